Source: an optimization exercise on an open RTL-to-GDS flow (aim: small area and a short achievable clock period). Production flows keep margins and buffers that such runs may drop.
At most, simulation tests tie the RTL to the original design; equivalence was not proved.
The runs stand in the order in which they began. Some may have run side by side, so a run need not build on the results above it, and the first need not be the original design.
The series may have gaps, and a smaller design here may also do less where the tests do not look.
The RTL of runs 2 to 4, 11 and 14 to 18 was laid out without a check of its function.
Power is estimated from default activity; no workload was simulated.

[flow/design.v]
module reflex_core (
    input wire clk,                   
    input wire rst_n,                 
    input wire signed [15:0] z_pos,   
    input wire signed [15:0] z_vel,   
    input wire signed [15:0] kp_gain,
    input wire signed [15:0] kd_gain,
    input wire signed [15:0] vel_threshold,  
    output reg signed [15:0] u_out,   
    output reg guardian_active        
);
    reg signed [31:0] p_term;
    reg signed [31:0] d_term;
    reg signed [31:0] raw_sum;
    localparam signed [15:0] MAX_OUT = 16'd2000;   
    localparam signed [15:0] MIN_OUT = -16'd2000;  
    always @(posedge clk or negedge rst_n) begin
        if (!rst_n) begin
            u_out <= 16'd0;
            guardian_active <= 1'b0;
            p_term <= 32'd0;
            d_term <= 32'd0;
        end else begin
            if (($signed(z_vel) > $signed(vel_threshold)) || 
                ($signed(z_vel) < -$signed(vel_threshold))) begin
                guardian_active <= 1'b1;
                d_term <= z_vel * (kd_gain <<< 1); 
            end else begin
                guardian_active <= 1'b0;
                d_term <= z_vel * kd_gain;
            end
            p_term <= z_pos * kp_gain;  
            raw_sum = -(p_term + d_term); 
            if (raw_sum > MAX_OUT) 
                u_out <= MAX_OUT;
            else if (raw_sum < MIN_OUT) 
                u_out <= MIN_OUT;
            else
                u_out <= raw_sum[15:0];  
        end
    end
endmodule
[flow/run.sh]
#!/bin/bash
# synth_recipe.tcl (not shown) runs the flow's synth.tcl, then flattens the netlist and writes it again
# the make line also repeats each setting of config.mk as NAME=value (left out here)
make -C /OpenROAD-flow-scripts/flow DESIGN_CONFIG=/design/flow/config.mk WORK_HOME=/design/flow/orfs CLKGATE_MAP_FILE= SYNTH_SCRIPT=/design/flow/synth_recipe.tcl finish
[flow/config.mk]
export PLATFORM = sky130hd
export DESIGN_NAME = reflex_core
export DESIGN_NICKNAME = reflex_core
export VERILOG_FILES = /design/flow/design.v
export SDC_FILE = /design/flow/constraint.sdc
export NUM_CORES = 4
export LEC_CHECK = 0
export CAP_MARGIN = 20
export CORE_MARGIN = 2
export CORE_UTILIZATION = 40
export SLEW_MARGIN = 20
[flow/constraint.sdc]
create_clock -name core_clock -period 8.0 [get_ports {clk}]
set_input_delay 1.6000 -clock core_clock [delete_from_list [all_inputs] [get_ports {clk}]]
set_output_delay 1.6000 -clock core_clock [all_outputs]
set_load 0.01 [all_outputs]
==> results of run 1 <==
[per-layer routing]
metal / routed length [um] / vias to the layer above / global-route usage
met5: 13 / - / 0
met4: 1270 / 2 / 0.0400
met3: 2080 / 75 / 0.0194
met2: 29400 / 360 / 0.324
met1: 27200 / 9976 / 0.264
li1: - / 9265 / -
[how the worst max path moves through the flow]
stage                from          to  slack (ps)
6_report       kd_gain[3]  d_term[25]         300
5_1_grt        kd_gain[5]  d_term[31]         -20
4_1_cts          z_vel[4]  d_term[25]          90
3_5_place_dp     z_vel[4]  d_term[25]        -240
3_3_place_gp     z_vel[4]  d_term[25]        -180
2_1_floorplan   z_vel[15]  d_term[30]         410
[final cells by class]
class	count	area [um^2]
clock buffer	11	253
multi-input combinational	2008	21000
sequential	81	2030
clock inverter	5	77.6
tap	855	1070
fill	6170	34300
inverter	699	2620
timing repair buffer	332	2940
[per-stage QoR]
stage / hold WS [ps] / utilization / TNS, ps
after detailed placement: 763 / 0.460 / -1140
after global placement: 743 / 0.460 / -738
after CTS: 776 / 0.465 / 0
final: 765 / 0.467 / 0
after global routing: 821 / 0.467 / -27.9
after floorplan: 676 / - / 0
[kinds of logic after synthesis]
group	Yosys count
adder cells (fa/ha/maj)	782
AND/OR/NAND/NOR	785
XOR/XNOR	104
flip-flops	81
AO/OA/AOI/OAI	319
buffers and inverters	780
multiplexers	18
[registers in the layout, indices dropped and copies added (netlist names)]
signal           cells
guardian_active      1
d_term              32
p_term              32
u_out               16
[worst max-delay path: cells and delay by family]
kind | cells | cell delay, ps
AOI/OAI and AO/OA | 5 | 890
xor gates and xnor gates | 1 | 210
adders and majority gates | 7 | 3000
buffers and inverters | 7 | 960
and+or+nand+nor | 4 | 1230
[layout by cell type, fill, tap and decap left out, types with 15 or more instances in the layout]
cell type	synthesis	routed
ha_1	257	257
a21oi_1	74	69
buf_4	0	220
clkdlybuf4s50_1	0	85
nand3_1	23	23
nand2b_1	25	25
nor3_1	25	25
o21a_1	23	22
nand2_1	321	320
nor2_1	87	86
a21o_1	37	37
nand4_1	15	15
and2_1	236	236
o21ai_0	56	56
xor2_1	25	25
inv_1	698	697
xnor2_1	76	76
dfrtp_1	81	81
fa_1	525	524
[timing repair]
item / in CTS / in global routing
endpoints found under the setup margin: 0 / 9
gates resized for setup: 0 / 26
buffers inserted: 0 / 2
==> results.txt, run 1 <==
* Run status: complete, no violations
* Synth Cell Area at 0.0259 mm^2
* GRT Resource Usage Total at 0.190
* Most common cell in the synthesized netlist: inv_1
* Slew @ Worst Pin at 750 ps
* Post-Synthesis Cells at 2869
* Critical-path top delay cell: fa_1
* Final wirelength at 60000 um
* Hold endpoint: u_out[0]
* Hold Startpoint: d_term[0]
* # DRC at 0
* Root buf cell: clkbuf_16
* Max FO, Critical Path at 12
* Pre-antenna DRT Iters at 5
* Dpl hpwl at 53400 um
* Synthesized area per cell at 9.02 um^2
* Die Y at 258 um
* Critical R2R Launch: d_term[1]
* Number of synthesized flops with an enable pin at 0
* Global-route congestion overflow total at 0
* CP Launch Type: input pin
* Worst Path Required at 8210 ps
* Crit share post-route at 0.963
* Fmax at 130 MHz
* Multiplexer share of the synthesized area at 0.00754
* Reg2reg end: u_out[5]
* Core Area at 0.0642 mm^2
* # diodes at 0
* Hold bufs inserted after CTS at 0
* Hold depth at 3
* Crit Path Class: input pin to flop
* CP Capture Type: flop
* Worst slack, placed at -242 ps
* First-pass GRT wire length at 104000 um
* Via count at 19700
* Max_slew headroom at 0.495
* Final min period at 7700 ps
* Critical Path AT at 7920 ps
* Xor/xnor share of the synthesized area at 0.0361
* Worst Setup Slack, final at 298 ps
* Pins over their slew limit at 0
* Post-Place Cell Area at 0.0295 mm^2
* Syn. warnings at 1
* Die area at 0.0667 mm^2
* Prevailing post-synth register cell: dfrtp_1
* CTS H-tree lvls at 3
* Nets@finish at 3995
* Synth Area in Adders at 0.530
* MaxCap Viol Count at 0
* Ranking of synthesized cells by area: fa_1 41%, ha_1 12%, inv_1 10%
* Final Hold Fails at 0
* Delay of the slowest critical-path stage at 550 ps
* Gpl congestion at 0.866
* Post-route ant nets at 0
* Synth-to-layout area growth at 15.8%
* Clock buffer depth at 2
* Asr flop ratio synth at 1.00
* Setup Skew at 7.22 ps
* Routed WL per cell at 15.0 um
* Clock Sinks at 81
* Share of layout cells above drive strength 1 at 0.0963
* Largest net degree at the start of global routing at 82
* Site row count at 93
* Post-synth top cells: 698 x inv_1, 525 x fa_1, 321 x nand2_1
* Yosys top cell by area: fa_1
* Post-synthesis simple-gate area fraction at 0.150
* Starting Density at 0.403
* Reg-to-reg setup timing slack at 3110 ps
* CTS tree: yes
* Number of synthesized register bits at 81
* Compound-Gate Fraction of Synth Area at 0.0841
* R2R cell count at 14
* Vias in the first global route at 21400
* Final non-filler cell total at 3991
* Initial DRC count at 1166
* I/O pins at 99
* Initial antenna violation count at 1
* Largest family of logic cells by synthesized area: adder cells
* Cts bufs inserted at 9
* Cells along the critical path: clkdlybuf4s50_1 -> buf_12 -> buf_4 -> and2_1 -> fa_1 -> inv_1 -> fa_1 -> inv_1 -> ha_1 -> fa_1 -> inv_1 -> fa_1 -> fa_1 -> inv_1 -> ha_1 -> or4_1 -> o22ai_2 -> o221ai_2 -> and3_1 -> o31a_1 -> or4_1 -> a31oi_2 -> xor2_1 -> o21ai_0
* Via density at 4.93
* Skew-Pair Late Insertion Delay at 340 ps
* Final Cell Area at 0.0300 mm^2
* Netlist cell types at 79
* Final setup vio count at 0
* Clk slew on worst S/H paths at 60 ps
* Most common cell on crit path: fa_1
* DIE WIDTH at 258 um
* Port-buffer cells at 98
* Share of the synthesized area in the top cell type at 0.406
* DP Cell Count at 3973
* Seq/Total Area, Yosys at 0.0783
* Class of the worst hold path: flop to flop
Power of run 1 is not shown: default switching activity piles up to over one toggle a cycle in this logic, so the estimate is an artifact.
==> run 2, diff against run 1 <==
==> flow/design.v (replaced) <==
module reflex_core (
    input wire clk,
    input wire rst_n,
    input wire signed [15:0] z_pos,
    input wire signed [15:0] z_vel,
    input wire signed [15:0] kp_gain,
    input wire signed [15:0] kd_gain,
    input wire signed [15:0] vel_threshold,
    output wire signed [15:0] u_out,
    output reg guardian_active
);
    wire [15:0] nthr = -vel_threshold;
    wire g = ($signed(z_vel) > $signed(vel_threshold)) | ($signed(z_vel) < $signed(nthr));
    wire [7:0] bp_one_d, bp_two_d, bp_ngn_d;
    wire [7:0] bd_one_d, bd_two_d, bd_ngn_d;
    assign bp_one_d[0] = ~(kp_gain[0] ^ 1'b0);
    assign bp_two_d[0] = ~((kp_gain[1] & ~kp_gain[0] & ~1'b0) | (~kp_gain[1] & kp_gain[0] & 1'b0));
    assign bp_ngn_d[0] = ~kp_gain[1] & (kp_gain[0] | 1'b0);
    assign bp_one_d[1] = ~(kp_gain[2] ^ kp_gain[1]);
    assign bp_two_d[1] = ~((kp_gain[3] & ~kp_gain[2] & ~kp_gain[1]) | (~kp_gain[3] & kp_gain[2] & kp_gain[1]));
    assign bp_ngn_d[1] = ~kp_gain[3] & (kp_gain[2] | kp_gain[1]);
    assign bp_one_d[2] = ~(kp_gain[4] ^ kp_gain[3]);
    assign bp_two_d[2] = ~((kp_gain[5] & ~kp_gain[4] & ~kp_gain[3]) | (~kp_gain[5] & kp_gain[4] & kp_gain[3]));
    assign bp_ngn_d[2] = ~kp_gain[5] & (kp_gain[4] | kp_gain[3]);
    assign bp_one_d[3] = ~(kp_gain[6] ^ kp_gain[5]);
    assign bp_two_d[3] = ~((kp_gain[7] & ~kp_gain[6] & ~kp_gain[5]) | (~kp_gain[7] & kp_gain[6] & kp_gain[5]));
    assign bp_ngn_d[3] = ~kp_gain[7] & (kp_gain[6] | kp_gain[5]);
    assign bp_one_d[4] = ~(kp_gain[8] ^ kp_gain[7]);
    assign bp_two_d[4] = ~((kp_gain[9] & ~kp_gain[8] & ~kp_gain[7]) | (~kp_gain[9] & kp_gain[8] & kp_gain[7]));
    assign bp_ngn_d[4] = ~kp_gain[9] & (kp_gain[8] | kp_gain[7]);
    assign bp_one_d[5] = ~(kp_gain[10] ^ kp_gain[9]);
    assign bp_two_d[5] = ~((kp_gain[11] & ~kp_gain[10] & ~kp_gain[9]) | (~kp_gain[11] & kp_gain[10] & kp_gain[9]));
    assign bp_ngn_d[5] = ~kp_gain[11] & (kp_gain[10] | kp_gain[9]);
    assign bp_one_d[6] = ~(kp_gain[12] ^ kp_gain[11]);
    assign bp_two_d[6] = ~((kp_gain[13] & ~kp_gain[12] & ~kp_gain[11]) | (~kp_gain[13] & kp_gain[12] & kp_gain[11]));
    assign bp_ngn_d[6] = ~kp_gain[13] & (kp_gain[12] | kp_gain[11]);
    assign bp_one_d[7] = ~(kp_gain[14] ^ kp_gain[13]);
    assign bp_two_d[7] = ~((kp_gain[15] & ~kp_gain[14] & ~kp_gain[13]) | (~kp_gain[15] & kp_gain[14] & kp_gain[13]));
    assign bp_ngn_d[7] = ~kp_gain[15] & (kp_gain[14] | kp_gain[13]);
    assign bd_one_d[0] = ~(kd_gain[0] ^ 1'b0);
    assign bd_two_d[0] = ~((kd_gain[1] & ~kd_gain[0] & ~1'b0) | (~kd_gain[1] & kd_gain[0] & 1'b0));
    assign bd_ngn_d[0] = ~kd_gain[1] & (kd_gain[0] | 1'b0);
    assign bd_one_d[1] = ~(kd_gain[2] ^ kd_gain[1]);
    assign bd_two_d[1] = ~((kd_gain[3] & ~kd_gain[2] & ~kd_gain[1]) | (~kd_gain[3] & kd_gain[2] & kd_gain[1]));
    assign bd_ngn_d[1] = ~kd_gain[3] & (kd_gain[2] | kd_gain[1]);
    assign bd_one_d[2] = ~(kd_gain[4] ^ kd_gain[3]);
    assign bd_two_d[2] = ~((kd_gain[5] & ~kd_gain[4] & ~kd_gain[3]) | (~kd_gain[5] & kd_gain[4] & kd_gain[3]));
    assign bd_ngn_d[2] = ~kd_gain[5] & (kd_gain[4] | kd_gain[3]);
    assign bd_one_d[3] = ~(kd_gain[6] ^ kd_gain[5]);
    assign bd_two_d[3] = ~((kd_gain[7] & ~kd_gain[6] & ~kd_gain[5]) | (~kd_gain[7] & kd_gain[6] & kd_gain[5]));
    assign bd_ngn_d[3] = ~kd_gain[7] & (kd_gain[6] | kd_gain[5]);
    assign bd_one_d[4] = ~(kd_gain[8] ^ kd_gain[7]);
    assign bd_two_d[4] = ~((kd_gain[9] & ~kd_gain[8] & ~kd_gain[7]) | (~kd_gain[9] & kd_gain[8] & kd_gain[7]));
    assign bd_ngn_d[4] = ~kd_gain[9] & (kd_gain[8] | kd_gain[7]);
    assign bd_one_d[5] = ~(kd_gain[10] ^ kd_gain[9]);
    assign bd_two_d[5] = ~((kd_gain[11] & ~kd_gain[10] & ~kd_gain[9]) | (~kd_gain[11] & kd_gain[10] & kd_gain[9]));
    assign bd_ngn_d[5] = ~kd_gain[11] & (kd_gain[10] | kd_gain[9]);
    assign bd_one_d[6] = ~(kd_gain[12] ^ kd_gain[11]);
    assign bd_two_d[6] = ~((kd_gain[13] & ~kd_gain[12] & ~kd_gain[11]) | (~kd_gain[13] & kd_gain[12] & kd_gain[11]));
    assign bd_ngn_d[6] = ~kd_gain[13] & (kd_gain[12] | kd_gain[11]);
    assign bd_one_d[7] = ~(kd_gain[14] ^ kd_gain[13]);
    assign bd_two_d[7] = ~((kd_gain[15] & ~kd_gain[14] & ~kd_gain[13]) | (~kd_gain[15] & kd_gain[14] & kd_gain[13]));
    assign bd_ngn_d[7] = ~kd_gain[15] & (kd_gain[14] | kd_gain[13]);
    reg vld_a;
    always @(posedge clk or negedge rst_n)
        if (!rst_n) begin vld_a <= 1'b0; guardian_active <= 1'b0; end
        else begin vld_a <= 1'b1; guardian_active <= g; end
    reg [15:0] zp;
    reg [16:0] zv;
    reg [7:0] bp_one, bp_two, bp_ngn;
    reg [7:0] bd_one, bd_two, bd_ngn;
    always @(posedge clk) begin
        zp <= z_pos;
        zv <= g ? {z_vel, 1'b0} : {z_vel[15], z_vel};
        bp_one <= bp_one_d;
        bp_two <= bp_two_d;
        bp_ngn <= bp_ngn_d;
        bd_one <= bd_one_d;
        bd_two <= bd_two_d;
        bd_ngn <= bd_ngn_d;
    end
    wire px1 = ~(zp[0] ^ bp_ngn[0]);
    wire px2 = ~(zp[1] ^ bp_ngn[0]);
    wire px3 = ~(zp[2] ^ bp_ngn[0]);
    wire px4 = ~(zp[3] ^ bp_ngn[0]);
    wire px5 = ~(zp[4] ^ bp_ngn[0]);
    wire px6 = ~(zp[5] ^ bp_ngn[0]);
    wire px7 = ~(zp[6] ^ bp_ngn[0]);
    wire px8 = ~(zp[7] ^ bp_ngn[0]);
    wire px9 = ~(zp[8] ^ bp_ngn[0]);
    wire px10 = ~(zp[9] ^ bp_ngn[0]);
    wire px11 = ~(zp[10] ^ bp_ngn[0]);
    wire px12 = ~(zp[11] ^ bp_ngn[0]);
    wire px13 = ~(zp[12] ^ bp_ngn[0]);
    wire px14 = ~(zp[13] ^ bp_ngn[0]);
    wire px15 = ~(zp[14] ^ bp_ngn[0]);
    wire px16 = ~(zp[15] ^ bp_ngn[0]);
    wire pq17;
    rc_pp u_pq17 (.onen(bp_one[0]), .twon(bp_two[0]), .x0n(px1), .x1n(~bp_ngn[0]), .pp(pq17));
    wire pq18;
    rc_pp u_pq18 (.onen(bp_one[0]), .twon(bp_two[0]), .x0n(px2), .x1n(px1), .pp(pq18));
    wire pq19;
    rc_pp u_pq19 (.onen(bp_one[0]), .twon(bp_two[0]), .x0n(px3), .x1n(px2), .pp(pq19));
    wire pq20;
    rc_pp u_pq20 (.onen(bp_one[0]), .twon(bp_two[0]), .x0n(px4), .x1n(px3), .pp(pq20));
    wire pq21;
    rc_pp u_pq21 (.onen(bp_one[0]), .twon(bp_two[0]), .x0n(px5), .x1n(px4), .pp(pq21));
    wire pq22;
    rc_pp u_pq22 (.onen(bp_one[0]), .twon(bp_two[0]), .x0n(px6), .x1n(px5), .pp(pq22));
    wire pq23;
    rc_pp u_pq23 (.onen(bp_one[0]), .twon(bp_two[0]), .x0n(px7), .x1n(px6), .pp(pq23));
    wire pq24;
    rc_pp u_pq24 (.onen(bp_one[0]), .twon(bp_two[0]), .x0n(px8), .x1n(px7), .pp(pq24));
    wire pq25;
    rc_pp u_pq25 (.onen(bp_one[0]), .twon(bp_two[0]), .x0n(px9), .x1n(px8), .pp(pq25));
    wire pq26;
    rc_pp u_pq26 (.onen(bp_one[0]), .twon(bp_two[0]), .x0n(px10), .x1n(px9), .pp(pq26));
    wire pq27;
    rc_pp u_pq27 (.onen(bp_one[0]), .twon(bp_two[0]), .x0n(px11), .x1n(px10), .pp(pq27));
    wire pq28;
    rc_pp u_pq28 (.onen(bp_one[0]), .twon(bp_two[0]), .x0n(px12), .x1n(px11), .pp(pq28));
    wire pq29;
    rc_pp u_pq29 (.onen(bp_one[0]), .twon(bp_two[0]), .x0n(px13), .x1n(px12), .pp(pq29));
    wire pq30;
    rc_pp u_pq30 (.onen(bp_one[0]), .twon(bp_two[0]), .x0n(px14), .x1n(px13), .pp(pq30));
    wire pq31;
    rc_pp u_pq31 (.onen(bp_one[0]), .twon(bp_two[0]), .x0n(px15), .x1n(px14), .pp(pq31));
    wire pq32;
    rc_pp u_pq32 (.onen(bp_one[0]), .twon(bp_two[0]), .x0n(px16), .x1n(px15), .pp(pq32));
    wire pt33 = (bp_one[0] & bp_two[0]) | px16;
    wire px34 = ~(zp[0] ^ bp_ngn[1]);
    wire px35 = ~(zp[1] ^ bp_ngn[1]);
    wire px36 = ~(zp[2] ^ bp_ngn[1]);
    wire px37 = ~(zp[3] ^ bp_ngn[1]);
    wire px38 = ~(zp[4] ^ bp_ngn[1]);
    wire px39 = ~(zp[5] ^ bp_ngn[1]);
    wire px40 = ~(zp[6] ^ bp_ngn[1]);
    wire px41 = ~(zp[7] ^ bp_ngn[1]);
    wire px42 = ~(zp[8] ^ bp_ngn[1]);
    wire px43 = ~(zp[9] ^ bp_ngn[1]);
    wire px44 = ~(zp[10] ^ bp_ngn[1]);
    wire px45 = ~(zp[11] ^ bp_ngn[1]);
    wire px46 = ~(zp[12] ^ bp_ngn[1]);
    wire px47 = ~(zp[13] ^ bp_ngn[1]);
    wire px48 = ~(zp[14] ^ bp_ngn[1]);
    wire px49 = ~(zp[15] ^ bp_ngn[1]);
    wire pq50;
    rc_pp u_pq50 (.onen(bp_one[1]), .twon(bp_two[1]), .x0n(px34), .x1n(~bp_ngn[1]), .pp(pq50));
    wire pq51;
    rc_pp u_pq51 (.onen(bp_one[1]), .twon(bp_two[1]), .x0n(px35), .x1n(px34), .pp(pq51));
    wire pq52;
    rc_pp u_pq52 (.onen(bp_one[1]), .twon(bp_two[1]), .x0n(px36), .x1n(px35), .pp(pq52));
    wire pq53;
    rc_pp u_pq53 (.onen(bp_one[1]), .twon(bp_two[1]), .x0n(px37), .x1n(px36), .pp(pq53));
    wire pq54;
    rc_pp u_pq54 (.onen(bp_one[1]), .twon(bp_two[1]), .x0n(px38), .x1n(px37), .pp(pq54));
    wire pq55;
    rc_pp u_pq55 (.onen(bp_one[1]), .twon(bp_two[1]), .x0n(px39), .x1n(px38), .pp(pq55));
    wire pq56;
    rc_pp u_pq56 (.onen(bp_one[1]), .twon(bp_two[1]), .x0n(px40), .x1n(px39), .pp(pq56));
    wire pq57;
    rc_pp u_pq57 (.onen(bp_one[1]), .twon(bp_two[1]), .x0n(px41), .x1n(px40), .pp(pq57));
    wire pq58;
    rc_pp u_pq58 (.onen(bp_one[1]), .twon(bp_two[1]), .x0n(px42), .x1n(px41), .pp(pq58));
    wire pq59;
    rc_pp u_pq59 (.onen(bp_one[1]), .twon(bp_two[1]), .x0n(px43), .x1n(px42), .pp(pq59));
    wire pq60;
    rc_pp u_pq60 (.onen(bp_one[1]), .twon(bp_two[1]), .x0n(px44), .x1n(px43), .pp(pq60));
    wire pq61;
    rc_pp u_pq61 (.onen(bp_one[1]), .twon(bp_two[1]), .x0n(px45), .x1n(px44), .pp(pq61));
    wire pq62;
    rc_pp u_pq62 (.onen(bp_one[1]), .twon(bp_two[1]), .x0n(px46), .x1n(px45), .pp(pq62));
    wire pq63;
    rc_pp u_pq63 (.onen(bp_one[1]), .twon(bp_two[1]), .x0n(px47), .x1n(px46), .pp(pq63));
    wire pq64;
    rc_pp u_pq64 (.onen(bp_one[1]), .twon(bp_two[1]), .x0n(px48), .x1n(px47), .pp(pq64));
    wire pq65;
    rc_pp u_pq65 (.onen(bp_one[1]), .twon(bp_two[1]), .x0n(px49), .x1n(px48), .pp(pq65));
    wire pt66 = (bp_one[1] & bp_two[1]) | px49;
    wire px67 = ~(zp[0] ^ bp_ngn[2]);
    wire px68 = ~(zp[1] ^ bp_ngn[2]);
    wire px69 = ~(zp[2] ^ bp_ngn[2]);
    wire px70 = ~(zp[3] ^ bp_ngn[2]);
    wire px71 = ~(zp[4] ^ bp_ngn[2]);
    wire px72 = ~(zp[5] ^ bp_ngn[2]);
    wire px73 = ~(zp[6] ^ bp_ngn[2]);
    wire px74 = ~(zp[7] ^ bp_ngn[2]);
    wire px75 = ~(zp[8] ^ bp_ngn[2]);
    wire px76 = ~(zp[9] ^ bp_ngn[2]);
    wire px77 = ~(zp[10] ^ bp_ngn[2]);
    wire px78 = ~(zp[11] ^ bp_ngn[2]);
    wire px79 = ~(zp[12] ^ bp_ngn[2]);
    wire px80 = ~(zp[13] ^ bp_ngn[2]);
    wire px81 = ~(zp[14] ^ bp_ngn[2]);
    wire px82 = ~(zp[15] ^ bp_ngn[2]);
    wire pq83;
    rc_pp u_pq83 (.onen(bp_one[2]), .twon(bp_two[2]), .x0n(px67), .x1n(~bp_ngn[2]), .pp(pq83));
    wire pq84;
    rc_pp u_pq84 (.onen(bp_one[2]), .twon(bp_two[2]), .x0n(px68), .x1n(px67), .pp(pq84));
    wire pq85;
    rc_pp u_pq85 (.onen(bp_one[2]), .twon(bp_two[2]), .x0n(px69), .x1n(px68), .pp(pq85));
    wire pq86;
    rc_pp u_pq86 (.onen(bp_one[2]), .twon(bp_two[2]), .x0n(px70), .x1n(px69), .pp(pq86));
    wire pq87;
    rc_pp u_pq87 (.onen(bp_one[2]), .twon(bp_two[2]), .x0n(px71), .x1n(px70), .pp(pq87));
    wire pq88;
    rc_pp u_pq88 (.onen(bp_one[2]), .twon(bp_two[2]), .x0n(px72), .x1n(px71), .pp(pq88));
    wire pq89;
    rc_pp u_pq89 (.onen(bp_one[2]), .twon(bp_two[2]), .x0n(px73), .x1n(px72), .pp(pq89));
    wire pq90;
    rc_pp u_pq90 (.onen(bp_one[2]), .twon(bp_two[2]), .x0n(px74), .x1n(px73), .pp(pq90));
    wire pq91;
    rc_pp u_pq91 (.onen(bp_one[2]), .twon(bp_two[2]), .x0n(px75), .x1n(px74), .pp(pq91));
    wire pq92;
    rc_pp u_pq92 (.onen(bp_one[2]), .twon(bp_two[2]), .x0n(px76), .x1n(px75), .pp(pq92));
    wire pq93;
    rc_pp u_pq93 (.onen(bp_one[2]), .twon(bp_two[2]), .x0n(px77), .x1n(px76), .pp(pq93));
    wire pq94;
    rc_pp u_pq94 (.onen(bp_one[2]), .twon(bp_two[2]), .x0n(px78), .x1n(px77), .pp(pq94));
    wire pq95;
    rc_pp u_pq95 (.onen(bp_one[2]), .twon(bp_two[2]), .x0n(px79), .x1n(px78), .pp(pq95));
    wire pq96;
    rc_pp u_pq96 (.onen(bp_one[2]), .twon(bp_two[2]), .x0n(px80), .x1n(px79), .pp(pq96));
    wire pq97;
    rc_pp u_pq97 (.onen(bp_one[2]), .twon(bp_two[2]), .x0n(px81), .x1n(px80), .pp(pq97));
    wire pq98;
    rc_pp u_pq98 (.onen(bp_one[2]), .twon(bp_two[2]), .x0n(px82), .x1n(px81), .pp(pq98));
    wire pt99 = (bp_one[2] & bp_two[2]) | px82;
    wire px100 = ~(zp[0] ^ bp_ngn[3]);
    wire px101 = ~(zp[1] ^ bp_ngn[3]);
    wire px102 = ~(zp[2] ^ bp_ngn[3]);
    wire px103 = ~(zp[3] ^ bp_ngn[3]);
    wire px104 = ~(zp[4] ^ bp_ngn[3]);
    wire px105 = ~(zp[5] ^ bp_ngn[3]);
    wire px106 = ~(zp[6] ^ bp_ngn[3]);
    wire px107 = ~(zp[7] ^ bp_ngn[3]);
    wire px108 = ~(zp[8] ^ bp_ngn[3]);
    wire px109 = ~(zp[9] ^ bp_ngn[3]);
    wire px110 = ~(zp[10] ^ bp_ngn[3]);
    wire px111 = ~(zp[11] ^ bp_ngn[3]);
    wire px112 = ~(zp[12] ^ bp_ngn[3]);
    wire px113 = ~(zp[13] ^ bp_ngn[3]);
    wire px114 = ~(zp[14] ^ bp_ngn[3]);
    wire px115 = ~(zp[15] ^ bp_ngn[3]);
    wire pq116;
    rc_pp u_pq116 (.onen(bp_one[3]), .twon(bp_two[3]), .x0n(px100), .x1n(~bp_ngn[3]), .pp(pq116));
    wire pq117;
    rc_pp u_pq117 (.onen(bp_one[3]), .twon(bp_two[3]), .x0n(px101), .x1n(px100), .pp(pq117));
    wire pq118;
    rc_pp u_pq118 (.onen(bp_one[3]), .twon(bp_two[3]), .x0n(px102), .x1n(px101), .pp(pq118));
    wire pq119;
    rc_pp u_pq119 (.onen(bp_one[3]), .twon(bp_two[3]), .x0n(px103), .x1n(px102), .pp(pq119));
    wire pq120;
    rc_pp u_pq120 (.onen(bp_one[3]), .twon(bp_two[3]), .x0n(px104), .x1n(px103), .pp(pq120));
    wire pq121;
    rc_pp u_pq121 (.onen(bp_one[3]), .twon(bp_two[3]), .x0n(px105), .x1n(px104), .pp(pq121));
    wire pq122;
    rc_pp u_pq122 (.onen(bp_one[3]), .twon(bp_two[3]), .x0n(px106), .x1n(px105), .pp(pq122));
    wire pq123;
    rc_pp u_pq123 (.onen(bp_one[3]), .twon(bp_two[3]), .x0n(px107), .x1n(px106), .pp(pq123));
    wire pq124;
    rc_pp u_pq124 (.onen(bp_one[3]), .twon(bp_two[3]), .x0n(px108), .x1n(px107), .pp(pq124));
    wire pq125;
    rc_pp u_pq125 (.onen(bp_one[3]), .twon(bp_two[3]), .x0n(px109), .x1n(px108), .pp(pq125));
    wire pq126;
    rc_pp u_pq126 (.onen(bp_one[3]), .twon(bp_two[3]), .x0n(px110), .x1n(px109), .pp(pq126));
    wire pq127;
    rc_pp u_pq127 (.onen(bp_one[3]), .twon(bp_two[3]), .x0n(px111), .x1n(px110), .pp(pq127));
    wire pq128;
    rc_pp u_pq128 (.onen(bp_one[3]), .twon(bp_two[3]), .x0n(px112), .x1n(px111), .pp(pq128));
    wire pq129;
    rc_pp u_pq129 (.onen(bp_one[3]), .twon(bp_two[3]), .x0n(px113), .x1n(px112), .pp(pq129));
    wire pq130;
    rc_pp u_pq130 (.onen(bp_one[3]), .twon(bp_two[3]), .x0n(px114), .x1n(px113), .pp(pq130));
    wire pq131;
    rc_pp u_pq131 (.onen(bp_one[3]), .twon(bp_two[3]), .x0n(px115), .x1n(px114), .pp(pq131));
    wire pt132 = (bp_one[3] & bp_two[3]) | px115;
    wire px133 = ~(zp[0] ^ bp_ngn[4]);
    wire px134 = ~(zp[1] ^ bp_ngn[4]);
    wire px135 = ~(zp[2] ^ bp_ngn[4]);
    wire px136 = ~(zp[3] ^ bp_ngn[4]);
    wire px137 = ~(zp[4] ^ bp_ngn[4]);
    wire px138 = ~(zp[5] ^ bp_ngn[4]);
    wire px139 = ~(zp[6] ^ bp_ngn[4]);
    wire px140 = ~(zp[7] ^ bp_ngn[4]);
    wire px141 = ~(zp[8] ^ bp_ngn[4]);
    wire px142 = ~(zp[9] ^ bp_ngn[4]);
    wire px143 = ~(zp[10] ^ bp_ngn[4]);
    wire px144 = ~(zp[11] ^ bp_ngn[4]);
    wire px145 = ~(zp[12] ^ bp_ngn[4]);
    wire px146 = ~(zp[13] ^ bp_ngn[4]);
    wire px147 = ~(zp[14] ^ bp_ngn[4]);
    wire px148 = ~(zp[15] ^ bp_ngn[4]);
    wire pq149;
    rc_pp u_pq149 (.onen(bp_one[4]), .twon(bp_two[4]), .x0n(px133), .x1n(~bp_ngn[4]), .pp(pq149));
    wire pq150;
    rc_pp u_pq150 (.onen(bp_one[4]), .twon(bp_two[4]), .x0n(px134), .x1n(px133), .pp(pq150));
    wire pq151;
    rc_pp u_pq151 (.onen(bp_one[4]), .twon(bp_two[4]), .x0n(px135), .x1n(px134), .pp(pq151));
    wire pq152;
    rc_pp u_pq152 (.onen(bp_one[4]), .twon(bp_two[4]), .x0n(px136), .x1n(px135), .pp(pq152));
    wire pq153;
    rc_pp u_pq153 (.onen(bp_one[4]), .twon(bp_two[4]), .x0n(px137), .x1n(px136), .pp(pq153));
    wire pq154;
    rc_pp u_pq154 (.onen(bp_one[4]), .twon(bp_two[4]), .x0n(px138), .x1n(px137), .pp(pq154));
    wire pq155;
    rc_pp u_pq155 (.onen(bp_one[4]), .twon(bp_two[4]), .x0n(px139), .x1n(px138), .pp(pq155));
    wire pq156;
    rc_pp u_pq156 (.onen(bp_one[4]), .twon(bp_two[4]), .x0n(px140), .x1n(px139), .pp(pq156));
    wire pq157;
    rc_pp u_pq157 (.onen(bp_one[4]), .twon(bp_two[4]), .x0n(px141), .x1n(px140), .pp(pq157));
    wire pq158;
    rc_pp u_pq158 (.onen(bp_one[4]), .twon(bp_two[4]), .x0n(px142), .x1n(px141), .pp(pq158));
    wire pq159;
    rc_pp u_pq159 (.onen(bp_one[4]), .twon(bp_two[4]), .x0n(px143), .x1n(px142), .pp(pq159));
    wire pq160;
    rc_pp u_pq160 (.onen(bp_one[4]), .twon(bp_two[4]), .x0n(px144), .x1n(px143), .pp(pq160));
    wire pq161;
    rc_pp u_pq161 (.onen(bp_one[4]), .twon(bp_two[4]), .x0n(px145), .x1n(px144), .pp(pq161));
    wire pq162;
    rc_pp u_pq162 (.onen(bp_one[4]), .twon(bp_two[4]), .x0n(px146), .x1n(px145), .pp(pq162));
    wire pq163;
    rc_pp u_pq163 (.onen(bp_one[4]), .twon(bp_two[4]), .x0n(px147), .x1n(px146), .pp(pq163));
    wire pq164;
    rc_pp u_pq164 (.onen(bp_one[4]), .twon(bp_two[4]), .x0n(px148), .x1n(px147), .pp(pq164));
    wire pt165 = (bp_one[4] & bp_two[4]) | px148;
    wire px166 = ~(zp[0] ^ bp_ngn[5]);
    wire px167 = ~(zp[1] ^ bp_ngn[5]);
    wire px168 = ~(zp[2] ^ bp_ngn[5]);
    wire px169 = ~(zp[3] ^ bp_ngn[5]);
    wire px170 = ~(zp[4] ^ bp_ngn[5]);
    wire px171 = ~(zp[5] ^ bp_ngn[5]);
    wire px172 = ~(zp[6] ^ bp_ngn[5]);
    wire px173 = ~(zp[7] ^ bp_ngn[5]);
    wire px174 = ~(zp[8] ^ bp_ngn[5]);
    wire px175 = ~(zp[9] ^ bp_ngn[5]);
    wire px176 = ~(zp[10] ^ bp_ngn[5]);
    wire px177 = ~(zp[11] ^ bp_ngn[5]);
    wire px178 = ~(zp[12] ^ bp_ngn[5]);
    wire px179 = ~(zp[13] ^ bp_ngn[5]);
    wire px180 = ~(zp[14] ^ bp_ngn[5]);
    wire px181 = ~(zp[15] ^ bp_ngn[5]);
    wire pq182;
    rc_pp u_pq182 (.onen(bp_one[5]), .twon(bp_two[5]), .x0n(px166), .x1n(~bp_ngn[5]), .pp(pq182));
    wire pq183;
    rc_pp u_pq183 (.onen(bp_one[5]), .twon(bp_two[5]), .x0n(px167), .x1n(px166), .pp(pq183));
    wire pq184;
    rc_pp u_pq184 (.onen(bp_one[5]), .twon(bp_two[5]), .x0n(px168), .x1n(px167), .pp(pq184));
    wire pq185;
    rc_pp u_pq185 (.onen(bp_one[5]), .twon(bp_two[5]), .x0n(px169), .x1n(px168), .pp(pq185));
    wire pq186;
    rc_pp u_pq186 (.onen(bp_one[5]), .twon(bp_two[5]), .x0n(px170), .x1n(px169), .pp(pq186));
    wire pq187;
    rc_pp u_pq187 (.onen(bp_one[5]), .twon(bp_two[5]), .x0n(px171), .x1n(px170), .pp(pq187));
    wire pq188;
    rc_pp u_pq188 (.onen(bp_one[5]), .twon(bp_two[5]), .x0n(px172), .x1n(px171), .pp(pq188));
    wire pq189;
    rc_pp u_pq189 (.onen(bp_one[5]), .twon(bp_two[5]), .x0n(px173), .x1n(px172), .pp(pq189));
    wire pq190;
    rc_pp u_pq190 (.onen(bp_one[5]), .twon(bp_two[5]), .x0n(px174), .x1n(px173), .pp(pq190));
    wire pq191;
    rc_pp u_pq191 (.onen(bp_one[5]), .twon(bp_two[5]), .x0n(px175), .x1n(px174), .pp(pq191));
    wire pq192;
    rc_pp u_pq192 (.onen(bp_one[5]), .twon(bp_two[5]), .x0n(px176), .x1n(px175), .pp(pq192));
    wire pq193;
    rc_pp u_pq193 (.onen(bp_one[5]), .twon(bp_two[5]), .x0n(px177), .x1n(px176), .pp(pq193));
    wire pq194;
    rc_pp u_pq194 (.onen(bp_one[5]), .twon(bp_two[5]), .x0n(px178), .x1n(px177), .pp(pq194));
    wire pq195;
    rc_pp u_pq195 (.onen(bp_one[5]), .twon(bp_two[5]), .x0n(px179), .x1n(px178), .pp(pq195));
    wire pq196;
    rc_pp u_pq196 (.onen(bp_one[5]), .twon(bp_two[5]), .x0n(px180), .x1n(px179), .pp(pq196));
    wire pq197;
    rc_pp u_pq197 (.onen(bp_one[5]), .twon(bp_two[5]), .x0n(px181), .x1n(px180), .pp(pq197));
    wire pt198 = (bp_one[5] & bp_two[5]) | px181;
    wire px199 = ~(zp[0] ^ bp_ngn[6]);
    wire px200 = ~(zp[1] ^ bp_ngn[6]);
    wire px201 = ~(zp[2] ^ bp_ngn[6]);
    wire px202 = ~(zp[3] ^ bp_ngn[6]);
    wire px203 = ~(zp[4] ^ bp_ngn[6]);
    wire px204 = ~(zp[5] ^ bp_ngn[6]);
    wire px205 = ~(zp[6] ^ bp_ngn[6]);
    wire px206 = ~(zp[7] ^ bp_ngn[6]);
    wire px207 = ~(zp[8] ^ bp_ngn[6]);
    wire px208 = ~(zp[9] ^ bp_ngn[6]);
    wire px209 = ~(zp[10] ^ bp_ngn[6]);
    wire px210 = ~(zp[11] ^ bp_ngn[6]);
    wire px211 = ~(zp[12] ^ bp_ngn[6]);
    wire px212 = ~(zp[13] ^ bp_ngn[6]);
    wire px213 = ~(zp[14] ^ bp_ngn[6]);
    wire px214 = ~(zp[15] ^ bp_ngn[6]);
    wire pq215;
    rc_pp u_pq215 (.onen(bp_one[6]), .twon(bp_two[6]), .x0n(px199), .x1n(~bp_ngn[6]), .pp(pq215));
    wire pq216;
    rc_pp u_pq216 (.onen(bp_one[6]), .twon(bp_two[6]), .x0n(px200), .x1n(px199), .pp(pq216));
    wire pq217;
    rc_pp u_pq217 (.onen(bp_one[6]), .twon(bp_two[6]), .x0n(px201), .x1n(px200), .pp(pq217));
    wire pq218;
    rc_pp u_pq218 (.onen(bp_one[6]), .twon(bp_two[6]), .x0n(px202), .x1n(px201), .pp(pq218));
    wire pq219;
    rc_pp u_pq219 (.onen(bp_one[6]), .twon(bp_two[6]), .x0n(px203), .x1n(px202), .pp(pq219));
    wire pq220;
    rc_pp u_pq220 (.onen(bp_one[6]), .twon(bp_two[6]), .x0n(px204), .x1n(px203), .pp(pq220));
    wire pq221;
    rc_pp u_pq221 (.onen(bp_one[6]), .twon(bp_two[6]), .x0n(px205), .x1n(px204), .pp(pq221));
    wire pq222;
    rc_pp u_pq222 (.onen(bp_one[6]), .twon(bp_two[6]), .x0n(px206), .x1n(px205), .pp(pq222));
    wire pq223;
    rc_pp u_pq223 (.onen(bp_one[6]), .twon(bp_two[6]), .x0n(px207), .x1n(px206), .pp(pq223));
    wire pq224;
    rc_pp u_pq224 (.onen(bp_one[6]), .twon(bp_two[6]), .x0n(px208), .x1n(px207), .pp(pq224));
    wire pq225;
    rc_pp u_pq225 (.onen(bp_one[6]), .twon(bp_two[6]), .x0n(px209), .x1n(px208), .pp(pq225));
    wire pq226;
    rc_pp u_pq226 (.onen(bp_one[6]), .twon(bp_two[6]), .x0n(px210), .x1n(px209), .pp(pq226));
    wire pq227;
    rc_pp u_pq227 (.onen(bp_one[6]), .twon(bp_two[6]), .x0n(px211), .x1n(px210), .pp(pq227));
    wire pq228;
    rc_pp u_pq228 (.onen(bp_one[6]), .twon(bp_two[6]), .x0n(px212), .x1n(px211), .pp(pq228));
    wire pq229;
    rc_pp u_pq229 (.onen(bp_one[6]), .twon(bp_two[6]), .x0n(px213), .x1n(px212), .pp(pq229));
    wire pq230;
    rc_pp u_pq230 (.onen(bp_one[6]), .twon(bp_two[6]), .x0n(px214), .x1n(px213), .pp(pq230));
    wire pt231 = (bp_one[6] & bp_two[6]) | px214;
    wire px232 = ~(zp[0] ^ bp_ngn[7]);
    wire px233 = ~(zp[1] ^ bp_ngn[7]);
    wire px234 = ~(zp[2] ^ bp_ngn[7]);
    wire px235 = ~(zp[3] ^ bp_ngn[7]);
    wire px236 = ~(zp[4] ^ bp_ngn[7]);
    wire px237 = ~(zp[5] ^ bp_ngn[7]);
    wire px238 = ~(zp[6] ^ bp_ngn[7]);
    wire px239 = ~(zp[7] ^ bp_ngn[7]);
    wire px240 = ~(zp[8] ^ bp_ngn[7]);
    wire px241 = ~(zp[9] ^ bp_ngn[7]);
    wire px242 = ~(zp[10] ^ bp_ngn[7]);
    wire px243 = ~(zp[11] ^ bp_ngn[7]);
    wire px244 = ~(zp[12] ^ bp_ngn[7]);
    wire px245 = ~(zp[13] ^ bp_ngn[7]);
    wire px246 = ~(zp[14] ^ bp_ngn[7]);
    wire px247 = ~(zp[15] ^ bp_ngn[7]);
    wire pq248;
    rc_pp u_pq248 (.onen(bp_one[7]), .twon(bp_two[7]), .x0n(px232), .x1n(~bp_ngn[7]), .pp(pq248));
    wire pq249;
    rc_pp u_pq249 (.onen(bp_one[7]), .twon(bp_two[7]), .x0n(px233), .x1n(px232), .pp(pq249));
    wire pq250;
    rc_pp u_pq250 (.onen(bp_one[7]), .twon(bp_two[7]), .x0n(px234), .x1n(px233), .pp(pq250));
    wire pq251;
    rc_pp u_pq251 (.onen(bp_one[7]), .twon(bp_two[7]), .x0n(px235), .x1n(px234), .pp(pq251));
    wire pq252;
    rc_pp u_pq252 (.onen(bp_one[7]), .twon(bp_two[7]), .x0n(px236), .x1n(px235), .pp(pq252));
    wire pq253;
    rc_pp u_pq253 (.onen(bp_one[7]), .twon(bp_two[7]), .x0n(px237), .x1n(px236), .pp(pq253));
    wire pq254;
    rc_pp u_pq254 (.onen(bp_one[7]), .twon(bp_two[7]), .x0n(px238), .x1n(px237), .pp(pq254));
    wire pq255;
    rc_pp u_pq255 (.onen(bp_one[7]), .twon(bp_two[7]), .x0n(px239), .x1n(px238), .pp(pq255));
    wire pq256;
    rc_pp u_pq256 (.onen(bp_one[7]), .twon(bp_two[7]), .x0n(px240), .x1n(px239), .pp(pq256));
    wire pq257;
    rc_pp u_pq257 (.onen(bp_one[7]), .twon(bp_two[7]), .x0n(px241), .x1n(px240), .pp(pq257));
    wire pq258;
    rc_pp u_pq258 (.onen(bp_one[7]), .twon(bp_two[7]), .x0n(px242), .x1n(px241), .pp(pq258));
    wire pq259;
    rc_pp u_pq259 (.onen(bp_one[7]), .twon(bp_two[7]), .x0n(px243), .x1n(px242), .pp(pq259));
    wire pq260;
    rc_pp u_pq260 (.onen(bp_one[7]), .twon(bp_two[7]), .x0n(px244), .x1n(px243), .pp(pq260));
    wire pq261;
    rc_pp u_pq261 (.onen(bp_one[7]), .twon(bp_two[7]), .x0n(px245), .x1n(px244), .pp(pq261));
    wire pq262;
    rc_pp u_pq262 (.onen(bp_one[7]), .twon(bp_two[7]), .x0n(px246), .x1n(px245), .pp(pq262));
    wire pq263;
    rc_pp u_pq263 (.onen(bp_one[7]), .twon(bp_two[7]), .x0n(px247), .x1n(px246), .pp(pq263));
    wire pt264 = (bp_one[7] & bp_two[7]) | px247;
    wire dx265 = ~(zv[0] ^ bd_ngn[0]);
    wire dx266 = ~(zv[1] ^ bd_ngn[0]);
    wire dx267 = ~(zv[2] ^ bd_ngn[0]);
    wire dx268 = ~(zv[3] ^ bd_ngn[0]);
    wire dx269 = ~(zv[4] ^ bd_ngn[0]);
    wire dx270 = ~(zv[5] ^ bd_ngn[0]);
    wire dx271 = ~(zv[6] ^ bd_ngn[0]);
    wire dx272 = ~(zv[7] ^ bd_ngn[0]);
    wire dx273 = ~(zv[8] ^ bd_ngn[0]);
    wire dx274 = ~(zv[9] ^ bd_ngn[0]);
    wire dx275 = ~(zv[10] ^ bd_ngn[0]);
    wire dx276 = ~(zv[11] ^ bd_ngn[0]);
    wire dx277 = ~(zv[12] ^ bd_ngn[0]);
    wire dx278 = ~(zv[13] ^ bd_ngn[0]);
    wire dx279 = ~(zv[14] ^ bd_ngn[0]);
    wire dx280 = ~(zv[15] ^ bd_ngn[0]);
    wire dx281 = ~(zv[16] ^ bd_ngn[0]);
    wire dq282;
    rc_pp u_dq282 (.onen(bd_one[0]), .twon(bd_two[0]), .x0n(dx265), .x1n(~bd_ngn[0]), .pp(dq282));
    wire dq283;
    rc_pp u_dq283 (.onen(bd_one[0]), .twon(bd_two[0]), .x0n(dx266), .x1n(dx265), .pp(dq283));
    wire dq284;
    rc_pp u_dq284 (.onen(bd_one[0]), .twon(bd_two[0]), .x0n(dx267), .x1n(dx266), .pp(dq284));
    wire dq285;
    rc_pp u_dq285 (.onen(bd_one[0]), .twon(bd_two[0]), .x0n(dx268), .x1n(dx267), .pp(dq285));
    wire dq286;
    rc_pp u_dq286 (.onen(bd_one[0]), .twon(bd_two[0]), .x0n(dx269), .x1n(dx268), .pp(dq286));
    wire dq287;
    rc_pp u_dq287 (.onen(bd_one[0]), .twon(bd_two[0]), .x0n(dx270), .x1n(dx269), .pp(dq287));
    wire dq288;
    rc_pp u_dq288 (.onen(bd_one[0]), .twon(bd_two[0]), .x0n(dx271), .x1n(dx270), .pp(dq288));
    wire dq289;
    rc_pp u_dq289 (.onen(bd_one[0]), .twon(bd_two[0]), .x0n(dx272), .x1n(dx271), .pp(dq289));
    wire dq290;
    rc_pp u_dq290 (.onen(bd_one[0]), .twon(bd_two[0]), .x0n(dx273), .x1n(dx272), .pp(dq290));
    wire dq291;
    rc_pp u_dq291 (.onen(bd_one[0]), .twon(bd_two[0]), .x0n(dx274), .x1n(dx273), .pp(dq291));
    wire dq292;
    rc_pp u_dq292 (.onen(bd_one[0]), .twon(bd_two[0]), .x0n(dx275), .x1n(dx274), .pp(dq292));
    wire dq293;
    rc_pp u_dq293 (.onen(bd_one[0]), .twon(bd_two[0]), .x0n(dx276), .x1n(dx275), .pp(dq293));
    wire dq294;
    rc_pp u_dq294 (.onen(bd_one[0]), .twon(bd_two[0]), .x0n(dx277), .x1n(dx276), .pp(dq294));
    wire dq295;
    rc_pp u_dq295 (.onen(bd_one[0]), .twon(bd_two[0]), .x0n(dx278), .x1n(dx277), .pp(dq295));
    wire dq296;
    rc_pp u_dq296 (.onen(bd_one[0]), .twon(bd_two[0]), .x0n(dx279), .x1n(dx278), .pp(dq296));
    wire dq297;
    rc_pp u_dq297 (.onen(bd_one[0]), .twon(bd_two[0]), .x0n(dx280), .x1n(dx279), .pp(dq297));
    wire dq298;
    rc_pp u_dq298 (.onen(bd_one[0]), .twon(bd_two[0]), .x0n(dx281), .x1n(dx280), .pp(dq298));
    wire dt299 = (bd_one[0] & bd_two[0]) | dx281;
    wire dx300 = ~(zv[0] ^ bd_ngn[1]);
    wire dx301 = ~(zv[1] ^ bd_ngn[1]);
    wire dx302 = ~(zv[2] ^ bd_ngn[1]);
    wire dx303 = ~(zv[3] ^ bd_ngn[1]);
    wire dx304 = ~(zv[4] ^ bd_ngn[1]);
    wire dx305 = ~(zv[5] ^ bd_ngn[1]);
    wire dx306 = ~(zv[6] ^ bd_ngn[1]);
    wire dx307 = ~(zv[7] ^ bd_ngn[1]);
    wire dx308 = ~(zv[8] ^ bd_ngn[1]);
    wire dx309 = ~(zv[9] ^ bd_ngn[1]);
    wire dx310 = ~(zv[10] ^ bd_ngn[1]);
    wire dx311 = ~(zv[11] ^ bd_ngn[1]);
    wire dx312 = ~(zv[12] ^ bd_ngn[1]);
    wire dx313 = ~(zv[13] ^ bd_ngn[1]);
    wire dx314 = ~(zv[14] ^ bd_ngn[1]);
    wire dx315 = ~(zv[15] ^ bd_ngn[1]);
    wire dx316 = ~(zv[16] ^ bd_ngn[1]);
    wire dq317;
    rc_pp u_dq317 (.onen(bd_one[1]), .twon(bd_two[1]), .x0n(dx300), .x1n(~bd_ngn[1]), .pp(dq317));
    wire dq318;
    rc_pp u_dq318 (.onen(bd_one[1]), .twon(bd_two[1]), .x0n(dx301), .x1n(dx300), .pp(dq318));
    wire dq319;
    rc_pp u_dq319 (.onen(bd_one[1]), .twon(bd_two[1]), .x0n(dx302), .x1n(dx301), .pp(dq319));
    wire dq320;
    rc_pp u_dq320 (.onen(bd_one[1]), .twon(bd_two[1]), .x0n(dx303), .x1n(dx302), .pp(dq320));
    wire dq321;
    rc_pp u_dq321 (.onen(bd_one[1]), .twon(bd_two[1]), .x0n(dx304), .x1n(dx303), .pp(dq321));
    wire dq322;
    rc_pp u_dq322 (.onen(bd_one[1]), .twon(bd_two[1]), .x0n(dx305), .x1n(dx304), .pp(dq322));
    wire dq323;
    rc_pp u_dq323 (.onen(bd_one[1]), .twon(bd_two[1]), .x0n(dx306), .x1n(dx305), .pp(dq323));
    wire dq324;
    rc_pp u_dq324 (.onen(bd_one[1]), .twon(bd_two[1]), .x0n(dx307), .x1n(dx306), .pp(dq324));
    wire dq325;
    rc_pp u_dq325 (.onen(bd_one[1]), .twon(bd_two[1]), .x0n(dx308), .x1n(dx307), .pp(dq325));
    wire dq326;
    rc_pp u_dq326 (.onen(bd_one[1]), .twon(bd_two[1]), .x0n(dx309), .x1n(dx308), .pp(dq326));
    wire dq327;
    rc_pp u_dq327 (.onen(bd_one[1]), .twon(bd_two[1]), .x0n(dx310), .x1n(dx309), .pp(dq327));
    wire dq328;
    rc_pp u_dq328 (.onen(bd_one[1]), .twon(bd_two[1]), .x0n(dx311), .x1n(dx310), .pp(dq328));
    wire dq329;
    rc_pp u_dq329 (.onen(bd_one[1]), .twon(bd_two[1]), .x0n(dx312), .x1n(dx311), .pp(dq329));
    wire dq330;
    rc_pp u_dq330 (.onen(bd_one[1]), .twon(bd_two[1]), .x0n(dx313), .x1n(dx312), .pp(dq330));
    wire dq331;
    rc_pp u_dq331 (.onen(bd_one[1]), .twon(bd_two[1]), .x0n(dx314), .x1n(dx313), .pp(dq331));
    wire dq332;
    rc_pp u_dq332 (.onen(bd_one[1]), .twon(bd_two[1]), .x0n(dx315), .x1n(dx314), .pp(dq332));
    wire dq333;
    rc_pp u_dq333 (.onen(bd_one[1]), .twon(bd_two[1]), .x0n(dx316), .x1n(dx315), .pp(dq333));
    wire dt334 = (bd_one[1] & bd_two[1]) | dx316;
    wire dx335 = ~(zv[0] ^ bd_ngn[2]);
    wire dx336 = ~(zv[1] ^ bd_ngn[2]);
    wire dx337 = ~(zv[2] ^ bd_ngn[2]);
    wire dx338 = ~(zv[3] ^ bd_ngn[2]);
    wire dx339 = ~(zv[4] ^ bd_ngn[2]);
    wire dx340 = ~(zv[5] ^ bd_ngn[2]);
    wire dx341 = ~(zv[6] ^ bd_ngn[2]);
    wire dx342 = ~(zv[7] ^ bd_ngn[2]);
    wire dx343 = ~(zv[8] ^ bd_ngn[2]);
    wire dx344 = ~(zv[9] ^ bd_ngn[2]);
    wire dx345 = ~(zv[10] ^ bd_ngn[2]);
    wire dx346 = ~(zv[11] ^ bd_ngn[2]);
    wire dx347 = ~(zv[12] ^ bd_ngn[2]);
    wire dx348 = ~(zv[13] ^ bd_ngn[2]);
    wire dx349 = ~(zv[14] ^ bd_ngn[2]);
    wire dx350 = ~(zv[15] ^ bd_ngn[2]);
    wire dx351 = ~(zv[16] ^ bd_ngn[2]);
    wire dq352;
    rc_pp u_dq352 (.onen(bd_one[2]), .twon(bd_two[2]), .x0n(dx335), .x1n(~bd_ngn[2]), .pp(dq352));
    wire dq353;
    rc_pp u_dq353 (.onen(bd_one[2]), .twon(bd_two[2]), .x0n(dx336), .x1n(dx335), .pp(dq353));
    wire dq354;
    rc_pp u_dq354 (.onen(bd_one[2]), .twon(bd_two[2]), .x0n(dx337), .x1n(dx336), .pp(dq354));
    wire dq355;
    rc_pp u_dq355 (.onen(bd_one[2]), .twon(bd_two[2]), .x0n(dx338), .x1n(dx337), .pp(dq355));
    wire dq356;
    rc_pp u_dq356 (.onen(bd_one[2]), .twon(bd_two[2]), .x0n(dx339), .x1n(dx338), .pp(dq356));
    wire dq357;
    rc_pp u_dq357 (.onen(bd_one[2]), .twon(bd_two[2]), .x0n(dx340), .x1n(dx339), .pp(dq357));
    wire dq358;
    rc_pp u_dq358 (.onen(bd_one[2]), .twon(bd_two[2]), .x0n(dx341), .x1n(dx340), .pp(dq358));
    wire dq359;
    rc_pp u_dq359 (.onen(bd_one[2]), .twon(bd_two[2]), .x0n(dx342), .x1n(dx341), .pp(dq359));
    wire dq360;
    rc_pp u_dq360 (.onen(bd_one[2]), .twon(bd_two[2]), .x0n(dx343), .x1n(dx342), .pp(dq360));
    wire dq361;
    rc_pp u_dq361 (.onen(bd_one[2]), .twon(bd_two[2]), .x0n(dx344), .x1n(dx343), .pp(dq361));
    wire dq362;
    rc_pp u_dq362 (.onen(bd_one[2]), .twon(bd_two[2]), .x0n(dx345), .x1n(dx344), .pp(dq362));
    wire dq363;
    rc_pp u_dq363 (.onen(bd_one[2]), .twon(bd_two[2]), .x0n(dx346), .x1n(dx345), .pp(dq363));
    wire dq364;
    rc_pp u_dq364 (.onen(bd_one[2]), .twon(bd_two[2]), .x0n(dx347), .x1n(dx346), .pp(dq364));
    wire dq365;
    rc_pp u_dq365 (.onen(bd_one[2]), .twon(bd_two[2]), .x0n(dx348), .x1n(dx347), .pp(dq365));
    wire dq366;
    rc_pp u_dq366 (.onen(bd_one[2]), .twon(bd_two[2]), .x0n(dx349), .x1n(dx348), .pp(dq366));
    wire dq367;
    rc_pp u_dq367 (.onen(bd_one[2]), .twon(bd_two[2]), .x0n(dx350), .x1n(dx349), .pp(dq367));
    wire dq368;
    rc_pp u_dq368 (.onen(bd_one[2]), .twon(bd_two[2]), .x0n(dx351), .x1n(dx350), .pp(dq368));
    wire dt369 = (bd_one[2] & bd_two[2]) | dx351;
    wire dx370 = ~(zv[0] ^ bd_ngn[3]);
    wire dx371 = ~(zv[1] ^ bd_ngn[3]);
    wire dx372 = ~(zv[2] ^ bd_ngn[3]);
    wire dx373 = ~(zv[3] ^ bd_ngn[3]);
    wire dx374 = ~(zv[4] ^ bd_ngn[3]);
    wire dx375 = ~(zv[5] ^ bd_ngn[3]);
    wire dx376 = ~(zv[6] ^ bd_ngn[3]);
    wire dx377 = ~(zv[7] ^ bd_ngn[3]);
    wire dx378 = ~(zv[8] ^ bd_ngn[3]);
    wire dx379 = ~(zv[9] ^ bd_ngn[3]);
    wire dx380 = ~(zv[10] ^ bd_ngn[3]);
    wire dx381 = ~(zv[11] ^ bd_ngn[3]);
    wire dx382 = ~(zv[12] ^ bd_ngn[3]);
    wire dx383 = ~(zv[13] ^ bd_ngn[3]);
    wire dx384 = ~(zv[14] ^ bd_ngn[3]);
    wire dx385 = ~(zv[15] ^ bd_ngn[3]);
    wire dx386 = ~(zv[16] ^ bd_ngn[3]);
    wire dq387;
    rc_pp u_dq387 (.onen(bd_one[3]), .twon(bd_two[3]), .x0n(dx370), .x1n(~bd_ngn[3]), .pp(dq387));
    wire dq388;
    rc_pp u_dq388 (.onen(bd_one[3]), .twon(bd_two[3]), .x0n(dx371), .x1n(dx370), .pp(dq388));
    wire dq389;
    rc_pp u_dq389 (.onen(bd_one[3]), .twon(bd_two[3]), .x0n(dx372), .x1n(dx371), .pp(dq389));
    wire dq390;
    rc_pp u_dq390 (.onen(bd_one[3]), .twon(bd_two[3]), .x0n(dx373), .x1n(dx372), .pp(dq390));
    wire dq391;
    rc_pp u_dq391 (.onen(bd_one[3]), .twon(bd_two[3]), .x0n(dx374), .x1n(dx373), .pp(dq391));
    wire dq392;
    rc_pp u_dq392 (.onen(bd_one[3]), .twon(bd_two[3]), .x0n(dx375), .x1n(dx374), .pp(dq392));
    wire dq393;
    rc_pp u_dq393 (.onen(bd_one[3]), .twon(bd_two[3]), .x0n(dx376), .x1n(dx375), .pp(dq393));
    wire dq394;
    rc_pp u_dq394 (.onen(bd_one[3]), .twon(bd_two[3]), .x0n(dx377), .x1n(dx376), .pp(dq394));
    wire dq395;
    rc_pp u_dq395 (.onen(bd_one[3]), .twon(bd_two[3]), .x0n(dx378), .x1n(dx377), .pp(dq395));
    wire dq396;
    rc_pp u_dq396 (.onen(bd_one[3]), .twon(bd_two[3]), .x0n(dx379), .x1n(dx378), .pp(dq396));
    wire dq397;
    rc_pp u_dq397 (.onen(bd_one[3]), .twon(bd_two[3]), .x0n(dx380), .x1n(dx379), .pp(dq397));
    wire dq398;
    rc_pp u_dq398 (.onen(bd_one[3]), .twon(bd_two[3]), .x0n(dx381), .x1n(dx380), .pp(dq398));
    wire dq399;
    rc_pp u_dq399 (.onen(bd_one[3]), .twon(bd_two[3]), .x0n(dx382), .x1n(dx381), .pp(dq399));
    wire dq400;
    rc_pp u_dq400 (.onen(bd_one[3]), .twon(bd_two[3]), .x0n(dx383), .x1n(dx382), .pp(dq400));
    wire dq401;
    rc_pp u_dq401 (.onen(bd_one[3]), .twon(bd_two[3]), .x0n(dx384), .x1n(dx383), .pp(dq401));
    wire dq402;
    rc_pp u_dq402 (.onen(bd_one[3]), .twon(bd_two[3]), .x0n(dx385), .x1n(dx384), .pp(dq402));
    wire dq403;
    rc_pp u_dq403 (.onen(bd_one[3]), .twon(bd_two[3]), .x0n(dx386), .x1n(dx385), .pp(dq403));
    wire dt404 = (bd_one[3] & bd_two[3]) | dx386;
    wire dx405 = ~(zv[0] ^ bd_ngn[4]);
    wire dx406 = ~(zv[1] ^ bd_ngn[4]);
    wire dx407 = ~(zv[2] ^ bd_ngn[4]);
    wire dx408 = ~(zv[3] ^ bd_ngn[4]);
    wire dx409 = ~(zv[4] ^ bd_ngn[4]);
    wire dx410 = ~(zv[5] ^ bd_ngn[4]);
    wire dx411 = ~(zv[6] ^ bd_ngn[4]);
    wire dx412 = ~(zv[7] ^ bd_ngn[4]);
    wire dx413 = ~(zv[8] ^ bd_ngn[4]);
    wire dx414 = ~(zv[9] ^ bd_ngn[4]);
    wire dx415 = ~(zv[10] ^ bd_ngn[4]);
    wire dx416 = ~(zv[11] ^ bd_ngn[4]);
    wire dx417 = ~(zv[12] ^ bd_ngn[4]);
    wire dx418 = ~(zv[13] ^ bd_ngn[4]);
    wire dx419 = ~(zv[14] ^ bd_ngn[4]);
    wire dx420 = ~(zv[15] ^ bd_ngn[4]);
    wire dx421 = ~(zv[16] ^ bd_ngn[4]);
    wire dq422;
    rc_pp u_dq422 (.onen(bd_one[4]), .twon(bd_two[4]), .x0n(dx405), .x1n(~bd_ngn[4]), .pp(dq422));
    wire dq423;
    rc_pp u_dq423 (.onen(bd_one[4]), .twon(bd_two[4]), .x0n(dx406), .x1n(dx405), .pp(dq423));
    wire dq424;
    rc_pp u_dq424 (.onen(bd_one[4]), .twon(bd_two[4]), .x0n(dx407), .x1n(dx406), .pp(dq424));
    wire dq425;
    rc_pp u_dq425 (.onen(bd_one[4]), .twon(bd_two[4]), .x0n(dx408), .x1n(dx407), .pp(dq425));
    wire dq426;
    rc_pp u_dq426 (.onen(bd_one[4]), .twon(bd_two[4]), .x0n(dx409), .x1n(dx408), .pp(dq426));
    wire dq427;
    rc_pp u_dq427 (.onen(bd_one[4]), .twon(bd_two[4]), .x0n(dx410), .x1n(dx409), .pp(dq427));
    wire dq428;
    rc_pp u_dq428 (.onen(bd_one[4]), .twon(bd_two[4]), .x0n(dx411), .x1n(dx410), .pp(dq428));
    wire dq429;
    rc_pp u_dq429 (.onen(bd_one[4]), .twon(bd_two[4]), .x0n(dx412), .x1n(dx411), .pp(dq429));
    wire dq430;
    rc_pp u_dq430 (.onen(bd_one[4]), .twon(bd_two[4]), .x0n(dx413), .x1n(dx412), .pp(dq430));
    wire dq431;
    rc_pp u_dq431 (.onen(bd_one[4]), .twon(bd_two[4]), .x0n(dx414), .x1n(dx413), .pp(dq431));
    wire dq432;
    rc_pp u_dq432 (.onen(bd_one[4]), .twon(bd_two[4]), .x0n(dx415), .x1n(dx414), .pp(dq432));
    wire dq433;
    rc_pp u_dq433 (.onen(bd_one[4]), .twon(bd_two[4]), .x0n(dx416), .x1n(dx415), .pp(dq433));
    wire dq434;
    rc_pp u_dq434 (.onen(bd_one[4]), .twon(bd_two[4]), .x0n(dx417), .x1n(dx416), .pp(dq434));
    wire dq435;
    rc_pp u_dq435 (.onen(bd_one[4]), .twon(bd_two[4]), .x0n(dx418), .x1n(dx417), .pp(dq435));
    wire dq436;
    rc_pp u_dq436 (.onen(bd_one[4]), .twon(bd_two[4]), .x0n(dx419), .x1n(dx418), .pp(dq436));
    wire dq437;
    rc_pp u_dq437 (.onen(bd_one[4]), .twon(bd_two[4]), .x0n(dx420), .x1n(dx419), .pp(dq437));
    wire dq438;
    rc_pp u_dq438 (.onen(bd_one[4]), .twon(bd_two[4]), .x0n(dx421), .x1n(dx420), .pp(dq438));
    wire dt439 = (bd_one[4] & bd_two[4]) | dx421;
    wire dx440 = ~(zv[0] ^ bd_ngn[5]);
    wire dx441 = ~(zv[1] ^ bd_ngn[5]);
    wire dx442 = ~(zv[2] ^ bd_ngn[5]);
    wire dx443 = ~(zv[3] ^ bd_ngn[5]);
    wire dx444 = ~(zv[4] ^ bd_ngn[5]);
    wire dx445 = ~(zv[5] ^ bd_ngn[5]);
    wire dx446 = ~(zv[6] ^ bd_ngn[5]);
    wire dx447 = ~(zv[7] ^ bd_ngn[5]);
    wire dx448 = ~(zv[8] ^ bd_ngn[5]);
    wire dx449 = ~(zv[9] ^ bd_ngn[5]);
    wire dx450 = ~(zv[10] ^ bd_ngn[5]);
    wire dx451 = ~(zv[11] ^ bd_ngn[5]);
    wire dx452 = ~(zv[12] ^ bd_ngn[5]);
    wire dx453 = ~(zv[13] ^ bd_ngn[5]);
    wire dx454 = ~(zv[14] ^ bd_ngn[5]);
    wire dx455 = ~(zv[15] ^ bd_ngn[5]);
    wire dx456 = ~(zv[16] ^ bd_ngn[5]);
    wire dq457;
    rc_pp u_dq457 (.onen(bd_one[5]), .twon(bd_two[5]), .x0n(dx440), .x1n(~bd_ngn[5]), .pp(dq457));
    wire dq458;
    rc_pp u_dq458 (.onen(bd_one[5]), .twon(bd_two[5]), .x0n(dx441), .x1n(dx440), .pp(dq458));
    wire dq459;
    rc_pp u_dq459 (.onen(bd_one[5]), .twon(bd_two[5]), .x0n(dx442), .x1n(dx441), .pp(dq459));
    wire dq460;
    rc_pp u_dq460 (.onen(bd_one[5]), .twon(bd_two[5]), .x0n(dx443), .x1n(dx442), .pp(dq460));
    wire dq461;
    rc_pp u_dq461 (.onen(bd_one[5]), .twon(bd_two[5]), .x0n(dx444), .x1n(dx443), .pp(dq461));
    wire dq462;
    rc_pp u_dq462 (.onen(bd_one[5]), .twon(bd_two[5]), .x0n(dx445), .x1n(dx444), .pp(dq462));
    wire dq463;
    rc_pp u_dq463 (.onen(bd_one[5]), .twon(bd_two[5]), .x0n(dx446), .x1n(dx445), .pp(dq463));
    wire dq464;
    rc_pp u_dq464 (.onen(bd_one[5]), .twon(bd_two[5]), .x0n(dx447), .x1n(dx446), .pp(dq464));
    wire dq465;
    rc_pp u_dq465 (.onen(bd_one[5]), .twon(bd_two[5]), .x0n(dx448), .x1n(dx447), .pp(dq465));
    wire dq466;
    rc_pp u_dq466 (.onen(bd_one[5]), .twon(bd_two[5]), .x0n(dx449), .x1n(dx448), .pp(dq466));
    wire dq467;
    rc_pp u_dq467 (.onen(bd_one[5]), .twon(bd_two[5]), .x0n(dx450), .x1n(dx449), .pp(dq467));
    wire dq468;
    rc_pp u_dq468 (.onen(bd_one[5]), .twon(bd_two[5]), .x0n(dx451), .x1n(dx450), .pp(dq468));
    wire dq469;
    rc_pp u_dq469 (.onen(bd_one[5]), .twon(bd_two[5]), .x0n(dx452), .x1n(dx451), .pp(dq469));
    wire dq470;
    rc_pp u_dq470 (.onen(bd_one[5]), .twon(bd_two[5]), .x0n(dx453), .x1n(dx452), .pp(dq470));
    wire dq471;
    rc_pp u_dq471 (.onen(bd_one[5]), .twon(bd_two[5]), .x0n(dx454), .x1n(dx453), .pp(dq471));
    wire dq472;
    rc_pp u_dq472 (.onen(bd_one[5]), .twon(bd_two[5]), .x0n(dx455), .x1n(dx454), .pp(dq472));
    wire dq473;
    rc_pp u_dq473 (.onen(bd_one[5]), .twon(bd_two[5]), .x0n(dx456), .x1n(dx455), .pp(dq473));
    wire dt474 = (bd_one[5] & bd_two[5]) | dx456;
    wire dx475 = ~(zv[0] ^ bd_ngn[6]);
    wire dx476 = ~(zv[1] ^ bd_ngn[6]);
    wire dx477 = ~(zv[2] ^ bd_ngn[6]);
    wire dx478 = ~(zv[3] ^ bd_ngn[6]);
    wire dx479 = ~(zv[4] ^ bd_ngn[6]);
    wire dx480 = ~(zv[5] ^ bd_ngn[6]);
    wire dx481 = ~(zv[6] ^ bd_ngn[6]);
    wire dx482 = ~(zv[7] ^ bd_ngn[6]);
    wire dx483 = ~(zv[8] ^ bd_ngn[6]);
    wire dx484 = ~(zv[9] ^ bd_ngn[6]);
    wire dx485 = ~(zv[10] ^ bd_ngn[6]);
    wire dx486 = ~(zv[11] ^ bd_ngn[6]);
    wire dx487 = ~(zv[12] ^ bd_ngn[6]);
    wire dx488 = ~(zv[13] ^ bd_ngn[6]);
    wire dx489 = ~(zv[14] ^ bd_ngn[6]);
    wire dx490 = ~(zv[15] ^ bd_ngn[6]);
    wire dx491 = ~(zv[16] ^ bd_ngn[6]);
    wire dq492;
    rc_pp u_dq492 (.onen(bd_one[6]), .twon(bd_two[6]), .x0n(dx475), .x1n(~bd_ngn[6]), .pp(dq492));
    wire dq493;
    rc_pp u_dq493 (.onen(bd_one[6]), .twon(bd_two[6]), .x0n(dx476), .x1n(dx475), .pp(dq493));
    wire dq494;
    rc_pp u_dq494 (.onen(bd_one[6]), .twon(bd_two[6]), .x0n(dx477), .x1n(dx476), .pp(dq494));
    wire dq495;
    rc_pp u_dq495 (.onen(bd_one[6]), .twon(bd_two[6]), .x0n(dx478), .x1n(dx477), .pp(dq495));
    wire dq496;
    rc_pp u_dq496 (.onen(bd_one[6]), .twon(bd_two[6]), .x0n(dx479), .x1n(dx478), .pp(dq496));
    wire dq497;
    rc_pp u_dq497 (.onen(bd_one[6]), .twon(bd_two[6]), .x0n(dx480), .x1n(dx479), .pp(dq497));
    wire dq498;
    rc_pp u_dq498 (.onen(bd_one[6]), .twon(bd_two[6]), .x0n(dx481), .x1n(dx480), .pp(dq498));
    wire dq499;
    rc_pp u_dq499 (.onen(bd_one[6]), .twon(bd_two[6]), .x0n(dx482), .x1n(dx481), .pp(dq499));
    wire dq500;
    rc_pp u_dq500 (.onen(bd_one[6]), .twon(bd_two[6]), .x0n(dx483), .x1n(dx482), .pp(dq500));
    wire dq501;
    rc_pp u_dq501 (.onen(bd_one[6]), .twon(bd_two[6]), .x0n(dx484), .x1n(dx483), .pp(dq501));
    wire dq502;
    rc_pp u_dq502 (.onen(bd_one[6]), .twon(bd_two[6]), .x0n(dx485), .x1n(dx484), .pp(dq502));
    wire dq503;
    rc_pp u_dq503 (.onen(bd_one[6]), .twon(bd_two[6]), .x0n(dx486), .x1n(dx485), .pp(dq503));
    wire dq504;
    rc_pp u_dq504 (.onen(bd_one[6]), .twon(bd_two[6]), .x0n(dx487), .x1n(dx486), .pp(dq504));
    wire dq505;
    rc_pp u_dq505 (.onen(bd_one[6]), .twon(bd_two[6]), .x0n(dx488), .x1n(dx487), .pp(dq505));
    wire dq506;
    rc_pp u_dq506 (.onen(bd_one[6]), .twon(bd_two[6]), .x0n(dx489), .x1n(dx488), .pp(dq506));
    wire dq507;
    rc_pp u_dq507 (.onen(bd_one[6]), .twon(bd_two[6]), .x0n(dx490), .x1n(dx489), .pp(dq507));
    wire dq508;
    rc_pp u_dq508 (.onen(bd_one[6]), .twon(bd_two[6]), .x0n(dx491), .x1n(dx490), .pp(dq508));
    wire dt509 = (bd_one[6] & bd_two[6]) | dx491;
    wire dx510 = ~(zv[0] ^ bd_ngn[7]);
    wire dx511 = ~(zv[1] ^ bd_ngn[7]);
    wire dx512 = ~(zv[2] ^ bd_ngn[7]);
    wire dx513 = ~(zv[3] ^ bd_ngn[7]);
    wire dx514 = ~(zv[4] ^ bd_ngn[7]);
    wire dx515 = ~(zv[5] ^ bd_ngn[7]);
    wire dx516 = ~(zv[6] ^ bd_ngn[7]);
    wire dx517 = ~(zv[7] ^ bd_ngn[7]);
    wire dx518 = ~(zv[8] ^ bd_ngn[7]);
    wire dx519 = ~(zv[9] ^ bd_ngn[7]);
    wire dx520 = ~(zv[10] ^ bd_ngn[7]);
    wire dx521 = ~(zv[11] ^ bd_ngn[7]);
    wire dx522 = ~(zv[12] ^ bd_ngn[7]);
    wire dx523 = ~(zv[13] ^ bd_ngn[7]);
    wire dx524 = ~(zv[14] ^ bd_ngn[7]);
    wire dx525 = ~(zv[15] ^ bd_ngn[7]);
    wire dx526 = ~(zv[16] ^ bd_ngn[7]);
    wire dq527;
    rc_pp u_dq527 (.onen(bd_one[7]), .twon(bd_two[7]), .x0n(dx510), .x1n(~bd_ngn[7]), .pp(dq527));
    wire dq528;
    rc_pp u_dq528 (.onen(bd_one[7]), .twon(bd_two[7]), .x0n(dx511), .x1n(dx510), .pp(dq528));
    wire dq529;
    rc_pp u_dq529 (.onen(bd_one[7]), .twon(bd_two[7]), .x0n(dx512), .x1n(dx511), .pp(dq529));
    wire dq530;
    rc_pp u_dq530 (.onen(bd_one[7]), .twon(bd_two[7]), .x0n(dx513), .x1n(dx512), .pp(dq530));
    wire dq531;
    rc_pp u_dq531 (.onen(bd_one[7]), .twon(bd_two[7]), .x0n(dx514), .x1n(dx513), .pp(dq531));
    wire dq532;
    rc_pp u_dq532 (.onen(bd_one[7]), .twon(bd_two[7]), .x0n(dx515), .x1n(dx514), .pp(dq532));
    wire dq533;
    rc_pp u_dq533 (.onen(bd_one[7]), .twon(bd_two[7]), .x0n(dx516), .x1n(dx515), .pp(dq533));
    wire dq534;
    rc_pp u_dq534 (.onen(bd_one[7]), .twon(bd_two[7]), .x0n(dx517), .x1n(dx516), .pp(dq534));
    wire dq535;
    rc_pp u_dq535 (.onen(bd_one[7]), .twon(bd_two[7]), .x0n(dx518), .x1n(dx517), .pp(dq535));
    wire dq536;
    rc_pp u_dq536 (.onen(bd_one[7]), .twon(bd_two[7]), .x0n(dx519), .x1n(dx518), .pp(dq536));
    wire dq537;
    rc_pp u_dq537 (.onen(bd_one[7]), .twon(bd_two[7]), .x0n(dx520), .x1n(dx519), .pp(dq537));
    wire dq538;
    rc_pp u_dq538 (.onen(bd_one[7]), .twon(bd_two[7]), .x0n(dx521), .x1n(dx520), .pp(dq538));
    wire dq539;
    rc_pp u_dq539 (.onen(bd_one[7]), .twon(bd_two[7]), .x0n(dx522), .x1n(dx521), .pp(dq539));
    wire dq540;
    rc_pp u_dq540 (.onen(bd_one[7]), .twon(bd_two[7]), .x0n(dx523), .x1n(dx522), .pp(dq540));
    wire dq541;
    rc_pp u_dq541 (.onen(bd_one[7]), .twon(bd_two[7]), .x0n(dx524), .x1n(dx523), .pp(dq541));
    wire dq542;
    rc_pp u_dq542 (.onen(bd_one[7]), .twon(bd_two[7]), .x0n(dx525), .x1n(dx524), .pp(dq542));
    wire dq543;
    rc_pp u_dq543 (.onen(bd_one[7]), .twon(bd_two[7]), .x0n(dx526), .x1n(dx525), .pp(dq543));
    wire dt544 = (bd_one[7] & bd_two[7]) | dx526;
    wire s545, c546;
    rc_ha u_s545 (.a(pq27), .b(pq58), .s(s545), .co(c546));
    wire s547, c548;
    rc_fa u_s547 (.a(pq29), .b(pq60), .c(pq91), .s(s547), .co(c548));
    wire s549, c550;
    rc_ha u_s549 (.a(pq122), .b(pq153), .s(s549), .co(c550));
    wire s551, c552;
    rc_fa u_s551 (.a(pq30), .b(pq61), .c(pq92), .s(s551), .co(c552));
    wire s553, c554;
    rc_ha u_s553 (.a(pq123), .b(pq154), .s(s553), .co(c554));
    wire s555, c556;
    rc_fa u_s555 (.a(pq31), .b(pq62), .c(pq93), .s(s555), .co(c556));
    wire s557, c558;
    rc_fa u_s557 (.a(pq124), .b(pq155), .c(pq186), .s(s557), .co(c558));
    wire s559, c560;
    rc_fa u_s559 (.a(pq217), .b(pq248), .c(bp_ngn[7]), .s(s559), .co(c560));
    wire s561, c562;
    rc_ha u_s561 (.a(dq296), .b(dq329), .s(s561), .co(c562));
    wire s563, c564;
    rc_fa u_s563 (.a(pq32), .b(pq63), .c(pq94), .s(s563), .co(c564));
    wire s565, c566;
    rc_fa u_s565 (.a(pq125), .b(pq156), .c(pq187), .s(s565), .co(c566));
    wire s567, c568;
    rc_fa u_s567 (.a(pq218), .b(pq249), .c(dq297), .s(s567), .co(c568));
    wire s569, c570;
    rc_ha u_s569 (.a(dq330), .b(dq363), .s(s569), .co(c570));
    wire s571 = 1'b1 ^ pt33 ^ pq64;
    wire c572 = (1'b1 & pt33) | (1'b1 & pq64) | (pt33 & pq64);
    wire s573, c574;
    rc_fa u_s573 (.a(pq95), .b(pq126), .c(pq157), .s(s573), .co(c574));
    wire s575, c576;
    rc_fa u_s575 (.a(pq188), .b(pq219), .c(pq250), .s(s575), .co(c576));
    wire s577, c578;
    rc_fa u_s577 (.a(dq298), .b(dq331), .c(dq364), .s(s577), .co(c578));
    wire s579, c580;
    rc_fa u_s579 (.a(pq65), .b(pq96), .c(pq127), .s(s579), .co(c580));
    wire s581, c582;
    rc_fa u_s581 (.a(pq158), .b(pq189), .c(pq220), .s(s581), .co(c582));
    wire s583, c584;
    rc_fa u_s583 (.a(pq251), .b(dt299), .c(dq332), .s(s583), .co(c584));
    wire s585, c586;
    rc_fa u_s585 (.a(pt66), .b(pq97), .c(pq128), .s(s585), .co(c586));
    wire s587, c588;
    rc_fa u_s587 (.a(pq159), .b(pq190), .c(pq221), .s(s587), .co(c588));
    wire s589, c590;
    rc_fa u_s589 (.a(pq98), .b(pq129), .c(pq160), .s(s589), .co(c590));
    wire s591, c592;
    rc_ha u_s591 (.a(pq23), .b(pq54), .s(s591), .co(c592));
    wire s593, c594;
    rc_fa u_s593 (.a(pq25), .b(pq56), .c(pq87), .s(s593), .co(c594));
    wire s595, c596;
    rc_ha u_s595 (.a(pq118), .b(pq149), .s(s595), .co(c596));
    wire s597, c598;
    rc_fa u_s597 (.a(pq26), .b(pq57), .c(pq88), .s(s597), .co(c598));
    wire s599, c600;
    rc_ha u_s599 (.a(pq119), .b(pq150), .s(s599), .co(c600));
    wire s601, c602;
    rc_fa u_s601 (.a(pq89), .b(pq120), .c(pq151), .s(s601), .co(c602));
    wire s603, c604;
    rc_fa u_s603 (.a(pq182), .b(bp_ngn[5]), .c(dq292), .s(s603), .co(c604));
    wire s605, c606;
    rc_fa u_s605 (.a(dq325), .b(dq358), .c(dq391), .s(s605), .co(c606));
    wire s607, c608;
    rc_fa u_s607 (.a(pq28), .b(pq59), .c(pq90), .s(s607), .co(c608));
    wire s609, c610;
    rc_fa u_s609 (.a(pq121), .b(pq152), .c(pq183), .s(s609), .co(c610));
    wire s611, c612;
    rc_fa u_s611 (.a(dq293), .b(dq326), .c(dq359), .s(s611), .co(c612));
    wire s613, c614;
    rc_ha u_s613 (.a(dq392), .b(dq425), .s(s613), .co(c614));
    wire s615, c616;
    rc_fa u_s615 (.a(pq184), .b(pq215), .c(bp_ngn[6]), .s(s615), .co(c616));
    wire s617, c618;
    rc_fa u_s617 (.a(dq294), .b(dq327), .c(dq360), .s(s617), .co(c618));
    wire s619, c620;
    rc_fa u_s619 (.a(dq393), .b(dq426), .c(dq459), .s(s619), .co(c620));
    wire s621, c622;
    rc_fa u_s621 (.a(dq492), .b(bd_ngn[6]), .c(s547), .s(s621), .co(c622));
    wire s623, c624;
    rc_fa u_s623 (.a(pq185), .b(pq216), .c(dq295), .s(s623), .co(c624));
    wire s625, c626;
    rc_fa u_s625 (.a(dq328), .b(dq361), .c(dq394), .s(s625), .co(c626));
    wire s627, c628;
    rc_fa u_s627 (.a(dq427), .b(dq460), .c(dq493), .s(s627), .co(c628));
    wire s629, c630;
    rc_fa u_s629 (.a(c548), .b(c550), .c(s551), .s(s629), .co(c630));
    wire s631, c632;
    rc_fa u_s631 (.a(dq362), .b(dq395), .c(dq428), .s(s631), .co(c632));
    wire s633, c634;
    rc_fa u_s633 (.a(dq461), .b(dq494), .c(dq527), .s(s633), .co(c634));
    wire s635, c636;
    rc_fa u_s635 (.a(bd_ngn[7]), .b(c552), .c(c554), .s(s635), .co(c636));
    wire s637, c638;
    rc_fa u_s637 (.a(s555), .b(s557), .c(s559), .s(s637), .co(c638));
    wire s639, c640;
    rc_fa u_s639 (.a(dq396), .b(dq429), .c(dq462), .s(s639), .co(c640));
    wire s641, c642;
    rc_fa u_s641 (.a(dq495), .b(dq528), .c(c556), .s(s641), .co(c642));
    wire s643, c644;
    rc_fa u_s643 (.a(c558), .b(c560), .c(c562), .s(s643), .co(c644));
    wire s645, c646;
    rc_fa u_s645 (.a(s563), .b(s565), .c(s567), .s(s645), .co(c646));
    wire s647, c648;
    rc_fa u_s647 (.a(dq397), .b(dq430), .c(dq463), .s(s647), .co(c648));
    wire s649, c650;
    rc_fa u_s649 (.a(dq496), .b(dq529), .c(c564), .s(s649), .co(c650));
    wire s651, c652;
    rc_fa u_s651 (.a(c566), .b(c568), .c(c570), .s(s651), .co(c652));
    wire s653, c654;
    rc_fa u_s653 (.a(s571), .b(s573), .c(s575), .s(s653), .co(c654));
    wire s655, c656;
    rc_fa u_s655 (.a(dq365), .b(dq398), .c(dq431), .s(s655), .co(c656));
    wire s657, c658;
    rc_fa u_s657 (.a(dq464), .b(dq497), .c(dq530), .s(s657), .co(c658));
    wire s659, c660;
    rc_fa u_s659 (.a(c572), .b(c574), .c(c576), .s(s659), .co(c660));
    wire s661, c662;
    rc_fa u_s661 (.a(c578), .b(s579), .c(s581), .s(s661), .co(c662));
    wire s663, c664;
    rc_fa u_s663 (.a(pq252), .b(dq333), .c(dq366), .s(s663), .co(c664));
    wire s665, c666;
    rc_fa u_s665 (.a(dq399), .b(dq432), .c(dq465), .s(s665), .co(c666));
    wire s667, c668;
    rc_fa u_s667 (.a(dq498), .b(dq531), .c(c580), .s(s667), .co(c668));
    wire s669, c670;
    rc_fa u_s669 (.a(c582), .b(c584), .c(s585), .s(s669), .co(c670));
    wire s671, c672;
    rc_fa u_s671 (.a(pq191), .b(pq222), .c(pq253), .s(s671), .co(c672));
    wire s673, c674;
    rc_fa u_s673 (.a(dt334), .b(dq367), .c(dq400), .s(s673), .co(c674));
    wire s675, c676;
    rc_fa u_s675 (.a(dq433), .b(dq466), .c(dq499), .s(s675), .co(c676));
    wire s677, c678;
    rc_fa u_s677 (.a(dq532), .b(c586), .c(c588), .s(s677), .co(c678));
    wire s679, c680;
    rc_fa u_s679 (.a(pt99), .b(pq130), .c(pq161), .s(s679), .co(c680));
    wire s681, c682;
    rc_fa u_s681 (.a(pq192), .b(pq223), .c(pq254), .s(s681), .co(c682));
    wire s683, c684;
    rc_fa u_s683 (.a(dq368), .b(dq401), .c(dq434), .s(s683), .co(c684));
    wire s685, c686;
    rc_fa u_s685 (.a(dq467), .b(dq500), .c(dq533), .s(s685), .co(c686));
    wire s687, c688;
    rc_fa u_s687 (.a(pq131), .b(pq162), .c(pq193), .s(s687), .co(c688));
    wire s689, c690;
    rc_fa u_s689 (.a(pq224), .b(pq255), .c(dt369), .s(s689), .co(c690));
    wire s691, c692;
    rc_fa u_s691 (.a(dq402), .b(dq435), .c(dq468), .s(s691), .co(c692));
    wire s693, c694;
    rc_fa u_s693 (.a(pt132), .b(pq163), .c(pq194), .s(s693), .co(c694));
    wire s695, c696;
    rc_fa u_s695 (.a(pq225), .b(pq256), .c(dq403), .s(s695), .co(c696));
    wire s697, c698;
    rc_fa u_s697 (.a(pq164), .b(pq195), .c(pq226), .s(s697), .co(c698));
    wire s699, c700;
    rc_fa u_s699 (.a(pq21), .b(pq52), .c(pq83), .s(s699), .co(c700));
    wire s701, c702;
    rc_ha u_s701 (.a(pq22), .b(pq53), .s(s701), .co(c702));
    wire s703, c704;
    rc_fa u_s703 (.a(pq85), .b(pq116), .c(bp_ngn[3]), .s(s703), .co(c704));
    wire s705, c706;
    rc_fa u_s705 (.a(dq288), .b(dq321), .c(dq354), .s(s705), .co(c706));
    wire s707, c708;
    rc_fa u_s707 (.a(pq24), .b(pq55), .c(pq86), .s(s707), .co(c708));
    wire s709, c710;
    rc_fa u_s709 (.a(pq117), .b(dq289), .c(dq322), .s(s709), .co(c710));
    wire s711, c712;
    rc_ha u_s711 (.a(dq355), .b(dq388), .s(s711), .co(c712));
    wire s713, c714;
    rc_fa u_s713 (.a(bp_ngn[4]), .b(dq290), .c(dq323), .s(s713), .co(c714));
    wire s715, c716;
    rc_fa u_s715 (.a(dq356), .b(dq389), .c(dq422), .s(s715), .co(c716));
    wire s717, c718;
    rc_fa u_s717 (.a(bd_ngn[4]), .b(s593), .c(s595), .s(s717), .co(c718));
    wire s719, c720;
    rc_fa u_s719 (.a(dq291), .b(dq324), .c(dq357), .s(s719), .co(c720));
    wire s721, c722;
    rc_fa u_s721 (.a(dq390), .b(dq423), .c(c594), .s(s721), .co(c722));
    wire s723, c724;
    rc_fa u_s723 (.a(c596), .b(s597), .c(s599), .s(s723), .co(c724));
    wire s725, c726;
    rc_fa u_s725 (.a(dq424), .b(dq457), .c(bd_ngn[5]), .s(s725), .co(c726));
    wire s727, c728;
    rc_fa u_s727 (.a(s545), .b(c598), .c(c600), .s(s727), .co(c728));
    wire s729, c730;
    rc_fa u_s729 (.a(s601), .b(s603), .c(s605), .s(s729), .co(c730));
    wire s731, c732;
    rc_fa u_s731 (.a(dq458), .b(c546), .c(c602), .s(s731), .co(c732));
    wire s733, c734;
    rc_fa u_s733 (.a(c604), .b(c606), .c(s607), .s(s733), .co(c734));
    wire s735, c736;
    rc_fa u_s735 (.a(s609), .b(s611), .c(s613), .s(s735), .co(c736));
    wire s737, c738;
    rc_fa u_s737 (.a(s549), .b(c608), .c(c610), .s(s737), .co(c738));
    wire s739, c740;
    rc_fa u_s739 (.a(c612), .b(c614), .c(s615), .s(s739), .co(c740));
    wire s741, c742;
    rc_fa u_s741 (.a(s617), .b(s619), .c(s621), .s(s741), .co(c742));
    wire s743, c744;
    rc_fa u_s743 (.a(s553), .b(c616), .c(c618), .s(s743), .co(c744));
    wire s745, c746;
    rc_fa u_s745 (.a(c620), .b(c622), .c(s623), .s(s745), .co(c746));
    wire s747, c748;
    rc_fa u_s747 (.a(s625), .b(s627), .c(s629), .s(s747), .co(c748));
    wire s749, c750;
    rc_fa u_s749 (.a(s561), .b(c624), .c(c626), .s(s749), .co(c750));
    wire s751, c752;
    rc_fa u_s751 (.a(c628), .b(c630), .c(s631), .s(s751), .co(c752));
    wire s753, c754;
    rc_fa u_s753 (.a(s633), .b(s635), .c(s637), .s(s753), .co(c754));
    wire s755, c756;
    rc_fa u_s755 (.a(s569), .b(c632), .c(c634), .s(s755), .co(c756));
    wire s757, c758;
    rc_fa u_s757 (.a(c636), .b(c638), .c(s639), .s(s757), .co(c758));
    wire s759, c760;
    rc_fa u_s759 (.a(s641), .b(s643), .c(s645), .s(s759), .co(c760));
    wire s761, c762;
    rc_fa u_s761 (.a(s577), .b(c640), .c(c642), .s(s761), .co(c762));
    wire s763, c764;
    rc_fa u_s763 (.a(c644), .b(c646), .c(s647), .s(s763), .co(c764));
    wire s765, c766;
    rc_fa u_s765 (.a(s649), .b(s651), .c(s653), .s(s765), .co(c766));
    wire s767, c768;
    rc_fa u_s767 (.a(s583), .b(c648), .c(c650), .s(s767), .co(c768));
    wire s769, c770;
    rc_fa u_s769 (.a(c652), .b(c654), .c(s655), .s(s769), .co(c770));
    wire s771, c772;
    rc_fa u_s771 (.a(s657), .b(s659), .c(s661), .s(s771), .co(c772));
    wire s773, c774;
    rc_fa u_s773 (.a(s587), .b(c656), .c(c658), .s(s773), .co(c774));
    wire s775, c776;
    rc_fa u_s775 (.a(c660), .b(c662), .c(s663), .s(s775), .co(c776));
    wire s777, c778;
    rc_fa u_s777 (.a(s665), .b(s667), .c(s669), .s(s777), .co(c778));
    wire s779, c780;
    rc_fa u_s779 (.a(s589), .b(c664), .c(c666), .s(s779), .co(c780));
    wire s781, c782;
    rc_fa u_s781 (.a(c668), .b(c670), .c(s671), .s(s781), .co(c782));
    wire s783, c784;
    rc_fa u_s783 (.a(s673), .b(s675), .c(s677), .s(s783), .co(c784));
    wire s785, c786;
    rc_fa u_s785 (.a(c590), .b(c672), .c(c674), .s(s785), .co(c786));
    wire s787, c788;
    rc_fa u_s787 (.a(c676), .b(c678), .c(s679), .s(s787), .co(c788));
    wire s789, c790;
    rc_fa u_s789 (.a(s681), .b(s683), .c(s685), .s(s789), .co(c790));
    wire s791, c792;
    rc_fa u_s791 (.a(dq501), .b(dq534), .c(c680), .s(s791), .co(c792));
    wire s793, c794;
    rc_fa u_s793 (.a(c682), .b(c684), .c(c686), .s(s793), .co(c794));
    wire s795, c796;
    rc_fa u_s795 (.a(s687), .b(s689), .c(s691), .s(s795), .co(c796));
    wire s797, c798;
    rc_fa u_s797 (.a(dq436), .b(dq469), .c(dq502), .s(s797), .co(c798));
    wire s799, c800;
    rc_fa u_s799 (.a(dq535), .b(c688), .c(c690), .s(s799), .co(c800));
    wire s801, c802;
    rc_fa u_s801 (.a(c692), .b(s693), .c(s695), .s(s801), .co(c802));
    wire s803, c804;
    rc_fa u_s803 (.a(pq257), .b(dt404), .c(dq437), .s(s803), .co(c804));
    wire s805, c806;
    rc_fa u_s805 (.a(dq470), .b(dq503), .c(dq536), .s(s805), .co(c806));
    wire s807, c808;
    rc_fa u_s807 (.a(c694), .b(c696), .c(s697), .s(s807), .co(c808));
    wire s809, c810;
    rc_fa u_s809 (.a(pt165), .b(pq196), .c(pq227), .s(s809), .co(c810));
    wire s811, c812;
    rc_fa u_s811 (.a(pq258), .b(dq438), .c(dq471), .s(s811), .co(c812));
    wire s813, c814;
    rc_fa u_s813 (.a(dq504), .b(dq537), .c(c698), .s(s813), .co(c814));
    wire s815, c816;
    rc_fa u_s815 (.a(pq197), .b(pq228), .c(pq259), .s(s815), .co(c816));
    wire s817, c818;
    rc_fa u_s817 (.a(dt439), .b(dq472), .c(dq505), .s(s817), .co(c818));
    wire s819, c820;
    rc_fa u_s819 (.a(pt198), .b(pq229), .c(pq260), .s(s819), .co(c820));
    wire s821, c822;
    rc_fa u_s821 (.a(pq19), .b(pq50), .c(bp_ngn[1]), .s(s821), .co(c822));
    wire s823, c824;
    rc_ha u_s823 (.a(pq20), .b(pq51), .s(s823), .co(c824));
    wire s825, c826;
    rc_fa u_s825 (.a(bp_ngn[2]), .b(dq286), .c(dq319), .s(s825), .co(c826));
    wire s827, c828;
    rc_ha u_s827 (.a(dq352), .b(bd_ngn[2]), .s(s827), .co(c828));
    wire s829, c830;
    rc_fa u_s829 (.a(pq84), .b(dq287), .c(dq320), .s(s829), .co(c830));
    wire s831, c832;
    rc_fa u_s831 (.a(dq353), .b(c700), .c(s701), .s(s831), .co(c832));
    wire s833, c834;
    rc_fa u_s833 (.a(dq387), .b(bd_ngn[3]), .c(s591), .s(s833), .co(c834));
    wire s835, c836;
    rc_fa u_s835 (.a(c702), .b(s703), .c(s705), .s(s835), .co(c836));
    wire s837, c838;
    rc_fa u_s837 (.a(c592), .b(c704), .c(c706), .s(s837), .co(c838));
    wire s839, c840;
    rc_fa u_s839 (.a(s707), .b(s709), .c(s711), .s(s839), .co(c840));
    wire s841, c842;
    rc_fa u_s841 (.a(c708), .b(c710), .c(c712), .s(s841), .co(c842));
    wire s843, c844;
    rc_fa u_s843 (.a(s713), .b(s715), .c(s717), .s(s843), .co(c844));
    wire s845, c846;
    rc_fa u_s845 (.a(c714), .b(c716), .c(c718), .s(s845), .co(c846));
    wire s847, c848;
    rc_fa u_s847 (.a(s719), .b(s721), .c(s723), .s(s847), .co(c848));
    wire s849, c850;
    rc_fa u_s849 (.a(c720), .b(c722), .c(c724), .s(s849), .co(c850));
    wire s851, c852;
    rc_fa u_s851 (.a(s725), .b(s727), .c(s729), .s(s851), .co(c852));
    wire s853, c854;
    rc_fa u_s853 (.a(c726), .b(c728), .c(c730), .s(s853), .co(c854));
    wire s855, c856;
    rc_fa u_s855 (.a(s731), .b(s733), .c(s735), .s(s855), .co(c856));
    wire s857, c858;
    rc_fa u_s857 (.a(c732), .b(c734), .c(c736), .s(s857), .co(c858));
    wire s859, c860;
    rc_fa u_s859 (.a(s737), .b(s739), .c(s741), .s(s859), .co(c860));
    wire s861, c862;
    rc_fa u_s861 (.a(c738), .b(c740), .c(c742), .s(s861), .co(c862));
    wire s863, c864;
    rc_fa u_s863 (.a(s743), .b(s745), .c(s747), .s(s863), .co(c864));
    wire s865, c866;
    rc_fa u_s865 (.a(c744), .b(c746), .c(c748), .s(s865), .co(c866));
    wire s867, c868;
    rc_fa u_s867 (.a(s749), .b(s751), .c(s753), .s(s867), .co(c868));
    wire s869, c870;
    rc_fa u_s869 (.a(c750), .b(c752), .c(c754), .s(s869), .co(c870));
    wire s871, c872;
    rc_fa u_s871 (.a(s755), .b(s757), .c(s759), .s(s871), .co(c872));
    wire s873, c874;
    rc_fa u_s873 (.a(c756), .b(c758), .c(c760), .s(s873), .co(c874));
    wire s875, c876;
    rc_fa u_s875 (.a(s761), .b(s763), .c(s765), .s(s875), .co(c876));
    wire s877, c878;
    rc_fa u_s877 (.a(c762), .b(c764), .c(c766), .s(s877), .co(c878));
    wire s879, c880;
    rc_fa u_s879 (.a(s767), .b(s769), .c(s771), .s(s879), .co(c880));
    wire s881, c882;
    rc_fa u_s881 (.a(c768), .b(c770), .c(c772), .s(s881), .co(c882));
    wire s883, c884;
    rc_fa u_s883 (.a(s773), .b(s775), .c(s777), .s(s883), .co(c884));
    wire s885, c886;
    rc_fa u_s885 (.a(c774), .b(c776), .c(c778), .s(s885), .co(c886));
    wire s887, c888;
    rc_fa u_s887 (.a(s779), .b(s781), .c(s783), .s(s887), .co(c888));
    wire s889, c890;
    rc_fa u_s889 (.a(c780), .b(c782), .c(c784), .s(s889), .co(c890));
    wire s891, c892;
    rc_fa u_s891 (.a(s785), .b(s787), .c(s789), .s(s891), .co(c892));
    wire s893, c894;
    rc_fa u_s893 (.a(c786), .b(c788), .c(c790), .s(s893), .co(c894));
    wire s895, c896;
    rc_fa u_s895 (.a(s791), .b(s793), .c(s795), .s(s895), .co(c896));
    wire s897, c898;
    rc_fa u_s897 (.a(c792), .b(c794), .c(c796), .s(s897), .co(c898));
    wire s899, c900;
    rc_fa u_s899 (.a(s797), .b(s799), .c(s801), .s(s899), .co(c900));
    wire s901, c902;
    rc_fa u_s901 (.a(c798), .b(c800), .c(c802), .s(s901), .co(c902));
    wire s903, c904;
    rc_fa u_s903 (.a(s803), .b(s805), .c(s807), .s(s903), .co(c904));
    wire s905, c906;
    rc_fa u_s905 (.a(c804), .b(c806), .c(c808), .s(s905), .co(c906));
    wire s907, c908;
    rc_fa u_s907 (.a(s809), .b(s811), .c(s813), .s(s907), .co(c908));
    wire s909, c910;
    rc_fa u_s909 (.a(dq538), .b(c810), .c(c812), .s(s909), .co(c910));
    wire s911, c912;
    rc_fa u_s911 (.a(c814), .b(s815), .c(s817), .s(s911), .co(c912));
    wire s913, c914;
    rc_fa u_s913 (.a(dq473), .b(dq506), .c(dq539), .s(s913), .co(c914));
    wire s915, c916;
    rc_fa u_s915 (.a(c816), .b(c818), .c(s819), .s(s915), .co(c916));
    wire s917, c918;
    rc_fa u_s917 (.a(pq230), .b(pq261), .c(dt474), .s(s917), .co(c918));
    wire s919, c920;
    rc_fa u_s919 (.a(dq507), .b(dq540), .c(c820), .s(s919), .co(c920));
    wire s921, c922;
    rc_fa u_s921 (.a(pt231), .b(pq262), .c(dq508), .s(s921), .co(c922));
    wire s923, c924;
    rc_ha u_s923 (.a(pq17), .b(bp_ngn[0]), .s(s923), .co(c924));
    wire s925, c926;
    rc_ha u_s925 (.a(dq284), .b(dq317), .s(s925), .co(c926));
    wire s927, c928;
    rc_fa u_s927 (.a(dq285), .b(dq318), .c(c822), .s(s927), .co(c928));
    wire s929, c930;
    rc_fa u_s929 (.a(s699), .b(c824), .c(s825), .s(s929), .co(c930));
    wire s931, c932;
    rc_fa u_s931 (.a(c826), .b(c828), .c(s829), .s(s931), .co(c932));
    wire s933, c934;
    rc_fa u_s933 (.a(c830), .b(c832), .c(s833), .s(s933), .co(c934));
    wire s935, c936;
    rc_fa u_s935 (.a(c834), .b(c836), .c(s837), .s(s935), .co(c936));
    wire s937, c938;
    rc_fa u_s937 (.a(c838), .b(c840), .c(s841), .s(s937), .co(c938));
    wire s939, c940;
    rc_fa u_s939 (.a(c842), .b(c844), .c(s845), .s(s939), .co(c940));
    wire s941, c942;
    rc_fa u_s941 (.a(c846), .b(c848), .c(s849), .s(s941), .co(c942));
    wire s943, c944;
    rc_fa u_s943 (.a(c850), .b(c852), .c(s853), .s(s943), .co(c944));
    wire s945, c946;
    rc_fa u_s945 (.a(c854), .b(c856), .c(s857), .s(s945), .co(c946));
    wire s947, c948;
    rc_fa u_s947 (.a(c858), .b(c860), .c(s861), .s(s947), .co(c948));
    wire s949, c950;
    rc_fa u_s949 (.a(c862), .b(c864), .c(s865), .s(s949), .co(c950));
    wire s951, c952;
    rc_fa u_s951 (.a(c866), .b(c868), .c(s869), .s(s951), .co(c952));
    wire s953, c954;
    rc_fa u_s953 (.a(c870), .b(c872), .c(s873), .s(s953), .co(c954));
    wire s955, c956;
    rc_fa u_s955 (.a(c874), .b(c876), .c(s877), .s(s955), .co(c956));
    wire s957, c958;
    rc_fa u_s957 (.a(c878), .b(c880), .c(s881), .s(s957), .co(c958));
    wire s959, c960;
    rc_fa u_s959 (.a(c882), .b(c884), .c(s885), .s(s959), .co(c960));
    wire s961, c962;
    rc_fa u_s961 (.a(c886), .b(c888), .c(s889), .s(s961), .co(c962));
    wire s963, c964;
    rc_fa u_s963 (.a(c890), .b(c892), .c(s893), .s(s963), .co(c964));
    wire s965, c966;
    rc_fa u_s965 (.a(c894), .b(c896), .c(s897), .s(s965), .co(c966));
    wire s967, c968;
    rc_fa u_s967 (.a(c898), .b(c900), .c(s901), .s(s967), .co(c968));
    wire s969, c970;
    rc_fa u_s969 (.a(c902), .b(c904), .c(s905), .s(s969), .co(c970));
    wire s971, c972;
    rc_fa u_s971 (.a(c906), .b(c908), .c(s909), .s(s971), .co(c972));
    wire s973, c974;
    rc_fa u_s973 (.a(c910), .b(c912), .c(s913), .s(s973), .co(c974));
    wire s975, c976;
    rc_fa u_s975 (.a(c914), .b(c916), .c(s917), .s(s975), .co(c976));
    wire s977, c978;
    rc_fa u_s977 (.a(dq541), .b(c918), .c(c920), .s(s977), .co(c978));
    wire s979, c980;
    rc_fa u_s979 (.a(pq263), .b(dt509), .c(dq542), .s(s979), .co(c980));
    wire s981, c982;
    rc_ha u_s981 (.a(dq282), .b(bd_ngn[0]), .s(s981), .co(c982));
    wire s983, c984;
    rc_fa u_s983 (.a(pq18), .b(dq283), .c(c924), .s(s983), .co(c984));
    wire s985, c986;
    rc_fa u_s985 (.a(bd_ngn[1]), .b(s821), .c(s925), .s(s985), .co(c986));
    wire s987, c988;
    rc_fa u_s987 (.a(s823), .b(c926), .c(s927), .s(s987), .co(c988));
    wire s989, c990;
    rc_fa u_s989 (.a(s827), .b(c928), .c(s929), .s(s989), .co(c990));
    wire s991, c992;
    rc_fa u_s991 (.a(s831), .b(c930), .c(s931), .s(s991), .co(c992));
    wire s993, c994;
    rc_fa u_s993 (.a(s835), .b(c932), .c(s933), .s(s993), .co(c994));
    wire s995, c996;
    rc_fa u_s995 (.a(s839), .b(c934), .c(s935), .s(s995), .co(c996));
    wire s997, c998;
    rc_fa u_s997 (.a(s843), .b(c936), .c(s937), .s(s997), .co(c998));
    wire s999, c1000;
    rc_fa u_s999 (.a(s847), .b(c938), .c(s939), .s(s999), .co(c1000));
    wire s1001, c1002;
    rc_fa u_s1001 (.a(s851), .b(c940), .c(s941), .s(s1001), .co(c1002));
    wire s1003, c1004;
    rc_fa u_s1003 (.a(s855), .b(c942), .c(s943), .s(s1003), .co(c1004));
    wire s1005, c1006;
    rc_fa u_s1005 (.a(s859), .b(c944), .c(s945), .s(s1005), .co(c1006));
    wire s1007, c1008;
    rc_fa u_s1007 (.a(s863), .b(c946), .c(s947), .s(s1007), .co(c1008));
    wire s1009, c1010;
    rc_fa u_s1009 (.a(s867), .b(c948), .c(s949), .s(s1009), .co(c1010));
    wire s1011, c1012;
    rc_fa u_s1011 (.a(s871), .b(c950), .c(s951), .s(s1011), .co(c1012));
    wire s1013, c1014;
    rc_fa u_s1013 (.a(s875), .b(c952), .c(s953), .s(s1013), .co(c1014));
    wire s1015, c1016;
    rc_fa u_s1015 (.a(s879), .b(c954), .c(s955), .s(s1015), .co(c1016));
    wire s1017, c1018;
    rc_fa u_s1017 (.a(s883), .b(c956), .c(s957), .s(s1017), .co(c1018));
    wire s1019, c1020;
    rc_fa u_s1019 (.a(s887), .b(c958), .c(s959), .s(s1019), .co(c1020));
    wire s1021, c1022;
    rc_fa u_s1021 (.a(s891), .b(c960), .c(s961), .s(s1021), .co(c1022));
    wire s1023, c1024;
    rc_fa u_s1023 (.a(s895), .b(c962), .c(s963), .s(s1023), .co(c1024));
    wire s1025, c1026;
    rc_fa u_s1025 (.a(s899), .b(c964), .c(s965), .s(s1025), .co(c1026));
    wire s1027, c1028;
    rc_fa u_s1027 (.a(s903), .b(c966), .c(s967), .s(s1027), .co(c1028));
    wire s1029, c1030;
    rc_fa u_s1029 (.a(s907), .b(c968), .c(s969), .s(s1029), .co(c1030));
    wire s1031, c1032;
    rc_fa u_s1031 (.a(s911), .b(c970), .c(s971), .s(s1031), .co(c1032));
    wire s1033, c1034;
    rc_fa u_s1033 (.a(s915), .b(c972), .c(s973), .s(s1033), .co(c1034));
    wire s1035, c1036;
    rc_fa u_s1035 (.a(s919), .b(c974), .c(s975), .s(s1035), .co(c1036));
    wire s1037, c1038;
    rc_fa u_s1037 (.a(s921), .b(c976), .c(s977), .s(s1037), .co(c1038));
    wire s1039, c1040;
    rc_fa u_s1039 (.a(c922), .b(c978), .c(s979), .s(s1039), .co(c1040));
    wire s1041, c1042;
    rc_fa u_s1041 (.a(pt264), .b(dq543), .c(c980), .s(s1041), .co(c1042));
    reg vld_b;
    always @(posedge clk or negedge rst_n)
        if (!rst_n) vld_b <= 1'b0;
        else vld_b <= vld_a;
    reg [63:0] cs;
    always @(posedge clk) cs <= {c1042, dt544, s1041, c1040, s1039, c1038, s1037, c1036, s1035, c1034, s1033, c1032, s1031, c1030, s1029, c1028, s1027, c1026, s1025, c1024, s1023, c1022, s1021, c1020, s1019, c1018, s1017, c1016, s1015, c1014, s1013, c1012, s1011, c1010, s1009, c1008, s1007, c1006, s1005, c1004, s1003, c1002, s1001, c1000, s999, c998, s997, c996, s995, c994, s993, c992, s991, c990, s989, c988, s987, c986, s985, c984, s983, c982, s981, s923};
    wire [31:0] ra = {cs[62], cs[60], cs[58], cs[56], cs[54], cs[52], cs[50], cs[48], cs[46], cs[44], cs[42], cs[40], cs[38], cs[36], cs[34], cs[32], cs[30], cs[28], cs[26], cs[24], cs[22], cs[20], cs[18], cs[16], cs[14], cs[12], cs[10], cs[8], cs[6], cs[4], cs[2], cs[0]};
    wire [31:0] rb = {cs[63], cs[61], cs[59], cs[57], cs[55], cs[53], cs[51], cs[49], cs[47], cs[45], cs[43], cs[41], cs[39], cs[37], cs[35], cs[33], cs[31], cs[29], cs[27], cs[25], cs[23], cs[21], cs[19], cs[17], cs[15], cs[13], cs[11], cs[9], cs[7], cs[5], cs[3], cs[1]};
    wire [31:0] r = ra + rb;
    wire sat_hi = ~r[31] & ((|r[30:11]) | (r[10:0] > 11'd2000));
    wire sat_lo = r[31] & (~(&r[30:11]) | (r[10:0] < 11'd48));
    assign u_out = ~vld_b ? 16'd0 : sat_hi ? 16'd2000 : sat_lo ? 16'hf830 : r[15:0];
endmodule
module rc_fa (input wire a, input wire b, input wire c, output wire s, output wire co);
    assign s = a ^ b ^ c;
    assign co = (a & b) | (a & c) | (b & c);
endmodule
module rc_ha (input wire a, input wire b, output wire s, output wire co);
    assign s = a ^ b;
    assign co = a & b;
endmodule
module rc_pp (input wire onen, input wire twon, input wire x0n, input wire x1n, output wire pp);
    assign pp = ~((onen | x0n) & (twon | x1n));
endmodule
--- a/flow/config.mk
+++ b/flow/config.mk
@@ -9,3 +9,4 @@
 export CORE_MARGIN = 2
 export CORE_UTILIZATION = 40
 export SLEW_MARGIN = 20
+export SYNTH_HIERARCHICAL = 1
==> results.txt, run 2 <==
* Run status: complete, no violations
* Largest net degree at the start of global routing at 20 (-76%)
* Via density at 5.86 (+19%)
* Worst slack, placed at 2440 ps (+2680 ps)
* Cts bufs inserted at 17 (+8)
* GRT Resource Usage Total at 0.224 (+0.0341)
* Slew @ Worst Pin at 1080 ps (+329 ps)
* Clock buffer depth at 2 (unchanged)
* Skew-Pair Late Insertion Delay at 450 ps (+110 ps)
* Final Hold Fails at 0 (unchanged)
* Vias in the first global route at 13600 (-37%)
* Starting Density at 0.406 (+0.00347)
* Clock Sinks at 148 (+83%)
* Setup TNS at 0 ps (unchanged)
* Max_slew headroom at 0.279 (-0.216)
* Reg-to-reg setup timing slack at 3380 ps (+270 ps)
* Global-route congestion overflow total at 0 (unchanged)
* Critical-path top delay cell: clkdlybuf4s50_1
* Synth-to-layout area growth at 12.1%
* Cells along the critical path: ha_1 -> a21oi_2 -> o22ai_2 -> nor3_1 -> a211oi_1 -> a211oi_1 -> o41a_1 -> nor4bb_1 -> and4_1 -> nand2_2 -> a211oi_2 -> clkdlybuf4s50_1
* Most frequent cells in the layout: 293 x xnor2_1, 267 x o22ai_1, 233 x fa_1
* Max reg flops at 64
* Unrepaired setup endpoints after global routing: false
* Pre-antenna DRT Iters at 5 (unchanged)
* Hold bufs inserted after CTS at 0 (unchanged)
* CP Launch Type: flop
* Hold depth at 0 (-3)
* Via count at 13400 (-32%)
* Asr flop ratio synth at 0.0203 (-0.980)
* Dpl hpwl at 40600 um (-24%)
* DP Cell Count at 2248 (-43%)
* Class of the worst hold path: flop to flop
* Share of the synthesized area in the top cell type at 0.280 (-0.126)
* CP delay by family, top: compound AO/OA/AOI/OAI gates
* # DRC at 0 (unchanged)
* Syn. warnings at 7 (+6)
* Gpl congestion at 0.928 (+7.2%)
* Synthesized area per cell at 9.85 um^2 (+9.2%)
* Largest reg by FF count: cs
* MaxCap Viol Count at 0 (unchanged)
* Final wirelength at 47600 um (-21%)
* Most common cell on crit path: a211oi_1
* Site row count at 74 (-20%)
* Root buf cell: clkbuf_16
* Core Area at 0.0409 mm^2 (-36%)
* CTS H-tree lvls at 4 (+1)
* Critical Path AT at 4440 ps (-3480 ps)
* I/O pins at 99 (unchanged)
* Worst Path Required at 6400 ps (-1810 ps)
* R2R cell count at 8 (-6)
* Initial DRC count at 966 (-17%)
* Synth Cell Area at 0.0166 mm^2 (-36%)
* Post-synth top cells: 293 x xnor2_1, 267 x o22ai_1, 233 x fa_1
* Prevailing post-synth register cell: dfxtp_1
* Seq/Total Area, Yosys at 0.179 (+0.101)
* Worst Setup Slack, final at 1960 ps (+1660 ps)
* Netlist cell types at 78 (-1.3%)
* Crit path buf inv count at 1 (-6)
* Die area at 0.0432 mm^2 (-35%)
* Fmax at 165 MHz (+27%)
* Max FO, Critical Path at 11 (-1)
* Routed WL per cell at 20.9 um (+39%)
* Most common cell in the synthesized netlist: xnor2_1
* First-pass GRT wire length at 76100 um (-27%)
* Crit share post-route at 0.756 (-0.207)
* Setup bufs post-CTS at 0 (unchanged)
* Crit Path Class: flop to output pin
* Clk slew on worst S/H paths at 60 ps (about the same)
* CP Capture Type: output pin
* Delay of the slowest critical-path stage at 560 ps (about the same)
* Commonest non-fill, non-tap cell in the layout: xnor2_1
* Top flop regs: cs x64, zv x17, zp x16
* Yosys top cell by area: fa_1
* Ranking of synthesized cells by area: fa_1 28%, dfxtp_1 17%, xnor2_1 15%
* Final min period at 6040 ps (-1660 ps)
* Number of synthesized flops with an enable pin at 0 (unchanged)
* Number of synthesized register bits at 148 (+83%)
* Resize count post-CTS at 0 (unchanged)
* Port-buffer cells at 98 (unchanged)
* DIE WIDTH at 208 um (-20%)
* Die Y at 208 um (-20%)
* Fillers at 3930 (-36%)
* Share of layout cells above drive strength 1 at 0.0440 (-0.0523)
* Initial antenna violation count at 0 (-1)
* Post-route ant nets at 0 (unchanged)
* Final setup vio count at 0 (unchanged)
* Worst path depth at 12 (-50%)
* # diodes at 0 (unchanged)
* Pins over their slew limit at 0 (unchanged)
* Nets@finish at 2145 (-46%)
* Post-Synthesis Cells at 1688 (-41%)
* Setup Skew at 15.0 ps (+7.79 ps)
* CTS tree: yes
* Final non-filler cell total at 2281 (-43%)
-- run 2: cell types whose count changed in the layout (fill, tap and decap cells not counted), sizes merged, moves of 19 or more --
cell / previous run / this run
o22ai: 3 / 268
xor2: 26 / 6
and2: 236 / 4
xnor2: 78 / 293
nand2b: 25 / 6
fa: 525 / 233
dfrtp: 81 / 3
dfxtp: 0 / 145
o21ai: 66 / 34
ha: 257 / 94
buf: 235 / 15
nand2: 321 / 47
inv: 698 / 109
-- run 2: kinds of logic (layout without fill, tap and decap cells) --
family,after synthesis,count (layout),share of synthesized area
compound gates,480,480,0.187
fa+ha+maj,327,327,0.351
xor+xnor,299,299,0.159
simple gates,229,229,0.0696
buf+inv,187,248,0.0432
flops,148,148,0.179
mux,17,17,0.0114
other cells,1,1,0.000225
-- run 2: area by class of cell --
class	count	area (um^2)	share of cell area
sequential	148	2980	0.160
clock buffer	21	460	0.0247
tap	532	666	0.0357
clock inverter	11	115	0.00617
multi-input combinational	1353	12900	0.694
timing repair buffer	113	1100	0.0591
inverter	103	387	0.0207
-- run 2: through the flow --
step                utilization  area, um^2  hold slack, ps
global route              0.456       18600             369
global placement          0.441       18100             341
floorplan                     -       16600             331
CTS                       0.455       18600             357
detailed placement        0.441       18100             339
finish                    0.456       18600             355
-- run 2: final timing paths --
kind,from,end
worst min-delay path,vld_a,vld_b
min in group asynchronous,rst_n,vld_a
worst min register to register,vld_a,vld_b
max in group asynchronous,rst_n,guardian_active
worst max-delay path,cs[12],u_out[2]
worst max register to register,bp_ngn[5],cs[35]
-- run 2: layer usage --
metal  wire length (um)  global-route usage  vias up
li1                   -                   -     6118
met1              20800               0.301     6631
met2              22100               0.366      520
met3               3270              0.0414      102
met4               1400              0.0746        0
met5                  0                   0        -
-- run 2: per-module statistics from Yosys, one instance, submodules excluded --
| module | flip-flops and latches | area (um^2) | times used | cells |
|---|---|---|---|---|
| rc_fa | 0 | 20.0 | 232 | 1 |
| rc_pp | 0 | 6.26 | 264 | 1 |
| reflex_core | 148 | 10100 | 1 | 1176 |
| rc_ha | 0 | 12.5 | 16 | 1 |
Power of run 2 is not shown: the default activity estimate is doubtful for this run.
==> run 3, diff against run 2 <==
--- a/flow/design.v
+++ b/flow/design.v
@@ -9,8 +9,9 @@
     output wire signed [15:0] u_out,
     output reg guardian_active
 );
-    wire [15:0] nthr = -vel_threshold;
-    wire g = ($signed(z_vel) > $signed(vel_threshold)) | ($signed(z_vel) < $signed(nthr));
+    wire [16:0] g_dif = {vel_threshold[15], vel_threshold} - {z_vel[15], z_vel};
+    wire [16:0] g_sum = {z_vel[15], z_vel} + {vel_threshold[15], vel_threshold};
+    wire g = g_dif[16] | (g_sum[16] & ~(vel_threshold == 16'h8000));
     wire [7:0] bp_one_d, bp_two_d, bp_ngn_d;
     wire [7:0] bd_one_d, bd_two_d, bd_ngn_d;
     assign bp_one_d[0] = ~(kp_gain[0] ^ 1'b0);
@@ -1394,8 +1395,17 @@
     wire [31:0] ra = {cs[62], cs[60], cs[58], cs[56], cs[54], cs[52], cs[50], cs[48], cs[46], cs[44], cs[42], cs[40], cs[38], cs[36], cs[34], cs[32], cs[30], cs[28], cs[26], cs[24], cs[22], cs[20], cs[18], cs[16], cs[14], cs[12], cs[10], cs[8], cs[6], cs[4], cs[2], cs[0]};
     wire [31:0] rb = {cs[63], cs[61], cs[59], cs[57], cs[55], cs[53], cs[51], cs[49], cs[47], cs[45], cs[43], cs[41], cs[39], cs[37], cs[35], cs[33], cs[31], cs[29], cs[27], cs[25], cs[23], cs[21], cs[19], cs[17], cs[15], cs[13], cs[11], cs[9], cs[7], cs[5], cs[3], cs[1]};
     wire [31:0] r = ra + rb;
-    wire sat_hi = ~r[31] & ((|r[30:11]) | (r[10:0] > 11'd2000));
-    wire sat_lo = r[31] & (~(&r[30:11]) | (r[10:0] < 11'd48));
+    wire [31:0] rp = ra ^ rb;
+    wire [31:0] rk = ~(ra | rb);
+    wire [31:0] rg = ra & rb;
+    wire [11:0] rlo = {1'b0, ra[10:0]} + {1'b0, rb[10:0]};
+    wire c11 = rlo[11];
+    wire z_hi = &(rp[30:12] ^ rk[29:11]) & (rp[11] == c11);
+    wire o_hi = &(rp[30:12] ^ rg[29:11]) & (rp[11] != c11);
+    wire gt2000 = (&rlo[10:5]) | ((rlo[10:4] == 7'b1111101) & (|rlo[3:0]));
+    wire lt48 = ~(|rlo[10:6]) & ~(rlo[5] & rlo[4]);
+    wire sat_hi = ~r[31] & (~z_hi | gt2000);
+    wire sat_lo = r[31] & (~o_hi | lt48);
     assign u_out = ~vld_b ? 16'd0 : sat_hi ? 16'd2000 : sat_lo ? 16'hf830 : r[15:0];
 endmodule
 module rc_fa (input wire a, input wire b, input wire c, output wire s, output wire co);
--- a/flow/config.mk
+++ b/flow/config.mk
@@ -8,5 +8,6 @@
 export CAP_MARGIN = 20
 export CORE_MARGIN = 2
 export CORE_UTILIZATION = 40
+export SETUP_SLACK_MARGIN = 3.8
 export SLEW_MARGIN = 20
 export SYNTH_HIERARCHICAL = 1
==> results.txt, run 3 <==
* Number of synthesized flops with an enable pin at 0 (unchanged)
* Skew-Pair Late Insertion Delay at 450 ps (about the same)
* Routed WL per cell at 20.4 um (-2.1%)
* Core Area at 0.0400 mm^2 (-2.2%)
* Compound-Gate Fraction of Synth Area at 0.163 (-0.0237)
* Pre-antenna DRT Iters at 5 (unchanged)
* Largest family of logic cells by synthesized area: adder cells
* Synthesized area per cell at 10.4 um^2 (+5.3%)
* Reg-to-reg setup timing slack at 3860 ps (+480 ps)
* Synth-to-layout area growth at 15.8%
* Port-buffer cells at 98 (unchanged)
* Final setup vio count at 0 (unchanged)
* Netlist cell types at 72 (-7.7%)
* Reg2reg end: cs[35]
* Final Hold Fails at 0 (unchanged)
* Asr flop ratio synth at 0.0203 (unchanged)
* Final wirelength at 44800 um (-5.8%)
* Fmax at 203 MHz (+22%)
* Run status: complete, no violations
* Prevailing post-synth register cell: dfxtp_1
* Synth Area in Adders at 0.385 (+0.0339)
* Unrepaired setup endpoints after global routing: true
* CP Launch Type: flop
* Root buf cell: clkbuf_16
* Critical Path AT at 3340 ps (-1100 ps)
* Finished Core Util at 0.471 (+0.0160)
* Clock Sinks at 148 (unchanged)
* # DRC at 0 (unchanged)
* Commonest non-fill, non-tap cell in the layout: xnor2_1
* Yosys top cell by area: fa_1
* Crit path buf inv count at 3 (+2)
* Gpl congestion at 0.924 (-0.43%)
* GRT Resource Usage Total at 0.220 (-0.00412)
* Site row count at 73 (-1.4%)
* Crit share post-route at 0.617 (-0.138)
* Seq/Total Area, Yosys at 0.183 (+0.00371)
* Clock buffer depth at 2 (unchanged)
* Pins over their slew limit at 0 (unchanged)
* Setup crit start: cs[1]
* Delay of the slowest critical-path stage at 360 ps (-200 ps)
* Cells along the critical path: ha_4 -> fa_2 -> a211oi_4 -> o21ai_2 -> or3_4 -> a32oi_1 -> nand4_1 -> a211oi_4 -> buf_12 -> buf_4 -> a311oi_2 -> buf_2
* Max reg flops at 64 (unchanged)
* FF/Latch Area at 0.00304 mm^2 (+2.0%)
* Most common cell in the synthesized netlist: xnor2_1
* Number of synthesized register bits at 148 (unchanged)
* Area of the multi-input gates at 0.0128 mm^2 (-1.1%)
* Clk slew on worst S/H paths at 70 ps (about the same)
* Multiplexer share of the synthesized area at 0.0107 (-0.000761)
* Most common cell on crit path: a211oi_4
* Cts bufs inserted at 17 (unchanged)
* Share of layout cells above drive strength 1 at 0.113 (+0.0685)
* Top flop regs: cs x64, zv x17, zp x16
* Post-synth top cells: 293 x xnor2_1, 265 x o22ai_1, 244 x fa_1
* Via count at 12300 (-8.1%)
* Setup TNS at 0 ps (unchanged)
* Worst path depth at 12 (unchanged)
* Largest net degree at the start of global routing at 20 (unchanged)
* Nets@finish at 2094 (-2.4%)
* Crit Path Class: flop to output pin
* CP delay by family, top: compound AO/OA/AOI/OAI gates
* Most frequent cells in the layout: 293 x xnor2_1, 264 x o22ai_1, 241 x fa_1
* Post-Synthesis Cells at 1570 (-7.0%)
* Starting Density at 0.407 (+0.000885)
* Initial antenna violation count at 2 (+2)
* Final min period at 4940 ps (-1110 ps)
* First-pass GRT wire length at 71300 um (-6.3%)
* CTS tree: yes
* Post-synthesis simple-gate area fraction at 0.0452 (-0.0244)
* Worst setup path end: u_out[12]
* Critical-path top delay cell: fa_2
* Worst Path Required at 6400 ps (about the same)
* Global-route congestion overflow total at 0 (unchanged)
* # diodes at 0 (unchanged)
* Critical R2R Launch: bp_ngn[7]
* MaxCap Viol Count at 0 (unchanged)
* Slew @ Worst Pin at 700 ps (-379 ps)
* Fillers at 3703 (-5.8%)
* Setup Skew at 14.3 ps (-0.655 ps)
* Synth Cell Area at 0.0163 mm^2 (-2.0%)
* Die area at 0.0424 mm^2 (-2.0%)
* Dpl hpwl at 38000 um (-6.5%)
* CP Capture Type: output pin
* Initial DRC count at 779 (-19%)
* Via density at 5.60 (-4.5%)
* Max_slew headroom at 0.533 (+0.253)
* Xor/xnor share of the synthesized area at 0.164 (+0.00536)
* Syn. warnings at 7 (unchanged)
* Class of the worst hold path: flop to flop
* Largest reg by FF count: cs
* Ranking of synthesized cells by area: fa_1 30%, dfxtp_1 18%, xnor2_1 16%
* R2R cell count at 9 (+1)
* Die Y at 206 um (-1.0%)
* Vias in the first global route at 12800 (-5.9%)
* I/O pins at 99 (unchanged)
* Post-route ant nets at 0 (unchanged)
* Max FO, Critical Path at 7 (-4)
* CTS H-tree lvls at 4 (unchanged)
* Share of the synthesized area in the top cell type at 0.300 (+0.0193)
* DIE WIDTH at 206 um (-1.0%)
-- run 3: cell types whose count changed after synthesis, sizes merged, moves of 14 or more --
cell	change
mux2	-15
inv	+30
mux2i	+14
a21oi	-39
o21ai	-19
nor2	-36
ha	+17
nand2	-25
-- run 3: cell type report --
type	instances	area share
multi-input combinational	1217	0.678
sequential	148	0.161
timing repair buffer	140	0.0684
tap	525	0.0348
inverter	133	0.0265
clock buffer	17	0.0226
clock inverter	15	0.00856
-- run 3: worst register-to-register path: stages, from the launching register on --
cell and delay [ps]:
dfxtp_1 310, buf_4 290, xnor2_1 170, o22ai_1 240
fa_1 500, fa_1 590, fa_1 450, fa_1 400
fa_1 630, fa_1 440
-- run 3: metal layers --
layer	part of all wire	up-vias	routed length (um)	GRT usage
li1	-	5667	-	-
met5	0.00025	-	11	0
met2	0.46	402	20600	0.351
met3	0.071	73	3200	0.0420
met1	0.45	6150	20000	0.302
met4	0.023	2	1020	0.0719
-- run 3: worst min path at each step --
stage / slack, ps / end / cells after the start / startpoint
finish: 350 / vld_b / 0 / vld_a
global route: 370 / vld_b / 0 / vld_a
CTS: 360 / vld_b / 0 / vld_a
detailed placement: 340 / vld_b / 0 / vld_a
global placement: 340 / vld_b / 0 / vld_a
floorplan: 330 / vld_b / 0 / vld_a
-- run 3: timing repair --
action,CTS,global route
endpoints found under the setup margin,53,35
gates resized for setup,125,45
hold buffers,0,0
pin swaps,26,8
setup buffers,22,7
endpoints found under the hold margin,0,0
-- run 3: kinds of logic after synthesis --
family	Yosys count
mux	16
xor+xnor	305
flops	148
buf+inv	205
simple gates	142
other cells	1
compound gates	398
fa+ha+maj	355
-- run 3: modules after synthesis, one instance, submodules excluded --
module | area, um^2 | cells inside | times used | flip-flops and latches
rc_fa | 20.0 | 1 | 232 | 0
rc_ha | 12.5 | 1 | 16 | 0
reflex_core | 9800 | 1058 | 1 | 148
rc_pp | 6.26 | 1 | 264 | 0
-- run 3: per-stage QoR --
step,setup slack [ps],instances,area (um^2),hold slack [ps]
3_3_place_gp,2870,2134,17800,335
4_1_cts,3130,2188,18700,358
6_report,3060,2195,18900,354
3_5_place_dp,2820,2134,17800,342
5_1_grt,2890,2195,18900,367
2_1_floorplan,3760,1570,16300,331
Power of run 3 is not shown: the default activity estimate is doubtful for this run.
==> run 4, diff against run 3 <==
--- a/flow/config.mk
+++ b/flow/config.mk
@@ -8,6 +8,6 @@
 export CAP_MARGIN = 20
 export CORE_MARGIN = 2
 export CORE_UTILIZATION = 40
-export SETUP_SLACK_MARGIN = 3.8
+export SETUP_SLACK_MARGIN = 3.0
 export SLEW_MARGIN = 20
 export SYNTH_HIERARCHICAL = 1
==> results.txt, run 4 <==
* Run status: complete, no violations
* # diodes at 0 (unchanged)
* Reg-to-reg setup timing slack at 3360 ps (-500 ps)
* Max reg flops at 64 (unchanged)
* Critical R2R Launch: bp_ngn[2]
* Port-buffer cells at 98 (unchanged)
* Critical Path AT at 3450 ps (+110 ps)
* Final min period at 5050 ps (+113 ps)
* Largest net degree at the start of global routing at 20 (unchanged)
* Global-route congestion overflow total at 0 (unchanged)
* Number of synthesized register bits at 148 (unchanged)
* Initial DRC count at 744 (-4.5%)
* Fillers at 3729 (+0.70%)
* Max FO, Critical Path at 7 (unchanged)
* Clock buffer depth at 2 (unchanged)
* Die area at 0.0424 mm^2 (unchanged)
* Largest reg by FF count: cs
* Netlist cell types at 72 (unchanged)
* Seq/Total Area, Yosys at 0.183 (unchanged)
* Routed wl met2 at 20600 um (about the same)
* CP Launch Type: flop
* Crit share post-route at 0.631 (+0.0141)
* CTS tree: yes
* Prevailing post-synth register cell: dfxtp_1
* Post-Synthesis Cells at 1570 (unchanged)
* Syn. warnings at 7 (unchanged)
* Vias in the first global route at 12700 (-0.41%)
* Post-route ant nets at 0 (unchanged)
* R2R cell count at 8 (-1)
* Slew @ Worst Pin at 1130 ps (+432 ps)
* Initial antenna violation count at 0 (-2)
* Nets@finish at 2080 (-0.67%)
* Final Hold Fails at 0 (unchanged)
* Setup TNS at 0 ps (unchanged)
* GRT Resource Usage Total at 0.218 (-0.00196)
* Gpl congestion at 0.938 (+1.5%)
* Commonest non-fill, non-tap cell in the layout: xnor2_1
* Pre-antenna DRT Iters at 5 (unchanged)
* Synth-to-layout area growth at 14.3%
* Class of the worst hold path: flop to flop
* MaxCap Viol Count at 0 (unchanged)
* CTS H-tree lvls at 4 (unchanged)
* Clk slew on worst S/H paths at 70 ps (about the same)
* Final wirelength at 44800 um (-0.17%)
* Unrepaired setup endpoints after global routing: true
* CP Capture Type: output pin
* Post-synth top cells: 293 x xnor2_1, 265 x o22ai_1, 244 x fa_1
* Site row count at 73 (unchanged)
* Via density at 5.60 (about the same)
* Crit Path Class: flop to output pin
* Hold endpoint: vld_b
* Core Area at 0.0400 mm^2 (unchanged)
* Via count at 12200 (-0.72%)
* Clock Sinks at 148 (unchanged)
* Number of synthesized flops with an enable pin at 0 (unchanged)
* WL met1 at 20100 um (+0.55%)
* Final setup vio count at 0 (unchanged)
* Skew-Pair Late Insertion Delay at 450 ps (about the same)
* Pins over their slew limit at 0 (unchanged)
* Starting Density at 0.407 (unchanged)
* Dpl hpwl at 37900 um (-0.39%)
* Synth Cell Area at 0.0163 mm^2 (unchanged)
* Worst Path Required at 6400 ps (about the same)
* I/O pins at 99 (unchanged)
* Cts bufs inserted at 17 (unchanged)
* Met3 wire length at 3180 um (-0.66%)
* Share of layout cells above drive strength 1 at 0.0731 (-0.0395)
* Asr flop ratio synth at 0.0203 (unchanged)
* Yosys top cell by area: fa_1
* Synthesized area per cell at 10.4 um^2 (unchanged)
* # DRC at 0 (unchanged)
* Ranking of synthesized cells by area: fa_1 30%, dfxtp_1 18%, xnor2_1 16%
* Fmax at 198 MHz (-2.2%)
* Hold Startpoint: vld_a
* Most frequent cells in the layout: 291 x xnor2_1, 265 x o22ai_1, 243 x fa_1
* DIE WIDTH at 206 um (unchanged)
* Routed WL per cell at 20.5 um (+0.47%)
* Die Y at 206 um (unchanged)
* Reg2reg end: cs[31]
* Hold depth at 0 (unchanged)
* Max_slew headroom at 0.244 (-0.288)
* Share of the synthesized area in the top cell type at 0.300 (unchanged)
* Max layer used: met4
* Most common cell in the synthesized netlist: xnor2_1
* First-pass GRT wire length at 70700 um (-0.81%)
* Root buf cell: clkbuf_16
* Top flop regs: cs x64, zv x17, zp x16
* Setup Skew at 13.8 ps (-0.588 ps)
[run 4: cell counts after synthesis]
Identical to the previous run, type by type.
[run 4: layout make-up]
| type | count | area (um^2) | area share |
|---|---|---|---|
| clock buffer | 17 | 425 | 0.0229 |
| clock inverter | 15 | 140 | 0.00753 |
| inverter | 133 | 499 | 0.0268 |
| multi-input combinational | 1217 | 12700 | 0.683 |
| sequential | 148 | 2980 | 0.160 |
| tap | 525 | 657 | 0.0353 |
| timing repair buffer | 126 | 1190 | 0.0641 |
[run 4: through the flow]
stage               hold slack, ps  cell area [um^2]  cells  worst slack (ps)  utilization
floorplan                      331             16300   1570              3650            -
global placement               333             17700   2131              2840        0.443
detailed placement             335             17700   2131              2810        0.443
CTS                            352             18500   2176              2970        0.461
global route                   387             18600   2181              2800        0.465
finish                         351             18600   2181              2950        0.465
[run 4: routing by layer]
metal,global-route usage,vias to the layer above
met5,0,-
met4,0.0587,0
met3,0.0464,57
met2,0.352,408
met1,0.298,6101
li1,-,5640
[run 4: worst max path at each step]
stage,start,endpoint,slack (ps)
2_1_floorplan,bp_ngn[4],cs[31],3650
3_3_place_gp,cs[0],u_out[7],2840
3_5_place_dp,cs[0],u_out[8],2810
4_1_cts,cs[0],u_out[12],2970
5_1_grt,cs[0],u_out[4],2800
6_report,cs[0],u_out[4],2950
[run 4: repair_timing]
item / in CTS / in global routing
pin swaps: 13 / 12
setup endpoints to repair: 15 / 15
setup buffers: 12 / 5
cloned: 1 / 0
hold buffers: 0 / 0
resized for setup: 60 / 33
[run 4: critical path: stages (launching register included)]
cell and delay (ps):
dfxtp_2 340, ha_4 160, fa_2 370, a211oi_4 270, o21ai_2 130, a311oi_2 350
o211ai_1 200, nor4_4 330, buf_4 190, a2bb2oi_4 240, o31a_2 190, clkdlybuf4s15_2 220
[run 4: cells by family (layout without fill, tap and decap cells)]
family | after synthesis | after routing | share of synthesized area
other | 1 | 1 | 0.000230
flip-flops | 148 | 148 | 0.183
buffers and inverters | 205 | 291 | 0.0491
XOR/XNOR | 305 | 305 | 0.164
AND/OR/NAND/NOR | 142 | 142 | 0.0452
AO/OA/AOI/OAI | 398 | 398 | 0.163
multiplexers | 16 | 16 | 0.0107
adder cells (fa/ha/maj) | 355 | 355 | 0.385
[run 4: Yosys stat by module, one instance, submodules excluded]
module,area [um^2],flip-flops and latches,times used
rc_fa,20.0,0,232
rc_ha,12.5,0,16
rc_pp,6.26,0,264
reflex_core,9800,148,1
Power of run 4 is not shown: the default activity estimate is doubtful for this run.
==> run 5, diff against run 4 <==
--- a/flow/design.v
+++ b/flow/design.v
@@ -1390,20 +1390,204 @@
     always @(posedge clk or negedge rst_n)
         if (!rst_n) vld_b <= 1'b0;
         else vld_b <= vld_a;
-    reg [63:0] cs;
-    always @(posedge clk) cs <= {c1042, dt544, s1041, c1040, s1039, c1038, s1037, c1036, s1035, c1034, s1033, c1032, s1031, c1030, s1029, c1028, s1027, c1026, s1025, c1024, s1023, c1022, s1021, c1020, s1019, c1018, s1017, c1016, s1015, c1014, s1013, c1012, s1011, c1010, s1009, c1008, s1007, c1006, s1005, c1004, s1003, c1002, s1001, c1000, s999, c998, s997, c996, s995, c994, s993, c992, s991, c990, s989, c988, s987, c986, s985, c984, s983, c982, s981, s923};
-    wire [31:0] ra = {cs[62], cs[60], cs[58], cs[56], cs[54], cs[52], cs[50], cs[48], cs[46], cs[44], cs[42], cs[40], cs[38], cs[36], cs[34], cs[32], cs[30], cs[28], cs[26], cs[24], cs[22], cs[20], cs[18], cs[16], cs[14], cs[12], cs[10], cs[8], cs[6], cs[4], cs[2], cs[0]};
-    wire [31:0] rb = {cs[63], cs[61], cs[59], cs[57], cs[55], cs[53], cs[51], cs[49], cs[47], cs[45], cs[43], cs[41], cs[39], cs[37], cs[35], cs[33], cs[31], cs[29], cs[27], cs[25], cs[23], cs[21], cs[19], cs[17], cs[15], cs[13], cs[11], cs[9], cs[7], cs[5], cs[3], cs[1]};
-    wire [31:0] r = ra + rb;
-    wire [31:0] rp = ra ^ rb;
-    wire [31:0] rk = ~(ra | rb);
-    wire [31:0] rg = ra & rb;
-    wire [11:0] rlo = {1'b0, ra[10:0]} + {1'b0, rb[10:0]};
-    wire c11 = rlo[11];
-    wire z_hi = &(rp[30:12] ^ rk[29:11]) & (rp[11] == c11);
-    wire o_hi = &(rp[30:12] ^ rg[29:11]) & (rp[11] != c11);
-    wire gt2000 = (&rlo[10:5]) | ((rlo[10:4] == 7'b1111101) & (|rlo[3:0]));
-    wire lt48 = ~(|rlo[10:6]) & ~(rlo[5] & rlo[4]);
+    reg [62:0] cs;
+    always @(posedge clk) cs <= {(dt544 ^ c1042), (c1040 & s1041), (c1040 ^ s1041), (c1038 & s1039), (c1038 ^ s1039), (c1036 & s1037), (c1036 ^ s1037), (c1034 & s1035), (c1034 ^ s1035), (c1032 & s1033), (c1032 ^ s1033), (c1030 & s1031), (c1030 ^ s1031), (c1028 & s1029), (c1028 ^ s1029), (c1026 & s1027), (c1026 ^ s1027), (c1024 & s1025), (c1024 ^ s1025), (c1022 & s1023), (c1022 ^ s1023), (c1020 & s1021), (c1020 ^ s1021), (c1018 & s1019), (c1018 ^ s1019), (c1016 & s1017), (c1016 ^ s1017), (c1014 & s1015), (c1014 ^ s1015), (c1012 & s1013), (c1012 ^ s1013), (c1010 & s1011), (c1010 ^ s1011), (c1008 & s1009), (c1008 ^ s1009), (c1006 & s1007), (c1006 ^ s1007), (c1004 & s1005), (c1004 ^ s1005), (c1002 & s1003), (c1002 ^ s1003), (c1000 & s1001), (c1000 ^ s1001), (c998 & s999), (c998 ^ s999), (c996 & s997), (c996 ^ s997), (c994 & s995), (c994 ^ s995), (c992 & s993), (c992 ^ s993), (c990 & s991), (c990 ^ s991), (c988 & s989), (c988 ^ s989), (c986 & s987), (c986 ^ s987), (c984 & s985), (c984 ^ s985), (c982 & s983), (c982 ^ s983), (s923 & s981), (s923 ^ s981)};
+    wire [31:0] rp = {cs[62], cs[60], cs[58], cs[56], cs[54], cs[52], cs[50], cs[48], cs[46], cs[44], cs[42], cs[40], cs[38], cs[36], cs[34], cs[32], cs[30], cs[28], cs[26], cs[24], cs[22], cs[20], cs[18], cs[16], cs[14], cs[12], cs[10], cs[8], cs[6], cs[4], cs[2], cs[0]};
+    wire [31:0] rg = {1'b0, cs[61], cs[59], cs[57], cs[55], cs[53], cs[51], cs[49], cs[47], cs[45], cs[43], cs[41], cs[39], cs[37], cs[35], cs[33], cs[31], cs[29], cs[27], cs[25], cs[23], cs[21], cs[19], cs[17], cs[15], cs[13], cs[11], cs[9], cs[7], cs[5], cs[3], cs[1]};
+    wire [31:0] rk = ~(rp | rg);
+    wire pg0_1 = rg[1] | (rp[1] & rg[0]);
+    wire pp0_1 = rp[1] & rp[0];
+    wire pg0_3 = rg[3] | (rp[3] & rg[2]);
+    wire pp0_3 = rp[3] & rp[2];
+    wire pg0_5 = rg[5] | (rp[5] & rg[4]);
+    wire pp0_5 = rp[5] & rp[4];
+    wire pg0_7 = rg[7] | (rp[7] & rg[6]);
+    wire pp0_7 = rp[7] & rp[6];
+    wire pg0_9 = rg[9] | (rp[9] & rg[8]);
+    wire pp0_9 = rp[9] & rp[8];
+    wire pg0_11 = rg[11] | (rp[11] & rg[10]);
+    wire pp0_11 = rp[11] & rp[10];
+    wire pg0_13 = rg[13] | (rp[13] & rg[12]);
+    wire pp0_13 = rp[13] & rp[12];
+    wire pg0_15 = rg[15] | (rp[15] & rg[14]);
+    wire pp0_15 = rp[15] & rp[14];
+    wire pg0_17 = rg[17] | (rp[17] & rg[16]);
+    wire pp0_17 = rp[17] & rp[16];
+    wire pg0_19 = rg[19] | (rp[19] & rg[18]);
+    wire pp0_19 = rp[19] & rp[18];
+    wire pg0_21 = rg[21] | (rp[21] & rg[20]);
+    wire pp0_21 = rp[21] & rp[20];
+    wire pg0_23 = rg[23] | (rp[23] & rg[22]);
+    wire pp0_23 = rp[23] & rp[22];
+    wire pg0_25 = rg[25] | (rp[25] & rg[24]);
+    wire pp0_25 = rp[25] & rp[24];
+    wire pg0_27 = rg[27] | (rp[27] & rg[26]);
+    wire pp0_27 = rp[27] & rp[26];
+    wire pg0_29 = rg[29] | (rp[29] & rg[28]);
+    wire pp0_29 = rp[29] & rp[28];
+    wire pg1_2 = rg[2] | (rp[2] & pg0_1);
+    wire pp1_2 = rp[2] & pp0_1;
+    wire pg1_3 = pg0_3 | (pp0_3 & pg0_1);
+    wire pp1_3 = pp0_3 & pp0_1;
+    wire pg1_6 = rg[6] | (rp[6] & pg0_5);
+    wire pp1_6 = rp[6] & pp0_5;
+    wire pg1_7 = pg0_7 | (pp0_7 & pg0_5);
+    wire pp1_7 = pp0_7 & pp0_5;
+    wire pg1_10 = rg[10] | (rp[10] & pg0_9);
+    wire pp1_10 = rp[10] & pp0_9;
+    wire pg1_11 = pg0_11 | (pp0_11 & pg0_9);
+    wire pp1_11 = pp0_11 & pp0_9;
+    wire pg1_14 = rg[14] | (rp[14] & pg0_13);
+    wire pp1_14 = rp[14] & pp0_13;
+    wire pg1_15 = pg0_15 | (pp0_15 & pg0_13);
+    wire pp1_15 = pp0_15 & pp0_13;
+    wire pg1_18 = rg[18] | (rp[18] & pg0_17);
+    wire pp1_18 = rp[18] & pp0_17;
+    wire pg1_19 = pg0_19 | (pp0_19 & pg0_17);
+    wire pp1_19 = pp0_19 & pp0_17;
+    wire pg1_22 = rg[22] | (rp[22] & pg0_21);
+    wire pp1_22 = rp[22] & pp0_21;
+    wire pg1_23 = pg0_23 | (pp0_23 & pg0_21);
+    wire pp1_23 = pp0_23 & pp0_21;
+    wire pg1_26 = rg[26] | (rp[26] & pg0_25);
+    wire pp1_26 = rp[26] & pp0_25;
+    wire pg1_27 = pg0_27 | (pp0_27 & pg0_25);
+    wire pp1_27 = pp0_27 & pp0_25;
+    wire pg1_30 = rg[30] | (rp[30] & pg0_29);
+    wire pp1_30 = rp[30] & pp0_29;
+    wire pg2_4 = rg[4] | (rp[4] & pg1_3);
+    wire pp2_4 = rp[4] & pp1_3;
+    wire pg2_5 = pg0_5 | (pp0_5 & pg1_3);
+    wire pp2_5 = pp0_5 & pp1_3;
+    wire pg2_6 = pg1_6 | (pp1_6 & pg1_3);
+    wire pp2_6 = pp1_6 & pp1_3;
+    wire pg2_7 = pg1_7 | (pp1_7 & pg1_3);
+    wire pp2_7 = pp1_7 & pp1_3;
+    wire pg2_12 = rg[12] | (rp[12] & pg1_11);
+    wire pp2_12 = rp[12] & pp1_11;
+    wire pg2_13 = pg0_13 | (pp0_13 & pg1_11);
+    wire pp2_13 = pp0_13 & pp1_11;
+    wire pg2_14 = pg1_14 | (pp1_14 & pg1_11);
+    wire pp2_14 = pp1_14 & pp1_11;
+    wire pg2_15 = pg1_15 | (pp1_15 & pg1_11);
+    wire pp2_15 = pp1_15 & pp1_11;
+    wire pg2_20 = rg[20] | (rp[20] & pg1_19);
+    wire pp2_20 = rp[20] & pp1_19;
+    wire pg2_21 = pg0_21 | (pp0_21 & pg1_19);
+    wire pp2_21 = pp0_21 & pp1_19;
+    wire pg2_22 = pg1_22 | (pp1_22 & pg1_19);
+    wire pp2_22 = pp1_22 & pp1_19;
+    wire pg2_23 = pg1_23 | (pp1_23 & pg1_19);
+    wire pp2_23 = pp1_23 & pp1_19;
+    wire pg2_28 = rg[28] | (rp[28] & pg1_27);
+    wire pp2_28 = rp[28] & pp1_27;
+    wire pg2_29 = pg0_29 | (pp0_29 & pg1_27);
+    wire pp2_29 = pp0_29 & pp1_27;
+    wire pg2_30 = pg1_30 | (pp1_30 & pg1_27);
+    wire pp2_30 = pp1_30 & pp1_27;
+    wire pg3_8 = rg[8] | (rp[8] & pg2_7);
+    wire pp3_8 = rp[8] & pp2_7;
+    wire pg3_9 = pg0_9 | (pp0_9 & pg2_7);
+    wire pp3_9 = pp0_9 & pp2_7;
+    wire pg3_10 = pg1_10 | (pp1_10 & pg2_7);
+    wire pp3_10 = pp1_10 & pp2_7;
+    wire pg3_11 = pg1_11 | (pp1_11 & pg2_7);
+    wire pp3_11 = pp1_11 & pp2_7;
+    wire pg3_12 = pg2_12 | (pp2_12 & pg2_7);
+    wire pp3_12 = pp2_12 & pp2_7;
+    wire pg3_13 = pg2_13 | (pp2_13 & pg2_7);
+    wire pp3_13 = pp2_13 & pp2_7;
+    wire pg3_14 = pg2_14 | (pp2_14 & pg2_7);
+    wire pp3_14 = pp2_14 & pp2_7;
+    wire pg3_15 = pg2_15 | (pp2_15 & pg2_7);
+    wire pp3_15 = pp2_15 & pp2_7;
+    wire pg3_24 = rg[24] | (rp[24] & pg2_23);
+    wire pp3_24 = rp[24] & pp2_23;
+    wire pg3_25 = pg0_25 | (pp0_25 & pg2_23);
+    wire pp3_25 = pp0_25 & pp2_23;
+    wire pg3_26 = pg1_26 | (pp1_26 & pg2_23);
+    wire pp3_26 = pp1_26 & pp2_23;
+    wire pg3_27 = pg1_27 | (pp1_27 & pg2_23);
+    wire pp3_27 = pp1_27 & pp2_23;
+    wire pg3_28 = pg2_28 | (pp2_28 & pg2_23);
+    wire pp3_28 = pp2_28 & pp2_23;
+    wire pg3_29 = pg2_29 | (pp2_29 & pg2_23);
+    wire pp3_29 = pp2_29 & pp2_23;
+    wire pg3_30 = pg2_30 | (pp2_30 & pg2_23);
+    wire pp3_30 = pp2_30 & pp2_23;
+    wire pg4_16 = rg[16] | (rp[16] & pg3_15);
+    wire pp4_16 = rp[16] & pp3_15;
+    wire pg4_17 = pg0_17 | (pp0_17 & pg3_15);
+    wire pp4_17 = pp0_17 & pp3_15;
+    wire pg4_18 = pg1_18 | (pp1_18 & pg3_15);
+    wire pp4_18 = pp1_18 & pp3_15;
+    wire pg4_19 = pg1_19 | (pp1_19 & pg3_15);
+    wire pp4_19 = pp1_19 & pp3_15;
+    wire pg4_20 = pg2_20 | (pp2_20 & pg3_15);
+    wire pp4_20 = pp2_20 & pp3_15;
+    wire pg4_21 = pg2_21 | (pp2_21 & pg3_15);
+    wire pp4_21 = pp2_21 & pp3_15;
+    wire pg4_22 = pg2_22 | (pp2_22 & pg3_15);
+    wire pp4_22 = pp2_22 & pp3_15;
+    wire pg4_23 = pg2_23 | (pp2_23 & pg3_15);
+    wire pp4_23 = pp2_23 & pp3_15;
+    wire pg4_24 = pg3_24 | (pp3_24 & pg3_15);
+    wire pp4_24 = pp3_24 & pp3_15;
+    wire pg4_25 = pg3_25 | (pp3_25 & pg3_15);
+    wire pp4_25 = pp3_25 & pp3_15;
+    wire pg4_26 = pg3_26 | (pp3_26 & pg3_15);
+    wire pp4_26 = pp3_26 & pp3_15;
+    wire pg4_27 = pg3_27 | (pp3_27 & pg3_15);
+    wire pp4_27 = pp3_27 & pp3_15;
+    wire pg4_28 = pg3_28 | (pp3_28 & pg3_15);
+    wire pp4_28 = pp3_28 & pp3_15;
+    wire pg4_29 = pg3_29 | (pp3_29 & pg3_15);
+    wire pp4_29 = pp3_29 & pp3_15;
+    wire pg4_30 = pg3_30 | (pp3_30 & pg3_15);
+    wire pp4_30 = pp3_30 & pp3_15;
+    wire [31:0] c;
+    assign c[0] = 1'b0;
+    assign c[1] = rg[0];
+    assign c[2] = pg0_1;
+    assign c[3] = pg1_2;
+    assign c[4] = pg1_3;
+    assign c[5] = pg2_4;
+    assign c[6] = pg2_5;
+    assign c[7] = pg2_6;
+    assign c[8] = pg2_7;
+    assign c[9] = pg3_8;
+    assign c[10] = pg3_9;
+    assign c[11] = pg3_10;
+    assign c[12] = pg3_11;
+    assign c[13] = pg3_12;
+    assign c[14] = pg3_13;
+    assign c[15] = pg3_14;
+    assign c[16] = pg3_15;
+    assign c[17] = pg4_16;
+    assign c[18] = pg4_17;
+    assign c[19] = pg4_18;
+    assign c[20] = pg4_19;
+    assign c[21] = pg4_20;
+    assign c[22] = pg4_21;
+    assign c[23] = pg4_22;
+    assign c[24] = pg4_23;
+    assign c[25] = pg4_24;
+    assign c[26] = pg4_25;
+    assign c[27] = pg4_26;
+    assign c[28] = pg4_27;
+    assign c[29] = pg4_28;
+    assign c[30] = pg4_29;
+    assign c[31] = pg4_30;
+    wire [31:0] r = rp ^ {c[31:1], 1'b0};
+    wire z_hi = ~(rp[11] ^ c[11]) & ~(~rk[11] ^ rp[12]) & ~(~rk[12] ^ rp[13]) & ~(~rk[13] ^ rp[14]) & ~(~rk[14] ^ rp[15]) & ~(~rk[15] ^ rp[16]) & ~(~rk[16] ^ rp[17]) & ~(~rk[17] ^ rp[18]) & ~(~rk[18] ^ rp[19]) & ~(~rk[19] ^ rp[20]) & ~(~rk[20] ^ rp[21]) & ~(~rk[21] ^ rp[22]) & ~(~rk[22] ^ rp[23]) & ~(~rk[23] ^ rp[24]) & ~(~rk[24] ^ rp[25]) & ~(~rk[25] ^ rp[26]) & ~(~rk[26] ^ rp[27]) & ~(~rk[27] ^ rp[28]) & ~(~rk[28] ^ rp[29]) & ~(~rk[29] ^ rp[30]);
+    wire o_hi = (rp[11] ^ c[11]) & ~(rg[11] ^ ~rp[12]) & ~(rg[12] ^ ~rp[13]) & ~(rg[13] ^ ~rp[14]) & ~(rg[14] ^ ~rp[15]) & ~(rg[15] ^ ~rp[16]) & ~(rg[16] ^ ~rp[17]) & ~(rg[17] ^ ~rp[18]) & ~(rg[18] ^ ~rp[19]) & ~(rg[19] ^ ~rp[20]) & ~(rg[20] ^ ~rp[21]) & ~(rg[21] ^ ~rp[22]) & ~(rg[22] ^ ~rp[23]) & ~(rg[23] ^ ~rp[24]) & ~(rg[24] ^ ~rp[25]) & ~(rg[25] ^ ~rp[26]) & ~(rg[26] ^ ~rp[27]) & ~(rg[27] ^ ~rp[28]) & ~(rg[28] ^ ~rp[29]) & ~(rg[29] ^ ~rp[30]);
+    wire f_a = (rp[5] ^ c[5]) & ~(rg[5] ^ ~rp[6]) & ~(rg[6] ^ ~rp[7]) & ~(rg[7] ^ ~rp[8]) & ~(rg[8] ^ ~rp[9]) & ~(rg[9] ^ ~rp[10]);
+    wire f_b = (rp[4] ^ c[4]) & ~(rg[4] ^ rp[5]) & ~(~rk[5] ^ ~rp[6]) & ~(rg[6] ^ ~rp[7]) & ~(rg[7] ^ ~rp[8]) & ~(rg[8] ^ ~rp[9]) & ~(rg[9] ^ ~rp[10]);
+    wire f_c = ~rp[0] & ~(~rk[0] ^ rp[1]) & ~(~rk[1] ^ rp[2]) & ~(~rk[2] ^ rp[3]);
+    wire f_d = ~(rp[6] ^ c[6]) & ~(~rk[6] ^ rp[7]) & ~(~rk[7] ^ rp[8]) & ~(~rk[8] ^ rp[9]) & ~(~rk[9] ^ rp[10]);
+    wire f_e = (rp[4] ^ c[4]) & ~(rg[4] ^ ~rp[5]);
+    wire gt2000 = f_a | (f_b & ~f_c);
+    wire lt48 = f_d & ~f_e;
     wire sat_hi = ~r[31] & (~z_hi | gt2000);
     wire sat_lo = r[31] & (~o_hi | lt48);
     assign u_out = ~vld_b ? 16'd0 : sat_hi ? 16'd2000 : sat_lo ? 16'hf830 : r[15:0];
--- a/flow/config.mk
+++ b/flow/config.mk
@@ -8,6 +8,6 @@
 export CAP_MARGIN = 20
 export CORE_MARGIN = 2
 export CORE_UTILIZATION = 40
-export SETUP_SLACK_MARGIN = 3.0
+export SETUP_SLACK_MARGIN = 4.5
 export SLEW_MARGIN = 20
 export SYNTH_HIERARCHICAL = 1
==> results.txt, run 5 <==
* Run status: complete, no violations
* Asr flop ratio synth at 0.0204 (+0.000138)
* Final non-filler cell total at 2357 (+8.1%)
* Ranking of synthesized cells by area: fa_1 29%, dfxtp_1 18%, xnor2_1 15%
* Max_slew headroom at 0.529 (+0.285)
* Die Y at 205 um (-0.38%)
* # DRC at 0 (unchanged)
* Synth Cell Area at 0.0162 mm^2 (-0.78%)
* Most frequent cells in the layout: 218 x o22ai_1, 208 x xnor2_1, 118 x fa_2
* Final min period at 4820 ps (-233 ps)
* Max reg flops at 63 (-1.6%)
* Final wirelength at 52100 um (+16%)
* Setup TNS at 0 ps (unchanged)
* Post-Synthesis Cells at 1618 (+3.1%)
* Starting Density at 0.406 (-0.00131)
* Pre-antenna DRT Iters at 5 (unchanged)
* Initial antenna violation count at 0 (unchanged)
* Core Area at 0.0398 mm^2 (-0.46%)
* Final Hold Fails at 0 (unchanged)
* Gpl congestion at 0.969 (+3.3%)
* Slew @ Worst Pin at 697 ps (-435 ps)
* GRT Resource Usage Total at 0.245 (+0.0266)
* CP Launch Type: flop
* Yosys top cell by area: fa_1
* DP Cell Count at 2168 (+1.7%)
* Number of synthesized flops with an enable pin at 0 (unchanged)
* Syn. warnings at 7 (unchanged)
* Class of the worst hold path: flop to flop
* Port-buffer cells at 98 (unchanged)
* Via count at 13700 (+12%)
* Prevailing post-synth register cell: dfxtp_1
* Vias in the first global route at 13800 (+8.6%)
* Initial DRC count at 849 (+14%)
* Worst Path Required at 6400 ps (about the same)
* Critical Path AT at 3220 ps (-230 ps)
* Commonest non-fill, non-tap cell in the layout: o22ai_1
* First-pass GRT wire length at 78600 um (+11%)
* Largest net degree at the start of global routing at 28 (+40%)
* Crit share post-route at 0.602 (-0.0291)
* Synthesized area per cell at 9.99 um^2 (-3.7%)
* Post-synth top cells: 284 x xnor2_1, 264 x o22ai_1, 232 x fa_1
* Share of the synthesized area in the top cell type at 0.287 (-0.0125)
* DIE WIDTH at 205 um (-0.38%)
* Crit Path Class: flop to output pin
* Skew-Pair Late Insertion Delay at 450 ps (about the same)
* Clock Sinks at 147 (-0.68%)
* Setup Skew at 17.4 ps (+3.62 ps)
* Root buf cell: clkbuf_16
* Pins over their slew limit at 0 (unchanged)
* Most common cell in the synthesized netlist: xnor2_1
* CTS H-tree lvls at 4 (unchanged)
* Via density at 5.82 (+4.0%)
* CTS tree: yes
* Nets@finish at 2241 (+7.7%)
* Hold bufs inserted after CTS at 0 (unchanged)
* Clk slew on worst S/H paths at 70 ps (about the same)
* Cts bufs inserted at 17 (unchanged)
* Seq/Total Area, Yosys at 0.183 (+0.000190)
* Global-route congestion overflow total at 0 (unchanged)
* Post-route ant nets at 0 (unchanged)
* Dpl hpwl at 38700 um (+2.2%)
* Die area at 0.0420 mm^2 (-0.76%)
* Top flop regs: cs x63, zv x17, zp x16
* Clock buffer depth at 2 (unchanged)
* Final setup vio count at 0 (unchanged)
* Fillers at 3344 (-10%)
* Site row count at 73 (unchanged)
* Largest reg by FF count: cs
* Netlist cell types at 63 (-13%)
* Fmax at 208 MHz (+4.8%)
* MaxCap Viol Count at 0 (unchanged)
* I/O pins at 99 (unchanged)
* WHS at 349 ps (-2.20 ps)
* Number of synthesized register bits at 147 (-0.68%)
* Max FO, Critical Path at 3 (-4)
* Share of layout cells above drive strength 1 at 0.354 (+0.281)
* Unrepaired setup endpoints after global routing: true
* CP Capture Type: output pin
* # diodes at 0 (unchanged)
* Routed WL per cell at 22.1 um (+7.7%)
* Synth-to-layout area growth at 37.4%
==> run 5: per-module statistics from Yosys, one instance, submodules excluded <==
module,flip-flops and latches,cells inside,copies in the design,area [um^2]
reflex_core,147,1106,1,9670
rc_fa,0,1,232,20.0
rc_ha,0,1,16,12.5
rc_pp,0,1,264,6.26
==> run 5: final cells by class <==
type | count | area, um^2 | share of cell area
inverters | 89 | 354 | 0.0159
clock inverters | 13 | 140 | 0.00631
repair buffers | 260 | 2590 | 0.117
clock buffers | 19 | 454 | 0.0205
multi-input cells | 1304 | 14900 | 0.670
well taps | 525 | 657 | 0.0296
flip-flops and latches | 147 | 3140 | 0.141
==> run 5: timing repair <==
action	in CTS	in global routing
pin swaps	100	84
setup buffers	95	53
setup endpoints to repair	81	75
gates resized for setup	483	141
gates cloned	7	2
==> run 5: per-layer routing <==
layer | global-route usage | part of all wire | vias to the layer above
li1 | - | - | 6207
met1 | 0.309 | 0.40 | 6848
met2 | 0.423 | 0.49 | 558
met3 | 0.0452 | 0.074 | 103
met4 | 0.0773 | 0.032 | 0
met5 | 0 | 0 | -
==> run 5: critical path, cell delays in order (launching register included) <==
cell      delay, ps
dfxtp_4         350
nand4_1         110
or4_4           590
or3_1           320
a211o_1         270
a221oi_4        330
buf_6           170
mux2i_4         270
buf_6           140
o21a_1          110
buf_2           120
==> run 5: through the flow <==
stage | util | worst slack, ps | instance area (um^2)
floorplan | - | 3930 | 17100
global placement | 0.454 | 2950 | 18100
detailed placement | 0.454 | 2860 | 18100
CTS | 0.527 | 3200 | 21000
global route | 0.558 | 3080 | 22200
finish | 0.558 | 3180 | 22200
==> run 5: final timing paths <==
check | startpoint | endpoint | slack (ps) | depth (start not counted)
min in group asynchronous | rst_n | vld_a | 1330 | 1
min | vld_a | vld_b | 350 | 0
max reg2reg | zp[9] | cs[26] | 3760 | 9
max | cs[46] | u_out[4] | 3180 | 10
max in group asynchronous | rst_n | guardian_active | 6530 | 1
min reg2reg | vld_a | vld_b | 350 | 0
==> run 5: logic make-up (layout without fill, tap and decap cells) <==
| logic type | Yosys count | in the layout | synth area share |
|---|---|---|---|
| AOI/OAI and AO/OA | 423 | 426 | 0.171 |
| adders and majority gates | 340 | 340 | 0.371 |
| xor gates and xnor gates | 292 | 292 | 0.158 |
| and+or+nand+nor | 240 | 244 | 0.0753 |
| buffers and inverters | 174 | 381 | 0.0404 |
| DFF | 147 | 147 | 0.183 |
| other | 1 | 1 | 0.000232 |
| muxes | 1 | 1 | 0.000619 |
Power of run 5 is not shown: the default activity estimate is doubtful for this run.
==> run 6, diff against run 5 <==
--- a/flow/config.mk
+++ b/flow/config.mk
@@ -8,6 +8,6 @@
 export CAP_MARGIN = 20
 export CORE_MARGIN = 2
 export CORE_UTILIZATION = 40
-export SETUP_SLACK_MARGIN = 4.5
+export SETUP_SLACK_MARGIN = 3.3
 export SLEW_MARGIN = 20
 export SYNTH_HIERARCHICAL = 1
==> results.txt, run 6 <==
* Synth Cell Area at 0.0162 mm^2 (unchanged)
* Top flop regs: cs x63, zv x17, zp x16
* Synth-to-layout area growth at 14.6%
* Synthesized area per cell at 9.99 um^2 (unchanged)
* Cells along the critical path: nand4_1 -> or4_4 -> or3_4 -> a211o_1 -> a221oi_4 -> buf_6 -> mux2i_4 -> buf_6 -> nor3_2 -> buf_2
* Run status: complete, no violations
* Yosys top cell by area: fa_1
* Number of synthesized register bits at 147 (unchanged)
* Setup TNS at 0 ps (unchanged)
* Hold Startpoint: vld_a
* Area of the multi-input gates at 0.0127 mm^2 (-15%)
* Most common cell on crit path: buf_6
* Hold endpoint: vld_b
* Core Area at 0.0398 mm^2 (unchanged)
* Netlist cell types at 63 (unchanged)
* Global-route congestion overflow total at 0 (unchanged)
* Post-route ant nets at 0 (unchanged)
* Syn. warnings at 7 (unchanged)
* Finished Core Util at 0.465 (-0.0924)
* Seq/Total Area, Yosys at 0.183 (unchanged)
* Vias in the first global route at 13300 (-3.8%)
* Max FO, Critical Path at 4 (+1)
* CTS H-tree lvls at 4 (unchanged)
* Die Y at 205 um (unchanged)
* Prevailing post-synth register cell: dfxtp_1
* Max_slew headroom at 0.276 (-0.254)
* Via density at 5.73 (-1.5%)
* Nets@finish at 2109 (-5.9%)
* Asr flop ratio synth at 0.0204 (unchanged)
* Final min period at 4770 ps (-42.2 ps)
* Hold depth at 0 (unchanged)
* Initial DRC count at 718 (-15%)
* Crit Path Class: flop to output pin
* Final wirelength at 46200 um (-11%)
* Crit share post-route at 0.597 (-0.00527)
* DP Cell Count at 2166 (-0.092%)
* Pre-antenna DRT Iters at 7 (+2)
* Clock buffer depth at 2 (unchanged)
* I/O pins at 99 (unchanged)
* Critical R2R Launch: zp[7]
* Share of the synthesized area in the top cell type at 0.287 (unchanged)
* Delay of the slowest critical-path stage at 590 ps (about the same)
* Starting Density at 0.406 (unchanged)
* Final Hold Fails at 0 (unchanged)
* Largest reg by FF count: cs
* FF/Latch Area at 0.00300 mm^2 (-4.5%)
* CTS tree: yes
* Reg2reg end: cs[32]
* Setup Skew at 9.32 ps (-8.06 ps)
* Die area at 0.0420 mm^2 (unchanged)
* CP delay by family, top: simple AND/OR/NAND/NOR gates
* # DRC at 0 (unchanged)
* Largest net degree at the start of global routing at 54 (+93%)
* R2R cell count at 9 (unchanged)
* Number of synthesized flops with an enable pin at 0 (unchanged)
* Unrepaired setup endpoints after global routing: true
* First-pass GRT wire length at 73800 um (-6.2%)
* Worst slack, placed at 2950 ps (+92.5 ps)
* CP Launch Type: flop
* Gpl congestion at 0.971 (+0.17%)
* Most frequent cells in the layout: 284 x xnor2_1, 264 x o22ai_1, 232 x fa_1
* Fillers at 3801 (+14%)
* Setup crit start: cs[50]
* Critical-path top delay cell: or4_4
* Commonest non-fill, non-tap cell in the layout: xnor2_1
* Share of layout cells above drive strength 1 at 0.0853 (-0.268)
* Slew @ Worst Pin at 1080 ps (+388 ps)
* Site row count at 73 (unchanged)
* Post-synth top cells: 284 x xnor2_1, 264 x o22ai_1, 232 x fa_1
* Worst Path Required at 6400 ps (about the same)
* Dpl hpwl at 38800 um (+0.16%)
* Clk slew on worst S/H paths at 70 ps (about the same)
* Post-Synthesis Cells at 1618 (unchanged)
* Max reg flops at 63 (unchanged)
* Clock Sinks at 147 (unchanged)
* Crit path buf inv count at 3 (unchanged)
* Initial antenna violation count at 0 (unchanged)
* Routed WL per cell at 20.8 um (-6.1%)
* Fmax at 209 MHz (+0.88%)
* Critical Path AT at 3170 ps (-50 ps)
* MaxCap Viol Count at 0 (unchanged)
* Final non-filler cell total at 2225 (-5.6%)
* Final setup vio count at 0 (unchanged)
* GRT Resource Usage Total at 0.227 (-0.0175)
* Root buf cell: clkbuf_16
* Class of the worst hold path: flop to flop
* Ranking of synthesized cells by area: fa_1 29%, dfxtp_1 18%, xnor2_1 15%
* Via count at 12800 (-7.0%)
* Pins over their slew limit at 0 (unchanged)
* Most common cell in the synthesized netlist: xnor2_1
* CP Capture Type: output pin
* Port-buffer cells at 98 (unchanged)
* Skew-Pair Late Insertion Delay at 440 ps (about the same)
* # diodes at 0 (unchanged)
* DIE WIDTH at 205 um (unchanged)
* Reg-to-reg setup timing slack at 3470 ps (-290 ps)
* Worst Setup Slack, final at 3230 ps (+42.2 ps)
* Cts bufs inserted at 17 (unchanged)
## run 6: modules after synthesis, one instance, submodules excluded
module / copies in the design / cells / flops+latches
rc_ha: 16 / 1 / 0
reflex_core: 1 / 1106 / 147
rc_pp: 264 / 1 / 0
rc_fa: 232 / 1 / 0
## run 6: worst max-delay path by stage
stage / end / depth (start not counted)
finish: u_out[3] / 10
global route: u_out[2] / 10
CTS: u_out[4] / 9
detailed placement: zv[7] / 10
global placement: zv[13] / 11
floorplan: cs[30] / 11
## run 6: kinds of logic (layout without fill, tap and decap cells)
group                    Yosys count  after routing  synth area share
other                              1              1          0.000232
AND/OR/NAND/NOR                  240            240            0.0753
XOR/XNOR                         292            292             0.158
adder cells (fa/ha/maj)          340            340             0.371
multiplexers                       1              1          0.000619
buffers and inverters            174            256            0.0404
AO/OA/AOI/OAI                    423            423             0.171
flip-flops                       147            147             0.183
## run 6: final cells by class
class / count / area share
sequential: 147 / 0.162
clock buffer: 20 / 0.0241
clock inverter: 12 / 0.00905
multi-input combinational: 1297 / 0.686
inverter: 89 / 0.0180
tap: 525 / 0.0355
timing repair buffer: 135 / 0.0659
## run 6: per-stage QoR
stage / hold WS [ps] / area, um^2
floorplan: 331 / 16200
global placement: 334 / 17600
detailed placement: 337 / 17600
CTS: 353 / 18400
global route: 359 / 18500
finish: 350 / 18500
## run 6: layer usage
| layer | part of all wire | track usage | vias to the layer above |
|---|---|---|---|
| li1 | - | - | 5899 |
| met1 | 0.42 | 0.301 | 6320 |
| met2 | 0.47 | 0.377 | 456 |
| met3 | 0.079 | 0.0434 | 85 |
| met4 | 0.025 | 0.0686 | 0 |
| met5 | 0 | 0 | - |
## run 6: timing repair
action / in CTS / in global routing
setup buffers: 24 / 3
hold buffers: 0 / 0
pin swaps: 11 / 11
endpoints found under the setup margin: 22 / 33
gates resized for setup: 103 / 26
Power of run 6 is not shown: the default activity estimate is doubtful for this run.
==> run 7, diff against run 6 <==
--- a/flow/config.mk
+++ b/flow/config.mk
@@ -8,6 +8,6 @@
 export CAP_MARGIN = 20
 export CORE_MARGIN = 2
 export CORE_UTILIZATION = 40
-export SETUP_SLACK_MARGIN = 3.3
+export SETUP_SLACK_MARGIN = 3.5
 export SLEW_MARGIN = 20
 export SYNTH_HIERARCHICAL = 1
==> results.txt, run 7 <==
* Hold endpoint: vld_b
* Die Y at 205 um (unchanged)
* # diodes at 0 (unchanged)
* Initial DRC count at 877 (+22%)
* MaxCap Viol Count at 0 (unchanged)
* Critical Path AT at 3140 ps (-30 ps)
* FF/Latch Area at 0.00303 mm^2 (+1.2%)
* Max_slew headroom at 0.511 (+0.235)
* Root buf cell: clkbuf_16
* CTS H-tree lvls at 4 (unchanged)
* Crit path buf inv count at 3 (unchanged)
* Hold bufs inserted after CTS at 0 (unchanged)
* Final min period at 4740 ps (-31.6 ps)
* Run status: complete, no violations
* Setup TNS at 0 ps (unchanged)
* Area of the multi-input gates at 0.0127 mm^2 (-0.24%)
* Vias in the first global route at 13000 (-2.0%)
* Top flop regs: cs x63, zv x17, zp x16
* Crit share post-route at 0.593 (-0.00395)
* First-pass GRT wire length at 73600 um (-0.24%)
* Dpl hpwl at 38700 um (about the same)
* Slew @ Worst Pin at 724 ps (-360 ps)
* Number of synthesized flops with an enable pin at 0 (unchanged)
* Setup Skew at 10.3 ps (+1.00 ps)
* Yosys top cell by area: fa_1
* Final wirelength at 46300 um (+0.27%)
* Starting Density at 0.406 (unchanged)
* Largest net degree at the start of global routing at 54 (unchanged)
* GRT Resource Usage Total at 0.227 (about the same)
* Fmax at 211 MHz (+0.67%)
* Nets@finish at 2110 (+0.047%)
* Critical R2R Launch: zv[11]
* Port-buffer cells at 98 (unchanged)
* Most common cell in the synthesized netlist: xnor2_1
* Seq/Total Area, Yosys at 0.183 (unchanged)
* Worst slack, placed at 2920 ps (-36.0 ps)
* Unrepaired setup endpoints after global routing: true
* Number of synthesized register bits at 147 (unchanged)
* Asr flop ratio synth at 0.0204 (unchanged)
* Synth-to-layout area growth at 14.9%
* Pre-antenna DRT Iters at 5 (-2)
* Cts bufs inserted at 17 (unchanged)
* Via count at 12800 (-0.016%)
* Share of the synthesized area in the top cell type at 0.287 (unchanged)
* Commonest non-fill, non-tap cell in the layout: xnor2_1
* Initial antenna violation count at 0 (unchanged)
* Max reg flops at 63 (unchanged)
* Hold Startpoint: vld_a
* Crit Path Class: flop to output pin
* Worst Setup Slack, final at 3260 ps (+31.6 ps)
* Post-route ant nets at 0 (unchanged)
* Clk slew on worst S/H paths at 60 ps (about the same)
* Die area at 0.0420 mm^2 (unchanged)
* R2R cell count at 9 (unchanged)
* Cells along the critical path: nand4_1 -> or4_4 -> or3_1 -> a211o_1 -> a221oi_4 -> buf_12 -> mux2i_4 -> buf_6 -> o21a_1 -> buf_2
* Prevailing post-synth register cell: dfxtp_1
* Reg2reg end: cs[40]
* Synthesized area per cell at 9.99 um^2 (unchanged)
* I/O pins at 99 (unchanged)
* Largest reg by FF count: cs
* Routed WL per cell at 20.8 um (+0.23%)
* Delay of the slowest critical-path stage at 580 ps (about the same)
* Clock buffer depth at 2 (unchanged)
* Class of the worst hold path: flop to flop
* CP Launch Type: flop
* Synth Cell Area at 0.0162 mm^2 (unchanged)
* Most frequent cells in the layout: 284 x xnor2_1, 264 x o22ai_1, 232 x fa_1
* Netlist cell types at 63 (unchanged)
* Clock Sinks at 147 (unchanged)
* Critical-path top delay cell: or4_4
* Pins over their slew limit at 0 (unchanged)
* Global-route congestion overflow total at 0 (unchanged)
* Site row count at 73 (unchanged)
* Share of layout cells above drive strength 1 at 0.0976 (+0.0123)
* # DRC at 0 (unchanged)
* Gpl congestion at 0.955 (-1.6%)
* Hold depth at 0 (unchanged)
* DIE WIDTH at 205 um (unchanged)
* Final Hold Fails at 0 (unchanged)
* Syn. warnings at 7 (unchanged)
* Fillers at 3790 (-0.29%)
* CP delay by family, top: simple AND/OR/NAND/NOR gates
* Skew-Pair Late Insertion Delay at 440 ps (about the same)
* CTS tree: yes
* CP Capture Type: output pin
* Reg-to-reg setup timing slack at 3620 ps (+150 ps)
* Max FO, Critical Path at 4 (unchanged)
* Post-Synthesis Cells at 1618 (unchanged)
* Core Area at 0.0398 mm^2 (unchanged)
* Post-synth top cells: 284 x xnor2_1, 264 x o22ai_1, 232 x fa_1
* Ranking of synthesized cells by area: fa_1 29%, dfxtp_1 18%, xnor2_1 15%
* Final setup vio count at 0 (unchanged)
* Worst Path Required at 6400 ps (about the same)
* WHS at 351 ps (+1.04 ps)
* Via density at 5.73 (about the same)
==> run 7: changes by cell type in the layout (fill, tap and decap cells not counted), sizes merged <==
cell | before | now
dlygate4sd2 | 2 | 0
clkinv | 2 | 1
inv | 93 | 94
buf | 51 | 54
==> run 7: layout make-up <==
| cell class | instances | share of cell area |
|---|---|---|
| tap | 525 | 0.0354 |
| clock buffer | 20 | 0.0240 |
| multi-input combinational | 1297 | 0.682 |
| clock inverter | 12 | 0.00903 |
| sequential | 147 | 0.163 |
| timing repair buffer | 136 | 0.0681 |
| inverter | 89 | 0.0180 |
==> run 7: worst max path at each step <==
stage	from	end	slack (ps)	cells after the start
6_report	cs[50]	u_out[4]	3260	10
5_1_grt	cs[50]	u_out[4]	3150	10
4_1_cts	cs[48]	u_out[4]	3210	10
3_5_place_dp	z_vel[15]	zv[3]	2920	10
3_3_place_gp	z_vel[15]	zv[13]	3000	10
2_1_floorplan	bp_ngn[4]	cs[30]	3540	11
==> run 7: metal layers <==
layer / vias up / routed length [um] / global-route usage / share of wire
li1: 5914 / - / - / -
met1: 6352 / 20000 / 0.299 / 0.43
met2: 443 / 22200 / 0.382 / 0.48
met3: 49 / 3370 / 0.0452 / 0.073
met4: 0 / 796 / 0.0583 / 0.017
met5: - / 0 / 0 / 0
==> run 7: what timing repair did <==
action,4_1_cts,5_1_grt
resized for setup,106,51
pin swaps,11,11
endpoints found under the hold margin,0,0
endpoints found under the setup margin,56,49
buffers inserted,19,6
==> run 7: cell families after synthesis <==
group           Yosys count  share of synthesized area
mux                       1                   0.000619
simple gates            240                     0.0753
fa+ha+maj               340                      0.371
xor+xnor                292                      0.158
other cells               1                   0.000232
buf+inv                 174                     0.0404
compound gates          423                      0.171
flops                   147                      0.183
==> run 7: worst register-to-register path, delay by kind of cell (launching register included) <==
family / cells / cell delay (ps)
adders and majority gates: 7 / 3210
DFF: 1 / 700
AOI/OAI and AO/OA: 1 / 140
xor gates and xnor gates: 1 / 210
==> run 7: through the flow <==
stage          std cells  cell area (um^2)  utilization
3_5_place_dp        2169             17600        0.442
2_1_floorplan       1618             16200            -
3_3_place_gp        2169             17600        0.442
4_1_cts             2220             18400        0.462
5_1_grt             2226             18600        0.466
6_report            2226             18600        0.466
==> run 7: modules after synthesis, one instance, submodules excluded <==
module | area, um^2 | flops+latches | times used | cells inside
reflex_core | 9670 | 147 | 1 | 1106
rc_ha | 12.5 | 0 | 16 | 1
rc_fa | 20.0 | 0 | 232 | 1
rc_pp | 6.26 | 0 | 264 | 1
Power of run 7 is not shown: the default activity estimate is doubtful for this run.
==> run 8, diff against run 7 <==
--- a/flow/config.mk
+++ b/flow/config.mk
@@ -8,6 +8,6 @@
 export CAP_MARGIN = 20
 export CORE_MARGIN = 2
 export CORE_UTILIZATION = 40
-export SETUP_SLACK_MARGIN = 3.5
+export SETUP_SLACK_MARGIN = 3.8
 export SLEW_MARGIN = 20
 export SYNTH_HIERARCHICAL = 1
==> results.txt, run 8 <==
* Clk slew on worst S/H paths at 70 ps (about the same)
* Site row count at 73 (unchanged)
* Final wirelength at 47500 um (+2.5%)
* Largest reg by FF count: cs
* Netlist cell types at 63 (unchanged)
* First-pass GRT wire length at 73400 um (-0.19%)
* Largest net degree at the start of global routing at 54 (unchanged)
* Yosys top cell by area: fa_1
* MaxCap Viol Count at 0 (unchanged)
* Ranking of synthesized cells by area: fa_1 29%, dfxtp_1 18%, xnor2_1 15%
* Most frequent cells in the layout: 254 x xnor2_1, 247 x o22ai_1, 202 x fa_1
* Initial antenna violation count at 0 (unchanged)
* GRT Resource Usage Total at 0.229 (+0.00135)
* DP Cell Count at 2168 (-0.046%)
* Clock buffer depth at 2 (unchanged)
* Most common cell in the synthesized netlist: xnor2_1
* Delay of the slowest critical-path stage at 470 ps (-110 ps)
* Clock Sinks at 147 (unchanged)
* Cells along the critical path: buf_4 -> or3_2 -> a22oi_1 -> o221ai_1 -> nor4_1 -> and4b_2 -> mux2i_4 -> buf_6 -> nor3b_1 -> buf_2
* Commonest non-fill, non-tap cell in the layout: xnor2_1
* Skew-Pair Late Insertion Delay at 430 ps (about the same)
* Pre-antenna DRT Iters at 5 (unchanged)
* Core Area at 0.0398 mm^2 (unchanged)
* Starting Density at 0.406 (unchanged)
* Max FO, Critical Path at 5 (+1)
* Final min period at 4710 ps (-29.9 ps)
* Worst Path Required at 6400 ps (about the same)
* Final Hold Fails at 0 (unchanged)
* Syn. warnings at 7 (unchanged)
* Synth Cell Area at 0.0162 mm^2 (unchanged)
* CTS H-tree lvls at 4 (unchanged)
* Gpl congestion at 0.956 (+0.18%)
* Pins over their slew limit at 0 (unchanged)
* Number of synthesized flops with an enable pin at 0 (unchanged)
* Routed WL per cell at 20.9 um (+0.19%)
* Crit share post-route at 0.589 (-0.00374)
* Vias in the first global route at 12900 (-0.72%)
* Root buf cell: clkbuf_16
* # DRC at 0 (unchanged)
* Number of synthesized register bits at 147 (unchanged)
* Nets@finish at 2162 (+2.5%)
* Run status: complete, no violations
* Crit Path Class: flop to output pin
* Worst Setup Slack, final at 3290 ps (+29.9 ps)
* CP Launch Type: flop
* Top flop regs: cs x63, zv x17, zp x16
* Critical-path top delay cell: or3_2
* CTS tree: yes
* Prevailing post-synth register cell: dfxtp_1
* Share of the synthesized area in the top cell type at 0.287 (unchanged)
* Class of the worst hold path: flop to flop
* Final non-filler cell total at 2278 (+2.3%)
* Setup TNS at 0 ps (unchanged)
* Dpl hpwl at 38300 um (-0.98%)
* Max_slew headroom at 0.525 (+0.0139)
* Max reg flops at 63 (unchanged)
* Port-buffer cells at 98 (unchanged)
* DIE WIDTH at 205 um (unchanged)
* Post-route ant nets at 0 (unchanged)
* Final setup vio count at 0 (unchanged)
* Critical Path AT at 3110 ps (-30 ps)
* # diodes at 0 (unchanged)
* Die Y at 205 um (unchanged)
* Share of layout cells above drive strength 1 at 0.186 (+0.0884)
* Synth-to-layout area growth at 21.7%
* CP Capture Type: output pin
* Initial DRC count at 787 (-10%)
* Post-synth top cells: 284 x xnor2_1, 264 x o22ai_1, 232 x fa_1
* Die area at 0.0420 mm^2 (unchanged)
* Via density at 5.73 (about the same)
* Unrepaired setup endpoints after global routing: true
* Worst slack, placed at 2930 ps (+15.0 ps)
* I/O pins at 99 (unchanged)
* Post-Synthesis Cells at 1618 (unchanged)
* Slew @ Worst Pin at 712 ps (-12.4 ps)
* Via count at 13100 (+2.4%)
* Setup Skew at 7.63 ps (-2.70 ps)
* Cts bufs inserted at 17 (unchanged)
* Global-route congestion overflow total at 0 (unchanged)
* Synthesized area per cell at 9.99 um^2 (unchanged)
* Seq/Total Area, Yosys at 0.183 (unchanged)
* Asr flop ratio synth at 0.0204 (unchanged)
* Fmax at 212 MHz (+0.64%)
==> run 8: per-stage QoR <==
stage                      util  hold WS (ps)  area (um^2)
after floorplan               -           331        16200
after global placement    0.441           333        17600
after CTS                 0.472           352        18800
final                     0.494           350        19700
after global routing      0.494           354        19700
after detailed placement  0.441           336        17600
==> run 8: what timing repair did <==
item	4_1_cts	5_1_grt
gates cloned	0	0
hold buffers	0	0
buffers inserted	32	46
resized for setup	226	102
endpoints found under the setup margin	65	54
pin swaps	16	24
==> run 8: kinds of logic after synthesis <==
group                    synth area share
adder cells (fa/ha/maj)             0.371
other                            0.000232
AND/OR/NAND/NOR                    0.0753
buffers and inverters              0.0404
multiplexers                     0.000619
XOR/XNOR                            0.158
flip-flops                          0.183
AO/OA/AOI/OAI                       0.171
==> run 8: area by class of cell <==
type | instances | area [um^2]
clock buffers | 19 | 453
clock inverters | 13 | 113
fillers | 3651 | 20100
inverters | 89 | 334
multi-input cells | 1297 | 13300
flip-flops and latches | 147 | 3110
well taps | 525 | 657
repair buffers | 188 | 1760
==> run 8: final timing paths <==
path	start	to	slack, ps	cells past startpoint
max	cs[44]	u_out[1]	3290	10
min	vld_a	vld_b	350	0
max reg2reg	zp[8]	cs[30]	3800	9
min reg2reg	vld_a	vld_b	350	0
max in group asynchronous	rst_n	vld_b	6530	1
min in group asynchronous	rst_n	vld_a	1340	1
==> run 8: Yosys stat by module (local to each module, per instance) <==
module	copies in the design	area (um^2)	flip-flops and latches	cells inside
rc_fa	232	20.0	0	1
rc_ha	16	12.5	0	1
rc_pp	264	6.26	0	1
reflex_core	1	9670	147	1106
==> run 8: routing by layer <==
metal | vias to the layer above | routed length, um | global-route usage
met5 | - | 0 | 0
met4 | 0 | 1470 | 0.0758
met3 | 96 | 3470 | 0.0423
met2 | 527 | 22300 | 0.377
met1 | 6424 | 20200 | 0.302
li1 | 6012 | - | -
==> run 8: worst max-delay path, delay by kind of cell, from the launching register on <==
| kind | cells | cell delay (ps) |
|---|---|---|
| AND/OR/NAND/NOR | 4 | 1350 |
| buffers and inverters | 3 | 460 |
| AO/OA/AOI/OAI | 2 | 450 |
| flip-flops | 1 | 340 |
| multiplexers | 1 | 100 |
Power of run 8 is not shown: the default activity estimate is doubtful for this run.
==> run 9, diff against run 8 <==
--- a/flow/design.v
+++ b/flow/design.v
@@ -889,23 +889,23 @@
     rc_pp u_dq543 (.onen(bd_one[7]), .twon(bd_two[7]), .x0n(dx526), .x1n(dx525), .pp(dq543));
     wire dt544 = (bd_one[7] & bd_two[7]) | dx526;
     wire s545, c546;
-    rc_ha u_s545 (.a(pq27), .b(pq58), .s(s545), .co(c546));
+    rc_ha u_s545 (.a(bp_ngn[5]), .b(bd_ngn[5]), .s(s545), .co(c546));
     wire s547, c548;
-    rc_fa u_s547 (.a(pq29), .b(pq60), .c(pq91), .s(s547), .co(c548));
+    rc_fa u_s547 (.a(bp_ngn[6]), .b(bd_ngn[6]), .c(pq29), .s(s547), .co(c548));
     wire s549, c550;
-    rc_ha u_s549 (.a(pq122), .b(pq153), .s(s549), .co(c550));
+    rc_ha u_s549 (.a(pq60), .b(pq91), .s(s549), .co(c550));
     wire s551, c552;
     rc_fa u_s551 (.a(pq30), .b(pq61), .c(pq92), .s(s551), .co(c552));
     wire s553, c554;
     rc_ha u_s553 (.a(pq123), .b(pq154), .s(s553), .co(c554));
     wire s555, c556;
-    rc_fa u_s555 (.a(pq31), .b(pq62), .c(pq93), .s(s555), .co(c556));
+    rc_fa u_s555 (.a(bp_ngn[7]), .b(bd_ngn[7]), .c(pq31), .s(s555), .co(c556));
     wire s557, c558;
-    rc_fa u_s557 (.a(pq124), .b(pq155), .c(pq186), .s(s557), .co(c558));
+    rc_fa u_s557 (.a(pq62), .b(pq93), .c(pq124), .s(s557), .co(c558));
     wire s559, c560;
-    rc_fa u_s559 (.a(pq217), .b(pq248), .c(bp_ngn[7]), .s(s559), .co(c560));
+    rc_fa u_s559 (.a(pq155), .b(pq186), .c(pq217), .s(s559), .co(c560));
     wire s561, c562;
-    rc_ha u_s561 (.a(dq296), .b(dq329), .s(s561), .co(c562));
+    rc_ha u_s561 (.a(pq248), .b(dq296), .s(s561), .co(c562));
     wire s563, c564;
     rc_fa u_s563 (.a(pq32), .b(pq63), .c(pq94), .s(s563), .co(c564));
     wire s565, c566;
@@ -923,49 +923,49 @@
     wire s577, c578;
     rc_fa u_s577 (.a(dq298), .b(dq331), .c(dq364), .s(s577), .co(c578));
     wire s579, c580;
-    rc_fa u_s579 (.a(pq65), .b(pq96), .c(pq127), .s(s579), .co(c580));
+    rc_fa u_s579 (.a(dt299), .b(pq65), .c(pq96), .s(s579), .co(c580));
     wire s581, c582;
-    rc_fa u_s581 (.a(pq158), .b(pq189), .c(pq220), .s(s581), .co(c582));
+    rc_fa u_s581 (.a(pq127), .b(pq158), .c(pq189), .s(s581), .co(c582));
     wire s583, c584;
-    rc_fa u_s583 (.a(pq251), .b(dt299), .c(dq332), .s(s583), .co(c584));
+    rc_fa u_s583 (.a(pq220), .b(pq251), .c(dq332), .s(s583), .co(c584));
     wire s585, c586;
     rc_fa u_s585 (.a(pt66), .b(pq97), .c(pq128), .s(s585), .co(c586));
     wire s587, c588;
     rc_fa u_s587 (.a(pq159), .b(pq190), .c(pq221), .s(s587), .co(c588));
     wire s589, c590;
-    rc_fa u_s589 (.a(pq98), .b(pq129), .c(pq160), .s(s589), .co(c590));
+    rc_fa u_s589 (.a(dt334), .b(pq98), .c(pq129), .s(s589), .co(c590));
     wire s591, c592;
-    rc_ha u_s591 (.a(pq23), .b(pq54), .s(s591), .co(c592));
+    rc_ha u_s591 (.a(bp_ngn[3]), .b(bd_ngn[3]), .s(s591), .co(c592));
     wire s593, c594;
-    rc_fa u_s593 (.a(pq25), .b(pq56), .c(pq87), .s(s593), .co(c594));
+    rc_fa u_s593 (.a(bp_ngn[4]), .b(bd_ngn[4]), .c(pq25), .s(s593), .co(c594));
     wire s595, c596;
-    rc_ha u_s595 (.a(pq118), .b(pq149), .s(s595), .co(c596));
+    rc_ha u_s595 (.a(pq56), .b(pq87), .s(s595), .co(c596));
     wire s597, c598;
     rc_fa u_s597 (.a(pq26), .b(pq57), .c(pq88), .s(s597), .co(c598));
     wire s599, c600;
     rc_ha u_s599 (.a(pq119), .b(pq150), .s(s599), .co(c600));
     wire s601, c602;
-    rc_fa u_s601 (.a(pq89), .b(pq120), .c(pq151), .s(s601), .co(c602));
+    rc_fa u_s601 (.a(s545), .b(pq27), .c(pq58), .s(s601), .co(c602));
     wire s603, c604;
-    rc_fa u_s603 (.a(pq182), .b(bp_ngn[5]), .c(dq292), .s(s603), .co(c604));
+    rc_fa u_s603 (.a(pq89), .b(pq120), .c(pq151), .s(s603), .co(c604));
     wire s605, c606;
-    rc_fa u_s605 (.a(dq325), .b(dq358), .c(dq391), .s(s605), .co(c606));
+    rc_fa u_s605 (.a(pq182), .b(dq292), .c(dq325), .s(s605), .co(c606));
     wire s607, c608;
-    rc_fa u_s607 (.a(pq28), .b(pq59), .c(pq90), .s(s607), .co(c608));
+    rc_fa u_s607 (.a(c546), .b(pq28), .c(pq59), .s(s607), .co(c608));
     wire s609, c610;
-    rc_fa u_s609 (.a(pq121), .b(pq152), .c(pq183), .s(s609), .co(c610));
+    rc_fa u_s609 (.a(pq90), .b(pq121), .c(pq152), .s(s609), .co(c610));
     wire s611, c612;
-    rc_fa u_s611 (.a(dq293), .b(dq326), .c(dq359), .s(s611), .co(c612));
+    rc_fa u_s611 (.a(pq183), .b(dq293), .c(dq326), .s(s611), .co(c612));
     wire s613, c614;
-    rc_ha u_s613 (.a(dq392), .b(dq425), .s(s613), .co(c614));
+    rc_ha u_s613 (.a(dq359), .b(dq392), .s(s613), .co(c614));
     wire s615, c616;
-    rc_fa u_s615 (.a(pq184), .b(pq215), .c(bp_ngn[6]), .s(s615), .co(c616));
+    rc_fa u_s615 (.a(pq122), .b(pq153), .c(pq184), .s(s615), .co(c616));
     wire s617, c618;
-    rc_fa u_s617 (.a(dq294), .b(dq327), .c(dq360), .s(s617), .co(c618));
+    rc_fa u_s617 (.a(pq215), .b(dq294), .c(dq327), .s(s617), .co(c618));
     wire s619, c620;
-    rc_fa u_s619 (.a(dq393), .b(dq426), .c(dq459), .s(s619), .co(c620));
+    rc_fa u_s619 (.a(dq360), .b(dq393), .c(dq426), .s(s619), .co(c620));
     wire s621, c622;
-    rc_fa u_s621 (.a(dq492), .b(bd_ngn[6]), .c(s547), .s(s621), .co(c622));
+    rc_fa u_s621 (.a(dq459), .b(dq492), .c(s549), .s(s621), .co(c622));
     wire s623, c624;
     rc_fa u_s623 (.a(pq185), .b(pq216), .c(dq295), .s(s623), .co(c624));
     wire s625, c626;
@@ -973,29 +973,29 @@
     wire s627, c628;
     rc_fa u_s627 (.a(dq427), .b(dq460), .c(dq493), .s(s627), .co(c628));
     wire s629, c630;
-    rc_fa u_s629 (.a(c548), .b(c550), .c(s551), .s(s629), .co(c630));
+    rc_fa u_s629 (.a(c550), .b(s553), .c(c548), .s(s629), .co(c630));
     wire s631, c632;
-    rc_fa u_s631 (.a(dq362), .b(dq395), .c(dq428), .s(s631), .co(c632));
+    rc_fa u_s631 (.a(dq329), .b(dq362), .c(dq395), .s(s631), .co(c632));
     wire s633, c634;
-    rc_fa u_s633 (.a(dq461), .b(dq494), .c(dq527), .s(s633), .co(c634));
+    rc_fa u_s633 (.a(dq428), .b(dq461), .c(dq494), .s(s633), .co(c634));
     wire s635, c636;
-    rc_fa u_s635 (.a(bd_ngn[7]), .b(c552), .c(c554), .s(s635), .co(c636));
+    rc_fa u_s635 (.a(dq527), .b(c554), .c(s561), .s(s635), .co(c636));
     wire s637, c638;
-    rc_fa u_s637 (.a(s555), .b(s557), .c(s559), .s(s637), .co(c638));
+    rc_fa u_s637 (.a(c552), .b(s555), .c(s557), .s(s637), .co(c638));
     wire s639, c640;
     rc_fa u_s639 (.a(dq396), .b(dq429), .c(dq462), .s(s639), .co(c640));
     wire s641, c642;
-    rc_fa u_s641 (.a(dq495), .b(dq528), .c(c556), .s(s641), .co(c642));
+    rc_fa u_s641 (.a(dq495), .b(dq528), .c(c562), .s(s641), .co(c642));
     wire s643, c644;
-    rc_fa u_s643 (.a(c558), .b(c560), .c(c562), .s(s643), .co(c644));
+    rc_fa u_s643 (.a(s569), .b(c556), .c(c558), .s(s643), .co(c644));
     wire s645, c646;
-    rc_fa u_s645 (.a(s563), .b(s565), .c(s567), .s(s645), .co(c646));
+    rc_fa u_s645 (.a(c560), .b(s563), .c(s565), .s(s645), .co(c646));
     wire s647, c648;
     rc_fa u_s647 (.a(dq397), .b(dq430), .c(dq463), .s(s647), .co(c648));
     wire s649, c650;
-    rc_fa u_s649 (.a(dq496), .b(dq529), .c(c564), .s(s649), .co(c650));
+    rc_fa u_s649 (.a(dq496), .b(dq529), .c(c570), .s(s649), .co(c650));
     wire s651, c652;
-    rc_fa u_s651 (.a(c566), .b(c568), .c(c570), .s(s651), .co(c652));
+    rc_fa u_s651 (.a(c564), .b(c566), .c(c568), .s(s651), .co(c652));
     wire s653, c654;
     rc_fa u_s653 (.a(s571), .b(s573), .c(s575), .s(s653), .co(c654));
     wire s655, c656;
@@ -1015,9 +1015,9 @@
     wire s669, c670;
     rc_fa u_s669 (.a(c582), .b(c584), .c(s585), .s(s669), .co(c670));
     wire s671, c672;
-    rc_fa u_s671 (.a(pq191), .b(pq222), .c(pq253), .s(s671), .co(c672));
+    rc_fa u_s671 (.a(pq160), .b(pq191), .c(pq222), .s(s671), .co(c672));
     wire s673, c674;
-    rc_fa u_s673 (.a(dt334), .b(dq367), .c(dq400), .s(s673), .co(c674));
+    rc_fa u_s673 (.a(pq253), .b(dq367), .c(dq400), .s(s673), .co(c674));
     wire s675, c676;
     rc_fa u_s675 (.a(dq433), .b(dq466), .c(dq499), .s(s675), .co(c676));
     wire s677, c678;
@@ -1031,9 +1031,9 @@
     wire s685, c686;
     rc_fa u_s685 (.a(dq467), .b(dq500), .c(dq533), .s(s685), .co(c686));
     wire s687, c688;
-    rc_fa u_s687 (.a(pq131), .b(pq162), .c(pq193), .s(s687), .co(c688));
+    rc_fa u_s687 (.a(dt369), .b(pq131), .c(pq162), .s(s687), .co(c688));
     wire s689, c690;
-    rc_fa u_s689 (.a(pq224), .b(pq255), .c(dt369), .s(s689), .co(c690));
+    rc_fa u_s689 (.a(pq193), .b(pq224), .c(pq255), .s(s689), .co(c690));
     wire s691, c692;
     rc_fa u_s691 (.a(dq402), .b(dq435), .c(dq468), .s(s691), .co(c692));
     wire s693, c694;
@@ -1041,99 +1041,99 @@
     wire s695, c696;
     rc_fa u_s695 (.a(pq225), .b(pq256), .c(dq403), .s(s695), .co(c696));
     wire s697, c698;
-    rc_fa u_s697 (.a(pq164), .b(pq195), .c(pq226), .s(s697), .co(c698));
+    rc_fa u_s697 (.a(dt404), .b(pq164), .c(pq195), .s(s697), .co(c698));
     wire s699, c700;
-    rc_fa u_s699 (.a(pq21), .b(pq52), .c(pq83), .s(s699), .co(c700));
+    rc_fa u_s699 (.a(bp_ngn[2]), .b(bd_ngn[2]), .c(pq21), .s(s699), .co(c700));
     wire s701, c702;
     rc_ha u_s701 (.a(pq22), .b(pq53), .s(s701), .co(c702));
     wire s703, c704;
-    rc_fa u_s703 (.a(pq85), .b(pq116), .c(bp_ngn[3]), .s(s703), .co(c704));
+    rc_fa u_s703 (.a(s591), .b(pq23), .c(pq54), .s(s703), .co(c704));
     wire s705, c706;
-    rc_fa u_s705 (.a(dq288), .b(dq321), .c(dq354), .s(s705), .co(c706));
+    rc_fa u_s705 (.a(pq85), .b(pq116), .c(dq288), .s(s705), .co(c706));
     wire s707, c708;
-    rc_fa u_s707 (.a(pq24), .b(pq55), .c(pq86), .s(s707), .co(c708));
+    rc_fa u_s707 (.a(c592), .b(pq24), .c(pq55), .s(s707), .co(c708));
     wire s709, c710;
-    rc_fa u_s709 (.a(pq117), .b(dq289), .c(dq322), .s(s709), .co(c710));
+    rc_fa u_s709 (.a(pq86), .b(pq117), .c(dq289), .s(s709), .co(c710));
     wire s711, c712;
-    rc_ha u_s711 (.a(dq355), .b(dq388), .s(s711), .co(c712));
+    rc_ha u_s711 (.a(dq322), .b(dq355), .s(s711), .co(c712));
     wire s713, c714;
-    rc_fa u_s713 (.a(bp_ngn[4]), .b(dq290), .c(dq323), .s(s713), .co(c714));
+    rc_fa u_s713 (.a(pq118), .b(pq149), .c(dq290), .s(s713), .co(c714));
     wire s715, c716;
-    rc_fa u_s715 (.a(dq356), .b(dq389), .c(dq422), .s(s715), .co(c716));
+    rc_fa u_s715 (.a(dq323), .b(dq356), .c(dq389), .s(s715), .co(c716));
     wire s717, c718;
-    rc_fa u_s717 (.a(bd_ngn[4]), .b(s593), .c(s595), .s(s717), .co(c718));
+    rc_fa u_s717 (.a(dq422), .b(s595), .c(s593), .s(s717), .co(c718));
     wire s719, c720;
     rc_fa u_s719 (.a(dq291), .b(dq324), .c(dq357), .s(s719), .co(c720));
     wire s721, c722;
-    rc_fa u_s721 (.a(dq390), .b(dq423), .c(c594), .s(s721), .co(c722));
+    rc_fa u_s721 (.a(dq390), .b(dq423), .c(c596), .s(s721), .co(c722));
     wire s723, c724;
-    rc_fa u_s723 (.a(c596), .b(s597), .c(s599), .s(s723), .co(c724));
+    rc_fa u_s723 (.a(s599), .b(c594), .c(s597), .s(s723), .co(c724));
     wire s725, c726;
-    rc_fa u_s725 (.a(dq424), .b(dq457), .c(bd_ngn[5]), .s(s725), .co(c726));
+    rc_fa u_s725 (.a(dq358), .b(dq391), .c(dq424), .s(s725), .co(c726));
     wire s727, c728;
-    rc_fa u_s727 (.a(s545), .b(c598), .c(c600), .s(s727), .co(c728));
+    rc_fa u_s727 (.a(dq457), .b(c600), .c(c598), .s(s727), .co(c728));
     wire s729, c730;
     rc_fa u_s729 (.a(s601), .b(s603), .c(s605), .s(s729), .co(c730));
     wire s731, c732;
-    rc_fa u_s731 (.a(dq458), .b(c546), .c(c602), .s(s731), .co(c732));
+    rc_fa u_s731 (.a(dq425), .b(dq458), .c(s613), .s(s731), .co(c732));
     wire s733, c734;
-    rc_fa u_s733 (.a(c604), .b(c606), .c(s607), .s(s733), .co(c734));
+    rc_fa u_s733 (.a(c602), .b(c604), .c(c606), .s(s733), .co(c734));
     wire s735, c736;
-    rc_fa u_s735 (.a(s609), .b(s611), .c(s613), .s(s735), .co(c736));
+    rc_fa u_s735 (.a(s607), .b(s609), .c(s611), .s(s735), .co(c736));
     wire s737, c738;
-    rc_fa u_s737 (.a(s549), .b(c608), .c(c610), .s(s737), .co(c738));
+    rc_fa u_s737 (.a(c614), .b(c608), .c(c610), .s(s737), .co(c738));
     wire s739, c740;
-    rc_fa u_s739 (.a(c612), .b(c614), .c(s615), .s(s739), .co(c740));
+    rc_fa u_s739 (.a(c612), .b(s547), .c(s615), .s(s739), .co(c740));
     wire s741, c742;
     rc_fa u_s741 (.a(s617), .b(s619), .c(s621), .s(s741), .co(c742));
     wire s743, c744;
-    rc_fa u_s743 (.a(s553), .b(c616), .c(c618), .s(s743), .co(c744));
+    rc_fa u_s743 (.a(c616), .b(c618), .c(c620), .s(s743), .co(c744));
     wire s745, c746;
-    rc_fa u_s745 (.a(c620), .b(c622), .c(s623), .s(s745), .co(c746));
+    rc_fa u_s745 (.a(s551), .b(s623), .c(s625), .s(s745), .co(c746));
     wire s747, c748;
-    rc_fa u_s747 (.a(s625), .b(s627), .c(s629), .s(s747), .co(c748));
+    rc_fa u_s747 (.a(s627), .b(c622), .c(s629), .s(s747), .co(c748));
     wire s749, c750;
-    rc_fa u_s749 (.a(s561), .b(c624), .c(c626), .s(s749), .co(c750));
+    rc_fa u_s749 (.a(c624), .b(c626), .c(c628), .s(s749), .co(c750));
     wire s751, c752;
-    rc_fa u_s751 (.a(c628), .b(c630), .c(s631), .s(s751), .co(c752));
+    rc_fa u_s751 (.a(s559), .b(s631), .c(s633), .s(s751), .co(c752));
     wire s753, c754;
-    rc_fa u_s753 (.a(s633), .b(s635), .c(s637), .s(s753), .co(c754));
+    rc_fa u_s753 (.a(s635), .b(c630), .c(s637), .s(s753), .co(c754));
     wire s755, c756;
-    rc_fa u_s755 (.a(s569), .b(c632), .c(c634), .s(s755), .co(c756));
+    rc_fa u_s755 (.a(c632), .b(c634), .c(s567), .s(s755), .co(c756));
     wire s757, c758;
-    rc_fa u_s757 (.a(c636), .b(c638), .c(s639), .s(s757), .co(c758));
+    rc_fa u_s757 (.a(s639), .b(c636), .c(s641), .s(s757), .co(c758));
     wire s759, c760;
-    rc_fa u_s759 (.a(s641), .b(s643), .c(s645), .s(s759), .co(c760));
+    rc_fa u_s759 (.a(c638), .b(s643), .c(s645), .s(s759), .co(c760));
     wire s761, c762;
-    rc_fa u_s761 (.a(s577), .b(c640), .c(c642), .s(s761), .co(c762));
+    rc_fa u_s761 (.a(c640), .b(s577), .c(s647), .s(s761), .co(c762));
     wire s763, c764;
-    rc_fa u_s763 (.a(c644), .b(c646), .c(s647), .s(s763), .co(c764));
+    rc_fa u_s763 (.a(c642), .b(s649), .c(c644), .s(s763), .co(c764));
     wire s765, c766;
-    rc_fa u_s765 (.a(s649), .b(s651), .c(s653), .s(s765), .co(c766));
+    rc_fa u_s765 (.a(c646), .b(s651), .c(s653), .s(s765), .co(c766));
     wire s767, c768;
-    rc_fa u_s767 (.a(s583), .b(c648), .c(c650), .s(s767), .co(c768));
+    rc_fa u_s767 (.a(c648), .b(s583), .c(s655), .s(s767), .co(c768));
     wire s769, c770;
-    rc_fa u_s769 (.a(c652), .b(c654), .c(s655), .s(s769), .co(c770));
+    rc_fa u_s769 (.a(s657), .b(c650), .c(c652), .s(s769), .co(c770));
     wire s771, c772;
-    rc_fa u_s771 (.a(s657), .b(s659), .c(s661), .s(s771), .co(c772));
+    rc_fa u_s771 (.a(c654), .b(s659), .c(s661), .s(s771), .co(c772));
     wire s773, c774;
-    rc_fa u_s773 (.a(s587), .b(c656), .c(c658), .s(s773), .co(c774));
+    rc_fa u_s773 (.a(c656), .b(c658), .c(s587), .s(s773), .co(c774));
     wire s775, c776;
-    rc_fa u_s775 (.a(c660), .b(c662), .c(s663), .s(s775), .co(c776));
+    rc_fa u_s775 (.a(s663), .b(s665), .c(c660), .s(s775), .co(c776));
     wire s777, c778;
-    rc_fa u_s777 (.a(s665), .b(s667), .c(s669), .s(s777), .co(c778));
+    rc_fa u_s777 (.a(c662), .b(s667), .c(s669), .s(s777), .co(c778));
     wire s779, c780;
-    rc_fa u_s779 (.a(s589), .b(c664), .c(c666), .s(s779), .co(c780));
+    rc_fa u_s779 (.a(c664), .b(c666), .c(s589), .s(s779), .co(c780));
     wire s781, c782;
-    rc_fa u_s781 (.a(c668), .b(c670), .c(s671), .s(s781), .co(c782));
+    rc_fa u_s781 (.a(s671), .b(s673), .c(s675), .s(s781), .co(c782));
     wire s783, c784;
-    rc_fa u_s783 (.a(s673), .b(s675), .c(s677), .s(s783), .co(c784));
+    rc_fa u_s783 (.a(c668), .b(c670), .c(s677), .s(s783), .co(c784));
     wire s785, c786;
     rc_fa u_s785 (.a(c590), .b(c672), .c(c674), .s(s785), .co(c786));
     wire s787, c788;
-    rc_fa u_s787 (.a(c676), .b(c678), .c(s679), .s(s787), .co(c788));
+    rc_fa u_s787 (.a(c676), .b(s679), .c(s681), .s(s787), .co(c788));
     wire s789, c790;
-    rc_fa u_s789 (.a(s681), .b(s683), .c(s685), .s(s789), .co(c790));
+    rc_fa u_s789 (.a(s683), .b(s685), .c(c678), .s(s789), .co(c790));
     wire s791, c792;
     rc_fa u_s791 (.a(dq501), .b(dq534), .c(c680), .s(s791), .co(c792));
     wire s793, c794;
@@ -1147,7 +1147,7 @@
     wire s801, c802;
     rc_fa u_s801 (.a(c692), .b(s693), .c(s695), .s(s801), .co(c802));
     wire s803, c804;
-    rc_fa u_s803 (.a(pq257), .b(dt404), .c(dq437), .s(s803), .co(c804));
+    rc_fa u_s803 (.a(pq226), .b(pq257), .c(dq437), .s(s803), .co(c804));
     wire s805, c806;
     rc_fa u_s805 (.a(dq470), .b(dq503), .c(dq536), .s(s805), .co(c806));
     wire s807, c808;
@@ -1159,191 +1159,191 @@
     wire s813, c814;
     rc_fa u_s813 (.a(dq504), .b(dq537), .c(c698), .s(s813), .co(c814));
     wire s815, c816;
-    rc_fa u_s815 (.a(pq197), .b(pq228), .c(pq259), .s(s815), .co(c816));
+    rc_fa u_s815 (.a(dt439), .b(pq197), .c(pq228), .s(s815), .co(c816));
     wire s817, c818;
-    rc_fa u_s817 (.a(dt439), .b(dq472), .c(dq505), .s(s817), .co(c818));
+    rc_fa u_s817 (.a(pq259), .b(dq472), .c(dq505), .s(s817), .co(c818));
     wire s819, c820;
     rc_fa u_s819 (.a(pt198), .b(pq229), .c(pq260), .s(s819), .co(c820));
     wire s821, c822;
-    rc_fa u_s821 (.a(pq19), .b(pq50), .c(bp_ngn[1]), .s(s821), .co(c822));
+    rc_fa u_s821 (.a(bp_ngn[1]), .b(bd_ngn[1]), .c(pq19), .s(s821), .co(c822));
     wire s823, c824;
     rc_ha u_s823 (.a(pq20), .b(pq51), .s(s823), .co(c824));
     wire s825, c826;
-    rc_fa u_s825 (.a(bp_ngn[2]), .b(dq286), .c(dq319), .s(s825), .co(c826));
+    rc_fa u_s825 (.a(pq52), .b(pq83), .c(dq286), .s(s825), .co(c826));
     wire s827, c828;
-    rc_ha u_s827 (.a(dq352), .b(bd_ngn[2]), .s(s827), .co(c828));
+    rc_ha u_s827 (.a(dq319), .b(dq352), .s(s827), .co(c828));
     wire s829, c830;
     rc_fa u_s829 (.a(pq84), .b(dq287), .c(dq320), .s(s829), .co(c830));
     wire s831, c832;
-    rc_fa u_s831 (.a(dq353), .b(c700), .c(s701), .s(s831), .co(c832));
+    rc_fa u_s831 (.a(dq353), .b(s701), .c(c700), .s(s831), .co(c832));
     wire s833, c834;
-    rc_fa u_s833 (.a(dq387), .b(bd_ngn[3]), .c(s591), .s(s833), .co(c834));
+    rc_fa u_s833 (.a(dq321), .b(dq354), .c(dq387), .s(s833), .co(c834));
     wire s835, c836;
     rc_fa u_s835 (.a(c702), .b(s703), .c(s705), .s(s835), .co(c836));
     wire s837, c838;
-    rc_fa u_s837 (.a(c592), .b(c704), .c(c706), .s(s837), .co(c838));
+    rc_fa u_s837 (.a(dq388), .b(s711), .c(c704), .s(s837), .co(c838));
     wire s839, c840;
-    rc_fa u_s839 (.a(s707), .b(s709), .c(s711), .s(s839), .co(c840));
+    rc_fa u_s839 (.a(c706), .b(s707), .c(s709), .s(s839), .co(c840));
     wire s841, c842;
-    rc_fa u_s841 (.a(c708), .b(c710), .c(c712), .s(s841), .co(c842));
+    rc_fa u_s841 (.a(c712), .b(c708), .c(c710), .s(s841), .co(c842));
     wire s843, c844;
     rc_fa u_s843 (.a(s713), .b(s715), .c(s717), .s(s843), .co(c844));
     wire s845, c846;
-    rc_fa u_s845 (.a(c714), .b(c716), .c(c718), .s(s845), .co(c846));
+    rc_fa u_s845 (.a(c714), .b(c716), .c(s719), .s(s845), .co(c846));
     wire s847, c848;
-    rc_fa u_s847 (.a(s719), .b(s721), .c(s723), .s(s847), .co(c848));
+    rc_fa u_s847 (.a(s721), .b(c718), .c(s723), .s(s847), .co(c848));
     wire s849, c850;
-    rc_fa u_s849 (.a(c720), .b(c722), .c(c724), .s(s849), .co(c850));
+    rc_fa u_s849 (.a(c720), .b(s725), .c(c722), .s(s849), .co(c850));
     wire s851, c852;
-    rc_fa u_s851 (.a(s725), .b(s727), .c(s729), .s(s851), .co(c852));
+    rc_fa u_s851 (.a(c724), .b(s727), .c(s729), .s(s851), .co(c852));
     wire s853, c854;
-    rc_fa u_s853 (.a(c726), .b(c728), .c(c730), .s(s853), .co(c854));
+    rc_fa u_s853 (.a(c726), .b(s731), .c(c728), .s(s853), .co(c854));
     wire s855, c856;
-    rc_fa u_s855 (.a(s731), .b(s733), .c(s735), .s(s855), .co(c856));
+    rc_fa u_s855 (.a(c730), .b(s733), .c(s735), .s(s855), .co(c856));
     wire s857, c858;
     rc_fa u_s857 (.a(c732), .b(c734), .c(c736), .s(s857), .co(c858));
     wire s859, c860;
     rc_fa u_s859 (.a(s737), .b(s739), .c(s741), .s(s859), .co(c860));
     wire s861, c862;
-    rc_fa u_s861 (.a(c738), .b(c740), .c(c742), .s(s861), .co(c862));
+    rc_fa u_s861 (.a(c738), .b(c740), .c(s743), .s(s861), .co(c862));
     wire s863, c864;
-    rc_fa u_s863 (.a(s743), .b(s745), .c(s747), .s(s863), .co(c864));
+    rc_fa u_s863 (.a(s745), .b(c742), .c(s747), .s(s863), .co(c864));
     wire s865, c866;
-    rc_fa u_s865 (.a(c744), .b(c746), .c(c748), .s(s865), .co(c866));
+    rc_fa u_s865 (.a(c744), .b(c746), .c(s749), .s(s865), .co(c866));
     wire s867, c868;
-    rc_fa u_s867 (.a(s749), .b(s751), .c(s753), .s(s867), .co(c868));
+    rc_fa u_s867 (.a(s751), .b(c748), .c(s753), .s(s867), .co(c868));
     wire s869, c870;
-    rc_fa u_s869 (.a(c750), .b(c752), .c(c754), .s(s869), .co(c870));
+    rc_fa u_s869 (.a(c750), .b(c752), .c(s755), .s(s869), .co(c870));
     wire s871, c872;
-    rc_fa u_s871 (.a(s755), .b(s757), .c(s759), .s(s871), .co(c872));
+    rc_fa u_s871 (.a(s757), .b(c754), .c(s759), .s(s871), .co(c872));
     wire s873, c874;
-    rc_fa u_s873 (.a(c756), .b(c758), .c(c760), .s(s873), .co(c874));
+    rc_fa u_s873 (.a(c756), .b(s761), .c(c758), .s(s873), .co(c874));
     wire s875, c876;
-    rc_fa u_s875 (.a(s761), .b(s763), .c(s765), .s(s875), .co(c876));
+    rc_fa u_s875 (.a(s763), .b(c760), .c(s765), .s(s875), .co(c876));
     wire s877, c878;
-    rc_fa u_s877 (.a(c762), .b(c764), .c(c766), .s(s877), .co(c878));
+    rc_fa u_s877 (.a(c762), .b(s767), .c(c764), .s(s877), .co(c878));
     wire s879, c880;
-    rc_fa u_s879 (.a(s767), .b(s769), .c(s771), .s(s879), .co(c880));
+    rc_fa u_s879 (.a(s769), .b(c766), .c(s771), .s(s879), .co(c880));
     wire s881, c882;
-    rc_fa u_s881 (.a(c768), .b(c770), .c(c772), .s(s881), .co(c882));
+    rc_fa u_s881 (.a(c768), .b(s773), .c(c770), .s(s881), .co(c882));
     wire s883, c884;
-    rc_fa u_s883 (.a(s773), .b(s775), .c(s777), .s(s883), .co(c884));
+    rc_fa u_s883 (.a(s775), .b(c772), .c(s777), .s(s883), .co(c884));
     wire s885, c886;
-    rc_fa u_s885 (.a(c774), .b(c776), .c(c778), .s(s885), .co(c886));
+    rc_fa u_s885 (.a(c774), .b(s779), .c(s781), .s(s885), .co(c886));
     wire s887, c888;
-    rc_fa u_s887 (.a(s779), .b(s781), .c(s783), .s(s887), .co(c888));
+    rc_fa u_s887 (.a(c776), .b(c778), .c(s783), .s(s887), .co(c888));
     wire s889, c890;
-    rc_fa u_s889 (.a(c780), .b(c782), .c(c784), .s(s889), .co(c890));
+    rc_fa u_s889 (.a(c780), .b(c782), .c(s785), .s(s889), .co(c890));
     wire s891, c892;
-    rc_fa u_s891 (.a(s785), .b(s787), .c(s789), .s(s891), .co(c892));
+    rc_fa u_s891 (.a(s787), .b(c784), .c(s789), .s(s891), .co(c892));
     wire s893, c894;
-    rc_fa u_s893 (.a(c786), .b(c788), .c(c790), .s(s893), .co(c894));
+    rc_fa u_s893 (.a(c786), .b(c788), .c(s791), .s(s893), .co(c894));
     wire s895, c896;
-    rc_fa u_s895 (.a(s791), .b(s793), .c(s795), .s(s895), .co(c896));
+    rc_fa u_s895 (.a(s793), .b(s795), .c(c790), .s(s895), .co(c896));
     wire s897, c898;
-    rc_fa u_s897 (.a(c792), .b(c794), .c(c796), .s(s897), .co(c898));
+    rc_fa u_s897 (.a(s797), .b(c792), .c(c794), .s(s897), .co(c898));
     wire s899, c900;
-    rc_fa u_s899 (.a(s797), .b(s799), .c(s801), .s(s899), .co(c900));
+    rc_fa u_s899 (.a(c796), .b(s799), .c(s801), .s(s899), .co(c900));
     wire s901, c902;
-    rc_fa u_s901 (.a(c798), .b(c800), .c(c802), .s(s901), .co(c902));
+    rc_fa u_s901 (.a(c798), .b(s803), .c(s805), .s(s901), .co(c902));
     wire s903, c904;
-    rc_fa u_s903 (.a(s803), .b(s805), .c(s807), .s(s903), .co(c904));
+    rc_fa u_s903 (.a(c800), .b(c802), .c(s807), .s(s903), .co(c904));
     wire s905, c906;
-    rc_fa u_s905 (.a(c804), .b(c806), .c(c808), .s(s905), .co(c906));
+    rc_fa u_s905 (.a(c804), .b(c806), .c(s809), .s(s905), .co(c906));
     wire s907, c908;
-    rc_fa u_s907 (.a(s809), .b(s811), .c(s813), .s(s907), .co(c908));
+    rc_fa u_s907 (.a(s811), .b(c808), .c(s813), .s(s907), .co(c908));
     wire s909, c910;
     rc_fa u_s909 (.a(dq538), .b(c810), .c(c812), .s(s909), .co(c910));
     wire s911, c912;
-    rc_fa u_s911 (.a(c814), .b(s815), .c(s817), .s(s911), .co(c912));
+    rc_fa u_s911 (.a(s815), .b(s817), .c(c814), .s(s911), .co(c912));
     wire s913, c914;
     rc_fa u_s913 (.a(dq473), .b(dq506), .c(dq539), .s(s913), .co(c914));
     wire s915, c916;
     rc_fa u_s915 (.a(c816), .b(c818), .c(s819), .s(s915), .co(c916));
     wire s917, c918;
-    rc_fa u_s917 (.a(pq230), .b(pq261), .c(dt474), .s(s917), .co(c918));
+    rc_fa u_s917 (.a(dt474), .b(pq230), .c(pq261), .s(s917), .co(c918));
     wire s919, c920;
     rc_fa u_s919 (.a(dq507), .b(dq540), .c(c820), .s(s919), .co(c920));
     wire s921, c922;
     rc_fa u_s921 (.a(pt231), .b(pq262), .c(dq508), .s(s921), .co(c922));
     wire s923, c924;
-    rc_ha u_s923 (.a(pq17), .b(bp_ngn[0]), .s(s923), .co(c924));
+    rc_ha u_s923 (.a(bp_ngn[0]), .b(bd_ngn[0]), .s(s923), .co(c924));
     wire s925, c926;
-    rc_ha u_s925 (.a(dq284), .b(dq317), .s(s925), .co(c926));
+    rc_ha u_s925 (.a(pq50), .b(dq284), .s(s925), .co(c926));
     wire s927, c928;
-    rc_fa u_s927 (.a(dq285), .b(dq318), .c(c822), .s(s927), .co(c928));
+    rc_fa u_s927 (.a(dq285), .b(dq318), .c(s823), .s(s927), .co(c928));
     wire s929, c930;
-    rc_fa u_s929 (.a(s699), .b(c824), .c(s825), .s(s929), .co(c930));
+    rc_fa u_s929 (.a(c824), .b(s827), .c(s699), .s(s929), .co(c930));
     wire s931, c932;
-    rc_fa u_s931 (.a(c826), .b(c828), .c(s829), .s(s931), .co(c932));
+    rc_fa u_s931 (.a(c828), .b(c826), .c(s829), .s(s931), .co(c932));
     wire s933, c934;
-    rc_fa u_s933 (.a(c830), .b(c832), .c(s833), .s(s933), .co(c934));
+    rc_fa u_s933 (.a(c830), .b(s833), .c(c832), .s(s933), .co(c934));
     wire s935, c936;
     rc_fa u_s935 (.a(c834), .b(c836), .c(s837), .s(s935), .co(c936));
     wire s937, c938;
     rc_fa u_s937 (.a(c838), .b(c840), .c(s841), .s(s937), .co(c938));
     wire s939, c940;
-    rc_fa u_s939 (.a(c842), .b(c844), .c(s845), .s(s939), .co(c940));
+    rc_fa u_s939 (.a(c842), .b(s845), .c(c844), .s(s939), .co(c940));
     wire s941, c942;
-    rc_fa u_s941 (.a(c846), .b(c848), .c(s849), .s(s941), .co(c942));
+    rc_fa u_s941 (.a(c846), .b(s849), .c(c848), .s(s941), .co(c942));
     wire s943, c944;
-    rc_fa u_s943 (.a(c850), .b(c852), .c(s853), .s(s943), .co(c944));
+    rc_fa u_s943 (.a(c850), .b(s853), .c(c852), .s(s943), .co(c944));
     wire s945, c946;
     rc_fa u_s945 (.a(c854), .b(c856), .c(s857), .s(s945), .co(c946));
     wire s947, c948;
-    rc_fa u_s947 (.a(c858), .b(c860), .c(s861), .s(s947), .co(c948));
+    rc_fa u_s947 (.a(c858), .b(s861), .c(c860), .s(s947), .co(c948));
     wire s949, c950;
-    rc_fa u_s949 (.a(c862), .b(c864), .c(s865), .s(s949), .co(c950));
+    rc_fa u_s949 (.a(c862), .b(s865), .c(c864), .s(s949), .co(c950));
     wire s951, c952;
-    rc_fa u_s951 (.a(c866), .b(c868), .c(s869), .s(s951), .co(c952));
+    rc_fa u_s951 (.a(c866), .b(s869), .c(c868), .s(s951), .co(c952));
     wire s953, c954;
-    rc_fa u_s953 (.a(c870), .b(c872), .c(s873), .s(s953), .co(c954));
+    rc_fa u_s953 (.a(c870), .b(s873), .c(c872), .s(s953), .co(c954));
     wire s955, c956;
-    rc_fa u_s955 (.a(c874), .b(c876), .c(s877), .s(s955), .co(c956));
+    rc_fa u_s955 (.a(c874), .b(s877), .c(c876), .s(s955), .co(c956));
     wire s957, c958;
-    rc_fa u_s957 (.a(c878), .b(c880), .c(s881), .s(s957), .co(c958));
+    rc_fa u_s957 (.a(c878), .b(s881), .c(c880), .s(s957), .co(c958));
     wire s959, c960;
-    rc_fa u_s959 (.a(c882), .b(c884), .c(s885), .s(s959), .co(c960));
+    rc_fa u_s959 (.a(s885), .b(c882), .c(c884), .s(s959), .co(c960));
     wire s961, c962;
-    rc_fa u_s961 (.a(c886), .b(c888), .c(s889), .s(s961), .co(c962));
+    rc_fa u_s961 (.a(c886), .b(s889), .c(s891), .s(s961), .co(c962));
     wire s963, c964;
-    rc_fa u_s963 (.a(c890), .b(c892), .c(s893), .s(s963), .co(c964));
+    rc_fa u_s963 (.a(c890), .b(s893), .c(c892), .s(s963), .co(c964));
     wire s965, c966;
-    rc_fa u_s965 (.a(c894), .b(c896), .c(s897), .s(s965), .co(c966));
+    rc_fa u_s965 (.a(c894), .b(s897), .c(s899), .s(s965), .co(c966));
     wire s967, c968;
-    rc_fa u_s967 (.a(c898), .b(c900), .c(s901), .s(s967), .co(c968));
+    rc_fa u_s967 (.a(s901), .b(c898), .c(c900), .s(s967), .co(c968));
     wire s969, c970;
-    rc_fa u_s969 (.a(c902), .b(c904), .c(s905), .s(s969), .co(c970));
+    rc_fa u_s969 (.a(c902), .b(s905), .c(c904), .s(s969), .co(c970));
     wire s971, c972;
-    rc_fa u_s971 (.a(c906), .b(c908), .c(s909), .s(s971), .co(c972));
+    rc_fa u_s971 (.a(c906), .b(s909), .c(c908), .s(s971), .co(c972));
     wire s973, c974;
-    rc_fa u_s973 (.a(c910), .b(c912), .c(s913), .s(s973), .co(c974));
+    rc_fa u_s973 (.a(s913), .b(c910), .c(s915), .s(s973), .co(c974));
     wire s975, c976;
-    rc_fa u_s975 (.a(c914), .b(c916), .c(s917), .s(s975), .co(c976));
+    rc_fa u_s975 (.a(c914), .b(s917), .c(c916), .s(s975), .co(c976));
     wire s977, c978;
-    rc_fa u_s977 (.a(dq541), .b(c918), .c(c920), .s(s977), .co(c978));
+    rc_fa u_s977 (.a(dq541), .b(c918), .c(s921), .s(s977), .co(c978));
     wire s979, c980;
-    rc_fa u_s979 (.a(pq263), .b(dt509), .c(dq542), .s(s979), .co(c980));
+    rc_fa u_s979 (.a(dt509), .b(pq263), .c(dq542), .s(s979), .co(c980));
     wire s981, c982;
-    rc_ha u_s981 (.a(dq282), .b(bd_ngn[0]), .s(s981), .co(c982));
+    rc_ha u_s981 (.a(s923), .b(pq17), .s(s981), .co(c982));
     wire s983, c984;
-    rc_fa u_s983 (.a(pq18), .b(dq283), .c(c924), .s(s983), .co(c984));
+    rc_fa u_s983 (.a(c924), .b(pq18), .c(dq283), .s(s983), .co(c984));
     wire s985, c986;
-    rc_fa u_s985 (.a(bd_ngn[1]), .b(s821), .c(s925), .s(s985), .co(c986));
+    rc_fa u_s985 (.a(dq317), .b(s925), .c(s821), .s(s985), .co(c986));
     wire s987, c988;
-    rc_fa u_s987 (.a(s823), .b(c926), .c(s927), .s(s987), .co(c988));
+    rc_fa u_s987 (.a(c926), .b(c822), .c(s927), .s(s987), .co(c988));
     wire s989, c990;
-    rc_fa u_s989 (.a(s827), .b(c928), .c(s929), .s(s989), .co(c990));
+    rc_fa u_s989 (.a(s825), .b(c928), .c(s929), .s(s989), .co(c990));
     wire s991, c992;
     rc_fa u_s991 (.a(s831), .b(c930), .c(s931), .s(s991), .co(c992));
     wire s993, c994;
-    rc_fa u_s993 (.a(s835), .b(c932), .c(s933), .s(s993), .co(c994));
+    rc_fa u_s993 (.a(c932), .b(s835), .c(s933), .s(s993), .co(c994));
     wire s995, c996;
     rc_fa u_s995 (.a(s839), .b(c934), .c(s935), .s(s995), .co(c996));
     wire s997, c998;
-    rc_fa u_s997 (.a(s843), .b(c936), .c(s937), .s(s997), .co(c998));
+    rc_fa u_s997 (.a(c936), .b(s937), .c(s843), .s(s997), .co(c998));
     wire s999, c1000;
-    rc_fa u_s999 (.a(s847), .b(c938), .c(s939), .s(s999), .co(c1000));
+    rc_fa u_s999 (.a(c938), .b(s847), .c(s939), .s(s999), .co(c1000));
     wire s1001, c1002;
     rc_fa u_s1001 (.a(s851), .b(c940), .c(s941), .s(s1001), .co(c1002));
     wire s1003, c1004;
@@ -1351,7 +1351,7 @@
     wire s1005, c1006;
     rc_fa u_s1005 (.a(s859), .b(c944), .c(s945), .s(s1005), .co(c1006));
     wire s1007, c1008;
-    rc_fa u_s1007 (.a(s863), .b(c946), .c(s947), .s(s1007), .co(c1008));
+    rc_fa u_s1007 (.a(c946), .b(s863), .c(s947), .s(s1007), .co(c1008));
     wire s1009, c1010;
     rc_fa u_s1009 (.a(s867), .b(c948), .c(s949), .s(s1009), .co(c1010));
     wire s1011, c1012;
@@ -1365,25 +1365,25 @@
     wire s1019, c1020;
     rc_fa u_s1019 (.a(s887), .b(c958), .c(s959), .s(s1019), .co(c1020));
     wire s1021, c1022;
-    rc_fa u_s1021 (.a(s891), .b(c960), .c(s961), .s(s1021), .co(c1022));
+    rc_fa u_s1021 (.a(c888), .b(s961), .c(c960), .s(s1021), .co(c1022));
     wire s1023, c1024;
     rc_fa u_s1023 (.a(s895), .b(c962), .c(s963), .s(s1023), .co(c1024));
     wire s1025, c1026;
-    rc_fa u_s1025 (.a(s899), .b(c964), .c(s965), .s(s1025), .co(c1026));
+    rc_fa u_s1025 (.a(c896), .b(s965), .c(c964), .s(s1025), .co(c1026));
     wire s1027, c1028;
     rc_fa u_s1027 (.a(s903), .b(c966), .c(s967), .s(s1027), .co(c1028));
     wire s1029, c1030;
     rc_fa u_s1029 (.a(s907), .b(c968), .c(s969), .s(s1029), .co(c1030));
     wire s1031, c1032;
-    rc_fa u_s1031 (.a(s911), .b(c970), .c(s971), .s(s1031), .co(c1032));
+    rc_fa u_s1031 (.a(s911), .b(s971), .c(c970), .s(s1031), .co(c1032));
     wire s1033, c1034;
-    rc_fa u_s1033 (.a(s915), .b(c972), .c(s973), .s(s1033), .co(c1034));
+    rc_fa u_s1033 (.a(c912), .b(s973), .c(c972), .s(s1033), .co(c1034));
     wire s1035, c1036;
     rc_fa u_s1035 (.a(s919), .b(c974), .c(s975), .s(s1035), .co(c1036));
     wire s1037, c1038;
-    rc_fa u_s1037 (.a(s921), .b(c976), .c(s977), .s(s1037), .co(c1038));
+    rc_fa u_s1037 (.a(c920), .b(s977), .c(c976), .s(s1037), .co(c1038));
     wire s1039, c1040;
-    rc_fa u_s1039 (.a(c922), .b(c978), .c(s979), .s(s1039), .co(c1040));
+    rc_fa u_s1039 (.a(c922), .b(s979), .c(c978), .s(s1039), .co(c1040));
     wire s1041, c1042;
     rc_fa u_s1041 (.a(pt264), .b(dq543), .c(c980), .s(s1041), .co(c1042));
     reg vld_b;
@@ -1391,7 +1391,7 @@
         if (!rst_n) vld_b <= 1'b0;
         else vld_b <= vld_a;
     reg [62:0] cs;
-    always @(posedge clk) cs <= {(dt544 ^ c1042), (c1040 & s1041), (c1040 ^ s1041), (c1038 & s1039), (c1038 ^ s1039), (c1036 & s1037), (c1036 ^ s1037), (c1034 & s1035), (c1034 ^ s1035), (c1032 & s1033), (c1032 ^ s1033), (c1030 & s1031), (c1030 ^ s1031), (c1028 & s1029), (c1028 ^ s1029), (c1026 & s1027), (c1026 ^ s1027), (c1024 & s1025), (c1024 ^ s1025), (c1022 & s1023), (c1022 ^ s1023), (c1020 & s1021), (c1020 ^ s1021), (c1018 & s1019), (c1018 ^ s1019), (c1016 & s1017), (c1016 ^ s1017), (c1014 & s1015), (c1014 ^ s1015), (c1012 & s1013), (c1012 ^ s1013), (c1010 & s1011), (c1010 ^ s1011), (c1008 & s1009), (c1008 ^ s1009), (c1006 & s1007), (c1006 ^ s1007), (c1004 & s1005), (c1004 ^ s1005), (c1002 & s1003), (c1002 ^ s1003), (c1000 & s1001), (c1000 ^ s1001), (c998 & s999), (c998 ^ s999), (c996 & s997), (c996 ^ s997), (c994 & s995), (c994 ^ s995), (c992 & s993), (c992 ^ s993), (c990 & s991), (c990 ^ s991), (c988 & s989), (c988 ^ s989), (c986 & s987), (c986 ^ s987), (c984 & s985), (c984 ^ s985), (c982 & s983), (c982 ^ s983), (s923 & s981), (s923 ^ s981)};
+    always @(posedge clk) cs <= {(dt544 ^ c1042), (c1040 & s1041), (c1040 ^ s1041), (c1038 & s1039), (c1038 ^ s1039), (c1036 & s1037), (c1036 ^ s1037), (c1034 & s1035), (c1034 ^ s1035), (c1032 & s1033), (c1032 ^ s1033), (c1030 & s1031), (c1030 ^ s1031), (c1028 & s1029), (c1028 ^ s1029), (c1026 & s1027), (c1026 ^ s1027), (c1024 & s1025), (c1024 ^ s1025), (c1022 & s1023), (c1022 ^ s1023), (c1020 & s1021), (c1020 ^ s1021), (c1018 & s1019), (c1018 ^ s1019), (c1016 & s1017), (c1016 ^ s1017), (c1014 & s1015), (c1014 ^ s1015), (c1012 & s1013), (c1012 ^ s1013), (c1010 & s1011), (c1010 ^ s1011), (c1008 & s1009), (c1008 ^ s1009), (c1006 & s1007), (c1006 ^ s1007), (c1004 & s1005), (c1004 ^ s1005), (c1002 & s1003), (c1002 ^ s1003), (c1000 & s1001), (c1000 ^ s1001), (c998 & s999), (c998 ^ s999), (c996 & s997), (c996 ^ s997), (c994 & s995), (c994 ^ s995), (c992 & s993), (c992 ^ s993), (c990 & s991), (c990 ^ s991), (c988 & s989), (c988 ^ s989), (c986 & s987), (c986 ^ s987), (c984 & s985), (c984 ^ s985), (c982 & s983), (c982 ^ s983), (dq282 & s981), (dq282 ^ s981)};
     wire [31:0] rp = {cs[62], cs[60], cs[58], cs[56], cs[54], cs[52], cs[50], cs[48], cs[46], cs[44], cs[42], cs[40], cs[38], cs[36], cs[34], cs[32], cs[30], cs[28], cs[26], cs[24], cs[22], cs[20], cs[18], cs[16], cs[14], cs[12], cs[10], cs[8], cs[6], cs[4], cs[2], cs[0]};
     wire [31:0] rg = {1'b0, cs[61], cs[59], cs[57], cs[55], cs[53], cs[51], cs[49], cs[47], cs[45], cs[43], cs[41], cs[39], cs[37], cs[35], cs[33], cs[31], cs[29], cs[27], cs[25], cs[23], cs[21], cs[19], cs[17], cs[15], cs[13], cs[11], cs[9], cs[7], cs[5], cs[3], cs[1]};
     wire [31:0] rk = ~(rp | rg);
@@ -1579,8 +1579,8 @@
     assign c[30] = pg4_29;
     assign c[31] = pg4_30;
     wire [31:0] r = rp ^ {c[31:1], 1'b0};
-    wire z_hi = ~(rp[11] ^ c[11]) & ~(~rk[11] ^ rp[12]) & ~(~rk[12] ^ rp[13]) & ~(~rk[13] ^ rp[14]) & ~(~rk[14] ^ rp[15]) & ~(~rk[15] ^ rp[16]) & ~(~rk[16] ^ rp[17]) & ~(~rk[17] ^ rp[18]) & ~(~rk[18] ^ rp[19]) & ~(~rk[19] ^ rp[20]) & ~(~rk[20] ^ rp[21]) & ~(~rk[21] ^ rp[22]) & ~(~rk[22] ^ rp[23]) & ~(~rk[23] ^ rp[24]) & ~(~rk[24] ^ rp[25]) & ~(~rk[25] ^ rp[26]) & ~(~rk[26] ^ rp[27]) & ~(~rk[27] ^ rp[28]) & ~(~rk[28] ^ rp[29]) & ~(~rk[29] ^ rp[30]);
-    wire o_hi = (rp[11] ^ c[11]) & ~(rg[11] ^ ~rp[12]) & ~(rg[12] ^ ~rp[13]) & ~(rg[13] ^ ~rp[14]) & ~(rg[14] ^ ~rp[15]) & ~(rg[15] ^ ~rp[16]) & ~(rg[16] ^ ~rp[17]) & ~(rg[17] ^ ~rp[18]) & ~(rg[18] ^ ~rp[19]) & ~(rg[19] ^ ~rp[20]) & ~(rg[20] ^ ~rp[21]) & ~(rg[21] ^ ~rp[22]) & ~(rg[22] ^ ~rp[23]) & ~(rg[23] ^ ~rp[24]) & ~(rg[24] ^ ~rp[25]) & ~(rg[25] ^ ~rp[26]) & ~(rg[26] ^ ~rp[27]) & ~(rg[27] ^ ~rp[28]) & ~(rg[28] ^ ~rp[29]) & ~(rg[29] ^ ~rp[30]);
+    wire z_hi = ~(rp[11] ^ c[11]) & ~(~rk[11] ^ rp[12]) & ~(~rk[12] ^ rp[13]) & ~(~rk[13] ^ rp[14]) & ~(~rk[14] ^ rp[15]) & ~(~rk[15] ^ rp[16]) & ~(~rk[16] ^ rp[17]) & ~(~rk[17] ^ rp[18]) & ~(~rk[18] ^ rp[19]) & ~(~rk[19] ^ rp[20]) & ~(~rk[20] ^ rp[21]) & ~(~rk[21] ^ rp[22]) & ~(~rk[22] ^ rp[23]) & ~(~rk[23] ^ rp[24]) & ~(~rk[24] ^ rp[25]) & ~(~rk[25] ^ rp[26]) & ~(~rk[26] ^ rp[27]) & ~(~rk[27] ^ rp[28]) & ~(~rk[28] ^ rp[29]) & ~(~rk[29] ^ rp[30]) & ~(~rk[30] ^ rp[31]);
+    wire o_hi = (rp[11] ^ c[11]) & ~(rg[11] ^ ~rp[12]) & ~(rg[12] ^ ~rp[13]) & ~(rg[13] ^ ~rp[14]) & ~(rg[14] ^ ~rp[15]) & ~(rg[15] ^ ~rp[16]) & ~(rg[16] ^ ~rp[17]) & ~(rg[17] ^ ~rp[18]) & ~(rg[18] ^ ~rp[19]) & ~(rg[19] ^ ~rp[20]) & ~(rg[20] ^ ~rp[21]) & ~(rg[21] ^ ~rp[22]) & ~(rg[22] ^ ~rp[23]) & ~(rg[23] ^ ~rp[24]) & ~(rg[24] ^ ~rp[25]) & ~(rg[25] ^ ~rp[26]) & ~(rg[26] ^ ~rp[27]) & ~(rg[27] ^ ~rp[28]) & ~(rg[28] ^ ~rp[29]) & ~(rg[29] ^ ~rp[30]) & ~(rg[30] ^ ~rp[31]);
     wire f_a = (rp[5] ^ c[5]) & ~(rg[5] ^ ~rp[6]) & ~(rg[6] ^ ~rp[7]) & ~(rg[7] ^ ~rp[8]) & ~(rg[8] ^ ~rp[9]) & ~(rg[9] ^ ~rp[10]);
     wire f_b = (rp[4] ^ c[4]) & ~(rg[4] ^ rp[5]) & ~(~rk[5] ^ ~rp[6]) & ~(rg[6] ^ ~rp[7]) & ~(rg[7] ^ ~rp[8]) & ~(rg[8] ^ ~rp[9]) & ~(rg[9] ^ ~rp[10]);
     wire f_c = ~rp[0] & ~(~rk[0] ^ rp[1]) & ~(~rk[1] ^ rp[2]) & ~(~rk[2] ^ rp[3]);
@@ -1588,8 +1588,9 @@
     wire f_e = (rp[4] ^ c[4]) & ~(rg[4] ^ ~rp[5]);
     wire gt2000 = f_a | (f_b & ~f_c);
     wire lt48 = f_d & ~f_e;
-    wire sat_hi = ~r[31] & (~z_hi | gt2000);
-    wire sat_lo = r[31] & (~o_hi | lt48);
+    wire fits = z_hi | o_hi;
+    wire sat_hi = fits ? (z_hi & gt2000) : ~r[31];
+    wire sat_lo = fits ? (o_hi & lt48) : r[31];
     assign u_out = ~vld_b ? 16'd0 : sat_hi ? 16'd2000 : sat_lo ? 16'hf830 : r[15:0];
 endmodule
 module rc_fa (input wire a, input wire b, input wire c, output wire s, output wire co);
--- a/flow/config.mk
+++ b/flow/config.mk
@@ -8,6 +8,6 @@
 export CAP_MARGIN = 20
 export CORE_MARGIN = 2
 export CORE_UTILIZATION = 40
-export SETUP_SLACK_MARGIN = 3.8
+export SETUP_SLACK_MARGIN = 3.5
 export SLEW_MARGIN = 20
 export SYNTH_HIERARCHICAL = 1
==> results.txt, run 9 <==
* Largest reg by FF count: cs
* Skew-Pair Late Insertion Delay at 440 ps (about the same)
* Initial antenna violation count at 0 (unchanged)
* Worst vdd ir at 272 uV
* Share of layout cells above drive strength 1 at 0.0942 (-0.0918)
* Max_slew headroom at 0.540 (+0.0158)
* # DRC at 0 (unchanged)
* Fillers at 3656 (+0.14%)
* CP Capture Type: output pin
* Slew @ Worst Pin at 688 ps (-23.6 ps)
* Cells along the critical path: xnor2_2 -> nand2b_1 -> a221o_1 -> or4_4 -> a211oi_4 -> buf_4 -> a211oi_2 -> or3_4 -> a21oi_2 -> buf_2
* Via density at 5.66 (-1.3%)
* Synth Area in Adders at 0.384 (+0.0135)
* Class of the worst hold path: flop to flop
* Site row count at 72 (-1.4%)
* Share of the synthesized area in the top cell type at 0.298 (+0.0105)
* Final min period at 4590 ps (-119 ps)
* Switching share of power at 0.468
* Clk slew on worst S/H paths at 70 ps (about the same)
* Largest net degree at the start of global routing at 20 (-63%)
* Top flop regs: cs x63, zv x17, zp x16
* Worst slack, placed at 3080 ps (+147 ps)
* Commonest non-fill, non-tap cell in the layout: xnor2_1
* Critical Path AT at 2990 ps (-120 ps)
* Multiplexer share of the synthesized area at 0.0104 (+0.00981)
* Number of synthesized register bits at 147 (unchanged)
* Gpl congestion at 0.958 (+0.13%)
* Critical-path top delay cell: or4_4
* Worst Path Required at 6400 ps (about the same)
* Comb power frac at 0.718
* Max FO, Critical Path at 6 (+1)
* Die area at 0.0406 mm^2 (-3.4%)
* Global-route congestion overflow total at 0 (unchanged)
* Post-Synthesis Cells at 1518 (-6.2%)
* Initial DRC count at 862 (+9.5%)
* CP Launch Type: flop
* Crit Path Class: flop to output pin
* Pins over their slew limit at 0 (unchanged)
* Vias in the first global route at 12300 (-4.6%)
* Nets@finish at 2012 (-6.9%)
* Xor/xnor share of the synthesized area at 0.163 (+0.00464)
* Post-synth top cells: 282 x xnor2_1, 267 x o22ai_1, 232 x fa_1
* GRT Resource Usage Total at 0.217 (-0.0112)
* Starting Density at 0.405 (-0.00140)
* Most common cell in the synthesized netlist: xnor2_1
* Largest family of logic cells by synthesized area: adder cells
* Final wirelength at 43100 um (-9.2%)
* Crit share post-route at 0.574 (-0.0148)
* Core Area at 0.0386 mm^2 (-3.2%)
* Cts bufs inserted at 17 (unchanged)
* Ranking of synthesized cells by area: fa_1 30%, dfxtp_1 18%, xnor2_1 16%
* Number of synthesized flops with an enable pin at 0 (unchanged)
* Via count at 12000 (-8.1%)
* DP Cell Count at 2071 (-4.5%)
* Hold bufs inserted after CTS at 0 (unchanged)
* Static leakage at 6.94 nW
* Clock Sinks at 147 (unchanged)
* Clock buffer depth at 2 (unchanged)
* Prevailing post-synth register cell: dfxtp_1
* Root buf cell: clkbuf_16
* Post-route ant nets at 0 (unchanged)
* CTS H-tree lvls at 4 (unchanged)
* Asr flop ratio synth at 0.0204 (unchanged)
* Port-buffer cells at 98 (unchanged)
* Synth-to-layout area growth at 14.9%
* Setup Skew at 12.6 ps (+4.93 ps)
* Final Hold Fails at 0 (unchanged)
* Netlist cell types at 61 (-3.2%)
* DIE WIDTH at 201 um (-1.7%)
* Seq/Total Area, Yosys at 0.190 (+0.00666)
* Fmax at 218 MHz (+2.6%)
* I/O pins at 99 (unchanged)
* Synth Cell Area at 0.0156 mm^2 (-3.5%)
* Power per cell area at 445 mW/mm^2
* Syn. warnings at 7 (unchanged)
* Worst Setup Slack, final at 3410 ps (+119 ps)
* Delay of the slowest critical-path stage at 550 ps (+80 ps)
* First-pass GRT wire length at 68800 um (-6.4%)
* # diodes at 0 (unchanged)
* Run status: complete, no violations
* CTS tree: yes
* Most frequent cells in the layout: 280 x xnor2_1, 266 x o22ai_1, 232 x fa_1
* Final non-filler cell total at 2121 (-6.9%)
* Setup TNS at 0 ps (unchanged)
* P_int at 4.24 mW
* Unrepaired setup endpoints after global routing: true
* Routed WL per cell at 20.3 um (-2.5%)
* Sequential power share at 0.185
* Die Y at 201 um (-1.7%)
* Switch Pwr at 3.73 mW
* Yosys top cell by area: fa_1
* Post-synthesis simple-gate area fraction at 0.0532 (-0.0221)
* Dpl hpwl at 36400 um (-5.1%)
* Compound-Gate Fraction of Synth Area at 0.159 (-0.0122)
* Final setup vio count at 0 (unchanged)
* Clock share of power at 0.097
* Max reg flops at 63 (unchanged)
* WHS at 351 ps (+1.25 ps)
* Synthesized area per cell at 10.3 um^2 (+2.8%)
* MaxCap Viol Count at 0 (unchanged)
* Pre-antenna DRT Iters at 5 (unchanged)
* Total Power at 7.98 mW
[run 9: changes by cell type after synthesis, moves of 5 or more]
| cell | delta |
|---|---|
| nand2b_1 | -14 |
| a21oi_1 | +7 |
| nand2_1 | -15 |
| a221oi_1 | -14 |
| mux2i_1 | +13 |
| o211ai_1 | -16 |
| a211oi_1 | +6 |
| buf_1 | +5 |
| nor3_1 | -15 |
| clkbuf_1 | -21 |
| a22o_1 | -6 |
| or3_1 | -8 |
| nor2_1 | -9 |
[run 9: layer usage]
layer | global-route usage | routed length, um | vias up
met3 | 0.0408 | 3440 | 66
met2 | 0.346 | 19300 | 458
met5 | 0 | 0 | -
met4 | 0.0609 | 889 | 0
li1 | - | - | 5524
met1 | 0.303 | 19500 | 5950
[run 9: cell families after synthesis]
family	count (synthesis)
compound gates	393
xor+xnor	290
fa+ha+maj	340
buf+inv	164
flops	147
mux	16
other cells	1
simple gates	167
[run 9: Yosys stat by module, one instance, submodules excluded]
module       flip-flops and latches  cell area [um^2]  cells  times used
rc_pp                             0              6.26      1         264
rc_ha                             0              12.5      1          16
rc_fa                             0              20.0      1         232
reflex_core                     147              9100   1006           1
[run 9: path summary, 6_finish.rpt]
path                       depth (start not counted)         to       from  slack [ps]
setup / recovery                                  10  u_out[14]     cs[56]        3410
hold / removal                                     0      vld_b      vld_a         350
setup reg to reg                                   9     cs[30]  bp_ngn[3]        3630
hold reg to reg                                    0      vld_b      vld_a         350
max in group asynchronous                          1      vld_b      rst_n        6490
min in group asynchronous                          1      vld_a      rst_n        1350
[run 9: area by class of cell]
class	instances	area (um^2)	share of cell area
Sequential cell	147	3010	0.168
Clock buffer	19	443	0.0247
Multi-Input combinational cell	1207	12200	0.683
Inverter	92	345	0.0193
Clock inverter	13	118	0.00656
Tap cell	518	648	0.0362
Timing Repair Buffer	125	1110	0.0621
[run 9: stage by stage]
step / utilization / cell area [um^2]
2_1_floorplan: - / 15600
3_3_place_gp: 0.441 / 17000
3_5_place_dp: 0.441 / 17000
4_1_cts: 0.460 / 17700
5_1_grt: 0.465 / 17900
6_report: 0.465 / 17900
[run 9: timing repair]
| item | 4_1_cts | 5_1_grt |
|---|---|---|
| resized for setup | 114 | 41 |
| pin swaps | 19 | 17 |
| buffers inserted | 11 | 7 |
| hold endpoints to repair | 0 | 0 |
| setup endpoints to repair | 28 | 33 |
| cloned | 0 | 0 |
[run 9: worst max-delay path: cells and delay by family, from the launching register on]
| kind | cells | cell delay, ps |
|---|---|---|
| xor+xnor | 1 | 170 |
| compound gates | 4 | 700 |
| buf+inv | 2 | 280 |
| simple gates | 3 | 1040 |
| flops | 1 | 360 |
[run 9: power groups by stage]
| stage | Combinational [mW] | Sequential (mW) | Clock (mW) |
|---|---|---|---|
| after CTS | 5.71 | 1.46 | 0.793 |
| after global routing | 6.67 | 1.51 | 0.822 |
| after global placement | 5.47 | 1.47 | 0 |
| after floorplan | 3.88 | 1.29 | 0 |
| after detailed placement | 5.58 | 1.47 | 0 |
| final | 5.73 | 1.48 | 0.773 |
==> run 10, diff against run 9 <==
--- a/flow/config.mk
+++ b/flow/config.mk
@@ -8,6 +8,8 @@
 export CAP_MARGIN = 20
 export CORE_MARGIN = 2
 export CORE_UTILIZATION = 40
+export CTS_CLUSTER_DIAMETER = 100
+export CTS_CLUSTER_SIZE = 50
 export SETUP_SLACK_MARGIN = 3.5
 export SLEW_MARGIN = 20
 export SYNTH_HIERARCHICAL = 1
==> results.txt, run 10 <==
* Run status: complete, no violations
* Static leakage at 6.94 nW (unchanged)
* Vias in the first global route at 12300 (unchanged)
* Share of layout cells above drive strength 1 at 0.0942 (unchanged)
* First-pass GRT wire length at 68800 um (unchanged)
* Most common cell in the synthesized netlist: xnor2_1
* Hold Startpoint: vld_a
* Crit share post-route at 0.574 (unchanged)
* Port-buffer cells at 98 (unchanged)
* Max_slew headroom at 0.540 (unchanged)
* CP Launch Type: flop
* Number of synthesized register bits at 147 (unchanged)
* # DRC at 0 (unchanged)
* WHS at 351 ps (unchanged)
* Asr flop ratio synth at 0.0204 (unchanged)
* Setup Skew at 12.6 ps (unchanged)
* Core Area at 0.0386 mm^2 (unchanged)
* Clock buffer depth at 2 (unchanged)
* Netlist cell types at 61 (unchanged)
* Number of synthesized flops with an enable pin at 0 (unchanged)
* Ranking of synthesized cells by area: fa_1 30%, dfxtp_1 18%, xnor2_1 16%
* Clk slew on worst S/H paths at 70 ps (about the same)
* Yosys top cell by area: fa_1
* Largest reg by FF count: cs
* Clock Sinks at 147 (unchanged)
* Via count at 12000 (unchanged)
* Post-synthesis simple-gate area fraction at 0.0532 (unchanged)
* Unrepaired setup endpoints after global routing: true
* Syn. warnings at 7 (unchanged)
* Max FO, Critical Path at 6 (unchanged)
* Fmax at 218 MHz (unchanged)
* Compound-Gate Fraction of Synth Area at 0.159 (unchanged)
* Routed WL per cell at 20.3 um (unchanged)
* Dpl hpwl at 36400 um (unchanged)
* Largest family of logic cells by synthesized area: adder cells
* Cts bufs inserted at 17 (unchanged)
* Final Cell Area at 0.0179 mm^2 (unchanged)
* Post-synth top cells: 282 x xnor2_1, 267 x o22ai_1, 232 x fa_1
* Reg-to-reg setup timing slack at 3630 ps (about the same)
* CP Capture Type: output pin
* Class of the worst hold path: flop to flop
* Pins over their slew limit at 0 (unchanged)
* Finished Core Util at 0.465 (unchanged)
* # diodes at 0 (unchanged)
* I/O pins at 99 (unchanged)
* Prevailing post-synth register cell: dfxtp_1
* Reg2reg end: cs[30]
* Initial antenna violation count at 0 (unchanged)
* Site row count at 72 (unchanged)
* Top flop regs: cs x63, zv x17, zp x16
* Post-Place Cell Area at 0.0170 mm^2 (unchanged)
* MaxCap Viol Count at 0 (unchanged)
* Initial DRC count at 862 (unchanged)
* Synth-to-layout area growth at 14.9% (unchanged)
* Setup TNS at 0 ps (unchanged)
* Crit Path Class: flop to output pin
* Starting Density at 0.405 (unchanged)
* Die Y at 201 um (unchanged)
* Most frequent cells in the layout: 280 x xnor2_1, 266 x o22ai_1, 232 x fa_1
* Hold endpoint: vld_b
* Nets@finish at 2012 (unchanged)
* Hold depth at 0 (unchanged)
* Critical R2R Launch: bp_ngn[3]
* Power per cell area at 445 mW/mm^2 (unchanged)
* Post-Synthesis Cells at 1518 (unchanged)
* GRT Resource Usage Total at 0.217 (unchanged)
* Root buf cell: clkbuf_16
* Pre-antenna DRT Iters at 5 (unchanged)
* CTS H-tree lvls at 4 (unchanged)
* Via density at 5.66 (unchanged)
* Worst vdd ir at 272 uV (unchanged)
* DIE WIDTH at 201 um (unchanged)
* Seq/Total Area, Yosys at 0.190 (unchanged)
* Worst Path Required at 6400 ps (about the same)
* Die area at 0.0406 mm^2 (unchanged)
* Final min period at 4590 ps (unchanged)
* Fillers at 3656 (unchanged)
* Global-route congestion overflow total at 0 (unchanged)
* Hold bufs inserted after CTS at 0 (unchanged)
* Slew @ Worst Pin at 688 ps (unchanged)
* Post-route ant nets at 0 (unchanged)
* Max reg flops at 63 (unchanged)
* Synth Area in Adders at 0.384 (unchanged)
* Final wirelength at 43100 um (unchanged)
* Synth Cell Area at 0.0156 mm^2 (unchanged)
* Synthesized area per cell at 10.3 um^2 (unchanged)
* Xor/xnor share of the synthesized area at 0.163 (unchanged)
* R2R cell count at 9 (unchanged)
* Skew-Pair Late Insertion Delay at 440 ps (about the same)
* Multiplexer share of the synthesized area at 0.0104 (unchanged)
* Critical Path AT at 2990 ps (about the same)
* CTS tree: yes
* Commonest non-fill, non-tap cell in the layout: xnor2_1
* Largest net degree at the start of global routing at 20 (unchanged)
* Gpl congestion at 0.958 (unchanged)
* Share of the synthesized area in the top cell type at 0.298 (unchanged)
* Final setup vio count at 0 (unchanged)
* Final Hold Fails at 0 (unchanged)
run 10: cell counts in the layout (fill, tap and decap cells not counted):
No cell type changed its count.
run 10: worst max path at each step:
| stage | startpoint | endpoint | slack (ps) | depth (start not counted) |
|---|---|---|---|---|
| 4_1_cts | cs[56] | u_out[3] | 3400 | 9 |
| 3_5_place_dp | cs[56] | u_out[3] | 3080 | 9 |
| 2_1_floorplan | bp_ngn[4] | cs[32] | 3580 | 11 |
| 5_1_grt | cs[56] | u_out[3] | 3290 | 10 |
| 6_report | cs[56] | u_out[14] | 3410 | 10 |
| 3_3_place_gp | cs[56] | u_out[3] | 3110 | 9 |
run 10: kinds of logic after synthesis:
family	Yosys count
compound gates	393
xor+xnor	290
flops	147
mux	16
other cells	1
simple gates	167
buf+inv	164
fa+ha+maj	340
run 10: area by class of cell:
type                    count  area (um^2)  share of cell area
repair buffers            125         1110              0.0621
flip-flops and latches    147         3010               0.168
well taps                 518          648              0.0362
inverters                  92          345              0.0193
multi-input cells        1207        12200               0.683
clock inverters            13          118             0.00656
clock buffers              19          443              0.0247
run 10: routing by layer:
| metal | GRT usage | part of all wire | vias to the layer above |
|---|---|---|---|
| li1 | - | - | 5524 |
| met1 | 0.303 | 0.45 | 5950 |
| met2 | 0.346 | 0.45 | 458 |
| met3 | 0.0408 | 0.080 | 66 |
| met4 | 0.0609 | 0.021 | 0 |
| met5 | 0 | 0 | - |
run 10: report_power, final:
group | internal, mW | switching, mW | total, mW
Clock | 0.416 | 0.357 | 0.773
Sequential | 1.11 | 0.367 | 1.48
Combinational | 2.72 | 3.01 | 5.73
Total | 4.24 | 3.73 | 7.98
run 10: timing repair:
item / CTS / global route
endpoints found under the hold margin: 0 / 0
setup buffers: 11 / 7
pin swaps: 19 / 17
resized for setup: 114 / 41
setup endpoints to repair: 28 / 33
run 10: per-stage QoR:
step / worst slack [ps] / std cells / total power, mW
3_3_place_gp: 3110 / 2071 / 6.94
2_1_floorplan: 3580 / 1518 / 5.16
4_1_cts: 3400 / 2114 / 7.96
3_5_place_dp: 3080 / 2071 / 7.05
6_report: 3410 / 2121 / 7.98
5_1_grt: 3290 / 2121 / 9.00
run 10: critical path: stages (launching register included):
cell and delay, ps:
dfxtp_4 360, xnor2_2 170, nand2b_1 90, a221o_1 330, or4_4 550, a211oi_4 220, buf_4 150, a211oi_2 40
or3_4 400, a21oi_2 110, buf_2 130
run 10: modules after synthesis (local to each module, per instance):
module | area (um^2) | times used | cells inside | flip-flops and latches
rc_ha | 12.5 | 16 | 1 | 0
rc_pp | 6.26 | 264 | 1 | 0
rc_fa | 20.0 | 232 | 1 | 0
reflex_core | 9100 | 1 | 1006 | 147
==> run 11, diff against run 10 <==
--- a/flow/design.v
+++ b/flow/design.v
@@ -1579,8 +1579,76 @@
     assign c[30] = pg4_29;
     assign c[31] = pg4_30;
     wire [31:0] r = rp ^ {c[31:1], 1'b0};
-    wire z_hi = ~(rp[11] ^ c[11]) & ~(~rk[11] ^ rp[12]) & ~(~rk[12] ^ rp[13]) & ~(~rk[13] ^ rp[14]) & ~(~rk[14] ^ rp[15]) & ~(~rk[15] ^ rp[16]) & ~(~rk[16] ^ rp[17]) & ~(~rk[17] ^ rp[18]) & ~(~rk[18] ^ rp[19]) & ~(~rk[19] ^ rp[20]) & ~(~rk[20] ^ rp[21]) & ~(~rk[21] ^ rp[22]) & ~(~rk[22] ^ rp[23]) & ~(~rk[23] ^ rp[24]) & ~(~rk[24] ^ rp[25]) & ~(~rk[25] ^ rp[26]) & ~(~rk[26] ^ rp[27]) & ~(~rk[27] ^ rp[28]) & ~(~rk[28] ^ rp[29]) & ~(~rk[29] ^ rp[30]) & ~(~rk[30] ^ rp[31]);
-    wire o_hi = (rp[11] ^ c[11]) & ~(rg[11] ^ ~rp[12]) & ~(rg[12] ^ ~rp[13]) & ~(rg[13] ^ ~rp[14]) & ~(rg[14] ^ ~rp[15]) & ~(rg[15] ^ ~rp[16]) & ~(rg[16] ^ ~rp[17]) & ~(rg[17] ^ ~rp[18]) & ~(rg[18] ^ ~rp[19]) & ~(rg[19] ^ ~rp[20]) & ~(rg[20] ^ ~rp[21]) & ~(rg[21] ^ ~rp[22]) & ~(rg[22] ^ ~rp[23]) & ~(rg[23] ^ ~rp[24]) & ~(rg[24] ^ ~rp[25]) & ~(rg[25] ^ ~rp[26]) & ~(rg[26] ^ ~rp[27]) & ~(rg[27] ^ ~rp[28]) & ~(rg[28] ^ ~rp[29]) & ~(rg[29] ^ ~rp[30]) & ~(rg[30] ^ ~rp[31]);
+    wire z_hi_t0 = ~(~rk[11] ^ rp[12]);
+    wire z_hi_t1 = ~(~rk[12] ^ rp[13]);
+    wire z_hi_t2 = ~(~rk[13] ^ rp[14]);
+    wire z_hi_t3 = ~(~rk[14] ^ rp[15]);
+    wire z_hi_t4 = ~(~rk[15] ^ rp[16]);
+    wire z_hi_t5 = ~(~rk[16] ^ rp[17]);
+    wire z_hi_t6 = ~(~rk[17] ^ rp[18]);
+    wire z_hi_t7 = ~(~rk[18] ^ rp[19]);
+    wire z_hi_t8 = ~(~rk[19] ^ rp[20]);
+    wire z_hi_t9 = ~(~rk[20] ^ rp[21]);
+    wire z_hi_t10 = ~(~rk[21] ^ rp[22]);
+    wire z_hi_t11 = ~(~rk[22] ^ rp[23]);
+    wire z_hi_t12 = ~(~rk[23] ^ rp[24]);
+    wire z_hi_t13 = ~(~rk[24] ^ rp[25]);
+    wire z_hi_t14 = ~(~rk[25] ^ rp[26]);
+    wire z_hi_t15 = ~(~rk[26] ^ rp[27]);
+    wire z_hi_t16 = ~(~rk[27] ^ rp[28]);
+    wire z_hi_t17 = ~(~rk[28] ^ rp[29]);
+    wire z_hi_t18 = ~(~rk[29] ^ rp[30]);
+    wire z_hi_t19 = ~(~rk[30] ^ rp[31]);
+    wire z_hi_n0;
+    rc_nand4 u_z_hi_n0 (.a(z_hi_t0), .b(z_hi_t1), .c(z_hi_t2), .d(z_hi_t3), .y(z_hi_n0));
+    wire z_hi_n1;
+    rc_nand4 u_z_hi_n1 (.a(z_hi_t4), .b(z_hi_t5), .c(z_hi_t6), .d(z_hi_t7), .y(z_hi_n1));
+    wire z_hi_n2;
+    rc_nand4 u_z_hi_n2 (.a(z_hi_t8), .b(z_hi_t9), .c(z_hi_t10), .d(z_hi_t11), .y(z_hi_n2));
+    wire z_hi_n3;
+    rc_nand4 u_z_hi_n3 (.a(z_hi_t12), .b(z_hi_t13), .c(z_hi_t14), .d(z_hi_t15), .y(z_hi_n3));
+    wire z_hi_n4;
+    rc_nand4 u_z_hi_n4 (.a(z_hi_t16), .b(z_hi_t17), .c(z_hi_t18), .d(z_hi_t19), .y(z_hi_n4));
+    wire z_hi_a0;
+    rc_nor4 u_z_hi_a0 (.a(z_hi_n0), .b(z_hi_n1), .c(z_hi_n2), .d(z_hi_n3), .y(z_hi_a0));
+    wire z_hi_a1;
+    rc_nor4 u_z_hi_a1 (.a(z_hi_n4), .b(1'b0), .c(1'b0), .d(1'b0), .y(z_hi_a1));
+    wire z_hi = z_hi_a0 & z_hi_a1 & ~(rp[11] ^ c[11]);
+    wire o_hi_t0 = ~(rg[11] ^ ~rp[12]);
+    wire o_hi_t1 = ~(rg[12] ^ ~rp[13]);
+    wire o_hi_t2 = ~(rg[13] ^ ~rp[14]);
+    wire o_hi_t3 = ~(rg[14] ^ ~rp[15]);
+    wire o_hi_t4 = ~(rg[15] ^ ~rp[16]);
+    wire o_hi_t5 = ~(rg[16] ^ ~rp[17]);
+    wire o_hi_t6 = ~(rg[17] ^ ~rp[18]);
+    wire o_hi_t7 = ~(rg[18] ^ ~rp[19]);
+    wire o_hi_t8 = ~(rg[19] ^ ~rp[20]);
+    wire o_hi_t9 = ~(rg[20] ^ ~rp[21]);
+    wire o_hi_t10 = ~(rg[21] ^ ~rp[22]);
+    wire o_hi_t11 = ~(rg[22] ^ ~rp[23]);
+    wire o_hi_t12 = ~(rg[23] ^ ~rp[24]);
+    wire o_hi_t13 = ~(rg[24] ^ ~rp[25]);
+    wire o_hi_t14 = ~(rg[25] ^ ~rp[26]);
+    wire o_hi_t15 = ~(rg[26] ^ ~rp[27]);
+    wire o_hi_t16 = ~(rg[27] ^ ~rp[28]);
+    wire o_hi_t17 = ~(rg[28] ^ ~rp[29]);
+    wire o_hi_t18 = ~(rg[29] ^ ~rp[30]);
+    wire o_hi_t19 = ~(rg[30] ^ ~rp[31]);
+    wire o_hi_n0;
+    rc_nand4 u_o_hi_n0 (.a(o_hi_t0), .b(o_hi_t1), .c(o_hi_t2), .d(o_hi_t3), .y(o_hi_n0));
+    wire o_hi_n1;
+    rc_nand4 u_o_hi_n1 (.a(o_hi_t4), .b(o_hi_t5), .c(o_hi_t6), .d(o_hi_t7), .y(o_hi_n1));
+    wire o_hi_n2;
+    rc_nand4 u_o_hi_n2 (.a(o_hi_t8), .b(o_hi_t9), .c(o_hi_t10), .d(o_hi_t11), .y(o_hi_n2));
+    wire o_hi_n3;
+    rc_nand4 u_o_hi_n3 (.a(o_hi_t12), .b(o_hi_t13), .c(o_hi_t14), .d(o_hi_t15), .y(o_hi_n3));
+    wire o_hi_n4;
+    rc_nand4 u_o_hi_n4 (.a(o_hi_t16), .b(o_hi_t17), .c(o_hi_t18), .d(o_hi_t19), .y(o_hi_n4));
+    wire o_hi_a0;
+    rc_nor4 u_o_hi_a0 (.a(o_hi_n0), .b(o_hi_n1), .c(o_hi_n2), .d(o_hi_n3), .y(o_hi_a0));
+    wire o_hi_a1;
+    rc_nor4 u_o_hi_a1 (.a(o_hi_n4), .b(1'b0), .c(1'b0), .d(1'b0), .y(o_hi_a1));
+    wire o_hi = o_hi_a0 & o_hi_a1 & (rp[11] ^ c[11]);
     wire f_a = (rp[5] ^ c[5]) & ~(rg[5] ^ ~rp[6]) & ~(rg[6] ^ ~rp[7]) & ~(rg[7] ^ ~rp[8]) & ~(rg[8] ^ ~rp[9]) & ~(rg[9] ^ ~rp[10]);
     wire f_b = (rp[4] ^ c[4]) & ~(rg[4] ^ rp[5]) & ~(~rk[5] ^ ~rp[6]) & ~(rg[6] ^ ~rp[7]) & ~(rg[7] ^ ~rp[8]) & ~(rg[8] ^ ~rp[9]) & ~(rg[9] ^ ~rp[10]);
     wire f_c = ~rp[0] & ~(~rk[0] ^ rp[1]) & ~(~rk[1] ^ rp[2]) & ~(~rk[2] ^ rp[3]);
@@ -1597,6 +1665,12 @@
     assign s = a ^ b ^ c;
     assign co = (a & b) | (a & c) | (b & c);
 endmodule
+module rc_nand4 (input wire a, input wire b, input wire c, input wire d, output wire y);
+    assign y = ~(a & b & c & d);
+endmodule
+module rc_nor4 (input wire a, input wire b, input wire c, input wire d, output wire y);
+    assign y = ~(a | b | c | d);
+endmodule
 module rc_ha (input wire a, input wire b, output wire s, output wire co);
     assign s = a ^ b;
     assign co = a & b;
--- a/flow/config.mk
+++ b/flow/config.mk
@@ -8,8 +8,6 @@
 export CAP_MARGIN = 20
 export CORE_MARGIN = 2
 export CORE_UTILIZATION = 40
-export CTS_CLUSTER_DIAMETER = 100
-export CTS_CLUSTER_SIZE = 50
 export SETUP_SLACK_MARGIN = 3.5
 export SLEW_MARGIN = 20
 export SYNTH_HIERARCHICAL = 1
==> results.txt, run 11 <==
* Unrepaired setup endpoints after global routing: true
* Final Cell Area at 0.0183 mm^2 (+2.4%)
* Post-Synthesis Cells at 1574 (+3.7%)
* Via count at 12600 (+4.8%)
* Final min period at 4610 ps (+13.9 ps)
* Core Area at 0.0396 mm^2 (+2.8%)
* Root buf cell: clkbuf_16
* Synth Cell Area at 0.0160 mm^2 (+2.5%)
* Number of synthesized flops with an enable pin at 0 (unchanged)
* Slew @ Worst Pin at 758 ps (+70.0 ps)
* Class of the worst hold path: flop to flop
* Most frequent cells in the layout: 269 x xnor2_1, 265 x o22ai_1, 232 x fa_1
* CP Launch Type: flop
* Port-buffer cells at 98 (unchanged)
* Seq/Total Area, Yosys at 0.185 (-0.00467)
* Via density at 5.74 (+1.5%)
* Fillers at 3714 (+1.6%)
* Final setup vio count at 0 (unchanged)
* Synthesized area per cell at 10.2 um^2 (-1.1%)
* Critical Path AT at 3010 ps (+20 ps)
* Power per cell area at 443 mW/mm^2 (-0.56%)
* Largest net degree at the start of global routing at 20 (unchanged)
* Setup TNS at 0 ps (unchanged)
* Gpl congestion at 0.972 (+1.5%)
* CP Capture Type: output pin
* Site row count at 73 (+1.4%)
* Post-route ant nets at 0 (unchanged)
* Vias in the first global route at 12900 (+4.4%)
* Die area at 0.0416 mm^2 (+2.5%)
* Syn. warnings at 7 (unchanged)
* Top flop regs: cs x63, zv x17, zp x16
* Commonest non-fill, non-tap cell in the layout: xnor2_1
* Total Power at 8.12 mW (+1.8%)
* Netlist cell types at 62 (+1.6%)
* Initial DRC count at 837 (-2.9%)
* CTS tree: yes
* Global-route congestion overflow total at 0 (unchanged)
* Post-synth top cells: 269 x xnor2_1, 267 x o22ai_1, 232 x fa_1
* Most common cell in the synthesized netlist: xnor2_1
* Max FO, Critical Path at 4 (-2)
* Crit Path Class: flop to output pin
* Ranking of synthesized cells by area: fa_1 29%, dfxtp_1 18%, xnor2_1 15%
* Synth-to-layout area growth at 14.7%
* Crit share post-route at 0.576 (+0.00174)
* Asr flop ratio synth at 0.0204 (unchanged)
* Post-Place Cell Area at 0.0174 mm^2 (+2.3%)
* Clk slew on worst S/H paths at 70 ps (about the same)
* Static leakage at 6.97 nW (+0.39%)
* Pins over their slew limit at 0 (unchanged)
* Cts bufs inserted at 17 (unchanged)
* I/O pins at 99 (unchanged)
* Number of synthesized register bits at 147 (unchanged)
* Largest reg by FF count: cs
* Run status: complete, no violations
* Final Hold Fails at 0 (unchanged)
* Max_slew headroom at 0.494 (-0.0467)
* CTS H-tree lvls at 4 (unchanged)
* Max reg flops at 63 (unchanged)
* MaxCap Viol Count at 0 (unchanged)
* Clock Sinks at 147 (unchanged)
* Starting Density at 0.403 (-0.00112)
* Prevailing post-synth register cell: dfxtp_1
* Share of layout cells above drive strength 1 at 0.0907 (-0.00351)
* Initial antenna violation count at 0 (unchanged)
* DIE WIDTH at 204 um (+1.2%)
* Routed WL per cell at 20.9 um (+2.9%)
* Yosys top cell by area: fa_1
* # DRC at 0 (unchanged)
* GRT Resource Usage Total at 0.226 (+0.00828)
* First-pass GRT wire length at 72500 um (+5.4%)
* # diodes at 0 (unchanged)
* Worst vdd ir at 253 uV (-7.3%)
* Die Y at 204 um (+1.2%)
* Worst Path Required at 6400 ps (about the same)
* Clock buffer depth at 2 (unchanged)
* Fmax at 217 MHz (-0.30%)
* Nets@finish at 2075 (+3.1%)
* Pre-antenna DRT Iters at 4 (-1)
* Hold bufs inserted after CTS at 0 (unchanged)
* Final wirelength at 45800 um (+6.2%)
* Setup Skew at 10.9 ps (-1.65 ps)
* Dpl hpwl at 38600 um (+6.1%)
* Skew-Pair Late Insertion Delay at 440 ps (about the same)
* Share of the synthesized area in the top cell type at 0.290 (-0.00734)
run 11: per-layer routing:
layer  routed length (um)  share of wire  GRT usage  vias to the layer above
li1                     -              -          -                     5768
met1                20500           0.45      0.314                     6260
met2                21000           0.46      0.367                      492
met3                 3380          0.074     0.0362                       49
met4                  872          0.019     0.0580                        0
met5                    0              0          0                        -
run 11: metrics by stage:
stage               worst slack [ps]  hold WS [ps]   util  cells
finish                          3390           355  0.463   2190
global route                    3260           367  0.463   2190
CTS                             3290           359  0.460   2184
detailed placement              2870           343  0.439   2132
global placement                2880           333  0.439   2132
floorplan                       3580           331      -   1579
run 11: cell type report:
type	count	area, um^2	share of cell area
Inverter	85	319	0.0174
Multi-Input combinational cell	1270	12700	0.690
Clock buffer	18	429	0.0234
Clock inverter	13	114	0.00621
Timing Repair Buffer	132	1180	0.0642
Sequential cell	147	3000	0.163
Tap cell	525	657	0.0358
run 11: cells by family after synthesis:
group           after synthesis  synth area share
other cells                   2          0.000470
xor+xnor                    307             0.168
fa+ha+maj                   340             0.375
flops                       147             0.185
buf+inv                     163            0.0390
compound gates              412             0.168
simple gates                203            0.0647
run 11: final timing paths:
| path | slack [ps] | endpoint | from | cells after the start |
|---|---|---|---|---|
| worst max-delay path | 3390 | u_out[13] | cs[18] | 11 |
| worst min-delay path | 350 | vld_b | vld_a | 0 |
| worst max register to register | 3620 | cs[32] | zp[6] | 9 |
| worst min register to register | 350 | vld_b | vld_a | 0 |
| max in group asynchronous | 6490 | guardian_active | rst_n | 1 |
| min in group asynchronous | 1350 | vld_b | rst_n | 1 |
run 11: timing repair:
item / CTS / global route
gates resized for setup: 98 / 35
cloned: 1 / 0
setup endpoints to repair: 30 / 39
pin swaps: 23 / 18
hold endpoints to repair: 0 / 0
buffers inserted: 20 / 6
run 11: per-module statistics from Yosys (local to each module, per instance):
module	copies in the design	cells	flops+latches
rc_nor4	4	1	0
rc_ha	16	1	0
rc_pp	264	1	0
rc_fa	232	1	0
reflex_core	1	1048	147
rc_nand4	10	1	0
run 11: power by group:
group          total [mW]  internal (mW)  switching, mW
clock network       0.756          0.405          0.351
registers            1.48           1.12          0.365
logic                5.88           2.82           3.07
run 11: worst max-delay path: stages, from the launching register on:
cell      delay [ps]
dfxtp_4          360
ha_4             150
o21a_1           190
or2_4            290
a221oi_4         260
o22ai_2          130
o32a_4           410
a211oi_4         320
buf_6            160
buf_4            110
a211oi_1          30
buf_2            150
==> run 12, diff against run 11 <==
==> flow/design.v: back to that of run 9 <==
--- a/flow/config.mk
+++ b/flow/config.mk
@@ -7,7 +7,7 @@
 export LEC_CHECK = 0
 export CAP_MARGIN = 20
 export CORE_MARGIN = 2
-export CORE_UTILIZATION = 40
+export CORE_UTILIZATION = 60
 export SETUP_SLACK_MARGIN = 3.5
 export SLEW_MARGIN = 20
 export SYNTH_HIERARCHICAL = 1
==> results.txt, run 12 <==
* CTS H-tree lvls at 4 (unchanged)
* Critical Path AT at 3070 ps (+60 ps)
* Post-synth top cells: 282 x xnor2_1, 267 x o22ai_1, 232 x fa_1
* Number of synthesized register bits at 147 (unchanged)
* Final Cell Area at 0.0177 mm^2 (-3.6%)
* CTS tree: yes
* Met2 Usage GRT at 0.532 (+0.165)
* Die Y at 165 um (-19%)
* Post-Place Cell Area at 0.0168 mm^2 (-3.6%)
* Commonest non-fill, non-tap cell in the layout: xnor2_1
* Port-buffer cells at 98 (unchanged)
* Hold bufs inserted after CTS at 0 (unchanged)
* Cts bufs inserted at 17 (unchanged)
* Delay of the slowest critical-path stage at 560 ps (+150 ps)
* Final min period at 4670 ps (+60.7 ps)
* Asr flop ratio synth at 0.0204 (unchanged)
* Clock buffer depth at 2 (unchanged)
* Synth-to-layout area growth at 13.4%
* DIE WIDTH at 165 um (-19%)
* Unrepaired setup endpoints after global routing: true
* Final Hold Fails at 0 (unchanged)
* CP Capture Type: output pin
* Starting Density at 0.605 (+0.202)
* Worst Path Required at 6400 ps (about the same)
* Worst vdd ir at 301 uV (+19%)
* Share of the synthesized area in the top cell type at 0.298 (+0.00734)
* Largest net degree at the start of global routing at 20 (unchanged)
* Most frequent cells in the layout: 281 x xnor2_1, 267 x o22ai_1, 232 x fa_1
* Crit path buf inv count at 3 (unchanged)
* GR peak layer: met2
* Worst slack, placed at 3080 ps (+208 ps)
* Max_slew headroom at 0.403 (-0.0910)
* Total Power at 8.16 mW (+0.52%)
* Post-route ant nets at 0 (unchanged)
* Clock Sinks at 147 (unchanged)
* MaxCap Viol Count at 0 (unchanged)
* Max reg flops at 63 (unchanged)
* Critical-path top delay cell: or4_4
* Routed WL per cell at 23.4 um (+12%)
* Synth Cell Area at 0.0156 mm^2 (-2.5%)
* Initial DRC count at 1327 (+59%)
* Die area at 0.0273 mm^2 (-34%)
* Number of synthesized flops with an enable pin at 0 (unchanged)
* Most common cell on crit path: buf_4
* Skew-Pair Late Insertion Delay at 450 ps (about the same)
* CP Launch Type: flop
* Top flop regs: cs x63, zv x17, zp x16
* Netlist cell types at 61 (-1.6%)
* GRT Resource Usage Total at 0.342 (+0.116)
* Dpl hpwl at 35500 um (-8.1%)
* Run status: complete, no violations
* Setup Skew at 19.1 ps (+8.23 ps)
* I/O pins at 99 (unchanged)
* Core Area at 0.0258 mm^2 (-35%)
* Largest reg by FF count: cs
* Static leakage at 6.94 nW (-0.42%)
* Initial antenna violation count at 0 (unchanged)
* Share of layout cells above drive strength 1 at 0.0899 (-0.000747)
* Nets@finish at 2010 (-3.1%)
* Fmax at 214 MHz (-1.3%)
* First-pass GRT wire length at 69300 um (-4.4%)
* # DRC at 0 (unchanged)
* Cells along the critical path: nor3b_2 -> o21ai_1 -> a221o_1 -> or4_4 -> a211oi_4 -> buf_4 -> nor2_4 -> nor4_4 -> buf_4 -> and3_1 -> buf_2
* Gpl congestion at 0.984 (+1.2%)
* Prevailing post-synth register cell: dfxtp_1
* WHS at 348 ps (-6.11 ps)
* M1 GR Usage at 0.448 (+0.135)
* Site row count at 59 (-19%)
* Post-Synthesis Cells at 1518 (-3.6%)
* Vias in the first global route at 12500 (-2.7%)
* Pins over their slew limit at 0 (unchanged)
* Crit Path Class: flop to output pin
* Worst Setup Slack, final at 3330 ps (-60.7 ps)
* Max FO, Critical Path at 5 (+1)
* Root buf cell: clkbuf_16
* Pre-antenna DRT Iters at 7 (+3)
* Final wirelength at 45300 um (-1.0%)
* Power per cell area at 461 mW/mm^2 (+4.3%)
* Syn. warnings at 7 (unchanged)
* Met3 Usage GRT at 0.109 (+0.0727)
* Final setup vio count at 0 (unchanged)
* Via density at 6.42 (+12%)
* Ranking of synthesized cells by area: fa_1 30%, dfxtp_1 18%, xnor2_1 16%
* Class of the worst hold path: flop to flop
* Seq/Total Area, Yosys at 0.190 (+0.00467)
* Via count at 12400 (-1.0%)
* Global-route congestion overflow total at 0 (unchanged)
* Clk slew on worst S/H paths at 60 ps (about the same)
* Most common cell in the synthesized netlist: xnor2_1
* Crit share post-route at 0.584 (+0.00759)
* Setup TNS at 0 ps (unchanged)
* Synthesized area per cell at 10.3 um^2 (+1.1%)
* Yosys top cell by area: fa_1
* Slew @ Worst Pin at 895 ps (+136 ps)
* CP delay by family, top: simple AND/OR/NAND/NOR gates
==> run 12: timing repair <==
action	CTS	global route
gates resized for setup	108	39
hold endpoints to repair	0	0
pin swaps	20	13
endpoints found under the setup margin	36	32
cloned	0	0
setup buffers	14	2
==> run 12: cells by family after synthesis <==
logic type | synth area share
fa+ha+maj | 0.384
mux | 0.0104
xor+xnor | 0.163
compound gates | 0.159
buf+inv | 0.0401
other cells | 0.000240
simple gates | 0.0532
flops | 0.190
==> run 12: per-module statistics from Yosys (local to each module, per instance) <==
module       area, um^2  cells  flops+latches  copies in the design
rc_fa              20.0      1              0                   232
reflex_core        9100   1006            147                     1
rc_ha              12.5      1              0                    16
rc_pp              6.26      1              0                   264
==> run 12: worst paths after layout <==
check	cells past startpoint	slack [ps]	start	to
hold / removal	0	350	vld_a	vld_b
hold reg to reg	0	350	vld_a	vld_b
setup reg to reg	9	3560	zv[15]	cs[36]
setup / recovery	11	3330	cs[36]	u_out[3]
max in group asynchronous	1	6350	rst_n	guardian_active
min in group asynchronous	1	1420	rst_n	vld_b
==> run 12: stage by stage <==
step                      utilization  instances
after floorplan                     -       1518
after global placement          0.652       1888
after detailed placement        0.652       1888
after CTS                       0.683       1934
after global routing            0.687       1936
final                           0.687       1937
==> run 12: worst register-to-register path, delay by kind of cell (launching register included) <==
| family | cells | cell delay (ps) |
|---|---|---|
| adders and majority gates | 7 | 3180 |
| DFF | 1 | 770 |
| xor gates and xnor gates | 1 | 230 |
| AOI/OAI and AO/OA | 1 | 160 |
==> run 12: report_power, final <==
group	internal, mW	switching (mW)
combinational	2.73	3.06
clock	0.506	0.358
sequential	1.11	0.396
==> run 12: cell type report <==
class                           instances  area (um^2)
Timing Repair Buffer                  123         1090
Tap cell                              335          419
Antenna cell                            1         2.50
Clock inverter                         13          173
Clock buffer                           19          443
Inverter                               92          345
Multi-Input combinational cell       1207        12200
Sequential cell                       147         3020
Fill cell                            2047         8070
==> run 12: metal layers <==
| layer | vias up | wire, um |
|---|---|---|
| li1 | 5529 | - |
| met1 | 6035 | 18600 |
| met2 | 722 | 20000 |
| met3 | 150 | 5060 |
| met4 | 2 | 1620 |
| met5 | - | 90 |
==> run 13, diff against run 12 <==
==> flow/flow/run.sh (new file) <==
#!/bin/bash
set -o pipefail
export BUFFER_PORTS_ARGS="-buffer_cell sky130_fd_sc_hd__buf_1"
bash standard.sh > standard.log 2>&1
status=$?
tail -n 40 standard.log
exit $status
==> flow/standard.sh (new file) <==
#!/bin/bash
# synth_recipe.tcl (not shown) runs the flow's synth.tcl, then flattens the netlist and writes it again
# the make line also repeats each setting of config.mk as NAME=value (left out here)
make -C /OpenROAD-flow-scripts/flow DESIGN_CONFIG=/design/flow/config.mk WORK_HOME=/design/flow/orfs CLKGATE_MAP_FILE= SYNTH_SCRIPT=/design/flow/synth_recipe.tcl "${@:-finish}"
--- a/flow/config.mk
+++ b/flow/config.mk
@@ -7,7 +7,7 @@
 export LEC_CHECK = 0
 export CAP_MARGIN = 20
 export CORE_MARGIN = 2
-export CORE_UTILIZATION = 60
+export CORE_UTILIZATION = 40
 export SETUP_SLACK_MARGIN = 3.5
 export SLEW_MARGIN = 20
 export SYNTH_HIERARCHICAL = 1
removed: flow/run.sh
==> results.txt, run 13 <==
* Power per cell area at 456 mW/mm^2 (-1.3%)
* Gpl congestion at 0.972 (-1.2%)
* Worst Path Required at 6400 ps (about the same)
* Number of synthesized flops with an enable pin at 0 (unchanged)
* First-pass GRT wire length at 71700 um (+3.4%)
* Top flop regs: cs x63, zv x17, zp x16
* Pins over their slew limit at 0 (unchanged)
* Skew-Pair Late Insertion Delay at 440 ps (about the same)
* Synthesized area per cell at 10.3 um^2 (unchanged)
* Synth Cell Area at 0.0156 mm^2 (unchanged)
* Post-synth top cells: 282 x xnor2_1, 267 x o22ai_1, 232 x fa_1
* Clock share of power at 0.104 (-0.002)
* Setup crit start: cs[40]
* Final Cell Area at 0.0174 mm^2 (-1.8%)
* Final setup vio count at 0 (unchanged)
* Static leakage at 6.72 nW (-3.2%)
* Netlist cell types at 61 (unchanged)
* Post-route ant nets at 0 (unchanged)
* Core Area at 0.0386 mm^2 (+50%)
* Final wirelength at 46000 um (+1.3%)
* Worst vdd ir at 251 uV (-17%)
* Hold Startpoint: vld_a
* R2R cell count at 9 (unchanged)
* Crit share post-route at 0.577 (-0.00665)
* CP Capture Type: output pin
* Asr flop ratio synth at 0.0204 (unchanged)
* Yosys top cell by area: fa_1
* Setup TNS at 0 ps (unchanged)
* # DRC at 0 (unchanged)
* Syn. warnings at 7 (unchanged)
* Nets@finish at 2009 (-0.050%)
* Global-route congestion overflow total at 0 (unchanged)
* CP Launch Type: flop
* Clock buffer depth at 2 (unchanged)
* Prevailing post-synth register cell: dfxtp_1
* DIE WIDTH at 201 um (+22%)
* Routed WL per cell at 21.7 um (-7.3%)
* Share of layout cells above drive strength 1 at 0.0881 (-0.00182)
* Area of the multi-input gates at 0.0122 mm^2 (about the same)
* Compound-Gate Fraction of Synth Area at 0.159 (unchanged)
* Max reg flops at 63 (unchanged)
* Xor/xnor share of the synthesized area at 0.163 (unchanged)
* Largest reg by FF count: cs
* Reg2reg end: cs[36]
* Critical R2R Launch: zp[14]
* Most frequent cells in the layout: 281 x xnor2_1, 267 x o22ai_1, 232 x fa_1
* Critical Path AT at 3020 ps (-50 ps)
* Root buf cell: clkbuf_16
* Switching share of power at 0.470 (+0.00257)
* Fillers at 3727 (+82%)
* Crit Path Class: flop to output pin
* Final min period at 4620 ps (-53.2 ps)
* Via count at 12100 (-2.5%)
* Largest family of logic cells by synthesized area: adder cells
* Max_slew headroom at 0.393 (-0.00974)
* Via density at 5.72 (-11%)
* Initial DRC count at 1024 (-23%)
* Seq/Total Area, Yosys at 0.190 (unchanged)
* Starting Density at 0.405 (-0.201)
* Die Y at 201 um (+22%)
* Dpl hpwl at 38200 um (+7.6%)
* Port-buffer cells at 98 (unchanged)
* Comb power frac at 0.708 (-0.002)
* Post-Place Cell Area at 0.0164 mm^2 (-2.4%)
* Clock Sinks at 147 (unchanged)
* WHS at 357 ps (+8.52 ps)
* MaxCap Viol Count at 0 (unchanged)
* Reg-to-reg setup timing slack at 3570 ps (about the same)
* Largest net degree at the start of global routing at 20 (unchanged)
* Max FO, Critical Path at 6 (+1)
* Pre-antenna DRT Iters at 7 (unchanged)
* Ranking of synthesized cells by area: fa_1 30%, dfxtp_1 18%, xnor2_1 16%
* Site row count at 72 (+22%)
* Fmax at 217 MHz (+1.2%)
* Post-synthesis simple-gate area fraction at 0.0532 (unchanged)
* Switch Pwr at 3.72 mW (-2.6%)
* Clk slew on worst S/H paths at 70 ps (about the same)
* P_int at 4.19 mW (-3.6%)
* Unrepaired setup endpoints after global routing: true
* Synth Area in Adders at 0.384 (unchanged)
* Cts bufs inserted at 17 (unchanged)
* FF/Latch Area at 0.00302 mm^2 (-0.17%)
* Die area at 0.0406 mm^2 (+49%)
* CTS H-tree lvls at 4 (unchanged)
* Synth-to-layout area growth at 11.3%
* Run status: complete, no violations
* GRT Resource Usage Total at 0.230 (-0.112)
* Most common cell in the synthesized netlist: xnor2_1
* Sequential power share at 0.189 (+0.004)
* Worst setup path end: u_out[12]
* Final Hold Fails at 0 (unchanged)
* Class of the worst hold path: flop to flop
* Setup Skew at 11.6 ps (-7.50 ps)
* Commonest non-fill, non-tap cell in the layout: xnor2_1
* Initial antenna violation count at 0 (unchanged)
* Number of synthesized register bits at 147 (unchanged)
* I/O pins at 99 (unchanged)
* Total Power at 7.91 mW (-3.1%)
* Vias in the first global route at 12300 (-1.8%)
* CTS tree: yes
* # diodes at 0 (-1)
* Slew @ Worst Pin at 911 ps (+15.8 ps)
* Multiplexer share of the synthesized area at 0.0104 (unchanged)
* Share of the synthesized area in the top cell type at 0.298 (unchanged)
* Post-Synthesis Cells at 1518 (unchanged)
==> run 13: cell types whose count changed in the layout (fill, tap and decap cells not counted), sizes merged <==
| cell | change |
|---|---|
| buf | +82 |
| clkdlybuf4s50 | -82 |
| inv | +5 |
| clkbuf | -3 |
| bufinv | -2 |
| clkinvlp | -2 |
| clkinv | +1 |
| diode | -1 |
==> run 13: area by class of cell <==
type	count	area share
clock buffers	17	0.0245
multi-input cells	1207	0.702
repair buffers	122	0.0331
clock inverters	15	0.00951
flip-flops and latches	147	0.174
inverters	92	0.0199
well taps	518	0.0373
==> run 13: how the worst min path moves through the flow <==
| stage | cells past startpoint | end | slack [ps] |
|---|---|---|---|
| after floorplan | 0 | vld_b | 330 |
| after global routing | 0 | vld_b | 370 |
| after CTS | 0 | vld_b | 360 |
| after detailed placement | 0 | vld_b | 340 |
| after global placement | 0 | vld_b | 340 |
| final | 0 | vld_b | 360 |
==> run 13: what timing repair did <==
action,CTS,global route
setup buffers,11,5
hold endpoints to repair,0,0
hold buffers,0,0
endpoints found under the setup margin,33,23
cloned,0,0
resized for setup,72,25
pin swaps,21,13
==> run 13: power by group through the flow <==
stage / logic [mW] / clock network (mW) / registers (mW)
floorplan: 3.88 / 0 / 1.29
global placement: 5.25 / 0 / 1.49
detailed placement: 5.49 / 0 / 1.49
CTS: 5.64 / 0.835 / 1.48
global route: 6.55 / 0.864 / 1.52
finish: 5.60 / 0.819 / 1.49
==> run 13: stage by stage <==
step / utilization / worst slack (ps) / instances
CTS: 0.447 / 3410 / 2112
floorplan: - / 3580 / 1518
global route: 0.450 / 3270 / 2118
detailed placement: 0.425 / 3360 / 2069
global placement: 0.425 / 3390 / 2069
finish: 0.450 / 3380 / 2118
==> run 13: cells by family (layout without fill, tap and decap cells) <==
| group | count (synthesis) | count (layout) |
|---|---|---|
| mux | 16 | 16 |
| buf+inv | 164 | 246 |
| simple gates | 167 | 167 |
| flops | 147 | 147 |
| fa+ha+maj | 340 | 340 |
| xor+xnor | 290 | 290 |
| other cells | 1 | 1 |
| compound gates | 393 | 393 |
==> run 13: per-module statistics from Yosys (local to each module, per instance) <==
module | flops+latches | area (um^2) | copies in the design | cells
rc_ha | 0 | 12.5 | 16 | 1
rc_pp | 0 | 6.26 | 264 | 1
reflex_core | 147 | 9100 | 1 | 1006
rc_fa | 0 | 20.0 | 232 | 1
==> run 13: critical path, cell delays in order, from the launching register on <==
cell and delay (ps):
dfxtp_4 360, nor3_2 180, nand2_1 70, a221o_1 320
or4_4 560, a211oi_4 330, a211oi_2 120, or3_4 390
nor2_1 120, buf_2 130
==> run 13: metal layers <==
| layer | wire [um] | global-route usage | share of wire | up-vias |
|---|---|---|---|---|
| met5 | 0 | 0 | 0 | - |
| met4 | 714 | 0.0538 | 0.016 | 0 |
| met3 | 3930 | 0.0465 | 0.085 | 56 |
| met2 | 20400 | 0.361 | 0.44 | 489 |
| met1 | 20900 | 0.327 | 0.46 | 6045 |
| li1 | - | - | - | 5531 |
==> run 14, diff against run 13 <==
--- a/flow/design.v
+++ b/flow/design.v
@@ -1386,14 +1386,46 @@
     rc_fa u_s1039 (.a(c922), .b(s979), .c(c978), .s(s1039), .co(c1040));
     wire s1041, c1042;
     rc_fa u_s1041 (.a(pt264), .b(dq543), .c(c980), .s(s1041), .co(c1042));
+    wire lp0 = (dq282 ^ s981);
+    wire lg0 = (dq282 & s981);
+    wire lp1 = (c982 ^ s983);
+    wire lg1 = (c982 & s983);
+    wire lp2 = (c984 ^ s985);
+    wire lg2 = (c984 & s985);
+    wire lp3 = (c986 ^ s987);
+    wire lg3 = (c986 & s987);
+    wire lp4 = (c988 ^ s989);
+    wire lg4 = (c988 & s989);
+    wire lp5 = (c990 ^ s991);
+    wire lg5 = (c990 & s991);
+    wire lpg1_1 = lg1 | (lp1 & lg0);
+    wire lpp1_1 = lp1 & lp0;
+    wire lpg1_3 = lg3 | (lp3 & lg2);
+    wire lpp1_3 = lp3 & lp2;
+    wire lpg1_5 = lg5 | (lp5 & lg4);
+    wire lpp1_5 = lp5 & lp4;
+    wire lpg2_2 = lg2 | (lp2 & lpg1_1);
+    wire lpp2_2 = lp2 & lpp1_1;
+    wire lpg2_3 = lpg1_3 | (lpp1_3 & lpg1_1);
+    wire lpp2_3 = lpp1_3 & lpp1_1;
+    wire lpg4_4 = lg4 | (lp4 & lpg2_3);
+    wire lpp4_4 = lp4 & lpp2_3;
+    wire lpg4_5 = lpg1_5 | (lpp1_5 & lpg2_3);
+    wire lpp4_5 = lpp1_5 & lpp2_3;
+    wire ls0 = lp0 ^ 1'b0;
+    wire ls1 = lp1 ^ lg0;
+    wire ls2 = lp2 ^ lpg1_1;
+    wire ls3 = lp3 ^ lpg2_2;
+    wire ls4 = lp4 ^ lpg2_3;
+    wire ls5 = lp5 ^ lpg4_4;
     reg vld_b;
     always @(posedge clk or negedge rst_n)
         if (!rst_n) vld_b <= 1'b0;
         else vld_b <= vld_a;
-    reg [62:0] cs;
-    always @(posedge clk) cs <= {(dt544 ^ c1042), (c1040 & s1041), (c1040 ^ s1041), (c1038 & s1039), (c1038 ^ s1039), (c1036 & s1037), (c1036 ^ s1037), (c1034 & s1035), (c1034 ^ s1035), (c1032 & s1033), (c1032 ^ s1033), (c1030 & s1031), (c1030 ^ s1031), (c1028 & s1029), (c1028 ^ s1029), (c1026 & s1027), (c1026 ^ s1027), (c1024 & s1025), (c1024 ^ s1025), (c1022 & s1023), (c1022 ^ s1023), (c1020 & s1021), (c1020 ^ s1021), (c1018 & s1019), (c1018 ^ s1019), (c1016 & s1017), (c1016 ^ s1017), (c1014 & s1015), (c1014 ^ s1015), (c1012 & s1013), (c1012 ^ s1013), (c1010 & s1011), (c1010 ^ s1011), (c1008 & s1009), (c1008 ^ s1009), (c1006 & s1007), (c1006 ^ s1007), (c1004 & s1005), (c1004 ^ s1005), (c1002 & s1003), (c1002 ^ s1003), (c1000 & s1001), (c1000 ^ s1001), (c998 & s999), (c998 ^ s999), (c996 & s997), (c996 ^ s997), (c994 & s995), (c994 ^ s995), (c992 & s993), (c992 ^ s993), (c990 & s991), (c990 ^ s991), (c988 & s989), (c988 ^ s989), (c986 & s987), (c986 ^ s987), (c984 & s985), (c984 ^ s985), (c982 & s983), (c982 ^ s983), (dq282 & s981), (dq282 ^ s981)};
-    wire [31:0] rp = {cs[62], cs[60], cs[58], cs[56], cs[54], cs[52], cs[50], cs[48], cs[46], cs[44], cs[42], cs[40], cs[38], cs[36], cs[34], cs[32], cs[30], cs[28], cs[26], cs[24], cs[22], cs[20], cs[18], cs[16], cs[14], cs[12], cs[10], cs[8], cs[6], cs[4], cs[2], cs[0]};
-    wire [31:0] rg = {1'b0, cs[61], cs[59], cs[57], cs[55], cs[53], cs[51], cs[49], cs[47], cs[45], cs[43], cs[41], cs[39], cs[37], cs[35], cs[33], cs[31], cs[29], cs[27], cs[25], cs[23], cs[21], cs[19], cs[17], cs[15], cs[13], cs[11], cs[9], cs[7], cs[5], cs[3], cs[1]};
+    reg [57:0] cs;
+    always @(posedge clk) cs <= {lpg4_5, ls5, ls4, ls3, ls2, ls1, ls0, (dt544 ^ c1042), (c1040 & s1041), (c1040 ^ s1041), (c1038 & s1039), (c1038 ^ s1039), (c1036 & s1037), (c1036 ^ s1037), (c1034 & s1035), (c1034 ^ s1035), (c1032 & s1033), (c1032 ^ s1033), (c1030 & s1031), (c1030 ^ s1031), (c1028 & s1029), (c1028 ^ s1029), (c1026 & s1027), (c1026 ^ s1027), (c1024 & s1025), (c1024 ^ s1025), (c1022 & s1023), (c1022 ^ s1023), (c1020 & s1021), (c1020 ^ s1021), (c1018 & s1019), (c1018 ^ s1019), (c1016 & s1017), (c1016 ^ s1017), (c1014 & s1015), (c1014 ^ s1015), (c1012 & s1013), (c1012 ^ s1013), (c1010 & s1011), (c1010 ^ s1011), (c1008 & s1009), (c1008 ^ s1009), (c1006 & s1007), (c1006 ^ s1007), (c1004 & s1005), (c1004 ^ s1005), (c1002 & s1003), (c1002 ^ s1003), (c1000 & s1001), (c1000 ^ s1001), (c998 & s999), (c998 ^ s999), (c996 & s997), (c996 ^ s997), (c994 & s995), (c994 ^ s995), (c992 & s993), (c992 ^ s993)};
+    wire [31:0] rp = {cs[50], cs[48], cs[46], cs[44], cs[42], cs[40], cs[38], cs[36], cs[34], cs[32], cs[30], cs[28], cs[26], cs[24], cs[22], cs[20], cs[18], cs[16], cs[14], cs[12], cs[10], cs[8], cs[6], cs[4], cs[2], cs[0], 1'b0, 1'b0, 1'b0, 1'b0, 1'b0, 1'b0};
+    wire [31:0] rg = {1'b0, cs[49], cs[47], cs[45], cs[43], cs[41], cs[39], cs[37], cs[35], cs[33], cs[31], cs[29], cs[27], cs[25], cs[23], cs[21], cs[19], cs[17], cs[15], cs[13], cs[11], cs[9], cs[7], cs[5], cs[3], cs[1], cs[57], 1'b0, 1'b0, 1'b0, 1'b0, 1'b0};
     wire [31:0] rk = ~(rp | rg);
     wire pg0_1 = rg[1] | (rp[1] & rg[0]);
     wire pp0_1 = rp[1] & rp[0];
@@ -1578,16 +1610,11 @@
     assign c[29] = pg4_28;
     assign c[30] = pg4_29;
     assign c[31] = pg4_30;
-    wire [31:0] r = rp ^ {c[31:1], 1'b0};
+    wire [31:0] r = {rp[31] ^ c[31], rp[30] ^ c[30], rp[29] ^ c[29], rp[28] ^ c[28], rp[27] ^ c[27], rp[26] ^ c[26], rp[25] ^ c[25], rp[24] ^ c[24], rp[23] ^ c[23], rp[22] ^ c[22], rp[21] ^ c[21], rp[20] ^ c[20], rp[19] ^ c[19], rp[18] ^ c[18], rp[17] ^ c[17], rp[16] ^ c[16], rp[15] ^ c[15], rp[14] ^ c[14], rp[13] ^ c[13], rp[12] ^ c[12], rp[11] ^ c[11], rp[10] ^ c[10], rp[9] ^ c[9], rp[8] ^ c[8], rp[7] ^ c[7], rp[6] ^ c[6], cs[56], cs[55], cs[54], cs[53], cs[52], cs[51]};
     wire z_hi = ~(rp[11] ^ c[11]) & ~(~rk[11] ^ rp[12]) & ~(~rk[12] ^ rp[13]) & ~(~rk[13] ^ rp[14]) & ~(~rk[14] ^ rp[15]) & ~(~rk[15] ^ rp[16]) & ~(~rk[16] ^ rp[17]) & ~(~rk[17] ^ rp[18]) & ~(~rk[18] ^ rp[19]) & ~(~rk[19] ^ rp[20]) & ~(~rk[20] ^ rp[21]) & ~(~rk[21] ^ rp[22]) & ~(~rk[22] ^ rp[23]) & ~(~rk[23] ^ rp[24]) & ~(~rk[24] ^ rp[25]) & ~(~rk[25] ^ rp[26]) & ~(~rk[26] ^ rp[27]) & ~(~rk[27] ^ rp[28]) & ~(~rk[28] ^ rp[29]) & ~(~rk[29] ^ rp[30]) & ~(~rk[30] ^ rp[31]);
     wire o_hi = (rp[11] ^ c[11]) & ~(rg[11] ^ ~rp[12]) & ~(rg[12] ^ ~rp[13]) & ~(rg[13] ^ ~rp[14]) & ~(rg[14] ^ ~rp[15]) & ~(rg[15] ^ ~rp[16]) & ~(rg[16] ^ ~rp[17]) & ~(rg[17] ^ ~rp[18]) & ~(rg[18] ^ ~rp[19]) & ~(rg[19] ^ ~rp[20]) & ~(rg[20] ^ ~rp[21]) & ~(rg[21] ^ ~rp[22]) & ~(rg[22] ^ ~rp[23]) & ~(rg[23] ^ ~rp[24]) & ~(rg[24] ^ ~rp[25]) & ~(rg[25] ^ ~rp[26]) & ~(rg[26] ^ ~rp[27]) & ~(rg[27] ^ ~rp[28]) & ~(rg[28] ^ ~rp[29]) & ~(rg[29] ^ ~rp[30]) & ~(rg[30] ^ ~rp[31]);
-    wire f_a = (rp[5] ^ c[5]) & ~(rg[5] ^ ~rp[6]) & ~(rg[6] ^ ~rp[7]) & ~(rg[7] ^ ~rp[8]) & ~(rg[8] ^ ~rp[9]) & ~(rg[9] ^ ~rp[10]);
-    wire f_b = (rp[4] ^ c[4]) & ~(rg[4] ^ rp[5]) & ~(~rk[5] ^ ~rp[6]) & ~(rg[6] ^ ~rp[7]) & ~(rg[7] ^ ~rp[8]) & ~(rg[8] ^ ~rp[9]) & ~(rg[9] ^ ~rp[10]);
-    wire f_c = ~rp[0] & ~(~rk[0] ^ rp[1]) & ~(~rk[1] ^ rp[2]) & ~(~rk[2] ^ rp[3]);
-    wire f_d = ~(rp[6] ^ c[6]) & ~(~rk[6] ^ rp[7]) & ~(~rk[7] ^ rp[8]) & ~(~rk[8] ^ rp[9]) & ~(~rk[9] ^ rp[10]);
-    wire f_e = (rp[4] ^ c[4]) & ~(rg[4] ^ ~rp[5]);
-    wire gt2000 = f_a | (f_b & ~f_c);
-    wire lt48 = f_d & ~f_e;
+    wire gt2000 = (&r[10:5]) | ((r[10:4] == 7'b1111101) & (|r[3:0]));
+    wire lt48 = ~(|r[10:6]) & ~(r[5] & r[4]);
     wire fits = z_hi | o_hi;
     wire sat_hi = fits ? (z_hi & gt2000) : ~r[31];
     wire sat_lo = fits ? (o_hi & lt48) : r[31];
==> results.txt, run 14 <==
* MaxCap Viol Count at 0 (unchanged)
* Prevailing post-synth register cell: dfxtp_1
* Syn. warnings at 7 (unchanged)
* Synth Cell Area at 0.0154 mm^2 (-1.5%)
* Die Y at 200 um (-0.73%)
* Commonest non-fill, non-tap cell in the layout: xnor2_1
* Clock buffer depth at 2 (unchanged)
* Post-Synthesis Cells at 1478 (-2.6%)
* Skew-Pair Late Insertion Delay at 440 ps (about the same)
* DIE WIDTH at 200 um (-0.73%)
* Routed WL per cell at 22.2 um (+2.3%)
* Die area at 0.0400 mm^2 (-1.5%)
* Most common cell in the synthesized netlist: xnor2_1
* Total Power at 7.84 mW (-0.91%)
* Synthesized area per cell at 10.4 um^2 (+1.2%)
* Yosys top cell by area: fa_1
* Max_slew headroom at 0.497 (+0.104)
* Clk slew on worst S/H paths at 70 ps (about the same)
* Final Cell Area at 0.0170 mm^2 (-2.2%)
* Share of layout cells above drive strength 1 at 0.0734 (-0.0147)
* Max reg flops at 58 (-7.9%)
* First-pass GRT wire length at 70600 um (-1.6%)
* Power per cell area at 462 mW/mm^2 (+1.4%)
* CTS tree: yes
* Critical Path AT at 3010 ps (about the same)
* Netlist cell types at 60 (-1.6%)
* Post-Place Cell Area at 0.0162 mm^2 (-1.4%)
* Seq/Total Area, Yosys at 0.186 (-0.00364)
* Root buf cell: clkbuf_16
* Setup Skew at 12.5 ps (+0.826 ps)
* Final min period at 4610 ps (-10.3 ps)
* Largest reg by FF count: cs
* Final wirelength at 45800 um (-0.35%)
* Asr flop ratio synth at 0.0211 (+0.000719)
* Max FO, Critical Path at 4 (-2)
* Initial antenna violation count at 0 (unchanged)
* Hold bufs inserted after CTS at 0 (unchanged)
* Final Hold Fails at 0 (unchanged)
* Site row count at 71 (-1.4%)
* Initial DRC count at 1103 (+7.7%)
* Fillers at 3559 (-4.5%)
* Cts bufs inserted at 17 (unchanged)
* Number of synthesized flops with an enable pin at 0 (unchanged)
* Ranking of synthesized cells by area: fa_1 31%, dfxtp_1 18%, xnor2_1 15%
* Global-route congestion overflow total at 0 (unchanged)
* Largest net degree at the start of global routing at 20 (unchanged)
* I/O pins at 99 (unchanged)
* Clock Sinks at 142 (-3.4%)
* # diodes at 0 (unchanged)
* Number of synthesized register bits at 142 (-3.4%)
* Area of the multi-input gates at 0.0120 mm^2 (-1.9%)
* Run status: complete, no violations
* Gpl congestion at 0.974 (+0.14%)
* Class of the worst hold path: flop to flop
* Nets@finish at 1959 (-2.5%)
* Final setup vio count at 0 (unchanged)
* Share of the synthesized area in the top cell type at 0.306 (+0.00842)
* Worst vdd ir at 334 uV (+33%)
* Top flop regs: cs x58, zv x17, zp x16
* Pre-antenna DRT Iters at 7 (unchanged)
* Core Area at 0.0378 mm^2 (-2.1%)
* Via count at 11800 (-2.8%)
* Crit Path Class: flop to output pin
* GRT Resource Usage Total at 0.239 (+0.00881)
* Unrepaired setup endpoints after global routing: true
* Dpl hpwl at 38500 um (+0.85%)
* Most frequent cells in the layout: 270 x xnor2_1, 266 x o22ai_1, 235 x fa_1
* Post-route ant nets at 0 (unchanged)
* Static leakage at 6.62 nW (-1.5%)
* Pins over their slew limit at 0 (unchanged)
* CP Capture Type: output pin
* Slew @ Worst Pin at 754 ps (-156 ps)
* Final non-filler cell total at 2064 (-2.5%)
* FF/Latch Area at 0.00290 mm^2 (-3.9%)
* Worst Path Required at 6400 ps (about the same)
* CP Launch Type: flop
* # DRC at 0 (unchanged)
* Starting Density at 0.407 (+0.00243)
* Vias in the first global route at 11900 (-3.0%)
* Post-synth top cells: 270 x xnor2_1, 266 x o22ai_1, 235 x fa_1
* Port-buffer cells at 98 (unchanged)
* Crit share post-route at 0.576 (-0.00128)
* Fmax at 217 MHz (+0.22%)
* DP Cell Count at 2025 (-2.1%)
* CTS H-tree lvls at 4 (unchanged)
* Synth-to-layout area growth at 10.5%
* Via density at 5.71 (-0.29%)
* Setup TNS at 0 ps (unchanged)
* WHS at 353 ps (-4.03 ps)
## run 14: cell types whose count changed after synthesis, sizes merged, moves of 7 or more
cell,change
xor2,+9
nor2,-7
xnor2,-12
o21ai,-9
a21oi,-8
## run 14: per-module statistics from Yosys (local to each module, per instance)
module | copies in the design | cells inside | flip-flops and latches
reflex_core | 1 | 966 | 142
rc_pp | 264 | 1 | 0
rc_fa | 232 | 1 | 0
rc_ha | 16 | 1 | 0
## run 14: path summary, 6_finish.rpt
kind                              from         endpoint  slack, ps  cells after the start
worst max-delay path            cs[29]         u_out[0]       3390                      8
worst min-delay path             vld_a            vld_b        350                      0
worst max register to register   zp[1]           cs[22]       3580                      9
worst min register to register   vld_a            vld_b        350                      0
max in group asynchronous        rst_n            vld_a       6660                      1
min in group asynchronous        rst_n  guardian_active       1050                      1
## run 14: area by class of cell
type                    instances  share of cell area
well taps                     511              0.0377
multi-input cells            1170               0.705
inverters                      97              0.0214
clock buffers                  17              0.0251
clock inverters                15              0.0110
flip-flops and latches        142               0.171
repair buffers                112              0.0294
## run 14: timing repair
| item | CTS | global route |
|---|---|---|
| endpoints found under the setup margin | 31 | 34 |
| pin swaps | 14 | 10 |
| setup buffers | 4 | 3 |
| resized for setup | 37 | 25 |
## run 14: critical path: stages, from the launching register on
cell and delay, ps:
dfxtp_2 320, or3_1 370, a222oi_1 280, o211ai_1 170, or4_4 610, nor4_4 280
o21a_1 250, and2_1 150, buf_2 130
## run 14: cell families after synthesis
logic type,count (synthesis),synth area share
other,1,0.000244
flip-flops,142,0.186
multiplexers,16,0.0105
AO/OA/AOI/OAI,380,0.159
XOR/XNOR,287,0.164
buffers and inverters,166,0.0411
AND/OR/NAND/NOR,149,0.0504
adder cells (fa/ha/maj),337,0.389
## run 14: routing by layer
layer  part of all wire  vias to the layer above  track usage
met5                  0                        -            0
met4              0.024                        0       0.0647
met3              0.095                       90       0.0558
met2               0.43                      541        0.364
met1               0.45                     5813        0.340
li1                   -                     5334            -
## run 14: stage by stage
step | worst slack [ps] | util
2_1_floorplan | 3580 | -
3_3_place_gp | 3370 | 0.428
3_5_place_dp | 3350 | 0.428
4_1_cts | 3380 | 0.447
5_1_grt | 3300 | 0.450
6_report | 3390 | 0.450
## run 14: where the power goes
part           switching (mW)  internal [mW]
Sequential              0.335           1.08
Combinational            2.97           2.61
Clock                   0.367          0.475
==> run 15, diff against run 14 <==
--- a/flow/design.v
+++ b/flow/design.v
@@ -1398,34 +1398,55 @@
     wire lg4 = (c988 & s989);
     wire lp5 = (c990 ^ s991);
     wire lg5 = (c990 & s991);
+    wire lp6 = (c992 ^ s993);
+    wire lg6 = (c992 & s993);
+    wire lp7 = (c994 ^ s995);
+    wire lg7 = (c994 & s995);
+    wire lp8 = (c996 ^ s997);
+    wire lg8 = (c996 & s997);
     wire lpg1_1 = lg1 | (lp1 & lg0);
     wire lpp1_1 = lp1 & lp0;
     wire lpg1_3 = lg3 | (lp3 & lg2);
     wire lpp1_3 = lp3 & lp2;
     wire lpg1_5 = lg5 | (lp5 & lg4);
     wire lpp1_5 = lp5 & lp4;
+    wire lpg1_7 = lg7 | (lp7 & lg6);
+    wire lpp1_7 = lp7 & lp6;
     wire lpg2_2 = lg2 | (lp2 & lpg1_1);
     wire lpp2_2 = lp2 & lpp1_1;
     wire lpg2_3 = lpg1_3 | (lpp1_3 & lpg1_1);
     wire lpp2_3 = lpp1_3 & lpp1_1;
+    wire lpg2_6 = lg6 | (lp6 & lpg1_5);
+    wire lpp2_6 = lp6 & lpp1_5;
+    wire lpg2_7 = lpg1_7 | (lpp1_7 & lpg1_5);
+    wire lpp2_7 = lpp1_7 & lpp1_5;
     wire lpg4_4 = lg4 | (lp4 & lpg2_3);
     wire lpp4_4 = lp4 & lpp2_3;
     wire lpg4_5 = lpg1_5 | (lpp1_5 & lpg2_3);
     wire lpp4_5 = lpp1_5 & lpp2_3;
+    wire lpg4_6 = lpg2_6 | (lpp2_6 & lpg2_3);
+    wire lpp4_6 = lpp2_6 & lpp2_3;
+    wire lpg4_7 = lpg2_7 | (lpp2_7 & lpg2_3);
+    wire lpp4_7 = lpp2_7 & lpp2_3;
+    wire lpg8_8 = lg8 | (lp8 & lpg4_7);
+    wire lpp8_8 = lp8 & lpp4_7;
     wire ls0 = lp0 ^ 1'b0;
     wire ls1 = lp1 ^ lg0;
     wire ls2 = lp2 ^ lpg1_1;
     wire ls3 = lp3 ^ lpg2_2;
     wire ls4 = lp4 ^ lpg2_3;
     wire ls5 = lp5 ^ lpg4_4;
+    wire ls6 = lp6 ^ lpg4_5;
+    wire ls7 = lp7 ^ lpg4_6;
+    wire ls8 = lp8 ^ lpg4_7;
     reg vld_b;
     always @(posedge clk or negedge rst_n)
         if (!rst_n) vld_b <= 1'b0;
         else vld_b <= vld_a;
-    reg [57:0] cs;
-    always @(posedge clk) cs <= {lpg4_5, ls5, ls4, ls3, ls2, ls1, ls0, (dt544 ^ c1042), (c1040 & s1041), (c1040 ^ s1041), (c1038 & s1039), (c1038 ^ s1039), (c1036 & s1037), (c1036 ^ s1037), (c1034 & s1035), (c1034 ^ s1035), (c1032 & s1033), (c1032 ^ s1033), (c1030 & s1031), (c1030 ^ s1031), (c1028 & s1029), (c1028 ^ s1029), (c1026 & s1027), (c1026 ^ s1027), (c1024 & s1025), (c1024 ^ s1025), (c1022 & s1023), (c1022 ^ s1023), (c1020 & s1021), (c1020 ^ s1021), (c1018 & s1019), (c1018 ^ s1019), (c1016 & s1017), (c1016 ^ s1017), (c1014 & s1015), (c1014 ^ s1015), (c1012 & s1013), (c1012 ^ s1013), (c1010 & s1011), (c1010 ^ s1011), (c1008 & s1009), (c1008 ^ s1009), (c1006 & s1007), (c1006 ^ s1007), (c1004 & s1005), (c1004 ^ s1005), (c1002 & s1003), (c1002 ^ s1003), (c1000 & s1001), (c1000 ^ s1001), (c998 & s999), (c998 ^ s999), (c996 & s997), (c996 ^ s997), (c994 & s995), (c994 ^ s995), (c992 & s993), (c992 ^ s993)};
-    wire [31:0] rp = {cs[50], cs[48], cs[46], cs[44], cs[42], cs[40], cs[38], cs[36], cs[34], cs[32], cs[30], cs[28], cs[26], cs[24], cs[22], cs[20], cs[18], cs[16], cs[14], cs[12], cs[10], cs[8], cs[6], cs[4], cs[2], cs[0], 1'b0, 1'b0, 1'b0, 1'b0, 1'b0, 1'b0};
-    wire [31:0] rg = {1'b0, cs[49], cs[47], cs[45], cs[43], cs[41], cs[39], cs[37], cs[35], cs[33], cs[31], cs[29], cs[27], cs[25], cs[23], cs[21], cs[19], cs[17], cs[15], cs[13], cs[11], cs[9], cs[7], cs[5], cs[3], cs[1], cs[57], 1'b0, 1'b0, 1'b0, 1'b0, 1'b0};
+    reg [54:0] cs;
+    always @(posedge clk) cs <= {lpg8_8, ls8, ls7, ls6, ls5, ls4, ls3, ls2, ls1, ls0, (dt544 ^ c1042), (c1040 & s1041), (c1040 ^ s1041), (c1038 & s1039), (c1038 ^ s1039), (c1036 & s1037), (c1036 ^ s1037), (c1034 & s1035), (c1034 ^ s1035), (c1032 & s1033), (c1032 ^ s1033), (c1030 & s1031), (c1030 ^ s1031), (c1028 & s1029), (c1028 ^ s1029), (c1026 & s1027), (c1026 ^ s1027), (c1024 & s1025), (c1024 ^ s1025), (c1022 & s1023), (c1022 ^ s1023), (c1020 & s1021), (c1020 ^ s1021), (c1018 & s1019), (c1018 ^ s1019), (c1016 & s1017), (c1016 ^ s1017), (c1014 & s1015), (c1014 ^ s1015), (c1012 & s1013), (c1012 ^ s1013), (c1010 & s1011), (c1010 ^ s1011), (c1008 & s1009), (c1008 ^ s1009), (c1006 & s1007), (c1006 ^ s1007), (c1004 & s1005), (c1004 ^ s1005), (c1002 & s1003), (c1002 ^ s1003), (c1000 & s1001), (c1000 ^ s1001), (c998 & s999), (c998 ^ s999)};
+    wire [31:0] rp = {cs[44], cs[42], cs[40], cs[38], cs[36], cs[34], cs[32], cs[30], cs[28], cs[26], cs[24], cs[22], cs[20], cs[18], cs[16], cs[14], cs[12], cs[10], cs[8], cs[6], cs[4], cs[2], cs[0], 1'b0, 1'b0, 1'b0, 1'b0, 1'b0, 1'b0, 1'b0, 1'b0, 1'b0};
+    wire [31:0] rg = {1'b0, cs[43], cs[41], cs[39], cs[37], cs[35], cs[33], cs[31], cs[29], cs[27], cs[25], cs[23], cs[21], cs[19], cs[17], cs[15], cs[13], cs[11], cs[9], cs[7], cs[5], cs[3], cs[1], cs[54], 1'b0, 1'b0, 1'b0, 1'b0, 1'b0, 1'b0, 1'b0, 1'b0};
     wire [31:0] rk = ~(rp | rg);
     wire pg0_1 = rg[1] | (rp[1] & rg[0]);
     wire pp0_1 = rp[1] & rp[0];
@@ -1610,7 +1631,7 @@
     assign c[29] = pg4_28;
     assign c[30] = pg4_29;
     assign c[31] = pg4_30;
-    wire [31:0] r = {rp[31] ^ c[31], rp[30] ^ c[30], rp[29] ^ c[29], rp[28] ^ c[28], rp[27] ^ c[27], rp[26] ^ c[26], rp[25] ^ c[25], rp[24] ^ c[24], rp[23] ^ c[23], rp[22] ^ c[22], rp[21] ^ c[21], rp[20] ^ c[20], rp[19] ^ c[19], rp[18] ^ c[18], rp[17] ^ c[17], rp[16] ^ c[16], rp[15] ^ c[15], rp[14] ^ c[14], rp[13] ^ c[13], rp[12] ^ c[12], rp[11] ^ c[11], rp[10] ^ c[10], rp[9] ^ c[9], rp[8] ^ c[8], rp[7] ^ c[7], rp[6] ^ c[6], cs[56], cs[55], cs[54], cs[53], cs[52], cs[51]};
+    wire [31:0] r = {rp[31] ^ c[31], rp[30] ^ c[30], rp[29] ^ c[29], rp[28] ^ c[28], rp[27] ^ c[27], rp[26] ^ c[26], rp[25] ^ c[25], rp[24] ^ c[24], rp[23] ^ c[23], rp[22] ^ c[22], rp[21] ^ c[21], rp[20] ^ c[20], rp[19] ^ c[19], rp[18] ^ c[18], rp[17] ^ c[17], rp[16] ^ c[16], rp[15] ^ c[15], rp[14] ^ c[14], rp[13] ^ c[13], rp[12] ^ c[12], rp[11] ^ c[11], rp[10] ^ c[10], rp[9] ^ c[9], cs[53], cs[52], cs[51], cs[50], cs[49], cs[48], cs[47], cs[46], cs[45]};
     wire z_hi = ~(rp[11] ^ c[11]) & ~(~rk[11] ^ rp[12]) & ~(~rk[12] ^ rp[13]) & ~(~rk[13] ^ rp[14]) & ~(~rk[14] ^ rp[15]) & ~(~rk[15] ^ rp[16]) & ~(~rk[16] ^ rp[17]) & ~(~rk[17] ^ rp[18]) & ~(~rk[18] ^ rp[19]) & ~(~rk[19] ^ rp[20]) & ~(~rk[20] ^ rp[21]) & ~(~rk[21] ^ rp[22]) & ~(~rk[22] ^ rp[23]) & ~(~rk[23] ^ rp[24]) & ~(~rk[24] ^ rp[25]) & ~(~rk[25] ^ rp[26]) & ~(~rk[26] ^ rp[27]) & ~(~rk[27] ^ rp[28]) & ~(~rk[28] ^ rp[29]) & ~(~rk[29] ^ rp[30]) & ~(~rk[30] ^ rp[31]);
     wire o_hi = (rp[11] ^ c[11]) & ~(rg[11] ^ ~rp[12]) & ~(rg[12] ^ ~rp[13]) & ~(rg[13] ^ ~rp[14]) & ~(rg[14] ^ ~rp[15]) & ~(rg[15] ^ ~rp[16]) & ~(rg[16] ^ ~rp[17]) & ~(rg[17] ^ ~rp[18]) & ~(rg[18] ^ ~rp[19]) & ~(rg[19] ^ ~rp[20]) & ~(rg[20] ^ ~rp[21]) & ~(rg[21] ^ ~rp[22]) & ~(rg[22] ^ ~rp[23]) & ~(rg[23] ^ ~rp[24]) & ~(rg[24] ^ ~rp[25]) & ~(rg[25] ^ ~rp[26]) & ~(rg[26] ^ ~rp[27]) & ~(rg[27] ^ ~rp[28]) & ~(rg[28] ^ ~rp[29]) & ~(rg[29] ^ ~rp[30]) & ~(rg[30] ^ ~rp[31]);
     wire gt2000 = (&r[10:5]) | ((r[10:4] == 7'b1111101) & (|r[3:0]));
==> results.txt, run 15 <==
* Run status: complete, no violations
* Largest net degree at the start of global routing at 20 (unchanged)
* Dpl hpwl at 38300 um (-0.48%)
* Setup crit start: cs[54]
* Share of the synthesized area in the top cell type at 0.308 (+0.00168)
* DP Cell Count at 2033 (+0.40%)
* # DRC at 0 (unchanged)
* Class of the worst hold path: flop to flop
* Clk slew on worst S/H paths at 60 ps (about the same)
* Prevailing post-synth register cell: dfxtp_1
* Switching share of power at 0.472 (+0.00300)
* Critical Path AT at 3090 ps (+80 ps)
* Initial antenna violation count at 0 (unchanged)
* Yosys top cell by area: fa_1
* Switch Pwr at 3.70 mW (+0.62%)
* DIE WIDTH at 200 um (about the same)
* Reg2reg end: cs[16]
* Max_slew headroom at 0.510 (+0.0135)
* Clock Sinks at 139 (-2.1%)
* Asr flop ratio synth at 0.0216 (+0.000456)
* Vias in the first global route at 11900 (-0.49%)
* Most frequent cells in the layout: 267 x xnor2_1, 264 x o22ai_1, 236 x fa_1
* Finished Core Util at 0.449 (-0.00103)
* Post-route ant nets at 0 (unchanged)
* I/O pins at 99 (unchanged)
* GRT Resource Usage Total at 0.238 (-0.000793)
* Comb power frac at 0.721 (+0.008)
* Most common cell in the synthesized netlist: xnor2_1
* R2R cell count at 9 (unchanged)
* Final non-filler cell total at 2069 (+0.24%)
* CTS H-tree lvls at 4 (unchanged)
* Number of synthesized flops with an enable pin at 0 (unchanged)
* Skew-Pair Late Insertion Delay at 450 ps (about the same)
* Netlist cell types at 58 (-3.3%)
* Unrepaired setup endpoints after global routing: true
* Hold depth at 0 (unchanged)
* Cts bufs inserted at 17 (unchanged)
* Final setup vio count at 0 (unchanged)
* WL met1 at 20600 um (-0.71%)
* Fmax at 213 MHz (-1.8%)
* Worst setup path end: u_out[13]
* # diodes at 0 (unchanged)
* Static leakage at 6.60 nW (-0.25%)
* Pins over their slew limit at 0 (unchanged)
* Post-Place Cell Area at 0.0162 mm^2 (unchanged)
* Largest reg by FF count: cs
* Via density at 5.65 (-1.0%)
* Seq/Total Area, Yosys at 0.182 (-0.00369)
* Clock share of power at 0.102 (-0.006)
* First-pass GRT wire length at 70600 um (+0.13%)
* Synth Cell Area at 0.0153 mm^2 (-0.12%)
* Max layer used: met4
* Post-synth top cells: 267 x xnor2_1, 264 x o22ai_1, 236 x fa_1
* Ranking of synthesized cells by area: fa_1 31%, dfxtp_1 18%, xnor2_1 15%
* Die Y at 200 um (about the same)
* CTS tree: yes
* MaxCap Viol Count at 0 (unchanged)
* Routed WL per cell at 22.0 um (-1.0%)
* Number of synthesized register bits at 139 (-2.1%)
* Worst Path Required at 6400 ps (about the same)
* Final min period at 4690 ps (+86.0 ps)
* Clock buffer depth at 2 (unchanged)
* Syn. warnings at 7 (unchanged)
* Pre-antenna DRT Iters at 5 (-2)
* Slew @ Worst Pin at 735 ps (-19.2 ps)
* Crit Path Class: flop to output pin
* Critical R2R Launch: zp[2]
* Root buf cell: clkbuf_16
* Sequential power share at 0.177 (-0.003)
* Synthesized area per cell at 10.3 um^2 (-0.46%)
* Die area at 0.0400 mm^2 (-0.12%)
* Gpl congestion at 0.989 (+1.5%)
* WHS at 358 ps (+4.81 ps)
* Max reg flops at 55 (-5.2%)
* Nets@finish at 1965 (+0.31%)
* Power per cell area at 463 mW/mm^2 (+0.21%)
* Crit share post-route at 0.586 (+0.0108)
* Core Area at 0.0378 mm^2 (unchanged)
* Starting Density at 0.406 (-0.000497)
* Global-route congestion overflow total at 0 (unchanged)
* Port-buffer cells at 98 (unchanged)
* Met3 wire length at 3840 um (-11%)
* Share of layout cells above drive strength 1 at 0.0674 (-0.00601)
* Reg-to-reg setup timing slack at 3600 ps (+20 ps)
* Commonest non-fill, non-tap cell in the layout: xnor2_1
* Top flop regs: cs x55, zv x17, zp x16
* Final Hold Fails at 0 (unchanged)
* Site row count at 71 (unchanged)
* Via count at 11700 (-0.81%)
* Final wirelength at 45400 um (-0.78%)
* Initial DRC count at 924 (-16%)
* CP Launch Type: flop
* Setup Skew at 13.3 ps (+0.873 ps)
* Post-Synthesis Cells at 1483 (+0.34%)
* Synth-to-layout area growth at 10.4%
* CP Capture Type: output pin
* Final Cell Area at 0.0169 mm^2 (-0.23%)
* Routed wl met2 at 20100 um (+2.7%)
* Setup TNS at 0 ps (unchanged)
* Max FO, Critical Path at 6 (+2)
* Worst vdd ir at 258 uV (-23%)
* P_int at 4.14 mW (-0.58%)
-- run 15: changes by cell type after synthesis, sizes merged, moves of 4 or more --
cell    previous run  this run
a21o              22        18
and2               9         2
and3               2         6
buf               23        27
clkbuf            46        41
inv               97       101
nand2             14        24
o211ai            10         6
o21a               7        11
o21ai             13        18
-- run 15: area by class of cell --
cell class,instances,area (um^2)
sequential,139,2830
clock buffer,21,470
clock inverter,11,111
tap,511,639
fill,3623,20800
inverter,101,379
multi-input combinational,1175,12000
timing repair buffer,111,495
-- run 15: power by group through the flow --
stage	sequential (mW)	combinational [mW]	clock, mW
floorplan	1.22	3.91	0
global placement	1.38	5.46	0
detailed placement	1.39	5.60	0
CTS	1.37	5.70	0.817
global route	1.41	6.63	0.845
finish	1.39	5.65	0.797
-- run 15: per-module statistics from Yosys (local to each module, per instance) --
module,flip-flops and latches,times used
reflex_core,139,1
rc_fa,0,232
rc_ha,0,16
rc_pp,0,264
-- run 15: critical path, stage by stage (launching register included) --
cell	delay [ps]
dfxtp_2	330
ha_4	150
or2_4	230
ha_4	160
or3_4	350
a22oi_2	200
o2111ai_2	160
nor4b_4	230
buf_4	190
a21oi_4	90
a21oi_4	210
buf_6	140
a21oi_1	60
buf_2	150
-- run 15: metrics by stage --
step | power (mW) | worst slack, ps
floorplan | 5.13 | 3580
global placement | 6.84 | 3370
detailed placement | 6.99 | 3320
CTS | 7.89 | 3210
global route | 8.89 | 3180
finish | 7.84 | 3310
-- run 15: what timing repair did --
action,CTS,global route
setup buffers,4,0
gates resized for setup,36,25
endpoints found under the setup margin,31,24
pin swaps,9,7
hold buffers,0,0
-- run 15: cells by family (layout without fill, tap and decap cells) --
group	Yosys count	count (layout)	synth area share
AND/OR/NAND/NOR	153	153	0.0513
AO/OA/AOI/OAI	386	386	0.162
buffers and inverters	169	244	0.0419
multiplexers	15	15	0.00986
flip-flops	139	139	0.182
other	1	1	0.000244
XOR/XNOR	282	282	0.161
adder cells (fa/ha/maj)	338	338	0.391
-- run 15: worst min-delay path by stage --
| stage | start | to | slack (ps) |
|---|---|---|---|
| 6_report | vld_a | vld_b | 360 |
| 3_5_place_dp | vld_a | vld_b | 350 |
| 4_1_cts | vld_a | vld_b | 370 |
| 3_3_place_gp | vld_a | vld_b | 330 |
| 5_1_grt | vld_a | vld_b | 360 |
| 2_1_floorplan | vld_a | vld_b | 330 |
-- run 15: metal layers --
layer  vias to the layer above  GRT usage
li1                       5364          -
met1                      5819      0.335
met2                       440      0.368
met3                        60     0.0549
met4                         0     0.0653
met5                         -          0
## Run 16: large edit since run 15, in outline
flow/design.v: 1654 -> 1685 lines; modules unchanged: 3
  reflex_core: edited, 1643 -> 1674 lines, shown in part
==> module reflex_core, changes in run 16, first 45 of 1670 lines <==
@@ -62,416 +62,568 @@
     assign bd_one_d[7] = ~(kd_gain[14] ^ kd_gain[13]);
     assign bd_two_d[7] = ~((kd_gain[15] & ~kd_gain[14] & ~kd_gain[13]) | (~kd_gain[15] & kd_gain[14] & kd_gain[13]));
     assign bd_ngn_d[7] = ~kd_gain[15] & (kd_gain[14] | kd_gain[13]);
-    reg vld_a;
-    always @(posedge clk or negedge rst_n)
-        if (!rst_n) begin vld_a <= 1'b0; guardian_active <= 1'b0; end
-        else begin vld_a <= 1'b1; guardian_active <= g; end
-    reg [15:0] zp;
-    reg [16:0] zv;
-    reg [7:0] bp_one, bp_two, bp_ngn;
-    reg [7:0] bd_one, bd_two, bd_ngn;
-    always @(posedge clk) begin
-        zp <= z_pos;
-        zv <= g ? {z_vel, 1'b0} : {z_vel[15], z_vel};
-        bp_one <= bp_one_d;
-        bp_two <= bp_two_d;
-        bp_ngn <= bp_ngn_d;
-        bd_one <= bd_one_d;
-        bd_two <= bd_two_d;
-        bd_ngn <= bd_ngn_d;
-    end
-    wire px1 = ~(zp[0] ^ bp_ngn[0]);
-    wire px2 = ~(zp[1] ^ bp_ngn[0]);
-    wire px3 = ~(zp[2] ^ bp_ngn[0]);
-    wire px4 = ~(zp[3] ^ bp_ngn[0]);
-    wire px5 = ~(zp[4] ^ bp_ngn[0]);
-    wire px6 = ~(zp[5] ^ bp_ngn[0]);
-    wire px7 = ~(zp[6] ^ bp_ngn[0]);
-    wire px8 = ~(zp[7] ^ bp_ngn[0]);
-    wire px9 = ~(zp[8] ^ bp_ngn[0]);
-    wire px10 = ~(zp[9] ^ bp_ngn[0]);
-    wire px11 = ~(zp[10] ^ bp_ngn[0]);
-    wire px12 = ~(zp[11] ^ bp_ngn[0]);
-    wire px13 = ~(zp[12] ^ bp_ngn[0]);
-    wire px14 = ~(zp[13] ^ bp_ngn[0]);
-    wire px15 = ~(zp[14] ^ bp_ngn[0]);
-    wire px16 = ~(zp[15] ^ bp_ngn[0]);
+    wire px1 = ~(z_pos[0] ^ bp_ngn_d[0]);
+    wire px2 = ~(z_pos[1] ^ bp_ngn_d[0]);
+    wire px3 = ~(z_pos[2] ^ bp_ngn_d[0]);
+    wire px4 = ~(z_pos[3] ^ bp_ngn_d[0]);
+    wire px5 = ~(z_pos[4] ^ bp_ngn_d[0]);
+    wire px6 = ~(z_pos[5] ^ bp_ngn_d[0]);
+    wire px7 = ~(z_pos[6] ^ bp_ngn_d[0]);
--- a/flow/config.mk
+++ b/flow/config.mk
@@ -8,6 +8,6 @@
 export CAP_MARGIN = 20
 export CORE_MARGIN = 2
 export CORE_UTILIZATION = 40
-export SETUP_SLACK_MARGIN = 3.5
+export SETUP_SLACK_MARGIN = 3.8
 export SLEW_MARGIN = 20
 export SYNTH_HIERARCHICAL = 1
==> results.txt, run 16 <==
* Compound-Gate Fraction of Synth Area at 0.153 (-0.00998)
* Largest reg by FF count: pa
* Synthesized area per cell at 10.7 um^2 (+3.6%)
* Unrepaired setup endpoints after global routing: true
* Most common cell in the synthesized netlist: xnor2_1
* Via density at 5.62 (-0.47%)
* Die area at 0.0435 mm^2 (+8.8%)
* Final wirelength at 44700 um (-1.6%)
* Power per cell area at 457 mW/mm^2 (-1.3%)
* Largest family of logic cells by synthesized area: adder cells
* Site row count at 74 (+4.2%)
* Number of synthesized register bits at 186 (+34%)
* Share of layout cells above drive strength 1 at 0.101 (+0.0333)
* Cells along the critical path: or4_4 -> o21ai_4 -> a31oi_4 -> nor4_4 -> buf_4 -> or3b_4 -> a211oi_4 -> a22o_1 -> buf_2
* Number of synthesized flops with an enable pin at 0 (unchanged)
* Syn. warnings at 7 (unchanged)
* CTS tree: yes
* Fmax at 217 MHz (+1.9%)
* Delay of the slowest critical-path stage at 520 ps (+170 ps)
* Most frequent cells in the layout: 272 x xnor2_1, 266 x o22ai_1, 230 x fa_1
* Netlist cell types at 69 (+19%)
* Die Y at 209 um (+4.3%)
* CP Capture Type: output pin
* Final setup vio count at 0 (unchanged)
* Asr flop ratio synth at 0.0161 (-0.00545)
* Gpl congestion at 0.925 (-6.4%)
* Switching share of power at 0.449 (-0.0231)
* CTS H-tree lvls at 4 (unchanged)
* Critical-path top delay cell: or4_4
* Fillers at 3855 (+6.4%)
* Top flop regs: pa x84, cs x58, zv x17
* Comb power frac at 0.688 (-0.033)
* First-pass GRT wire length at 71500 um (+1.3%)
* Commonest non-fill, non-tap cell in the layout: xnor2_1
* MaxCap Viol Count at 0 (unchanged)
* Final min period at 4600 ps (-88.3 ps)
* Share of the synthesized area in the top cell type at 0.280 (-0.0278)
* Post-Synthesis Cells at 1560 (+5.2%)
* Static leakage at 7.54 nW (+14%)
* Worst vdd ir at 278 uV (+7.9%)
* Synth-to-layout area growth at 13.3%
* Core Area at 0.0410 mm^2 (+8.6%)
* Prevailing post-synth register cell: dfxtp_1
* Run status: complete, no violations
* Clock Sinks at 186 (+34%)
* Nets@finish at 2112 (+7.5%)
* Root buf cell: clkbuf_16
* Xor/xnor share of the synthesized area at 0.149 (-0.0122)
* Switch Pwr at 3.88 mW (+5.0%)
* Multiplexer share of the synthesized area at 0.00987 (about the same)
* Initial DRC count at 893 (-3.4%)
* Pre-antenna DRT Iters at 5 (unchanged)
* Max_slew headroom at 0.315 (-0.195)
* CP Launch Type: flop
* Post-synth top cells: 272 x xnor2_1, 266 x o22ai_1, 234 x fa_1
* Slew @ Worst Pin at 1030 ps (+292 ps)
* Synth Area in Adders at 0.378 (-0.0130)
* Post-route ant nets at 0 (unchanged)
* Class of the worst hold path: flop to flop
* Starting Density at 0.408 (+0.00135)
* I/O pins at 99 (unchanged)
* Initial antenna violation count at 0 (unchanged)
* Via count at 12400 (+6.3%)
* Seq/Total Area, Yosys at 0.223 (+0.0412)
* Clock share of power at 0.104 (+0.002)
* Max FO, Critical Path at 5 (-1)
* Pins over their slew limit at 0 (unchanged)
* Max reg flops at 84 (+53%)
* Cts bufs inserted at 17 (unchanged)
* Worst Path Required at 6400 ps (about the same)
* Setup TNS at 0 ps (unchanged)
* Clock buffer depth at 2 (unchanged)
* Hold bufs inserted after CTS at 0 (unchanged)
* Clk slew on worst S/H paths at 70 ps (about the same)
* Port-buffer cells at 98 (unchanged)
* Dpl hpwl at 37100 um (-3.3%)
* Ranking of synthesized cells by area: fa_1 28%, dfxtp_1 22%, xnor2_1 14%
* Yosys top cell by area: fa_1
* Sequential power share at 0.208 (+0.031)
* Global-route congestion overflow total at 0 (unchanged)
* Critical Path AT at 3000 ps (-90 ps)
* Setup Skew at 12.2 ps (-1.12 ps)
* Synth Cell Area at 0.0167 mm^2 (+9.0%)
* DP Cell Count at 2138 (+5.2%)
* GRT Resource Usage Total at 0.209 (-0.0286)
* Largest net degree at the start of global routing at 20 (unchanged)
* P_int at 4.77 mW (+15%)
* Final Hold Fails at 0 (unchanged)
* Vias in the first global route at 13100 (+11%)
* Skew-Pair Late Insertion Delay at 450 ps (about the same)
* Final non-filler cell total at 2210 (+6.8%)
* Post-synthesis simple-gate area fraction at 0.0482 (-0.00311)
* Routed WL per cell at 20.2 um (-7.9%)
* # diodes at 0 (unchanged)
* Crit share post-route at 0.575 (-0.0110)
* DIE WIDTH at 209 um (+4.3%)
* # DRC at 0 (unchanged)
* Crit Path Class: flop to output pin
==> run 16: final timing paths <==
check | startpoint | to | slack (ps) | depth (start not counted)
setup / recovery | cs[36] | u_out[6] | 3400 | 9
min in group asynchronous | rst_n | guardian_active | 980 | 1
hold reg to reg | vld_a | vld_b | 360 | 0
hold / removal | vld_a | vld_b | 360 | 0
max in group asynchronous | rst_n | vld_a | 6830 | 1
setup reg to reg | zv[16] | cs[28] | 4010 | 8
==> run 16: per-module statistics from Yosys (local to each module, per instance) <==
module	area, um^2	cells	flops+latches
rc_fa	20.0	1	0
reflex_core	9890	1020	186
rc_pp	6.26	1	0
rc_ha	12.5	1	0
==> run 16: critical path: cells and delay by family, from the launching register on <==
| kind | cells | cell delay, ps |
|---|---|---|
| compound gates | 4 | 670 |
| simple gates | 3 | 1200 |
| buf+inv | 2 | 310 |
| flops | 1 | 360 |
==> run 16: what timing repair did <==
item / in CTS / in global routing
buffers inserted: 12 / 28
gates cloned: 0 / 0
endpoints found under the setup margin: 32 / 34
gates resized for setup: 57 / 14
pin swaps: 6 / 10
==> run 16: logic make-up (layout without fill, tap and decap cells) <==
group	Yosys count	count (layout)
AO/OA/AOI/OAI	389	389
adder cells (fa/ha/maj)	365	365
XOR/XNOR	284	284
flip-flops	186	186
buffers and inverters	169	287
AND/OR/NAND/NOR	150	150
multiplexers	16	16
other	1	1
==> run 16: metal layers <==
metal,vias to the layer above,share of wire,global-route usage
met1,6211,0.46,0.285
met4,0,0.027,0.0719
met5,-,0,0
met3,85,0.049,0.0225
li1,5731,-,-
met2,393,0.47,0.348
==> run 16: power groups by stage <==
stage / registers, mW / clock network [mW] / logic, mW
2_1_floorplan: 1.64 / 0 / 4.16
3_3_place_gp: 1.79 / 0 / 5.69
3_5_place_dp: 1.80 / 0 / 5.79
4_1_cts: 1.79 / 0.920 / 5.98
5_1_grt: 1.84 / 0.957 / 6.96
6_report: 1.80 / 0.902 / 5.96
==> run 16: stage by stage <==
stage / instance area, um^2 / utilization / hold slack (ps) / power (mW) / setup WS, ps
2_1_floorplan: 16800 / - / 331 / 5.80 / 3770
6_report: 19000 / 0.462 / 355 / 8.66 / 3400
3_3_place_gp: 17700 / 0.430 / 336 / 7.48 / 3210
4_1_cts: 18600 / 0.454 / 355 / 8.69 / 3420
5_1_grt: 19000 / 0.462 / 361 / 9.76 / 3290
3_5_place_dp: 17700 / 0.430 / 339 / 7.59 / 3110
==> run 16: layout make-up <==
class | instances | area (um^2) | area share
tap | 532 | 666 | 0.0351
timing repair buffer | 153 | 863 | 0.0456
inverter | 102 | 383 | 0.0202
clock inverter | 13 | 179 | 0.00944
clock buffer | 19 | 453 | 0.0239
multi-input combinational | 1205 | 12600 | 0.667
sequential | 186 | 3760 | 0.198
==> run 17, diff against run 16 <==
==> flow/design.v: back to that of run 14 <==
--- a/flow/config.mk
+++ b/flow/config.mk
@@ -8,6 +8,6 @@
 export CAP_MARGIN = 20
 export CORE_MARGIN = 2
 export CORE_UTILIZATION = 40
-export SETUP_SLACK_MARGIN = 3.8
+export SETUP_SLACK_MARGIN = 3.7
 export SLEW_MARGIN = 20
 export SYNTH_HIERARCHICAL = 1
==> results.txt, run 17 <==
* Run status: complete, no violations
* Number of synthesized flops with an enable pin at 0 (unchanged)
* Reg2reg end: cs[26]
* Initial DRC count at 1017 (+14%)
* Die Y at 200 um (-4.1%)
* Number of synthesized register bits at 142 (-24%)
* Largest reg by FF count: cs
* Prevailing post-synth register cell: dfxtp_1
* Synth Cell Area at 0.0154 mm^2 (-8.1%)
* CTS tree: yes
* FF/Latch Area at 0.00296 mm^2 (-21%)
* Pre-antenna DRT Iters at 9 (+4)
* Max_slew headroom at 0.462 (+0.148)
* Setup TNS at 0 ps (unchanged)
* Nets@finish at 1956 (-7.4%)
* Top flop regs: cs x58, zv x17, zp x16
* I/O pins at 99 (unchanged)
* CP Capture Type: output pin
* Switching share of power at 0.470 (+0.0216)
* Commonest non-fill, non-tap cell in the layout: xnor2_1
* Final wirelength at 46400 um (+3.8%)
* Clock buffer depth at 2 (unchanged)
* Final setup vio count at 0 (unchanged)
* R2R cell count at 9 (+1)
* WHS at 364 ps (+8.70 ps)
* Slew @ Worst Pin at 805 ps (-221 ps)
* Final Hold Fails at 0 (unchanged)
* Asr flop ratio synth at 0.0211 (+0.00500)
* Post-synth top cells: 270 x xnor2_1, 266 x o22ai_1, 235 x fa_1
* GRT Resource Usage Total at 0.239 (+0.0298)
* Post-Synthesis Cells at 1478 (-5.3%)
* DP Cell Count at 2027 (-5.2%)
* Power per cell area at 456 mW/mm^2 (-0.28%)
* Crit share post-route at 0.576 (+0.000988)
* Synthesized area per cell at 10.4 um^2 (-3.0%)
* Via density at 5.74 (+2.2%)
* Port-buffer cells at 98 (unchanged)
* Fillers at 3607 (-6.4%)
* Die area at 0.0400 mm^2 (-8.0%)
* Total Power at 7.78 mW (-10%)
* Post-route ant nets at 0 (unchanged)
* Pins over their slew limit at 0 (unchanged)
* Fmax at 217 MHz (-0.17%)
* Critical Path AT at 3010 ps (about the same)
* Clock share of power at 0.104 (about the same)
* Max reg flops at 58 (-31%)
* Share of the synthesized area in the top cell type at 0.306 (+0.0261)
* MaxCap Viol Count at 0 (unchanged)
* Initial antenna violation count at 0 (unchanged)
* Worst vdd ir at 278 uV (about the same)
* Netlist cell types at 60 (-13%)
* Most frequent cells in the layout: 267 x xnor2_1, 264 x o22ai_1, 235 x fa_1
* Via count at 11800 (-4.7%)
* Dpl hpwl at 38900 um (+4.9%)
* Comb power frac at 0.713 (+0.025)
* Crit Path Class: flop to output pin
* Setup crit start: cs[30]
* Setup Skew at 15.6 ps (+3.35 ps)
* Switch Pwr at 3.66 mW (-5.8%)
* Seq/Total Area, Yosys at 0.186 (-0.0375)
* Ranking of synthesized cells by area: fa_1 31%, dfxtp_1 18%, xnor2_1 15%
* Max FO, Critical Path at 6 (+1)
* CP Launch Type: flop
* Share of layout cells above drive strength 1 at 0.0942 (-0.00652)
* Most common cell in the synthesized netlist: xnor2_1
* Class of the worst hold path: flop to flop
* P_int at 4.12 mW (-14%)
* Syn. warnings at 7 (unchanged)
* Static leakage at 6.63 nW (-12%)
* Final min period at 4610 ps (+7.90 ps)
* Area of the multi-input gates at 0.0120 mm^2 (-5.2%)
* Cts bufs inserted at 17 (unchanged)
* Global-route congestion overflow total at 0 (unchanged)
* # DRC at 0 (unchanged)
* First-pass GRT wire length at 71100 um (-0.67%)
* Worst setup path end: u_out[0]
* Site row count at 71 (-4.1%)
* Core Area at 0.0378 mm^2 (-8.0%)
* Worst Path Required at 6400 ps (about the same)
* Unrepaired setup endpoints after global routing: true
* Sequential power share at 0.183 (-0.025)
* Routed WL per cell at 22.5 um (+11%)
* CTS H-tree lvls at 4 (unchanged)
* Reg-to-reg setup timing slack at 3810 ps (-200 ps)
* Yosys top cell by area: fa_1
* Starting Density at 0.407 (-0.000853)
* Skew-Pair Late Insertion Delay at 440 ps (about the same)
* Largest net degree at the start of global routing at 20 (unchanged)
* Clock Sinks at 142 (-24%)
* Vias in the first global route at 12000 (-8.9%)
* Critical R2R Launch: zp[4]
* Synth-to-layout area growth at 11.1%
* Final non-filler cell total at 2061 (-6.7%)
* Root buf cell: clkbuf_16
* # diodes at 0 (unchanged)
* Clk slew on worst S/H paths at 80 ps (about the same)
* Gpl congestion at 0.950 (+2.7%)
* DIE WIDTH at 200 um (-4.1%)
-- run 17: worst min-delay path by stage --
| stage | endpoint | slack (ps) | start | cells after the start |
|---|---|---|---|---|
| 2_1_floorplan | vld_b | 330 | vld_a | 0 |
| 3_3_place_gp | vld_b | 330 | vld_a | 0 |
| 3_5_place_dp | vld_b | 360 | vld_a | 0 |
| 4_1_cts | vld_b | 370 | vld_a | 0 |
| 5_1_grt | vld_b | 370 | vld_a | 0 |
| 6_report | vld_b | 360 | vld_a | 0 |
-- run 17: logic make-up after synthesis --
group                      after synthesis  share of synthesized area
DFF                                    142                      0.186
other                                    1                   0.000244
xor gates and xnor gates               287                      0.164
AOI/OAI and AO/OA                      380                      0.159
buffers and inverters                  166                     0.0411
adders and majority gates              337                      0.389
and+or+nand+nor                        149                     0.0504
muxes                                   16                     0.0105
-- run 17: power by group through the flow --
stage | combinational [mW] | sequential (mW) | clock (mW)
3_5_place_dp | 5.45 | 1.42 | 0
2_1_floorplan | 3.86 | 1.24 | 0
5_1_grt | 6.44 | 1.45 | 0.856
6_report | 5.54 | 1.42 | 0.810
3_3_place_gp | 5.25 | 1.42 | 0
4_1_cts | 5.55 | 1.41 | 0.826
-- run 17: through the flow --
| step | area [um^2] | setup WS (ps) | util |
|---|---|---|---|
| finish | 17100 | 3390 | 0.452 |
| floorplan | 15400 | 3730 | - |
| global route | 17100 | 3290 | 0.452 |
| detailed placement | 16200 | 3320 | 0.428 |
| global placement | 16200 | 3330 | 0.428 |
| CTS | 16900 | 3400 | 0.448 |
-- run 17: what timing repair did --
action                     in CTS  in global routing
gates resized for setup        64                 56
setup endpoints to repair      41                 32
hold buffers                    0                  0
pin swaps                      15                  7
buffers inserted                2                  0
-- run 17: routing by layer --
metal  GRT usage  share of wire  vias up  routed length, um
met5           0              0        -                  0
met4      0.0606          0.018        0                833
met3      0.0484          0.082       71               3810
met2       0.372           0.44      504              20600
met1       0.341           0.46     5930              21200
li1            -              -     5335                  -
-- run 17: layout make-up --
class | count | area share
timing repair buffer | 109 | 0.0309
sequential | 142 | 0.173
inverter | 97 | 0.0213
clock buffer | 17 | 0.0249
clock inverter | 15 | 0.00960
multi-input combinational | 1170 | 0.703
tap | 511 | 0.0375
-- run 17: modules after synthesis (local to each module, per instance) --
module	cells	area (um^2)	flip-flops and latches
rc_pp	1	6.26	0
reflex_core	966	8870	142
rc_fa	1	20.0	0
rc_ha	1	12.5	0
-- run 17: critical path, stage by stage (launching register included) --
cell and delay [ps]:
dfxtp_2 370, or3_1 350, a222oi_1 260, o211ai_1 180, or4_4 600, nor4_4 310, o21a_1 230, and2_1 140
buf_2 120
==> run 18, diff against run 17 <==
==> flow/flow/run.sh (replaced) <==
#!/bin/bash
set -o pipefail
export BUFFER_PORTS_ARGS="-buffer_cell sky130_fd_sc_hd__buf_1"
export CTS_ARGS="-sink_clustering_enable -sink_clustering_size 40 -sink_clustering_max_diameter 150 -repair_clock_nets -root_buf sky130_fd_sc_hd__clkbuf_16 -buf_list sky130_fd_sc_hd__clkbuf_16"
bash standard.sh > standard.log 2>&1
status=$?
tail -n 40 standard.log
exit $status
--- a/flow/config.mk
+++ b/flow/config.mk
@@ -8,6 +8,6 @@
 export CAP_MARGIN = 20
 export CORE_MARGIN = 2
 export CORE_UTILIZATION = 40
-export SETUP_SLACK_MARGIN = 3.7
+export SETUP_SLACK_MARGIN = 3.5
 export SLEW_MARGIN = 20
 export SYNTH_HIERARCHICAL = 1
==> results.txt, run 18 <==
* Post-Synthesis Cells at 1478 (unchanged)
* GRT Resource Usage Total at 0.239 (-0.000325)
* Commonest non-fill, non-tap cell in the layout: xnor2_1
* Most common cell in the synthesized netlist: xnor2_1
* Share of the synthesized area in the top cell type at 0.306 (unchanged)
* Number of synthesized register bits at 142 (unchanged)
* GR peak layer: met2
* Nets@finish at 1959 (+0.15%)
* I/O pins at 99 (unchanged)
* Largest net degree at the start of global routing at 20 (unchanged)
* Critical Path AT at 3010 ps (about the same)
* Pre-antenna DRT Iters at 7 (-2)
* Dpl hpwl at 38500 um (-0.93%)
* CP delay by family, top: simple AND/OR/NAND/NOR gates
* Fillers at 3559 (-1.3%)
* Multiplexer share of the synthesized area at 0.0105 (unchanged)
* Slew @ Worst Pin at 754 ps (-51.0 ps)
* Synth Cell Area at 0.0154 mm^2 (unchanged)
* Site row count at 71 (unchanged)
* CTS H-tree lvls at 4 (unchanged)
* Post-synthesis simple-gate area fraction at 0.0504 (unchanged)
* Vias in the first global route at 11900 (-0.18%)
* CP Launch Type: flop
* Initial antenna violation count at 0 (unchanged)
* Largest reg by FF count: cs
* Clock Sinks at 142 (unchanged)
* Final min period at 4610 ps (-5.61 ps)
* Root buf cell: clkbuf_16
* Final wirelength at 45800 um (-1.3%)
* Initial DRC count at 1103 (+8.5%)
* Xor/xnor share of the synthesized area at 0.164 (unchanged)
* Starting Density at 0.407 (unchanged)
* Cells along the critical path: or3_1 -> a222oi_1 -> o211ai_1 -> or4_4 -> nor4_4 -> o21a_1 -> and2_1 -> buf_2
* Final Hold Fails at 0 (unchanged)
* Worst slack, placed at 3350 ps (+28.0 ps)
* Worst Path Required at 6400 ps (about the same)
* Hold bufs inserted after CTS at 0 (unchanged)
* Cts bufs inserted at 17 (unchanged)
* Seq/Total Area, Yosys at 0.186 (unchanged)
* Synthesized area per cell at 10.4 um^2 (unchanged)
* Class of the worst hold path: flop to flop
* Clk slew on worst S/H paths at 70 ps (about the same)
* Via density at 5.71 (-0.67%)
* Routed WL per cell at 22.2 um (-1.5%)
* Post-Place Cell Area at 0.0162 mm^2 (about the same)
* Prevailing post-synth register cell: dfxtp_1
* Static leakage at 6.62 nW (-0.11%)
* Yosys top cell by area: fa_1
* Setup Skew at 12.5 ps (-3.11 ps)
* Crit share post-route at 0.576 (-0.000701)
* Total Power at 7.84 mW (+0.80%)
* Share of layout cells above drive strength 1 at 0.0734 (-0.0208)
* Crit Path Class: flop to output pin
* Via count at 11800 (-0.52%)
* DP Cell Count at 2025 (-0.099%)
* Fmax at 217 MHz (+0.12%)
* Ranking of synthesized cells by area: fa_1 31%, dfxtp_1 18%, xnor2_1 15%
* Worst path depth at 8 (unchanged)
* Global-route congestion overflow total at 0 (unchanged)
* Synth Area in Adders at 0.389 (unchanged)
* Post-route ant nets at 0 (unchanged)
* Top flop regs: cs x58, zv x17, zp x16
* Critical-path top delay cell: or4_4
* Largest family of logic cells by synthesized area: adder cells
* Compound-Gate Fraction of Synth Area at 0.159 (unchanged)
* Gpl congestion at 0.974 (+2.5%)
* Final non-filler cell total at 2064 (+0.15%)
* Setup TNS at 0 ps (unchanged)
* Syn. warnings at 7 (unchanged)
* Post-synth top cells: 270 x xnor2_1, 266 x o22ai_1, 235 x fa_1
* Met2 Usage GRT at 0.364 (-0.00746)
* # diodes at 0 (unchanged)
* Max FO, Critical Path at 4 (-2)
* Power per cell area at 462 mW/mm^2 (+1.4%)
* Hold depth at 0 (unchanged)
* Unrepaired setup endpoints after global routing: true
* Most frequent cells in the layout: 270 x xnor2_1, 266 x o22ai_1, 235 x fa_1
* Die area at 0.0400 mm^2 (unchanged)
* Synth-to-layout area growth at 10.5%
* Skew-Pair Late Insertion Delay at 440 ps (about the same)
* Met3 Usage GRT at 0.0558 (+0.00739)
* Final setup vio count at 0 (unchanged)
* M1 GR Usage at 0.340 (-0.000885)
* # DRC at 0 (unchanged)
* Port-buffer cells at 98 (unchanged)
* First-pass GRT wire length at 70600 um (-0.73%)
* Number of synthesized flops with an enable pin at 0 (unchanged)
* Asr flop ratio synth at 0.0211 (unchanged)
* Clock buffer depth at 2 (unchanged)
* DIE WIDTH at 200 um (unchanged)
* R2R cell count at 9 (unchanged)
* Delay of the slowest critical-path stage at 610 ps (about the same)
* CTS tree: yes
* Max reg flops at 58 (unchanged)
* Pins over their slew limit at 0 (unchanged)
* CP Capture Type: output pin
* MaxCap Viol Count at 0 (unchanged)
* Die Y at 200 um (unchanged)
* Core Area at 0.0378 mm^2 (unchanged)
* Netlist cell types at 60 (unchanged)
* Final Cell Area at 0.0170 mm^2 (-0.56%)
* Run status: complete, no violations
* Max_slew headroom at 0.497 (+0.0341)
* Worst vdd ir at 334 uV (+20%)
* Worst Setup Slack, final at 3390 ps (+5.61 ps)
* Crit path buf inv count at 1 (unchanged)
run 18: cell counts after synthesis:
Identical to the previous run, type by type.
run 18: stage by stage:
step                      hold WS [ps]   util
after floorplan                    331      -
after global placement             335  0.428
after detailed placement           338  0.428
after CTS                          353  0.447
after global routing               359  0.450
final                              353  0.450
run 18: layout make-up:
class | count | area, um^2 | area share
clock buffer | 17 | 425 | 0.0251
clock inverter | 15 | 186 | 0.0110
inverter | 97 | 364 | 0.0214
multi-input combinational | 1170 | 12000 | 0.705
sequential | 142 | 2900 | 0.171
tap | 511 | 639 | 0.0377
timing repair buffer | 112 | 499 | 0.0294
run 18: what timing repair did:
action                                  4_1_cts  5_1_grt
buffers inserted                              4        3
pin swaps                                    14       10
endpoints found under the setup margin       31       34
resized for setup                            37       25
run 18: report_power, final:
part / internal [mW] / leakage [nW] / total (mW) / switching, mW
sequential: 1.08 / 1.20 / 1.41 / 0.335
combinational: 2.61 / 5.12 / 5.59 / 2.97
clock: 0.475 / 0.300 / 0.843 / 0.367
run 18: cells by family after synthesis:
| kind of cell | Yosys count |
|---|---|
| compound gates | 380 |
| xor+xnor | 287 |
| fa+ha+maj | 337 |
| buf+inv | 166 |
| flops | 142 |
| mux | 16 |
| other cells | 1 |
| simple gates | 149 |
run 18: Yosys stat by module, one instance, submodules excluded:
module,cells,times used
rc_fa,1,232
rc_ha,1,16
rc_pp,1,264
reflex_core,966,1
run 18: path summary, 6_finish.rpt:
kind                                   end  slack, ps    from
setup / recovery                  u_out[0]       3390  cs[29]
hold / removal                       vld_b        350   vld_a
setup reg to reg                    cs[22]       3580   zp[1]
hold reg to reg                      vld_b        350   vld_a
max in group asynchronous            vld_a       6660   rst_n
min in group asynchronous  guardian_active       1050   rst_n
run 18: routing by layer:
metal  part of all wire  wire length (um)  vias up
li1                   -                 -     5334
met1               0.45             20800     5813
met2               0.43             19600      541
met3              0.095              4330       90
met4              0.024              1100        0
met5                  0                 0        -
==> run 19, diff against run 18 <==
--- a/flow/design.v
+++ b/flow/design.v
@@ -9,9 +9,9 @@
     output wire signed [15:0] u_out,
     output reg guardian_active
 );
-    wire [16:0] g_dif = {vel_threshold[15], vel_threshold} - {z_vel[15], z_vel};
-    wire [16:0] g_sum = {z_vel[15], z_vel} + {vel_threshold[15], vel_threshold};
-    wire g = g_dif[16] | (g_sum[16] & ~(vel_threshold == 16'h8000));
+    wire [15:0] g_zx = z_vel ^ {16{z_vel[15]}};
+    wire [16:0] g_cmp = {1'b0, g_zx} + {1'b0, ~vel_threshold} + {16'd0, z_vel[15]};
+    wire g = vel_threshold[15] ? ~((vel_threshold == 16'h8000) & (z_vel == 16'h8000)) : g_cmp[16];
     wire [7:0] bp_one_d, bp_two_d, bp_ngn_d;
     wire [7:0] bd_one_d, bd_two_d, bd_ngn_d;
     assign bp_one_d[0] = ~(kp_gain[0] ^ 1'b0);
==> flow/flow/run.sh (replaced) <==
#!/bin/bash
set -o pipefail
export BUFFER_PORTS_ARGS="-buffer_cell sky130_fd_sc_hd__buf_1"
bash standard.sh > standard.log 2>&1
status=$?
tail -n 40 standard.log
exit $status
--- a/flow/config.mk
+++ b/flow/config.mk
@@ -8,6 +8,7 @@
 export CAP_MARGIN = 20
 export CORE_MARGIN = 2
 export CORE_UTILIZATION = 40
+export PLACE_DENSITY = 0.75
 export SETUP_SLACK_MARGIN = 3.5
 export SLEW_MARGIN = 20
 export SYNTH_HIERARCHICAL = 1
==> results.txt, run 19 <==
* Delay of the slowest critical-path stage at 770 ps (+160 ps)
* Clk slew on worst S/H paths at 60 ps (about the same)
* Max_slew headroom at 0.323 (-0.174)
* Max FO, Critical Path at 8 (+4)
* Prevailing post-synth register cell: dfxtp_1
* Core Area at 0.0376 mm^2 (-0.47%)
* Yosys top cell by area: fa_1
* Critical Path AT at 4760 ps (+1750 ps)
* Final wirelength at 45500 um (-0.66%)
* First-pass GRT wire length at 69900 um (-0.98%)
* Die area at 0.0397 mm^2 (-0.79%)
* Via count at 11900 (+0.98%)
* Starting Density at 0.406 (-0.00137)
* Dpl hpwl at 37600 um (-2.2%)
* MaxCap Viol Count at 0 (unchanged)
* CP Capture Type: flop
* # DRC at 0 (unchanged)
* Most common cell in the synthesized netlist: xnor2_1
* Clock buffer depth at 2 (unchanged)
* Share of layout cells above drive strength 1 at 0.0820 (+0.00857)
* Fmax at 226 MHz (+3.9%)
* Largest net degree at the start of global routing at 20 (unchanged)
* Number of synthesized register bits at 142 (unchanged)
* Setup TNS at 0 ps (unchanged)
* Global-route congestion overflow total at 0 (unchanged)
* Unrepaired setup endpoints after global routing: false
* Final min period at 4430 ps (-172 ps)
* Crit path buf inv count at 0 (-1)
* Site row count at 71 (unchanged)
* Vias in the first global route at 11900 (-0.42%)
* Netlist cell types at 55 (-8.3%)
* Largest reg by FF count: cs
* Critical-path top delay cell: dfxtp_1
* Crit share post-route at 0.554 (-0.0216)
* CP Launch Type: flop
* Ranking of synthesized cells by area: fa_1 31%, dfxtp_1 18%, xnor2_1 16%
* Final Hold Fails at 0 (unchanged)
* Skew-Pair Late Insertion Delay at 450 ps (about the same)
* Nets@finish at 1928 (-1.6%)
* Slew @ Worst Pin at 1020 ps (+262 ps)
* Asr flop ratio synth at 0.0211 (unchanged)
* Share of the synthesized area in the top cell type at 0.309 (+0.00249)
* Gpl congestion at 0.992 (+1.8%)
* Max reg flops at 58 (unchanged)
* Initial antenna violation count at 0 (unchanged)
* Crit Path Class: flop to flop
* Most frequent cells in the layout: 281 x xnor2_1, 265 x o22ai_1, 235 x fa_1
* Post-route ant nets at 0 (unchanged)
* Run status: complete, no violations
* Syn. warnings at 7 (unchanged)
* I/O pins at 99 (unchanged)
* Synth-to-layout area growth at 10.8%
* Class of the worst hold path: flop to flop
* CP delay by family, top: adder cells
* Initial DRC count at 1324 (+20%)
* Final Cell Area at 0.0169 mm^2 (-0.54%)
* Via density at 5.81 (+1.8%)
* DIE WIDTH at 199 um (-0.40%)
* Post-synth top cells: 281 x xnor2_1, 265 x o22ai_1, 235 x fa_1
* Setup Skew at 11.9 ps (-0.599 ps)
* Cts bufs inserted at 17 (unchanged)
* Clock Sinks at 142 (unchanged)
* Worst Path Required at 8320 ps (+1920 ps)
* Pins over their slew limit at 0 (unchanged)
* Commonest non-fill, non-tap cell in the layout: xnor2_1
* Seq/Total Area, Yosys at 0.187 (+0.00151)
* Routed WL per cell at 22.2 um (+0.12%)
* Pre-antenna DRT Iters at 9 (+2)
* Root buf cell: clkbuf_16
* Top flop regs: cs x58, zv x17, zp x16
* Number of synthesized flops with an enable pin at 0 (unchanged)
* # diodes at 0 (unchanged)
* Synth Cell Area at 0.0152 mm^2 (-0.81%)
* Synthesized area per cell at 10.4 um^2 (about the same)
* Die Y at 199 um (-0.40%)
* Post-Place Cell Area at 0.0160 mm^2 (-0.70%)
* GRT Resource Usage Total at 0.236 (-0.00250)
* Port-buffer cells at 98 (unchanged)
* CTS tree: yes
* Most common cell on crit path: fa_1
* Cells along the critical path: xnor2_1 -> o22ai_1 -> fa_1 -> fa_1 -> fa_1 -> fa_1 -> fa_1 -> fa_1 -> ha_1
* Final setup vio count at 0 (unchanged)
* CTS H-tree lvls at 4 (unchanged)
* Post-Synthesis Cells at 1466 (-0.81%)
==> run 19: cell types whose count changed in the layout (fill, tap and decap cells not counted), sizes merged, moves of 4 or more <==
| cell | before | now |
|---|---|---|
| o21ai | 13 | 17 |
| a21oi | 36 | 28 |
| mux2i | 15 | 0 |
| xnor2 | 270 | 281 |
| inv | 107 | 98 |
| mux2 | 1 | 15 |
| ha | 102 | 87 |
| a211oi | 3 | 7 |
| and2 | 9 | 5 |
==> run 19: worst reg2reg max path: cells and delay by family, from the launching register on <==
| family | cells | cell delay, ps |
|---|---|---|
| adders and majority gates | 7 | 3070 |
| xor gates and xnor gates | 1 | 220 |
| AOI/OAI and AO/OA | 1 | 260 |
| DFF | 1 | 770 |
==> run 19: repair_timing <==
| action | 4_1_cts | 5_1_grt |
|---|---|---|
| endpoints found under the setup margin | 33 | 31 |
| hold endpoints to repair | 0 | 0 |
| pin swaps | 8 | 9 |
| hold buffers | 0 | 0 |
| setup buffers | 1 | 3 |
| resized for setup | 40 | 29 |
==> run 19: final timing paths <==
path,startpoint,endpoint,slack (ps),depth (start not counted)
worst max-delay path,zp[10],cs[22],3570,9
worst min register to register,vld_a,vld_b,350,0
worst min-delay path,vld_a,vld_b,350,0
max in group asynchronous,rst_n,guardian_active,6670,1
worst max register to register,zp[10],cs[22],3570,9
min in group asynchronous,rst_n,vld_b,1050,1
==> run 19: Yosys stat by module (local to each module, per instance) <==
| module | times used | flip-flops and latches | cell area (um^2) | cells inside |
|---|---|---|---|---|
| reflex_core | 1 | 142 | 8750 | 954 |
| rc_fa | 232 | 0 | 20.0 | 1 |
| rc_ha | 16 | 0 | 12.5 | 1 |
| rc_pp | 264 | 0 | 6.26 | 1 |
==> run 19: logic make-up after synthesis <==
family / count (synthesis) / synth area share
fa+ha+maj: 322 / 0.380
mux: 15 / 0.0111
compound gates: 385 / 0.163
simple gates: 138 / 0.0458
buf+inv: 165 / 0.0410
other cells: 1 / 0.000246
xor+xnor: 298 / 0.171
flops: 142 / 0.187
==> run 19: per-stage QoR <==
stage | hold WS (ps) | std cells | utilization | setup slack, ps
floorplan | 331 | 1466 | - | 3580
global placement | 335 | 2012 | 0.427 | 3330
detailed placement | 335 | 2012 | 0.427 | 3250
CTS | 349 | 2045 | 0.446 | 3510
global route | 353 | 2048 | 0.449 | 3480
finish | 348 | 2048 | 0.449 | 3570
==> run 19: layer usage <==
layer  wire (um)  up-vias  track usage
met2       20200      631        0.368
li1            -     5295            -
met5           0        -            0
met4        1080        0       0.0680
met3        5070       90       0.0719
met1       19100     5877        0.318
==> run 19: cell type report <==
cell class                      instances  area (um^2)
Fill cell                            3513        20700
Multi-Input combinational cell       1159        11900
Sequential cell                       142         2900
Tap cell                              511          639
Timing Repair Buffer                  112          485
Clock buffer                           20          467
Inverter                               92          345
Clock inverter                         12          123
Power of run 19 is not shown: the default activity estimate is doubtful for this run.
==> run 20, diff against run 19 <==
--- a/flow/config.mk
+++ b/flow/config.mk
@@ -8,7 +8,6 @@
 export CAP_MARGIN = 20
 export CORE_MARGIN = 2
 export CORE_UTILIZATION = 40
-export PLACE_DENSITY = 0.75
 export SETUP_SLACK_MARGIN = 3.5
 export SLEW_MARGIN = 20
 export SYNTH_HIERARCHICAL = 1
==> results.txt, run 20 <==
* Run status: complete, no violations
* Worst Setup Slack, final at 3630 ps (+66.0 ps)
* Seq/Total Area, Yosys at 0.187 (unchanged)
* Slew @ Worst Pin at 1020 ps (+7.78 ps)
* Share of layout cells above drive strength 1 at 0.0825 (+0.000543)
* # diodes at 0 (unchanged)
* Site row count at 71 (unchanged)
* Worst slack, placed at 3370 ps (+120 ps)
* Met3 wire length at 4590 um (-9.3%)
* Worst Path Required at 8320 ps (about the same)
* Core Area at 0.0376 mm^2 (unchanged)
* I/O pins at 99 (unchanged)
* Post-route ant nets at 0 (unchanged)
* Pre-antenna DRT Iters at 7 (-2)
* Max_slew headroom at 0.317 (-0.00518)
* Starting Density at 0.406 (unchanged)
* Top flop regs: cs x58, zv x17, zp x16
* Synth Area in Adders at 0.380 (unchanged)
* WHS at 354 ps (+5.85 ps)
* Post-synth top cells: 281 x xnor2_1, 265 x o22ai_1, 235 x fa_1
* Power per cell area at 462 mW/mm^2
* Compound-Gate Fraction of Synth Area at 0.163 (unchanged)
* Class of the worst hold path: flop to flop
* Skew-Pair Late Insertion Delay at 440 ps (about the same)
* Share of the synthesized area in the top cell type at 0.309 (unchanged)
* CP Launch Type: flop
* Max FO, Critical Path at 8 (unchanged)
* Dpl hpwl at 37600 um (-0.13%)
* Cells along the critical path: xnor2_1 -> o22ai_1 -> fa_1 -> fa_1 -> fa_1 -> fa_1 -> fa_1 -> fa_1 -> ha_1
* Initial antenna violation count at 0 (unchanged)
* Via density at 5.70 (-1.9%)
* Most common cell on crit path: fa_1
* Synth-to-layout area growth at 10.4%
* Multiplexer share of the synthesized area at 0.0111 (unchanged)
* Static leakage at 6.42 nW
* Gpl congestion at 0.973 (-1.9%)
* Final Hold Fails at 0 (unchanged)
* Most common cell in the synthesized netlist: xnor2_1
* Largest reg by FF count: cs
* Asr flop ratio synth at 0.0211 (unchanged)
* Clk slew on worst S/H paths at 70 ps (about the same)
* Unrepaired setup endpoints after global routing: false
* Finished Core Util at 0.448 (-0.00137)
* Routed WL per cell at 22.0 um (-1.1%)
* First-pass GRT wire length at 70400 um (+0.79%)
* Largest family of logic cells by synthesized area: adder cells
* Die area at 0.0397 mm^2 (unchanged)
* Pins over their slew limit at 0 (unchanged)
* Clock Sinks at 142 (unchanged)
* Crit Path Class: flop to flop
* Root buf cell: clkbuf_16
* Yosys top cell by area: fa_1
* Ranking of synthesized cells by area: fa_1 31%, dfxtp_1 18%, xnor2_1 16%
* Crit share post-route at 0.546 (-0.00826)
* Reg-to-reg setup timing slack at 3630 ps (+70 ps)
* Vias in the first global route at 12000 (+0.75%)
* Nets@finish at 1930 (+0.10%)
* Setup Skew at 16.9 ps (+5.03 ps)
* CP delay by family, top: adder cells
* MaxCap Viol Count at 0 (unchanged)
* Netlist cell types at 55 (unchanged)
* Final min period at 4370 ps (-66.0 ps)
* Max reg flops at 58 (unchanged)
* CTS H-tree lvls at 4 (unchanged)
* Setup TNS at 0 ps (unchanged)
* Final wirelength at 45000 um (-1.0%)
* Clock buffer depth at 2 (unchanged)
* Port-buffer cells at 98 (unchanged)
* Synthesized area per cell at 10.4 um^2 (unchanged)
* CTS tree: yes
* Final setup vio count at 0 (unchanged)
* Critical-path top delay cell: dfxtp_1
* DIE WIDTH at 199 um (unchanged)
* Xor/xnor share of the synthesized area at 0.171 (unchanged)
* Post-Synthesis Cells at 1466 (unchanged)
* Worst vdd ir at 216 uV
* Post-synthesis simple-gate area fraction at 0.0458 (unchanged)
* Routed wl met2 at 19000 um (-5.9%)
* Delay of the slowest critical-path stage at 750 ps (-20 ps)
* Most frequent cells in the layout: 280 x xnor2_1, 265 x o22ai_1, 235 x fa_1
* Crit path buf inv count at 0 (unchanged)
* Syn. warnings at 7 (unchanged)
* Initial DRC count at 978 (-26%)
* GRT Resource Usage Total at 0.238 (+0.00124)
* Largest net degree at the start of global routing at 20 (unchanged)
* Number of synthesized flops with an enable pin at 0 (unchanged)
* WL met1 at 20500 um (+7.2%)
* CP Capture Type: flop
* Critical Path AT at 4680 ps (-80 ps)
* Fillers at 3531 (+0.51%)
* Cts bufs inserted at 17 (unchanged)
* Global-route congestion overflow total at 0 (unchanged)
* Fmax at 229 MHz (+1.5%)
* Via count at 11700 (-1.8%)
* Prevailing post-synth register cell: dfxtp_1
* Max layer used: met4
* Die Y at 199 um (unchanged)
* Number of synthesized register bits at 142 (unchanged)
* Commonest non-fill, non-tap cell in the layout: xnor2_1
* Synth Cell Area at 0.0152 mm^2 (unchanged)
* # DRC at 0 (unchanged)
-- run 20: where the power goes --
part,internal [mW],switching [mW]
Sequential,1.08,0.356
Clock,0.399,0.341
Combinational,2.64,2.96
Total,4.12,3.65
-- run 20: path summary, 6_finish.rpt --
path	to	cells after the start	startpoint
min reg2reg	vld_b	0	vld_a
min	vld_b	0	vld_a
min in group asynchronous	vld_a	1	rst_n
max reg2reg	cs[18]	9	zp[7]
max	cs[18]	9	zp[7]
max in group asynchronous	guardian_active	1	rst_n
-- run 20: modules after synthesis (local to each module, per instance) --
module / flops+latches / cell area [um^2]
rc_fa: 0 / 20.0
rc_ha: 0 / 12.5
reflex_core: 142 / 8750
rc_pp: 0 / 6.26
-- run 20: what timing repair did --
item                       in CTS  in global routing
pin swaps                       6                 12
setup endpoints to repair      30                 29
hold buffers                    0                  0
gates resized for setup        34                 38
setup buffers                   2                  6
-- run 20: cells by family after synthesis --
| logic type | count (synthesis) |
|---|---|
| xor+xnor | 298 |
| buf+inv | 165 |
| fa+ha+maj | 322 |
| mux | 15 |
| flops | 142 |
| other cells | 1 |
| simple gates | 138 |
| compound gates | 385 |
-- run 20: through the flow --
stage	instance area, um^2	std cells	total power [mW]
detailed placement	16000	2010	6.98
global route	16800	2050	8.75
finish	16800	2050	7.77
CTS	16700	2044	7.83
floorplan	15200	1466	5.20
global placement	16000	2010	6.81
-- run 20: layout make-up --
cell class                      instances  area (um^2)  share of cell area
Clock buffer                           20          437              0.0259
Clock inverter                         12         87.6             0.00520
Inverter                               92          345              0.0205
Multi-Input combinational cell       1159        11900               0.709
Sequential cell                       142         2900               0.172
Tap cell                              511          639              0.0380
Timing Repair Buffer                  114          500              0.0297
-- run 20: routing by layer --
layer  vias up  track usage
met1      5829        0.332
met3        75       0.0770
met4         0       0.0644
li1       5299            -
met2       478        0.353
met5         -            0
-- run 20: worst reg2reg max path, delay by kind of cell, from the launching register on --
family                   cells  cell delay, ps
flip-flops                   1             750
XOR/XNOR                     1             220
AO/OA/AOI/OAI                1             290
adder cells (fa/ha/maj)      7            3000
==> run 21, diff against run 20 <==
--- a/flow/config.mk
+++ b/flow/config.mk
@@ -8,6 +8,6 @@
 export CAP_MARGIN = 20
 export CORE_MARGIN = 2
 export CORE_UTILIZATION = 40
-export SETUP_SLACK_MARGIN = 3.5
+export SETUP_SLACK_MARGIN = 3.7
 export SLEW_MARGIN = 20
 export SYNTH_HIERARCHICAL = 1
==> results.txt, run 21 <==
* Run status: complete, no violations
* Number of synthesized flops with an enable pin at 0 (unchanged)
* Worst Path Required at 6400 ps (-1920 ps)
* Reg2reg end: cs[24]
* Setup Skew at 18.3 ps (+1.45 ps)
* Final wirelength at 44700 um (-0.71%)
* Cts bufs inserted at 17 (unchanged)
* R2R cell count at 10 (+1)
* Setup TNS at 0 ps (unchanged)
* Final Hold Fails at 0 (unchanged)
* Vias in the first global route at 12000 (-0.11%)
* Ranking of synthesized cells by area: fa_1 31%, dfxtp_1 18%, xnor2_1 16%
* Largest net degree at the start of global routing at 20 (unchanged)
* Core Area at 0.0376 mm^2 (unchanged)
* Post-Synthesis Cells at 1466 (unchanged)
* Starting Density at 0.406 (unchanged)
* Hold depth at 0 (unchanged)
* Number of synthesized register bits at 142 (unchanged)
* Synthesized area per cell at 10.4 um^2 (unchanged)
* CP Capture Type: output pin
* Fmax at 230 MHz (+0.63%)
* Critical Path AT at 2740 ps (-1940 ps)
* Clock Sinks at 142 (unchanged)
* Syn. warnings at 7 (unchanged)
* Most frequent cells in the layout: 277 x xnor2_1, 263 x o22ai_1, 235 x fa_1
* Die area at 0.0397 mm^2 (unchanged)
* Nets@finish at 1947 (+0.88%)
* Max reg flops at 58 (unchanged)
* Routed WL per cell at 21.6 um (-1.5%)
* Site row count at 71 (unchanged)
* Max_slew headroom at 0.314 (-0.00368)
* Commonest non-fill, non-tap cell in the layout: xnor2_1
* Synth Cell Area at 0.0152 mm^2 (unchanged)
* Clk slew on worst S/H paths at 70 ps (about the same)
* Worst setup path end: u_out[1]
* Synth-to-layout area growth at 13.4%
* Die Y at 199 um (unchanged)
* Root buf cell: clkbuf_16
* Netlist cell types at 55 (unchanged)
* Largest reg by FF count: cs
* First-pass GRT wire length at 70200 um (-0.32%)
* Yosys top cell by area: fa_1
* Critical R2R Launch: bd_ngn[2]
* Reg-to-reg setup timing slack at 3790 ps (+160 ps)
* Most common cell in the synthesized netlist: xnor2_1
* Share of the synthesized area in the top cell type at 0.309 (unchanged)
* Fillers at 3527 (-0.11%)
* # diodes at 0 (unchanged)
* Crit Path Class: flop to output pin
* Post-route ant nets at 0 (unchanged)
* Slew @ Worst Pin at 1030 ps (+5.52 ps)
* Share of layout cells above drive strength 1 at 0.132 (+0.0500)
* Skew-Pair Late Insertion Delay at 460 ps (+20 ps)
* Clock buffer depth at 2 (unchanged)
* Setup crit start: cs[57]
* Most common cell on crit path: a21o_1
* DIE WIDTH at 199 um (unchanged)
* Seq/Total Area, Yosys at 0.187 (unchanged)
* Power per cell area at 463 mW/mm^2 (+0.30%)
* Hold bufs inserted after CTS at 0 (unchanged)
* MaxCap Viol Count at 0 (unchanged)
* Initial DRC count at 845 (-14%)
* I/O pins at 99 (unchanged)
* Top flop regs: cs x58, zv x17, zp x16
* CP Launch Type: flop
* Critical-path top delay cell: or4_4
* Gpl congestion at 0.957 (-1.6%)
* Via density at 5.70 (about the same)
* Global-route congestion overflow total at 0 (unchanged)
* Final min period at 4340 ps (-27.4 ps)
* Crit share post-route at 0.542 (-0.00342)
* FF/Latch Area at 0.00297 mm^2 (+2.6%)
* Area of the multi-input gates at 0.0121 mm^2 (+1.3%)
* Max FO, Critical Path at 4 (-4)
* CTS tree: yes
* GRT Resource Usage Total at 0.237 (-0.000662)
* Delay of the slowest critical-path stage at 520 ps (-230 ps)
* Dpl hpwl at 37400 um (-0.58%)
* Class of the worst hold path: flop to flop
* Unrepaired setup endpoints after global routing: true
* Final setup vio count at 0 (unchanged)
* Pins over their slew limit at 0 (unchanged)
* Post-synth top cells: 281 x xnor2_1, 265 x o22ai_1, 235 x fa_1
* # DRC at 0 (unchanged)
* WHS at 352 ps (-1.99 ps)
* Cells along the critical path: a21o_1 -> a21o_1 -> ha_4 -> nor2_2 -> xnor2_2 -> or4_4 -> and2_4 -> o21a_1 -> and2_1 -> buf_2
* Port-buffer cells at 98 (unchanged)
* Pre-antenna DRT Iters at 5 (-2)
* Worst vdd ir at 236 uV (+9.1%)
* Asr flop ratio synth at 0.0211 (unchanged)
* Static leakage at 6.59 nW (+2.7%)
* Initial antenna violation count at 1 (+1)
* Via count at 11800 (+0.75%)
* CTS H-tree lvls at 4 (unchanged)
* Prevailing post-synth register cell: dfxtp_1
-- run 21: cell families (layout without fill, tap and decap cells) --
family | count (synthesis) | after routing | synth area share
DFF | 142 | 142 | 0.187
AOI/OAI and AO/OA | 385 | 385 | 0.163
muxes | 15 | 15 | 0.0111
adders and majority gates | 322 | 322 | 0.380
xor gates and xnor gates | 298 | 298 | 0.171
other | 1 | 1 | 0.000246
and+or+nand+nor | 138 | 138 | 0.0458
buffers and inverters | 165 | 254 | 0.0410
-- run 21: how the worst min path moves through the flow --
stage / start / to
6_report: vld_a / vld_b
5_1_grt: vld_a / vld_b
4_1_cts: vld_a / vld_b
3_5_place_dp: vld_a / vld_b
3_3_place_gp: vld_a / vld_b
2_1_floorplan: vld_a / vld_b
-- run 21: layout make-up --
cell class | instances | area share
clock inverters | 12 | 0.00659
well taps | 511 | 0.0370
repair buffers | 131 | 0.0409
flip-flops and latches | 142 | 0.172
clock buffers | 19 | 0.0250
inverters | 92 | 0.0200
multi-input cells | 1159 | 0.699
-- run 21: what timing repair did --
action | 4_1_cts | 5_1_grt
pin swaps | 15 | 20
cloned | 0 | 0
setup buffers | 9 | 16
gates resized for setup | 77 | 89
endpoints found under the setup margin | 39 | 29
-- run 21: power by group --
part	leakage, nW	switching (mW)	internal (mW)	total (mW)
Sequential	1.21	0.360	1.09	1.45
Clock	0.262	0.342	0.429	0.771
Combinational	5.12	3.06	2.73	5.79
Total	6.59	3.76	4.25	8.01
-- run 21: per-module statistics from Yosys (local to each module, per instance) --
module | flip-flops and latches | cell area, um^2 | times used
rc_pp | 0 | 6.26 | 264
reflex_core | 142 | 8750 | 1
rc_fa | 0 | 20.0 | 232
rc_ha | 0 | 12.5 | 16
-- run 21: per-stage QoR --
stage | cells | cell area (um^2) | setup WS, ps | power [mW] | util
6_report | 2066 | 17300 | 3660 | 8.01 | 0.460
5_1_grt | 2066 | 17300 | 3560 | 9.01 | 0.460
2_1_floorplan | 1466 | 15300 | 3730 | 5.20 | -
4_1_cts | 2050 | 16900 | 3590 | 7.93 | 0.449
3_3_place_gp | 2010 | 16000 | 3320 | 6.88 | 0.427
3_5_place_dp | 2010 | 16000 | 3310 | 6.99 | 0.427
-- run 21: metal layers --
metal	track usage	vias up	part of all wire
met4	0.0636	0	0.019
li1	-	5335	-
met5	0	-	0
met1	0.341	5903	0.47
met2	0.358	467	0.43
met3	0.0532	64	0.086
-- run 21: critical path: cells and delay by family, from the launching register on --
kind	cells	cell delay, ps
adder cells (fa/ha/maj)	1	160
buffers and inverters	1	130
XOR/XNOR	1	100
AO/OA/AOI/OAI	3	580
flip-flops	1	330
AND/OR/NAND/NOR	4	1000
==> run 22, diff against run 21 <==
--- a/flow/config.mk
+++ b/flow/config.mk
@@ -8,6 +8,6 @@
 export CAP_MARGIN = 20
 export CORE_MARGIN = 2
 export CORE_UTILIZATION = 40
-export SETUP_SLACK_MARGIN = 3.7
+export SETUP_SLACK_MARGIN = 3.6
 export SLEW_MARGIN = 20
 export SYNTH_HIERARCHICAL = 1
==> results.txt, run 22 <==
* Clk slew on worst S/H paths at 60 ps (about the same)
* Initial antenna violation count at 0 (-1)
* Pins over their slew limit at 0 (unchanged)
* Share of the synthesized area in the top cell type at 0.309 (unchanged)
* Number of synthesized flops with an enable pin at 0 (unchanged)
* Dpl hpwl at 37600 um (+0.57%)
* Fmax at 231 MHz (about the same)
* CP Capture Type: output pin
* Clock Sinks at 142 (unchanged)
* R2R cell count at 10 (unchanged)
* Hold depth at 0 (unchanged)
* Die Y at 199 um (unchanged)
* Via count at 11600 (-1.3%)
* Worst vdd ir at 243 uV (+2.7%)
* Pre-antenna DRT Iters at 5 (unchanged)
* Via density at 5.65 (-0.73%)
* Post-Synthesis Cells at 1466 (unchanged)
* Seq/Total Area, Yosys at 0.187 (unchanged)
* Synthesized area per cell at 10.4 um^2 (unchanged)
* Skew-Pair Late Insertion Delay at 450 ps (about the same)
* GRT Resource Usage Total at 0.236 (-0.000715)
* Initial DRC count at 811 (-4.0%)
* Final Hold Fails at 0 (unchanged)
* Post-synth top cells: 281 x xnor2_1, 265 x o22ai_1, 235 x fa_1
* Synth Cell Area at 0.0152 mm^2 (unchanged)
* Post-route ant nets at 0 (unchanged)
* Crit Path Class: flop to output pin
* Static leakage at 6.50 nW (-1.4%)
* # DRC at 0 (unchanged)
* Unrepaired setup endpoints after global routing: true
* Largest net degree at the start of global routing at 20 (unchanged)
* Vias in the first global route at 12000 (+0.025%)
* Ranking of synthesized cells by area: fa_1 31%, dfxtp_1 18%, xnor2_1 16%
* Setup TNS at 0 ps (unchanged)
* Max_slew headroom at 0.318 (+0.00438)
* Synth-to-layout area growth at 12.1%
* Die area at 0.0397 mm^2 (unchanged)
* Starting Density at 0.406 (unchanged)
* Largest reg by FF count: cs
* Post-Place Cell Area at 0.0160 mm^2 (about the same)
* Max FO, Critical Path at 8 (+4)
* Final Cell Area at 0.0171 mm^2 (-1.2%)
* Delay of the slowest critical-path stage at 370 ps (-150 ps)
* Crit path buf inv count at 2 (+1)
* Setup Skew at 20.2 ps (+1.89 ps)
* I/O pins at 99 (unchanged)
* Final wirelength at 44700 um (about the same)
* Nets@finish at 1934 (-0.67%)
* Critical Path AT at 2740 ps (about the same)
* Slew @ Worst Pin at 1020 ps (-6.57 ps)
* Routed WL per cell at 21.8 um (+0.64%)
* Share of layout cells above drive strength 1 at 0.112 (-0.0204)
* CP delay by family, top: compound AO/OA/AOI/OAI gates
* Yosys top cell by area: fa_1
* Most frequent cells in the layout: 279 x xnor2_1, 265 x o22ai_1, 235 x fa_1
* MaxCap Viol Count at 0 (unchanged)
* Netlist cell types at 55 (unchanged)
* CTS H-tree lvls at 4 (unchanged)
* Gpl congestion at 0.936 (-2.2%)
* Class of the worst hold path: flop to flop
* Top flop regs: cs x58, zv x17, zp x16
* Hold bufs inserted after CTS at 0 (unchanged)
* Crit share post-route at 0.542 (about the same)
* Critical-path top delay cell: o31ai_2
* Asr flop ratio synth at 0.0211 (unchanged)
* Worst path depth at 11 (+1)
* Final setup vio count at 0 (unchanged)
* # diodes at 0 (unchanged)
* Clock buffer depth at 2 (unchanged)
* Number of synthesized register bits at 142 (unchanged)
* DIE WIDTH at 199 um (unchanged)
* Cells along the critical path: ha_4 -> nor4_4 -> a211oi_2 -> o31ai_2 -> o221ai_1 -> a21oi_2 -> buf_6 -> nand3_4 -> o21ai_4 -> o21a_1 -> buf_2
* Root buf cell: clkbuf_16
* Worst Path Required at 6400 ps (about the same)
* CTS tree: yes
* Commonest non-fill, non-tap cell in the layout: xnor2_1
* Syn. warnings at 7 (unchanged)
* Cts bufs inserted at 17 (unchanged)
* Most common cell in the synthesized netlist: xnor2_1
* First-pass GRT wire length at 69700 um (-0.73%)
* Prevailing post-synth register cell: dfxtp_1
* Port-buffer cells at 98 (unchanged)
* Run status: complete, no violations
* Core Area at 0.0376 mm^2 (unchanged)
* Power per cell area at 464 mW/mm^2 (+0.19%)
* Global-route congestion overflow total at 0 (unchanged)
* Site row count at 71 (unchanged)
* Fillers at 3556 (+0.82%)
* Max reg flops at 58 (unchanged)
* Final min period at 4340 ps (-2.72 ps)
* CP Launch Type: flop
## run 22: changes by cell type in the layout (fill, tap and decap cells not counted), moves of 4 or more
cell,change
dfxtp_1,+13
buf_1,+4
buf_6,-4
dfxtp_2,-11
buf_4,-9
## run 22: metal layers
metal,wire [um],global-route usage,vias to the layer above
li1,-,-,5318
met1,20900,0.336,5794
met2,19100,0.351,438
met3,3840,0.0655,65
met4,875,0.0652,0
met5,0,0,-
## run 22: path summary, 6_finish.rpt
check                           startpoint              end  slack, ps
worst max-delay path                cs[30]         u_out[5]       3660
worst min-delay path                 vld_a            vld_b        350
worst max register to register   bd_ngn[2]           cs[24]       3770
worst min register to register       vld_a            vld_b        350
max in group asynchronous            rst_n            vld_a       6660
min in group asynchronous            rst_n  guardian_active       1050
## run 22: through the flow
step	util	setup slack, ps	power, mW	hold WS (ps)	instances
global route	0.455	3550	8.99	369	2054
floorplan	-	3620	5.20	331	1466
CTS	0.449	3570	7.91	355	2050
finish	0.455	3660	7.93	353	2054
detailed placement	0.426	3370	6.97	340	2009
global placement	0.426	3400	6.77	338	2009
## run 22: cell type report
class | count | area (um^2) | share of cell area
clock buffer | 21 | 470 | 0.0275
clock inverter | 11 | 98.8 | 0.00579
inverter | 92 | 345 | 0.0202
multi-input combinational | 1159 | 12000 | 0.704
sequential | 142 | 2950 | 0.173
tap | 511 | 639 | 0.0374
timing repair buffer | 118 | 554 | 0.0324
## run 22: cells by family after synthesis
logic type / count (synthesis) / synth area share
other: 1 / 0.000246
multiplexers: 15 / 0.0111
XOR/XNOR: 298 / 0.171
flip-flops: 142 / 0.187
AO/OA/AOI/OAI: 385 / 0.163
buffers and inverters: 165 / 0.0410
adder cells (fa/ha/maj): 322 / 0.380
AND/OR/NAND/NOR: 138 / 0.0458
## run 22: report_power, final
group | internal (mW) | total (mW) | switching (mW)
Clock | 0.430 | 0.779 | 0.349
Sequential | 1.09 | 1.45 | 0.361
Combinational | 2.70 | 5.70 | 3.00
Total | 4.22 | 7.93 | 3.71
## run 22: timing repair
action                                  in CTS  in global routing
setup buffers                                9                  4
gates resized for setup                     59                 72
pin swaps                                   15                 22
hold endpoints to repair                     0                  0
endpoints found under the setup margin      35                 30
## run 22: per-module statistics from Yosys, one instance, submodules excluded
module / copies in the design / cell area, um^2 / flops+latches
reflex_core: 1 / 8750 / 142
rc_fa: 232 / 20.0 / 0
rc_ha: 16 / 12.5 / 0
rc_pp: 264 / 6.26 / 0
==> run 23, diff against run 22 <==
--- a/flow/design.v
+++ b/flow/design.v
@@ -1398,34 +1398,55 @@
     wire lg4 = (c988 & s989);
     wire lp5 = (c990 ^ s991);
     wire lg5 = (c990 & s991);
+    wire lp6 = (c992 ^ s993);
+    wire lg6 = (c992 & s993);
+    wire lp7 = (c994 ^ s995);
+    wire lg7 = (c994 & s995);
+    wire lp8 = (c996 ^ s997);
+    wire lg8 = (c996 & s997);
     wire lpg1_1 = lg1 | (lp1 & lg0);
     wire lpp1_1 = lp1 & lp0;
     wire lpg1_3 = lg3 | (lp3 & lg2);
     wire lpp1_3 = lp3 & lp2;
     wire lpg1_5 = lg5 | (lp5 & lg4);
     wire lpp1_5 = lp5 & lp4;
+    wire lpg1_7 = lg7 | (lp7 & lg6);
+    wire lpp1_7 = lp7 & lp6;
     wire lpg2_2 = lg2 | (lp2 & lpg1_1);
     wire lpp2_2 = lp2 & lpp1_1;
     wire lpg2_3 = lpg1_3 | (lpp1_3 & lpg1_1);
     wire lpp2_3 = lpp1_3 & lpp1_1;
+    wire lpg2_6 = lg6 | (lp6 & lpg1_5);
+    wire lpp2_6 = lp6 & lpp1_5;
+    wire lpg2_7 = lpg1_7 | (lpp1_7 & lpg1_5);
+    wire lpp2_7 = lpp1_7 & lpp1_5;
     wire lpg4_4 = lg4 | (lp4 & lpg2_3);
     wire lpp4_4 = lp4 & lpp2_3;
     wire lpg4_5 = lpg1_5 | (lpp1_5 & lpg2_3);
     wire lpp4_5 = lpp1_5 & lpp2_3;
+    wire lpg4_6 = lpg2_6 | (lpp2_6 & lpg2_3);
+    wire lpp4_6 = lpp2_6 & lpp2_3;
+    wire lpg4_7 = lpg2_7 | (lpp2_7 & lpg2_3);
+    wire lpp4_7 = lpp2_7 & lpp2_3;
+    wire lpg8_8 = lg8 | (lp8 & lpg4_7);
+    wire lpp8_8 = lp8 & lpp4_7;
     wire ls0 = lp0 ^ 1'b0;
     wire ls1 = lp1 ^ lg0;
     wire ls2 = lp2 ^ lpg1_1;
     wire ls3 = lp3 ^ lpg2_2;
     wire ls4 = lp4 ^ lpg2_3;
     wire ls5 = lp5 ^ lpg4_4;
+    wire ls6 = lp6 ^ lpg4_5;
+    wire ls7 = lp7 ^ lpg4_6;
+    wire ls8 = lp8 ^ lpg4_7;
     reg vld_b;
     always @(posedge clk or negedge rst_n)
         if (!rst_n) vld_b <= 1'b0;
         else vld_b <= vld_a;
-    reg [57:0] cs;
-    always @(posedge clk) cs <= {lpg4_5, ls5, ls4, ls3, ls2, ls1, ls0, (dt544 ^ c1042), (c1040 & s1041), (c1040 ^ s1041), (c1038 & s1039), (c1038 ^ s1039), (c1036 & s1037), (c1036 ^ s1037), (c1034 & s1035), (c1034 ^ s1035), (c1032 & s1033), (c1032 ^ s1033), (c1030 & s1031), (c1030 ^ s1031), (c1028 & s1029), (c1028 ^ s1029), (c1026 & s1027), (c1026 ^ s1027), (c1024 & s1025), (c1024 ^ s1025), (c1022 & s1023), (c1022 ^ s1023), (c1020 & s1021), (c1020 ^ s1021), (c1018 & s1019), (c1018 ^ s1019), (c1016 & s1017), (c1016 ^ s1017), (c1014 & s1015), (c1014 ^ s1015), (c1012 & s1013), (c1012 ^ s1013), (c1010 & s1011), (c1010 ^ s1011), (c1008 & s1009), (c1008 ^ s1009), (c1006 & s1007), (c1006 ^ s1007), (c1004 & s1005), (c1004 ^ s1005), (c1002 & s1003), (c1002 ^ s1003), (c1000 & s1001), (c1000 ^ s1001), (c998 & s999), (c998 ^ s999), (c996 & s997), (c996 ^ s997), (c994 & s995), (c994 ^ s995), (c992 & s993), (c992 ^ s993)};
-    wire [31:0] rp = {cs[50], cs[48], cs[46], cs[44], cs[42], cs[40], cs[38], cs[36], cs[34], cs[32], cs[30], cs[28], cs[26], cs[24], cs[22], cs[20], cs[18], cs[16], cs[14], cs[12], cs[10], cs[8], cs[6], cs[4], cs[2], cs[0], 1'b0, 1'b0, 1'b0, 1'b0, 1'b0, 1'b0};
-    wire [31:0] rg = {1'b0, cs[49], cs[47], cs[45], cs[43], cs[41], cs[39], cs[37], cs[35], cs[33], cs[31], cs[29], cs[27], cs[25], cs[23], cs[21], cs[19], cs[17], cs[15], cs[13], cs[11], cs[9], cs[7], cs[5], cs[3], cs[1], cs[57], 1'b0, 1'b0, 1'b0, 1'b0, 1'b0};
+    reg [54:0] cs;
+    always @(posedge clk) cs <= {lpg8_8, ls8, ls7, ls6, ls5, ls4, ls3, ls2, ls1, ls0, (dt544 ^ c1042), (c1040 & s1041), (c1040 ^ s1041), (c1038 & s1039), (c1038 ^ s1039), (c1036 & s1037), (c1036 ^ s1037), (c1034 & s1035), (c1034 ^ s1035), (c1032 & s1033), (c1032 ^ s1033), (c1030 & s1031), (c1030 ^ s1031), (c1028 & s1029), (c1028 ^ s1029), (c1026 & s1027), (c1026 ^ s1027), (c1024 & s1025), (c1024 ^ s1025), (c1022 & s1023), (c1022 ^ s1023), (c1020 & s1021), (c1020 ^ s1021), (c1018 & s1019), (c1018 ^ s1019), (c1016 & s1017), (c1016 ^ s1017), (c1014 & s1015), (c1014 ^ s1015), (c1012 & s1013), (c1012 ^ s1013), (c1010 & s1011), (c1010 ^ s1011), (c1008 & s1009), (c1008 ^ s1009), (c1006 & s1007), (c1006 ^ s1007), (c1004 & s1005), (c1004 ^ s1005), (c1002 & s1003), (c1002 ^ s1003), (c1000 & s1001), (c1000 ^ s1001), (c998 & s999), (c998 ^ s999)};
+    wire [31:0] rp = {cs[44], cs[42], cs[40], cs[38], cs[36], cs[34], cs[32], cs[30], cs[28], cs[26], cs[24], cs[22], cs[20], cs[18], cs[16], cs[14], cs[12], cs[10], cs[8], cs[6], cs[4], cs[2], cs[0], 1'b0, 1'b0, 1'b0, 1'b0, 1'b0, 1'b0, 1'b0, 1'b0, 1'b0};
+    wire [31:0] rg = {1'b0, cs[43], cs[41], cs[39], cs[37], cs[35], cs[33], cs[31], cs[29], cs[27], cs[25], cs[23], cs[21], cs[19], cs[17], cs[15], cs[13], cs[11], cs[9], cs[7], cs[5], cs[3], cs[1], cs[54], 1'b0, 1'b0, 1'b0, 1'b0, 1'b0, 1'b0, 1'b0, 1'b0};
     wire [31:0] rk = ~(rp | rg);
     wire pg0_1 = rg[1] | (rp[1] & rg[0]);
     wire pp0_1 = rp[1] & rp[0];
@@ -1610,7 +1631,7 @@
     assign c[29] = pg4_28;
     assign c[30] = pg4_29;
     assign c[31] = pg4_30;
-    wire [31:0] r = {rp[31] ^ c[31], rp[30] ^ c[30], rp[29] ^ c[29], rp[28] ^ c[28], rp[27] ^ c[27], rp[26] ^ c[26], rp[25] ^ c[25], rp[24] ^ c[24], rp[23] ^ c[23], rp[22] ^ c[22], rp[21] ^ c[21], rp[20] ^ c[20], rp[19] ^ c[19], rp[18] ^ c[18], rp[17] ^ c[17], rp[16] ^ c[16], rp[15] ^ c[15], rp[14] ^ c[14], rp[13] ^ c[13], rp[12] ^ c[12], rp[11] ^ c[11], rp[10] ^ c[10], rp[9] ^ c[9], rp[8] ^ c[8], rp[7] ^ c[7], rp[6] ^ c[6], cs[56], cs[55], cs[54], cs[53], cs[52], cs[51]};
+    wire [31:0] r = {rp[31] ^ c[31], rp[30] ^ c[30], rp[29] ^ c[29], rp[28] ^ c[28], rp[27] ^ c[27], rp[26] ^ c[26], rp[25] ^ c[25], rp[24] ^ c[24], rp[23] ^ c[23], rp[22] ^ c[22], rp[21] ^ c[21], rp[20] ^ c[20], rp[19] ^ c[19], rp[18] ^ c[18], rp[17] ^ c[17], rp[16] ^ c[16], rp[15] ^ c[15], rp[14] ^ c[14], rp[13] ^ c[13], rp[12] ^ c[12], rp[11] ^ c[11], rp[10] ^ c[10], rp[9] ^ c[9], cs[53], cs[52], cs[51], cs[50], cs[49], cs[48], cs[47], cs[46], cs[45]};
     wire z_hi = ~(rp[11] ^ c[11]) & ~(~rk[11] ^ rp[12]) & ~(~rk[12] ^ rp[13]) & ~(~rk[13] ^ rp[14]) & ~(~rk[14] ^ rp[15]) & ~(~rk[15] ^ rp[16]) & ~(~rk[16] ^ rp[17]) & ~(~rk[17] ^ rp[18]) & ~(~rk[18] ^ rp[19]) & ~(~rk[19] ^ rp[20]) & ~(~rk[20] ^ rp[21]) & ~(~rk[21] ^ rp[22]) & ~(~rk[22] ^ rp[23]) & ~(~rk[23] ^ rp[24]) & ~(~rk[24] ^ rp[25]) & ~(~rk[25] ^ rp[26]) & ~(~rk[26] ^ rp[27]) & ~(~rk[27] ^ rp[28]) & ~(~rk[28] ^ rp[29]) & ~(~rk[29] ^ rp[30]) & ~(~rk[30] ^ rp[31]);
     wire o_hi = (rp[11] ^ c[11]) & ~(rg[11] ^ ~rp[12]) & ~(rg[12] ^ ~rp[13]) & ~(rg[13] ^ ~rp[14]) & ~(rg[14] ^ ~rp[15]) & ~(rg[15] ^ ~rp[16]) & ~(rg[16] ^ ~rp[17]) & ~(rg[17] ^ ~rp[18]) & ~(rg[18] ^ ~rp[19]) & ~(rg[19] ^ ~rp[20]) & ~(rg[20] ^ ~rp[21]) & ~(rg[21] ^ ~rp[22]) & ~(rg[22] ^ ~rp[23]) & ~(rg[23] ^ ~rp[24]) & ~(rg[24] ^ ~rp[25]) & ~(rg[25] ^ ~rp[26]) & ~(rg[26] ^ ~rp[27]) & ~(rg[27] ^ ~rp[28]) & ~(rg[28] ^ ~rp[29]) & ~(rg[29] ^ ~rp[30]) & ~(rg[30] ^ ~rp[31]);
     wire gt2000 = (&r[10:5]) | ((r[10:4] == 7'b1111101) & (|r[3:0]));
--- a/flow/config.mk
+++ b/flow/config.mk
@@ -8,6 +8,7 @@
 export CAP_MARGIN = 20
 export CORE_MARGIN = 2
 export CORE_UTILIZATION = 40
-export SETUP_SLACK_MARGIN = 3.6
+export CTS_BUF_LIST = sky130_fd_sc_hd__clkbuf_8
+export SETUP_SLACK_MARGIN = 3.5
 export SLEW_MARGIN = 20
 export SYNTH_HIERARCHICAL = 1
==> results.txt, run 23 <==
* Run status: complete, no violations
* # diodes at 0 (unchanged)
* Clock Sinks at 139 (-2.1%)
* First-pass GRT wire length at 67900 um (-2.5%)
* Reg2reg end: cs[16]
* Nets@finish at 1916 (-0.93%)
* Fillers at 3667 (+3.1%)
* DP Cell Count at 1998 (-0.55%)
* Final min period at 4480 ps (+141 ps)
* Pre-antenna DRT Iters at 7 (+2)
* Syn. warnings at 7 (unchanged)
* Worst Path Required at 6400 ps (about the same)
* Netlist cell types at 52 (-5.5%)
* CP Launch Type: flop
* Synth-to-layout area growth at 9.35%
* Final non-filler cell total at 2035 (-0.93%)
* Initial antenna violation count at 0 (unchanged)
* Skew-Pair Late Insertion Delay at 490 ps (+40 ps)
* Top flop regs: cs x55, zv x17, zp x16
* Clk slew on worst S/H paths at 90 ps (+30 ps)
* Hold bufs inserted after CTS at 0 (unchanged)
* Seq/Total Area, Yosys at 0.185 (-0.00256)
* Crit Path Class: flop to output pin
* Die area at 0.0394 mm^2 (-0.73%)
* CP delay by family, top: simple AND/OR/NAND/NOR gates
* GRT Resource Usage Total at 0.228 (-0.00838)
* Vias in the first global route at 11700 (-2.3%)
* Critical R2R Launch: zp[8]
* Hold depth at 0 (unchanged)
* Routed WL per cell at 21.2 um (-2.8%)
* Max FO, Critical Path at 8 (unchanged)
* Starting Density at 0.404 (-0.00208)
* Max_slew headroom at 0.526 (+0.208)
* CTS H-tree lvls at 4 (unchanged)
* Die Y at 198 um (-0.37%)
* Static leakage at 6.31 nW (-2.9%)
* Synthesized area per cell at 10.4 um^2 (about the same)
* R2R cell count at 9 (-1)
* Site row count at 71 (unchanged)
* CTS tree: yes
* Via density at 5.68 (+0.50%)
* Crit path buf inv count at 1 (-1)
* Share of the synthesized area in the top cell type at 0.312 (+0.00365)
* Cells along the critical path: ha_4 -> or2_4 -> ha_4 -> or3_4 -> o21ai_2 -> o211ai_1 -> o21bai_4 -> and2_4 -> and3_1 -> buf_2
* Cts bufs inserted at 17 (unchanged)
* Most common cell in the synthesized netlist: xnor2_1
* Worst vdd ir at 287 uV (+18%)
* Core Area at 0.0375 mm^2 (-0.24%)
* Pins over their slew limit at 0 (unchanged)
* Setup Skew at 17.3 ps (-2.96 ps)
* Global-route congestion overflow total at 0 (unchanged)
* Delay of the slowest critical-path stage at 350 ps (-20 ps)
* Initial DRC count at 870 (+7.3%)
* Hold Startpoint: vld_a
* DIE WIDTH at 198 um (-0.37%)
* Asr flop ratio synth at 0.0216 (+0.000456)
* Final setup vio count at 0 (unchanged)
* Unrepaired setup endpoints after global routing: true
* Hold endpoint: vld_b
* Post-Synthesis Cells at 1455 (-0.75%)
* Share of layout cells above drive strength 1 at 0.0794 (-0.0327)
* Fmax at 223 MHz (-3.1%)
* Max reg flops at 55 (-5.2%)
* Most common cell on crit path: ha_4
* Largest reg by FF count: cs
* Port-buffer cells at 98 (unchanged)
* MaxCap Viol Count at 0 (unchanged)
* I/O pins at 99 (unchanged)
* Critical Path AT at 2880 ps (+140 ps)
* Yosys top cell by area: fa_1
* Critical-path top delay cell: or3_4
* Via count at 11600 (-0.43%)
* Setup TNS at 0 ps (unchanged)
* Root buf cell: clkbuf_8
* Ranking of synthesized cells by area: fa_1 31%, dfxtp_1 18%, xnor2_1 16%
* Gpl congestion at 0.952 (+1.6%)
* Most frequent cells in the layout: 269 x xnor2_1, 267 x o22ai_1, 236 x fa_1
* Dpl hpwl at 36400 um (-3.1%)
* # DRC at 0 (unchanged)
* Reg-to-reg setup timing slack at 3610 ps (-160 ps)
* Class of the worst hold path: flop to flop
* Number of synthesized flops with an enable pin at 0 (unchanged)
* Post-synth top cells: 270 x xnor2_1, 267 x o22ai_1, 236 x fa_1
* Synth Cell Area at 0.0151 mm^2 (-0.75%)
* Clock buffer depth at 2 (unchanged)
* Number of synthesized register bits at 139 (-2.1%)
* Post-route ant nets at 0 (unchanged)
* Commonest non-fill, non-tap cell in the layout: xnor2_1
* CP Capture Type: output pin
* Prevailing post-synth register cell: dfxtp_1
* Largest net degree at the start of global routing at 20 (unchanged)
* Final wirelength at 43100 um (-3.7%)
* Crit share post-route at 0.560 (+0.0176)
* Slew @ Worst Pin at 710 ps (-313 ps)
* Final Hold Fails at 0 (unchanged)
* Power per cell area at 441 mW/mm^2 (-5.0%)
## run 23: cell count changes in the layout (fill, tap and decap cells not counted), moves of 7 or more
cell / change
buf_4: -7
clkbuf_16: -17
clkbuf_8: +15
dfxtp_1: +27
dfxtp_2: -22
dfxtp_4: -8
xnor2_1: -10
xor2_1: +7
## run 23: cell type report
cell class | instances | area [um^2] | area share
inverter | 95 | 357 | 0.0216
tap | 511 | 639 | 0.0386
sequential | 139 | 2830 | 0.171
clock buffer | 18 | 248 | 0.0150
timing repair buffer | 108 | 480 | 0.0290
clock inverter | 14 | 136 | 0.00824
multi-input combinational | 1150 | 11900 | 0.716
## run 23: routing by layer
layer | part of all wire | track usage | up-vias
met4 | 0.021 | 0.0644 | 0
met1 | 0.45 | 0.313 | 5781
li1 | - | - | 5240
met5 | 0 | 0 | -
met3 | 0.085 | 0.0529 | 64
met2 | 0.45 | 0.360 | 480
## run 23: how the worst max path moves through the flow
stage / start / end / slack [ps] / cells after the start
floorplan: bp_ngn[4] / cs[14] / 3580 / 11
global placement: z_vel[15] / zv[15] / 3100 / 9
detailed placement: z_vel[15] / zv[15] / 3030 / 9
CTS: cs[12] / u_out[5] / 3490 / 9
global route: cs[0] / u_out[14] / 3420 / 10
finish: cs[0] / u_out[0] / 3520 / 10
## run 23: logic make-up after synthesis
family	share of synthesized area
compound gates	0.160
xor+xnor	0.170
fa+ha+maj	0.384
buf+inv	0.0425
flops	0.185
mux	0.0104
other cells	0.000248
simple gates	0.0474
## run 23: repair_timing
action	4_1_cts	5_1_grt
setup buffers	4	0
resized for setup	59	21
endpoints found under the setup margin	31	32
pin swaps	6	8
gates cloned	1	0
## run 23: per-stage QoR
step / total power, mW / hold slack (ps) / instance area [um^2] / utilization / worst slack [ps]
3_5_place_dp: 6.57 / 339 / 15900 / 0.424 / 3030
4_1_cts: 7.32 / 359 / 16500 / 0.440 / 3490
2_1_floorplan: 4.99 / 331 / 15100 / - / 3580
5_1_grt: 8.28 / 364 / 16500 / 0.441 / 3420
6_report: 7.29 / 357 / 16500 / 0.441 / 3520
3_3_place_gp: 6.42 / 334 / 15900 / 0.424 / 3100
## run 23: modules after synthesis (local to each module, per instance)
module | cell area [um^2] | cells | flops+latches
rc_ha | 12.5 | 1 | 0
rc_pp | 6.26 | 1 | 0
rc_fa | 20.0 | 1 | 0
reflex_core | 8630 | 943 | 139
## run 23: power breakdown
| group | internal [mW] | switching, mW |
|---|---|---|
| Clock | 0.260 | 0.314 |
| Combinational | 2.53 | 2.81 |
| Sequential | 1.05 | 0.329 |
## run 23: worst register-to-register path: stages, from the launching register on
cell and delay [ps]:
dfxtp_1 770, xnor2_1 240, o22ai_1 150, fa_1 480, fa_1 590, fa_1 450, fa_1 400, fa_1 500
fa_1 410, ha_1 280
==> run 24, diff against run 23 <==
--- a/flow/config.mk
+++ b/flow/config.mk
@@ -8,7 +8,6 @@
 export CAP_MARGIN = 20
 export CORE_MARGIN = 2
 export CORE_UTILIZATION = 40
-export CTS_BUF_LIST = sky130_fd_sc_hd__clkbuf_8
 export SETUP_SLACK_MARGIN = 3.5
 export SLEW_MARGIN = 20
 export SYNTH_HIERARCHICAL = 1
==> results.txt, run 24 <==
* Core Area at 0.0375 mm^2 (unchanged)
* Vias in the first global route at 11800 (+0.80%)
* Max FO, Critical Path at 8 (unchanged)
* Number of synthesized flops with an enable pin at 0 (unchanged)
* Max reg flops at 55 (unchanged)
* Power per cell area at 445 mW/mm^2 (+1.0%)
* DIE WIDTH at 198 um (unchanged)
* Pre-antenna DRT Iters at 7 (unchanged)
* Fmax at 227 MHz (+1.7%)
* Root buf cell: clkbuf_16
* Site row count at 71 (unchanged)
* Clock Sinks at 139 (unchanged)
* Post-route ant nets at 0 (unchanged)
* CTS tree: yes
* Final Hold Fails at 0 (unchanged)
* Dpl hpwl at 36400 um (unchanged)
* Static leakage at 6.36 nW (+0.78%)
* Setup Skew at 12.7 ps (-4.58 ps)
* Critical Path AT at 2800 ps (-80 ps)
* Setup TNS at 0 ps (unchanged)
* CP Capture Type: output pin
* I/O pins at 99 (unchanged)
* Cts bufs inserted at 17 (unchanged)
* Slew @ Worst Pin at 716 ps (+6.60 ps)
* Unrepaired setup endpoints after global routing: true
* Total Power at 7.42 mW (+1.7%)
* Starting Density at 0.404 (unchanged)
* Post-Synthesis Cells at 1455 (unchanged)
* Synth Cell Area at 0.0151 mm^2 (unchanged)
* Seq/Total Area, Yosys at 0.185 (unchanged)
* Share of layout cells above drive strength 1 at 0.0703 (-0.00905)
* CTS H-tree lvls at 4 (unchanged)
* Run status: complete, no violations
* Commonest non-fill, non-tap cell in the layout: xnor2_1
* Gpl congestion at 0.952 (unchanged)
* Final Cell Area at 0.0167 mm^2 (+0.73%)
* Finished Core Util at 0.445 (+0.00324)
* Initial DRC count at 861 (-1.0%)
* Share of the synthesized area in the top cell type at 0.312 (unchanged)
* Hold bufs inserted after CTS at 0 (unchanged)
* Routed WL per cell at 21.2 um (about the same)
* Top flop regs: cs x55, zv x17, zp x16
* Final min period at 4400 ps (-74.1 ps)
* Asr flop ratio synth at 0.0216 (unchanged)
* Crit Path Class: flop to output pin
* Syn. warnings at 7 (unchanged)
* Max_slew headroom at 0.522 (-0.00440)
* Initial antenna violation count at 0 (unchanged)
* Number of synthesized register bits at 139 (unchanged)
* Most frequent cells in the layout: 269 x xnor2_1, 267 x o22ai_1, 236 x fa_1
* GRT Resource Usage Total at 0.226 (-0.00135)
* Fillers at 3648 (-0.52%)
* Global-route congestion overflow total at 0 (unchanged)
* Synthesized area per cell at 10.4 um^2 (unchanged)
* Die Y at 198 um (unchanged)
* Post-synth top cells: 270 x xnor2_1, 267 x o22ai_1, 236 x fa_1
* Ranking of synthesized cells by area: fa_1 31%, dfxtp_1 18%, xnor2_1 16%
* Post-Place Cell Area at 0.0159 mm^2 (unchanged)
* Worst vdd ir at 270 uV (-6.0%)
* Clock buffer depth at 2 (unchanged)
* Yosys top cell by area: fa_1
* Skew-Pair Late Insertion Delay at 440 ps (-50 ps)
* Worst Setup Slack, final at 3600 ps (+74.1 ps)
* Largest reg by FF count: cs
* Port-buffer cells at 98 (unchanged)
* Most common cell in the synthesized netlist: xnor2_1
* Final non-filler cell total at 2032 (-0.15%)
* CP Launch Type: flop
* Netlist cell types at 52 (unchanged)
* Nets@finish at 1913 (-0.16%)
* Die area at 0.0394 mm^2 (unchanged)
* Prevailing post-synth register cell: dfxtp_1
* Worst slack, placed at 3030 ps (unchanged)
* Pins over their slew limit at 0 (unchanged)
* Crit share post-route at 0.550 (-0.00926)
* First-pass GRT wire length at 67900 um (-0.11%)
* # DRC at 0 (unchanged)
* Largest net degree at the start of global routing at 20 (unchanged)
* Class of the worst hold path: flop to flop
* Final wirelength at 43000 um (-0.17%)
* Clk slew on worst S/H paths at 60 ps (-30 ps)
* Via density at 5.66 (-0.33%)
* WHS at 350 ps (-6.37 ps)
* Via count at 11500 (-0.48%)
* DP Cell Count at 1998 (unchanged)
* MaxCap Viol Count at 0 (unchanged)
* Synth-to-layout area growth at 10.2%
* Final setup vio count at 0 (unchanged)
* # diodes at 0 (unchanged)
* Worst Path Required at 6400 ps (about the same)
-- run 24: layer usage --
layer	up-vias	GRT usage	wire length (um)
met5	-	0	0
met1	5771	0.310	19200
met4	0	0.0697	1030
met2	429	0.355	19200
li1	5243	-	-
met3	67	0.0539	3670
-- run 24: cell families after synthesis --
| logic type | count (synthesis) | share of synthesized area |
|---|---|---|
| xor gates and xnor gates | 294 | 0.170 |
| adders and majority gates | 323 | 0.384 |
| other | 1 | 0.000248 |
| buffers and inverters | 167 | 0.0425 |
| AOI/OAI and AO/OA | 375 | 0.160 |
| DFF | 139 | 0.185 |
| and+or+nand+nor | 142 | 0.0474 |
| muxes | 14 | 0.0104 |
-- run 24: repair_timing --
item | 4_1_cts | 5_1_grt
gates cloned | 1 | 0
pin swaps | 5 | 11
buffers inserted | 1 | 0
endpoints found under the setup margin | 30 | 30
resized for setup | 38 | 24
-- run 24: where the power goes --
group	total, mW	switching [mW]	internal [mW]
Clock	0.782	0.338	0.444
Combinational	5.26	2.76	2.49
Sequential	1.38	0.334	1.05
-- run 24: final timing paths --
path	endpoint	from	slack, ps	cells after the start
min	vld_b	vld_a	350	0
max	u_out[12]	cs[25]	3600	8
min reg2reg	vld_b	vld_a	350	0
max in group asynchronous	vld_a	rst_n	6790	1
max reg2reg	cs[16]	zp[8]	3610	9
min in group asynchronous	guardian_active	rst_n	1000	1
-- run 24: final cells by class --
class,instances,area [um^2],share of cell area
multi-input combinational,1150,11800,0.710
timing repair buffer,105,442,0.0265
clock inverter,13,133,0.00796
tap,511,639,0.0384
inverter,95,357,0.0214
clock buffer,19,443,0.0266
sequential,139,2820,0.169
-- run 24: Yosys stat by module, one instance, submodules excluded --
| module | cell area, um^2 | cells | flops+latches | times used |
|---|---|---|---|---|
| rc_fa | 20.0 | 1 | 0 | 232 |
| reflex_core | 8630 | 943 | 139 | 1 |
| rc_ha | 12.5 | 1 | 0 | 16 |
| rc_pp | 6.26 | 1 | 0 | 264 |
-- run 24: worst max-delay path, cell delays in order (launching register included) --
cell and delay [ps]:
dfxtp_1 360, nor4_2 310, o21ai_1 160, a2111oi_4 450, o211ai_1 260, o21bai_4 320, or2b_4 210, o211a_1 150
buf_1 150

-- port drivers added, routing unchanged --
Ports are ideal in the flow. The routed layouts listed here were re-timed in OpenROAD.
Step 1: set_driving_cell puts a clkbuf_16 on clk and a buf_2 on each other input, an assumption about the parent block.
Step 2 times the ports against the registers' clock, not the clock port: input delays grow and output delays shrink by t, the midpoint of the rising clock arrivals with the driver on.
a / b / c = ideal ports / drivers / drivers and shift; a / b = the first two.
| run | shift t [ns] | setup slack, ns | worst slew at a driven data input, ns |
|---|---|---|---|
| run 1 | 0.386 | 0.298 / 0.319 / -0.067 | 0.05 |
| run 2 | 0.493 | 1.955 / 1.904 / 2.398 | 0.04 |
| run 3 | 0.490 | 3.063 / 3.015 / 3.489 | 0.05 |
| run 4 | 0.485 | 2.951 / 2.907 / 3.090 | 0.05 |
| run 5 | 0.492 | 3.183 / 3.133 / 3.625 | 0.07 |
| run 6 | 0.483 | 3.226 / 3.176 / 3.215 | 0.09 |
| run 7 | 0.480 | 3.257 / 3.209 / 3.277 | 0.11 |
| run 8 | 0.481 | 3.287 / 3.236 / 3.490 | 0.05 |
| run 9 | 0.487 | 3.406 / 3.356 / 3.543 | 0.04 |
| run 10 | 0.487 | 3.406 / 3.356 / 3.543 | 0.04 |
| run 11 | 0.485 | 3.392 / 3.340 / 3.313 | 0.09 |
| run 12 | 0.487 | 3.331 / 3.281 / 3.465 | 0.05 |
| run 13 | 0.484 | 3.384 / 3.333 / 3.565 | 0.04 |
| run 14 | 0.486 | 3.395 / 3.346 / 3.578 | 0.04 |
| run 15 | 0.487 | 3.309 / 3.261 / 3.602 | 0.05 |
| run 16 | 0.494 | 3.397 / 3.350 / 3.538 | 0.05 |
| run 17 | 0.482 | 3.389 / 3.342 / 3.663 | 0.09 |
| run 18 | 0.486 | 3.395 / 3.346 / 3.578 | 0.04 |
| run 19 | 0.490 | 3.567 / 3.562 / 3.567 | 0.04 |
| run 20 | 0.481 | 3.633 / 3.590 / 3.633 | 0.04 |
| run 21 | 0.494 | 3.661 / 3.612 / 3.685 | 0.04 |
| run 22 | 0.492 | 3.663 / 3.616 / 3.712 | 0.04 |
| run 23 | 0.528 | 3.523 / 3.477 / 3.612 | 0.05 |
| run 24 | 0.482 | 3.597 / 3.549 / 3.614 | 0.05 |
With both steps, setup timing fails in run 1, where it was met with ideal ports. For run 1, which loses most, drivers alone change the setup slack by +0.021 ns; drivers and shift together by -0.365 ns.
